Context: an optimization exercise on an open-source flow, tuned for small area, a short achievable clock period and few clock cycles per item. The choices shown serve that exercise and are no tape-out recipe. RTL that was checked went through simulation tests only; none was proved equivalent to the original. Runs are listed by start time; runs that overlapped did not see each other's results, and the first one shown may already differ from the original design. Some runs may be left out. An edit can pass the tests and still lose a function that they never use. For runs 1 to 11, 16, 18, 25, 28 and 29, only the layout was checked, not whether the RTL still works. Power and IR drop assume default switching activity.

==> design/flow/design.v <==
`timescale 1ns / 1ps
module multiplier
(
    input CLK,
    input [31:0] A,
    input [31:0] B,
    output reg [63:0] P
);
reg [31:0] a_r;
reg [31:0] b_r;
reg [63:0] p1, p2, p3, p4;
always @(posedge CLK) begin
    a_r <= A;
    b_r <= B;
    p1 <= a_r * b_r;
    p2 <= p1;
    p3 <= p2;
    p4 <= p3;
    P <= p4;
end
endmodule
`timescale 1ns / 1ps
module matrix_multiplier_v2
# (
    ADDR_WIDTH = 17,
    DATA_WIDTH = 32
)
(
    input clk,
    input rst,
    input start,
    input [DATA_WIDTH - 1 : 0] x_data,
    input [DATA_WIDTH - 1 : 0] y_data,
    input [ADDR_WIDTH - 1 : 0] x_rows,
    input [ADDR_WIDTH - 1 : 0] y_cols,
    input [ADDR_WIDTH - 1 : 0] x_cols_y_rows,
    output reg [ADDR_WIDTH - 1 : 0] x_addr,
    output reg [ADDR_WIDTH - 1 : 0] y_addr,
    output reg [ADDR_WIDTH - 1 : 0] z_addr,
    output reg [DATA_WIDTH - 1 : 0] z_data,
    output reg z_wen,
    output reg busy
);
reg [DATA_WIDTH - 1 : 0] multi_iter;
reg [DATA_WIDTH - 1 : 0] x_row;
reg [DATA_WIDTH - 1 : 0] y_col;
reg [DATA_WIDTH - 1 : 0] x_col_y_row;
reg [1:0] x_addr_cnt_en;
reg x_addr_cnt_rst;
reg [1:0] y_addr_cnt_en;
reg y_addr_cnt_rst;
reg z_addr_cnt_en;
reg z_addr_cnt_rst;
reg z_sum_reg_en;
reg z_sum_reg_rst;
reg multi_iter_en;
reg multi_iter_rst;
reg x_row_en;
reg x_row_rst;
reg y_col_en;
reg y_col_rst;
reg x_col_y_row_en;
reg x_col_y_row_rst;
wire [63:0] x_mul_y;
reg [2:0] current_state;
reg [2:0] next_state;
localparam done = 0, x_row_loop = 1, y_col_loop = 2, x_addr_loop = 3, x_col_y_row_loop = 4, y_addr_loop = 5, z_sum_loop = 6, z_sum_store = 7;
always @ (posedge clk) begin
    if (rst)
        current_state <= done;
    else
        current_state <= next_state;
end
always @(
    current_state,
    start,
    z_data,
    multi_iter,
    x_row,
    y_col,
    x_col_y_row,
    x_data,
    x_rows,
    y_cols,
    x_cols_y_rows
     ) begin
    busy = 0;
    z_wen = 0;
    x_addr_cnt_en = 0;
    x_addr_cnt_rst = 0;
    y_addr_cnt_en = 0;
    y_addr_cnt_rst = 0;
    z_addr_cnt_en = 0;
    z_addr_cnt_rst = 0;
    z_sum_reg_en = 0;
    z_sum_reg_rst = 0;
    multi_iter_en = 0;
    multi_iter_rst = 0;
    x_row_en = 0;
    x_row_rst = 0;
    y_col_en = 0;
    y_col_rst = 0;
    x_col_y_row_en = 0;
    x_col_y_row_rst = 0;
    next_state = current_state;
    case (current_state)
        done:
        begin
            if (start) begin
                busy = 1;
                x_addr_cnt_rst = 1;
                y_addr_cnt_rst = 1;
                z_addr_cnt_rst = 1;
                z_sum_reg_rst = 1;
                multi_iter_rst = 1;
                x_row_rst = 1;
                y_col_rst = 1;
                x_col_y_row_rst = 1;
                next_state = x_row_loop;
            end
        end
        x_row_loop:
        begin
            busy = 1;
            if (x_row == x_rows) begin
                next_state = done;
            end
            else begin
                y_col_rst = 1;
                next_state = y_col_loop;
            end
        end
        y_col_loop:
        begin
            busy = 1;
            if (y_col == y_cols) begin
                x_row_en = 1;
                next_state = x_row_loop;
            end
            else begin
                z_sum_reg_rst = 1;
                x_addr_cnt_rst = 1;
                multi_iter_rst = 1;
                x_col_y_row_rst = 1;
                next_state = x_addr_loop;
            end
        end
        x_addr_loop:
        begin
            busy = 1;
            if (multi_iter == x_row) begin
                next_state = x_col_y_row_loop; 
            end
            else begin
                x_addr_cnt_en = 2'b01;
                multi_iter_en = 1;
            end
        end
        x_col_y_row_loop:
        begin
            busy = 1;
            if (x_col_y_row == x_cols_y_rows) begin
                z_wen = 1;
                z_addr_cnt_en = 1;
                y_col_en = 1;
                next_state = y_col_loop;
            end
            else begin
                y_addr_cnt_rst = 1;
                multi_iter_rst = 1;
                next_state = y_addr_loop;
            end
        end
        y_addr_loop:
        begin
            busy = 1;
            if (multi_iter == x_col_y_row) begin
                multi_iter_en = 1;
                y_addr_cnt_en = 2'b10;
            end
            else if(multi_iter == x_col_y_row + 1) begin
                multi_iter_rst = 1;
                next_state = z_sum_loop;
            end
            else begin
                multi_iter_en = 1;
                y_addr_cnt_en = 2'b01;
            end
        end
        z_sum_loop:
        begin
            busy = 1;
            multi_iter_en = 1;
            if (multi_iter == 6)
                next_state = z_sum_store;
        end
        z_sum_store:
        begin
            busy = 1;
            z_sum_reg_en = 1;
            x_addr_cnt_en = 2'b10;
            x_col_y_row_en = 1;
            next_state = x_col_y_row_loop;
        end
        default:
        begin
            busy = 0;
            z_wen = 0;
            x_addr_cnt_en = 0;
            x_addr_cnt_rst = 0;
            y_addr_cnt_en = 0;
            y_addr_cnt_rst = 0;
            z_addr_cnt_en = 0;
            z_addr_cnt_rst = 0;
            z_sum_reg_en = 0;
            z_sum_reg_rst = 0;
            multi_iter_en = 0;
            multi_iter_rst = 0;
            x_row_en = 0;
            x_row_rst = 0;
            y_col_en = 0;
            y_col_rst = 0;
            x_col_y_row_en = 0;
            x_col_y_row_rst = 0;
        end
    endcase
end
always @(posedge clk) begin
    if (x_addr_cnt_rst)
        x_addr <= 0;
    else if(x_addr_cnt_en == 2'b01) 
        x_addr <= x_addr + x_cols_y_rows;
    else if (x_addr_cnt_en == 2'b10)
        x_addr <= x_addr + 1;
end
always @(posedge clk) begin
    if (y_addr_cnt_rst)
        y_addr <= 0;
    else if(y_addr_cnt_en == 2'b01)
        y_addr <= y_addr + y_cols;
    else if(y_addr_cnt_en == 2'b10) 
        y_addr <= y_addr + y_col;
end
always @(posedge clk) begin
    if (z_addr_cnt_rst)
        z_addr <= 0;
    else if(z_addr_cnt_en) 
        z_addr <= z_addr + 1;
end
always @(posedge clk) begin
    if (multi_iter_rst)
        multi_iter <= 0;
    else if(multi_iter_en) 
        multi_iter <= multi_iter + 1;
end
always @(posedge clk) begin
    if (x_row_rst)
        x_row <= 0;
    else if(x_row_en) 
        x_row <= x_row + 1;
end
always @(posedge clk) begin
    if (y_col_rst)
        y_col <= 0;
    else if(y_col_en) 
        y_col <= y_col + 1;
end
always @(posedge clk) begin
    if (x_col_y_row_rst)
        x_col_y_row <= 0;
    else if(x_col_y_row_en) 
        x_col_y_row <= x_col_y_row + 1;
end
always @(posedge clk) begin
    if (z_sum_reg_rst)
        z_data <= 0;
    else if(z_sum_reg_en) 
        z_data <= x_mul_y[31:0] + z_data;
end
multiplier multiplier
(
    .CLK(clk),
    .A(x_data),
    .B(y_data),
    .P(x_mul_y)
);
endmodule
==> design/flow/run.sh <==
#!/bin/bash
# synth_recipe.tcl (not shown) runs the flow's synth.tcl, then flattens the netlist and writes it again
# the make line also repeats each setting of config.mk as NAME=value (left out here)
make -C /OpenROAD-flow-scripts/flow DESIGN_CONFIG=/design/flow/config.mk WORK_HOME=/design/flow/orfs CLKGATE_MAP_FILE= SYNTH_SCRIPT=/design/flow/synth_recipe.tcl finish
==> design/flow/config.mk <==
export PLATFORM = sky130hd
export DESIGN_NAME = matrix_multiplier_v2
export DESIGN_NICKNAME = matrix_multiplier_v2
export VERILOG_FILES = /design/flow/design.v
export SDC_FILE = /design/flow/constraint.sdc
export NUM_CORES = 4
export LEC_CHECK = 0
export CAP_MARGIN = 20
export CORE_MARGIN = 2
export CORE_UTILIZATION = 40
export SLEW_MARGIN = 20
==> design/flow/constraint.sdc <==
create_clock -name core_clock -period 8.5 [get_ports {clk}]
set_input_delay 1.7000 -clock core_clock [delete_from_list [all_inputs] [get_ports {clk}]]
set_output_delay 1.7000 -clock core_clock [all_outputs]
set_load 0.01 [all_outputs]
==> results.tsv, run 1 <==
stage	metric	value	unit
sta	Tcrit/Tclk final	0.899	
critical_path	FF-to-FF setup slack	0.85	ns
global_route	GRT met3 Usage	0.0272	
global_route	initial antenna violation count	5	
clock_tree	Clock Latency Late Sink	0.62	ns
sta	setup ws final	0.854	ns
route	initial detailed-routing violation count	1566	
cells_and_area	final core occ	0.459	
route	drt wl/cell	17.5	um
clock_tree	CTS tree	built	
route	Antenna Nets Post-Route	0	
place	Post-DP HPWL	69.7	mm
sta	Worst-Margin Slew	1.01	ns
route	DR vias	25200	
synth	main combinational cell family by area after synthesis	adder cells	
cells_and_area	Synth-to-Final Area Change	13.4	%
sta	final-report hold violation count	0	
synth	cell area after synthesis	0.0346	mm2
cells_and_area	commonest non-fill, non-tap cell in the layout	inv_1	
clock_tree	CTS root buf	clkbuf_16	
place	placer congestion estimate	0.892	
synth	#FFs+latches synth	438	
clock_tree	CTS Hold Bufs	0	
cells_and_area	fill cell count	8212	
global_route	vias in the first global route	25300	
flow_run	max cap viols	0	
global_route	first-pass GRT wire length	142	mm
worst_hold_path	hold endpoint	multiplier.p3[30]	
sta	skew final	0.0380	ns
floorplanning	Die W	298	um
synth	synthesized-area fraction occupied by adder cells	0.308	
sta	RSZ-0062 raised after global routing	false	
floorplanning	core area	0.0855	mm2
place	Place WS	0.805	ns
critical_path	Crit Path Class	flop to flop	
clock_tree	clock tree buffer depth	3	
global_route	GRT Overall Usage	0.201	
worst_hold_path	Worst Hold Class	flop to flop	
synth	ys async rst share	0	
worst_hold_path	Hold Path Stages	0	
clock_tree	CTS buffer count	49	
clock_tree	deepest level of the CTS H-tree	2	
clock_tree	clock-pin slew on the worst setup and hold paths	0.06	ns
sta	TNS Setup	0	ns
floorplanning	initial cell density of the core	0.405	
cells_and_area	most frequent cells in the layout	inv_1 (449), dfxtp_1 (438), fa_1 (412)	
clock_tree	post-CTS sizing	0	
critical_path	worst reg2reg path depth	24	
sta	fin. max-slew vios	0	
route	TritonRoute pass-1 iters	5	
sta	Peak Freq	131	MHz
synth	Post-synth EDFFs	0	
synth	main flop type after synthesis	dfxtp_1	
global_route	largest net degree at the start of global routing	80	
sta	Tmin final	7.65	ns
clock_tree	# clock sinks	438	
synth	Cells after Synth	3789	
cells_and_area	share of layout cells above drive strength 1	0.0436	
worst_hold_path	Worst Min Path Start	multiplier.p2[30]	
synth	post-synthesis simple-gate area fraction	0.188	
critical_path	crit path capture type	flop	
floorplanning	die area	0.0890	mm2
route	drt total wl	88.8	mm
synth	post-synthesis compound-gate area fraction	0.0676	
critical_path	WP data arrival	8.10	ns
synth	yosys warns	2	
cells_and_area	final net count	4602	
sta	Worst slew margin	0.324	
place	port bufs	202	
run_status	outcome	complete, no violations	
critical_path	reg2reg start	multiplier.a_r[6]	
critical_path	crit-path max FO	26	
floorplanning	Placement Rows	107	
synth	XOR/XNOR share of the synthesized area	0.0978	
global_route	Remaining Overflow, GRT	0	
route	residual DRC count	0	
synth	mux contribution to synthesized area	0.0125	
sta	Finish-stage setup viols	0	
global_route	M1 GR Usage	0.284	
floorplanning	Die Y	298	um
critical_path	worst path required time	8.96	ns
critical_path	R2R Path End	multiplier.p1[31]	
synth	library cells used by synthesis	83	
route	via/cell ratio	4.98	
floorplanning	IO Pins	203	
clock_tree	Post-CTS Repair Setup Buffers	0	
global_route	M2 GR Usage	0.319	
synth	sequential cell area fraction in the yosys report	0.253	
synth	syn avg cell area	9.14	um2
critical_path	Startpoint Class	flop	
global_route	grt peak-use layer	met2	
[stage by stage]
step	hold WS, ns	cells	area, um2
final	0.291	5066	39300
after CTS	0.291	5064	39300
after global routing	0.305	5065	39300
after global placement	0.310	4972	37600
after detailed placement	0.312	4972	37600
after floorplan	0.310	3789	34600
[Yosys cell counts (13+ instances only)]
master | count | area, um2
mux2i_1 | 24 | 240
nand2b_1 | 15 | 93.8
nor3_1 | 48 | 240
nor2_1 | 258 | 968
a2111oi_0 | 18 | 158
nand3_1 | 70 | 350
and3_1 | 35 | 219
a21o_1 | 29 | 218
nand4_1 | 57 | 357
o21a_1 | 13 | 97.6
buf_2 | 15 | 75.1
and4_1 | 14 | 123
mux2_2 | 17 | 191
o21ai_0 | 57 | 285
fa_1 | 412 | 8250
nor2b_1 | 13 | 81.3
xnor2_1 | 260 | 2280
xor2_1 | 125 | 1090
nor4_1 | 33 | 206
ha_1 | 193 | 2410
o22ai_1 | 13 | 81.3
a31oi_1 | 15 | 93.8
inv_1 | 449 | 1690
a211oi_1 | 34 | 255
and2_1 | 305 | 1910
nand2_1 | 402 | 1510
or3_1 | 24 | 150
clkbuf_1 | 168 | 631
dfxtp_1 | 438 | 8770
a21oi_1 | 109 | 546
[state kept, by name (all words and copies together), names as in the netlist, 17 cells and up]
name and count:
y_addr 17, z_addr 17, multi_iter 32, x_addr 17, multiplier.p2 32, multiplier.p1 32, y_col 32, multiplier.b_r 32
multiplier.P 32, multiplier.p4 32, z_data 32, x_row 32, multiplier.p3 32, multiplier.a_r 32, x_col_y_row 32
[critical path, stage by stage (launching register included)]
cell and delay, ns:
dfxtp_1 0.98, and2_1 0.27, fa_1 0.45, fa_1 0.51, inv_1 0.05, fa_1 0.46
fa_1 0.49, inv_1 0.04, ha_1 0.26, ha_1 0.30, fa_1 0.48, inv_1 0.05
fa_1 0.47, inv_1 0.04, ha_1 0.22, or3_1 0.38, nor4_1 0.15, a21boi_0 0.32
nor4_1 0.13, o2111ai_1 0.25, a21oi_1 0.11, o31ai_1 0.46, nand2_1 0.18, a311oi_1 0.33
xnor2_1 0.09
[metal layers]
layer	vias up	part of all wire	routed length [um]
li1	12200	-	-
met1	12300	0.47	41700
met2	634	0.45	39900
met3	118	0.053	4710
met4	0	0.028	2510
met5	-	0	0
[cell type report]
| class | instances | area, um2 | area share |
|---|---|---|---|
| flip-flops and latches | 438 | 8770 | 0.223 |
| inverters | 450 | 1690 | 0.0430 |
| well taps | 1144 | 1430 | 0.0364 |
| diodes | 2 | 5.00 | 0.000127 |
| clock inverters | 23 | 332 | 0.00844 |
| multi-input cells | 2700 | 23400 | 0.595 |
| clock buffers | 69 | 1370 | 0.0349 |
| repair buffers | 240 | 2310 | 0.0587 |
[worst max path at each step]
stage	start	end	slack [ns]	cells past startpoint
floorplan	multiplier.a_r[13]	multiplier.p1[30]	1.77	23
global placement	multiplier.a_r[6]	multiplier.p1[31]	0.92	24
detailed placement	multiplier.a_r[6]	multiplier.p1[31]	0.81	24
CTS	multiplier.a_r[6]	multiplier.p1[31]	0.78	24
global route	multiplier.a_r[6]	multiplier.p1[31]	0.41	24
finish	multiplier.a_r[6]	multiplier.p1[31]	0.85	24
[logic make-up (layout without fill, tap and decap cells)]
group	after synthesis	after routing
fa+ha+maj	606	606
xor+xnor	386	386
mux	41	41
simple gates	1312	1312
flops	438	438
compound gates	355	355
other cells	0	2
buf+inv	651	782
Power of run 1 is not shown: the default activity estimate is doubtful for this run.
==> run 2: changes to the inputs <==
==> design/flow/design.v (replaced) <==
`timescale 1ns / 1ps
module mul_pp_tree
(
    input  [31:0] A,
    input  [31:0] B,
    output [121:0] MID
);
wire pp0_0 = A[0] & B[0];
wire pp0_1 = A[1] & B[0];
wire pp0_2 = A[2] & B[0];
wire pp0_3 = A[3] & B[0];
wire pp0_4 = A[4] & B[0];
wire pp0_5 = A[5] & B[0];
wire pp0_6 = A[6] & B[0];
wire pp0_7 = A[7] & B[0];
wire pp0_8 = A[8] & B[0];
wire pp0_9 = A[9] & B[0];
wire pp0_10 = A[10] & B[0];
wire pp0_11 = A[11] & B[0];
wire pp0_12 = A[12] & B[0];
wire pp0_13 = A[13] & B[0];
wire pp0_14 = A[14] & B[0];
wire pp0_15 = A[15] & B[0];
wire pp0_16 = A[16] & B[0];
wire pp0_17 = A[17] & B[0];
wire pp0_18 = A[18] & B[0];
wire pp0_19 = A[19] & B[0];
wire pp0_20 = A[20] & B[0];
wire pp0_21 = A[21] & B[0];
wire pp0_22 = A[22] & B[0];
wire pp0_23 = A[23] & B[0];
wire pp0_24 = A[24] & B[0];
wire pp0_25 = A[25] & B[0];
wire pp0_26 = A[26] & B[0];
wire pp0_27 = A[27] & B[0];
wire pp0_28 = A[28] & B[0];
wire pp0_29 = A[29] & B[0];
wire pp0_30 = A[30] & B[0];
wire pp0_31 = A[31] & B[0];
wire pp1_0 = A[0] & B[1];
wire pp1_1 = A[1] & B[1];
wire pp1_2 = A[2] & B[1];
wire pp1_3 = A[3] & B[1];
wire pp1_4 = A[4] & B[1];
wire pp1_5 = A[5] & B[1];
wire pp1_6 = A[6] & B[1];
wire pp1_7 = A[7] & B[1];
wire pp1_8 = A[8] & B[1];
wire pp1_9 = A[9] & B[1];
wire pp1_10 = A[10] & B[1];
wire pp1_11 = A[11] & B[1];
wire pp1_12 = A[12] & B[1];
wire pp1_13 = A[13] & B[1];
wire pp1_14 = A[14] & B[1];
wire pp1_15 = A[15] & B[1];
wire pp1_16 = A[16] & B[1];
wire pp1_17 = A[17] & B[1];
wire pp1_18 = A[18] & B[1];
wire pp1_19 = A[19] & B[1];
wire pp1_20 = A[20] & B[1];
wire pp1_21 = A[21] & B[1];
wire pp1_22 = A[22] & B[1];
wire pp1_23 = A[23] & B[1];
wire pp1_24 = A[24] & B[1];
wire pp1_25 = A[25] & B[1];
wire pp1_26 = A[26] & B[1];
wire pp1_27 = A[27] & B[1];
wire pp1_28 = A[28] & B[1];
wire pp1_29 = A[29] & B[1];
wire pp1_30 = A[30] & B[1];
wire pp2_0 = A[0] & B[2];
wire pp2_1 = A[1] & B[2];
wire pp2_2 = A[2] & B[2];
wire pp2_3 = A[3] & B[2];
wire pp2_4 = A[4] & B[2];
wire pp2_5 = A[5] & B[2];
wire pp2_6 = A[6] & B[2];
wire pp2_7 = A[7] & B[2];
wire pp2_8 = A[8] & B[2];
wire pp2_9 = A[9] & B[2];
wire pp2_10 = A[10] & B[2];
wire pp2_11 = A[11] & B[2];
wire pp2_12 = A[12] & B[2];
wire pp2_13 = A[13] & B[2];
wire pp2_14 = A[14] & B[2];
wire pp2_15 = A[15] & B[2];
wire pp2_16 = A[16] & B[2];
wire pp2_17 = A[17] & B[2];
wire pp2_18 = A[18] & B[2];
wire pp2_19 = A[19] & B[2];
wire pp2_20 = A[20] & B[2];
wire pp2_21 = A[21] & B[2];
wire pp2_22 = A[22] & B[2];
wire pp2_23 = A[23] & B[2];
wire pp2_24 = A[24] & B[2];
wire pp2_25 = A[25] & B[2];
wire pp2_26 = A[26] & B[2];
wire pp2_27 = A[27] & B[2];
wire pp2_28 = A[28] & B[2];
wire pp2_29 = A[29] & B[2];
wire pp3_0 = A[0] & B[3];
wire pp3_1 = A[1] & B[3];
wire pp3_2 = A[2] & B[3];
wire pp3_3 = A[3] & B[3];
wire pp3_4 = A[4] & B[3];
wire pp3_5 = A[5] & B[3];
wire pp3_6 = A[6] & B[3];
wire pp3_7 = A[7] & B[3];
wire pp3_8 = A[8] & B[3];
wire pp3_9 = A[9] & B[3];
wire pp3_10 = A[10] & B[3];
wire pp3_11 = A[11] & B[3];
wire pp3_12 = A[12] & B[3];
wire pp3_13 = A[13] & B[3];
wire pp3_14 = A[14] & B[3];
wire pp3_15 = A[15] & B[3];
wire pp3_16 = A[16] & B[3];
wire pp3_17 = A[17] & B[3];
wire pp3_18 = A[18] & B[3];
wire pp3_19 = A[19] & B[3];
wire pp3_20 = A[20] & B[3];
wire pp3_21 = A[21] & B[3];
wire pp3_22 = A[22] & B[3];
wire pp3_23 = A[23] & B[3];
wire pp3_24 = A[24] & B[3];
wire pp3_25 = A[25] & B[3];
wire pp3_26 = A[26] & B[3];
wire pp3_27 = A[27] & B[3];
wire pp3_28 = A[28] & B[3];
wire pp4_0 = A[0] & B[4];
wire pp4_1 = A[1] & B[4];
wire pp4_2 = A[2] & B[4];
wire pp4_3 = A[3] & B[4];
wire pp4_4 = A[4] & B[4];
wire pp4_5 = A[5] & B[4];
wire pp4_6 = A[6] & B[4];
wire pp4_7 = A[7] & B[4];
wire pp4_8 = A[8] & B[4];
wire pp4_9 = A[9] & B[4];
wire pp4_10 = A[10] & B[4];
wire pp4_11 = A[11] & B[4];
wire pp4_12 = A[12] & B[4];
wire pp4_13 = A[13] & B[4];
wire pp4_14 = A[14] & B[4];
wire pp4_15 = A[15] & B[4];
wire pp4_16 = A[16] & B[4];
wire pp4_17 = A[17] & B[4];
wire pp4_18 = A[18] & B[4];
wire pp4_19 = A[19] & B[4];
wire pp4_20 = A[20] & B[4];
wire pp4_21 = A[21] & B[4];
wire pp4_22 = A[22] & B[4];
wire pp4_23 = A[23] & B[4];
wire pp4_24 = A[24] & B[4];
wire pp4_25 = A[25] & B[4];
wire pp4_26 = A[26] & B[4];
wire pp4_27 = A[27] & B[4];
wire pp5_0 = A[0] & B[5];
wire pp5_1 = A[1] & B[5];
wire pp5_2 = A[2] & B[5];
wire pp5_3 = A[3] & B[5];
wire pp5_4 = A[4] & B[5];
wire pp5_5 = A[5] & B[5];
wire pp5_6 = A[6] & B[5];
wire pp5_7 = A[7] & B[5];
wire pp5_8 = A[8] & B[5];
wire pp5_9 = A[9] & B[5];
wire pp5_10 = A[10] & B[5];
wire pp5_11 = A[11] & B[5];
wire pp5_12 = A[12] & B[5];
wire pp5_13 = A[13] & B[5];
wire pp5_14 = A[14] & B[5];
wire pp5_15 = A[15] & B[5];
wire pp5_16 = A[16] & B[5];
wire pp5_17 = A[17] & B[5];
wire pp5_18 = A[18] & B[5];
wire pp5_19 = A[19] & B[5];
wire pp5_20 = A[20] & B[5];
wire pp5_21 = A[21] & B[5];
wire pp5_22 = A[22] & B[5];
wire pp5_23 = A[23] & B[5];
wire pp5_24 = A[24] & B[5];
wire pp5_25 = A[25] & B[5];
wire pp5_26 = A[26] & B[5];
wire pp6_0 = A[0] & B[6];
wire pp6_1 = A[1] & B[6];
wire pp6_2 = A[2] & B[6];
wire pp6_3 = A[3] & B[6];
wire pp6_4 = A[4] & B[6];
wire pp6_5 = A[5] & B[6];
wire pp6_6 = A[6] & B[6];
wire pp6_7 = A[7] & B[6];
wire pp6_8 = A[8] & B[6];
wire pp6_9 = A[9] & B[6];
wire pp6_10 = A[10] & B[6];
wire pp6_11 = A[11] & B[6];
wire pp6_12 = A[12] & B[6];
wire pp6_13 = A[13] & B[6];
wire pp6_14 = A[14] & B[6];
wire pp6_15 = A[15] & B[6];
wire pp6_16 = A[16] & B[6];
wire pp6_17 = A[17] & B[6];
wire pp6_18 = A[18] & B[6];
wire pp6_19 = A[19] & B[6];
wire pp6_20 = A[20] & B[6];
wire pp6_21 = A[21] & B[6];
wire pp6_22 = A[22] & B[6];
wire pp6_23 = A[23] & B[6];
wire pp6_24 = A[24] & B[6];
wire pp6_25 = A[25] & B[6];
wire pp7_0 = A[0] & B[7];
wire pp7_1 = A[1] & B[7];
wire pp7_2 = A[2] & B[7];
wire pp7_3 = A[3] & B[7];
wire pp7_4 = A[4] & B[7];
wire pp7_5 = A[5] & B[7];
wire pp7_6 = A[6] & B[7];
wire pp7_7 = A[7] & B[7];
wire pp7_8 = A[8] & B[7];
wire pp7_9 = A[9] & B[7];
wire pp7_10 = A[10] & B[7];
wire pp7_11 = A[11] & B[7];
wire pp7_12 = A[12] & B[7];
wire pp7_13 = A[13] & B[7];
wire pp7_14 = A[14] & B[7];
wire pp7_15 = A[15] & B[7];
wire pp7_16 = A[16] & B[7];
wire pp7_17 = A[17] & B[7];
wire pp7_18 = A[18] & B[7];
wire pp7_19 = A[19] & B[7];
wire pp7_20 = A[20] & B[7];
wire pp7_21 = A[21] & B[7];
wire pp7_22 = A[22] & B[7];
wire pp7_23 = A[23] & B[7];
wire pp7_24 = A[24] & B[7];
wire pp8_0 = A[0] & B[8];
wire pp8_1 = A[1] & B[8];
wire pp8_2 = A[2] & B[8];
wire pp8_3 = A[3] & B[8];
wire pp8_4 = A[4] & B[8];
wire pp8_5 = A[5] & B[8];
wire pp8_6 = A[6] & B[8];
wire pp8_7 = A[7] & B[8];
wire pp8_8 = A[8] & B[8];
wire pp8_9 = A[9] & B[8];
wire pp8_10 = A[10] & B[8];
wire pp8_11 = A[11] & B[8];
wire pp8_12 = A[12] & B[8];
wire pp8_13 = A[13] & B[8];
wire pp8_14 = A[14] & B[8];
wire pp8_15 = A[15] & B[8];
wire pp8_16 = A[16] & B[8];
wire pp8_17 = A[17] & B[8];
wire pp8_18 = A[18] & B[8];
wire pp8_19 = A[19] & B[8];
wire pp8_20 = A[20] & B[8];
wire pp8_21 = A[21] & B[8];
wire pp8_22 = A[22] & B[8];
wire pp8_23 = A[23] & B[8];
wire pp9_0 = A[0] & B[9];
wire pp9_1 = A[1] & B[9];
wire pp9_2 = A[2] & B[9];
wire pp9_3 = A[3] & B[9];
wire pp9_4 = A[4] & B[9];
wire pp9_5 = A[5] & B[9];
wire pp9_6 = A[6] & B[9];
wire pp9_7 = A[7] & B[9];
wire pp9_8 = A[8] & B[9];
wire pp9_9 = A[9] & B[9];
wire pp9_10 = A[10] & B[9];
wire pp9_11 = A[11] & B[9];
wire pp9_12 = A[12] & B[9];
wire pp9_13 = A[13] & B[9];
wire pp9_14 = A[14] & B[9];
wire pp9_15 = A[15] & B[9];
wire pp9_16 = A[16] & B[9];
wire pp9_17 = A[17] & B[9];
wire pp9_18 = A[18] & B[9];
wire pp9_19 = A[19] & B[9];
wire pp9_20 = A[20] & B[9];
wire pp9_21 = A[21] & B[9];
wire pp9_22 = A[22] & B[9];
wire pp10_0 = A[0] & B[10];
wire pp10_1 = A[1] & B[10];
wire pp10_2 = A[2] & B[10];
wire pp10_3 = A[3] & B[10];
wire pp10_4 = A[4] & B[10];
wire pp10_5 = A[5] & B[10];
wire pp10_6 = A[6] & B[10];
wire pp10_7 = A[7] & B[10];
wire pp10_8 = A[8] & B[10];
wire pp10_9 = A[9] & B[10];
wire pp10_10 = A[10] & B[10];
wire pp10_11 = A[11] & B[10];
wire pp10_12 = A[12] & B[10];
wire pp10_13 = A[13] & B[10];
wire pp10_14 = A[14] & B[10];
wire pp10_15 = A[15] & B[10];
wire pp10_16 = A[16] & B[10];
wire pp10_17 = A[17] & B[10];
wire pp10_18 = A[18] & B[10];
wire pp10_19 = A[19] & B[10];
wire pp10_20 = A[20] & B[10];
wire pp10_21 = A[21] & B[10];
wire pp11_0 = A[0] & B[11];
wire pp11_1 = A[1] & B[11];
wire pp11_2 = A[2] & B[11];
wire pp11_3 = A[3] & B[11];
wire pp11_4 = A[4] & B[11];
wire pp11_5 = A[5] & B[11];
wire pp11_6 = A[6] & B[11];
wire pp11_7 = A[7] & B[11];
wire pp11_8 = A[8] & B[11];
wire pp11_9 = A[9] & B[11];
wire pp11_10 = A[10] & B[11];
wire pp11_11 = A[11] & B[11];
wire pp11_12 = A[12] & B[11];
wire pp11_13 = A[13] & B[11];
wire pp11_14 = A[14] & B[11];
wire pp11_15 = A[15] & B[11];
wire pp11_16 = A[16] & B[11];
wire pp11_17 = A[17] & B[11];
wire pp11_18 = A[18] & B[11];
wire pp11_19 = A[19] & B[11];
wire pp11_20 = A[20] & B[11];
wire pp12_0 = A[0] & B[12];
wire pp12_1 = A[1] & B[12];
wire pp12_2 = A[2] & B[12];
wire pp12_3 = A[3] & B[12];
wire pp12_4 = A[4] & B[12];
wire pp12_5 = A[5] & B[12];
wire pp12_6 = A[6] & B[12];
wire pp12_7 = A[7] & B[12];
wire pp12_8 = A[8] & B[12];
wire pp12_9 = A[9] & B[12];
wire pp12_10 = A[10] & B[12];
wire pp12_11 = A[11] & B[12];
wire pp12_12 = A[12] & B[12];
wire pp12_13 = A[13] & B[12];
wire pp12_14 = A[14] & B[12];
wire pp12_15 = A[15] & B[12];
wire pp12_16 = A[16] & B[12];
wire pp12_17 = A[17] & B[12];
wire pp12_18 = A[18] & B[12];
wire pp12_19 = A[19] & B[12];
wire pp13_0 = A[0] & B[13];
wire pp13_1 = A[1] & B[13];
wire pp13_2 = A[2] & B[13];
wire pp13_3 = A[3] & B[13];
wire pp13_4 = A[4] & B[13];
wire pp13_5 = A[5] & B[13];
wire pp13_6 = A[6] & B[13];
wire pp13_7 = A[7] & B[13];
wire pp13_8 = A[8] & B[13];
wire pp13_9 = A[9] & B[13];
wire pp13_10 = A[10] & B[13];
wire pp13_11 = A[11] & B[13];
wire pp13_12 = A[12] & B[13];
wire pp13_13 = A[13] & B[13];
wire pp13_14 = A[14] & B[13];
wire pp13_15 = A[15] & B[13];
wire pp13_16 = A[16] & B[13];
wire pp13_17 = A[17] & B[13];
wire pp13_18 = A[18] & B[13];
wire pp14_0 = A[0] & B[14];
wire pp14_1 = A[1] & B[14];
wire pp14_2 = A[2] & B[14];
wire pp14_3 = A[3] & B[14];
wire pp14_4 = A[4] & B[14];
wire pp14_5 = A[5] & B[14];
wire pp14_6 = A[6] & B[14];
wire pp14_7 = A[7] & B[14];
wire pp14_8 = A[8] & B[14];
wire pp14_9 = A[9] & B[14];
wire pp14_10 = A[10] & B[14];
wire pp14_11 = A[11] & B[14];
wire pp14_12 = A[12] & B[14];
wire pp14_13 = A[13] & B[14];
wire pp14_14 = A[14] & B[14];
wire pp14_15 = A[15] & B[14];
wire pp14_16 = A[16] & B[14];
wire pp14_17 = A[17] & B[14];
wire pp15_0 = A[0] & B[15];
wire pp15_1 = A[1] & B[15];
wire pp15_2 = A[2] & B[15];
wire pp15_3 = A[3] & B[15];
wire pp15_4 = A[4] & B[15];
wire pp15_5 = A[5] & B[15];
wire pp15_6 = A[6] & B[15];
wire pp15_7 = A[7] & B[15];
wire pp15_8 = A[8] & B[15];
wire pp15_9 = A[9] & B[15];
wire pp15_10 = A[10] & B[15];
wire pp15_11 = A[11] & B[15];
wire pp15_12 = A[12] & B[15];
wire pp15_13 = A[13] & B[15];
wire pp15_14 = A[14] & B[15];
wire pp15_15 = A[15] & B[15];
wire pp15_16 = A[16] & B[15];
wire pp16_0 = A[0] & B[16];
wire pp16_1 = A[1] & B[16];
wire pp16_2 = A[2] & B[16];
wire pp16_3 = A[3] & B[16];
wire pp16_4 = A[4] & B[16];
wire pp16_5 = A[5] & B[16];
wire pp16_6 = A[6] & B[16];
wire pp16_7 = A[7] & B[16];
wire pp16_8 = A[8] & B[16];
wire pp16_9 = A[9] & B[16];
wire pp16_10 = A[10] & B[16];
wire pp16_11 = A[11] & B[16];
wire pp16_12 = A[12] & B[16];
wire pp16_13 = A[13] & B[16];
wire pp16_14 = A[14] & B[16];
wire pp16_15 = A[15] & B[16];
wire pp17_0 = A[0] & B[17];
wire pp17_1 = A[1] & B[17];
wire pp17_2 = A[2] & B[17];
wire pp17_3 = A[3] & B[17];
wire pp17_4 = A[4] & B[17];
wire pp17_5 = A[5] & B[17];
wire pp17_6 = A[6] & B[17];
wire pp17_7 = A[7] & B[17];
wire pp17_8 = A[8] & B[17];
wire pp17_9 = A[9] & B[17];
wire pp17_10 = A[10] & B[17];
wire pp17_11 = A[11] & B[17];
wire pp17_12 = A[12] & B[17];
wire pp17_13 = A[13] & B[17];
wire pp17_14 = A[14] & B[17];
wire pp18_0 = A[0] & B[18];
wire pp18_1 = A[1] & B[18];
wire pp18_2 = A[2] & B[18];
wire pp18_3 = A[3] & B[18];
wire pp18_4 = A[4] & B[18];
wire pp18_5 = A[5] & B[18];
wire pp18_6 = A[6] & B[18];
wire pp18_7 = A[7] & B[18];
wire pp18_8 = A[8] & B[18];
wire pp18_9 = A[9] & B[18];
wire pp18_10 = A[10] & B[18];
wire pp18_11 = A[11] & B[18];
wire pp18_12 = A[12] & B[18];
wire pp18_13 = A[13] & B[18];
wire pp19_0 = A[0] & B[19];
wire pp19_1 = A[1] & B[19];
wire pp19_2 = A[2] & B[19];
wire pp19_3 = A[3] & B[19];
wire pp19_4 = A[4] & B[19];
wire pp19_5 = A[5] & B[19];
wire pp19_6 = A[6] & B[19];
wire pp19_7 = A[7] & B[19];
wire pp19_8 = A[8] & B[19];
wire pp19_9 = A[9] & B[19];
wire pp19_10 = A[10] & B[19];
wire pp19_11 = A[11] & B[19];
wire pp19_12 = A[12] & B[19];
wire pp20_0 = A[0] & B[20];
wire pp20_1 = A[1] & B[20];
wire pp20_2 = A[2] & B[20];
wire pp20_3 = A[3] & B[20];
wire pp20_4 = A[4] & B[20];
wire pp20_5 = A[5] & B[20];
wire pp20_6 = A[6] & B[20];
wire pp20_7 = A[7] & B[20];
wire pp20_8 = A[8] & B[20];
wire pp20_9 = A[9] & B[20];
wire pp20_10 = A[10] & B[20];
wire pp20_11 = A[11] & B[20];
wire pp21_0 = A[0] & B[21];
wire pp21_1 = A[1] & B[21];
wire pp21_2 = A[2] & B[21];
wire pp21_3 = A[3] & B[21];
wire pp21_4 = A[4] & B[21];
wire pp21_5 = A[5] & B[21];
wire pp21_6 = A[6] & B[21];
wire pp21_7 = A[7] & B[21];
wire pp21_8 = A[8] & B[21];
wire pp21_9 = A[9] & B[21];
wire pp21_10 = A[10] & B[21];
wire pp22_0 = A[0] & B[22];
wire pp22_1 = A[1] & B[22];
wire pp22_2 = A[2] & B[22];
wire pp22_3 = A[3] & B[22];
wire pp22_4 = A[4] & B[22];
wire pp22_5 = A[5] & B[22];
wire pp22_6 = A[6] & B[22];
wire pp22_7 = A[7] & B[22];
wire pp22_8 = A[8] & B[22];
wire pp22_9 = A[9] & B[22];
wire pp23_0 = A[0] & B[23];
wire pp23_1 = A[1] & B[23];
wire pp23_2 = A[2] & B[23];
wire pp23_3 = A[3] & B[23];
wire pp23_4 = A[4] & B[23];
wire pp23_5 = A[5] & B[23];
wire pp23_6 = A[6] & B[23];
wire pp23_7 = A[7] & B[23];
wire pp23_8 = A[8] & B[23];
wire pp24_0 = A[0] & B[24];
wire pp24_1 = A[1] & B[24];
wire pp24_2 = A[2] & B[24];
wire pp24_3 = A[3] & B[24];
wire pp24_4 = A[4] & B[24];
wire pp24_5 = A[5] & B[24];
wire pp24_6 = A[6] & B[24];
wire pp24_7 = A[7] & B[24];
wire pp25_0 = A[0] & B[25];
wire pp25_1 = A[1] & B[25];
wire pp25_2 = A[2] & B[25];
wire pp25_3 = A[3] & B[25];
wire pp25_4 = A[4] & B[25];
wire pp25_5 = A[5] & B[25];
wire pp25_6 = A[6] & B[25];
wire pp26_0 = A[0] & B[26];
wire pp26_1 = A[1] & B[26];
wire pp26_2 = A[2] & B[26];
wire pp26_3 = A[3] & B[26];
wire pp26_4 = A[4] & B[26];
wire pp26_5 = A[5] & B[26];
wire pp27_0 = A[0] & B[27];
wire pp27_1 = A[1] & B[27];
wire pp27_2 = A[2] & B[27];
wire pp27_3 = A[3] & B[27];
wire pp27_4 = A[4] & B[27];
wire pp28_0 = A[0] & B[28];
wire pp28_1 = A[1] & B[28];
wire pp28_2 = A[2] & B[28];
wire pp28_3 = A[3] & B[28];
wire pp29_0 = A[0] & B[29];
wire pp29_1 = A[1] & B[29];
wire pp29_2 = A[2] & B[29];
wire pp30_0 = A[0] & B[30];
wire pp30_1 = A[1] & B[30];
wire pp31_0 = A[0] & B[31];
wire m1, m2;
csa_ha u_m1 (.a(pp0_28), .b(pp1_27), .s(m1), .co(m2));
wire m3, m4;
csa_fa u_m3 (.a(pp0_29), .b(pp1_28), .c(pp2_27), .s(m3), .co(m4));
wire m5, m6;
csa_ha u_m5 (.a(pp3_26), .b(pp4_25), .s(m5), .co(m6));
wire m7, m8;
csa_fa u_m7 (.a(pp0_30), .b(pp1_29), .c(pp2_28), .s(m7), .co(m8));
wire m9, m10;
csa_fa u_m9 (.a(pp3_27), .b(pp4_26), .c(pp5_25), .s(m9), .co(m10));
wire m11, m12;
csa_ha u_m11 (.a(pp6_24), .b(pp7_23), .s(m11), .co(m12));
wire m13 = pp0_31 ^ pp1_30 ^ pp2_29;
wire m14 = pp3_28 ^ pp4_27 ^ pp5_26;
wire m15 = pp6_25 ^ pp7_24 ^ pp8_23;
wire m16 = pp9_22 ^ pp10_21;
wire m17, m18;
csa_ha u_m17 (.a(pp0_19), .b(pp1_18), .s(m17), .co(m18));
wire m19, m20;
csa_fa u_m19 (.a(pp0_20), .b(pp1_19), .c(pp2_18), .s(m19), .co(m20));
wire m21, m22;
csa_ha u_m21 (.a(pp3_17), .b(pp4_16), .s(m21), .co(m22));
wire m23, m24;
csa_fa u_m23 (.a(pp0_21), .b(pp1_20), .c(pp2_19), .s(m23), .co(m24));
wire m25, m26;
csa_fa u_m25 (.a(pp3_18), .b(pp4_17), .c(pp5_16), .s(m25), .co(m26));
wire m27, m28;
csa_ha u_m27 (.a(pp6_15), .b(pp7_14), .s(m27), .co(m28));
wire m29, m30;
csa_fa u_m29 (.a(pp0_22), .b(pp1_21), .c(pp2_20), .s(m29), .co(m30));
wire m31, m32;
csa_fa u_m31 (.a(pp3_19), .b(pp4_18), .c(pp5_17), .s(m31), .co(m32));
wire m33, m34;
csa_fa u_m33 (.a(pp6_16), .b(pp7_15), .c(pp8_14), .s(m33), .co(m34));
wire m35, m36;
csa_ha u_m35 (.a(pp9_13), .b(pp10_12), .s(m35), .co(m36));
wire m37, m38;
csa_fa u_m37 (.a(pp0_23), .b(pp1_22), .c(pp2_21), .s(m37), .co(m38));
wire m39, m40;
csa_fa u_m39 (.a(pp3_20), .b(pp4_19), .c(pp5_18), .s(m39), .co(m40));
wire m41, m42;
csa_fa u_m41 (.a(pp6_17), .b(pp7_16), .c(pp8_15), .s(m41), .co(m42));
wire m43, m44;
csa_fa u_m43 (.a(pp9_14), .b(pp10_13), .c(pp11_12), .s(m43), .co(m44));
wire m45, m46;
csa_ha u_m45 (.a(pp12_11), .b(pp13_10), .s(m45), .co(m46));
wire m47, m48;
csa_fa u_m47 (.a(pp0_24), .b(pp1_23), .c(pp2_22), .s(m47), .co(m48));
wire m49, m50;
csa_fa u_m49 (.a(pp3_21), .b(pp4_20), .c(pp5_19), .s(m49), .co(m50));
wire m51, m52;
csa_fa u_m51 (.a(pp6_18), .b(pp7_17), .c(pp8_16), .s(m51), .co(m52));
wire m53, m54;
csa_fa u_m53 (.a(pp9_15), .b(pp10_14), .c(pp11_13), .s(m53), .co(m54));
wire m55, m56;
csa_fa u_m55 (.a(pp12_12), .b(pp13_11), .c(pp14_10), .s(m55), .co(m56));
wire m57, m58;
csa_ha u_m57 (.a(pp15_9), .b(pp16_8), .s(m57), .co(m58));
wire m59, m60;
csa_fa u_m59 (.a(pp0_25), .b(pp1_24), .c(pp2_23), .s(m59), .co(m60));
wire m61, m62;
csa_fa u_m61 (.a(pp3_22), .b(pp4_21), .c(pp5_20), .s(m61), .co(m62));
wire m63, m64;
csa_fa u_m63 (.a(pp6_19), .b(pp7_18), .c(pp8_17), .s(m63), .co(m64));
wire m65, m66;
csa_fa u_m65 (.a(pp9_16), .b(pp10_15), .c(pp11_14), .s(m65), .co(m66));
wire m67, m68;
csa_fa u_m67 (.a(pp12_13), .b(pp13_12), .c(pp14_11), .s(m67), .co(m68));
wire m69, m70;
csa_fa u_m69 (.a(pp15_10), .b(pp16_9), .c(pp17_8), .s(m69), .co(m70));
wire m71, m72;
csa_ha u_m71 (.a(pp18_7), .b(pp19_6), .s(m71), .co(m72));
wire m73, m74;
csa_fa u_m73 (.a(pp0_26), .b(pp1_25), .c(pp2_24), .s(m73), .co(m74));
wire m75, m76;
csa_fa u_m75 (.a(pp3_23), .b(pp4_22), .c(pp5_21), .s(m75), .co(m76));
wire m77, m78;
csa_fa u_m77 (.a(pp6_20), .b(pp7_19), .c(pp8_18), .s(m77), .co(m78));
wire m79, m80;
csa_fa u_m79 (.a(pp9_17), .b(pp10_16), .c(pp11_15), .s(m79), .co(m80));
wire m81, m82;
csa_fa u_m81 (.a(pp12_14), .b(pp13_13), .c(pp14_12), .s(m81), .co(m82));
wire m83, m84;
csa_fa u_m83 (.a(pp15_11), .b(pp16_10), .c(pp17_9), .s(m83), .co(m84));
wire m85, m86;
csa_fa u_m85 (.a(pp18_8), .b(pp19_7), .c(pp20_6), .s(m85), .co(m86));
wire m87, m88;
csa_ha u_m87 (.a(pp21_5), .b(pp22_4), .s(m87), .co(m88));
wire m89, m90;
csa_fa u_m89 (.a(pp0_27), .b(pp1_26), .c(pp2_25), .s(m89), .co(m90));
wire m91, m92;
csa_fa u_m91 (.a(pp3_24), .b(pp4_23), .c(pp5_22), .s(m91), .co(m92));
wire m93, m94;
csa_fa u_m93 (.a(pp6_21), .b(pp7_20), .c(pp8_19), .s(m93), .co(m94));
wire m95, m96;
csa_fa u_m95 (.a(pp9_18), .b(pp10_17), .c(pp11_16), .s(m95), .co(m96));
wire m97, m98;
csa_fa u_m97 (.a(pp12_15), .b(pp13_14), .c(pp14_13), .s(m97), .co(m98));
wire m99, m100;
csa_fa u_m99 (.a(pp15_12), .b(pp16_11), .c(pp17_10), .s(m99), .co(m100));
wire m101, m102;
csa_fa u_m101 (.a(pp18_9), .b(pp19_8), .c(pp20_7), .s(m101), .co(m102));
wire m103, m104;
csa_fa u_m103 (.a(pp21_6), .b(pp22_5), .c(pp23_4), .s(m103), .co(m104));
wire m105, m106;
csa_ha u_m105 (.a(pp24_3), .b(pp25_2), .s(m105), .co(m106));
wire m107, m108;
csa_fa u_m107 (.a(pp2_26), .b(pp3_25), .c(pp4_24), .s(m107), .co(m108));
wire m109, m110;
csa_fa u_m109 (.a(pp5_23), .b(pp6_22), .c(pp7_21), .s(m109), .co(m110));
wire m111, m112;
csa_fa u_m111 (.a(pp8_20), .b(pp9_19), .c(pp10_18), .s(m111), .co(m112));
wire m113, m114;
csa_fa u_m113 (.a(pp11_17), .b(pp12_16), .c(pp13_15), .s(m113), .co(m114));
wire m115, m116;
csa_fa u_m115 (.a(pp14_14), .b(pp15_13), .c(pp16_12), .s(m115), .co(m116));
wire m117, m118;
csa_fa u_m117 (.a(pp17_11), .b(pp18_10), .c(pp19_9), .s(m117), .co(m118));
wire m119, m120;
csa_fa u_m119 (.a(pp20_8), .b(pp21_7), .c(pp22_6), .s(m119), .co(m120));
wire m121, m122;
csa_fa u_m121 (.a(pp23_5), .b(pp24_4), .c(pp25_3), .s(m121), .co(m122));
wire m123, m124;
csa_fa u_m123 (.a(pp26_2), .b(pp27_1), .c(pp28_0), .s(m123), .co(m124));
wire m125, m126;
csa_fa u_m125 (.a(pp5_24), .b(pp6_23), .c(pp7_22), .s(m125), .co(m126));
wire m127, m128;
csa_fa u_m127 (.a(pp8_21), .b(pp9_20), .c(pp10_19), .s(m127), .co(m128));
wire m129, m130;
csa_fa u_m129 (.a(pp11_18), .b(pp12_17), .c(pp13_16), .s(m129), .co(m130));
wire m131, m132;
csa_fa u_m131 (.a(pp14_15), .b(pp15_14), .c(pp16_13), .s(m131), .co(m132));
wire m133, m134;
csa_fa u_m133 (.a(pp17_12), .b(pp18_11), .c(pp19_10), .s(m133), .co(m134));
wire m135, m136;
csa_fa u_m135 (.a(pp20_9), .b(pp21_8), .c(pp22_7), .s(m135), .co(m136));
wire m137, m138;
csa_fa u_m137 (.a(pp23_6), .b(pp24_5), .c(pp25_4), .s(m137), .co(m138));
wire m139, m140;
csa_fa u_m139 (.a(pp26_3), .b(pp27_2), .c(pp28_1), .s(m139), .co(m140));
wire m141, m142;
csa_fa u_m141 (.a(pp29_0), .b(m3), .c(m5), .s(m141), .co(m142));
wire m143, m144;
csa_fa u_m143 (.a(pp8_22), .b(pp9_21), .c(pp10_20), .s(m143), .co(m144));
wire m145, m146;
csa_fa u_m145 (.a(pp11_19), .b(pp12_18), .c(pp13_17), .s(m145), .co(m146));
wire m147, m148;
csa_fa u_m147 (.a(pp14_16), .b(pp15_15), .c(pp16_14), .s(m147), .co(m148));
wire m149, m150;
csa_fa u_m149 (.a(pp17_13), .b(pp18_12), .c(pp19_11), .s(m149), .co(m150));
wire m151, m152;
csa_fa u_m151 (.a(pp20_10), .b(pp21_9), .c(pp22_8), .s(m151), .co(m152));
wire m153, m154;
csa_fa u_m153 (.a(pp23_7), .b(pp24_6), .c(pp25_5), .s(m153), .co(m154));
wire m155, m156;
csa_fa u_m155 (.a(pp26_4), .b(pp27_3), .c(pp28_2), .s(m155), .co(m156));
wire m157, m158;
csa_fa u_m157 (.a(pp29_1), .b(pp30_0), .c(m7), .s(m157), .co(m158));
wire m159, m160;
csa_fa u_m159 (.a(m9), .b(m11), .c(m4), .s(m159), .co(m160));
wire m161 = pp11_20 ^ pp12_19 ^ pp13_18;
wire m162 = pp14_17 ^ pp15_16 ^ pp16_15;
wire m163 = pp17_14 ^ pp18_13 ^ pp19_12;
wire m164 = pp20_11 ^ pp21_10 ^ pp22_9;
wire m165 = pp23_8 ^ pp24_7 ^ pp25_6;
wire m166 = pp26_5 ^ pp27_4 ^ pp28_3;
wire m167 = pp29_2 ^ pp30_1 ^ pp31_0;
wire m168 = m13 ^ m14 ^ m15;
wire m169 = m16 ^ m8 ^ m10;
wire m170, m171;
csa_ha u_m170 (.a(pp0_13), .b(pp1_12), .s(m170), .co(m171));
wire m172, m173;
csa_fa u_m172 (.a(pp0_14), .b(pp1_13), .c(pp2_12), .s(m172), .co(m173));
wire m174, m175;
csa_ha u_m174 (.a(pp3_11), .b(pp4_10), .s(m174), .co(m175));
wire m176, m177;
csa_fa u_m176 (.a(pp0_15), .b(pp1_14), .c(pp2_13), .s(m176), .co(m177));
wire m178, m179;
csa_fa u_m178 (.a(pp3_12), .b(pp4_11), .c(pp5_10), .s(m178), .co(m179));
wire m180, m181;
csa_ha u_m180 (.a(pp6_9), .b(pp7_8), .s(m180), .co(m181));
wire m182, m183;
csa_fa u_m182 (.a(pp0_16), .b(pp1_15), .c(pp2_14), .s(m182), .co(m183));
wire m184, m185;
csa_fa u_m184 (.a(pp3_13), .b(pp4_12), .c(pp5_11), .s(m184), .co(m185));
wire m186, m187;
csa_fa u_m186 (.a(pp6_10), .b(pp7_9), .c(pp8_8), .s(m186), .co(m187));
wire m188, m189;
csa_ha u_m188 (.a(pp9_7), .b(pp10_6), .s(m188), .co(m189));
wire m190, m191;
csa_fa u_m190 (.a(pp0_17), .b(pp1_16), .c(pp2_15), .s(m190), .co(m191));
wire m192, m193;
csa_fa u_m192 (.a(pp3_14), .b(pp4_13), .c(pp5_12), .s(m192), .co(m193));
wire m194, m195;
csa_fa u_m194 (.a(pp6_11), .b(pp7_10), .c(pp8_9), .s(m194), .co(m195));
wire m196, m197;
csa_fa u_m196 (.a(pp9_8), .b(pp10_7), .c(pp11_6), .s(m196), .co(m197));
wire m198, m199;
csa_ha u_m198 (.a(pp12_5), .b(pp13_4), .s(m198), .co(m199));
wire m200, m201;
csa_fa u_m200 (.a(pp0_18), .b(pp1_17), .c(pp2_16), .s(m200), .co(m201));
wire m202, m203;
csa_fa u_m202 (.a(pp3_15), .b(pp4_14), .c(pp5_13), .s(m202), .co(m203));
wire m204, m205;
csa_fa u_m204 (.a(pp6_12), .b(pp7_11), .c(pp8_10), .s(m204), .co(m205));
wire m206, m207;
csa_fa u_m206 (.a(pp9_9), .b(pp10_8), .c(pp11_7), .s(m206), .co(m207));
wire m208, m209;
csa_fa u_m208 (.a(pp12_6), .b(pp13_5), .c(pp14_4), .s(m208), .co(m209));
wire m210, m211;
csa_ha u_m210 (.a(pp15_3), .b(pp16_2), .s(m210), .co(m211));
wire m212, m213;
csa_fa u_m212 (.a(pp2_17), .b(pp3_16), .c(pp4_15), .s(m212), .co(m213));
wire m214, m215;
csa_fa u_m214 (.a(pp5_14), .b(pp6_13), .c(pp7_12), .s(m214), .co(m215));
wire m216, m217;
csa_fa u_m216 (.a(pp8_11), .b(pp9_10), .c(pp10_9), .s(m216), .co(m217));
wire m218, m219;
csa_fa u_m218 (.a(pp11_8), .b(pp12_7), .c(pp13_6), .s(m218), .co(m219));
wire m220, m221;
csa_fa u_m220 (.a(pp14_5), .b(pp15_4), .c(pp16_3), .s(m220), .co(m221));
wire m222, m223;
csa_fa u_m222 (.a(pp17_2), .b(pp18_1), .c(pp19_0), .s(m222), .co(m223));
wire m224, m225;
csa_fa u_m224 (.a(pp5_15), .b(pp6_14), .c(pp7_13), .s(m224), .co(m225));
wire m226, m227;
csa_fa u_m226 (.a(pp8_12), .b(pp9_11), .c(pp10_10), .s(m226), .co(m227));
wire m228, m229;
csa_fa u_m228 (.a(pp11_9), .b(pp12_8), .c(pp13_7), .s(m228), .co(m229));
wire m230, m231;
csa_fa u_m230 (.a(pp14_6), .b(pp15_5), .c(pp16_4), .s(m230), .co(m231));
wire m232, m233;
csa_fa u_m232 (.a(pp17_3), .b(pp18_2), .c(pp19_1), .s(m232), .co(m233));
wire m234, m235;
csa_fa u_m234 (.a(pp20_0), .b(m19), .c(m21), .s(m234), .co(m235));
wire m236, m237;
csa_fa u_m236 (.a(pp8_13), .b(pp9_12), .c(pp10_11), .s(m236), .co(m237));
wire m238, m239;
csa_fa u_m238 (.a(pp11_10), .b(pp12_9), .c(pp13_8), .s(m238), .co(m239));
wire m240, m241;
csa_fa u_m240 (.a(pp14_7), .b(pp15_6), .c(pp16_5), .s(m240), .co(m241));
wire m242, m243;
csa_fa u_m242 (.a(pp17_4), .b(pp18_3), .c(pp19_2), .s(m242), .co(m243));
wire m244, m245;
csa_fa u_m244 (.a(pp20_1), .b(pp21_0), .c(m23), .s(m244), .co(m245));
wire m246, m247;
csa_fa u_m246 (.a(m25), .b(m27), .c(m20), .s(m246), .co(m247));
wire m248, m249;
csa_fa u_m248 (.a(pp11_11), .b(pp12_10), .c(pp13_9), .s(m248), .co(m249));
wire m250, m251;
csa_fa u_m250 (.a(pp14_8), .b(pp15_7), .c(pp16_6), .s(m250), .co(m251));
wire m252, m253;
csa_fa u_m252 (.a(pp17_5), .b(pp18_4), .c(pp19_3), .s(m252), .co(m253));
wire m254, m255;
csa_fa u_m254 (.a(pp20_2), .b(pp21_1), .c(pp22_0), .s(m254), .co(m255));
wire m256, m257;
csa_fa u_m256 (.a(m29), .b(m31), .c(m33), .s(m256), .co(m257));
wire m258, m259;
csa_fa u_m258 (.a(m35), .b(m24), .c(m26), .s(m258), .co(m259));
wire m260, m261;
csa_fa u_m260 (.a(pp14_9), .b(pp15_8), .c(pp16_7), .s(m260), .co(m261));
wire m262, m263;
csa_fa u_m262 (.a(pp17_6), .b(pp18_5), .c(pp19_4), .s(m262), .co(m263));
wire m264, m265;
csa_fa u_m264 (.a(pp20_3), .b(pp21_2), .c(pp22_1), .s(m264), .co(m265));
wire m266, m267;
csa_fa u_m266 (.a(pp23_0), .b(m37), .c(m39), .s(m266), .co(m267));
wire m268, m269;
csa_fa u_m268 (.a(m41), .b(m43), .c(m45), .s(m268), .co(m269));
wire m270, m271;
csa_fa u_m270 (.a(m30), .b(m32), .c(m34), .s(m270), .co(m271));
wire m272, m273;
csa_fa u_m272 (.a(pp17_7), .b(pp18_6), .c(pp19_5), .s(m272), .co(m273));
wire m274, m275;
csa_fa u_m274 (.a(pp20_4), .b(pp21_3), .c(pp22_2), .s(m274), .co(m275));
wire m276, m277;
csa_fa u_m276 (.a(pp23_1), .b(pp24_0), .c(m47), .s(m276), .co(m277));
wire m278, m279;
csa_fa u_m278 (.a(m49), .b(m51), .c(m53), .s(m278), .co(m279));
wire m280, m281;
csa_fa u_m280 (.a(m55), .b(m57), .c(m38), .s(m280), .co(m281));
wire m282, m283;
csa_fa u_m282 (.a(m40), .b(m42), .c(m44), .s(m282), .co(m283));
wire m284, m285;
csa_fa u_m284 (.a(pp20_5), .b(pp21_4), .c(pp22_3), .s(m284), .co(m285));
wire m286, m287;
csa_fa u_m286 (.a(pp23_2), .b(pp24_1), .c(pp25_0), .s(m286), .co(m287));
wire m288, m289;
csa_fa u_m288 (.a(m59), .b(m61), .c(m63), .s(m288), .co(m289));
wire m290, m291;
csa_fa u_m290 (.a(m65), .b(m67), .c(m69), .s(m290), .co(m291));
wire m292, m293;
csa_fa u_m292 (.a(m71), .b(m48), .c(m50), .s(m292), .co(m293));
wire m294, m295;
csa_fa u_m294 (.a(m52), .b(m54), .c(m56), .s(m294), .co(m295));
wire m296, m297;
csa_fa u_m296 (.a(pp23_3), .b(pp24_2), .c(pp25_1), .s(m296), .co(m297));
wire m298, m299;
csa_fa u_m298 (.a(pp26_0), .b(m73), .c(m75), .s(m298), .co(m299));
wire m300, m301;
csa_fa u_m300 (.a(m77), .b(m79), .c(m81), .s(m300), .co(m301));
wire m302, m303;
csa_fa u_m302 (.a(m83), .b(m85), .c(m87), .s(m302), .co(m303));
wire m304, m305;
csa_fa u_m304 (.a(m60), .b(m62), .c(m64), .s(m304), .co(m305));
wire m306, m307;
csa_fa u_m306 (.a(m66), .b(m68), .c(m70), .s(m306), .co(m307));
wire m308, m309;
csa_fa u_m308 (.a(pp26_1), .b(pp27_0), .c(m89), .s(m308), .co(m309));
wire m310, m311;
csa_fa u_m310 (.a(m91), .b(m93), .c(m95), .s(m310), .co(m311));
wire m312, m313;
csa_fa u_m312 (.a(m97), .b(m99), .c(m101), .s(m312), .co(m313));
wire m314, m315;
csa_fa u_m314 (.a(m103), .b(m105), .c(m74), .s(m314), .co(m315));
wire m316, m317;
csa_fa u_m316 (.a(m76), .b(m78), .c(m80), .s(m316), .co(m317));
wire m318, m319;
csa_fa u_m318 (.a(m82), .b(m84), .c(m86), .s(m318), .co(m319));
wire m320, m321;
csa_fa u_m320 (.a(m1), .b(m107), .c(m109), .s(m320), .co(m321));
wire m322, m323;
csa_fa u_m322 (.a(m111), .b(m113), .c(m115), .s(m322), .co(m323));
wire m324, m325;
csa_fa u_m324 (.a(m117), .b(m119), .c(m121), .s(m324), .co(m325));
wire m326, m327;
csa_fa u_m326 (.a(m123), .b(m90), .c(m92), .s(m326), .co(m327));
wire m328, m329;
csa_fa u_m328 (.a(m94), .b(m96), .c(m98), .s(m328), .co(m329));
wire m330, m331;
csa_fa u_m330 (.a(m100), .b(m102), .c(m104), .s(m330), .co(m331));
wire m332, m333;
csa_fa u_m332 (.a(m2), .b(m125), .c(m127), .s(m332), .co(m333));
wire m334, m335;
csa_fa u_m334 (.a(m129), .b(m131), .c(m133), .s(m334), .co(m335));
wire m336, m337;
csa_fa u_m336 (.a(m135), .b(m137), .c(m139), .s(m336), .co(m337));
wire m338, m339;
csa_fa u_m338 (.a(m141), .b(m108), .c(m110), .s(m338), .co(m339));
wire m340, m341;
csa_fa u_m340 (.a(m112), .b(m114), .c(m116), .s(m340), .co(m341));
wire m342, m343;
csa_fa u_m342 (.a(m118), .b(m120), .c(m122), .s(m342), .co(m343));
wire m344, m345;
csa_fa u_m344 (.a(m6), .b(m143), .c(m145), .s(m344), .co(m345));
wire m346, m347;
csa_fa u_m346 (.a(m147), .b(m149), .c(m151), .s(m346), .co(m347));
wire m348, m349;
csa_fa u_m348 (.a(m153), .b(m155), .c(m157), .s(m348), .co(m349));
wire m350, m351;
csa_fa u_m350 (.a(m159), .b(m126), .c(m128), .s(m350), .co(m351));
wire m352, m353;
csa_fa u_m352 (.a(m130), .b(m132), .c(m134), .s(m352), .co(m353));
wire m354, m355;
csa_fa u_m354 (.a(m136), .b(m138), .c(m140), .s(m354), .co(m355));
wire m356 = m12 ^ m161 ^ m162;
wire m357 = m163 ^ m164 ^ m165;
wire m358 = m166 ^ m167 ^ m168;
wire m359 = m169 ^ m144 ^ m146;
wire m360 = m148 ^ m150 ^ m152;
wire m361 = m154 ^ m156 ^ m158;
wire m362, m363;
csa_ha u_m362 (.a(pp0_9), .b(pp1_8), .s(m362), .co(m363));
wire m364, m365;
csa_fa u_m364 (.a(pp0_10), .b(pp1_9), .c(pp2_8), .s(m364), .co(m365));
wire m366, m367;
csa_ha u_m366 (.a(pp3_7), .b(pp4_6), .s(m366), .co(m367));
wire m368, m369;
csa_fa u_m368 (.a(pp0_11), .b(pp1_10), .c(pp2_9), .s(m368), .co(m369));
wire m370, m371;
csa_fa u_m370 (.a(pp3_8), .b(pp4_7), .c(pp5_6), .s(m370), .co(m371));
wire m372, m373;
csa_ha u_m372 (.a(pp6_5), .b(pp7_4), .s(m372), .co(m373));
wire m374, m375;
csa_fa u_m374 (.a(pp0_12), .b(pp1_11), .c(pp2_10), .s(m374), .co(m375));
wire m376, m377;
csa_fa u_m376 (.a(pp3_9), .b(pp4_8), .c(pp5_7), .s(m376), .co(m377));
wire m378, m379;
csa_fa u_m378 (.a(pp6_6), .b(pp7_5), .c(pp8_4), .s(m378), .co(m379));
wire m380, m381;
csa_ha u_m380 (.a(pp9_3), .b(pp10_2), .s(m380), .co(m381));
wire m382, m383;
csa_fa u_m382 (.a(pp2_11), .b(pp3_10), .c(pp4_9), .s(m382), .co(m383));
wire m384, m385;
csa_fa u_m384 (.a(pp5_8), .b(pp6_7), .c(pp7_6), .s(m384), .co(m385));
wire m386, m387;
csa_fa u_m386 (.a(pp8_5), .b(pp9_4), .c(pp10_3), .s(m386), .co(m387));
wire m388, m389;
csa_fa u_m388 (.a(pp11_2), .b(pp12_1), .c(pp13_0), .s(m388), .co(m389));
wire m390, m391;
csa_fa u_m390 (.a(pp5_9), .b(pp6_8), .c(pp7_7), .s(m390), .co(m391));
wire m392, m393;
csa_fa u_m392 (.a(pp8_6), .b(pp9_5), .c(pp10_4), .s(m392), .co(m393));
wire m394, m395;
csa_fa u_m394 (.a(pp11_3), .b(pp12_2), .c(pp13_1), .s(m394), .co(m395));
wire m396, m397;
csa_fa u_m396 (.a(pp14_0), .b(m172), .c(m174), .s(m396), .co(m397));
wire m398, m399;
csa_fa u_m398 (.a(pp8_7), .b(pp9_6), .c(pp10_5), .s(m398), .co(m399));
wire m400, m401;
csa_fa u_m400 (.a(pp11_4), .b(pp12_3), .c(pp13_2), .s(m400), .co(m401));
wire m402, m403;
csa_fa u_m402 (.a(pp14_1), .b(pp15_0), .c(m176), .s(m402), .co(m403));
wire m404, m405;
csa_fa u_m404 (.a(m178), .b(m180), .c(m173), .s(m404), .co(m405));
wire m406, m407;
csa_fa u_m406 (.a(pp11_5), .b(pp12_4), .c(pp13_3), .s(m406), .co(m407));
wire m408, m409;
csa_fa u_m408 (.a(pp14_2), .b(pp15_1), .c(pp16_0), .s(m408), .co(m409));
wire m410, m411;
csa_fa u_m410 (.a(m182), .b(m184), .c(m186), .s(m410), .co(m411));
wire m412, m413;
csa_fa u_m412 (.a(m188), .b(m177), .c(m179), .s(m412), .co(m413));
wire m414, m415;
csa_fa u_m414 (.a(pp14_3), .b(pp15_2), .c(pp16_1), .s(m414), .co(m415));
wire m416, m417;
csa_fa u_m416 (.a(pp17_0), .b(m190), .c(m192), .s(m416), .co(m417));
wire m418, m419;
csa_fa u_m418 (.a(m194), .b(m196), .c(m198), .s(m418), .co(m419));
wire m420, m421;
csa_fa u_m420 (.a(m183), .b(m185), .c(m187), .s(m420), .co(m421));
wire m422, m423;
csa_fa u_m422 (.a(pp17_1), .b(pp18_0), .c(m200), .s(m422), .co(m423));
wire m424, m425;
csa_fa u_m424 (.a(m202), .b(m204), .c(m206), .s(m424), .co(m425));
wire m426, m427;
csa_fa u_m426 (.a(m208), .b(m210), .c(m191), .s(m426), .co(m427));
wire m428, m429;
csa_fa u_m428 (.a(m193), .b(m195), .c(m197), .s(m428), .co(m429));
wire m430, m431;
csa_fa u_m430 (.a(m17), .b(m212), .c(m214), .s(m430), .co(m431));
wire m432, m433;
csa_fa u_m432 (.a(m216), .b(m218), .c(m220), .s(m432), .co(m433));
wire m434, m435;
csa_fa u_m434 (.a(m222), .b(m201), .c(m203), .s(m434), .co(m435));
wire m436, m437;
csa_fa u_m436 (.a(m205), .b(m207), .c(m209), .s(m436), .co(m437));
wire m438, m439;
csa_fa u_m438 (.a(m18), .b(m224), .c(m226), .s(m438), .co(m439));
wire m440, m441;
csa_fa u_m440 (.a(m228), .b(m230), .c(m232), .s(m440), .co(m441));
wire m442, m443;
csa_fa u_m442 (.a(m234), .b(m213), .c(m215), .s(m442), .co(m443));
wire m444, m445;
csa_fa u_m444 (.a(m217), .b(m219), .c(m221), .s(m444), .co(m445));
wire m446, m447;
csa_fa u_m446 (.a(m22), .b(m236), .c(m238), .s(m446), .co(m447));
wire m448, m449;
csa_fa u_m448 (.a(m240), .b(m242), .c(m244), .s(m448), .co(m449));
wire m450, m451;
csa_fa u_m450 (.a(m246), .b(m225), .c(m227), .s(m450), .co(m451));
wire m452, m453;
csa_fa u_m452 (.a(m229), .b(m231), .c(m233), .s(m452), .co(m453));
wire m454, m455;
csa_fa u_m454 (.a(m28), .b(m248), .c(m250), .s(m454), .co(m455));
wire m456, m457;
csa_fa u_m456 (.a(m252), .b(m254), .c(m256), .s(m456), .co(m457));
wire m458, m459;
csa_fa u_m458 (.a(m258), .b(m237), .c(m239), .s(m458), .co(m459));
wire m460, m461;
csa_fa u_m460 (.a(m241), .b(m243), .c(m245), .s(m460), .co(m461));
wire m462, m463;
csa_fa u_m462 (.a(m36), .b(m260), .c(m262), .s(m462), .co(m463));
wire m464, m465;
csa_fa u_m464 (.a(m264), .b(m266), .c(m268), .s(m464), .co(m465));
wire m466, m467;
csa_fa u_m466 (.a(m270), .b(m249), .c(m251), .s(m466), .co(m467));
wire m468, m469;
csa_fa u_m468 (.a(m253), .b(m255), .c(m257), .s(m468), .co(m469));
wire m470, m471;
csa_fa u_m470 (.a(m46), .b(m272), .c(m274), .s(m470), .co(m471));
wire m472, m473;
csa_fa u_m472 (.a(m276), .b(m278), .c(m280), .s(m472), .co(m473));
wire m474, m475;
csa_fa u_m474 (.a(m282), .b(m261), .c(m263), .s(m474), .co(m475));
wire m476, m477;
csa_fa u_m476 (.a(m265), .b(m267), .c(m269), .s(m476), .co(m477));
wire m478, m479;
csa_fa u_m478 (.a(m58), .b(m284), .c(m286), .s(m478), .co(m479));
wire m480, m481;
csa_fa u_m480 (.a(m288), .b(m290), .c(m292), .s(m480), .co(m481));
wire m482, m483;
csa_fa u_m482 (.a(m294), .b(m273), .c(m275), .s(m482), .co(m483));
wire m484, m485;
csa_fa u_m484 (.a(m277), .b(m279), .c(m281), .s(m484), .co(m485));
wire m486, m487;
csa_fa u_m486 (.a(m72), .b(m296), .c(m298), .s(m486), .co(m487));
wire m488, m489;
csa_fa u_m488 (.a(m300), .b(m302), .c(m304), .s(m488), .co(m489));
wire m490, m491;
csa_fa u_m490 (.a(m306), .b(m285), .c(m287), .s(m490), .co(m491));
wire m492, m493;
csa_fa u_m492 (.a(m289), .b(m291), .c(m293), .s(m492), .co(m493));
wire m494, m495;
csa_fa u_m494 (.a(m88), .b(m308), .c(m310), .s(m494), .co(m495));
wire m496, m497;
csa_fa u_m496 (.a(m312), .b(m314), .c(m316), .s(m496), .co(m497));
wire m498, m499;
csa_fa u_m498 (.a(m318), .b(m297), .c(m299), .s(m498), .co(m499));
wire m500, m501;
csa_fa u_m500 (.a(m301), .b(m303), .c(m305), .s(m500), .co(m501));
wire m502, m503;
csa_fa u_m502 (.a(m106), .b(m320), .c(m322), .s(m502), .co(m503));
wire m504, m505;
csa_fa u_m504 (.a(m324), .b(m326), .c(m328), .s(m504), .co(m505));
wire m506, m507;
csa_fa u_m506 (.a(m330), .b(m309), .c(m311), .s(m506), .co(m507));
wire m508, m509;
csa_fa u_m508 (.a(m313), .b(m315), .c(m317), .s(m508), .co(m509));
wire m510, m511;
csa_fa u_m510 (.a(m124), .b(m332), .c(m334), .s(m510), .co(m511));
wire m512, m513;
csa_fa u_m512 (.a(m336), .b(m338), .c(m340), .s(m512), .co(m513));
wire m514, m515;
csa_fa u_m514 (.a(m342), .b(m321), .c(m323), .s(m514), .co(m515));
wire m516, m517;
csa_fa u_m516 (.a(m325), .b(m327), .c(m329), .s(m516), .co(m517));
wire m518, m519;
csa_fa u_m518 (.a(m142), .b(m344), .c(m346), .s(m518), .co(m519));
wire m520, m521;
csa_fa u_m520 (.a(m348), .b(m350), .c(m352), .s(m520), .co(m521));
wire m522, m523;
csa_fa u_m522 (.a(m354), .b(m333), .c(m335), .s(m522), .co(m523));
wire m524, m525;
csa_fa u_m524 (.a(m337), .b(m339), .c(m341), .s(m524), .co(m525));
wire m526 = m160 ^ m356 ^ m357;
wire m527 = m358 ^ m359 ^ m360;
wire m528 = m361 ^ m345 ^ m347;
wire m529 = m349 ^ m351 ^ m353;
wire m530, m531;
csa_ha u_m530 (.a(pp0_6), .b(pp1_5), .s(m530), .co(m531));
wire m532, m533;
csa_fa u_m532 (.a(pp0_7), .b(pp1_6), .c(pp2_5), .s(m532), .co(m533));
wire m534, m535;
csa_ha u_m534 (.a(pp3_4), .b(pp4_3), .s(m534), .co(m535));
wire m536, m537;
csa_fa u_m536 (.a(pp0_8), .b(pp1_7), .c(pp2_6), .s(m536), .co(m537));
wire m538, m539;
csa_fa u_m538 (.a(pp3_5), .b(pp4_4), .c(pp5_3), .s(m538), .co(m539));
wire m540, m541;
csa_ha u_m540 (.a(pp6_2), .b(pp7_1), .s(m540), .co(m541));
wire m542, m543;
csa_fa u_m542 (.a(pp2_7), .b(pp3_6), .c(pp4_5), .s(m542), .co(m543));
wire m544, m545;
csa_fa u_m544 (.a(pp5_4), .b(pp6_3), .c(pp7_2), .s(m544), .co(m545));
wire m546, m547;
csa_fa u_m546 (.a(pp8_1), .b(pp9_0), .c(m362), .s(m546), .co(m547));
wire m548, m549;
csa_fa u_m548 (.a(pp5_5), .b(pp6_4), .c(pp7_3), .s(m548), .co(m549));
wire m550, m551;
csa_fa u_m550 (.a(pp8_2), .b(pp9_1), .c(pp10_0), .s(m550), .co(m551));
wire m552, m553;
csa_fa u_m552 (.a(m364), .b(m366), .c(m363), .s(m552), .co(m553));
wire m554, m555;
csa_fa u_m554 (.a(pp8_3), .b(pp9_2), .c(pp10_1), .s(m554), .co(m555));
wire m556, m557;
csa_fa u_m556 (.a(pp11_0), .b(m368), .c(m370), .s(m556), .co(m557));
wire m558, m559;
csa_fa u_m558 (.a(m372), .b(m365), .c(m367), .s(m558), .co(m559));
wire m560, m561;
csa_fa u_m560 (.a(pp11_1), .b(pp12_0), .c(m374), .s(m560), .co(m561));
wire m562, m563;
csa_fa u_m562 (.a(m376), .b(m378), .c(m380), .s(m562), .co(m563));
wire m564, m565;
csa_fa u_m564 (.a(m369), .b(m371), .c(m373), .s(m564), .co(m565));
wire m566, m567;
csa_fa u_m566 (.a(m170), .b(m382), .c(m384), .s(m566), .co(m567));
wire m568, m569;
csa_fa u_m568 (.a(m386), .b(m388), .c(m375), .s(m568), .co(m569));
wire m570, m571;
csa_fa u_m570 (.a(m377), .b(m379), .c(m381), .s(m570), .co(m571));
wire m572, m573;
csa_fa u_m572 (.a(m171), .b(m390), .c(m392), .s(m572), .co(m573));
wire m574, m575;
csa_fa u_m574 (.a(m394), .b(m396), .c(m383), .s(m574), .co(m575));
wire m576, m577;
csa_fa u_m576 (.a(m385), .b(m387), .c(m389), .s(m576), .co(m577));
wire m578, m579;
csa_fa u_m578 (.a(m175), .b(m398), .c(m400), .s(m578), .co(m579));
wire m580, m581;
csa_fa u_m580 (.a(m402), .b(m404), .c(m391), .s(m580), .co(m581));
wire m582, m583;
csa_fa u_m582 (.a(m393), .b(m395), .c(m397), .s(m582), .co(m583));
wire m584, m585;
csa_fa u_m584 (.a(m181), .b(m406), .c(m408), .s(m584), .co(m585));
wire m586, m587;
csa_fa u_m586 (.a(m410), .b(m412), .c(m399), .s(m586), .co(m587));
wire m588, m589;
csa_fa u_m588 (.a(m401), .b(m403), .c(m405), .s(m588), .co(m589));
wire m590, m591;
csa_fa u_m590 (.a(m189), .b(m414), .c(m416), .s(m590), .co(m591));
wire m592, m593;
csa_fa u_m592 (.a(m418), .b(m420), .c(m407), .s(m592), .co(m593));
wire m594, m595;
csa_fa u_m594 (.a(m409), .b(m411), .c(m413), .s(m594), .co(m595));
wire m596, m597;
csa_fa u_m596 (.a(m199), .b(m422), .c(m424), .s(m596), .co(m597));
wire m598, m599;
csa_fa u_m598 (.a(m426), .b(m428), .c(m415), .s(m598), .co(m599));
wire m600, m601;
csa_fa u_m600 (.a(m417), .b(m419), .c(m421), .s(m600), .co(m601));
wire m602, m603;
csa_fa u_m602 (.a(m211), .b(m430), .c(m432), .s(m602), .co(m603));
wire m604, m605;
csa_fa u_m604 (.a(m434), .b(m436), .c(m423), .s(m604), .co(m605));
wire m606, m607;
csa_fa u_m606 (.a(m425), .b(m427), .c(m429), .s(m606), .co(m607));
wire m608, m609;
csa_fa u_m608 (.a(m223), .b(m438), .c(m440), .s(m608), .co(m609));
wire m610, m611;
csa_fa u_m610 (.a(m442), .b(m444), .c(m431), .s(m610), .co(m611));
wire m612, m613;
csa_fa u_m612 (.a(m433), .b(m435), .c(m437), .s(m612), .co(m613));
wire m614, m615;
csa_fa u_m614 (.a(m235), .b(m446), .c(m448), .s(m614), .co(m615));
wire m616, m617;
csa_fa u_m616 (.a(m450), .b(m452), .c(m439), .s(m616), .co(m617));
wire m618, m619;
csa_fa u_m618 (.a(m441), .b(m443), .c(m445), .s(m618), .co(m619));
wire m620, m621;
csa_fa u_m620 (.a(m247), .b(m454), .c(m456), .s(m620), .co(m621));
wire m622, m623;
csa_fa u_m622 (.a(m458), .b(m460), .c(m447), .s(m622), .co(m623));
wire m624, m625;
csa_fa u_m624 (.a(m449), .b(m451), .c(m453), .s(m624), .co(m625));
wire m626, m627;
csa_fa u_m626 (.a(m259), .b(m462), .c(m464), .s(m626), .co(m627));
wire m628, m629;
csa_fa u_m628 (.a(m466), .b(m468), .c(m455), .s(m628), .co(m629));
wire m630, m631;
csa_fa u_m630 (.a(m457), .b(m459), .c(m461), .s(m630), .co(m631));
wire m632, m633;
csa_fa u_m632 (.a(m271), .b(m470), .c(m472), .s(m632), .co(m633));
wire m634, m635;
csa_fa u_m634 (.a(m474), .b(m476), .c(m463), .s(m634), .co(m635));
wire m636, m637;
csa_fa u_m636 (.a(m465), .b(m467), .c(m469), .s(m636), .co(m637));
wire m638, m639;
csa_fa u_m638 (.a(m283), .b(m478), .c(m480), .s(m638), .co(m639));
wire m640, m641;
csa_fa u_m640 (.a(m482), .b(m484), .c(m471), .s(m640), .co(m641));
wire m642, m643;
csa_fa u_m642 (.a(m473), .b(m475), .c(m477), .s(m642), .co(m643));
wire m644, m645;
csa_fa u_m644 (.a(m295), .b(m486), .c(m488), .s(m644), .co(m645));
wire m646, m647;
csa_fa u_m646 (.a(m490), .b(m492), .c(m479), .s(m646), .co(m647));
wire m648, m649;
csa_fa u_m648 (.a(m481), .b(m483), .c(m485), .s(m648), .co(m649));
wire m650, m651;
csa_fa u_m650 (.a(m307), .b(m494), .c(m496), .s(m650), .co(m651));
wire m652, m653;
csa_fa u_m652 (.a(m498), .b(m500), .c(m487), .s(m652), .co(m653));
wire m654, m655;
csa_fa u_m654 (.a(m489), .b(m491), .c(m493), .s(m654), .co(m655));
wire m656, m657;
csa_fa u_m656 (.a(m319), .b(m502), .c(m504), .s(m656), .co(m657));
wire m658, m659;
csa_fa u_m658 (.a(m506), .b(m508), .c(m495), .s(m658), .co(m659));
wire m660, m661;
csa_fa u_m660 (.a(m497), .b(m499), .c(m501), .s(m660), .co(m661));
wire m662, m663;
csa_fa u_m662 (.a(m331), .b(m510), .c(m512), .s(m662), .co(m663));
wire m664, m665;
csa_fa u_m664 (.a(m514), .b(m516), .c(m503), .s(m664), .co(m665));
wire m666, m667;
csa_fa u_m666 (.a(m505), .b(m507), .c(m509), .s(m666), .co(m667));
wire m668, m669;
csa_fa u_m668 (.a(m343), .b(m518), .c(m520), .s(m668), .co(m669));
wire m670, m671;
csa_fa u_m670 (.a(m522), .b(m524), .c(m511), .s(m670), .co(m671));
wire m672, m673;
csa_fa u_m672 (.a(m513), .b(m515), .c(m517), .s(m672), .co(m673));
wire m674 = m355 ^ m526 ^ m527;
wire m675 = m528 ^ m529 ^ m519;
wire m676 = m521 ^ m523 ^ m525;
wire m677, m678;
csa_ha u_m677 (.a(pp0_4), .b(pp1_3), .s(m677), .co(m678));
wire m679, m680;
csa_fa u_m679 (.a(pp0_5), .b(pp1_4), .c(pp2_3), .s(m679), .co(m680));
wire m681, m682;
csa_ha u_m681 (.a(pp3_2), .b(pp4_1), .s(m681), .co(m682));
wire m683, m684;
csa_fa u_m683 (.a(pp2_4), .b(pp3_3), .c(pp4_2), .s(m683), .co(m684));
wire m685, m686;
csa_fa u_m685 (.a(pp5_1), .b(pp6_0), .c(m530), .s(m685), .co(m686));
wire m687, m688;
csa_fa u_m687 (.a(pp5_2), .b(pp6_1), .c(pp7_0), .s(m687), .co(m688));
wire m689, m690;
csa_fa u_m689 (.a(m532), .b(m534), .c(m531), .s(m689), .co(m690));
wire m691, m692;
csa_fa u_m691 (.a(pp8_0), .b(m536), .c(m538), .s(m691), .co(m692));
wire m693, m694;
csa_fa u_m693 (.a(m540), .b(m533), .c(m535), .s(m693), .co(m694));
wire m695, m696;
csa_fa u_m695 (.a(m542), .b(m544), .c(m546), .s(m695), .co(m696));
wire m697, m698;
csa_fa u_m697 (.a(m537), .b(m539), .c(m541), .s(m697), .co(m698));
wire m699, m700;
csa_fa u_m699 (.a(m548), .b(m550), .c(m552), .s(m699), .co(m700));
wire m701, m702;
csa_fa u_m701 (.a(m543), .b(m545), .c(m547), .s(m701), .co(m702));
wire m703, m704;
csa_fa u_m703 (.a(m554), .b(m556), .c(m558), .s(m703), .co(m704));
wire m705, m706;
csa_fa u_m705 (.a(m549), .b(m551), .c(m553), .s(m705), .co(m706));
wire m707, m708;
csa_fa u_m707 (.a(m560), .b(m562), .c(m564), .s(m707), .co(m708));
wire m709, m710;
csa_fa u_m709 (.a(m555), .b(m557), .c(m559), .s(m709), .co(m710));
wire m711, m712;
csa_fa u_m711 (.a(m566), .b(m568), .c(m570), .s(m711), .co(m712));
wire m713, m714;
csa_fa u_m713 (.a(m561), .b(m563), .c(m565), .s(m713), .co(m714));
wire m715, m716;
csa_fa u_m715 (.a(m572), .b(m574), .c(m576), .s(m715), .co(m716));
wire m717, m718;
csa_fa u_m717 (.a(m567), .b(m569), .c(m571), .s(m717), .co(m718));
wire m719, m720;
csa_fa u_m719 (.a(m578), .b(m580), .c(m582), .s(m719), .co(m720));
wire m721, m722;
csa_fa u_m721 (.a(m573), .b(m575), .c(m577), .s(m721), .co(m722));
wire m723, m724;
csa_fa u_m723 (.a(m584), .b(m586), .c(m588), .s(m723), .co(m724));
wire m725, m726;
csa_fa u_m725 (.a(m579), .b(m581), .c(m583), .s(m725), .co(m726));
wire m727, m728;
csa_fa u_m727 (.a(m590), .b(m592), .c(m594), .s(m727), .co(m728));
wire m729, m730;
csa_fa u_m729 (.a(m585), .b(m587), .c(m589), .s(m729), .co(m730));
wire m731, m732;
csa_fa u_m731 (.a(m596), .b(m598), .c(m600), .s(m731), .co(m732));
wire m733, m734;
csa_fa u_m733 (.a(m591), .b(m593), .c(m595), .s(m733), .co(m734));
wire m735, m736;
csa_fa u_m735 (.a(m602), .b(m604), .c(m606), .s(m735), .co(m736));
wire m737, m738;
csa_fa u_m737 (.a(m597), .b(m599), .c(m601), .s(m737), .co(m738));
wire m739, m740;
csa_fa u_m739 (.a(m608), .b(m610), .c(m612), .s(m739), .co(m740));
wire m741, m742;
csa_fa u_m741 (.a(m603), .b(m605), .c(m607), .s(m741), .co(m742));
wire m743, m744;
csa_fa u_m743 (.a(m614), .b(m616), .c(m618), .s(m743), .co(m744));
wire m745, m746;
csa_fa u_m745 (.a(m609), .b(m611), .c(m613), .s(m745), .co(m746));
wire m747, m748;
csa_fa u_m747 (.a(m620), .b(m622), .c(m624), .s(m747), .co(m748));
wire m749, m750;
csa_fa u_m749 (.a(m615), .b(m617), .c(m619), .s(m749), .co(m750));
wire m751, m752;
csa_fa u_m751 (.a(m626), .b(m628), .c(m630), .s(m751), .co(m752));
wire m753, m754;
csa_fa u_m753 (.a(m621), .b(m623), .c(m625), .s(m753), .co(m754));
wire m755, m756;
csa_fa u_m755 (.a(m632), .b(m634), .c(m636), .s(m755), .co(m756));
wire m757, m758;
csa_fa u_m757 (.a(m627), .b(m629), .c(m631), .s(m757), .co(m758));
wire m759, m760;
csa_fa u_m759 (.a(m638), .b(m640), .c(m642), .s(m759), .co(m760));
wire m761, m762;
csa_fa u_m761 (.a(m633), .b(m635), .c(m637), .s(m761), .co(m762));
wire m763, m764;
csa_fa u_m763 (.a(m644), .b(m646), .c(m648), .s(m763), .co(m764));
wire m765, m766;
csa_fa u_m765 (.a(m639), .b(m641), .c(m643), .s(m765), .co(m766));
wire m767, m768;
csa_fa u_m767 (.a(m650), .b(m652), .c(m654), .s(m767), .co(m768));
wire m769, m770;
csa_fa u_m769 (.a(m645), .b(m647), .c(m649), .s(m769), .co(m770));
wire m771, m772;
csa_fa u_m771 (.a(m656), .b(m658), .c(m660), .s(m771), .co(m772));
wire m773, m774;
csa_fa u_m773 (.a(m651), .b(m653), .c(m655), .s(m773), .co(m774));
wire m775, m776;
csa_fa u_m775 (.a(m662), .b(m664), .c(m666), .s(m775), .co(m776));
wire m777, m778;
csa_fa u_m777 (.a(m657), .b(m659), .c(m661), .s(m777), .co(m778));
wire m779, m780;
csa_fa u_m779 (.a(m668), .b(m670), .c(m672), .s(m779), .co(m780));
wire m781, m782;
csa_fa u_m781 (.a(m663), .b(m665), .c(m667), .s(m781), .co(m782));
wire m783 = m674 ^ m675 ^ m676;
wire m784 = m669 ^ m671 ^ m673;
assign MID = {m782, m780, m784, m783, m778, m776, m781, m779, m774, m772, m777, m775, m770, m768, m773, m771, m766, m764, m769, m767, m762, m760, m765, m763, m758, m756, m761, m759, m754, m752, m757, m755, m750, m748, m753, m751, m746, m744, m749, m747, m742, m740, m745, m743, m738, m736, m741, m739, m734, m732, m737, m735, m730, m728, m733, m731, m726, m724, m729, m727, m722, m720, m725, m723, m718, m716, m721, m719, m714, m712, m717, m715, m710, m708, m713, m711, m706, m704, m709, m707, m702, m700, m705, m703, m698, m696, m701, m699, m694, m692, m697, m695, m690, m688, m693, m691, m686, m684, m689, m687, m682, m680, m685, m683, m678, m681, m679, pp5_0, m677, pp4_0, pp3_1, pp2_2, pp3_0, pp2_1, pp1_2, pp0_3, pp2_0, pp1_1, pp0_2, pp1_0, pp0_1, pp0_0};
endmodule
module mac_tree
(
    input  [121:0] MID,
    input  [31:0] ACC,
    output [31:0] SUM
);
wire k1, k2;
csa_ha u_k1 (.a(MID[6]), .b(MID[7]), .s(k1), .co(k2));
wire k3, k4;
csa_fa u_k3 (.a(MID[10]), .b(MID[11]), .c(MID[12]), .s(k3), .co(k4));
wire k5, k6;
csa_fa u_k5 (.a(MID[14]), .b(MID[15]), .c(MID[16]), .s(k5), .co(k6));
wire k7, k8;
csa_fa u_k7 (.a(MID[18]), .b(MID[19]), .c(MID[20]), .s(k7), .co(k8));
wire k9, k10;
csa_fa u_k9 (.a(MID[22]), .b(MID[23]), .c(MID[24]), .s(k9), .co(k10));
wire k11, k12;
csa_fa u_k11 (.a(MID[26]), .b(MID[27]), .c(MID[28]), .s(k11), .co(k12));
wire k13, k14;
csa_fa u_k13 (.a(MID[30]), .b(MID[31]), .c(MID[32]), .s(k13), .co(k14));
wire k15, k16;
csa_fa u_k15 (.a(MID[34]), .b(MID[35]), .c(MID[36]), .s(k15), .co(k16));
wire k17, k18;
csa_fa u_k17 (.a(MID[38]), .b(MID[39]), .c(MID[40]), .s(k17), .co(k18));
wire k19, k20;
csa_fa u_k19 (.a(MID[42]), .b(MID[43]), .c(MID[44]), .s(k19), .co(k20));
wire k21, k22;
csa_fa u_k21 (.a(MID[46]), .b(MID[47]), .c(MID[48]), .s(k21), .co(k22));
wire k23, k24;
csa_fa u_k23 (.a(MID[50]), .b(MID[51]), .c(MID[52]), .s(k23), .co(k24));
wire k25, k26;
csa_fa u_k25 (.a(MID[54]), .b(MID[55]), .c(MID[56]), .s(k25), .co(k26));
wire k27, k28;
csa_fa u_k27 (.a(MID[58]), .b(MID[59]), .c(MID[60]), .s(k27), .co(k28));
wire k29, k30;
csa_fa u_k29 (.a(MID[62]), .b(MID[63]), .c(MID[64]), .s(k29), .co(k30));
wire k31, k32;
csa_fa u_k31 (.a(MID[66]), .b(MID[67]), .c(MID[68]), .s(k31), .co(k32));
wire k33, k34;
csa_fa u_k33 (.a(MID[70]), .b(MID[71]), .c(MID[72]), .s(k33), .co(k34));
wire k35, k36;
csa_fa u_k35 (.a(MID[74]), .b(MID[75]), .c(MID[76]), .s(k35), .co(k36));
wire k37, k38;
csa_fa u_k37 (.a(MID[78]), .b(MID[79]), .c(MID[80]), .s(k37), .co(k38));
wire k39, k40;
csa_fa u_k39 (.a(MID[82]), .b(MID[83]), .c(MID[84]), .s(k39), .co(k40));
wire k41, k42;
csa_fa u_k41 (.a(MID[86]), .b(MID[87]), .c(MID[88]), .s(k41), .co(k42));
wire k43, k44;
csa_fa u_k43 (.a(MID[90]), .b(MID[91]), .c(MID[92]), .s(k43), .co(k44));
wire k45, k46;
csa_fa u_k45 (.a(MID[94]), .b(MID[95]), .c(MID[96]), .s(k45), .co(k46));
wire k47, k48;
csa_fa u_k47 (.a(MID[98]), .b(MID[99]), .c(MID[100]), .s(k47), .co(k48));
wire k49, k50;
csa_fa u_k49 (.a(MID[102]), .b(MID[103]), .c(MID[104]), .s(k49), .co(k50));
wire k51, k52;
csa_fa u_k51 (.a(MID[106]), .b(MID[107]), .c(MID[108]), .s(k51), .co(k52));
wire k53, k54;
csa_fa u_k53 (.a(MID[110]), .b(MID[111]), .c(MID[112]), .s(k53), .co(k54));
wire k55, k56;
csa_fa u_k55 (.a(MID[114]), .b(MID[115]), .c(MID[116]), .s(k55), .co(k56));
wire k57 = MID[118] ^ MID[119] ^ MID[120];
wire k58, k59;
csa_ha u_k58 (.a(MID[3]), .b(MID[4]), .s(k58), .co(k59));
wire k60, k61;
csa_fa u_k60 (.a(MID[8]), .b(MID[9]), .c(ACC[3]), .s(k60), .co(k61));
wire k62, k63;
csa_fa u_k62 (.a(MID[13]), .b(ACC[4]), .c(k3), .s(k62), .co(k63));
wire k64, k65;
csa_fa u_k64 (.a(MID[17]), .b(ACC[5]), .c(k5), .s(k64), .co(k65));
wire k66, k67;
csa_fa u_k66 (.a(MID[21]), .b(ACC[6]), .c(k7), .s(k66), .co(k67));
wire k68, k69;
csa_fa u_k68 (.a(MID[25]), .b(ACC[7]), .c(k9), .s(k68), .co(k69));
wire k70, k71;
csa_fa u_k70 (.a(MID[29]), .b(ACC[8]), .c(k11), .s(k70), .co(k71));
wire k72, k73;
csa_fa u_k72 (.a(MID[33]), .b(ACC[9]), .c(k13), .s(k72), .co(k73));
wire k74, k75;
csa_fa u_k74 (.a(MID[37]), .b(ACC[10]), .c(k15), .s(k74), .co(k75));
wire k76, k77;
csa_fa u_k76 (.a(MID[41]), .b(ACC[11]), .c(k17), .s(k76), .co(k77));
wire k78, k79;
csa_fa u_k78 (.a(MID[45]), .b(ACC[12]), .c(k19), .s(k78), .co(k79));
wire k80, k81;
csa_fa u_k80 (.a(MID[49]), .b(ACC[13]), .c(k21), .s(k80), .co(k81));
wire k82, k83;
csa_fa u_k82 (.a(MID[53]), .b(ACC[14]), .c(k23), .s(k82), .co(k83));
wire k84, k85;
csa_fa u_k84 (.a(MID[57]), .b(ACC[15]), .c(k25), .s(k84), .co(k85));
wire k86, k87;
csa_fa u_k86 (.a(MID[61]), .b(ACC[16]), .c(k27), .s(k86), .co(k87));
wire k88, k89;
csa_fa u_k88 (.a(MID[65]), .b(ACC[17]), .c(k29), .s(k88), .co(k89));
wire k90, k91;
csa_fa u_k90 (.a(MID[69]), .b(ACC[18]), .c(k31), .s(k90), .co(k91));
wire k92, k93;
csa_fa u_k92 (.a(MID[73]), .b(ACC[19]), .c(k33), .s(k92), .co(k93));
wire k94, k95;
csa_fa u_k94 (.a(MID[77]), .b(ACC[20]), .c(k35), .s(k94), .co(k95));
wire k96, k97;
csa_fa u_k96 (.a(MID[81]), .b(ACC[21]), .c(k37), .s(k96), .co(k97));
wire k98, k99;
csa_fa u_k98 (.a(MID[85]), .b(ACC[22]), .c(k39), .s(k98), .co(k99));
wire k100, k101;
csa_fa u_k100 (.a(MID[89]), .b(ACC[23]), .c(k41), .s(k100), .co(k101));
wire k102, k103;
csa_fa u_k102 (.a(MID[93]), .b(ACC[24]), .c(k43), .s(k102), .co(k103));
wire k104, k105;
csa_fa u_k104 (.a(MID[97]), .b(ACC[25]), .c(k45), .s(k104), .co(k105));
wire k106, k107;
csa_fa u_k106 (.a(MID[101]), .b(ACC[26]), .c(k47), .s(k106), .co(k107));
wire k108, k109;
csa_fa u_k108 (.a(MID[105]), .b(ACC[27]), .c(k49), .s(k108), .co(k109));
wire k110, k111;
csa_fa u_k110 (.a(MID[109]), .b(ACC[28]), .c(k51), .s(k110), .co(k111));
wire k112, k113;
csa_fa u_k112 (.a(MID[113]), .b(ACC[29]), .c(k53), .s(k112), .co(k113));
wire k114, k115;
csa_fa u_k114 (.a(MID[117]), .b(ACC[30]), .c(k55), .s(k114), .co(k115));
wire k116 = MID[121] ^ ACC[31] ^ k57;
wire k117, k118;
csa_ha u_k117 (.a(MID[1]), .b(MID[2]), .s(k117), .co(k118));
wire k119, k120;
csa_fa u_k119 (.a(MID[5]), .b(ACC[2]), .c(k58), .s(k119), .co(k120));
wire k121, k122;
csa_fa u_k121 (.a(k1), .b(k60), .c(k59), .s(k121), .co(k122));
wire k123, k124;
csa_fa u_k123 (.a(k2), .b(k62), .c(k61), .s(k123), .co(k124));
wire k125, k126;
csa_fa u_k125 (.a(k4), .b(k64), .c(k63), .s(k125), .co(k126));
wire k127, k128;
csa_fa u_k127 (.a(k6), .b(k66), .c(k65), .s(k127), .co(k128));
wire k129, k130;
csa_fa u_k129 (.a(k8), .b(k68), .c(k67), .s(k129), .co(k130));
wire k131, k132;
csa_fa u_k131 (.a(k10), .b(k70), .c(k69), .s(k131), .co(k132));
wire k133, k134;
csa_fa u_k133 (.a(k12), .b(k72), .c(k71), .s(k133), .co(k134));
wire k135, k136;
csa_fa u_k135 (.a(k14), .b(k74), .c(k73), .s(k135), .co(k136));
wire k137, k138;
csa_fa u_k137 (.a(k16), .b(k76), .c(k75), .s(k137), .co(k138));
wire k139, k140;
csa_fa u_k139 (.a(k18), .b(k78), .c(k77), .s(k139), .co(k140));
wire k141, k142;
csa_fa u_k141 (.a(k20), .b(k80), .c(k79), .s(k141), .co(k142));
wire k143, k144;
csa_fa u_k143 (.a(k22), .b(k82), .c(k81), .s(k143), .co(k144));
wire k145, k146;
csa_fa u_k145 (.a(k24), .b(k84), .c(k83), .s(k145), .co(k146));
wire k147, k148;
csa_fa u_k147 (.a(k26), .b(k86), .c(k85), .s(k147), .co(k148));
wire k149, k150;
csa_fa u_k149 (.a(k28), .b(k88), .c(k87), .s(k149), .co(k150));
wire k151, k152;
csa_fa u_k151 (.a(k30), .b(k90), .c(k89), .s(k151), .co(k152));
wire k153, k154;
csa_fa u_k153 (.a(k32), .b(k92), .c(k91), .s(k153), .co(k154));
wire k155, k156;
csa_fa u_k155 (.a(k34), .b(k94), .c(k93), .s(k155), .co(k156));
wire k157, k158;
csa_fa u_k157 (.a(k36), .b(k96), .c(k95), .s(k157), .co(k158));
wire k159, k160;
csa_fa u_k159 (.a(k38), .b(k98), .c(k97), .s(k159), .co(k160));
wire k161, k162;
csa_fa u_k161 (.a(k40), .b(k100), .c(k99), .s(k161), .co(k162));
wire k163, k164;
csa_fa u_k163 (.a(k42), .b(k102), .c(k101), .s(k163), .co(k164));
wire k165, k166;
csa_fa u_k165 (.a(k44), .b(k104), .c(k103), .s(k165), .co(k166));
wire k167, k168;
csa_fa u_k167 (.a(k46), .b(k106), .c(k105), .s(k167), .co(k168));
wire k169, k170;
csa_fa u_k169 (.a(k48), .b(k108), .c(k107), .s(k169), .co(k170));
wire k171, k172;
csa_fa u_k171 (.a(k50), .b(k110), .c(k109), .s(k171), .co(k172));
wire k173, k174;
csa_fa u_k173 (.a(k52), .b(k112), .c(k111), .s(k173), .co(k174));
wire k175, k176;
csa_fa u_k175 (.a(k54), .b(k114), .c(k113), .s(k175), .co(k176));
wire k177 = k56 ^ k116 ^ k115;
wire [31:0] ra = {k177, k175, k173, k171, k169, k167, k165, k163, k161, k159, k157, k155, k153, k151, k149, k147, k145, k143, k141, k139, k137, k135, k133, k131, k129, k127, k125, k123, k121, k119, ACC[1], MID[0]};
wire [31:0] rb = {k176, k174, k172, k170, k168, k166, k164, k162, k160, k158, k156, k154, k152, k150, k148, k146, k144, k142, k140, k138, k136, k134, k132, k130, k128, k126, k124, k122, k120, k118, k117, ACC[0]};
assign SUM = ra + rb;
endmodule
module csa_fa (input a, input b, input c, output s, output co);
assign s = a ^ b ^ c;
assign co = (a & b) | (a & c) | (b & c);
endmodule
module csa_ha (input a, input b, output s, output co);
assign s = a ^ b;
assign co = a & b;
endmodule
`timescale 1ns / 1ps
module matrix_multiplier_v2
# (
    parameter ADDR_WIDTH = 17,
    parameter DATA_WIDTH = 32
)
(
    input clk,
    input rst,
    input start,
    input [DATA_WIDTH - 1 : 0] x_data,
    input [DATA_WIDTH - 1 : 0] y_data,
    input [ADDR_WIDTH - 1 : 0] x_rows,
    input [ADDR_WIDTH - 1 : 0] y_cols,
    input [ADDR_WIDTH - 1 : 0] x_cols_y_rows,
    output reg [ADDR_WIDTH - 1 : 0] x_addr,
    output reg [ADDR_WIDTH - 1 : 0] y_addr,
    output reg [ADDR_WIDTH - 1 : 0] z_addr,
    output reg [DATA_WIDTH - 1 : 0] z_data,
    output reg z_wen,
    output reg busy
);
localparam AW = ADDR_WIDTH;
localparam DW = DATA_WIDTH;
reg          act;        
reg          kz;         
reg          fst;        
reg [AW-1:0] kcnt;       
reg [AW-1:0] kload;      
reg [AW-1:0] cm1;        
reg [AW-1:0] rcnt;       
reg [AW-1:0] col;        
reg [AW-1:0] rowbase;    
wire last_k = (kcnt == 0);
wire last_c = (col == cm1);
wire last_r = (rcnt == 0);
always @(posedge clk) begin
    if (rst) begin
        act <= 1'b0;
    end else if (start && !act) begin
        act     <= (x_rows != 0) && (y_cols != 0);
        kz      <= (x_cols_y_rows == 0);
        kload   <= (x_cols_y_rows == 0) ? {AW{1'b0}} : x_cols_y_rows - 1'b1;
        kcnt    <= (x_cols_y_rows == 0) ? {AW{1'b0}} : x_cols_y_rows - 1'b1;
        cm1     <= y_cols - 1'b1;
        rcnt    <= x_rows - 1'b1;
        col     <= {AW{1'b0}};
        rowbase <= {AW{1'b0}};
        x_addr  <= {AW{1'b0}};
        y_addr  <= {AW{1'b0}};
        fst     <= 1'b1;
    end else if (act) begin
        fst <= last_k;
        if (!last_k) begin
            kcnt   <= kcnt - 1'b1;
            x_addr <= x_addr + 1'b1;
            y_addr <= y_addr + y_cols;
        end else begin
            kcnt <= kload;
            if (!last_c) begin
                col    <= col + 1'b1;
                y_addr <= col + 1'b1;
                x_addr <= rowbase;
            end else begin
                col     <= {AW{1'b0}};
                y_addr  <= {AW{1'b0}};
                rowbase <= rowbase + x_cols_y_rows;
                x_addr  <= rowbase + x_cols_y_rows;
                rcnt    <= rcnt - 1'b1;
                if (last_r)
                    act <= 1'b0;
            end
        end
    end
end
reg v1, f1, l1;
reg v2, f2, l2;
reg [DW-1:0] a_r, b_r;
reg v3, f3, l3;
localparam MW = 122;
reg [MW-1:0] mid_r;
wire [MW-1:0] mid;
wire [DW-1:0] sum;
mul_pp_tree mul_pp_tree
(
    .A(a_r),
    .B(b_r),
    .MID(mid)
);
mac_tree mac_tree
(
    .MID(mid_r),
    .ACC(f3 ? {DW{1'b0}} : z_data),
    .SUM(sum)
);
always @(posedge clk) begin
    if (rst) begin
        v1 <= 1'b0; v2 <= 1'b0; v3 <= 1'b0;
        z_wen <= 1'b0;
        busy  <= 1'b0;
    end else begin
        v1 <= act;
        v2 <= v1;
        v3 <= v2;
        z_wen <= v3 & l3;
        busy  <= (start & (x_rows != 0) & (y_cols != 0)) | act | v1 | v2 | v3;
    end
end
always @(posedge clk) begin
    f1 <= fst;    l1 <= last_k;
    f2 <= f1;     l2 <= l1;
    f3 <= f2;     l3 <= l2;
    a_r <= kz ? {DW{1'b0}} : x_data;
    b_r <= y_data;
    mid_r <= mid;
    z_data <= sum;
end
always @(posedge clk) begin
    if (start && !busy)
        z_addr <= {AW{1'b0}};
    else if (z_wen)
        z_addr <= z_addr + 1'b1;
end
endmodule
--- a/design/flow/config.mk
+++ b/design/flow/config.mk
@@ -9,3 +9,5 @@
 export CORE_MARGIN = 2
 export CORE_UTILIZATION = 40
 export SLEW_MARGIN = 20
+export SYNTH_HIERARCHICAL = 1
+export SYNTH_MINIMUM_KEEP_SIZE = 0
==> results.tsv, run 2 <==
stage	metric	value	unit	change
synth	area leader, netlist	fa_1		
critical_path	worst reg2reg path depth	11		-54%
clock_tree	CTS buffer count	47		-4.1%
critical_path	CP max stage cell	a2111oi_0		
route	initial detailed-routing violation count	1467		-6.3%
floorplanning	Die W	281	um	-5.7%
power	PwrDens	346	mW/mm2	
synth	sequential cell area fraction in the yosys report	0.296		+0.0425
synth	yosys warns	7		+5
route	Antenna Nets Post-Route	0		unchanged
clock_tree	clock tree buffer depth	3		unchanged
sta	Worst slew margin	0.248		-0.0766
worst_hold_path	Worst Hold Class	flop to flop		
run_status	outcome	complete, no violations		
clock_tree	Clock Latency Late Sink	0.62	ns	about the same
global_route	largest net degree at the start of global routing	91		+14%
clock_tree	# clock sinks	385		-12%
floorplanning	Placement Rows	101		-5.6%
synth	main flop type after synthesis	dfxtp_1		
critical_path	Crit Path Class	input pin to flop		
place	Post-DP HPWL	63.9	mm	-8.4%
global_route	GRT Overall Usage	0.230		+0.0296
sta	skew final	0.0361	ns	-0.00197 ns
route	drt total wl	89.7	mm	+1.0%
sta	hold slack	0.323	ns	+0.0318 ns
cells_and_area	final net count	3530		-23%
sta	Tcrit/Tclk final	0.533		-0.367
floorplanning	initial cell density of the core	0.404		-0.000826
route	DR vias	21200		-16%
synth	Commonest cells post-synth	and2_1 (499), fa_1 (438), dfxtp_1 (247)		
clock_tree	CTS tree	built		
global_route	initial antenna violation count	14		+9
synth	ys async rst share	0		unchanged
floorplanning	Die Y	281	um	-5.7%
route	drt wl/cell	22.8	um	+30%
cells_and_area	Largest register FFs	122		
place	port bufs	202		unchanged
clock_tree	deepest level of the CTS H-tree	2		unchanged
place	placer congestion estimate	0.901		+1.1%
floorplanning	IO Pins	203		unchanged
flow_run	max cap viols	0		unchanged
cells_and_area	Final Cell Area	0.0345	mm2	-12%
sta	Worst-Margin Slew	1.13	ns	+0.115 ns
route	residual DRC count	0		unchanged
route	via/cell ratio	5.38		+7.9%
synth	Post-synth EDFFs	138		+138
sta	Peak Freq	221	MHz	+69%
sta	Finish-stage setup viols	0		unchanged
clock_tree	Post-CTS Repair Setup Buffers	0		unchanged
sta	RSZ-0062 raised after global routing	false		
synth	most frequent cell after synthesis	and2_1		
place	Placed Area	0.0330	mm2	-12%
clock_tree	clock-pin slew on the worst setup and hold paths	0.06	ns	about the same
cells_and_area	Biggest register	mid_r		
cells_and_area	Synth-to-Final Area Change	12.4	%	
floorplanning	die area	0.0791	mm2	-11%
critical_path	critical path's largest stage delay	0.89	ns	-0.09 ns
global_route	Remaining Overflow, GRT	0		unchanged
sta	final-report hold violation count	0		unchanged
cells_and_area	share of layout cells above drive strength 1	0.0475		+0.00387
route	TritonRoute pass-1 iters	5		unchanged
critical_path	worst path required time	8.84	ns	-0.12 ns
sta	TNS Setup	0	ns	unchanged
worst_hold_path	Hold Path Stages	0		unchanged
place	placed insts	3851		-23%
critical_path	Startpoint Class	input pin		
critical_path	WP data arrival	4.87	ns	-3.23 ns
sta	fin. max-slew vios	0		unchanged
synth	Cells after Synth	2828		-25%
clock_tree	CTS root buf	clkbuf_16		
power	Leak	14.1	nW	
sta	Tmin final	4.53	ns	-3.12 ns
synth	library cells used by synthesis	74		-11%
global_route	vias in the first global route	22800		-9.8%
power	Max IR drop VDD	0.000262	V	
cells_and_area	Non-Filler Instances	3938		-22%
cells_and_area	most frequent cells in the layout	and2_1 (499), fa_1 (438), dfxtp_1 (247)		
floorplanning	core area	0.0761	mm2	-11%
synth	cell area after synthesis	0.0307	mm2	-11%
critical_path	Most common cell on crit path	a21o_1		
synth	post-synth top area share	0.285		+0.0321
synth	syn avg cell area	10.9	um2	+19%
critical_path	critical-path cell list	clkdlybuf4s50_1, ha_1, fa_1, a21o_1, a21o_1, a2111oi_0, o31ai_1, a31oi_1, xnor2_1, a21oi_1, nor2_1		
critical_path	crit-path max FO	4		-85%
critical_path	crit path capture type	flop		
clock_tree	post-CTS sizing	0		unchanged
synth	#FFs+latches synth	385		-12%
synth	top cells by area, synth	fa_1 (29%), dfxtp_1 (16%), edfxtp_1 (13%), and2_1 (10%), ha_1 (4.2%)		
global_route	first-pass GRT wire length	137	mm	-3.1%
clock_tree	CTS Hold Bufs	0		unchanged
cells_and_area	commonest non-fill, non-tap cell in the layout	and2_1		
run 2: cell count changes after synthesis, moves of 42 or more:
cell	before	now
and2_1	305	499
buf_4	9	122
clkbuf_1	168	108
dfxtp_1	438	247
edfxtp_1	0	138
ha_1	193	103
inv_1	449	27
nand2_1	402	133
nand4_1	57	15
nor2_1	258	180
nor2b_1	13	75
xnor2_1	260	129
run 2: kinds of logic (layout without fill, tap and decap cells):
kind of cell / after synthesis / count (layout) / synth area share
compound gates: 298 / 298 / 0.0613
xor+xnor: 228 / 228 / 0.0656
fa+ha+maj: 541 / 541 / 0.327
buf+inv: 275 / 353 / 0.0489
flops: 385 / 385 / 0.296
mux: 25 / 25 / 0.00814
other cells: 0 / 2 / 0
simple gates: 1076 / 1076 / 0.193
run 2: cell type report:
| type | instances | area (um2) |
|---|---|---|
| repair buffers | 241 | 2330 |
| clock buffers | 65 | 1350 |
| diodes | 2 | 5.00 |
| well taps | 1030 | 1290 |
| clock inverters | 19 | 206 |
| inverters | 28 | 105 |
| flip-flops and latches | 385 | 9090 |
| fillers | 7124 | 41500 |
| multi-input cells | 2168 | 20200 |
run 2: worst max-delay path, delay by kind of cell:
family,cells,cell delay [ns]
xor gates and xnor gates,1,0.09
adders and majority gates,2,0.66
and+or+nand+nor,1,0.05
buffers and inverters,1,0.47
AOI/OAI and AO/OA,6,1.90
run 2: per-layer routing:
metal,vias up,part of all wire,global-route usage
met1,10800,0.43,0.310
met5,-,0.0019,0
li1,9289,-,-
met3,205,0.086,0.0564
met4,26,0.028,0.0666
met2,890,0.46,0.369
run 2: worst paths after layout:
kind	to	from	slack [ns]
setup reg to reg	z_data[29]	f3	4.12
hold reg to reg	f2	f1	0.32
hold / removal	f2	f1	0.32
setup / recovery	y_addr[14]	y_cols[0]	3.97
run 2: Yosys stat by module, one instance, submodules excluded:
module,area (um2),copies in the design,flip-flops and latches,cells inside
csa_fa,20.0,435,0,1
csa_ha,12.5,30,0,1
mac_tree,1820,1,0,261
matrix_multiplier_v2,14900,1,385,1320
mul_pp_tree,4930,1,0,782
run 2: metrics by stage:
step            util  total power (W)  setup slack, ns
2_1_floorplan      -          0.00826             3.94
3_3_place_gp   0.433          0.00969             3.43
3_5_place_dp   0.433          0.00987             3.38
4_1_cts        0.454           0.0120             4.06
5_1_grt        0.454           0.0129             3.80
6_report       0.454           0.0120             3.97
run 2: report_power, final:
part | total [W] | switching (W) | internal (W)
clock network | 0.00203 | 0.000851 | 0.00117
registers | 0.00257 | 0.000222 | 0.00235
logic | 0.00736 | 0.00430 | 0.00306
total | 0.0120 | 0.00537 | 0.00659
--- run 3: outline of the changes from run 2 ---
design/flow/design.v: 1640 -> 1632 lines; modules unchanged: 1
  mul_pp_tree: edited, 1320 -> 1320 lines, not shown
  mac_tree: edited, 187 -> 187 lines, not shown
  removed: csa_fa, csa_ha
--- a/design/flow/config.mk
+++ b/design/flow/config.mk
@@ -9,5 +9,3 @@
 export CORE_MARGIN = 2
 export CORE_UTILIZATION = 40
 export SLEW_MARGIN = 20
-export SYNTH_HIERARCHICAL = 1
-export SYNTH_MINIMUM_KEEP_SIZE = 0
==> results.tsv, run 3 <==
stage	metric	value	unit	change
floorplanning	core area	0.0771	mm2	+1.3%
floorplanning	Die Y	283	um	+0.48%
sta	hold slack	0.326	ns	+0.00269 ns
synth	ys async rst share	0		unchanged
place	Place WS	2.97	ns	-0.407 ns
clock_tree	CTS root buf	clkbuf_16		
critical_path	CP Capture Point	rcnt[13]		
critical_path	start point of the critical path	kcnt[8]		
power	PwrDens	317	mW/mm2	-8.4%
synth	Cells after Synth	3156		+12%
power	Power Total	0.0114	W	-4.8%
sta	skew final	0.0291	ns	-0.00699 ns
cells_and_area	Synth-to-Final Area Change	15.7	%	
global_route	GRT Overall Usage	0.214		-0.0163
sta	Worst slew margin	0.273		+0.0249
route	Antenna Nets Post-Route	0		unchanged
global_route	largest net degree at the start of global routing	73		-20%
synth	library cells used by synthesis	60		-19%
sta	final-report hold violation count	0		unchanged
flow_run	max cap viols	0		unchanged
synth	cell area after synthesis	0.0310	mm2	+0.98%
floorplanning	IO Pins	203		unchanged
critical_path	crit path capture type	flop		
global_route	Remaining Overflow, GRT	0		unchanged
critical_path	Startpoint Class	flop		
place	Post-DP HPWL	59.9	mm	-6.1%
critical_path	critical path's largest stage delay	0.84	ns	-0.05 ns
synth	syn avg cell area	9.84	um2	-9.5%
critical_path	FF-to-FF setup slack	3.60	ns	-0.52 ns
route	DR vias	21600		+2.0%
critical_path	worst path required time	8.72	ns	-0.12 ns
synth	main flop type after synthesis	dfxtp_1		
critical_path	Levels on crit path	8		-3
cells_and_area	most frequent cells in the layout	inv_1 (550), fa_1 (438), and2_1 (394)		
global_route	first-pass GRT wire length	129	mm	-5.9%
run_status	outcome	complete, no violations		
sta	Tcrit/Tclk final	0.576		+0.0435
place	port bufs	202		unchanged
worst_hold_path	Worst Hold Class	flop to flop		
cells_and_area	share of layout cells above drive strength 1	0.0412		-0.00632
critical_path	critical-path cell list	or4_4, or4_4, or4_1, nor2_1, nor2_1, nor3_2, buf_4, and2_1		
sta	Peak Freq	204	MHz	-7.6%
synth	yosys warns	1		-6
place	placer congestion estimate	0.862		-4.3%
floorplanning	Die W	283	um	+0.48%
critical_path	crit-path max FO	35		+31
clock_tree	CTS Hold Bufs	0		unchanged
global_route	vias in the first global route	22500		-1.5%
power	Max IR drop VDD	0.000519	V	+98%
global_route	GRT met3 Usage	0.0386		-0.0179
critical_path	worst reg2reg path depth	8		-3
clock_tree	deepest level of the CTS H-tree	2		unchanged
synth	post-synth top area share	0.282		-0.00276
floorplanning	die area	0.0799	mm2	+0.97%
global_route	M2 GR Usage	0.354		-0.0142
cells_and_area	Biggest register	mid_r		
synth	#FFs+latches synth	385		unchanged
synth	top cells by area, synth	fa_1 (28%), dfxtp_1 (16%), edfxtp_1 (13%), and2_1 (7.9%), inv_1 (6.7%)		
clock_tree	CTS buffer count	47		unchanged
sta	setup ws final	3.60	ns	-0.370 ns
cells_and_area	Final Cell Area	0.0359	mm2	+3.9%
floorplanning	initial cell density of the core	0.403		-0.00139
synth	most frequent cell after synthesis	inv_1		
route	initial detailed-routing violation count	1496		+2.0%
cells_and_area	commonest non-fill, non-tap cell in the layout	inv_1		
route	residual DRC count	0		unchanged
clock_tree	clock tree buffer depth	3		unchanged
cells_and_area	Largest register FFs	122		unchanged
place	Placed Area	0.0342	mm2	+3.6%
clock_tree	clock-pin slew on the worst setup and hold paths	0.06	ns	about the same
critical_path	CP bufs+invs	1		unchanged
route	drt total wl	83.5	mm	-6.9%
synth	Commonest cells post-synth	inv_1 (550), fa_1 (438), and2_1 (394)		
sta	Worst-Margin Slew	1.09	ns	-0.0398 ns
synth	area leader, netlist	fa_1		
sta	RSZ-0062 raised after global routing	false		
synth	sequential cell area fraction in the yosys report	0.293		-0.00286
clock_tree	post-CTS sizing	0		unchanged
route	TritonRoute pass-1 iters	5		unchanged
route	drt wl/cell	19.0	um	-16%
route	via/cell ratio	4.92		-8.5%
sta	Finish-stage setup viols	0		unchanged
cells_and_area	final net count	3970		+12%
synth	Post-synth EDFFs	138		unchanged
sta	fin. max-slew vios	0		unchanged
power	Leak	15.6	nW	+11%
clock_tree	Clock Latency Late Sink	0.61	ns	about the same
clock_tree	# clock sinks	385		unchanged
critical_path	Crit Path Class	flop to flop		
critical_path	CP max stage cell	nor2_1		
sta	Tmin final	4.90	ns	+0.370 ns
critical_path	Worst path top cell family by delay	simple AND/OR/NAND/NOR gates		
critical_path	R2R Path End	rcnt[13]		
global_route	initial antenna violation count	6		-8
clock_tree	Post-CTS Repair Setup Buffers	0		unchanged
floorplanning	Placement Rows	102		+0.99%
global_route	M1 GR Usage	0.288		-0.0223
clock_tree	CTS tree	built		
critical_path	reg2reg start	kcnt[8]		
sta	TNS Setup	0	ns	unchanged
critical_path	WP data arrival	5.12	ns	+0.25 ns
cells_and_area	n_diodes	0		-2
global_route	grt peak-use layer	met2		
-- run 3: cell count changes in the layout (fill, tap and decap cells not counted), moves of 6 or more --
cell,before,now
a21o_1,30,22
a21oi_1,104,66
and2_1,499,394
inv_1,27,550
mux2i_1,25,32
nand2_1,133,223
nand2b_1,5,23
nor2_1,177,169
nor3_1,43,51
o211ai_1,13,5
o21bai_1,10,4
xnor2_1,129,146
xor2_1,97,87
-- run 3: area by class of cell --
cell class                 count  area, um2
fill                        7395      41200
inverter                     551       2070
multi-input combinational   2093      19400
timing repair buffer         236       2300
clock buffer                  68       1440
tap                         1040       1300
clock inverter                19        283
sequential                   385       9090
-- run 3: logic make-up after synthesis --
family          after synthesis  share of synthesized area
simple gates               1054                      0.179
buf+inv                     678                     0.0826
fa+ha+maj                   538                      0.323
flops                       385                      0.293
compound gates              236                     0.0472
xor+xnor                    233                     0.0657
mux                          32                     0.0103
-- run 3: power by group --
part	total [W]	internal (W)	switching, W
Clock	0.00217	0.00131	0.000860
Combinational	0.00666	0.00286	0.00380
Sequential	0.00255	0.00235	0.000202
Total	0.0114	0.00652	0.00486
-- run 3: layer usage --
layer / vias up / part of all wire
met1: 10800 / 0.44
met3: 149 / 0.066
met2: 671 / 0.47
met4: 10 / 0.028
li1: 10000 / -
met5: - / 0.00078
-- run 3: metrics by stage --
stage | util | cells
2_1_floorplan | - | 3156
3_3_place_gp | 0.443 | 4304
3_5_place_dp | 0.443 | 4304
4_1_cts | 0.465 | 4391
5_1_grt | 0.466 | 4392
6_report | 0.466 | 4392
-- run 3: how the worst min path moves through the flow --
stage / startpoint / to / slack, ns / depth (start not counted)
after floorplan: f1 / f2 / 0.31 / 0
after global placement: l1 / l2 / 0.31 / 0
after detailed placement: l2 / l3 / 0.31 / 0
after CTS: l2 / l3 / 0.33 / 0
after global routing: l2 / l3 / 0.33 / 0
final: l2 / l3 / 0.33 / 0
## Run 4: large edit since run 3, in outline
design/flow/design.v: 1632 -> 1642 lines; modules unchanged: 0
  mul_pp_tree: edited, 1320 -> 1320 lines, not shown
  mac_tree: edited, 187 -> 187 lines, not shown
  csa_fa: new, 4 lines
  csa_ha: new, 4 lines
  matrix_multiplier_v2: edited, 123 -> 125 lines, not shown
==> module csa_fa as of run 4 <==
module csa_fa (input a, input b, input c, output s, output co);
assign s = a ^ b ^ c;
assign co = (a & b) | (a & c) | (b & c);
endmodule
==> module csa_ha as of run 4 <==
module csa_ha (input a, input b, output s, output co);
assign s = a ^ b;
assign co = a & b;
endmodule
--- a/design/flow/config.mk
+++ b/design/flow/config.mk
@@ -8,4 +8,7 @@
 export CAP_MARGIN = 20
 export CORE_MARGIN = 2
 export CORE_UTILIZATION = 40
+export SETUP_SLACK_MARGIN = 5
 export SLEW_MARGIN = 20
+export SYNTH_HIERARCHICAL = 1
+export SYNTH_MINIMUM_KEEP_SIZE = 0
==> results.tsv, run 4 <==
stage	metric	value	unit	change
critical_path	crit-path max FO	4		-89%
synth	sequential cell area fraction in the yosys report	0.246		-0.0464
critical_path	CP max stage cell	fa_2		
critical_path	critical-path cell list	buf_12, and2_4, fa_2, fa_1, fa_2, fa_1, fa_2, fa_2		
synth	Commonest cells post-synth	and2_1 (504), fa_1 (437), dfxtp_1 (350)		
floorplanning	die area	0.0736	mm2	-7.9%
global_route	initial antenna violation count	4		-2
synth	area leader, netlist	fa_1		
sta	Peak Freq	266	MHz	+30%
synth	ys async rst share	0		unchanged
clock_tree	CTS buffer count	42		-11%
synth	#FFs+latches synth	351		-8.8%
critical_path	crit path capture type	flop		
power	Clk pwr share	0.192		about the same
cells_and_area	multi-input logic area	0.0209	mm2	+7.7%
cells_and_area	commonest non-fill, non-tap cell in the layout	and2_1		
place	placer congestion estimate	0.896		+3.9%
critical_path	FF-to-FF setup slack	4.74	ns	+1.14 ns
worst_hold_path	hold endpoint	l2		
route	TritonRoute pass-1 iters	5		unchanged
power	Switching Share	0.416		-0.0107
critical_path	WP data arrival	4.23	ns	-0.89 ns
floorplanning	Die W	271	um	-4.0%
critical_path	Crit Path Class	flop to flop		
critical_path	reg2reg start	b_r[0]		
critical_path	Most common cell on crit path	fa_2		
synth	Post-synth EDFFs	1		-99%
worst_hold_path	Hold Path Stages	0		unchanged
synth	main flop type after synthesis	dfxtp_1		
sta	final-report hold violation count	0		unchanged
clock_tree	# clock sinks	351		-8.8%
global_route	GRT Overall Usage	0.234		+0.0199
cells_and_area	fill cell count	6403		-13%
cells_and_area	Synth-to-Final Area Change	19.0	%	
route	drt wl/cell	22.8	um	+20%
critical_path	CP bufs+invs	1		unchanged
sta	Worst-Margin Slew	0.996	ns	-0.0908 ns
global_route	first-pass GRT wire length	132	mm	+2.4%
cells_and_area	Biggest register	mid_r		
sta	fin. max-slew vios	0		unchanged
critical_path	Startpoint Class	flop		
power	combinational cell fraction of total power	0.587		+0.002
cells_and_area	final core occ	0.483		+0.0170
power	Max IR drop VDD	0.000260	V	-50%
power	register share of total power	0.221		-0.003
cells_and_area	share of layout cells above drive strength 1	0.151		+0.110
power	Net Sw Power	0.00411	W	-15%
clock_tree	CTS root buf	clkbuf_16		
synth	top cells by area, synth	fa_1 (31%), dfxtp_1 (25%), and2_1 (11%), xnor2_1 (4.1%), ha_1 (3.6%)		
power	Leak	14.2	nW	-9.3%
synth	Cells after Synth	2715		-14%
global_route	largest net degree at the start of global routing	86		+18%
sta	skew final	0.0281	ns	-0.00102 ns
global_route	vias in the first global route	22200		-1.3%
cells_and_area	most frequent cells in the layout	and2_1 (492), fa_1 (414), dfxtp_1 (309)		
floorplanning	initial cell density of the core	0.406		+0.00309
clock_tree	CTS tree	built		
worst_hold_path	Worst Min Path Start	l1		
floorplanning	core area	0.0704	mm2	-8.7%
floorplanning	Die Y	271	um	-4.0%
cells_and_area	final net count	3441		-13%
worst_hold_path	Worst Hold Class	flop to flop		
route	initial detailed-routing violation count	1454		-2.8%
sta	Finish-stage setup viols	0		unchanged
place	Post-DP HPWL	59.7	mm	-0.45%
synth	yosys warns	7		+6
flow_run	max cap viols	0		unchanged
critical_path	critical path's largest stage delay	0.56	ns	-0.28 ns
synth	library cells used by synthesis	90		+50%
synth	most frequent cell after synthesis	and2_1		
sta	TNS Setup	0	ns	unchanged
route	drt total wl	86.1	mm	+3.1%
clock_tree	deepest level of the CTS H-tree	2		unchanged
sta	Tmin final	3.76	ns	-1.14 ns
power	Internal Dissipation	0.00577	W	-12%
critical_path	Worst path top cell family by delay	adder cells		
floorplanning	Placement Rows	97		-4.9%
clock_tree	clock-pin slew on the worst setup and hold paths	0.06	ns	about the same
critical_path	R2R Path End	mid_r[110]		
power	PwrDens	291	mW/mm2	-8.3%
route	Antenna Nets Post-Route	0		unchanged
sta	Worst slew margin	0.336		+0.0632
synth	post-synth top area share	0.306		+0.0238
synth	cell area after synthesis	0.0286	mm2	-8.0%
sta	RSZ-0062 raised after global routing	true		
route	DR vias	20400		-5.4%
floorplanning	IO Pins	203		unchanged
sta	hold slack	0.324	ns	-0.00109 ns
cells_and_area	FF/Latch Area	0.00713	mm2	-22%
clock_tree	clock tree buffer depth	3		unchanged
critical_path	worst path required time	8.96	ns	+0.24 ns
route	via/cell ratio	5.41		+9.9%
sta	Tcrit/Tclk final	0.442		-0.134
clock_tree	Clock Latency Late Sink	0.59	ns	-0.02 ns
global_route	Remaining Overflow, GRT	0		unchanged
route	residual DRC count	0		unchanged
synth	syn avg cell area	10.5	um2	+7.0%
cells_and_area	Largest register FFs	122		unchanged
run_status	outcome	complete, no violations		
place	port bufs	202		unchanged
critical_path	worst reg2reg path depth	8		unchanged
==> run 4: cell types whose count changed after synthesis, sizes merged, moves of 91 or more <==
cell,delta
inv,-528
edfxtp,-137
nand2,-91
and2,+110
buf,+139
dfxtp,+103
==> run 4: metal layers <==
layer / track usage / wire length, um
met1: 0.311 / 37100
met2: 0.381 / 40100
met3: 0.0411 / 5570
met4: 0.0896 / 3270
met5: 0 / 11
==> run 4: Yosys stat by module (local to each module, per instance) <==
module                cell area [um2]  cells inside
mac_tree                         1820           261
matrix_multiplier_v2            12700          1207
csa_fa                           20.0             1
csa_ha                           12.5             1
mul_pp_tree                      4930           782
==> run 4: cell families (layout without fill, tap and decap cells) <==
group	count (synthesis)	in the layout	synth area share
compound gates	253	254	0.0631
xor+xnor	216	216	0.0679
fa+ha+maj	520	520	0.343
buf+inv	289	406	0.0559
flops	351	351	0.246
mux	34	34	0.0131
other cells	0	5	0
simple gates	1052	1053	0.211
==> run 4: worst max-delay path by stage <==
| stage | from | endpoint | cells past startpoint |
|---|---|---|---|
| finish | b_r[0] | mid_r[110] | 8 |
| global placement | y_cols[4] | rowbase[16] | 9 |
| CTS | b_r[0] | mid_r[110] | 8 |
| floorplan | y_cols[5] | row[0] | 6 |
| detailed placement | y_cols[4] | rowbase[16] | 9 |
| global route | mid_r[14] | z_data[28] | 11 |
==> run 4: worst register-to-register path: stages (launching register included) <==
cell and delay, ns:
dfxtp_4 0.35, buf_12 0.14, and2_4 0.16, fa_2 0.52, fa_1 0.45, fa_2 0.56
fa_1 0.45, fa_2 0.56, fa_2 0.43
==> run 4: cell type report <==
| class | instances | area share |
|---|---|---|
| inverter | 25 | 0.00283 |
| clock buffer | 58 | 0.0348 |
| sequential | 351 | 0.210 |
| timing repair buffer | 306 | 0.0943 |
| antenna | 5 | 0.000368 |
| clock inverter | 17 | 0.00780 |
| tap | 940 | 0.0346 |
| multi-input combinational | 2077 | 0.616 |
==> run 4: power groups by stage <==
stage / Clock, W / Sequential [W] / Combinational [W]
3_3_place_gp: 0 / 0.00222 / 0.00483
4_1_cts: 0.00194 / 0.00219 / 0.00554
5_1_grt: 0.00201 / 0.00222 / 0.00635
3_5_place_dp: 0 / 0.00223 / 0.00494
6_report: 0.00190 / 0.00219 / 0.00580
2_1_floorplan: 0 / 0.00219 / 0.00395
==> run 4: repair_timing <==
| action | CTS | global route |
|---|---|---|
| buffers inserted | 60 | 6 |
| resized for setup | 207 | 114 |
| hold buffers | 0 | 0 |
| endpoints found under the setup margin | 165 | 112 |
| cloned | 8 | 0 |
| pin swaps | 101 | 70 |
==> run 4: through the flow <==
step	power, W	cells	cell area (um2)	setup slack, ns
after floorplan	0.00613	2715	28900	4.66
after global placement	0.00705	3625	30800	3.38
after detailed placement	0.00717	3625	30800	3.32
after CTS	0.00967	3768	33600	4.72
after global routing	0.0106	3775	34000	4.70
final	0.00988	3779	34000	4.74
## Run 5: large edit since run 4, in outline
design/flow/design.v: 1642 -> 1634 lines; modules unchanged: 1
  mul_pp_tree: edited, 1320 -> 1320 lines, not shown
  mac_tree: edited, 187 -> 187 lines, not shown
  removed: csa_fa, csa_ha
--- a/design/flow/config.mk
+++ b/design/flow/config.mk
@@ -10,5 +10,3 @@
 export CORE_UTILIZATION = 40
 export SETUP_SLACK_MARGIN = 5
 export SLEW_MARGIN = 20
-export SYNTH_HIERARCHICAL = 1
-export SYNTH_MINIMUM_KEEP_SIZE = 0
==> results.tsv, run 5 <==
stage	metric	value	unit	change
cells_and_area	most frequent cells in the layout	inv_1 (505), fa_1 (393), and2_1 (382)		
synth	#FFs+latches synth	351		unchanged
cells_and_area	FF/Latch Area	0.00711	mm2	-0.28%
cells_and_area	commonest non-fill, non-tap cell in the layout	inv_1		
cells_and_area	Biggest register	mid_r		
synth	Cells after Synth	3019		+11%
sta	Worst-Margin Slew	0.906	ns	-0.0902 ns
sta	Finish-stage setup viols	0		unchanged
critical_path	Levels on crit path	16		+8
flow_run	max cap viols	0		unchanged
floorplanning	initial cell density of the core	0.402		-0.00342
power	PwrDens	290	mW/mm2	-0.16%
floorplanning	Die Y	271	um	about the same
synth	synthesized-area fraction occupied by adder cells	0.342		-0.000614
clock_tree	CTS root buf	clkbuf_16		
power	Clk pwr share	0.197		+0.005
route	via/cell ratio	4.92		-9.0%
critical_path	CP bufs+invs	4		+3
synth	library cells used by synthesis	70		-22%
critical_path	R2R Path End	z_data[18]		
place	Place WS	3.96	ns	+0.643 ns
sta	Tmin final	3.95	ns	+0.191 ns
place	Post-DP HPWL	56.0	mm	-6.1%
clock_tree	Clock Latency Late Sink	0.58	ns	about the same
floorplanning	Die W	271	um	about the same
global_route	Remaining Overflow, GRT	0		unchanged
synth	mux contribution to synthesized area	0.0139		+0.000895
power	register share of total power	0.213		-0.008
sta	TNS Setup	0	ns	unchanged
power	Max IR drop VDD	0.000286	V	+9.8%
critical_path	critical-path cell list	inv_2, fa_1, inv_1, fa_1, inv_1, fa_1, inv_2, ha_4, a21o_1, a211o_4, o32ai_4, nor2_4, a31o_4, a31o_4, a21oi_4, xnor2_1		
cells_and_area	share of layout cells above drive strength 1	0.130		-0.0211
clock_tree	CTS tree	built		
synth	sequential cell area fraction in the yosys report	0.246		-0.000442
run_status	outcome	complete, no violations		
floorplanning	IO Pins	203		unchanged
critical_path	reg2reg start	mid_r[38]		
clock_tree	clock tree buffer depth	3		unchanged
critical_path	FF-to-FF setup slack	4.55	ns	-0.19 ns
synth	Commonest cells post-synth	inv_1 (549), fa_1 (437), and2_1 (395)		
global_route	initial antenna violation count	14		+10
sta	final-report hold violation count	0		unchanged
route	drt wl/cell	19.3	um	-15%
clock_tree	CTS buffer count	43		+2.4%
clock_tree	# clock sinks	351		unchanged
global_route	largest net degree at the start of global routing	83		-3.5%
critical_path	WP data arrival	4.46	ns	+0.23 ns
route	drt total wl	81.4	mm	-5.4%
power	Net Sw Power	0.00419	W	+1.8%
floorplanning	core area	0.0711	mm2	+1.0%
synth	area leader, netlist	fa_1		
critical_path	Crit Path Class	flop to flop		
critical_path	worst reg2reg path depth	16		+8
cells_and_area	fill cell count	6634		+3.6%
synth	main flop type after synthesis	dfxtp_1		
critical_path	critical path's largest stage delay	0.53	ns	-0.03 ns
sta	Worst slew margin	0.396		+0.0602
synth	main combinational cell family by area after synthesis	adder cells		
synth	most frequent cell after synthesis	inv_1		
critical_path	start point of the critical path	mid_r[38]		
sta	RSZ-0062 raised after global routing	true		
worst_hold_path	Worst Hold Class	flop to flop		
synth	top cells by area, synth	fa_1 (31%), dfxtp_1 (24%), and2_1 (8.6%), inv_1 (7.2%), xnor2_1 (4.2%)		
synth	post-synthesis simple-gate area fraction	0.191		-0.0199
cells_and_area	Synth-to-Final Area Change	22.1	%	
sta	fin. max-slew vios	0		unchanged
cells_and_area	multi-input logic area	0.0199	mm2	-5.0%
place	placer congestion estimate	0.838		-6.5%
cells_and_area	final net count	3877		+13%
synth	post-synthesis compound-gate area fraction	0.0481		-0.0150
power	Leak	15.4	nW	+8.6%
synth	cell area after synthesis	0.0286	mm2	+0.18%
sta	Peak Freq	253	MHz	-4.8%
route	TritonRoute pass-1 iters	5		unchanged
global_route	first-pass GRT wire length	127	mm	-3.9%
route	residual DRC count	0		unchanged
route	DR vias	20800		+1.7%
critical_path	CP Capture Point	z_data[18]		
clock_tree	CTS Hold Bufs	0		unchanged
place	port bufs	202		unchanged
power	combinational cell fraction of total power	0.591		+0.004
critical_path	CP max stage cell	fa_1		
sta	hold slack	0.325	ns	+0.0000280 ns
synth	syn avg cell area	9.48	um2	-9.9%
cells_and_area	Largest register FFs	122		unchanged
floorplanning	die area	0.0737	mm2	+0.18%
synth	post-synth top area share	0.306		-0.000549
route	Antenna Nets Post-Route	0		unchanged
critical_path	crit-path max FO	3		-1
critical_path	Worst path top cell family by delay	adder cells		
sta	setup ws final	4.55	ns	-0.191 ns
power	Switching Share	0.413		-0.00324
clock_tree	clock-pin slew on the worst setup and hold paths	0.06	ns	about the same
global_route	vias in the first global route	22100		-0.55%
synth	XOR/XNOR share of the synthesized area	0.0684		+0.000490
critical_path	Most common cell on crit path	fa_1		
critical_path	crit path capture type	flop		
global_route	GRT Overall Usage	0.224		-0.0100
synth	Post-synth EDFFs	1		unchanged
synth	ys async rst share	0		unchanged
route	initial detailed-routing violation count	946		-35%
power	Internal Dissipation	0.00595	W	+3.2%
synth	yosys warns	1		-6
sta	skew final	0.0219	ns	-0.00618 ns
clock_tree	deepest level of the CTS H-tree	2		unchanged
sta	Tcrit/Tclk final	0.465		+0.0225
floorplanning	Placement Rows	98		+1.0%
critical_path	worst path required time	9.01	ns	+0.05 ns
critical_path	Startpoint Class	flop		
==> run 5: changes by cell type after synthesis, sizes merged, moves of 19 or more <==
cell,delta
mux2i,+21
and2,-109
nand2,+98
xor2,-19
a211oi,-29
inv,+526
o21ai,+20
nor2b,-22
buf,-132
==> run 5: metrics by stage <==
stage / util / std cells / instance area (um2) / total power (W)
CTS: 0.483 / 4205 / 34400 / 0.00970
global placement: 0.446 / 4080 / 31700 / 0.00713
global route: 0.491 / 4221 / 34900 / 0.0110
floorplan: - / 3019 / 28800 / 0.00580
detailed placement: 0.446 / 4080 / 31700 / 0.00719
finish: 0.491 / 4224 / 34900 / 0.0101
==> run 5: worst reg2reg max path: stages (launching register included) <==
cell     delay [ns]
dfxtp_2        0.32
inv_2          0.04
fa_1           0.53
inv_1          0.05
fa_1           0.47
inv_1          0.05
fa_1           0.49
inv_2          0.05
ha_4           0.21
a21o_1         0.18
a211o_4        0.30
o32ai_4        0.37
nor2_4         0.12
a31o_4         0.26
a31o_4         0.23
a21oi_4        0.12
xnor2_1        0.12
==> run 5: worst min-delay path by stage <==
stage / start / to / slack [ns] / depth (start not counted)
after floorplan: fst / f1 / 0.31 / 0
after global placement: f1 / f2 / 0.31 / 0
after CTS: f1 / f2 / 0.33 / 0
final: f1 / f2 / 0.32 / 0
after detailed placement: fst / f1 / 0.31 / 0
after global routing: l2 / l3 / 0.33 / 0
==> run 5: final cells by class <==
| class | instances | share of cell area |
|---|---|---|
| inverters | 552 | 0.0595 |
| clock inverters | 14 | 0.00734 |
| multi-input cells | 1991 | 0.569 |
| clock buffers | 63 | 0.0367 |
| diodes | 3 | 0.000215 |
| well taps | 950 | 0.0340 |
| flip-flops and latches | 351 | 0.203 |
| repair buffers | 300 | 0.0898 |
==> run 5: cells by family after synthesis <==
family | Yosys count
muxes | 39
buffers and inverters | 678
xor gates and xnor gates | 206
adders and majority gates | 520
AOI/OAI and AO/OA | 213
and+or+nand+nor | 1012
DFF | 351
==> run 5: timing repair <==
item                       4_1_cts  5_1_grt
setup buffers                   44       14
cloned                           4        2
gates resized for setup        197      124
pin swaps                      106       96
setup endpoints to repair      127      129
==> run 5: power by group through the flow <==
stage	Sequential (W)	Combinational (W)	Clock, W
after global routing	0.00219	0.00669	0.00211
final	0.00216	0.00599	0.00199
after detailed placement	0.00220	0.00499	0
after CTS	0.00216	0.00548	0.00205
after global placement	0.00220	0.00493	0
after floorplan	0.00215	0.00365	0
==> run 5: per-layer routing <==
layer	global-route usage	share of wire	vias up
li1	-	-	9608
met1	0.286	0.42	10400
met2	0.387	0.49	614
met3	0.0414	0.063	150
met4	0.0642	0.029	20
met5	0	0.0015	-
## Run 6: large edit since run 5, in outline
design/flow/design.v: 1634 -> 967 lines; modules unchanged: 0
  mul_pp_tree: edited, 1320 -> 633 lines, not shown
  mac_tree: edited, 187 -> 187 lines, not shown
  csa_fa: new, 4 lines
  csa_ha: new, 4 lines
  matrix_multiplier_v2: edited, 125 -> 137 lines, not shown
==> module csa_fa as of run 6 <==
module csa_fa (input a, input b, input c, output s, output co);
assign s = a ^ b ^ c;
assign co = (a & b) | (a & c) | (b & c);
endmodule
==> module csa_ha as of run 6 <==
module csa_ha (input a, input b, output s, output co);
assign s = a ^ b;
assign co = a & b;
endmodule
--- a/design/flow/config.mk
+++ b/design/flow/config.mk
@@ -10,3 +10,5 @@
 export CORE_UTILIZATION = 40
 export SETUP_SLACK_MARGIN = 5
 export SLEW_MARGIN = 20
+export SYNTH_HIERARCHICAL = 1
+export SYNTH_MINIMUM_KEEP_SIZE = 0
==> results.tsv, run 6 <==
stage	metric	value	unit	change
sta	Tcrit/Tclk final	0.474		+0.00893
critical_path	worst path required time	8.91	ns	-0.10 ns
route	drt total wl	76.5	mm	-6.1%
floorplanning	die area	0.0666	mm2	-9.6%
cells_and_area	FF/Latch Area	0.00734	mm2	+3.3%
critical_path	worst reg2reg path depth	11		-5
clock_tree	Clock Latency Late Sink	0.59	ns	about the same
critical_path	crit path capture type	flop		
cells_and_area	top flop regs	mid_r: 119 flops, a_r: 32 flops, z_data: 32 flops		
route	residual DRC count	0		unchanged
critical_path	reg2reg start	mid_r[27]		
synth	yosys warns	7		+6
route	via/cell ratio	5.58		+13%
floorplanning	Die Y	258	um	-4.9%
cells_and_area	final net count	3082		-21%
synth	post-synth top area share	0.281		-0.0243
critical_path	Startpoint Class	input pin		
floorplanning	core area	0.0641	mm2	-9.8%
sta	Worst-Margin Slew	1.09	ns	+0.187 ns
worst_hold_path	hold endpoint	f1		
synth	top cells by area, synth	dfxtp_1 (28%), fa_1 (18%), xnor2_1 (13%), a22oi_1 (7.3%), ha_1 (4.8%)		
clock_tree	clock-pin slew on the worst setup and hold paths	0.06	ns	about the same
synth	post-synthesis compound-gate area fraction	0.145		+0.0971
cells_and_area	Final Cell Area	0.0311	mm2	-11%
synth	library cells used by synthesis	89		+27%
synth	most frequent cell after synthesis	xnor2_1		
sta	fin. max-slew vios	0		unchanged
cells_and_area	multi-input logic area	0.0178	mm2	-11%
synth	Cells after Synth	2589		-14%
worst_hold_path	Worst Min Path Start	fst		
worst_hold_path	Hold Path Stages	0		unchanged
global_route	largest net degree at the start of global routing	76		-8.4%
synth	cell area after synthesis	0.0258	mm2	-9.8%
critical_path	crit-path max FO	5		+2
place	Placed Area	0.0276	mm2	-13%
global_route	vias in the first global route	20400		-7.6%
synth	Commonest cells post-synth	xnor2_1 (388), dfxtp_1 (363), a22oi_1 (250)		
route	drt wl/cell	21.7	um	+12%
cells_and_area	Biggest register	mid_r		
sta	RSZ-0062 raised after global routing	true		
floorplanning	IO Pins	203		unchanged
sta	Worst slew margin	0.270		-0.125
critical_path	FF-to-FF setup slack	4.78	ns	+0.23 ns
route	initial detailed-routing violation count	1716		+81%
clock_tree	# clock sinks	364		+3.7%
sta	skew final	0.0315	ns	+0.00959 ns
synth	mux contribution to synthesized area	0.00320		-0.0107
floorplanning	initial cell density of the core	0.403		+0.000414
synth	sequential cell area fraction in the yosys report	0.283		+0.0367
cells_and_area	commonest non-fill, non-tap cell in the layout	xnor2_1		
synth	#FFs+latches synth	364		+3.7%
clock_tree	deepest level of the CTS H-tree	2		unchanged
run_status	outcome	complete, no violations		
synth	synthesized-area fraction occupied by adder cells	0.224		-0.118
cells_and_area	Synth-to-Final Area Change	20.6	%	
synth	post-synthesis simple-gate area fraction	0.115		-0.0759
synth	main combinational cell family by area after synthesis	adder cells		
synth	ys async rst share	0		unchanged
synth	main flop type after synthesis	dfxtp_1		
place	Post-DP HPWL	52.4	mm	-6.4%
cells_and_area	fill cell count	5744		-13%
critical_path	R2R Path End	z_data[30]		
clock_tree	CTS Hold Bufs	0		unchanged
clock_tree	CTS tree	built		
sta	Tmin final	4.03	ns	+0.0759 ns
global_route	Remaining Overflow, GRT	0		unchanged
floorplanning	Placement Rows	93		-5.1%
cells_and_area	share of layout cells above drive strength 1	0.152		+0.0213
sta	final-report hold violation count	0		unchanged
place	placer congestion estimate	0.878		+4.8%
worst_hold_path	Worst Hold Class	flop to flop		
sta	Finish-stage setup viols	0		unchanged
place	port bufs	202		unchanged
route	TritonRoute pass-1 iters	6		+1
clock_tree	clock tree buffer depth	3		unchanged
clock_tree	CTS root buf	clkbuf_16		
flow_run	max cap viols	0		unchanged
global_route	initial antenna violation count	17		+3
sta	TNS Setup	0	ns	unchanged
global_route	GRT Overall Usage	0.225		+0.00116
route	DR vias	19700		-5.2%
synth	Post-synth EDFFs	1		unchanged
critical_path	Crit Path Class	input pin to flop		
sta	Peak Freq	248	MHz	-1.9%
cells_and_area	most frequent cells in the layout	xnor2_1 (385), dfxtp_1 (335), a22oi_1 (250)		
clock_tree	CTS buffer count	44		+2.3%
floorplanning	Die W	258	um	-4.9%
synth	XOR/XNOR share of the synthesized area	0.160		+0.0914
sta	hold slack	0.323	ns	-0.00155 ns
cells_and_area	Largest register FFs	119		-2.5%
synth	area leader, netlist	dfxtp_1		
global_route	first-pass GRT wire length	118	mm	-7.4%
synth	syn avg cell area	9.98	um2	+5.2%
route	Antenna Nets Post-Route	0		unchanged
critical_path	WP data arrival	4.44	ns	-0.02 ns
run 6: changes by cell type after synthesis, moves of 30 or more:
| cell | change |
|---|---|
| buf_1 | +34 |
| and2_1 | -385 |
| fa_1 | -210 |
| inv_1 | -526 |
| buf_2 | +30 |
| xnor2_1 | +251 |
| buf_4 | +121 |
| a22oi_1 | +244 |
| nor2_1 | +41 |
| nand2_1 | -124 |
run 6: per-layer routing:
layer	GRT usage	vias up	part of all wire
met3	0.0539	216	0.081
met4	0.0902	22	0.040
met2	0.375	832	0.48
met5	0	-	0.0019
li1	-	8939	-
met1	0.280	9694	0.40
run 6: what timing repair did:
action                     4_1_cts  5_1_grt
setup endpoints to repair      109      106
setup buffers                   37       16
resized for setup              224      107
pin swaps                       86       70
cloned                          10        5
run 6: how the worst max path moves through the flow:
| stage | start | endpoint | slack, ns | depth (start not counted) |
|---|---|---|---|---|
| global route | y_cols[10] | row[11] | 4.42 | 10 |
| global placement | y_cols[10] | row[14] | 3.35 | 10 |
| detailed placement | y_cols[10] | row[14] | 3.31 | 10 |
| floorplan | y_cols[10] | row[11] | 4.22 | 10 |
| finish | y_cols[10] | row[14] | 4.47 | 11 |
| CTS | y_cols[10] | row[7] | 4.54 | 11 |
run 6: logic make-up (layout without fill, tap and decap cells):
logic type / Yosys count / in the layout
adders and majority gates: 326 / 326
DFF: 364 / 364
buffers and inverters: 335 / 416
AOI/OAI and AO/OA: 513 / 514
muxes: 8 / 8
and+or+nand+nor: 580 / 581
xor gates and xnor gates: 463 / 463
other: 0 / 6
run 6: through the flow:
| stage | utilization | cells | setup slack (ns) |
|---|---|---|---|
| after floorplan | - | 2589 | 4.22 |
| after global placement | 0.430 | 3379 | 3.35 |
| after detailed placement | 0.430 | 3379 | 3.31 |
| after CTS | 0.476 | 3506 | 4.54 |
| after global routing | 0.486 | 3531 | 4.42 |
| final | 0.486 | 3533 | 4.47 |
run 6: final cells by class:
cell class                      count  share of cell area
Clock buffer                       52              0.0390
Clock inverter                     28              0.0144
Tap cell                          855              0.0344
Inverter                           25             0.00309
Antenna cell                        6            0.000482
Sequential cell                   364               0.236
Multi-Input combinational cell   1892               0.571
Timing Repair Buffer              311               0.102
run 6: worst max-delay path, stage by stage:
cell	delay [ns]
buf_8	0.11
xnor2_4	0.12
a311oi_2	0.28
a21oi_1	0.12
or4_1	0.51
a211o_1	0.31
or4_4	0.53
buf_12	0.17
bufbuf_16	0.27
o31ai_4	0.24
a21oi_2	0.08
run 6: per-module statistics from Yosys, one instance, submodules excluded:
module | cells | times used | cell area [um2]
mul_pp_tree | 819 | 1 | 6110
matrix_multiplier_v2 | 1240 | 1 | 12800
mac_tree | 274 | 1 | 2010
csa_fa | 1 | 225 | 20.0
csa_ha | 1 | 31 | 12.5
Power of run 6 is not shown: the default activity estimate is doubtful for this run.
==> run 7: changes to the inputs <==
--- a/design/flow/design.v
+++ b/design/flow/design.v
@@ -5,7 +5,7 @@
     input  [15:0] ONE,
     input  [15:0] TWO,
     input  [15:0] NEG,
-    output [118:0] MID
+    output [91:0] MID
 );
 wire pp0_0 = (ONE[0] & A[0]) ^ NEG[0];
 wire pp0_1 = ((ONE[0] & A[1]) | (TWO[0] & A[0])) ^ NEG[0];
@@ -630,193 +630,193 @@
 csa_fa u_m348 (.a(m240), .b(m242), .c(m244), .s(m348), .co(m349));
 wire m350 = m251 ^ m252 ^ m253;
 wire m351 = m246 ^ m248 ^ m250;
-assign MID = {m349, m347, m351, m350, m345, m343, m348, m346, m341, m339, m344, m342, m337, m335, m340, m338, m333, m331, m336, m334, m329, m327, m332, m330, m325, m323, m328, m326, m321, m319, m324, m322, m317, m315, m320, m318, m313, m311, m316, m314, m309, m307, m312, m310, m305, m303, m308, m306, m301, m299, m304, m302, m297, m295, m300, m298, m293, m291, m296, m294, m289, m287, m292, m290, m285, m283, m288, m286, m281, m279, m284, m282, m277, m275, m280, m278, m273, m271, m276, m274, m269, m267, m272, m270, m265, m263, m268, m266, m261, m259, m264, m262, m257, m260, m258, NEG[4], m255, m256, pp3_1, pp2_3, m254, NEG[3], pp3_0, pp2_2, pp2_1, pp1_3, pp0_5, NEG[2], pp2_0, pp1_2, pp0_4, pp1_1, pp0_3, NEG[1], pp1_0, pp0_2, pp0_1, NEG[0], pp0_0};
+wire m352, m353;
+csa_ha u_m352 (.a(pp0_4), .b(pp1_2), .s(m352), .co(m353));
+wire m354, m355;
+csa_ha u_m354 (.a(pp0_5), .b(pp1_3), .s(m354), .co(m355));
+wire m356, m357;
+csa_fa u_m356 (.a(pp2_2), .b(pp3_0), .c(NEG[3]), .s(m356), .co(m357));
+wire m358, m359;
+csa_fa u_m358 (.a(pp2_3), .b(pp3_1), .c(m256), .s(m358), .co(m359));
+wire m360, m361;
+csa_fa u_m360 (.a(NEG[4]), .b(m258), .c(m260), .s(m360), .co(m361));
+wire m362, m363;
+csa_fa u_m362 (.a(m262), .b(m264), .c(m259), .s(m362), .co(m363));
+wire m364, m365;
+csa_fa u_m364 (.a(m266), .b(m268), .c(m263), .s(m364), .co(m365));
+wire m366, m367;
+csa_fa u_m366 (.a(m270), .b(m272), .c(m267), .s(m366), .co(m367));
+wire m368, m369;
+csa_fa u_m368 (.a(m274), .b(m276), .c(m271), .s(m368), .co(m369));
+wire m370, m371;
+csa_fa u_m370 (.a(m278), .b(m280), .c(m275), .s(m370), .co(m371));
+wire m372, m373;
+csa_fa u_m372 (.a(m282), .b(m284), .c(m279), .s(m372), .co(m373));
+wire m374, m375;
+csa_fa u_m374 (.a(m286), .b(m288), .c(m283), .s(m374), .co(m375));
+wire m376, m377;
+csa_fa u_m376 (.a(m290), .b(m292), .c(m287), .s(m376), .co(m377));
+wire m378, m379;
+csa_fa u_m378 (.a(m294), .b(m296), .c(m291), .s(m378), .co(m379));
+wire m380, m381;
+csa_fa u_m380 (.a(m298), .b(m300), .c(m295), .s(m380), .co(m381));
+wire m382, m383;
+csa_fa u_m382 (.a(m302), .b(m304), .c(m299), .s(m382), .co(m383));
+wire m384, m385;
+csa_fa u_m384 (.a(m306), .b(m308), .c(m303), .s(m384), .co(m385));
+wire m386, m387;
+csa_fa u_m386 (.a(m310), .b(m312), .c(m307), .s(m386), .co(m387));
+wire m388, m389;
+csa_fa u_m388 (.a(m314), .b(m316), .c(m311), .s(m388), .co(m389));
+wire m390, m391;
+csa_fa u_m390 (.a(m318), .b(m320), .c(m315), .s(m390), .co(m391));
+wire m392, m393;
+csa_fa u_m392 (.a(m322), .b(m324), .c(m319), .s(m392), .co(m393));
+wire m394, m395;
+csa_fa u_m394 (.a(m326), .b(m328), .c(m323), .s(m394), .co(m395));
+wire m396, m397;
+csa_fa u_m396 (.a(m330), .b(m332), .c(m327), .s(m396), .co(m397));
+wire m398, m399;
+csa_fa u_m398 (.a(m334), .b(m336), .c(m331), .s(m398), .co(m399));
+wire m400, m401;
+csa_fa u_m400 (.a(m338), .b(m340), .c(m335), .s(m400), .co(m401));
+wire m402, m403;
+csa_fa u_m402 (.a(m342), .b(m344), .c(m339), .s(m402), .co(m403));
+wire m404, m405;
+csa_fa u_m404 (.a(m346), .b(m348), .c(m343), .s(m404), .co(m405));
+wire m406 = m350 ^ m351 ^ m347;
+assign MID = {m405, m406, m349, m403, m404, m345, m401, m402, m341, m399, m400, m337, m397, m398, m333, m395, m396, m329, m393, m394, m325, m391, m392, m321, m389, m390, m317, m387, m388, m313, m385, m386, m309, m383, m384, m305, m381, m382, m301, m379, m380, m297, m377, m378, m293, m375, m376, m289, m373, m374, m285, m371, m372, m281, m369, m370, m277, m367, m368, m273, m365, m366, m269, m363, m364, m265, m361, m362, m261, m359, m360, m257, m357, m358, m255, m355, m356, m254, m353, m354, pp2_1, m352, NEG[2], pp2_0, pp1_1, pp0_3, NEG[1], pp1_0, pp0_2, pp0_1, NEG[0], pp0_0};
 endmodule
 module mac_tree
 (
-    input  [118:0] MID,
+    input  [91:0] MID,
     input  [31:0] ACC,
     output [31:0] SUM
 );
 wire k1, k2;
-csa_ha u_k1 (.a(MID[8]), .b(MID[9]), .s(k1), .co(k2));
+csa_ha u_k1 (.a(MID[3]), .b(MID[4]), .s(k1), .co(k2));
 wire k3, k4;
-csa_ha u_k3 (.a(MID[12]), .b(MID[13]), .s(k3), .co(k4));
+csa_ha u_k3 (.a(MID[6]), .b(MID[7]), .s(k3), .co(k4));
 wire k5, k6;
-csa_fa u_k5 (.a(MID[15]), .b(MID[16]), .c(MID[17]), .s(k5), .co(k6));
+csa_fa u_k5 (.a(MID[8]), .b(MID[9]), .c(MID[10]), .s(k5), .co(k6));
 wire k7, k8;
-csa_fa u_k7 (.a(MID[19]), .b(MID[20]), .c(MID[21]), .s(k7), .co(k8));
+csa_fa u_k7 (.a(MID[11]), .b(MID[12]), .c(MID[13]), .s(k7), .co(k8));
 wire k9, k10;
-csa_fa u_k9 (.a(MID[23]), .b(MID[24]), .c(MID[25]), .s(k9), .co(k10));
+csa_fa u_k9 (.a(MID[14]), .b(MID[15]), .c(MID[16]), .s(k9), .co(k10));
 wire k11, k12;
-csa_fa u_k11 (.a(MID[27]), .b(MID[28]), .c(MID[29]), .s(k11), .co(k12));
+csa_fa u_k11 (.a(MID[17]), .b(MID[18]), .c(MID[19]), .s(k11), .co(k12));
 wire k13, k14;
-csa_fa u_k13 (.a(MID[31]), .b(MID[32]), .c(MID[33]), .s(k13), .co(k14));
+csa_fa u_k13 (.a(MID[20]), .b(MID[21]), .c(MID[22]), .s(k13), .co(k14));
 wire k15, k16;
-csa_fa u_k15 (.a(MID[35]), .b(MID[36]), .c(MID[37]), .s(k15), .co(k16));
+csa_fa u_k15 (.a(MID[23]), .b(MID[24]), .c(MID[25]), .s(k15), .co(k16));
 wire k17, k18;
-csa_fa u_k17 (.a(MID[39]), .b(MID[40]), .c(MID[41]), .s(k17), .co(k18));
+csa_fa u_k17 (.a(MID[26]), .b(MID[27]), .c(MID[28]), .s(k17), .co(k18));
 wire k19, k20;
-csa_fa u_k19 (.a(MID[43]), .b(MID[44]), .c(MID[45]), .s(k19), .co(k20));
+csa_fa u_k19 (.a(MID[29]), .b(MID[30]), .c(MID[31]), .s(k19), .co(k20));
 wire k21, k22;
-csa_fa u_k21 (.a(MID[47]), .b(MID[48]), .c(MID[49]), .s(k21), .co(k22));
+csa_fa u_k21 (.a(MID[32]), .b(MID[33]), .c(MID[34]), .s(k21), .co(k22));
 wire k23, k24;
-csa_fa u_k23 (.a(MID[51]), .b(MID[52]), .c(MID[53]), .s(k23), .co(k24));
+csa_fa u_k23 (.a(MID[35]), .b(MID[36]), .c(MID[37]), .s(k23), .co(k24));
 wire k25, k26;
-csa_fa u_k25 (.a(MID[55]), .b(MID[56]), .c(MID[57]), .s(k25), .co(k26));
+csa_fa u_k25 (.a(MID[38]), .b(MID[39]), .c(MID[40]), .s(k25), .co(k26));
 wire k27, k28;
-csa_fa u_k27 (.a(MID[59]), .b(MID[60]), .c(MID[61]), .s(k27), .co(k28));
+csa_fa u_k27 (.a(MID[41]), .b(MID[42]), .c(MID[43]), .s(k27), .co(k28));
 wire k29, k30;
-csa_fa u_k29 (.a(MID[63]), .b(MID[64]), .c(MID[65]), .s(k29), .co(k30));
+csa_fa u_k29 (.a(MID[44]), .b(MID[45]), .c(MID[46]), .s(k29), .co(k30));
 wire k31, k32;
-csa_fa u_k31 (.a(MID[67]), .b(MID[68]), .c(MID[69]), .s(k31), .co(k32));
+csa_fa u_k31 (.a(MID[47]), .b(MID[48]), .c(MID[49]), .s(k31), .co(k32));
 wire k33, k34;
-csa_fa u_k33 (.a(MID[71]), .b(MID[72]), .c(MID[73]), .s(k33), .co(k34));
+csa_fa u_k33 (.a(MID[50]), .b(MID[51]), .c(MID[52]), .s(k33), .co(k34));
 wire k35, k36;
-csa_fa u_k35 (.a(MID[75]), .b(MID[76]), .c(MID[77]), .s(k35), .co(k36));
+csa_fa u_k35 (.a(MID[53]), .b(MID[54]), .c(MID[55]), .s(k35), .co(k36));
 wire k37, k38;
-csa_fa u_k37 (.a(MID[79]), .b(MID[80]), .c(MID[81]), .s(k37), .co(k38));
+csa_fa u_k37 (.a(MID[56]), .b(MID[57]), .c(MID[58]), .s(k37), .co(k38));
 wire k39, k40;
-csa_fa u_k39 (.a(MID[83]), .b(MID[84]), .c(MID[85]), .s(k39), .co(k40));
+csa_fa u_k39 (.a(MID[59]), .b(MID[60]), .c(MID[61]), .s(k39), .co(k40));
 wire k41, k42;
-csa_fa u_k41 (.a(MID[87]), .b(MID[88]), .c(MID[89]), .s(k41), .co(k42));
+csa_fa u_k41 (.a(MID[62]), .b(MID[63]), .c(MID[64]), .s(k41), .co(k42));
 wire k43, k44;
-csa_fa u_k43 (.a(MID[91]), .b(MID[92]), .c(MID[93]), .s(k43), .co(k44));
+csa_fa u_k43 (.a(MID[65]), .b(MID[66]), .c(MID[67]), .s(k43), .co(k44));
 wire k45, k46;
-csa_fa u_k45 (.a(MID[95]), .b(MID[96]), .c(MID[97]), .s(k45), .co(k46));
+csa_fa u_k45 (.a(MID[68]), .b(MID[69]), .c(MID[70]), .s(k45), .co(k46));
 wire k47, k48;
-csa_fa u_k47 (.a(MID[99]), .b(MID[100]), .c(MID[101]), .s(k47), .co(k48));
+csa_fa u_k47 (.a(MID[71]), .b(MID[72]), .c(MID[73]), .s(k47), .co(k48));
 wire k49, k50;
-csa_fa u_k49 (.a(MID[103]), .b(MID[104]), .c(MID[105]), .s(k49), .co(k50));
+csa_fa u_k49 (.a(MID[74]), .b(MID[75]), .c(MID[76]), .s(k49), .co(k50));
 wire k51, k52;
-csa_fa u_k51 (.a(MID[107]), .b(MID[108]), .c(MID[109]), .s(k51), .co(k52));
+csa_fa u_k51 (.a(MID[77]), .b(MID[78]), .c(MID[79]), .s(k51), .co(k52));
 wire k53, k54;
-csa_fa u_k53 (.a(MID[111]), .b(MID[112]), .c(MID[113]), .s(k53), .co(k54));
-wire k55 = MID[115] ^ MID[116] ^ MID[117];
-wire k56, k57;
-csa_ha u_k56 (.a(MID[3]), .b(MID[4]), .s(k56), .co(k57));
-wire k58, k59;
-csa_ha u_k58 (.a(MID[6]), .b(MID[7]), .s(k58), .co(k59));
+csa_fa u_k53 (.a(MID[80]), .b(MID[81]), .c(MID[82]), .s(k53), .co(k54));
+wire k55, k56;
+csa_fa u_k55 (.a(MID[83]), .b(MID[84]), .c(MID[85]), .s(k55), .co(k56));
+wire k57, k58;
+csa_fa u_k57 (.a(MID[86]), .b(MID[87]), .c(MID[88]), .s(k57), .co(k58));
+wire k59 = MID[89] ^ MID[90] ^ MID[91];
 wire k60, k61;
-csa_fa u_k60 (.a(MID[10]), .b(MID[11]), .c(ACC[4]), .s(k60), .co(k61));
+csa_ha u_k60 (.a(MID[0]), .b(MID[1]), .s(k60), .co(k61));
 wire k62, k63;
-csa_fa u_k62 (.a(MID[14]), .b(ACC[5]), .c(k3), .s(k62), .co(k63));
+csa_ha u_k62 (.a(MID[2]), .b(ACC[1]), .s(k62), .co(k63));
 wire k64, k65;
-csa_fa u_k64 (.a(MID[18]), .b(ACC[6]), .c(k5), .s(k64), .co(k65));
+csa_fa u_k64 (.a(MID[5]), .b(ACC[2]), .c(k1), .s(k64), .co(k65));
 wire k66, k67;
-csa_fa u_k66 (.a(MID[22]), .b(ACC[7]), .c(k7), .s(k66), .co(k67));
+csa_fa u_k66 (.a(ACC[3]), .b(k3), .c(k2), .s(k66), .co(k67));
 wire k68, k69;
-csa_fa u_k68 (.a(MID[26]), .b(ACC[8]), .c(k9), .s(k68), .co(k69));
+csa_fa u_k68 (.a(ACC[4]), .b(k5), .c(k4), .s(k68), .co(k69));
 wire k70, k71;
-csa_fa u_k70 (.a(MID[30]), .b(ACC[9]), .c(k11), .s(k70), .co(k71));
+csa_fa u_k70 (.a(ACC[5]), .b(k7), .c(k6), .s(k70), .co(k71));
 wire k72, k73;
-csa_fa u_k72 (.a(MID[34]), .b(ACC[10]), .c(k13), .s(k72), .co(k73));
+csa_fa u_k72 (.a(ACC[6]), .b(k9), .c(k8), .s(k72), .co(k73));
 wire k74, k75;
-csa_fa u_k74 (.a(MID[38]), .b(ACC[11]), .c(k15), .s(k74), .co(k75));
+csa_fa u_k74 (.a(ACC[7]), .b(k11), .c(k10), .s(k74), .co(k75));
 wire k76, k77;
-csa_fa u_k76 (.a(MID[42]), .b(ACC[12]), .c(k17), .s(k76), .co(k77));
+csa_fa u_k76 (.a(ACC[8]), .b(k13), .c(k12), .s(k76), .co(k77));
 wire k78, k79;
-csa_fa u_k78 (.a(MID[46]), .b(ACC[13]), .c(k19), .s(k78), .co(k79));
+csa_fa u_k78 (.a(ACC[9]), .b(k15), .c(k14), .s(k78), .co(k79));
 wire k80, k81;
-csa_fa u_k80 (.a(MID[50]), .b(ACC[14]), .c(k21), .s(k80), .co(k81));
+csa_fa u_k80 (.a(ACC[10]), .b(k17), .c(k16), .s(k80), .co(k81));
 wire k82, k83;
-csa_fa u_k82 (.a(MID[54]), .b(ACC[15]), .c(k23), .s(k82), .co(k83));
+csa_fa u_k82 (.a(ACC[11]), .b(k19), .c(k18), .s(k82), .co(k83));
 wire k84, k85;
-csa_fa u_k84 (.a(MID[58]), .b(ACC[16]), .c(k25), .s(k84), .co(k85));
+csa_fa u_k84 (.a(ACC[12]), .b(k21), .c(k20), .s(k84), .co(k85));
 wire k86, k87;
-csa_fa u_k86 (.a(MID[62]), .b(ACC[17]), .c(k27), .s(k86), .co(k87));
+csa_fa u_k86 (.a(ACC[13]), .b(k23), .c(k22), .s(k86), .co(k87));
 wire k88, k89;
-csa_fa u_k88 (.a(MID[66]), .b(ACC[18]), .c(k29), .s(k88), .co(k89));
+csa_fa u_k88 (.a(ACC[14]), .b(k25), .c(k24), .s(k88), .co(k89));
 wire k90, k91;
-csa_fa u_k90 (.a(MID[70]), .b(ACC[19]), .c(k31), .s(k90), .co(k91));
+csa_fa u_k90 (.a(ACC[15]), .b(k27), .c(k26), .s(k90), .co(k91));
 wire k92, k93;
-csa_fa u_k92 (.a(MID[74]), .b(ACC[20]), .c(k33), .s(k92), .co(k93));
+csa_fa u_k92 (.a(ACC[16]), .b(k29), .c(k28), .s(k92), .co(k93));
 wire k94, k95;
-csa_fa u_k94 (.a(MID[78]), .b(ACC[21]), .c(k35), .s(k94), .co(k95));
+csa_fa u_k94 (.a(ACC[17]), .b(k31), .c(k30), .s(k94), .co(k95));
 wire k96, k97;
-csa_fa u_k96 (.a(MID[82]), .b(ACC[22]), .c(k37), .s(k96), .co(k97));
+csa_fa u_k96 (.a(ACC[18]), .b(k33), .c(k32), .s(k96), .co(k97));
 wire k98, k99;
-csa_fa u_k98 (.a(MID[86]), .b(ACC[23]), .c(k39), .s(k98), .co(k99));
+csa_fa u_k98 (.a(ACC[19]), .b(k35), .c(k34), .s(k98), .co(k99));
 wire k100, k101;
-csa_fa u_k100 (.a(MID[90]), .b(ACC[24]), .c(k41), .s(k100), .co(k101));
+csa_fa u_k100 (.a(ACC[20]), .b(k37), .c(k36), .s(k100), .co(k101));
 wire k102, k103;
-csa_fa u_k102 (.a(MID[94]), .b(ACC[25]), .c(k43), .s(k102), .co(k103));
+csa_fa u_k102 (.a(ACC[21]), .b(k39), .c(k38), .s(k102), .co(k103));
 wire k104, k105;
-csa_fa u_k104 (.a(MID[98]), .b(ACC[26]), .c(k45), .s(k104), .co(k105));
+csa_fa u_k104 (.a(ACC[22]), .b(k41), .c(k40), .s(k104), .co(k105));
 wire k106, k107;
-csa_fa u_k106 (.a(MID[102]), .b(ACC[27]), .c(k47), .s(k106), .co(k107));
+csa_fa u_k106 (.a(ACC[23]), .b(k43), .c(k42), .s(k106), .co(k107));
 wire k108, k109;
-csa_fa u_k108 (.a(MID[106]), .b(ACC[28]), .c(k49), .s(k108), .co(k109));
+csa_fa u_k108 (.a(ACC[24]), .b(k45), .c(k44), .s(k108), .co(k109));
 wire k110, k111;
-csa_fa u_k110 (.a(MID[110]), .b(ACC[29]), .c(k51), .s(k110), .co(k111));
+csa_fa u_k110 (.a(ACC[25]), .b(k47), .c(k46), .s(k110), .co(k111));
 wire k112, k113;
-csa_fa u_k112 (.a(MID[114]), .b(ACC[30]), .c(k53), .s(k112), .co(k113));
-wire k114 = MID[118] ^ ACC[31] ^ k55;
-wire k115, k116;
-csa_ha u_k115 (.a(MID[0]), .b(MID[1]), .s(k115), .co(k116));
-wire k117, k118;
-csa_ha u_k117 (.a(MID[2]), .b(ACC[1]), .s(k117), .co(k118));
-wire k119, k120;
-csa_fa u_k119 (.a(MID[5]), .b(ACC[2]), .c(k56), .s(k119), .co(k120));
-wire k121, k122;
-csa_fa u_k121 (.a(ACC[3]), .b(k58), .c(k57), .s(k121), .co(k122));
-wire k123, k124;
-csa_fa u_k123 (.a(k1), .b(k60), .c(k59), .s(k123), .co(k124));
-wire k125, k126;
-csa_fa u_k125 (.a(k2), .b(k62), .c(k61), .s(k125), .co(k126));
-wire k127, k128;
-csa_fa u_k127 (.a(k4), .b(k64), .c(k63), .s(k127), .co(k128));
-wire k129, k130;
-csa_fa u_k129 (.a(k6), .b(k66), .c(k65), .s(k129), .co(k130));
-wire k131, k132;
-csa_fa u_k131 (.a(k8), .b(k68), .c(k67), .s(k131), .co(k132));
-wire k133, k134;
-csa_fa u_k133 (.a(k10), .b(k70), .c(k69), .s(k133), .co(k134));
-wire k135, k136;
-csa_fa u_k135 (.a(k12), .b(k72), .c(k71), .s(k135), .co(k136));
-wire k137, k138;
-csa_fa u_k137 (.a(k14), .b(k74), .c(k73), .s(k137), .co(k138));
-wire k139, k140;
-csa_fa u_k139 (.a(k16), .b(k76), .c(k75), .s(k139), .co(k140));
-wire k141, k142;
-csa_fa u_k141 (.a(k18), .b(k78), .c(k77), .s(k141), .co(k142));
-wire k143, k144;
-csa_fa u_k143 (.a(k20), .b(k80), .c(k79), .s(k143), .co(k144));
-wire k145, k146;
-csa_fa u_k145 (.a(k22), .b(k82), .c(k81), .s(k145), .co(k146));
-wire k147, k148;
-csa_fa u_k147 (.a(k24), .b(k84), .c(k83), .s(k147), .co(k148));
-wire k149, k150;
-csa_fa u_k149 (.a(k26), .b(k86), .c(k85), .s(k149), .co(k150));
-wire k151, k152;
-csa_fa u_k151 (.a(k28), .b(k88), .c(k87), .s(k151), .co(k152));
-wire k153, k154;
-csa_fa u_k153 (.a(k30), .b(k90), .c(k89), .s(k153), .co(k154));
-wire k155, k156;
-csa_fa u_k155 (.a(k32), .b(k92), .c(k91), .s(k155), .co(k156));
-wire k157, k158;
-csa_fa u_k157 (.a(k34), .b(k94), .c(k93), .s(k157), .co(k158));
-wire k159, k160;
-csa_fa u_k159 (.a(k36), .b(k96), .c(k95), .s(k159), .co(k160));
-wire k161, k162;
-csa_fa u_k161 (.a(k38), .b(k98), .c(k97), .s(k161), .co(k162));
-wire k163, k164;
-csa_fa u_k163 (.a(k40), .b(k100), .c(k99), .s(k163), .co(k164));
-wire k165, k166;
-csa_fa u_k165 (.a(k42), .b(k102), .c(k101), .s(k165), .co(k166));
-wire k167, k168;
-csa_fa u_k167 (.a(k44), .b(k104), .c(k103), .s(k167), .co(k168));
-wire k169, k170;
-csa_fa u_k169 (.a(k46), .b(k106), .c(k105), .s(k169), .co(k170));
-wire k171, k172;
-csa_fa u_k171 (.a(k48), .b(k108), .c(k107), .s(k171), .co(k172));
-wire k173, k174;
-csa_fa u_k173 (.a(k50), .b(k110), .c(k109), .s(k173), .co(k174));
-wire k175, k176;
-csa_fa u_k175 (.a(k52), .b(k112), .c(k111), .s(k175), .co(k176));
-wire k177 = k54 ^ k114 ^ k113;
-wire [31:0] ra = {k177, k175, k173, k171, k169, k167, k165, k163, k161, k159, k157, k155, k153, k151, k149, k147, k145, k143, k141, k139, k137, k135, k133, k131, k129, k127, k125, k123, k121, k119, k117, ACC[0]};
-wire [31:0] rb = {k176, k174, k172, k170, k168, k166, k164, k162, k160, k158, k156, k154, k152, k150, k148, k146, k144, k142, k140, k138, k136, k134, k132, k130, k128, k126, k124, k122, k120, k118, k116, k115};
+csa_fa u_k112 (.a(ACC[26]), .b(k49), .c(k48), .s(k112), .co(k113));
+wire k114, k115;
+csa_fa u_k114 (.a(ACC[27]), .b(k51), .c(k50), .s(k114), .co(k115));
+wire k116, k117;
+csa_fa u_k116 (.a(ACC[28]), .b(k53), .c(k52), .s(k116), .co(k117));
+wire k118, k119;
+csa_fa u_k118 (.a(ACC[29]), .b(k55), .c(k54), .s(k118), .co(k119));
+wire k120, k121;
+csa_fa u_k120 (.a(ACC[30]), .b(k57), .c(k56), .s(k120), .co(k121));
+wire k122 = ACC[31] ^ k59 ^ k58;
+wire [31:0] ra = {k122, k120, k118, k116, k114, k112, k110, k108, k106, k104, k102, k100, k98, k96, k94, k92, k90, k88, k86, k84, k82, k80, k78, k76, k74, k72, k70, k68, k66, k64, k62, ACC[0]};
+wire [31:0] rb = {k121, k119, k117, k115, k113, k111, k109, k107, k105, k103, k101, k99, k97, k95, k93, k91, k89, k87, k85, k83, k81, k79, k77, k75, k73, k71, k69, k67, k65, k63, k61, k60};
 assign SUM = ra + rb;
 endmodule
 module csa_fa (input a, input b, input c, output s, output co);
@@ -851,7 +851,7 @@
 );
 localparam AW = ADDR_WIDTH;
 localparam DW = DATA_WIDTH;
-localparam MW = 119;
+localparam MW = 92;
 localparam ND = 16;
 reg          act;        
 reg          kz;         
==> results.tsv, run 7 <==
stage	metric	value	unit	change
route	via/cell ratio	5.70		+2.1%
synth	Commonest cells post-synth	xnor2_1 (392), dfxtp_1 (336), a22oi_1 (257)		
cells_and_area	commonest non-fill, non-tap cell in the layout	xnor2_1		
critical_path	crit-path max FO	5		unchanged
clock_tree	CTS tree	built		
sta	Finish-stage setup viols	0		unchanged
synth	main flop type after synthesis	dfxtp_1		
power	PwrDens	351	mW/mm2	
synth	Cells after Synth	2572		-0.66%
synth	library cells used by synthesis	83		-6.7%
flow_run	max cap viols	0		unchanged
floorplanning	die area	0.0659	mm2	-1.1%
cells_and_area	final core occ	0.492		+0.00610
cells_and_area	share of layout cells above drive strength 1	0.155		+0.00308
floorplanning	Placement Rows	92		-1.1%
place	port bufs	202		unchanged
global_route	first-pass GRT wire length	124	mm	+5.0%
global_route	GRT Overall Usage	0.239		+0.0139
clock_tree	clock tree buffer depth	3		unchanged
route	drt wl/cell	22.7	um	+4.9%
cells_and_area	top flop regs	mid_r: 92 flops, a_r: 32 flops, z_data: 32 flops		
worst_hold_path	Worst Min Path Start	f2		
place	Post-DP HPWL	54.7	mm	+4.3%
route	residual DRC count	0		unchanged
sta	skew final	0.0348	ns	+0.00335 ns
global_route	vias in the first global route	21000		+3.0%
critical_path	reg2reg start	two_r[3]		
global_route	largest net degree at the start of global routing	71		-6.6%
cells_and_area	fill cell count	5736		-0.14%
synth	area leader, netlist	dfxtp_1		
sta	fin. max-slew vios	0		unchanged
cells_and_area	final net count	3088		+0.19%
clock_tree	CTS root buf	clkbuf_16		
route	TritonRoute pass-1 iters	7		+1
cells_and_area	Synth-to-Final Area Change	21.5	%	
floorplanning	IO Pins	203		unchanged
clock_tree	# clock sinks	337		-7.4%
worst_hold_path	Hold Path Stages	0		unchanged
run_status	outcome	complete, no violations		
clock_tree	Clock Latency Late Sink	0.59	ns	about the same
place	placer congestion estimate	0.898		+2.2%
power	Power Total	0.0109	W	
floorplanning	Die Y	257	um	-0.56%
critical_path	Startpoint Class	flop		
synth	syn avg cell area	9.93	um2	-0.49%
sta	Tmin final	3.74	ns	-0.285 ns
clock_tree	deepest level of the CTS H-tree	2		unchanged
critical_path	worst reg2reg path depth	12		+1
synth	yosys warns	7		unchanged
sta	Worst-Margin Slew	1.06	ns	-0.0282 ns
global_route	Remaining Overflow, GRT	0		unchanged
critical_path	Crit Path Class	flop to flop		
sta	TNS Setup	0	ns	unchanged
cells_and_area	Non-Filler Instances	3526		-0.20%
cells_and_area	most frequent cells in the layout	xnor2_1 (380), dfxtp_1 (293), a22oi_1 (233)		
route	initial detailed-routing violation count	1742		+1.5%
sta	Worst slew margin	0.284		+0.0133
clock_tree	clock-pin slew on the worst setup and hold paths	0.07	ns	about the same
power	Max IR drop VDD	0.000269	V	
worst_hold_path	Worst Hold Class	flop to flop		
power	Leak	11.3	nW	
floorplanning	core area	0.0631	mm2	-1.6%
floorplanning	Die W	257	um	-0.56%
floorplanning	initial cell density of the core	0.405		+0.00193
sta	Peak Freq	267	MHz	+7.6%
synth	top cells by area, synth	dfxtp_1 (26%), fa_1 (18%), xnor2_1 (13%), a22oi_1 (7.6%), ha_1 (4.9%)		
synth	cell area after synthesis	0.0255	mm2	-1.1%
synth	ys async rst share	0		unchanged
cells_and_area	Biggest register	mid_r		
synth	#FFs+latches synth	337		-7.4%
critical_path	worst path required time	8.97	ns	+0.06 ns
route	DR vias	20100		+1.9%
cells_and_area	Largest register FFs	92		-23%
route	Antenna Nets Post-Route	0		unchanged
synth	sequential cell area fraction in the yosys report	0.265		-0.0179
synth	most frequent cell after synthesis	xnor2_1		
clock_tree	CTS buffer count	41		-6.8%
sta	Tcrit/Tclk final	0.440		-0.0336
critical_path	WP data arrival	4.21	ns	-0.23 ns
sta	RSZ-0062 raised after global routing	true		
synth	Post-synth EDFFs	1		unchanged
synth	post-synth top area share	0.263		-0.0179
critical_path	crit path capture type	flop		
place	placed insts	3365		-0.41%
critical_path	start point of the critical path	two_r[3]		
global_route	initial antenna violation count	12		-5
sta	final-report hold violation count	0		unchanged
route	drt total wl	80.1	mm	+4.7%
==> run 7: cell count changes in the layout (fill, tap and decap cells not counted), sizes merged, moves of 12 or more <==
cell    before  now
a21o        31   13
bufbuf       2   14
dfxtp      363  336
mux2i        6   20
nand2      107  125
nand3       34   49
nor2       159  113
nor4        25   38
o41ai        0   12
==> run 7: layer usage <==
metal  wire (um)  global-route usage  vias up
met2       36700               0.385      896
met4        2720              0.0921       18
met3        6340              0.0527      195
met1       34300               0.313     9937
li1            -                   -     9036
met5         105                   0        -
==> run 7: layout make-up <==
type	instances	area (um2)	share of cell area
Clock buffer	48	1100	0.0356
Inverter	32	120	0.00387
Antenna cell	3	7.51	0.000242
Sequential cell	337	6890	0.222
Timing Repair Buffer	324	3610	0.117
Tap cell	846	1060	0.0341
Multi-Input combinational cell	1908	17900	0.578
Clock inverter	28	288	0.00928
==> run 7: worst paths after layout <==
| check | endpoint | slack [ns] |
|---|---|---|
| setup reg to reg | mid_r[90] | 4.76 |
| hold / removal | f3 | 0.34 |
| setup / recovery | mid_r[90] | 4.76 |
| hold reg to reg | f3 | 0.34 |
==> run 7: cells by family (layout without fill, tap and decap cells) <==
| logic type | count (synthesis) | count (layout) | share of synthesized area |
|---|---|---|---|
| buffers and inverters | 329 | 432 | 0.0673 |
| AOI/OAI and AO/OA | 509 | 509 | 0.145 |
| xor gates and xnor gates | 474 | 474 | 0.166 |
| muxes | 30 | 30 | 0.0123 |
| other | 0 | 3 | 0 |
| adders and majority gates | 326 | 326 | 0.227 |
| and+or+nand+nor | 567 | 569 | 0.118 |
| DFF | 337 | 337 | 0.265 |
==> run 7: worst max-delay path: stages (launching register included) <==
cell	delay (ns)
dfxtp_4	0.35
buf_12	0.13
a22oi_2	0.20
xnor2_2	0.10
fa_1	0.61
fa_1	0.46
fa_1	0.46
fa_2	0.37
xor2_2	0.16
xnor2_1	0.19
xnor2_1	0.14
xnor3_2	0.27
xnor3_1	0.18
==> run 7: modules after synthesis, one instance, submodules excluded <==
module,area [um2],times used,flip-flops and latches
csa_fa,20.0,225,0
csa_ha,12.5,31,0
mac_tree,1830,1,0
matrix_multiplier_v2,12900,1,337
mul_pp_tree,5860,1,0
==> run 7: per-stage QoR <==
| step | hold slack [ns] | setup slack (ns) | cell area [um2] |
|---|---|---|---|
| global route | 0.340 | 4.64 | 31000 |
| finish | 0.335 | 4.76 | 31000 |
| detailed placement | 0.312 | 3.51 | 27700 |
| global placement | 0.311 | 3.59 | 27700 |
| CTS | 0.322 | 4.77 | 30400 |
| floorplan | 0.310 | 4.80 | 26000 |
==> run 7: where the power goes <==
part / total, W / switching, W / internal (W)
Clock: 0.00180 / 0.000764 / 0.00104
Combinational: 0.00684 / 0.00371 / 0.00312
Sequential: 0.00225 / 0.000226 / 0.00202
==> run 7: what timing repair did <==
item	4_1_cts	5_1_grt
hold buffers	0	0
gates cloned	17	0
setup endpoints to repair	125	103
resized for setup	182	93
buffers inserted	30	35
pin swaps	57	63
==> run 8: changes to the inputs <==
--- a/design/flow/design.v
+++ b/design/flow/design.v
@@ -5,7 +5,7 @@
     input  [15:0] ONE,
     input  [15:0] TWO,
     input  [15:0] NEG,
-    output [91:0] MID
+    output [118:0] MID
 );
 wire pp0_0 = (ONE[0] & A[0]) ^ NEG[0];
 wire pp0_1 = ((ONE[0] & A[1]) | (TWO[0] & A[0])) ^ NEG[0];
@@ -630,68 +630,15 @@
 csa_fa u_m348 (.a(m240), .b(m242), .c(m244), .s(m348), .co(m349));
 wire m350 = m251 ^ m252 ^ m253;
 wire m351 = m246 ^ m248 ^ m250;
-wire m352, m353;
-csa_ha u_m352 (.a(pp0_4), .b(pp1_2), .s(m352), .co(m353));
-wire m354, m355;
-csa_ha u_m354 (.a(pp0_5), .b(pp1_3), .s(m354), .co(m355));
-wire m356, m357;
-csa_fa u_m356 (.a(pp2_2), .b(pp3_0), .c(NEG[3]), .s(m356), .co(m357));
-wire m358, m359;
-csa_fa u_m358 (.a(pp2_3), .b(pp3_1), .c(m256), .s(m358), .co(m359));
-wire m360, m361;
-csa_fa u_m360 (.a(NEG[4]), .b(m258), .c(m260), .s(m360), .co(m361));
-wire m362, m363;
-csa_fa u_m362 (.a(m262), .b(m264), .c(m259), .s(m362), .co(m363));
-wire m364, m365;
-csa_fa u_m364 (.a(m266), .b(m268), .c(m263), .s(m364), .co(m365));
-wire m366, m367;
-csa_fa u_m366 (.a(m270), .b(m272), .c(m267), .s(m366), .co(m367));
-wire m368, m369;
-csa_fa u_m368 (.a(m274), .b(m276), .c(m271), .s(m368), .co(m369));
-wire m370, m371;
-csa_fa u_m370 (.a(m278), .b(m280), .c(m275), .s(m370), .co(m371));
-wire m372, m373;
-csa_fa u_m372 (.a(m282), .b(m284), .c(m279), .s(m372), .co(m373));
-wire m374, m375;
-csa_fa u_m374 (.a(m286), .b(m288), .c(m283), .s(m374), .co(m375));
-wire m376, m377;
-csa_fa u_m376 (.a(m290), .b(m292), .c(m287), .s(m376), .co(m377));
-wire m378, m379;
-csa_fa u_m378 (.a(m294), .b(m296), .c(m291), .s(m378), .co(m379));
-wire m380, m381;
-csa_fa u_m380 (.a(m298), .b(m300), .c(m295), .s(m380), .co(m381));
-wire m382, m383;
-csa_fa u_m382 (.a(m302), .b(m304), .c(m299), .s(m382), .co(m383));
-wire m384, m385;
-csa_fa u_m384 (.a(m306), .b(m308), .c(m303), .s(m384), .co(m385));
-wire m386, m387;
-csa_fa u_m386 (.a(m310), .b(m312), .c(m307), .s(m386), .co(m387));
-wire m388, m389;
-csa_fa u_m388 (.a(m314), .b(m316), .c(m311), .s(m388), .co(m389));
-wire m390, m391;
-csa_fa u_m390 (.a(m318), .b(m320), .c(m315), .s(m390), .co(m391));
-wire m392, m393;
-csa_fa u_m392 (.a(m322), .b(m324), .c(m319), .s(m392), .co(m393));
-wire m394, m395;
-csa_fa u_m394 (.a(m326), .b(m328), .c(m323), .s(m394), .co(m395));
-wire m396, m397;
-csa_fa u_m396 (.a(m330), .b(m332), .c(m327), .s(m396), .co(m397));
-wire m398, m399;
-csa_fa u_m398 (.a(m334), .b(m336), .c(m331), .s(m398), .co(m399));
-wire m400, m401;
-csa_fa u_m400 (.a(m338), .b(m340), .c(m335), .s(m400), .co(m401));
-wire m402, m403;
-csa_fa u_m402 (.a(m342), .b(m344), .c(m339), .s(m402), .co(m403));
-wire m404, m405;
-csa_fa u_m404 (.a(m346), .b(m348), .c(m343), .s(m404), .co(m405));
-wire m406 = m350 ^ m351 ^ m347;
-assign MID = {m405, m406, m349, m403, m404, m345, m401, m402, m341, m399, m400, m337, m397, m398, m333, m395, m396, m329, m393, m394, m325, m391, m392, m321, m389, m390, m317, m387, m388, m313, m385, m386, m309, m383, m384, m305, m381, m382, m301, m379, m380, m297, m377, m378, m293, m375, m376, m289, m373, m374, m285, m371, m372, m281, m369, m370, m277, m367, m368, m273, m365, m366, m269, m363, m364, m265, m361, m362, m261, m359, m360, m257, m357, m358, m255, m355, m356, m254, m353, m354, pp2_1, m352, NEG[2], pp2_0, pp1_1, pp0_3, NEG[1], pp1_0, pp0_2, pp0_1, NEG[0], pp0_0};
+assign MID = {m349, m347, m351, m350, m345, m343, m348, m346, m341, m339, m344, m342, m337, m335, m340, m338, m333, m331, m336, m334, m329, m327, m332, m330, m325, m323, m328, m326, m321, m319, m324, m322, m317, m315, m320, m318, m313, m311, m316, m314, m309, m307, m312, m310, m305, m303, m308, m306, m301, m299, m304, m302, m297, m295, m300, m298, m293, m291, m296, m294, m289, m287, m292, m290, m285, m283, m288, m286, m281, m279, m284, m282, m277, m275, m280, m278, m273, m271, m276, m274, m269, m267, m272, m270, m265, m263, m268, m266, m261, m259, m264, m262, m257, m260, m258, NEG[4], m255, m256, pp3_1, pp2_3, m254, NEG[3], pp3_0, pp2_2, pp2_1, pp1_3, pp0_5, NEG[2], pp2_0, pp1_2, pp0_4, pp1_1, pp0_3, NEG[1], pp1_0, pp0_2, pp0_1, NEG[0], pp0_0};
 endmodule
 module mac_tree
 (
-    input  [91:0] MID,
+    input  [118:0] MID,
     input  [31:0] ACC,
-    output [31:0] SUM
+    input  [31:0] ACC2,
+    output [31:0] S,
+    output [31:0] C
 );
 wire k1, k2;
 csa_ha u_k1 (.a(MID[3]), .b(MID[4]), .s(k1), .co(k2));
@@ -700,124 +647,243 @@
 wire k5, k6;
 csa_fa u_k5 (.a(MID[8]), .b(MID[9]), .c(MID[10]), .s(k5), .co(k6));
 wire k7, k8;
-csa_fa u_k7 (.a(MID[11]), .b(MID[12]), .c(MID[13]), .s(k7), .co(k8));
+csa_ha u_k7 (.a(MID[11]), .b(ACC[4]), .s(k7), .co(k8));
 wire k9, k10;
-csa_fa u_k9 (.a(MID[14]), .b(MID[15]), .c(MID[16]), .s(k9), .co(k10));
+csa_fa u_k9 (.a(MID[12]), .b(MID[13]), .c(MID[14]), .s(k9), .co(k10));
 wire k11, k12;
-csa_fa u_k11 (.a(MID[17]), .b(MID[18]), .c(MID[19]), .s(k11), .co(k12));
+csa_ha u_k11 (.a(ACC[5]), .b(ACC2[5]), .s(k11), .co(k12));
 wire k13, k14;
-csa_fa u_k13 (.a(MID[20]), .b(MID[21]), .c(MID[22]), .s(k13), .co(k14));
+csa_fa u_k13 (.a(MID[15]), .b(MID[16]), .c(MID[17]), .s(k13), .co(k14));
 wire k15, k16;
-csa_fa u_k15 (.a(MID[23]), .b(MID[24]), .c(MID[25]), .s(k15), .co(k16));
+csa_fa u_k15 (.a(MID[18]), .b(ACC[6]), .c(ACC2[6]), .s(k15), .co(k16));
 wire k17, k18;
-csa_fa u_k17 (.a(MID[26]), .b(MID[27]), .c(MID[28]), .s(k17), .co(k18));
+csa_fa u_k17 (.a(MID[19]), .b(MID[20]), .c(MID[21]), .s(k17), .co(k18));
 wire k19, k20;
-csa_fa u_k19 (.a(MID[29]), .b(MID[30]), .c(MID[31]), .s(k19), .co(k20));
+csa_fa u_k19 (.a(MID[22]), .b(ACC[7]), .c(ACC2[7]), .s(k19), .co(k20));
 wire k21, k22;
-csa_fa u_k21 (.a(MID[32]), .b(MID[33]), .c(MID[34]), .s(k21), .co(k22));
+csa_fa u_k21 (.a(MID[23]), .b(MID[24]), .c(MID[25]), .s(k21), .co(k22));
 wire k23, k24;
-csa_fa u_k23 (.a(MID[35]), .b(MID[36]), .c(MID[37]), .s(k23), .co(k24));
+csa_fa u_k23 (.a(MID[26]), .b(ACC[8]), .c(ACC2[8]), .s(k23), .co(k24));
 wire k25, k26;
-csa_fa u_k25 (.a(MID[38]), .b(MID[39]), .c(MID[40]), .s(k25), .co(k26));
+csa_fa u_k25 (.a(MID[27]), .b(MID[28]), .c(MID[29]), .s(k25), .co(k26));
 wire k27, k28;
-csa_fa u_k27 (.a(MID[41]), .b(MID[42]), .c(MID[43]), .s(k27), .co(k28));
+csa_fa u_k27 (.a(MID[30]), .b(ACC[9]), .c(ACC2[9]), .s(k27), .co(k28));
 wire k29, k30;
-csa_fa u_k29 (.a(MID[44]), .b(MID[45]), .c(MID[46]), .s(k29), .co(k30));
+csa_fa u_k29 (.a(MID[31]), .b(MID[32]), .c(MID[33]), .s(k29), .co(k30));
 wire k31, k32;
-csa_fa u_k31 (.a(MID[47]), .b(MID[48]), .c(MID[49]), .s(k31), .co(k32));
+csa_fa u_k31 (.a(MID[34]), .b(ACC[10]), .c(ACC2[10]), .s(k31), .co(k32));
 wire k33, k34;
-csa_fa u_k33 (.a(MID[50]), .b(MID[51]), .c(MID[52]), .s(k33), .co(k34));
+csa_fa u_k33 (.a(MID[35]), .b(MID[36]), .c(MID[37]), .s(k33), .co(k34));
 wire k35, k36;
-csa_fa u_k35 (.a(MID[53]), .b(MID[54]), .c(MID[55]), .s(k35), .co(k36));
+csa_fa u_k35 (.a(MID[38]), .b(ACC[11]), .c(ACC2[11]), .s(k35), .co(k36));
 wire k37, k38;
-csa_fa u_k37 (.a(MID[56]), .b(MID[57]), .c(MID[58]), .s(k37), .co(k38));
+csa_fa u_k37 (.a(MID[39]), .b(MID[40]), .c(MID[41]), .s(k37), .co(k38));
 wire k39, k40;
-csa_fa u_k39 (.a(MID[59]), .b(MID[60]), .c(MID[61]), .s(k39), .co(k40));
+csa_fa u_k39 (.a(MID[42]), .b(ACC[12]), .c(ACC2[12]), .s(k39), .co(k40));
 wire k41, k42;
-csa_fa u_k41 (.a(MID[62]), .b(MID[63]), .c(MID[64]), .s(k41), .co(k42));
+csa_fa u_k41 (.a(MID[43]), .b(MID[44]), .c(MID[45]), .s(k41), .co(k42));
 wire k43, k44;
-csa_fa u_k43 (.a(MID[65]), .b(MID[66]), .c(MID[67]), .s(k43), .co(k44));
+csa_fa u_k43 (.a(MID[46]), .b(ACC[13]), .c(ACC2[13]), .s(k43), .co(k44));
 wire k45, k46;
-csa_fa u_k45 (.a(MID[68]), .b(MID[69]), .c(MID[70]), .s(k45), .co(k46));
+csa_fa u_k45 (.a(MID[47]), .b(MID[48]), .c(MID[49]), .s(k45), .co(k46));
 wire k47, k48;
-csa_fa u_k47 (.a(MID[71]), .b(MID[72]), .c(MID[73]), .s(k47), .co(k48));
+csa_fa u_k47 (.a(MID[50]), .b(ACC[14]), .c(ACC2[14]), .s(k47), .co(k48));
 wire k49, k50;
-csa_fa u_k49 (.a(MID[74]), .b(MID[75]), .c(MID[76]), .s(k49), .co(k50));
+csa_fa u_k49 (.a(MID[51]), .b(MID[52]), .c(MID[53]), .s(k49), .co(k50));
 wire k51, k52;
-csa_fa u_k51 (.a(MID[77]), .b(MID[78]), .c(MID[79]), .s(k51), .co(k52));
+csa_fa u_k51 (.a(MID[54]), .b(ACC[15]), .c(ACC2[15]), .s(k51), .co(k52));
 wire k53, k54;
-csa_fa u_k53 (.a(MID[80]), .b(MID[81]), .c(MID[82]), .s(k53), .co(k54));
+csa_fa u_k53 (.a(MID[55]), .b(MID[56]), .c(MID[57]), .s(k53), .co(k54));
 wire k55, k56;
-csa_fa u_k55 (.a(MID[83]), .b(MID[84]), .c(MID[85]), .s(k55), .co(k56));
+csa_fa u_k55 (.a(MID[58]), .b(ACC[16]), .c(ACC2[16]), .s(k55), .co(k56));
 wire k57, k58;
-csa_fa u_k57 (.a(MID[86]), .b(MID[87]), .c(MID[88]), .s(k57), .co(k58));
-wire k59 = MID[89] ^ MID[90] ^ MID[91];
-wire k60, k61;
-csa_ha u_k60 (.a(MID[0]), .b(MID[1]), .s(k60), .co(k61));
-wire k62, k63;
-csa_ha u_k62 (.a(MID[2]), .b(ACC[1]), .s(k62), .co(k63));
-wire k64, k65;
-csa_fa u_k64 (.a(MID[5]), .b(ACC[2]), .c(k1), .s(k64), .co(k65));
-wire k66, k67;
-csa_fa u_k66 (.a(ACC[3]), .b(k3), .c(k2), .s(k66), .co(k67));
-wire k68, k69;
-csa_fa u_k68 (.a(ACC[4]), .b(k5), .c(k4), .s(k68), .co(k69));
-wire k70, k71;
-csa_fa u_k70 (.a(ACC[5]), .b(k7), .c(k6), .s(k70), .co(k71));
-wire k72, k73;
-csa_fa u_k72 (.a(ACC[6]), .b(k9), .c(k8), .s(k72), .co(k73));
-wire k74, k75;
-csa_fa u_k74 (.a(ACC[7]), .b(k11), .c(k10), .s(k74), .co(k75));
-wire k76, k77;
-csa_fa u_k76 (.a(ACC[8]), .b(k13), .c(k12), .s(k76), .co(k77));
-wire k78, k79;
-csa_fa u_k78 (.a(ACC[9]), .b(k15), .c(k14), .s(k78), .co(k79));
-wire k80, k81;
-csa_fa u_k80 (.a(ACC[10]), .b(k17), .c(k16), .s(k80), .co(k81));
-wire k82, k83;
-csa_fa u_k82 (.a(ACC[11]), .b(k19), .c(k18), .s(k82), .co(k83));
-wire k84, k85;
-csa_fa u_k84 (.a(ACC[12]), .b(k21), .c(k20), .s(k84), .co(k85));
-wire k86, k87;
-csa_fa u_k86 (.a(ACC[13]), .b(k23), .c(k22), .s(k86), .co(k87));
-wire k88, k89;
-csa_fa u_k88 (.a(ACC[14]), .b(k25), .c(k24), .s(k88), .co(k89));
-wire k90, k91;
-csa_fa u_k90 (.a(ACC[15]), .b(k27), .c(k26), .s(k90), .co(k91));
-wire k92, k93;
-csa_fa u_k92 (.a(ACC[16]), .b(k29), .c(k28), .s(k92), .co(k93));
-wire k94, k95;
-csa_fa u_k94 (.a(ACC[17]), .b(k31), .c(k30), .s(k94), .co(k95));
-wire k96, k97;
-csa_fa u_k96 (.a(ACC[18]), .b(k33), .c(k32), .s(k96), .co(k97));
-wire k98, k99;
-csa_fa u_k98 (.a(ACC[19]), .b(k35), .c(k34), .s(k98), .co(k99));
-wire k100, k101;
-csa_fa u_k100 (.a(ACC[20]), .b(k37), .c(k36), .s(k100), .co(k101));
-wire k102, k103;
-csa_fa u_k102 (.a(ACC[21]), .b(k39), .c(k38), .s(k102), .co(k103));
-wire k104, k105;
-csa_fa u_k104 (.a(ACC[22]), .b(k41), .c(k40), .s(k104), .co(k105));
-wire k106, k107;
-csa_fa u_k106 (.a(ACC[23]), .b(k43), .c(k42), .s(k106), .co(k107));
-wire k108, k109;
-csa_fa u_k108 (.a(ACC[24]), .b(k45), .c(k44), .s(k108), .co(k109));
-wire k110, k111;
-csa_fa u_k110 (.a(ACC[25]), .b(k47), .c(k46), .s(k110), .co(k111));
-wire k112, k113;
-csa_fa u_k112 (.a(ACC[26]), .b(k49), .c(k48), .s(k112), .co(k113));
-wire k114, k115;
-csa_fa u_k114 (.a(ACC[27]), .b(k51), .c(k50), .s(k114), .co(k115));
-wire k116, k117;
-csa_fa u_k116 (.a(ACC[28]), .b(k53), .c(k52), .s(k116), .co(k117));
-wire k118, k119;
-csa_fa u_k118 (.a(ACC[29]), .b(k55), .c(k54), .s(k118), .co(k119));
-wire k120, k121;
-csa_fa u_k120 (.a(ACC[30]), .b(k57), .c(k56), .s(k120), .co(k121));
-wire k122 = ACC[31] ^ k59 ^ k58;
-wire [31:0] ra = {k122, k120, k118, k116, k114, k112, k110, k108, k106, k104, k102, k100, k98, k96, k94, k92, k90, k88, k86, k84, k82, k80, k78, k76, k74, k72, k70, k68, k66, k64, k62, ACC[0]};
-wire [31:0] rb = {k121, k119, k117, k115, k113, k111, k109, k107, k105, k103, k101, k99, k97, k95, k93, k91, k89, k87, k85, k83, k81, k79, k77, k75, k73, k71, k69, k67, k65, k63, k61, k60};
-assign SUM = ra + rb;
+csa_fa u_k57 (.a(MID[59]), .b(MID[60]), .c(MID[61]), .s(k57), .co(k58));
+wire k59, k60;
+csa_fa u_k59 (.a(MID[62]), .b(ACC[17]), .c(ACC2[17]), .s(k59), .co(k60));
+wire k61, k62;
+csa_fa u_k61 (.a(MID[63]), .b(MID[64]), .c(MID[65]), .s(k61), .co(k62));
+wire k63, k64;
+csa_fa u_k63 (.a(MID[66]), .b(ACC[18]), .c(ACC2[18]), .s(k63), .co(k64));
+wire k65, k66;
+csa_fa u_k65 (.a(MID[67]), .b(MID[68]), .c(MID[69]), .s(k65), .co(k66));
+wire k67, k68;
+csa_fa u_k67 (.a(MID[70]), .b(ACC[19]), .c(ACC2[19]), .s(k67), .co(k68));
+wire k69, k70;
+csa_fa u_k69 (.a(MID[71]), .b(MID[72]), .c(MID[73]), .s(k69), .co(k70));
+wire k71, k72;
+csa_fa u_k71 (.a(MID[74]), .b(ACC[20]), .c(ACC2[20]), .s(k71), .co(k72));
+wire k73, k74;
+csa_fa u_k73 (.a(MID[75]), .b(MID[76]), .c(MID[77]), .s(k73), .co(k74));
+wire k75, k76;
+csa_fa u_k75 (.a(MID[78]), .b(ACC[21]), .c(ACC2[21]), .s(k75), .co(k76));
+wire k77, k78;
+csa_fa u_k77 (.a(MID[79]), .b(MID[80]), .c(MID[81]), .s(k77), .co(k78));
+wire k79, k80;
+csa_fa u_k79 (.a(MID[82]), .b(ACC[22]), .c(ACC2[22]), .s(k79), .co(k80));
+wire k81, k82;
+csa_fa u_k81 (.a(MID[83]), .b(MID[84]), .c(MID[85]), .s(k81), .co(k82));
+wire k83, k84;
+csa_fa u_k83 (.a(MID[86]), .b(ACC[23]), .c(ACC2[23]), .s(k83), .co(k84));
+wire k85, k86;
+csa_fa u_k85 (.a(MID[87]), .b(MID[88]), .c(MID[89]), .s(k85), .co(k86));
+wire k87, k88;
+csa_fa u_k87 (.a(MID[90]), .b(ACC[24]), .c(ACC2[24]), .s(k87), .co(k88));
+wire k89, k90;
+csa_fa u_k89 (.a(MID[91]), .b(MID[92]), .c(MID[93]), .s(k89), .co(k90));
+wire k91, k92;
+csa_fa u_k91 (.a(MID[94]), .b(ACC[25]), .c(ACC2[25]), .s(k91), .co(k92));
+wire k93, k94;
+csa_fa u_k93 (.a(MID[95]), .b(MID[96]), .c(MID[97]), .s(k93), .co(k94));
+wire k95, k96;
+csa_fa u_k95 (.a(MID[98]), .b(ACC[26]), .c(ACC2[26]), .s(k95), .co(k96));
+wire k97, k98;
+csa_fa u_k97 (.a(MID[99]), .b(MID[100]), .c(MID[101]), .s(k97), .co(k98));
+wire k99, k100;
+csa_fa u_k99 (.a(MID[102]), .b(ACC[27]), .c(ACC2[27]), .s(k99), .co(k100));
+wire k101, k102;
+csa_fa u_k101 (.a(MID[103]), .b(MID[104]), .c(MID[105]), .s(k101), .co(k102));
+wire k103, k104;
+csa_fa u_k103 (.a(MID[106]), .b(ACC[28]), .c(ACC2[28]), .s(k103), .co(k104));
+wire k105, k106;
+csa_fa u_k105 (.a(MID[107]), .b(MID[108]), .c(MID[109]), .s(k105), .co(k106));
+wire k107, k108;
+csa_fa u_k107 (.a(MID[110]), .b(ACC[29]), .c(ACC2[29]), .s(k107), .co(k108));
+wire k109, k110;
+csa_fa u_k109 (.a(MID[111]), .b(MID[112]), .c(MID[113]), .s(k109), .co(k110));
+wire k111, k112;
+csa_fa u_k111 (.a(MID[114]), .b(ACC[30]), .c(ACC2[30]), .s(k111), .co(k112));
+wire k113 = MID[115] ^ MID[116] ^ MID[117];
+wire k114 = MID[118] ^ ACC[31] ^ ACC2[31];
+wire k115, k116;
+csa_ha u_k115 (.a(MID[0]), .b(MID[1]), .s(k115), .co(k116));
+wire k117, k118;
+csa_ha u_k117 (.a(MID[2]), .b(ACC[1]), .s(k117), .co(k118));
+wire k119, k120;
+csa_fa u_k119 (.a(MID[5]), .b(ACC[2]), .c(ACC2[2]), .s(k119), .co(k120));
+wire k121, k122;
+csa_fa u_k121 (.a(ACC[3]), .b(ACC2[3]), .c(k3), .s(k121), .co(k122));
+wire k123, k124;
+csa_fa u_k123 (.a(ACC2[4]), .b(k5), .c(k7), .s(k123), .co(k124));
+wire k125, k126;
+csa_fa u_k125 (.a(k9), .b(k11), .c(k6), .s(k125), .co(k126));
+wire k127, k128;
+csa_fa u_k127 (.a(k13), .b(k15), .c(k10), .s(k127), .co(k128));
+wire k129, k130;
+csa_fa u_k129 (.a(k17), .b(k19), .c(k14), .s(k129), .co(k130));
+wire k131, k132;
+csa_fa u_k131 (.a(k21), .b(k23), .c(k18), .s(k131), .co(k132));
+wire k133, k134;
+csa_fa u_k133 (.a(k25), .b(k27), .c(k22), .s(k133), .co(k134));
+wire k135, k136;
+csa_fa u_k135 (.a(k29), .b(k31), .c(k26), .s(k135), .co(k136));
+wire k137, k138;
+csa_fa u_k137 (.a(k33), .b(k35), .c(k30), .s(k137), .co(k138));
+wire k139, k140;
+csa_fa u_k139 (.a(k37), .b(k39), .c(k34), .s(k139), .co(k140));
+wire k141, k142;
+csa_fa u_k141 (.a(k41), .b(k43), .c(k38), .s(k141), .co(k142));
+wire k143, k144;
+csa_fa u_k143 (.a(k45), .b(k47), .c(k42), .s(k143), .co(k144));
+wire k145, k146;
+csa_fa u_k145 (.a(k49), .b(k51), .c(k46), .s(k145), .co(k146));
+wire k147, k148;
+csa_fa u_k147 (.a(k53), .b(k55), .c(k50), .s(k147), .co(k148));
+wire k149, k150;
+csa_fa u_k149 (.a(k57), .b(k59), .c(k54), .s(k149), .co(k150));
+wire k151, k152;
+csa_fa u_k151 (.a(k61), .b(k63), .c(k58), .s(k151), .co(k152));
+wire k153, k154;
+csa_fa u_k153 (.a(k65), .b(k67), .c(k62), .s(k153), .co(k154));
+wire k155, k156;
+csa_fa u_k155 (.a(k69), .b(k71), .c(k66), .s(k155), .co(k156));
+wire k157, k158;
+csa_fa u_k157 (.a(k73), .b(k75), .c(k70), .s(k157), .co(k158));
+wire k159, k160;
+csa_fa u_k159 (.a(k77), .b(k79), .c(k74), .s(k159), .co(k160));
+wire k161, k162;
+csa_fa u_k161 (.a(k81), .b(k83), .c(k78), .s(k161), .co(k162));
+wire k163, k164;
+csa_fa u_k163 (.a(k85), .b(k87), .c(k82), .s(k163), .co(k164));
+wire k165, k166;
+csa_fa u_k165 (.a(k89), .b(k91), .c(k86), .s(k165), .co(k166));
+wire k167, k168;
+csa_fa u_k167 (.a(k93), .b(k95), .c(k90), .s(k167), .co(k168));
+wire k169, k170;
+csa_fa u_k169 (.a(k97), .b(k99), .c(k94), .s(k169), .co(k170));
+wire k171, k172;
+csa_fa u_k171 (.a(k101), .b(k103), .c(k98), .s(k171), .co(k172));
+wire k173, k174;
+csa_fa u_k173 (.a(k105), .b(k107), .c(k102), .s(k173), .co(k174));
+wire k175, k176;
+csa_fa u_k175 (.a(k109), .b(k111), .c(k106), .s(k175), .co(k176));
+wire k177 = k113 ^ k114 ^ k110;
+wire k178, k179;
+csa_ha u_k178 (.a(ACC[0]), .b(ACC2[0]), .s(k178), .co(k179));
+wire k180, k181;
+csa_fa u_k180 (.a(ACC2[1]), .b(k117), .c(k116), .s(k180), .co(k181));
+wire k182, k183;
+csa_fa u_k182 (.a(k1), .b(k119), .c(k118), .s(k182), .co(k183));
+wire k184, k185;
+csa_fa u_k184 (.a(k2), .b(k121), .c(k120), .s(k184), .co(k185));
+wire k186, k187;
+csa_fa u_k186 (.a(k4), .b(k123), .c(k122), .s(k186), .co(k187));
+wire k188, k189;
+csa_fa u_k188 (.a(k8), .b(k125), .c(k124), .s(k188), .co(k189));
+wire k190, k191;
+csa_fa u_k190 (.a(k12), .b(k127), .c(k126), .s(k190), .co(k191));
+wire k192, k193;
+csa_fa u_k192 (.a(k16), .b(k129), .c(k128), .s(k192), .co(k193));
+wire k194, k195;
+csa_fa u_k194 (.a(k20), .b(k131), .c(k130), .s(k194), .co(k195));
+wire k196, k197;
+csa_fa u_k196 (.a(k24), .b(k133), .c(k132), .s(k196), .co(k197));
+wire k198, k199;
+csa_fa u_k198 (.a(k28), .b(k135), .c(k134), .s(k198), .co(k199));
+wire k200, k201;
+csa_fa u_k200 (.a(k32), .b(k137), .c(k136), .s(k200), .co(k201));
+wire k202, k203;
+csa_fa u_k202 (.a(k36), .b(k139), .c(k138), .s(k202), .co(k203));
+wire k204, k205;
+csa_fa u_k204 (.a(k40), .b(k141), .c(k140), .s(k204), .co(k205));
+wire k206, k207;
+csa_fa u_k206 (.a(k44), .b(k143), .c(k142), .s(k206), .co(k207));
+wire k208, k209;
+csa_fa u_k208 (.a(k48), .b(k145), .c(k144), .s(k208), .co(k209));
+wire k210, k211;
+csa_fa u_k210 (.a(k52), .b(k147), .c(k146), .s(k210), .co(k211));
+wire k212, k213;
+csa_fa u_k212 (.a(k56), .b(k149), .c(k148), .s(k212), .co(k213));
+wire k214, k215;
+csa_fa u_k214 (.a(k60), .b(k151), .c(k150), .s(k214), .co(k215));
+wire k216, k217;
+csa_fa u_k216 (.a(k64), .b(k153), .c(k152), .s(k216), .co(k217));
+wire k218, k219;
+csa_fa u_k218 (.a(k68), .b(k155), .c(k154), .s(k218), .co(k219));
+wire k220, k221;
+csa_fa u_k220 (.a(k72), .b(k157), .c(k156), .s(k220), .co(k221));
+wire k222, k223;
+csa_fa u_k222 (.a(k76), .b(k159), .c(k158), .s(k222), .co(k223));
+wire k224, k225;
+csa_fa u_k224 (.a(k80), .b(k161), .c(k160), .s(k224), .co(k225));
+wire k226, k227;
+csa_fa u_k226 (.a(k84), .b(k163), .c(k162), .s(k226), .co(k227));
+wire k228, k229;
+csa_fa u_k228 (.a(k88), .b(k165), .c(k164), .s(k228), .co(k229));
+wire k230, k231;
+csa_fa u_k230 (.a(k92), .b(k167), .c(k166), .s(k230), .co(k231));
+wire k232, k233;
+csa_fa u_k232 (.a(k96), .b(k169), .c(k168), .s(k232), .co(k233));
+wire k234, k235;
+csa_fa u_k234 (.a(k100), .b(k171), .c(k170), .s(k234), .co(k235));
+wire k236, k237;
+csa_fa u_k236 (.a(k104), .b(k173), .c(k172), .s(k236), .co(k237));
+wire k238, k239;
+csa_fa u_k238 (.a(k108), .b(k175), .c(k174), .s(k238), .co(k239));
+wire k240 = k112 ^ k177 ^ k176;
+wire [31:0] ra = {k240, k238, k236, k234, k232, k230, k228, k226, k224, k222, k220, k218, k216, k214, k212, k210, k208, k206, k204, k202, k200, k198, k196, k194, k192, k190, k188, k186, k184, k182, k180, k115};
+wire [31:0] rb = {k239, k237, k235, k233, k231, k229, k227, k225, k223, k221, k219, k217, k215, k213, k211, k209, k207, k205, k203, k201, k199, k197, k195, k193, k191, k189, k187, k185, k183, k181, k179, k178};
+assign S = ra;
+assign C = rb;
 endmodule
 module csa_fa (input a, input b, input c, output s, output co);
 assign s = a ^ b ^ c;
@@ -851,69 +917,83 @@
 );
 localparam AW = ADDR_WIDTH;
 localparam DW = DATA_WIDTH;
-localparam MW = 92;
+localparam MW = 119;
 localparam ND = 16;
 reg          act;        
 reg          kz;         
+reg          k1, c1;     
 reg          fst;        
+reg          lk, lc, lr; 
 reg [AW-1:0] kcnt;       
+reg [AW-1:0] ccnt;       
+reg [AW-1:0] rcnt;       
 reg [AW-1:0] col;        
-reg [AW-1:0] row;        
 reg [AW-1:0] rowbase;    
 wire [AW-1:0] col_inc = col + 1'b1;
-wire [AW-1:0] row_inc = row + 1'b1;
 wire [AW-1:0] x_inc   = x_addr + 1'b1;
-wire last_k = kz | (kcnt == 1);
-wire last_c = (col_inc == y_cols);
-wire last_r = (row_inc == x_rows);
 always @(posedge clk) begin
     if (rst)
         act <= 1'b0;
     else if (start)
         act <= (x_rows != 0) && (y_cols != 0);
-    else if (last_k && last_c && last_r)
+    else if (lk && lc && lr)
         act <= 1'b0;
 end
 always @(posedge clk) begin
     if (start) begin
         kz      <= (x_cols_y_rows == 0);
+        k1      <= (x_cols_y_rows == 1);
+        c1      <= (y_cols == 1);
+        lk      <= (x_cols_y_rows == 0) || (x_cols_y_rows == 1);
+        lc      <= (y_cols == 1);
+        lr      <= (x_rows == 1);
         kcnt    <= x_cols_y_rows;
+        ccnt    <= y_cols;
+        rcnt    <= x_rows;
         col     <= {AW{1'b0}};
-        row     <= {AW{1'b0}};
         rowbase <= {AW{1'b0}};
         x_addr  <= {AW{1'b0}};
         y_addr  <= {AW{1'b0}};
         fst     <= 1'b1;
     end else begin
-        fst <= last_k;
-        if (!last_k) begin
+        fst <= lk;
+        if (!lk) begin
             kcnt   <= kcnt - 1'b1;
+            lk     <= (kcnt == 2);
             x_addr <= x_inc;
             y_addr <= y_addr + y_cols;
         end else begin
             kcnt <= x_cols_y_rows;
-            if (!last_c) begin
+            lk   <= kz | k1;
+            if (!lc) begin
+                ccnt   <= ccnt - 1'b1;
+                lc     <= (ccnt == 2);
                 col    <= col_inc;
                 y_addr <= col_inc;
                 x_addr <= rowbase;
             end else begin
+                ccnt    <= y_cols;
+                lc      <= c1;
                 col     <= {AW{1'b0}};
                 y_addr  <= {AW{1'b0}};
-                row     <= row_inc;
+                rcnt    <= rcnt - 1'b1;
+                lr      <= (rcnt == 2);
                 rowbase <= x_inc;
                 x_addr  <= x_inc;
             end
         end
     end
 end
-reg v1, f1, l1;
-reg v2, f2, l2;
+reg v1, f1, l1;                      
+reg v2, f2, l2;                      
 reg [DW-1:0] a_r;
 reg [ND-1:0] one_r, two_r, neg_r;    
-reg v3, f3, l3;
+reg v3, f3, l3;                      
 reg [MW-1:0] mid_r;
+reg v4, l4;                          
+reg [DW-1:0] acc_s, acc_c;
 wire [MW-1:0] mid;
-wire [DW-1:0] sum;
+wire [DW-1:0] nxt_s, nxt_c;
 mul_pp_tree mul_pp_tree
 (
     .A(a_r),
@@ -925,20 +1005,23 @@
 mac_tree mac_tree
 (
     .MID(mid_r),
-    .ACC(f3 ? {DW{1'b0}} : z_data),
-    .SUM(sum)
+    .ACC(f3 ? {DW{1'b0}} : acc_s),
+    .ACC2(f3 ? {DW{1'b0}} : acc_c),
+    .S(nxt_s),
+    .C(nxt_c)
 );
 always @(posedge clk) begin
     if (rst) begin
-        v1 <= 1'b0; v2 <= 1'b0; v3 <= 1'b0;
+        v1 <= 1'b0; v2 <= 1'b0; v3 <= 1'b0; v4 <= 1'b0;
         z_wen <= 1'b0;
         busy  <= 1'b0;
     end else begin
         v1 <= act;
         v2 <= v1;
         v3 <= v2;
-        z_wen <= v3 & l3;
-        busy  <= (start & (x_rows != 0) & (y_cols != 0)) | act | v1 | v2 | v3;
+        v4 <= v3;
+        z_wen <= v4 & l4;
+        busy  <= (start & (x_rows != 0) & (y_cols != 0)) | act | v1 | v2 | v3 | v4;
     end
 end
 wire [DW:0] yb = {y_data, 1'b0};
@@ -951,12 +1034,15 @@
     end
 end
 always @(posedge clk) begin
-    f1 <= fst;    l1 <= last_k;
+    f1 <= fst;    l1 <= lk;
     f2 <= f1;     l2 <= l1;
     f3 <= f2;     l3 <= l2;
+    l4 <= l3;
     a_r <= kz ? {DW{1'b0}} : x_data;
     mid_r <= mid;
-    z_data <= sum;
+    acc_s <= nxt_s;
+    acc_c <= nxt_c;
+    z_data <= acc_s + acc_c;
 end
 always @(posedge clk) begin
     if (start)
==> results.tsv, run 8 <==
stage	metric	value	unit	change
power	Power Total	0.0104	W	-4.1%
route	initial detailed-routing violation count	1445		-17%
synth	Post-synth EDFFs	39		+38
synth	syn avg cell area	10.4	um2	+5.1%
place	placer congestion estimate	0.901		+0.32%
global_route	largest net degree at the start of global routing	67		-5.6%
cells_and_area	share of layout cells above drive strength 1	0.0619		-0.0927
critical_path	WP data arrival	1.74	ns	-2.47 ns
clock_tree	deepest level of the CTS H-tree	2		unchanged
cells_and_area	Synth-to-Final Area Change	10.9	%	
critical_path	reg2reg start	two_r[0]		
synth	cell area after synthesis	0.0285	mm2	+12%
critical_path	crit-path max FO	7		+2
cells_and_area	Largest register FFs	119		+29%
power	register share of total power	0.307		+0.101
power	combinational cell fraction of total power	0.479		-0.149
global_route	Remaining Overflow, GRT	0		unchanged
critical_path	Crit Path Class	flop to output pin		
cells_and_area	FF/Latch Area	0.00946	mm2	+37%
cells_and_area	fill cell count	6556		+14%
route	via/cell ratio	5.38		-5.6%
route	TritonRoute pass-1 iters	6		-1
route	drt total wl	73.5	mm	-8.2%
floorplanning	Die Y	271	um	+5.6%
sta	setup ws final	5.06	ns	+0.301 ns
worst_hold_path	Worst Min Path Start	fst		
sta	Worst slew margin	0.356		+0.0727
power	PwrDens	330	mW/mm2	-6.0%
floorplanning	IO Pins	203		unchanged
critical_path	CP bufs+invs	1		unchanged
cells_and_area	final net count	3135		+1.5%
place	Place WS	4.16	ns	+0.648 ns
route	drt wl/cell	20.2	um	-11%
clock_tree	clock-pin slew on the worst setup and hold paths	0.06	ns	about the same
clock_tree	# clock sinks	452		+34%
clock_tree	Clock Latency Late Sink	0.62	ns	+0.03 ns
critical_path	crit path capture type	output pin		
clock_tree	clock tree buffer depth	3		unchanged
global_route	initial antenna violation count	8		-4
global_route	GRT Overall Usage	0.199		-0.0398
synth	library cells used by synthesis	71		-14%
place	Post-DP HPWL	53.4	mm	-2.3%
synth	top cells by area, synth	dfxtp_1 (29%), fa_1 (18%), xnor2_1 (11%), a22oi_1 (6.6%), buf_4 (4.9%)		
synth	most frequent cell after synthesis	dfxtp_1		
cells_and_area	most frequent cells in the layout	dfxtp_1 (399), xnor2_1 (369), fa_1 (256)		
critical_path	Worst path top cell family by delay	buffers and inverters		
cells_and_area	final core occ	0.450		-0.0420
clock_tree	CTS tree	built		
synth	area leader, netlist	dfxtp_1		
synth	ys async rst share	0		unchanged
power	Max IR drop VDD	0.000153	V	-43%
power	Internal Dissipation	0.00652	W	+5.5%
route	Antenna Nets Post-Route	0		unchanged
route	residual DRC count	0		unchanged
route	DR vias	19600		-2.6%
sta	Peak Freq	291	MHz	+8.8%
floorplanning	die area	0.0735	mm2	+12%
sta	fin. max-slew vios	0		unchanged
power	Net Sw Power	0.00392	W	-17%
sta	skew final	0.0358	ns	+0.00101 ns
critical_path	worst path required time	6.80	ns	-2.17 ns
place	port bufs	202		unchanged
synth	main flop type after synthesis	dfxtp_1		
cells_and_area	multi-input logic area	0.0169	mm2	-5.9%
critical_path	CP max stage cell	clkdlybuf4s50_1		
power	Switching Share	0.375		-0.0568
floorplanning	Die W	271	um	+5.6%
sta	Worst-Margin Slew	0.964	ns	-0.101 ns
clock_tree	CTS root buf	clkbuf_16		
global_route	first-pass GRT wire length	116	mm	-6.2%
sta	Tcrit/Tclk final	0.405		-0.0354
sta	TNS Setup	0	ns	unchanged
global_route	vias in the first global route	20400		-2.9%
floorplanning	Placement Rows	97		+5.4%
worst_hold_path	Worst Hold Class	flop to flop		
critical_path	critical path's largest stage delay	0.63	ns	+0.02 ns
floorplanning	initial cell density of the core	0.405		+0.000671
flow_run	max cap viols	0		unchanged
run_status	outcome	complete, no violations		
synth	yosys warns	7		unchanged
synth	Cells after Synth	2736		+6.4%
sta	Finish-stage setup viols	0		unchanged
critical_path	critical-path cell list	clkdlybuf4s50_1		
cells_and_area	commonest non-fill, non-tap cell in the layout	dfxtp_1		
power	Leak	11.7	nW	+3.2%
synth	#FFs+latches synth	452		+34%
sta	Tmin final	3.44	ns	-0.301 ns
floorplanning	core area	0.0704	mm2	+12%
sta	RSZ-0062 raised after global routing	true		
synth	sequential cell area fraction in the yosys report	0.331		+0.0661
sta	final-report hold violation count	0		unchanged
critical_path	Startpoint Class	flop		
cells_and_area	Biggest register	mid_r		
critical_path	start point of the critical path	x_addr[0]		
synth	post-synth top area share	0.290		+0.0263
power	Clk pwr share	0.214		+0.048
clock_tree	CTS buffer count	50		+22%
synth	Commonest cells post-synth	dfxtp_1 (413), xnor2_1 (369), fa_1 (257)		
==> run 8: cell count changes after synthesis, moves of 14 or more <==
cell      before  now
nand3_1       48   31
mux2i_1       20    6
xnor2_1      392  369
nor2b_1       96  121
a21oi_1       57   42
edfxtp_1       1   39
nor2_1       112  127
o21ai_0       49   91
dfxtp_1      336  413
fa_1         227  257
nand2_1      124  140
buf_4        107  187
==> run 8: final timing paths <==
check / cells after the start / slack, ns / endpoint
max: 1 / 5.06 / x_addr[0]
max reg2reg: 7 / 5.15 / mid_r[107]
min reg2reg: 0 / 0.33 / f1
min: 0 / 0.33 / f1
==> run 8: layout make-up <==
cell class                      instances  share of cell area
Sequential cell                       452               0.299
Multi-Input combinational cell       1886               0.533
Clock buffer                           71              0.0455
Timing Repair Buffer                  244              0.0736
Antenna cell                            3            0.000237
Clock inverter                         21             0.00901
Inverter                               23             0.00281
Tap cell                              940              0.0371
==> run 8: timing repair <==
| action | 4_1_cts | 5_1_grt |
|---|---|---|
| pin swaps | 3 | 2 |
| endpoints found under the hold margin | 0 | 0 |
| buffers inserted | 1 | 1 |
| endpoints found under the setup margin | 10 | 16 |
| hold buffers | 0 | 0 |
| resized for setup | 2 | 17 |
==> run 8: stage by stage <==
step	std cells	area (um2)	hold slack, ns
floorplan	2736	28500	0.310
global placement	3543	29900	0.311
detailed placement	3543	29900	0.314
CTS	3636	31600	0.327
global route	3640	31700	0.336
finish	3640	31700	0.326
==> run 8: logic make-up (layout without fill, tap and decap cells) <==
| group | count (synthesis) | count (layout) | synth area share |
|---|---|---|---|
| XOR/XNOR | 442 | 442 | 0.138 |
| buffers and inverters | 398 | 359 | 0.0791 |
| multiplexers | 6 | 6 | 0.00210 |
| other | 0 | 3 | 0 |
| adder cells (fa/ha/maj) | 360 | 360 | 0.225 |
| flip-flops | 452 | 452 | 0.331 |
| AO/OA/AOI/OAI | 534 | 534 | 0.130 |
| AND/OR/NAND/NOR | 544 | 544 | 0.0944 |
==> run 8: power by group through the flow <==
stage,clock [W],sequential (W),combinational (W)
global placement,0,0.00324,0.00492
floorplan,0,0.00315,0.00541
detailed placement,0,0.00324,0.00508
global route,0.00239,0.00327,0.00575
CTS,0.00230,0.00321,0.00510
finish,0.00224,0.00320,0.00500
==> run 8: metal layers <==
| layer | global-route usage | routed length, um | part of all wire | vias up |
|---|---|---|---|---|
| li1 | - | - | - | 9018 |
| met1 | 0.264 | 31700 | 0.43 | 9624 |
| met2 | 0.324 | 34200 | 0.47 | 757 |
| met3 | 0.0432 | 5430 | 0.074 | 159 |
| met4 | 0.0652 | 2110 | 0.029 | 10 |
| met5 | 0 | 66 | 0.00090 | - |
==> run 8: modules after synthesis (local to each module, per instance) <==
module | cells | flip-flops and latches | area, um2 | copies in the design
csa_ha | 1 | 0 | 12.5 | 32
csa_fa | 1 | 0 | 20.0 | 255
matrix_multiplier_v2 | 1559 | 452 | 16400 | 1
mac_tree | 71 | 0 | 563 | 1
mul_pp_tree | 819 | 0 | 6110 | 1
==> run 9: changes to the inputs <==
==> design/flow/flow/run.sh (new file) <==
#!/bin/bash
# The standard layout, with the ports buffered by a plain buffer
# instead of the delay cell buffer_ports picks by default.
set -euo pipefail
bash standard.sh "BUFFER_PORTS_ARGS=-buffer_cell sky130_fd_sc_hd__buf_2" finish > standard.log 2>&1
==> design/flow/standard.sh (new file) <==
#!/bin/bash
# synth_recipe.tcl (not shown) runs the flow's synth.tcl, then flattens the netlist and writes it again
# the make line also repeats each setting of config.mk as NAME=value (left out here)
make -C /OpenROAD-flow-scripts/flow DESIGN_CONFIG=/design/flow/config.mk WORK_HOME=/design/flow/orfs CLKGATE_MAP_FILE= SYNTH_SCRIPT=/design/flow/synth_recipe.tcl "${@:-finish}"
removed: design/flow/run.sh
==> results.tsv, run 9 <==
stage	metric	value	unit	change
synth	main flop type after synthesis	dfxtp_1		
clock_tree	CTS buffer count	49		-2.0%
critical_path	Startpoint Class	flop		
place	placed insts	3538		-0.14%
cells_and_area	share of layout cells above drive strength 1	0.135		+0.0727
power	PwrDens	336	mW/mm2	+1.9%
route	residual DRC count	0		unchanged
synth	syn avg cell area	10.4	um2	unchanged
power	Power Total	0.0103	W	-1.5%
critical_path	R2R Path End	mid_r[111]		
place	Place WS	4.08	ns	-0.0756 ns
sta	setup ws final	5.06	ns	-0.000890 ns
critical_path	CP bufs+invs	0		-1
floorplanning	initial cell density of the core	0.405		unchanged
clock_tree	Clock Latency Late Sink	0.62	ns	about the same
global_route	GRT Overall Usage	0.197		-0.00193
floorplanning	Placement Rows	97		unchanged
critical_path	WP data arrival	3.92	ns	+2.18 ns
synth	Commonest cells post-synth	dfxtp_1 (413), xnor2_1 (369), fa_1 (257)		
critical_path	Most common cell on crit path	fa_1		
sta	Tmin final	3.44	ns	+0.000890 ns
run_status	outcome	complete, no violations		
sta	Worst slew margin	0.280		-0.0765
critical_path	CP max stage cell	dfxtp_1		
critical_path	Worst path top cell family by delay	adder cells		
sta	skew final	0.0286	ns	-0.00727 ns
cells_and_area	Biggest register	mid_r		
sta	hold slack	0.326	ns	+0.0000370 ns
synth	Cells after Synth	2736		unchanged
clock_tree	CTS tree	built		
critical_path	start point of the critical path	two_r[8]		
cells_and_area	Largest register FFs	119		unchanged
sta	Finish-stage setup viols	0		unchanged
synth	cell area after synthesis	0.0285	mm2	unchanged
floorplanning	IO Pins	203		unchanged
global_route	first-pass GRT wire length	115	mm	-0.95%
place	port bufs	202		unchanged
critical_path	FF-to-FF setup slack	5.06	ns	-0.09 ns
floorplanning	Die W	271	um	unchanged
floorplanning	die area	0.0735	mm2	unchanged
clock_tree	deepest level of the CTS H-tree	2		unchanged
route	initial detailed-routing violation count	1391		-3.7%
sta	Tcrit/Tclk final	0.405		about the same
sta	Peak Freq	291	MHz	about the same
synth	most frequent cell after synthesis	dfxtp_1		
floorplanning	core area	0.0704	mm2	unchanged
synth	yosys warns	7		unchanged
synth	Post-synth EDFFs	39		unchanged
sta	final-report hold violation count	0		unchanged
cells_and_area	final net count	3127		-0.26%
critical_path	reg2reg start	two_r[8]		
cells_and_area	Synth-to-Final Area Change	7.27	%	
critical_path	crit path capture type	flop		
clock_tree	clock-pin slew on the worst setup and hold paths	0.06	ns	about the same
route	TritonRoute pass-1 iters	6		unchanged
synth	post-synth top area share	0.290		unchanged
cells_and_area	fill cell count	6744		+2.9%
critical_path	crit-path max FO	15		+8
place	Post-DP HPWL	52.5	mm	-1.8%
critical_path	worst path required time	8.98	ns	+2.18 ns
synth	top cells by area, synth	dfxtp_1 (29%), fa_1 (18%), xnor2_1 (11%), a22oi_1 (6.6%), buf_4 (4.9%)		
global_route	initial antenna violation count	6		-2
cells_and_area	Non-Filler Instances	3635		-0.14%
synth	ys async rst share	0		unchanged
critical_path	worst reg2reg path depth	6		-1
synth	area leader, netlist	dfxtp_1		
route	via/cell ratio	5.34		-0.69%
sta	fin. max-slew vios	0		unchanged
sta	TNS Setup	0	ns	unchanged
sta	RSZ-0062 raised after global routing	false		
global_route	Remaining Overflow, GRT	0		unchanged
synth	sequential cell area fraction in the yosys report	0.331		unchanged
flow_run	max cap viols	0		unchanged
synth	#FFs+latches synth	452		unchanged
power	Max IR drop VDD	0.000165	V	+7.7%
power	Leak	11.8	nW	+0.59%
global_route	vias in the first global route	20300		-0.37%
route	drt total wl	72.6	mm	-1.2%
route	DR vias	19400		-0.83%
synth	library cells used by synthesis	71		unchanged
critical_path	Crit Path Class	flop to flop		
route	drt wl/cell	20.0	um	-1.1%
clock_tree	clock tree buffer depth	3		unchanged
clock_tree	Post-CTS Repair Setup Buffers	0		-1
global_route	largest net degree at the start of global routing	99		+48%
critical_path	critical-path cell list	a22oi_1, xnor2_1, fa_1, fa_1, fa_1, fa_1		
place	placer congestion estimate	0.896		-0.57%
floorplanning	Die Y	271	um	unchanged
clock_tree	CTS root buf	clkbuf_16		
sta	Worst-Margin Slew	1.08	ns	+0.115 ns
cells_and_area	most frequent cells in the layout	dfxtp_1 (396), xnor2_1 (369), fa_1 (257)		
critical_path	critical path's largest stage delay	0.90	ns	+0.27 ns
clock_tree	# clock sinks	452		unchanged
cells_and_area	commonest non-fill, non-tap cell in the layout	dfxtp_1		
critical_path	CP Capture Point	mid_r[111]		
route	Antenna Nets Post-Route	0		unchanged
worst_hold_path	Worst Hold Class	flop to flop		
critical_path	Levels on crit path	6		+5
[run 9: cell counts after synthesis]
Identical to the previous run, type by type.
[run 9: Yosys stat by module, one instance, submodules excluded]
module                flip-flops and latches  times used
csa_fa                                     0         255
csa_ha                                     0          32
mac_tree                                   0           1
matrix_multiplier_v2                     452           1
mul_pp_tree                                0           1
[run 9: layer usage]
metal | GRT usage | up-vias | wire (um)
li1 | - | 8993 | -
met2 | 0.326 | 698 | 34200
met5 | 0 | - | 8
met4 | 0.0661 | 2 | 1990
met3 | 0.0358 | 141 | 4770
met1 | 0.260 | 9572 | 31700
[run 9: area by class of cell]
cell class                 count  area, um2  area share
antenna                        6       15.0    0.000490
clock buffer                  66       1390      0.0455
clock inverter                25        353      0.0115
inverter                      23       88.8     0.00290
multi-input combinational   1886      16800       0.550
sequential                   452       9460       0.309
tap                          940       1180      0.0384
timing repair buffer         237       1280      0.0417
[run 9: repair_timing]
| item | CTS | global route |
|---|---|---|
| gates resized for setup | 3 | 12 |
| setup endpoints to repair | 39 | 7 |
| hold buffers | 0 | 0 |
[run 9: through the flow]
step / util / instance area (um2)
final: 0.435 / 30600
after global routing: 0.435 / 30600
after CTS: 0.434 / 30600
after detailed placement: 0.410 / 28800
after global placement: 0.410 / 28800
after floorplan: - / 28500
[run 9: worst min-delay path by stage]
| stage | slack (ns) | startpoint | cells past startpoint | end |
|---|---|---|---|---|
| after CTS | 0.33 | f1 | 0 | f2 |
| after global routing | 0.34 | f1 | 0 | f2 |
| after global placement | 0.31 | l1 | 0 | l2 |
| after floorplan | 0.31 | fst | 0 | f1 |
| final | 0.33 | f1 | 0 | f2 |
| after detailed placement | 0.31 | f2 | 0 | f3 |
[run 9: cell families (layout without fill, tap and decap cells)]
kind of cell | Yosys count | count (layout) | share of synthesized area
other | 0 | 6 | 0
buffers and inverters | 398 | 351 | 0.0791
and+or+nand+nor | 544 | 544 | 0.0944
AOI/OAI and AO/OA | 534 | 534 | 0.130
adders and majority gates | 360 | 360 | 0.225
muxes | 6 | 6 | 0.00210
DFF | 452 | 452 | 0.331
xor gates and xnor gates | 442 | 442 | 0.138
[run 9: report_power, final]
group,total [W],switching [W],internal [W]
Sequential,0.00321,0.000385,0.00282
Clock,0.00227,0.000941,0.00132
Combinational,0.00482,0.00258,0.00224
Total,0.0103,0.00391,0.00638
==> run 10: changes to the inputs <==
==> design/flow/flow/run.sh (replaced) <==
#!/bin/bash
# The standard layout, with the ports buffered by a plain buffer
# instead of the delay cell buffer_ports picks by default.
set -euo pipefail
bash standard.sh "BUFFER_PORTS_ARGS=-buffer_cell sky130_fd_sc_hd__buf_2" SETUP_SLACK_MARGIN=5.5 finish > standard.log 2>&1
==> results.tsv, run 10 <==
stage	metric	value	unit	change
critical_path	Crit Path Class	flop to flop		
floorplanning	die area	0.0735	mm2	unchanged
cells_and_area	final net count	3164		+1.2%
flow_run	max cap viols	0		unchanged
power	Leak	12.3	nW	+4.5%
floorplanning	IO Pins	203		unchanged
worst_hold_path	Worst Hold Class	flop to flop		
worst_hold_path	Worst Min Path Start	f2		
synth	Commonest cells post-synth	dfxtp_1 (413), xnor2_1 (369), fa_1 (257)		
synth	post-synth top area share	0.290		unchanged
critical_path	crit-path max FO	25		+10
route	drt wl/cell	20.9	um	+4.5%
critical_path	WP data arrival	3.55	ns	-0.37 ns
place	placer congestion estimate	0.916		+2.3%
clock_tree	CTS Hold Bufs	0		unchanged
cells_and_area	most frequent cells in the layout	dfxtp_1 (361), xnor2_1 (357), fa_1 (246)		
route	residual DRC count	0		unchanged
critical_path	start point of the critical path	neg_r[4]		
synth	top cells by area, synth	dfxtp_1 (29%), fa_1 (18%), xnor2_1 (11%), a22oi_1 (6.6%), buf_4 (4.9%)		
cells_and_area	fill cell count	6603		-2.1%
synth	post-synthesis compound-gate area fraction	0.130		unchanged
synth	post-synthesis simple-gate area fraction	0.0944		unchanged
synth	sequential cell area fraction in the yosys report	0.331		unchanged
synth	ys async rst share	0		unchanged
cells_and_area	final core occ	0.453		+0.0185
synth	yosys warns	7		unchanged
clock_tree	clock tree buffer depth	3		unchanged
sta	Peak Freq	326	MHz	+12%
synth	synthesized-area fraction occupied by adder cells	0.225		unchanged
critical_path	critical-path cell list	clkbuf_8, xnor2_2, fa_1, fa_2, fa_2, fa_1		
global_route	M1 GR Usage	0.258		-0.00245
route	via/cell ratio	5.42		+1.5%
clock_tree	CTS tree	built		
sta	Finish-stage setup viols	0		unchanged
clock_tree	CTS buffer count	53		+8.2%
route	drt total wl	76.8	mm	+5.8%
cells_and_area	share of layout cells above drive strength 1	0.183		+0.0487
place	Placed Area	0.0289	mm2	+0.35%
place	Place WS	4.13	ns	+0.0457 ns
sta	setup ws final	5.44	ns	+0.377 ns
synth	library cells used by synthesis	71		unchanged
critical_path	CP bufs+invs	1		+1
global_route	grt peak-use layer	met2		
synth	syn avg cell area	10.4	um2	unchanged
global_route	GRT met3 Usage	0.0518		+0.0161
global_route	vias in the first global route	20800		+2.5%
floorplanning	initial cell density of the core	0.405		unchanged
synth	XOR/XNOR share of the synthesized area	0.138		unchanged
synth	Cells after Synth	2736		unchanged
sta	Worst slew margin	0.456		+0.176
synth	most frequent cell after synthesis	dfxtp_1		
floorplanning	Die W	271	um	unchanged
synth	#FFs+latches synth	452		unchanged
place	Post-DP HPWL	54.2	mm	+3.3%
clock_tree	deepest level of the CTS H-tree	2		unchanged
cells_and_area	Final Cell Area	0.0319	mm2	+4.3%
critical_path	FF-to-FF setup slack	5.44	ns	+0.38 ns
sta	Worst-Margin Slew	0.815	ns	-0.263 ns
cells_and_area	commonest non-fill, non-tap cell in the layout	dfxtp_1		
route	DR vias	19900		+2.7%
power	PwrDens	331	mW/mm2	-1.5%
global_route	first-pass GRT wire length	120	mm	+4.0%
global_route	largest net degree at the start of global routing	99		unchanged
global_route	M2 GR Usage	0.345		+0.0189
critical_path	critical path's largest stage delay	0.61	ns	-0.29 ns
route	initial detailed-routing violation count	1662		+19%
sta	Tmin final	3.06	ns	-0.377 ns
clock_tree	# clock sinks	452		unchanged
place	port bufs	202		unchanged
run_status	outcome	complete, no violations		
floorplanning	core area	0.0704	mm2	unchanged
route	Antenna Nets Post-Route	0		unchanged
critical_path	Startpoint Class	flop		
cells_and_area	Biggest register	mid_r		
synth	Post-synth EDFFs	39		unchanged
sta	TNS Setup	0	ns	unchanged
sta	skew final	0.0406	ns	+0.0120 ns
critical_path	reg2reg start	neg_r[4]		
sta	fin. max-slew vios	0		unchanged
critical_path	Worst path top cell family by delay	adder cells		
sta	Tcrit/Tclk final	0.361		-0.0444
critical_path	crit path capture type	flop		
synth	area leader, netlist	dfxtp_1		
clock_tree	Clock Latency Late Sink	0.64	ns	+0.02 ns
cells_and_area	Synth-to-Final Area Change	11.8	%	
cells_and_area	multi-input logic area	0.0172	mm2	+2.2%
global_route	GRT Overall Usage	0.207		+0.00979
cells_and_area	Largest register FFs	119		unchanged
synth	cell area after synthesis	0.0285	mm2	unchanged
route	TritonRoute pass-1 iters	7		+1
floorplanning	Placement Rows	97		unchanged
synth	main combinational cell family by area after synthesis	adder cells		
synth	main flop type after synthesis	dfxtp_1		
critical_path	CP max stage cell	fa_1		
cells_and_area	FF/Latch Area	0.00958	mm2	+1.3%
sta	RSZ-0062 raised after global routing	true		
synth	mux contribution to synthesized area	0.00210		unchanged
global_route	initial antenna violation count	29		+23
floorplanning	Die Y	271	um	unchanged
clock_tree	CTS root buf	clkbuf_16		
critical_path	worst path required time	8.99	ns	about the same
global_route	Remaining Overflow, GRT	0		unchanged
sta	final-report hold violation count	0		unchanged
clock_tree	clock-pin slew on the worst setup and hold paths	0.06	ns	about the same
power	Max IR drop VDD	0.000199	V	+21%
run 10: cells by family after synthesis:
| group | count (synthesis) |
|---|---|
| flops | 452 |
| buf+inv | 398 |
| simple gates | 544 |
| compound gates | 534 |
| xor+xnor | 442 |
| fa+ha+maj | 360 |
| mux | 6 |
run 10: power breakdown:
group          total [W]  internal (W)  switching [W]
clock            0.00235       0.00141       0.000949
sequential       0.00321       0.00282       0.000393
combinational    0.00500       0.00236        0.00264
run 10: repair_timing:
action,4_1_cts,5_1_grt
cloned,8,1
setup endpoints to repair,111,33
gates resized for setup,130,64
pin swaps,39,59
setup buffers,12,11
run 10: final timing paths:
check,to,cells after the start
setup / recovery,mid_r[107],6
hold / removal,f3,0
setup reg to reg,mid_r[107],6
hold reg to reg,f3,0
run 10: area by class of cell:
type,instances,area share
multi-input combinational,1886,0.540
sequential,452,0.300
timing repair buffer,270,0.0617
clock buffer,76,0.0487
tap,940,0.0368
clock inverter,21,0.00909
inverter,23,0.00278
antenna,11,0.000862
run 10: through the flow:
stage / hold slack (ns) / total power, W / cells
global placement: 0.311 / 0.00801 / 3539
floorplan: 0.310 / 0.00858 / 2736
detailed placement: 0.312 / 0.00819 / 3539
global route: 0.337 / 0.0115 / 3673
finish: 0.323 / 0.0106 / 3679
CTS: 0.326 / 0.0107 / 3656
run 10: layer usage:
layer / vias up / share of wire
met2: 846 / 0.47
met1: 9737 / 0.40
li1: 9086 / -
met4: 34 / 0.038
met5: - / 0.0030
met3: 224 / 0.084
run 10: per-module statistics from Yosys (local to each module, per instance):
module                cell area [um2]  copies in the design  cells
matrix_multiplier_v2            16400                     1   1559
mul_pp_tree                      6110                     1    819
mac_tree                          563                     1     71
csa_fa                           20.0                   255      1
csa_ha                           12.5                    32      1
==> run 11: changes to the inputs <==
==> design/flow/flow/run.sh (replaced) <==
#!/bin/bash
# The standard layout, with the ports buffered by a plain buffer
# instead of the delay cell buffer_ports picks by default.
set -euo pipefail
bash standard.sh "BUFFER_PORTS_ARGS=-buffer_cell sky130_fd_sc_hd__buf_2" SETUP_SLACK_MARGIN=5.8 finish > standard.log 2>&1
==> results.tsv, run 11 <==
stage	metric	value	unit	change
run_status	outcome	complete, no violations		
synth	#FFs+latches synth	452		unchanged
global_route	largest net degree at the start of global routing	57		-42%
critical_path	Startpoint Class	flop		
floorplanning	Die Y	271	um	unchanged
route	TritonRoute pass-1 iters	5		-2
sta	Peak Freq	335	MHz	+2.7%
cells_and_area	most frequent cells in the layout	xnor2_1 (354), dfxtp_1 (295), fa_1 (224)		
critical_path	Crit Path Class	flop to flop		
synth	cell area after synthesis	0.0285	mm2	unchanged
synth	Cells after Synth	2736		unchanged
place	placer congestion estimate	0.894		-2.5%
synth	ys async rst share	0		unchanged
route	via/cell ratio	5.39		-0.57%
cells_and_area	Synth-to-Final Area Change	17.6	%	
power	Max IR drop VDD	0.000186	V	-6.3%
sta	skew final	0.0450	ns	+0.00437 ns
clock_tree	Clock Latency Late Sink	0.63	ns	about the same
cells_and_area	Largest register FFs	119		unchanged
synth	sequential cell area fraction in the yosys report	0.331		unchanged
synth	Post-synth EDFFs	39		unchanged
floorplanning	Die W	271	um	unchanged
critical_path	worst path required time	8.97	ns	-0.02 ns
clock_tree	CTS tree	built		
sta	setup ws final	5.52	ns	+0.0797 ns
clock_tree	deepest level of the CTS H-tree	2		unchanged
critical_path	WP data arrival	3.46	ns	-0.09 ns
synth	most frequent cell after synthesis	dfxtp_1		
route	initial detailed-routing violation count	1693		+1.9%
floorplanning	die area	0.0735	mm2	unchanged
floorplanning	initial cell density of the core	0.405		unchanged
route	drt total wl	78.3	mm	+2.0%
sta	Tmin final	2.98	ns	-0.0797 ns
floorplanning	IO Pins	203		unchanged
sta	Worst slew margin	0.565		+0.109
synth	main flop type after synthesis	dfxtp_1		
synth	syn avg cell area	10.4	um2	unchanged
route	residual DRC count	0		unchanged
clock_tree	clock tree buffer depth	3		unchanged
floorplanning	Placement Rows	97		unchanged
worst_hold_path	Worst Hold Class	flop to flop		
clock_tree	# clock sinks	452		unchanged
flow_run	max cap viols	0		unchanged
cells_and_area	Biggest register	mid_r		
sta	RSZ-0062 raised after global routing	true		
floorplanning	core area	0.0704	mm2	unchanged
sta	fin. max-slew vios	0		unchanged
critical_path	crit path capture type	flop		
global_route	vias in the first global route	21200		+2.0%
sta	final-report hold violation count	0		unchanged
clock_tree	CTS root buf	clkbuf_16		
route	Antenna Nets Post-Route	0		unchanged
cells_and_area	commonest non-fill, non-tap cell in the layout	xnor2_1		
synth	Commonest cells post-synth	dfxtp_1 (413), xnor2_1 (369), fa_1 (257)		
sta	Finish-stage setup viols	0		unchanged
cells_and_area	share of layout cells above drive strength 1	0.255		+0.0720
synth	library cells used by synthesis	71		unchanged
power	PwrDens	321	mW/mm2	-3.1%
sta	TNS Setup	0	ns	unchanged
critical_path	crit-path max FO	4		-84%
global_route	initial antenna violation count	26		-10%
cells_and_area	final net count	3242		+2.5%
global_route	Remaining Overflow, GRT	0		unchanged
route	DR vias	20300		+1.7%
place	Post-DP HPWL	53.9	mm	-0.51%
place	port bufs	202		unchanged
place	Place WS	4.44	ns	+0.310 ns
global_route	GRT Overall Usage	0.212		+0.00457
global_route	first-pass GRT wire length	122	mm	+2.2%
route	drt wl/cell	20.8	um	-0.32%
clock_tree	CTS buffer count	52		-1.9%
sta	Worst-Margin Slew	0.647	ns	-0.169 ns
clock_tree	clock-pin slew on the worst setup and hold paths	0.06	ns	about the same
sta	Tcrit/Tclk final	0.351		-0.00938
synth	area leader, netlist	dfxtp_1		
synth	top cells by area, synth	dfxtp_1 (29%), fa_1 (18%), xnor2_1 (11%), a22oi_1 (6.6%), buf_4 (4.9%)		
synth	post-synth top area share	0.290		unchanged
power	Leak	12.8	nW	+4.6%
synth	yosys warns	7		unchanged
==> run 11: cell counts after synthesis <==
Identical to the previous run, type by type.
==> run 11: layer usage <==
| layer | up-vias | part of all wire | global-route usage |
|---|---|---|---|
| met5 | - | 0.0016 | 0 |
| met2 | 819 | 0.46 | 0.340 |
| met4 | 18 | 0.055 | 0.113 |
| met1 | 9939 | 0.41 | 0.269 |
| met3 | 245 | 0.073 | 0.0427 |
| li1 | 9245 | - | - |
==> run 11: what timing repair did <==
action                                  CTS  global route
endpoints found under the setup margin  274           174
gates resized for setup                 303           119
gates cloned                             10             0
pin swaps                                45            69
buffers inserted                         75            29
hold endpoints to repair                  0             0
hold buffers                              0             0
==> run 11: final timing paths <==
kind / depth (start not counted) / from / endpoint / slack, ns
setup / recovery: 8 / two_r[1] / mid_r[103] / 5.52
hold reg to reg: 0 / f2 / f3 / 0.31
hold / removal: 0 / f2 / f3 / 0.31
setup reg to reg: 8 / two_r[1] / mid_r[103] / 5.52
==> run 11: area by class of cell <==
| cell class | count | area [um2] |
|---|---|---|
| antenna | 18 | 45.0 |
| clock buffer | 73 | 1470 |
| clock inverter | 22 | 214 |
| fill | 6414 | 36800 |
| inverter | 23 | 87.6 |
| multi-input combinational | 1886 | 17700 |
| sequential | 452 | 9730 |
| tap | 940 | 1180 |
| timing repair buffer | 349 | 3150 |
==> run 11: critical path, cell delays in order, from the launching register on <==
cell	delay, ns
dfxtp_4	0.35
buf_12	0.13
buf_12	0.13
a22oi_2	0.13
xnor2_1	0.15
fa_1	0.45
fa_1	0.50
fa_2	0.57
fa_2	0.42
==> run 11: Yosys stat by module (local to each module, per instance) <==
module | times used | cells inside | flip-flops and latches
csa_fa | 255 | 1 | 0
csa_ha | 32 | 1 | 0
mac_tree | 1 | 71 | 0
matrix_multiplier_v2 | 1 | 1559 | 452
mul_pp_tree | 1 | 819 | 0
==> run 11: report_power, final <==
| part | internal, W | switching [W] |
|---|---|---|
| logic | 0.00260 | 0.00274 |
| clock network | 0.00125 | 0.000946 |
| registers | 0.00284 | 0.000399 |
==> run 11: logic make-up (layout without fill, tap and decap cells) <==
logic type / after synthesis / count (layout) / share of synthesized area
buf+inv: 398 / 467 / 0.0791
flops: 452 / 452 / 0.331
fa+ha+maj: 360 / 360 / 0.225
compound gates: 534 / 534 / 0.130
simple gates: 544 / 544 / 0.0944
other cells: 0 / 18 / 0
xor+xnor: 442 / 442 / 0.138
mux: 6 / 6 / 0.00210
==> run 11: through the flow <==
step | util | cells | cell area (um2) | hold WS (ns) | power [W]
finish | 0.477 | 3763 | 33600 | 0.307 | 0.0108
global route | 0.477 | 3759 | 33600 | 0.310 | 0.0118
CTS | 0.466 | 3716 | 32800 | 0.298 | 0.0107
detailed placement | 0.414 | 3536 | 29100 | 0.314 | 0.00818
global placement | 0.414 | 3536 | 29100 | 0.315 | 0.00806
floorplan | - | 2736 | 29100 | 0.310 | 0.00864
--- run 12: outline of the changes from run 11 ---
design/flow/design.v: 1053 -> 1053 lines; modules unchanged: 2
  mul_pp_tree: edited, 633 -> 535 lines, not shown
  mac_tree: edited, 253 -> 351 lines, not shown
  matrix_multiplier_v2: edited, 157 -> 157 lines
==> module matrix_multiplier_v2, changes in run 12 <==
@@ -21,7 +21,7 @@
 );
 localparam AW = ADDR_WIDTH;
 localparam DW = DATA_WIDTH;
-localparam MW = 119;
+localparam MW = 167;
 localparam ND = 16;
 reg          act;        
 reg          kz;         
==> design/flow/flow/run.sh (replaced) <==
#!/bin/bash
# The standard layout, with the ports buffered by a plain buffer
# instead of the delay cell buffer_ports picks by default.
set -euo pipefail
bash standard.sh "BUFFER_PORTS_ARGS=-buffer_cell sky130_fd_sc_hd__buf_2" SETUP_SLACK_MARGIN=5.5 finish > standard.log 2>&1
==> results.tsv, run 12 <==
stage	metric	value	unit	change
clock_tree	deepest level of the CTS H-tree	2		unchanged
floorplanning	initial cell density of the core	0.402		-0.00319
route	residual DRC count	0		unchanged
cells_and_area	share of layout cells above drive strength 1	0.143		-0.112
cells_and_area	final core occ	0.432		-0.0451
global_route	M1 GR Usage	0.263		-0.00552
route	via/cell ratio	5.40		+0.22%
power	Switching Share	0.377		-0.00225
global_route	first-pass GRT wire length	120	mm	-1.7%
critical_path	WP data arrival	3.50	ns	+0.04 ns
synth	main flop type after synthesis	dfxtp_1		
cells_and_area	Synth-to-Final Area Change	7.37	%	
sta	Finish-stage setup viols	0		unchanged
place	placer congestion estimate	0.872		-2.4%
power	combinational cell fraction of total power	0.481		-0.015
route	drt wl/cell	20.7	um	-0.66%
power	Max IR drop VDD	0.000210	V	+13%
critical_path	Startpoint Class	input pin		
cells_and_area	Biggest register	mid_r		
floorplanning	Die Y	277	um	+2.1%
synth	post-synth top area share	0.310		+0.0200
power	Clk pwr share	0.218		+0.014
global_route	vias in the first global route	21000		-1.1%
floorplanning	Die W	277	um	+2.1%
power	register share of total power	0.301		about the same
route	drt total wl	76.8	mm	-1.9%
power	Net Sw Power	0.00443	W	+8.5%
cells_and_area	final net count	3174		-2.1%
cells_and_area	multi-input logic area	0.0169	mm2	-4.3%
critical_path	CP Capture Point	y_addr[16]		
floorplanning	Placement Rows	100		+3.1%
critical_path	FF-to-FF setup slack	5.53	ns	about the same
sta	Worst-Margin Slew	1.09	ns	+0.440 ns
critical_path	Crit Path Class	input pin to flop		
synth	Commonest cells post-synth	dfxtp_1 (461), xnor2_1 (367), fa_1 (257)		
place	port bufs	202		unchanged
global_route	Remaining Overflow, GRT	0		unchanged
clock_tree	# clock sinks	500		+11%
flow_run	max cap viols	0		unchanged
synth	most frequent cell after synthesis	dfxtp_1		
floorplanning	IO Pins	203		unchanged
critical_path	worst path required time	8.98	ns	about the same
synth	yosys warns	7		unchanged
power	Leak	12.4	nW	-3.4%
synth	library cells used by synthesis	65		-8.5%
cells_and_area	FF/Latch Area	0.0104	mm2	+7.2%
critical_path	start point of the critical path	y_cols[0]		
clock_tree	Clock Latency Late Sink	0.62	ns	about the same
run_status	outcome	complete, no violations		
sta	TNS Setup	0	ns	unchanged
global_route	GRT Overall Usage	0.197		-0.0142
global_route	largest net degree at the start of global routing	99		+74%
synth	ys async rst share	0		unchanged
critical_path	crit-path max FO	4		unchanged
synth	top cells by area, synth	dfxtp_1 (31%), fa_1 (17%), xnor2_1 (11%), a22oi_1 (6.5%), buf_4 (5.9%)		
place	Post-DP HPWL	54.4	mm	+1.0%
cells_and_area	most frequent cells in the layout	dfxtp_1 (436), xnor2_1 (367), fa_1 (256), a22oi_1 (256), buf_2 (201)		
worst_hold_path	Worst Hold Class	flop to flop		
route	DR vias	20100		-1.1%
global_route	grt peak-use layer	met2		
route	TritonRoute pass-1 iters	6		+1
synth	#FFs+latches synth	500		+11%
critical_path	worst reg2reg path depth	7		-1
synth	Post-synth EDFFs	39		unchanged
sta	final-report hold violation count	0		unchanged
sta	RSZ-0062 raised after global routing	true		
power	Internal Dissipation	0.00732	W	+9.5%
cells_and_area	fill cell count	7035		+9.7%
critical_path	reg2reg start	two_r[7]		
clock_tree	CTS root buf	clkbuf_16		
floorplanning	core area	0.0741	mm2	+5.2%
sta	skew final	0.0218	ns	-0.0232 ns
synth	cell area after synthesis	0.0298	mm2	+4.4%
sta	Worst slew margin	0.275		-0.290
sta	Tcrit/Tclk final	0.355		+0.00333
sta	Peak Freq	332	MHz	-0.94%
global_route	M2 GR Usage	0.326		-0.0134
sta	fin. max-slew vios	0		unchanged
power	PwrDens	368	mW/mm2	+15%
floorplanning	die area	0.0767	mm2	+4.3%
cells_and_area	Largest register FFs	167		+40%
cells_and_area	commonest non-fill, non-tap cell in the layout	dfxtp_1		
route	Antenna Nets Post-Route	0		unchanged
clock_tree	clock tree buffer depth	3		unchanged
critical_path	crit path capture type	flop		
critical_path	R2R Path End	mid_r[162]		
clock_tree	CTS buffer count	53		+1.9%
synth	syn avg cell area	10.6	um2	+1.3%
clock_tree	clock-pin slew on the worst setup and hold paths	0.06	ns	about the same
global_route	GRT met3 Usage	0.0291		-0.0136
sta	Tmin final	3.01	ns	+0.0283 ns
clock_tree	CTS tree	built		
synth	sequential cell area fraction in the yosys report	0.349		+0.0183
global_route	initial antenna violation count	7		-73%
synth	Cells after Synth	2821		+3.1%
route	initial detailed-routing violation count	1717		+1.4%
synth	area leader, netlist	dfxtp_1		
-- run 12: final cells by class --
type	instances	share of cell area
inverter	25	0.00309
multi-input combinational	1877	0.530
sequential	500	0.326
timing repair buffer	239	0.0411
tap	969	0.0379
clock inverter	27	0.0135
clock buffer	72	0.0481
antenna	6	0.000469
-- run 12: through the flow --
| stage | setup slack (ns) | power [W] | hold WS (ns) | instance area [um2] | std cells |
|---|---|---|---|---|---|
| floorplan | 5.16 | 0.00979 | 0.310 | 29900 | 2821 |
| global route | 5.38 | 0.0128 | 0.326 | 32000 | 3715 |
| CTS | 5.51 | 0.0119 | 0.324 | 31900 | 3707 |
| finish | 5.49 | 0.0118 | 0.323 | 32000 | 3715 |
| detailed placement | 4.35 | 0.00930 | 0.316 | 29900 | 3608 |
| global placement | 4.47 | 0.00909 | 0.311 | 29900 | 3608 |
-- run 12: Yosys stat by module, one instance, submodules excluded --
module	cells inside	flip-flops and latches
csa_ha	1	0
matrix_multiplier_v2	1600	500
mul_pp_tree	861	0
csa_fa	1	0
mac_tree	73	0
-- run 12: what timing repair did --
action,CTS,global route
endpoints found under the setup margin,69,23
setup buffers,0,2
resized for setup,13,23
pin swaps,1,7
hold buffers,0,0
-- run 12: logic make-up after synthesis --
kind of cell,count (synthesis),synth area share
AOI/OAI and AO/OA,537,0.124
and+or+nand+nor,536,0.0892
DFF,500,0.349
buffers and inverters,444,0.0872
xor gates and xnor gates,438,0.132
adders and majority gates,360,0.216
muxes,6,0.00202
-- run 12: worst min path at each step --
stage / start / to / slack, ns / cells past startpoint
after detailed placement: l1 / l2 / 0.32 / 0
after global routing: l2 / l3 / 0.33 / 0
after global placement: l1 / l2 / 0.31 / 0
final: l2 / l3 / 0.32 / 0
after floorplan: fst / f1 / 0.31 / 0
after CTS: fst / f1 / 0.32 / 0
-- run 12: power by group through the flow --
stage	combinational [W]	clock [W]	sequential, W
global placement	0.00552	0	0.00357
detailed placement	0.00572	0	0.00358
finish	0.00566	0.00257	0.00354
global route	0.00649	0.00270	0.00360
floorplan	0.00632	0	0.00347
CTS	0.00576	0.00262	0.00354
-- run 12: metal layers --
| layer | vias to the layer above | part of all wire |
|---|---|---|
| met5 | - | 0.00016 |
| met4 | 2 | 0.034 |
| met3 | 164 | 0.064 |
| met2 | 785 | 0.47 |
| met1 | 9978 | 0.43 |
| li1 | 9122 | - |
-- run 12: critical path, cell delays in order --
cell	delay [ns]
buf_8	0.10
ha_4	0.16
fa_2	0.41
a211oi_4	0.27
o21a_1	0.21
nor3_2	0.07
o21ai_2	0.20
a31oi_2	0.12
xnor2_1	0.15
o22ai_1	0.09
Testbench counts for the RTL of run 12, summed over its fixed seeds: cycles 9,759, items 95.
==> run 13: changes to the inputs <==
==> design/flow/flow/run.sh (replaced) <==
#!/bin/bash
# The standard layout, with the ports buffered by a plain buffer
# instead of the delay cell buffer_ports picks by default.
set -euo pipefail
bash standard.sh "BUFFER_PORTS_ARGS=-buffer_cell sky130_fd_sc_hd__buf_2" SETUP_SLACK_MARGIN=5.8 finish > standard.log 2>&1
--- a/design/flow/config.mk
+++ b/design/flow/config.mk
@@ -7,8 +7,9 @@
 export LEC_CHECK = 0
 export CAP_MARGIN = 20
 export CORE_MARGIN = 2
-export CORE_UTILIZATION = 40
-export SETUP_SLACK_MARGIN = 5
+export CORE_UTILIZATION = 60
+export CTS_CLUSTER_DIAMETER = 100
+export CTS_CLUSTER_SIZE = 20
 export SLEW_MARGIN = 20
 export SYNTH_HIERARCHICAL = 1
 export SYNTH_MINIMUM_KEEP_SIZE = 0
==> results.tsv, run 13 <==
stage	metric	value	unit	change
synth	Cells after Synth	2821		unchanged
critical_path	Crit Path Class	input pin to flop		
clock_tree	deepest level of the CTS H-tree	1		-1
power	Leak	12.5	nW	+0.62%
sta	RSZ-0062 raised after global routing	true		
power	Max IR drop VDD	0.000216	V	+2.7%
floorplanning	Die W	227	um	-18%
floorplanning	Placement Rows	81		-19%
cells_and_area	most frequent cells in the layout	xnor2_1 (365), dfxtp_1 (357), a22oi_1 (256)		
synth	Commonest cells post-synth	dfxtp_1 (461), xnor2_1 (367), fa_1 (257)		
clock_tree	CTS tree	built		
synth	sequential cell area fraction in the yosys report	0.349		unchanged
critical_path	worst path required time	8.97	ns	about the same
global_route	vias in the first global route	20500		-2.6%
route	via/cell ratio	5.90		+9.4%
sta	Worst-Margin Slew	0.856	ns	-0.231 ns
clock_tree	clock-pin slew on the worst setup and hold paths	0.08	ns	+0.02 ns
cells_and_area	final net count	3227		+1.7%
synth	post-synth top area share	0.310		unchanged
critical_path	R2R Path End	mid_r[156]		
route	drt wl/cell	21.8	um	+5.2%
route	DR vias	20200		+0.78%
synth	main flop type after synthesis	dfxtp_1		
flow_run	max cap viols	0		unchanged
global_route	largest net degree at the start of global routing	99		unchanged
route	residual DRC count	0		unchanged
place	port bufs	202		unchanged
critical_path	reg2reg start	two_r[10]		
cells_and_area	commonest non-fill, non-tap cell in the layout	xnor2_1		
sta	Finish-stage setup viols	0		unchanged
clock_tree	CTS root buf	clkbuf_16		
global_route	first-pass GRT wire length	117	mm	-2.7%
route	drt total wl	74.5	mm	-3.1%
sta	final-report hold violation count	0		unchanged
critical_path	FF-to-FF setup slack	5.84	ns	+0.31 ns
worst_hold_path	hold endpoint	f3		
worst_hold_path	Hold Path Stages	0		unchanged
critical_path	crit-path max FO	3		-1
cells_and_area	Synth-to-Final Area Change	7.66	%	
critical_path	Startpoint Class	input pin		
worst_hold_path	Worst Hold Class	flop to flop		
sta	Tmin final	2.97	ns	-0.0441 ns
synth	yosys warns	7		unchanged
synth	area leader, netlist	dfxtp_1		
clock_tree	CTS buffer count	30		-43%
global_route	GRT Overall Usage	0.294		+0.0963
cells_and_area	Biggest register	mid_r		
sta	skew final	0.0181	ns	-0.00362 ns
critical_path	crit path capture type	flop		
sta	Tcrit/Tclk final	0.349		-0.00519
run_status	outcome	complete, no violations		
critical_path	CP max stage cell	fa_2		
floorplanning	initial cell density of the core	0.609		+0.206
synth	syn avg cell area	10.6	um2	unchanged
critical_path	worst reg2reg path depth	5		-2
synth	Post-synth EDFFs	39		unchanged
place	Post-DP HPWL	52.0	mm	-4.4%
global_route	Remaining Overflow, GRT	0		unchanged
sta	fin. max-slew vios	0		unchanged
global_route	initial antenna violation count	4		-3
route	TritonRoute pass-1 iters	6		unchanged
route	initial detailed-routing violation count	1749		+1.9%
synth	#FFs+latches synth	500		unchanged
floorplanning	Die Y	227	um	-18%
floorplanning	IO Pins	203		unchanged
synth	most frequent cell after synthesis	dfxtp_1		
synth	top cells by area, synth	dfxtp_1 (31%), fa_1 (17%), xnor2_1 (11%), a22oi_1 (6.5%), buf_4 (5.9%)		
critical_path	WP data arrival	3.44	ns	-0.06 ns
clock_tree	Clock Latency Late Sink	0.61	ns	about the same
power	PwrDens	338	mW/mm2	-7.9%
synth	library cells used by synthesis	65		unchanged
cells_and_area	final core occ	0.655		+0.223
sta	Peak Freq	337	MHz	+1.5%
clock_tree	clock tree buffer depth	3		unchanged
synth	cell area after synthesis	0.0298	mm2	unchanged
critical_path	critical path's largest stage delay	0.41	ns	about the same
cells_and_area	Largest register FFs	167		unchanged
sta	Worst slew margin	0.429		+0.155
place	placer congestion estimate	0.920		+5.5%
critical_path	critical-path cell list	buf_8, ha_4, fa_2, a211oi_4, o21a_2, nor3_4, o21ai_2, a21oi_1, xnor2_1, o22ai_1		
route	Antenna Nets Post-Route	0		unchanged
synth	ys async rst share	0		unchanged
floorplanning	die area	0.0515	mm2	-33%
floorplanning	core area	0.0490	mm2	-34%
worst_hold_path	Worst Min Path Start	f2		
sta	TNS Setup	0	ns	unchanged
cells_and_area	share of layout cells above drive strength 1	0.186		+0.0426
clock_tree	CTS Hold Bufs	0		unchanged
cells_and_area	fill cell count	3825		-46%
clock_tree	# clock sinks	500		unchanged
==> run 13: cell counts after synthesis <==
No cell type changed its count.
==> run 13: critical path: cells and delay by family <==
kind	cells	cell delay (ns)
AO/OA/AOI/OAI	5	0.85
AND/OR/NAND/NOR	1	0.06
adder cells (fa/ha/maj)	2	0.56
buffers and inverters	1	0.10
XOR/XNOR	1	0.16
==> run 13: worst max-delay path by stage <==
stage	startpoint	endpoint	slack, ns	cells past startpoint
5_1_grt	y_cols[7]	y_addr[16]	5.45	9
3_3_place_gp	start	col[12]	4.46	6
2_1_floorplan	y_cols[0]	y_addr[16]	5.16	9
3_5_place_dp	start	col[12]	4.37	6
6_report	y_cols[0]	y_addr[14]	5.53	10
4_1_cts	y_cols[9]	y_addr[16]	5.54	9
==> run 13: cell type report <==
type                            count  area [um2]  share of cell area
Antenna cell                        2        5.00            0.000156
Clock inverter                      4        75.1             0.00234
Multi-Input combinational cell   1877       17100               0.533
Tap cell                          664         831              0.0259
Inverter                           25         106             0.00332
Sequential cell                   500       10600               0.331
Timing Repair Buffer              315        2530              0.0788
Clock buffer                       36         795              0.0248
==> run 13: per-stage QoR <==
step | instance area [um2] | hold WS (ns) | setup WS [ns] | cells | power, W
floorplan | 29900 | 0.310 | 5.16 | 2821 | 0.00979
global placement | 29500 | 0.312 | 4.46 | 3299 | 0.00896
detailed placement | 29500 | 0.312 | 4.37 | 3299 | 0.00917
CTS | 31500 | 0.335 | 5.54 | 3389 | 0.0108
global route | 32100 | 0.340 | 5.45 | 3423 | 0.0119
finish | 32100 | 0.332 | 5.53 | 3423 | 0.0109
==> run 13: what timing repair did <==
action	4_1_cts	5_1_grt
endpoints found under the setup margin	231	116
gates resized for setup	229	83
buffers inserted	50	31
pin swaps	24	19
==> run 13: kinds of logic (layout without fill, tap and decap cells) <==
group,count (synthesis),count (layout),synth area share
adders and majority gates,360,360,0.216
AOI/OAI and AO/OA,537,537,0.124
DFF,500,500,0.349
and+or+nand+nor,536,536,0.0892
other,0,2,0
buffers and inverters,444,380,0.0872
xor gates and xnor gates,438,438,0.132
muxes,6,6,0.00202
==> run 13: per-module statistics from Yosys (local to each module, per instance) <==
module,cells,cell area (um2)
mac_tree,73,601
csa_fa,1,20.0
mul_pp_tree,861,6380
csa_ha,1,12.5
matrix_multiplier_v2,1600,17300
==> run 13: report_power, final <==
part           internal, W  switching [W]  total (W)
sequential         0.00313       0.000421    0.00355
clock             0.000696       0.000810    0.00151
combinational      0.00281        0.00299    0.00580
==> run 13: metal layers <==
layer | wire length [um] | up-vias | track usage
met5 | 7 | - | 0
met4 | 2470 | 2 | 0.0917
met3 | 5690 | 151 | 0.0575
met2 | 33700 | 825 | 0.464
met1 | 32600 | 10000 | 0.408
li1 | - | 9195 | -
==> run 14: changes to the inputs <==
==> design/flow/flow/run.sh (replaced) <==
#!/bin/bash
# The standard layout, with the ports buffered by a plain buffer
# instead of the delay cell buffer_ports picks by default.
set -euo pipefail
bash standard.sh "BUFFER_PORTS_ARGS=-buffer_cell sky130_fd_sc_hd__buf_2" SETUP_SLACK_MARGIN=5.5 finish > standard.log 2>&1
==> results.tsv, run 14 <==
stage	metric	value	unit	change
place	Place WS	4.54	ns	+0.166 ns
worst_hold_path	Worst Hold Class	flop to flop		
cells_and_area	Biggest register	mid_r		
sta	setup ws final	5.51	ns	-0.0190 ns
critical_path	Worst path top cell family by delay	compound AO/OA/AOI/OAI gates		
clock_tree	clock-pin slew on the worst setup and hold paths	0.09	ns	about the same
synth	Cells after Synth	2821		unchanged
clock_tree	clock tree buffer depth	3		unchanged
critical_path	CP bufs+invs	1		unchanged
worst_hold_path	Hold Path Stages	0		unchanged
sta	RSZ-0062 raised after global routing	true		
cells_and_area	Largest register FFs	167		unchanged
synth	most frequent cell after synthesis	dfxtp_1		
power	Leak	11.9	nW	-4.9%
power	PwrDens	348	mW/mm2	+2.9%
critical_path	CP max stage cell	fa_2		
cells_and_area	Synth-to-Final Area Change	2.41	%	
synth	Post-synth EDFFs	39		unchanged
cells_and_area	commonest non-fill, non-tap cell in the layout	dfxtp_1		
global_route	M2 GR Usage	0.447		-0.0166
sta	Tmin final	2.99	ns	+0.0190 ns
synth	top cells by area, synth	dfxtp_1 (31%), fa_1 (17%), xnor2_1 (11%), a22oi_1 (6.5%), buf_4 (5.9%)		
sta	fin. max-slew vios	0		unchanged
route	DR vias	19600		-3.2%
floorplanning	initial cell density of the core	0.609		unchanged
critical_path	critical-path cell list	buf_8, ha_4, fa_2, a211oi_4, o21a_2, nor3_4, o21ai_4, a31oi_1, xnor2_1, o22ai_1		
power	Net Sw Power	0.00416	W	-1.5%
route	residual DRC count	0		unchanged
power	Clk pwr share	0.141		+0.002
clock_tree	Clock Latency Late Sink	0.61	ns	about the same
sta	Worst slew margin	0.269		-0.160
critical_path	WP data arrival	3.44	ns	about the same
worst_hold_path	Worst Min Path Start	fst		
power	Power Total	0.0106	W	-2.1%
sta	final-report hold violation count	0		unchanged
power	register share of total power	0.334		+0.007
floorplanning	core area	0.0490	mm2	unchanged
global_route	vias in the first global route	19900		-2.6%
global_route	Remaining Overflow, GRT	0		unchanged
floorplanning	IO Pins	203		unchanged
global_route	M1 GR Usage	0.403		-0.00501
global_route	initial antenna violation count	4		unchanged
sta	Finish-stage setup viols	0		unchanged
global_route	GRT Overall Usage	0.286		-0.00738
critical_path	FF-to-FF setup slack	5.57	ns	-0.27 ns
sta	TNS Setup	0	ns	unchanged
synth	area leader, netlist	dfxtp_1		
sta	Worst-Margin Slew	1.09	ns	+0.239 ns
floorplanning	Die W	227	um	unchanged
power	Switching Share	0.391		+0.00248
floorplanning	die area	0.0515	mm2	unchanged
critical_path	worst reg2reg path depth	10		+5
worst_hold_path	hold endpoint	f1		
route	TritonRoute pass-1 iters	6		unchanged
route	drt wl/cell	21.6	um	-0.48%
critical_path	Startpoint Class	input pin		
critical_path	crit path capture type	flop		
synth	Commonest cells post-synth	dfxtp_1 (461), xnor2_1 (367), fa_1 (257)		
synth	post-synth top area share	0.310		unchanged
critical_path	reg2reg start	acc_s[0]		
place	port bufs	202		unchanged
route	drt total wl	72.5	mm	-2.7%
critical_path	critical path's largest stage delay	0.36	ns	-0.05 ns
cells_and_area	fill cell count	4056		+6.0%
cells_and_area	share of layout cells above drive strength 1	0.127		-0.0590
global_route	GRT met3 Usage	0.0535		-0.00402
clock_tree	# clock sinks	500		unchanged
synth	main flop type after synthesis	dfxtp_1		
power	Max IR drop VDD	0.000246	V	+14%
floorplanning	Placement Rows	81		unchanged
place	Post-DP HPWL	51.9	mm	-0.19%
power	combinational cell fraction of total power	0.525		-0.009
route	via/cell ratio	5.84		-1.0%
global_route	largest net degree at the start of global routing	99		unchanged
synth	#FFs+latches synth	500		unchanged
clock_tree	CTS buffer count	30		unchanged
place	placer congestion estimate	0.900		-2.2%
sta	Tcrit/Tclk final	0.352		+0.00223
route	Antenna Nets Post-Route	0		unchanged
synth	ys async rst share	0		unchanged
cells_and_area	most frequent cells in the layout	dfxtp_1 (432), xnor2_1 (367), fa_1 (256), a22oi_1 (256), buf_2 (201)		
run_status	outcome	complete, no violations		
critical_path	R2R Path End	z_data[24]		
synth	cell area after synthesis	0.0298	mm2	unchanged
synth	sequential cell area fraction in the yosys report	0.349		unchanged
critical_path	worst path required time	8.95	ns	-0.02 ns
global_route	grt peak-use layer	met2		
synth	syn avg cell area	10.6	um2	unchanged
global_route	first-pass GRT wire length	113	mm	-3.0%
clock_tree	CTS Hold Bufs	0		unchanged
clock_tree	CTS tree	built		
critical_path	Crit Path Class	input pin to flop		
synth	library cells used by synthesis	65		unchanged
route	initial detailed-routing violation count	1732		-0.97%
floorplanning	Die Y	227	um	unchanged
sta	skew final	0.0219	ns	+0.00373 ns
critical_path	crit-path max FO	4		+1
clock_tree	CTS root buf	clkbuf_16		
clock_tree	deepest level of the CTS H-tree	1		unchanged
power	Internal Dissipation	0.00647	W	-2.5%
flow_run	max cap viols	0		unchanged
synth	yosys warns	7		unchanged
sta	Peak Freq	335	MHz	-0.64%
cells_and_area	final net count	3150		-2.4%
## run 14: final cells by class
| cell class | count | area, um2 | area share |
|---|---|---|---|
| Tap cell | 664 | 831 | 0.0272 |
| Timing Repair Buffer | 238 | 1320 | 0.0432 |
| Clock inverter | 4 | 71.3 | 0.00234 |
| Multi-Input combinational cell | 1877 | 16900 | 0.555 |
| Antenna cell | 1 | 2.50 | 0.0000820 |
| Clock buffer | 39 | 806 | 0.0264 |
| Sequential cell | 500 | 10400 | 0.342 |
| Inverter | 25 | 93.8 | 0.00308 |
## run 14: cell families after synthesis
| kind of cell | synth area share |
|---|---|
| compound gates | 0.124 |
| simple gates | 0.0892 |
| flops | 0.349 |
| buf+inv | 0.0872 |
| xor+xnor | 0.132 |
| fa+ha+maj | 0.216 |
| mux | 0.00202 |
## run 14: metal layers
metal	wire length, um	vias up
met3	5830	141
met5	49	-
met1	32100	9574
met2	32300	814
li1	-	9030
met4	2200	4
## run 14: through the flow
| stage | hold slack (ns) | util | instance area (um2) | cells |
|---|---|---|---|---|
| after CTS | 0.330 | 0.621 | 30400 | 3344 |
| after global placement | 0.312 | 0.602 | 29500 | 3300 |
| after global routing | 0.336 | 0.623 | 30500 | 3348 |
| after floorplan | 0.310 | - | 29900 | 2821 |
| final | 0.329 | 0.623 | 30500 | 3348 |
| after detailed placement | 0.312 | 0.602 | 29500 | 3300 |
## run 14: modules after synthesis, one instance, submodules excluded
module	area, um2	flip-flops and latches	cells inside	times used
mul_pp_tree	6380	0	861	1
csa_ha	12.5	0	1	32
csa_fa	20.0	0	1	255
matrix_multiplier_v2	17300	500	1600	1
mac_tree	601	0	73	1
## run 14: power groups by stage
stage	registers, W	clock network (W)	logic [W]
global route	0.00361	0.00163	0.00641
CTS	0.00354	0.00155	0.00568
detailed placement	0.00359	0	0.00564
finish	0.00355	0.00150	0.00558
global placement	0.00358	0	0.00539
floorplan	0.00347	0	0.00632
## run 14: timing repair
action | CTS | global route
pin swaps | 7 | 12
gates cloned | 0 | 0
endpoints found under the setup margin | 52 | 14
setup buffers | 1 | 3
gates resized for setup | 24 | 22
## run 14: how the worst max path moves through the flow
stage,startpoint,end,slack [ns],cells past startpoint
after floorplan,y_cols[0],y_addr[16],5.16,9
after global placement,start,col[5],4.61,8
after detailed placement,start,col[5],4.54,8
after CTS,y_cols[0],y_addr[16],5.50,10
after global routing,y_cols[9],y_addr[16],5.45,9
final,y_cols[0],y_addr[16],5.51,10
==> run 15: changes to the inputs <==
--- a/design/flow/design.v
+++ b/design/flow/design.v
@@ -925,7 +925,7 @@
 reg          fst;        
 reg          lk, lc, lr; 
 reg [AW-1:0] kcnt;       
-reg [AW-1:0] ccnt;       
+reg [AW-1:0] cm1;        
 reg [AW-1:0] rcnt;       
 reg [AW-1:0] col;        
 reg [AW-1:0] rowbase;    
@@ -948,7 +948,7 @@
         lc      <= (y_cols == 1);
         lr      <= (x_rows == 1);
         kcnt    <= x_cols_y_rows;
-        ccnt    <= y_cols;
+        cm1     <= y_cols - 1'b1;
         rcnt    <= x_rows;
         col     <= {AW{1'b0}};
         rowbase <= {AW{1'b0}};
@@ -961,18 +961,16 @@
             kcnt   <= kcnt - 1'b1;
             lk     <= (kcnt == 2);
             x_addr <= x_inc;
-            y_addr <= y_addr + y_cols;
+            y_addr <= y_addr + cm1 + 1'b1;
         end else begin
             kcnt <= x_cols_y_rows;
             lk   <= kz | k1;
             if (!lc) begin
-                ccnt   <= ccnt - 1'b1;
-                lc     <= (ccnt == 2);
+                lc     <= (col_inc == cm1);
                 col    <= col_inc;
                 y_addr <= col_inc;
                 x_addr <= rowbase;
             end else begin
-                ccnt    <= y_cols;
                 lc      <= c1;
                 col     <= {AW{1'b0}};
                 y_addr  <= {AW{1'b0}};
==> results.tsv, run 15 <==
stage	metric	value	unit	change
cells_and_area	share of layout cells above drive strength 1	0.123		-0.00341
critical_path	critical-path cell list	buf_2		
sta	Worst slew margin	0.272		+0.00298
cells_and_area	Non-Filler Instances	3348		unchanged
flow_run	max cap viols	0		unchanged
floorplanning	Die Y	227	um	-0.13%
sta	Tcrit/Tclk final	0.344		-0.00759
synth	ys async rst share	0		unchanged
global_route	Remaining Overflow, GRT	0		unchanged
synth	main flop type after synthesis	dfxtp_1		
floorplanning	IO Pins	203		unchanged
route	TritonRoute pass-1 iters	7		+1
synth	sequential cell area fraction in the yosys report	0.350		+0.000956
power	Leak	11.8	nW	-0.57%
global_route	initial antenna violation count	25		+21
synth	Commonest cells post-synth	dfxtp_1 (461), xnor2_1 (377), a22oi_1 (257), fa_1 (257), buf_4 (234)		
clock_tree	# clock sinks	500		unchanged
clock_tree	CTS root buf	clkbuf_16		
cells_and_area	Biggest register	mid_r		
cells_and_area	final net count	3140		-0.32%
route	residual DRC count	0		unchanged
sta	RSZ-0062 raised after global routing	true		
sta	Worst-Margin Slew	1.09	ns	-0.00447 ns
worst_hold_path	Worst Hold Class	flop to flop		
sta	fin. max-slew vios	0		unchanged
synth	yosys warns	7		unchanged
critical_path	WP data arrival	1.22	ns	-2.22 ns
clock_tree	CTS buffer count	29		-3.3%
synth	Cells after Synth	2789		-1.1%
global_route	vias in the first global route	20100		+0.75%
synth	most frequent cell after synthesis	dfxtp_1		
floorplanning	Placement Rows	81		unchanged
synth	syn avg cell area	10.7	um2	+0.87%
cells_and_area	Synth-to-Final Area Change	2.39	%	about the same
global_route	first-pass GRT wire length	113	mm	-0.63%
place	port bufs	202		unchanged
synth	library cells used by synthesis	69		+6.2%
floorplanning	die area	0.0513	mm2	-0.27%
sta	TNS Setup	0	ns	unchanged
synth	cell area after synthesis	0.0297	mm2	-0.27%
critical_path	Startpoint Class	flop		
sta	Tmin final	2.92	ns	-0.0645 ns
global_route	GRT Overall Usage	0.286		-0.000525
route	via/cell ratio	5.76		-1.5%
cells_and_area	most frequent cells in the layout	dfxtp_1 (444), xnor2_1 (377), a22oi_1 (257)		
critical_path	CP bufs+invs	1		unchanged
place	placed insts	3289		-0.33%
critical_path	crit path capture type	output pin		
clock_tree	deepest level of the CTS H-tree	1		unchanged
sta	final-report hold violation count	0		unchanged
place	Post-DP HPWL	51.5	mm	-0.92%
power	Max IR drop VDD	0.000225	V	-8.5%
power	PwrDens	342	mW/mm2	-1.7%
route	initial detailed-routing violation count	1526		-12%
floorplanning	Die W	227	um	-0.13%
critical_path	crit-path max FO	6		+2
synth	top cells by area, synth	dfxtp_1 (31%), fa_1 (17%), xnor2_1 (11%), a22oi_1 (6.5%), buf_4 (5.9%)		
synth	Post-synth EDFFs	39		unchanged
sta	Peak Freq	342	MHz	+2.2%
critical_path	worst path required time	6.80	ns	-2.15 ns
sta	skew final	0.0319	ns	+0.0100 ns
critical_path	CP max stage cell	dfxtp_1		
route	drt total wl	71.5	mm	-1.3%
clock_tree	clock tree buffer depth	3		unchanged
synth	area leader, netlist	dfxtp_1		
cells_and_area	commonest non-fill, non-tap cell in the layout	dfxtp_1		
critical_path	Worst path top cell family by delay	flip-flops		
critical_path	critical path's largest stage delay	0.43	ns	+0.07 ns
cells_and_area	Largest register FFs	167		unchanged
clock_tree	CTS Hold Bufs	0		unchanged
sta	Finish-stage setup viols	0		unchanged
route	DR vias	19300		-1.5%
global_route	largest net degree at the start of global routing	94		-5.1%
run_status	outcome	complete, no violations		
floorplanning	core area	0.0490	mm2	unchanged
synth	post-synth top area share	0.311		+0.000848
floorplanning	initial cell density of the core	0.607		-0.00166
clock_tree	Clock Latency Late Sink	0.62	ns	about the same
clock_tree	CTS tree	built		
critical_path	Crit Path Class	flop to output pin		
clock_tree	clock-pin slew on the worst setup and hold paths	0.08	ns	about the same
place	placer congestion estimate	0.875		-2.8%
route	Antenna Nets Post-Route	0		unchanged
synth	#FFs+latches synth	500		unchanged
route	drt wl/cell	21.4	um	-1.3%
==> run 15: changes by cell type in the layout (fill, tap and decap cells not counted), moves of 10 or more <==
cell,delta
nand2_1,-21
buf_4,+17
diode_2,+15
o21ai_0,-14
dfxtp_1,+12
inv_1,+12
xnor2_1,+10
==> run 15: layout make-up <==
class	count	area (um2)
timing repair buffer	250	1380
antenna	16	40.0
tap	664	831
clock buffer	35	748
sequential	500	10400
inverter	37	143
fill	4098	18500
clock inverter	3	66.3
timing repair inverter	1	5.00
multi-input combinational	1842	16800
==> run 15: timing repair <==
item	in CTS	in global routing
setup endpoints to repair	26	10
pin swaps	1	4
setup buffers	2	2
hold endpoints to repair	0	0
cloned	1	0
resized for setup	10	16
==> run 15: power breakdown <==
part / internal, W / total [W] / switching, W
Sequential: 0.00311 / 0.00349 / 0.000382
Clock: 0.000657 / 0.00145 / 0.000791
Combinational: 0.00262 / 0.00547 / 0.00286
==> run 15: worst paths after layout <==
check	from	endpoint	slack (ns)	depth (start not counted)
max	z_addr[5]	z_addr[5]	5.58	1
min	f1	f2	0.33	0
max reg2reg	two_r[8]	mid_r[162]	5.58	7
min reg2reg	f1	f2	0.33	0
==> run 15: through the flow <==
| stage | cell area [um2] | setup WS, ns | hold slack [ns] | total power, W | utilization |
|---|---|---|---|---|---|
| after floorplan | 29700 | 5.56 | 0.310 | 0.00968 | - |
| after global placement | 29400 | 4.78 | 0.311 | 0.00885 | 0.601 |
| after detailed placement | 29400 | 4.80 | 0.312 | 0.00903 | 0.601 |
| after CTS | 30300 | 5.47 | 0.332 | 0.0105 | 0.619 |
| after global routing | 30400 | 5.41 | 0.337 | 0.0115 | 0.621 |
| final | 30400 | 5.58 | 0.332 | 0.0104 | 0.621 |
==> run 15: per-module statistics from Yosys (local to each module, per instance) <==
module                times used  flops+latches  area, um2  cells inside
mac_tree                       1              0        601            73
csa_fa                       255              0       20.0             1
matrix_multiplier_v2           1            500      17200          1568
mul_pp_tree                    1              0       6380           861
csa_ha                        32              0       12.5             1
==> run 15: kinds of logic after synthesis <==
group | after synthesis | share of synthesized area
buf+inv | 447 | 0.0876
flops | 500 | 0.350
simple gates | 525 | 0.0885
compound gates | 495 | 0.117
fa+ha+maj | 361 | 0.217
xor+xnor | 456 | 0.138
mux | 5 | 0.00168
==> run 15: metal layers <==
metal | vias to the layer above | global-route usage | share of wire
li1 | 8971 | - | -
met1 | 9472 | 0.355 | 0.40
met2 | 669 | 0.497 | 0.50
met3 | 143 | 0.0531 | 0.069
met4 | 18 | 0.102 | 0.033
met5 | - | 0 | 0.0018
Testbench counts for the RTL of run 15, summed over its fixed seeds: cycles 9,759, items 95.
==> run 16: changes to the inputs <==
--- a/design/flow/design.v
+++ b/design/flow/design.v
@@ -5,7 +5,7 @@
     input  [15:0] ONE,
     input  [15:0] TWO,
     input  [15:0] NEG,
-    output [166:0] MID
+    output [118:0] MID
 );
 wire pp0_0 = (ONE[0] & A[0]) ^ NEG[0];
 wire pp0_1 = ((ONE[0] & A[1]) | (TWO[0] & A[0])) ^ NEG[0];
@@ -532,356 +532,356 @@
 wire m251 = m32 ^ m133 ^ m134;
 wire m252 = m135 ^ m136 ^ m126;
 wire m253 = m128 ^ m130 ^ m132;
-assign MID = {m250, m248, m246, m253, m252, m251, m244, m242, m240, m249, m247, m245, m238, m236, m234, m243, m241, m239, m232, m230, m228, m237, m235, m233, m226, m224, m222, m231, m229, m227, m220, m218, m216, m225, m223, m221, m214, m212, m210, m219, m217, m215, m208, m206, m204, m213, m211, m209, m202, m200, m198, m207, m205, m203, m196, m194, m192, m201, m199, m197, m190, m188, m186, m195, m193, m191, m184, m182, m180, m189, m187, m185, m178, m176, m174, m183, m181, m179, m172, m170, m168, m177, m175, m173, m166, m164, m162, m171, m169, m167, m160, m158, m156, m165, m163, m161, m154, m152, m150, m159, m157, m155, m148, m146, m153, m151, m149, NEG[7], m144, m142, m147, m145, pp6_1, pp5_3, m140, m143, m141, NEG[6], pp6_0, pp5_2, m138, m139, pp5_1, pp4_3, pp3_5, pp2_7, m137, NEG[5], pp5_0, pp4_2, pp3_4, pp2_6, pp4_1, pp3_3, pp2_5, pp1_7, pp0_9, NEG[4], pp4_0, pp3_2, pp2_4, pp1_6, pp0_8, pp3_1, pp2_3, pp1_5, pp0_7, NEG[3], pp3_0, pp2_2, pp1_4, pp0_6, pp2_1, pp1_3, pp0_5, NEG[2], pp2_0, pp1_2, pp0_4, pp1_1, pp0_3, NEG[1], pp1_0, pp0_2, pp0_1, NEG[0], pp0_0};
+wire m254, m255;
+csa_ha u_m254 (.a(pp0_6), .b(pp1_4), .s(m254), .co(m255));
+wire m256, m257;
+csa_ha u_m256 (.a(pp0_7), .b(pp1_5), .s(m256), .co(m257));
+wire m258, m259;
+csa_fa u_m258 (.a(pp0_8), .b(pp1_6), .c(pp2_4), .s(m258), .co(m259));
+wire m260, m261;
+csa_ha u_m260 (.a(pp3_2), .b(pp4_0), .s(m260), .co(m261));
+wire m262, m263;
+csa_fa u_m262 (.a(pp0_9), .b(pp1_7), .c(pp2_5), .s(m262), .co(m263));
+wire m264, m265;
+csa_ha u_m264 (.a(pp3_3), .b(pp4_1), .s(m264), .co(m265));
+wire m266, m267;
+csa_fa u_m266 (.a(pp2_6), .b(pp3_4), .c(pp4_2), .s(m266), .co(m267));
+wire m268, m269;
+csa_fa u_m268 (.a(pp5_0), .b(NEG[5]), .c(m137), .s(m268), .co(m269));
+wire m270, m271;
+csa_fa u_m270 (.a(pp2_7), .b(pp3_5), .c(pp4_3), .s(m270), .co(m271));
+wire m272, m273;
+csa_fa u_m272 (.a(pp5_1), .b(m139), .c(m138), .s(m272), .co(m273));
+wire m274, m275;
+csa_fa u_m274 (.a(pp5_2), .b(pp6_0), .c(NEG[6]), .s(m274), .co(m275));
+wire m276, m277;
+csa_fa u_m276 (.a(m141), .b(m143), .c(m140), .s(m276), .co(m277));
+wire m278, m279;
+csa_fa u_m278 (.a(pp5_3), .b(pp6_1), .c(m145), .s(m278), .co(m279));
+wire m280, m281;
+csa_fa u_m280 (.a(m147), .b(m142), .c(m144), .s(m280), .co(m281));
+wire m282, m283;
+csa_fa u_m282 (.a(NEG[7]), .b(m149), .c(m151), .s(m282), .co(m283));
+wire m284, m285;
+csa_fa u_m284 (.a(m153), .b(m146), .c(m148), .s(m284), .co(m285));
+wire m286, m287;
+csa_fa u_m286 (.a(m155), .b(m157), .c(m159), .s(m286), .co(m287));
+wire m288, m289;
+csa_fa u_m288 (.a(m150), .b(m152), .c(m154), .s(m288), .co(m289));
+wire m290, m291;
+csa_fa u_m290 (.a(m161), .b(m163), .c(m165), .s(m290), .co(m291));
+wire m292, m293;
+csa_fa u_m292 (.a(m156), .b(m158), .c(m160), .s(m292), .co(m293));
+wire m294, m295;
+csa_fa u_m294 (.a(m167), .b(m169), .c(m171), .s(m294), .co(m295));
+wire m296, m297;
+csa_fa u_m296 (.a(m162), .b(m164), .c(m166), .s(m296), .co(m297));
+wire m298, m299;
+csa_fa u_m298 (.a(m173), .b(m175), .c(m177), .s(m298), .co(m299));
+wire m300, m301;
+csa_fa u_m300 (.a(m168), .b(m170), .c(m172), .s(m300), .co(m301));
+wire m302, m303;
+csa_fa u_m302 (.a(m179), .b(m181), .c(m183), .s(m302), .co(m303));
+wire m304, m305;
+csa_fa u_m304 (.a(m174), .b(m176), .c(m178), .s(m304), .co(m305));
+wire m306, m307;
+csa_fa u_m306 (.a(m185), .b(m187), .c(m189), .s(m306), .co(m307));
+wire m308, m309;
+csa_fa u_m308 (.a(m180), .b(m182), .c(m184), .s(m308), .co(m309));
+wire m310, m311;
+csa_fa u_m310 (.a(m191), .b(m193), .c(m195), .s(m310), .co(m311));
+wire m312, m313;
+csa_fa u_m312 (.a(m186), .b(m188), .c(m190), .s(m312), .co(m313));
+wire m314, m315;
+csa_fa u_m314 (.a(m197), .b(m199), .c(m201), .s(m314), .co(m315));
+wire m316, m317;
+csa_fa u_m316 (.a(m192), .b(m194), .c(m196), .s(m316), .co(m317));
+wire m318, m319;
+csa_fa u_m318 (.a(m203), .b(m205), .c(m207), .s(m318), .co(m319));
+wire m320, m321;
+csa_fa u_m320 (.a(m198), .b(m200), .c(m202), .s(m320), .co(m321));
+wire m322, m323;
+csa_fa u_m322 (.a(m209), .b(m211), .c(m213), .s(m322), .co(m323));
+wire m324, m325;
+csa_fa u_m324 (.a(m204), .b(m206), .c(m208), .s(m324), .co(m325));
+wire m326, m327;
+csa_fa u_m326 (.a(m215), .b(m217), .c(m219), .s(m326), .co(m327));
+wire m328, m329;
+csa_fa u_m328 (.a(m210), .b(m212), .c(m214), .s(m328), .co(m329));
+wire m330, m331;
+csa_fa u_m330 (.a(m221), .b(m223), .c(m225), .s(m330), .co(m331));
+wire m332, m333;
+csa_fa u_m332 (.a(m216), .b(m218), .c(m220), .s(m332), .co(m333));
+wire m334, m335;
+csa_fa u_m334 (.a(m227), .b(m229), .c(m231), .s(m334), .co(m335));
+wire m336, m337;
+csa_fa u_m336 (.a(m222), .b(m224), .c(m226), .s(m336), .co(m337));
+wire m338, m339;
+csa_fa u_m338 (.a(m233), .b(m235), .c(m237), .s(m338), .co(m339));
+wire m340, m341;
+csa_fa u_m340 (.a(m228), .b(m230), .c(m232), .s(m340), .co(m341));
+wire m342, m343;
+csa_fa u_m342 (.a(m239), .b(m241), .c(m243), .s(m342), .co(m343));
+wire m344, m345;
+csa_fa u_m344 (.a(m234), .b(m236), .c(m238), .s(m344), .co(m345));
+wire m346, m347;
+csa_fa u_m346 (.a(m245), .b(m247), .c(m249), .s(m346), .co(m347));
+wire m348, m349;
+csa_fa u_m348 (.a(m240), .b(m242), .c(m244), .s(m348), .co(m349));
+wire m350 = m251 ^ m252 ^ m253;
+wire m351 = m246 ^ m248 ^ m250;
+assign MID = {m349, m347, m351, m350, m345, m343, m348, m346, m341, m339, m344, m342, m337, m335, m340, m338, m333, m331, m336, m334, m329, m327, m332, m330, m325, m323, m328, m326, m321, m319, m324, m322, m317, m315, m320, m318, m313, m311, m316, m314, m309, m307, m312, m310, m305, m303, m308, m306, m301, m299, m304, m302, m297, m295, m300, m298, m293, m291, m296, m294, m289, m287, m292, m290, m285, m283, m288, m286, m281, m279, m284, m282, m277, m275, m280, m278, m273, m271, m276, m274, m269, m267, m272, m270, m265, m263, m268, m266, m261, m259, m264, m262, m257, m260, m258, NEG[4], m255, m256, pp3_1, pp2_3, m254, NEG[3], pp3_0, pp2_2, pp2_1, pp1_3, pp0_5, NEG[2], pp2_0, pp1_2, pp0_4, pp1_1, pp0_3, NEG[1], pp1_0, pp0_2, pp0_1, NEG[0], pp0_0};
 endmodule
 module mac_tree
 (
-    input  [166:0] MID,
+    input  [118:0] MID,
     input  [31:0] ACC,
     input  [31:0] ACC2,
     output [31:0] S,
     output [31:0] C
 );
 wire k1, k2;
-csa_ha u_k1 (.a(MID[15]), .b(MID[16]), .s(k1), .co(k2));
+csa_ha u_k1 (.a(MID[3]), .b(MID[4]), .s(k1), .co(k2));
 wire k3, k4;
-csa_ha u_k3 (.a(MID[20]), .b(MID[21]), .s(k3), .co(k4));
+csa_ha u_k3 (.a(MID[6]), .b(MID[7]), .s(k3), .co(k4));
 wire k5, k6;
-csa_fa u_k5 (.a(MID[24]), .b(MID[25]), .c(MID[26]), .s(k5), .co(k6));
+csa_fa u_k5 (.a(MID[8]), .b(MID[9]), .c(MID[10]), .s(k5), .co(k6));
 wire k7, k8;
-csa_ha u_k7 (.a(MID[27]), .b(MID[28]), .s(k7), .co(k8));
+csa_ha u_k7 (.a(MID[11]), .b(ACC[4]), .s(k7), .co(k8));
 wire k9, k10;
-csa_fa u_k9 (.a(MID[30]), .b(MID[31]), .c(MID[32]), .s(k9), .co(k10));
+csa_fa u_k9 (.a(MID[12]), .b(MID[13]), .c(MID[14]), .s(k9), .co(k10));
 wire k11, k12;
-csa_ha u_k11 (.a(MID[33]), .b(MID[34]), .s(k11), .co(k12));
+csa_ha u_k11 (.a(ACC[5]), .b(ACC2[5]), .s(k11), .co(k12));
 wire k13, k14;
-csa_fa u_k13 (.a(MID[35]), .b(MID[36]), .c(MID[37]), .s(k13), .co(k14));
+csa_fa u_k13 (.a(MID[15]), .b(MID[16]), .c(MID[17]), .s(k13), .co(k14));
 wire k15, k16;
-csa_fa u_k15 (.a(MID[38]), .b(MID[39]), .c(MID[40]), .s(k15), .co(k16));
+csa_fa u_k15 (.a(MID[18]), .b(ACC[6]), .c(ACC2[6]), .s(k15), .co(k16));
 wire k17, k18;
-csa_fa u_k17 (.a(MID[41]), .b(MID[42]), .c(MID[43]), .s(k17), .co(k18));
+csa_fa u_k17 (.a(MID[19]), .b(MID[20]), .c(MID[21]), .s(k17), .co(k18));
 wire k19, k20;
-csa_fa u_k19 (.a(MID[44]), .b(MID[45]), .c(MID[46]), .s(k19), .co(k20));
+csa_fa u_k19 (.a(MID[22]), .b(ACC[7]), .c(ACC2[7]), .s(k19), .co(k20));
 wire k21, k22;
-csa_fa u_k21 (.a(MID[47]), .b(MID[48]), .c(MID[49]), .s(k21), .co(k22));
+csa_fa u_k21 (.a(MID[23]), .b(MID[24]), .c(MID[25]), .s(k21), .co(k22));
 wire k23, k24;
-csa_fa u_k23 (.a(MID[50]), .b(MID[51]), .c(MID[52]), .s(k23), .co(k24));
+csa_fa u_k23 (.a(MID[26]), .b(ACC[8]), .c(ACC2[8]), .s(k23), .co(k24));
 wire k25, k26;
-csa_fa u_k25 (.a(MID[53]), .b(MID[54]), .c(MID[55]), .s(k25), .co(k26));
+csa_fa u_k25 (.a(MID[27]), .b(MID[28]), .c(MID[29]), .s(k25), .co(k26));
 wire k27, k28;
-csa_fa u_k27 (.a(MID[56]), .b(MID[57]), .c(MID[58]), .s(k27), .co(k28));
+csa_fa u_k27 (.a(MID[30]), .b(ACC[9]), .c(ACC2[9]), .s(k27), .co(k28));
 wire k29, k30;
-csa_fa u_k29 (.a(MID[59]), .b(MID[60]), .c(MID[61]), .s(k29), .co(k30));
+csa_fa u_k29 (.a(MID[31]), .b(MID[32]), .c(MID[33]), .s(k29), .co(k30));
 wire k31, k32;
-csa_fa u_k31 (.a(MID[62]), .b(MID[63]), .c(MID[64]), .s(k31), .co(k32));
+csa_fa u_k31 (.a(MID[34]), .b(ACC[10]), .c(ACC2[10]), .s(k31), .co(k32));
 wire k33, k34;
-csa_fa u_k33 (.a(MID[65]), .b(MID[66]), .c(MID[67]), .s(k33), .co(k34));
+csa_fa u_k33 (.a(MID[35]), .b(MID[36]), .c(MID[37]), .s(k33), .co(k34));
 wire k35, k36;
-csa_fa u_k35 (.a(MID[68]), .b(MID[69]), .c(MID[70]), .s(k35), .co(k36));
+csa_fa u_k35 (.a(MID[38]), .b(ACC[11]), .c(ACC2[11]), .s(k35), .co(k36));
 wire k37, k38;
-csa_fa u_k37 (.a(MID[71]), .b(MID[72]), .c(MID[73]), .s(k37), .co(k38));
+csa_fa u_k37 (.a(MID[39]), .b(MID[40]), .c(MID[41]), .s(k37), .co(k38));
 wire k39, k40;
-csa_fa u_k39 (.a(MID[74]), .b(MID[75]), .c(MID[76]), .s(k39), .co(k40));
+csa_fa u_k39 (.a(MID[42]), .b(ACC[12]), .c(ACC2[12]), .s(k39), .co(k40));
 wire k41, k42;
-csa_fa u_k41 (.a(MID[77]), .b(MID[78]), .c(MID[79]), .s(k41), .co(k42));
+csa_fa u_k41 (.a(MID[43]), .b(MID[44]), .c(MID[45]), .s(k41), .co(k42));
 wire k43, k44;
-csa_fa u_k43 (.a(MID[80]), .b(MID[81]), .c(MID[82]), .s(k43), .co(k44));
+csa_fa u_k43 (.a(MID[46]), .b(ACC[13]), .c(ACC2[13]), .s(k43), .co(k44));
 wire k45, k46;
-csa_fa u_k45 (.a(MID[83]), .b(MID[84]), .c(MID[85]), .s(k45), .co(k46));
+csa_fa u_k45 (.a(MID[47]), .b(MID[48]), .c(MID[49]), .s(k45), .co(k46));
 wire k47, k48;
-csa_fa u_k47 (.a(MID[86]), .b(MID[87]), .c(MID[88]), .s(k47), .co(k48));
+csa_fa u_k47 (.a(MID[50]), .b(ACC[14]), .c(ACC2[14]), .s(k47), .co(k48));
 wire k49, k50;
-csa_fa u_k49 (.a(MID[89]), .b(MID[90]), .c(MID[91]), .s(k49), .co(k50));
+csa_fa u_k49 (.a(MID[51]), .b(MID[52]), .c(MID[53]), .s(k49), .co(k50));
 wire k51, k52;
-csa_fa u_k51 (.a(MID[92]), .b(MID[93]), .c(MID[94]), .s(k51), .co(k52));
+csa_fa u_k51 (.a(MID[54]), .b(ACC[15]), .c(ACC2[15]), .s(k51), .co(k52));
 wire k53, k54;
-csa_fa u_k53 (.a(MID[95]), .b(MID[96]), .c(MID[97]), .s(k53), .co(k54));
+csa_fa u_k53 (.a(MID[55]), .b(MID[56]), .c(MID[57]), .s(k53), .co(k54));
 wire k55, k56;
-csa_fa u_k55 (.a(MID[98]), .b(MID[99]), .c(MID[100]), .s(k55), .co(k56));
+csa_fa u_k55 (.a(MID[58]), .b(ACC[16]), .c(ACC2[16]), .s(k55), .co(k56));
 wire k57, k58;
-csa_fa u_k57 (.a(MID[101]), .b(MID[102]), .c(MID[103]), .s(k57), .co(k58));
+csa_fa u_k57 (.a(MID[59]), .b(MID[60]), .c(MID[61]), .s(k57), .co(k58));
 wire k59, k60;
-csa_fa u_k59 (.a(MID[104]), .b(MID[105]), .c(MID[106]), .s(k59), .co(k60));
+csa_fa u_k59 (.a(MID[62]), .b(ACC[17]), .c(ACC2[17]), .s(k59), .co(k60));
 wire k61, k62;
-csa_fa u_k61 (.a(MID[107]), .b(MID[108]), .c(MID[109]), .s(k61), .co(k62));
+csa_fa u_k61 (.a(MID[63]), .b(MID[64]), .c(MID[65]), .s(k61), .co(k62));
 wire k63, k64;
-csa_fa u_k63 (.a(MID[110]), .b(MID[111]), .c(MID[112]), .s(k63), .co(k64));
+csa_fa u_k63 (.a(MID[66]), .b(ACC[18]), .c(ACC2[18]), .s(k63), .co(k64));
 wire k65, k66;
-csa_fa u_k65 (.a(MID[113]), .b(MID[114]), .c(MID[115]), .s(k65), .co(k66));
+csa_fa u_k65 (.a(MID[67]), .b(MID[68]), .c(MID[69]), .s(k65), .co(k66));
 wire k67, k68;
-csa_fa u_k67 (.a(MID[116]), .b(MID[117]), .c(MID[118]), .s(k67), .co(k68));
+csa_fa u_k67 (.a(MID[70]), .b(ACC[19]), .c(ACC2[19]), .s(k67), .co(k68));
 wire k69, k70;
-csa_fa u_k69 (.a(MID[119]), .b(MID[120]), .c(MID[121]), .s(k69), .co(k70));
+csa_fa u_k69 (.a(MID[71]), .b(MID[72]), .c(MID[73]), .s(k69), .co(k70));
 wire k71, k72;
-csa_fa u_k71 (.a(MID[122]), .b(MID[123]), .c(MID[124]), .s(k71), .co(k72));
+csa_fa u_k71 (.a(MID[74]), .b(ACC[20]), .c(ACC2[20]), .s(k71), .co(k72));
 wire k73, k74;
-csa_fa u_k73 (.a(MID[125]), .b(MID[126]), .c(MID[127]), .s(k73), .co(k74));
+csa_fa u_k73 (.a(MID[75]), .b(MID[76]), .c(MID[77]), .s(k73), .co(k74));
 wire k75, k76;
-csa_fa u_k75 (.a(MID[128]), .b(MID[129]), .c(MID[130]), .s(k75), .co(k76));
+csa_fa u_k75 (.a(MID[78]), .b(ACC[21]), .c(ACC2[21]), .s(k75), .co(k76));
 wire k77, k78;
-csa_fa u_k77 (.a(MID[131]), .b(MID[132]), .c(MID[133]), .s(k77), .co(k78));
+csa_fa u_k77 (.a(MID[79]), .b(MID[80]), .c(MID[81]), .s(k77), .co(k78));
 wire k79, k80;
-csa_fa u_k79 (.a(MID[134]), .b(MID[135]), .c(MID[136]), .s(k79), .co(k80));
+csa_fa u_k79 (.a(MID[82]), .b(ACC[22]), .c(ACC2[22]), .s(k79), .co(k80));
 wire k81, k82;
-csa_fa u_k81 (.a(MID[137]), .b(MID[138]), .c(MID[139]), .s(k81), .co(k82));
+csa_fa u_k81 (.a(MID[83]), .b(MID[84]), .c(MID[85]), .s(k81), .co(k82));
 wire k83, k84;
-csa_fa u_k83 (.a(MID[140]), .b(MID[141]), .c(MID[142]), .s(k83), .co(k84));
+csa_fa u_k83 (.a(MID[86]), .b(ACC[23]), .c(ACC2[23]), .s(k83), .co(k84));
 wire k85, k86;
-csa_fa u_k85 (.a(MID[143]), .b(MID[144]), .c(MID[145]), .s(k85), .co(k86));
+csa_fa u_k85 (.a(MID[87]), .b(MID[88]), .c(MID[89]), .s(k85), .co(k86));
 wire k87, k88;
-csa_fa u_k87 (.a(MID[146]), .b(MID[147]), .c(MID[148]), .s(k87), .co(k88));
+csa_fa u_k87 (.a(MID[90]), .b(ACC[24]), .c(ACC2[24]), .s(k87), .co(k88));
 wire k89, k90;
-csa_fa u_k89 (.a(MID[149]), .b(MID[150]), .c(MID[151]), .s(k89), .co(k90));
+csa_fa u_k89 (.a(MID[91]), .b(MID[92]), .c(MID[93]), .s(k89), .co(k90));
 wire k91, k92;
-csa_fa u_k91 (.a(MID[152]), .b(MID[153]), .c(MID[154]), .s(k91), .co(k92));
+csa_fa u_k91 (.a(MID[94]), .b(ACC[25]), .c(ACC2[25]), .s(k91), .co(k92));
 wire k93, k94;
-csa_fa u_k93 (.a(MID[155]), .b(MID[156]), .c(MID[157]), .s(k93), .co(k94));
+csa_fa u_k93 (.a(MID[95]), .b(MID[96]), .c(MID[97]), .s(k93), .co(k94));
 wire k95, k96;
-csa_fa u_k95 (.a(MID[158]), .b(MID[159]), .c(MID[160]), .s(k95), .co(k96));
-wire k97 = MID[161] ^ MID[162] ^ MID[163];
-wire k98 = MID[164] ^ MID[165] ^ MID[166];
+csa_fa u_k95 (.a(MID[98]), .b(ACC[26]), .c(ACC2[26]), .s(k95), .co(k96));
+wire k97, k98;
+csa_fa u_k97 (.a(MID[99]), .b(MID[100]), .c(MID[101]), .s(k97), .co(k98));
 wire k99, k100;
-csa_ha u_k99 (.a(MID[3]), .b(MID[4]), .s(k99), .co(k100));
+csa_fa u_k99 (.a(MID[102]), .b(ACC[27]), .c(ACC2[27]), .s(k99), .co(k100));
 wire k101, k102;
-csa_ha u_k101 (.a(MID[6]), .b(MID[7]), .s(k101), .co(k102));
+csa_fa u_k101 (.a(MID[103]), .b(MID[104]), .c(MID[105]), .s(k101), .co(k102));
 wire k103, k104;
-csa_fa u_k103 (.a(MID[8]), .b(MID[9]), .c(MID[10]), .s(k103), .co(k104));
+csa_fa u_k103 (.a(MID[106]), .b(ACC[28]), .c(ACC2[28]), .s(k103), .co(k104));
 wire k105, k106;
-csa_ha u_k105 (.a(MID[11]), .b(ACC[4]), .s(k105), .co(k106));
+csa_fa u_k105 (.a(MID[107]), .b(MID[108]), .c(MID[109]), .s(k105), .co(k106));
 wire k107, k108;
-csa_fa u_k107 (.a(MID[12]), .b(MID[13]), .c(MID[14]), .s(k107), .co(k108));
+csa_fa u_k107 (.a(MID[110]), .b(ACC[29]), .c(ACC2[29]), .s(k107), .co(k108));
 wire k109, k110;
-csa_ha u_k109 (.a(ACC[5]), .b(ACC2[5]), .s(k109), .co(k110));
+csa_fa u_k109 (.a(MID[111]), .b(MID[112]), .c(MID[113]), .s(k109), .co(k110));
 wire k111, k112;
-csa_fa u_k111 (.a(MID[17]), .b(MID[18]), .c(MID[19]), .s(k111), .co(k112));
-wire k113, k114;
-csa_fa u_k113 (.a(ACC[6]), .b(ACC2[6]), .c(k1), .s(k113), .co(k114));
+csa_fa u_k111 (.a(MID[114]), .b(ACC[30]), .c(ACC2[30]), .s(k111), .co(k112));
+wire k113 = MID[115] ^ MID[116] ^ MID[117];
+wire k114 = MID[118] ^ ACC[31] ^ ACC2[31];
 wire k115, k116;
-csa_fa u_k115 (.a(MID[22]), .b(MID[23]), .c(ACC[7]), .s(k115), .co(k116));
+csa_ha u_k115 (.a(MID[0]), .b(MID[1]), .s(k115), .co(k116));
 wire k117, k118;
-csa_fa u_k117 (.a(ACC2[7]), .b(k3), .c(k2), .s(k117), .co(k118));
+csa_ha u_k117 (.a(MID[2]), .b(ACC[1]), .s(k117), .co(k118));
 wire k119, k120;
-csa_fa u_k119 (.a(MID[29]), .b(ACC[8]), .c(ACC2[8]), .s(k119), .co(k120));
+csa_fa u_k119 (.a(MID[5]), .b(ACC[2]), .c(ACC2[2]), .s(k119), .co(k120));
 wire k121, k122;
-csa_fa u_k121 (.a(k5), .b(k7), .c(k4), .s(k121), .co(k122));
+csa_fa u_k121 (.a(ACC[3]), .b(ACC2[3]), .c(k3), .s(k121), .co(k122));
 wire k123, k124;
-csa_fa u_k123 (.a(ACC[9]), .b(ACC2[9]), .c(k9), .s(k123), .co(k124));
+csa_fa u_k123 (.a(ACC2[4]), .b(k5), .c(k7), .s(k123), .co(k124));
 wire k125, k126;
-csa_fa u_k125 (.a(k11), .b(k6), .c(k8), .s(k125), .co(k126));
+csa_fa u_k125 (.a(k9), .b(k11), .c(k6), .s(k125), .co(k126));
 wire k127, k128;
-csa_fa u_k127 (.a(ACC[10]), .b(ACC2[10]), .c(k13), .s(k127), .co(k128));
+csa_fa u_k127 (.a(k13), .b(k15), .c(k10), .s(k127), .co(k128));
 wire k129, k130;
-csa_fa u_k129 (.a(k15), .b(k10), .c(k12), .s(k129), .co(k130));
+csa_fa u_k129 (.a(k17), .b(k19), .c(k14), .s(k129), .co(k130));
 wire k131, k132;
-csa_fa u_k131 (.a(ACC[11]), .b(ACC2[11]), .c(k17), .s(k131), .co(k132));
+csa_fa u_k131 (.a(k21), .b(k23), .c(k18), .s(k131), .co(k132));
 wire k133, k134;
-csa_fa u_k133 (.a(k19), .b(k14), .c(k16), .s(k133), .co(k134));
+csa_fa u_k133 (.a(k25), .b(k27), .c(k22), .s(k133), .co(k134));
 wire k135, k136;
-csa_fa u_k135 (.a(ACC[12]), .b(ACC2[12]), .c(k21), .s(k135), .co(k136));
+csa_fa u_k135 (.a(k29), .b(k31), .c(k26), .s(k135), .co(k136));
 wire k137, k138;
-csa_fa u_k137 (.a(k23), .b(k18), .c(k20), .s(k137), .co(k138));
+csa_fa u_k137 (.a(k33), .b(k35), .c(k30), .s(k137), .co(k138));
 wire k139, k140;
-csa_fa u_k139 (.a(ACC[13]), .b(ACC2[13]), .c(k25), .s(k139), .co(k140));
+csa_fa u_k139 (.a(k37), .b(k39), .c(k34), .s(k139), .co(k140));
 wire k141, k142;
-csa_fa u_k141 (.a(k27), .b(k22), .c(k24), .s(k141), .co(k142));
+csa_fa u_k141 (.a(k41), .b(k43), .c(k38), .s(k141), .co(k142));
 wire k143, k144;
-csa_fa u_k143 (.a(ACC[14]), .b(ACC2[14]), .c(k29), .s(k143), .co(k144));
+csa_fa u_k143 (.a(k45), .b(k47), .c(k42), .s(k143), .co(k144));
 wire k145, k146;
-csa_fa u_k145 (.a(k31), .b(k26), .c(k28), .s(k145), .co(k146));
+csa_fa u_k145 (.a(k49), .b(k51), .c(k46), .s(k145), .co(k146));
 wire k147, k148;
-csa_fa u_k147 (.a(ACC[15]), .b(ACC2[15]), .c(k33), .s(k147), .co(k148));
+csa_fa u_k147 (.a(k53), .b(k55), .c(k50), .s(k147), .co(k148));
 wire k149, k150;
-csa_fa u_k149 (.a(k35), .b(k30), .c(k32), .s(k149), .co(k150));
+csa_fa u_k149 (.a(k57), .b(k59), .c(k54), .s(k149), .co(k150));
 wire k151, k152;
-csa_fa u_k151 (.a(ACC[16]), .b(ACC2[16]), .c(k37), .s(k151), .co(k152));
+csa_fa u_k151 (.a(k61), .b(k63), .c(k58), .s(k151), .co(k152));
 wire k153, k154;
-csa_fa u_k153 (.a(k39), .b(k34), .c(k36), .s(k153), .co(k154));
+csa_fa u_k153 (.a(k65), .b(k67), .c(k62), .s(k153), .co(k154));
 wire k155, k156;
-csa_fa u_k155 (.a(ACC[17]), .b(ACC2[17]), .c(k41), .s(k155), .co(k156));
+csa_fa u_k155 (.a(k69), .b(k71), .c(k66), .s(k155), .co(k156));
 wire k157, k158;
-csa_fa u_k157 (.a(k43), .b(k38), .c(k40), .s(k157), .co(k158));
+csa_fa u_k157 (.a(k73), .b(k75), .c(k70), .s(k157), .co(k158));
 wire k159, k160;
-csa_fa u_k159 (.a(ACC[18]), .b(ACC2[18]), .c(k45), .s(k159), .co(k160));
+csa_fa u_k159 (.a(k77), .b(k79), .c(k74), .s(k159), .co(k160));
 wire k161, k162;
-csa_fa u_k161 (.a(k47), .b(k42), .c(k44), .s(k161), .co(k162));
+csa_fa u_k161 (.a(k81), .b(k83), .c(k78), .s(k161), .co(k162));
 wire k163, k164;
-csa_fa u_k163 (.a(ACC[19]), .b(ACC2[19]), .c(k49), .s(k163), .co(k164));
+csa_fa u_k163 (.a(k85), .b(k87), .c(k82), .s(k163), .co(k164));
 wire k165, k166;
-csa_fa u_k165 (.a(k51), .b(k46), .c(k48), .s(k165), .co(k166));
+csa_fa u_k165 (.a(k89), .b(k91), .c(k86), .s(k165), .co(k166));
 wire k167, k168;
-csa_fa u_k167 (.a(ACC[20]), .b(ACC2[20]), .c(k53), .s(k167), .co(k168));
+csa_fa u_k167 (.a(k93), .b(k95), .c(k90), .s(k167), .co(k168));
 wire k169, k170;
-csa_fa u_k169 (.a(k55), .b(k50), .c(k52), .s(k169), .co(k170));
+csa_fa u_k169 (.a(k97), .b(k99), .c(k94), .s(k169), .co(k170));
 wire k171, k172;
-csa_fa u_k171 (.a(ACC[21]), .b(ACC2[21]), .c(k57), .s(k171), .co(k172));
+csa_fa u_k171 (.a(k101), .b(k103), .c(k98), .s(k171), .co(k172));
 wire k173, k174;
-csa_fa u_k173 (.a(k59), .b(k54), .c(k56), .s(k173), .co(k174));
+csa_fa u_k173 (.a(k105), .b(k107), .c(k102), .s(k173), .co(k174));
 wire k175, k176;
-csa_fa u_k175 (.a(ACC[22]), .b(ACC2[22]), .c(k61), .s(k175), .co(k176));
-wire k177, k178;
-csa_fa u_k177 (.a(k63), .b(k58), .c(k60), .s(k177), .co(k178));
-wire k179, k180;
-csa_fa u_k179 (.a(ACC[23]), .b(ACC2[23]), .c(k65), .s(k179), .co(k180));
-wire k181, k182;
-csa_fa u_k181 (.a(k67), .b(k62), .c(k64), .s(k181), .co(k182));
-wire k183, k184;
-csa_fa u_k183 (.a(ACC[24]), .b(ACC2[24]), .c(k69), .s(k183), .co(k184));
-wire k185, k186;
-csa_fa u_k185 (.a(k71), .b(k66), .c(k68), .s(k185), .co(k186));
-wire k187, k188;
-csa_fa u_k187 (.a(ACC[25]), .b(ACC2[25]), .c(k73), .s(k187), .co(k188));
-wire k189, k190;
-csa_fa u_k189 (.a(k75), .b(k70), .c(k72), .s(k189), .co(k190));
-wire k191, k192;
-csa_fa u_k191 (.a(ACC[26]), .b(ACC2[26]), .c(k77), .s(k191), .co(k192));
-wire k193, k194;
-csa_fa u_k193 (.a(k79), .b(k74), .c(k76), .s(k193), .co(k194));
-wire k195, k196;
-csa_fa u_k195 (.a(ACC[27]), .b(ACC2[27]), .c(k81), .s(k195), .co(k196));
-wire k197, k198;
-csa_fa u_k197 (.a(k83), .b(k78), .c(k80), .s(k197), .co(k198));
-wire k199, k200;
-csa_fa u_k199 (.a(ACC[28]), .b(ACC2[28]), .c(k85), .s(k199), .co(k200));
-wire k201, k202;
-csa_fa u_k201 (.a(k87), .b(k82), .c(k84), .s(k201), .co(k202));
-wire k203, k204;
-csa_fa u_k203 (.a(ACC[29]), .b(ACC2[29]), .c(k89), .s(k203), .co(k204));
-wire k205, k206;
-csa_fa u_k205 (.a(k91), .b(k86), .c(k88), .s(k205), .co(k206));
-wire k207, k208;
-csa_fa u_k207 (.a(ACC[30]), .b(ACC2[30]), .c(k93), .s(k207), .co(k208));
-wire k209, k210;
-csa_fa u_k209 (.a(k95), .b(k90), .c(k92), .s(k209), .co(k210));
-wire k211 = ACC[31] ^ ACC2[31] ^ k97;
-wire k212 = k98 ^ k94 ^ k96;
-wire k213, k214;
-csa_ha u_k213 (.a(MID[0]), .b(MID[1]), .s(k213), .co(k214));
-wire k215, k216;
-csa_ha u_k215 (.a(MID[2]), .b(ACC[1]), .s(k215), .co(k216));
-wire k217, k218;
-csa_fa u_k217 (.a(MID[5]), .b(ACC[2]), .c(ACC2[2]), .s(k217), .co(k218));
-wire k219, k220;
-csa_fa u_k219 (.a(ACC[3]), .b(ACC2[3]), .c(k101), .s(k219), .co(k220));
-wire k221, k222;
-csa_fa u_k221 (.a(ACC2[4]), .b(k103), .c(k105), .s(k221), .co(k222));
-wire k223, k224;
-csa_fa u_k223 (.a(k107), .b(k109), .c(k104), .s(k223), .co(k224));
-wire k225, k226;
-csa_fa u_k225 (.a(k111), .b(k113), .c(k108), .s(k225), .co(k226));
-wire k227, k228;
-csa_fa u_k227 (.a(k115), .b(k117), .c(k112), .s(k227), .co(k228));
-wire k229, k230;
-csa_fa u_k229 (.a(k119), .b(k121), .c(k116), .s(k229), .co(k230));
-wire k231, k232;
-csa_fa u_k231 (.a(k123), .b(k125), .c(k120), .s(k231), .co(k232));
-wire k233, k234;
-csa_fa u_k233 (.a(k127), .b(k129), .c(k124), .s(k233), .co(k234));
-wire k235, k236;
-csa_fa u_k235 (.a(k131), .b(k133), .c(k128), .s(k235), .co(k236));
-wire k237, k238;
-csa_fa u_k237 (.a(k135), .b(k137), .c(k132), .s(k237), .co(k238));
-wire k239, k240;
-csa_fa u_k239 (.a(k139), .b(k141), .c(k136), .s(k239), .co(k240));
-wire k241, k242;
-csa_fa u_k241 (.a(k143), .b(k145), .c(k140), .s(k241), .co(k242));
-wire k243, k244;
-csa_fa u_k243 (.a(k147), .b(k149), .c(k144), .s(k243), .co(k244));
-wire k245, k246;
-csa_fa u_k245 (.a(k151), .b(k153), .c(k148), .s(k245), .co(k246));
-wire k247, k248;
-csa_fa u_k247 (.a(k155), .b(k157), .c(k152), .s(k247), .co(k248));
-wire k249, k250;
-csa_fa u_k249 (.a(k159), .b(k161), .c(k156), .s(k249), .co(k250));
-wire k251, k252;
-csa_fa u_k251 (.a(k163), .b(k165), .c(k160), .s(k251), .co(k252));
-wire k253, k254;
-csa_fa u_k253 (.a(k167), .b(k169), .c(k164), .s(k253), .co(k254));
-wire k255, k256;
-csa_fa u_k255 (.a(k171), .b(k173), .c(k168), .s(k255), .co(k256));
-wire k257, k258;
-csa_fa u_k257 (.a(k175), .b(k177), .c(k172), .s(k257), .co(k258));
-wire k259, k260;
-csa_fa u_k259 (.a(k179), .b(k181), .c(k176), .s(k259), .co(k260));
-wire k261, k262;
-csa_fa u_k261 (.a(k183), .b(k185), .c(k180), .s(k261), .co(k262));
-wire k263, k264;
-csa_fa u_k263 (.a(k187), .b(k189), .c(k184), .s(k263), .co(k264));
-wire k265, k266;
-csa_fa u_k265 (.a(k191), .b(k193), .c(k188), .s(k265), .co(k266));
-wire k267, k268;
-csa_fa u_k267 (.a(k195), .b(k197), .c(k192), .s(k267), .co(k268));
-wire k269, k270;
-csa_fa u_k269 (.a(k199), .b(k201), .c(k196), .s(k269), .co(k270));
-wire k271, k272;
-csa_fa u_k271 (.a(k203), .b(k205), .c(k200), .s(k271), .co(k272));
-wire k273, k274;
-csa_fa u_k273 (.a(k207), .b(k209), .c(k204), .s(k273), .co(k274));
-wire k275 = k211 ^ k212 ^ k208;
-wire k276, k277;
-csa_ha u_k276 (.a(ACC[0]), .b(ACC2[0]), .s(k276), .co(k277));
-wire k278, k279;
-csa_fa u_k278 (.a(ACC2[1]), .b(k215), .c(k214), .s(k278), .co(k279));
-wire k280, k281;
-csa_fa u_k280 (.a(k99), .b(k217), .c(k216), .s(k280), .co(k281));
-wire k282, k283;
-csa_fa u_k282 (.a(k100), .b(k219), .c(k218), .s(k282), .co(k283));
-wire k284, k285;
-csa_fa u_k284 (.a(k102), .b(k221), .c(k220), .s(k284), .co(k285));
-wire k286, k287;
-csa_fa u_k286 (.a(k106), .b(k223), .c(k222), .s(k286), .co(k287));
-wire k288, k289;
-csa_fa u_k288 (.a(k110), .b(k225), .c(k224), .s(k288), .co(k289));
-wire k290, k291;
-csa_fa u_k290 (.a(k114), .b(k227), .c(k226), .s(k290), .co(k291));
-wire k292, k293;
-csa_fa u_k292 (.a(k118), .b(k229), .c(k228), .s(k292), .co(k293));
-wire k294, k295;
-csa_fa u_k294 (.a(k122), .b(k231), .c(k230), .s(k294), .co(k295));
-wire k296, k297;
-csa_fa u_k296 (.a(k126), .b(k233), .c(k232), .s(k296), .co(k297));
-wire k298, k299;
-csa_fa u_k298 (.a(k130), .b(k235), .c(k234), .s(k298), .co(k299));
-wire k300, k301;
-csa_fa u_k300 (.a(k134), .b(k237), .c(k236), .s(k300), .co(k301));
-wire k302, k303;
-csa_fa u_k302 (.a(k138), .b(k239), .c(k238), .s(k302), .co(k303));
-wire k304, k305;
-csa_fa u_k304 (.a(k142), .b(k241), .c(k240), .s(k304), .co(k305));
-wire k306, k307;
-csa_fa u_k306 (.a(k146), .b(k243), .c(k242), .s(k306), .co(k307));
-wire k308, k309;
-csa_fa u_k308 (.a(k150), .b(k245), .c(k244), .s(k308), .co(k309));
-wire k310, k311;
-csa_fa u_k310 (.a(k154), .b(k247), .c(k246), .s(k310), .co(k311));
-wire k312, k313;
-csa_fa u_k312 (.a(k158), .b(k249), .c(k248), .s(k312), .co(k313));
-wire k314, k315;
-csa_fa u_k314 (.a(k162), .b(k251), .c(k250), .s(k314), .co(k315));
-wire k316, k317;
-csa_fa u_k316 (.a(k166), .b(k253), .c(k252), .s(k316), .co(k317));
-wire k318, k319;
-csa_fa u_k318 (.a(k170), .b(k255), .c(k254), .s(k318), .co(k319));
-wire k320, k321;
-csa_fa u_k320 (.a(k174), .b(k257), .c(k256), .s(k320), .co(k321));
-wire k322, k323;
-csa_fa u_k322 (.a(k178), .b(k259), .c(k258), .s(k322), .co(k323));
-wire k324, k325;
-csa_fa u_k324 (.a(k182), .b(k261), .c(k260), .s(k324), .co(k325));
-wire k326, k327;
-csa_fa u_k326 (.a(k186), .b(k263), .c(k262), .s(k326), .co(k327));
-wire k328, k329;
-csa_fa u_k328 (.a(k190), .b(k265), .c(k264), .s(k328), .co(k329));
-wire k330, k331;
-csa_fa u_k330 (.a(k194), .b(k267), .c(k266), .s(k330), .co(k331));
-wire k332, k333;
-csa_fa u_k332 (.a(k198), .b(k269), .c(k268), .s(k332), .co(k333));
-wire k334, k335;
-csa_fa u_k334 (.a(k202), .b(k271), .c(k270), .s(k334), .co(k335));
-wire k336, k337;
-csa_fa u_k336 (.a(k206), .b(k273), .c(k272), .s(k336), .co(k337));
-wire k338 = k210 ^ k275 ^ k274;
-wire [31:0] ra = {k338, k336, k334, k332, k330, k328, k326, k324, k322, k320, k318, k316, k314, k312, k310, k308, k306, k304, k302, k300, k298, k296, k294, k292, k290, k288, k286, k284, k282, k280, k278, k213};
-wire [31:0] rb = {k337, k335, k333, k331, k329, k327, k325, k323, k321, k319, k317, k315, k313, k311, k309, k307, k305, k303, k301, k299, k297, k295, k293, k291, k289, k287, k285, k283, k281, k279, k277, k276};
+csa_fa u_k175 (.a(k109), .b(k111), .c(k106), .s(k175), .co(k176));
+wire k177 = k113 ^ k114 ^ k110;
+wire k178, k179;
+csa_ha u_k178 (.a(ACC[0]), .b(ACC2[0]), .s(k178), .co(k179));
+wire k180, k181;
+csa_fa u_k180 (.a(ACC2[1]), .b(k117), .c(k116), .s(k180), .co(k181));
+wire k182, k183;
+csa_fa u_k182 (.a(k1), .b(k119), .c(k118), .s(k182), .co(k183));
+wire k184, k185;
+csa_fa u_k184 (.a(k2), .b(k121), .c(k120), .s(k184), .co(k185));
+wire k186, k187;
+csa_fa u_k186 (.a(k4), .b(k123), .c(k122), .s(k186), .co(k187));
+wire k188, k189;
+csa_fa u_k188 (.a(k8), .b(k125), .c(k124), .s(k188), .co(k189));
+wire k190, k191;
+csa_fa u_k190 (.a(k12), .b(k127), .c(k126), .s(k190), .co(k191));
+wire k192, k193;
+csa_fa u_k192 (.a(k16), .b(k129), .c(k128), .s(k192), .co(k193));
+wire k194, k195;
+csa_fa u_k194 (.a(k20), .b(k131), .c(k130), .s(k194), .co(k195));
+wire k196, k197;
+csa_fa u_k196 (.a(k24), .b(k133), .c(k132), .s(k196), .co(k197));
+wire k198, k199;
+csa_fa u_k198 (.a(k28), .b(k135), .c(k134), .s(k198), .co(k199));
+wire k200, k201;
+csa_fa u_k200 (.a(k32), .b(k137), .c(k136), .s(k200), .co(k201));
+wire k202, k203;
+csa_fa u_k202 (.a(k36), .b(k139), .c(k138), .s(k202), .co(k203));
+wire k204, k205;
+csa_fa u_k204 (.a(k40), .b(k141), .c(k140), .s(k204), .co(k205));
+wire k206, k207;
+csa_fa u_k206 (.a(k44), .b(k143), .c(k142), .s(k206), .co(k207));
+wire k208, k209;
+csa_fa u_k208 (.a(k48), .b(k145), .c(k144), .s(k208), .co(k209));
+wire k210, k211;
+csa_fa u_k210 (.a(k52), .b(k147), .c(k146), .s(k210), .co(k211));
+wire k212, k213;
+csa_fa u_k212 (.a(k56), .b(k149), .c(k148), .s(k212), .co(k213));
+wire k214, k215;
+csa_fa u_k214 (.a(k60), .b(k151), .c(k150), .s(k214), .co(k215));
+wire k216, k217;
+csa_fa u_k216 (.a(k64), .b(k153), .c(k152), .s(k216), .co(k217));
+wire k218, k219;
+csa_fa u_k218 (.a(k68), .b(k155), .c(k154), .s(k218), .co(k219));
+wire k220, k221;
+csa_fa u_k220 (.a(k72), .b(k157), .c(k156), .s(k220), .co(k221));
+wire k222, k223;
+csa_fa u_k222 (.a(k76), .b(k159), .c(k158), .s(k222), .co(k223));
+wire k224, k225;
+csa_fa u_k224 (.a(k80), .b(k161), .c(k160), .s(k224), .co(k225));
+wire k226, k227;
+csa_fa u_k226 (.a(k84), .b(k163), .c(k162), .s(k226), .co(k227));
+wire k228, k229;
+csa_fa u_k228 (.a(k88), .b(k165), .c(k164), .s(k228), .co(k229));
+wire k230, k231;
+csa_fa u_k230 (.a(k92), .b(k167), .c(k166), .s(k230), .co(k231));
+wire k232, k233;
+csa_fa u_k232 (.a(k96), .b(k169), .c(k168), .s(k232), .co(k233));
+wire k234, k235;
+csa_fa u_k234 (.a(k100), .b(k171), .c(k170), .s(k234), .co(k235));
+wire k236, k237;
+csa_fa u_k236 (.a(k104), .b(k173), .c(k172), .s(k236), .co(k237));
+wire k238, k239;
+csa_fa u_k238 (.a(k108), .b(k175), .c(k174), .s(k238), .co(k239));
+wire k240 = k112 ^ k177 ^ k176;
+wire [31:0] ra = {k240, k238, k236, k234, k232, k230, k228, k226, k224, k222, k220, k218, k216, k214, k212, k210, k208, k206, k204, k202, k200, k198, k196, k194, k192, k190, k188, k186, k184, k182, k180, k115};
+wire [31:0] rb = {k239, k237, k235, k233, k231, k229, k227, k225, k223, k221, k219, k217, k215, k213, k211, k209, k207, k205, k203, k201, k199, k197, k195, k193, k191, k189, k187, k185, k183, k181, k179, k178};
 assign S = ra;
 assign C = rb;
 endmodule
@@ -917,7 +917,7 @@
 );
 localparam AW = ADDR_WIDTH;
 localparam DW = DATA_WIDTH;
-localparam MW = 167;
+localparam MW = 119;
 localparam ND = 16;
 reg          act;        
 reg          kz;         
==> results.tsv, run 16 <==
stage	metric	value	unit	change
synth	top cells by area, synth	dfxtp_1 (29%), fa_1 (18%), xnor2_1 (12%), a22oi_1 (6.6%), buf_4 (4.9%)		
floorplanning	Die Y	221	um	-2.2%
sta	Tcrit/Tclk final	0.352		+0.00841
global_route	grt peak-use layer	met2		
worst_hold_path	hold endpoint	l2		
flow_run	max cap viols	0		unchanged
critical_path	worst path required time	8.96	ns	+2.16 ns
clock_tree	# clock sinks	452		-9.6%
global_route	GRT met3 Usage	0.0509		-0.00227
global_route	initial antenna violation count	21		-16%
route	initial detailed-routing violation count	1336		-12%
synth	post-synth top area share	0.291		-0.0192
sta	Tmin final	3.00	ns	+0.0715 ns
clock_tree	Clock Latency Late Sink	0.61	ns	about the same
cells_and_area	fill cell count	3725		-9.1%
critical_path	critical-path cell list	buf_12, a22oi_2, xnor2_2, fa_1, fa_1, fa_1, fa_1		
clock_tree	CTS root buf	clkbuf_16		
sta	Worst slew margin	0.442		+0.169
global_route	GRT Overall Usage	0.279		-0.00634
floorplanning	die area	0.0490	mm2	-4.4%
synth	cell area after synthesis	0.0284	mm2	-4.5%
worst_hold_path	Hold Path Stages	0		unchanged
synth	main flop type after synthesis	dfxtp_1		
clock_tree	CTS Hold Bufs	0		unchanged
route	drt total wl	70.1	mm	-2.1%
cells_and_area	most frequent cells in the layout	dfxtp_1 (371), xnor2_1 (369), fa_1 (255)		
place	placed insts	3183		-3.2%
critical_path	Startpoint Class	flop		
route	residual DRC count	0		unchanged
sta	fin. max-slew vios	0		unchanged
synth	Commonest cells post-synth	dfxtp_1 (413), xnor2_1 (380), fa_1 (257)		
cells_and_area	Synth-to-Final Area Change	7.31	%	
sta	Worst-Margin Slew	0.836	ns	-0.254 ns
cells_and_area	FF/Latch Area	0.00955	mm2	-8.3%
place	Post-DP HPWL	48.3	mm	-6.2%
clock_tree	clock tree buffer depth	3		unchanged
power	Max IR drop VDD	0.000171	V	-24%
critical_path	WP data arrival	3.46	ns	+2.24 ns
synth	Post-synth EDFFs	39		unchanged
critical_path	worst reg2reg path depth	7		unchanged
cells_and_area	share of layout cells above drive strength 1	0.166		+0.0426
place	placer congestion estimate	0.881		+0.64%
global_route	vias in the first global route	19600		-2.5%
floorplanning	initial cell density of the core	0.608		+0.00123
synth	Cells after Synth	2691		-3.5%
cells_and_area	Non-Filler Instances	3267		-2.4%
global_route	M2 GR Usage	0.472		-0.0250
power	PwrDens	305	mW/mm2	-11%
synth	area leader, netlist	dfxtp_1		
power	Leak	11.9	nW	+0.44%
critical_path	crit path capture type	flop		
synth	sequential cell area fraction in the yosys report	0.333		-0.0174
synth	most frequent cell after synthesis	dfxtp_1		
worst_hold_path	Worst Min Path Start	l1		
critical_path	Most common cell on crit path	fa_1		
critical_path	R2R Path End	mid_r[103]		
place	Place WS	4.44	ns	-0.354 ns
synth	library cells used by synthesis	68		-1.4%
floorplanning	Placement Rows	79		-2.5%
critical_path	critical path's largest stage delay	0.58	ns	+0.15 ns
cells_and_area	Biggest register	mid_r		
sta	Finish-stage setup viols	0		unchanged
route	Antenna Nets Post-Route	0		unchanged
route	via/cell ratio	5.91		+2.7%
cells_and_area	Largest register FFs	119		-29%
cells_and_area	multi-input logic area	0.0171	mm2	+1.7%
global_route	Remaining Overflow, GRT	0		unchanged
route	DR vias	19300		+0.20%
route	drt wl/cell	21.4	um	+0.36%
cells_and_area	commonest non-fill, non-tap cell in the layout	dfxtp_1		
sta	final-report hold violation count	0		unchanged
sta	RSZ-0062 raised after global routing	true		
synth	yosys warns	7		unchanged
critical_path	CP max stage cell	fa_1		
floorplanning	IO Pins	203		unchanged
critical_path	crit-path max FO	12		+6
clock_tree	CTS tree	built		
sta	Peak Freq	334	MHz	-2.4%
clock_tree	deepest level of the CTS H-tree	1		unchanged
sta	TNS Setup	0	ns	unchanged
synth	syn avg cell area	10.5	um2	-1.0%
run_status	outcome	complete, no violations		
floorplanning	core area	0.0467	mm2	-4.7%
critical_path	FF-to-FF setup slack	5.50	ns	-0.07 ns
synth	ys async rst share	0		unchanged
clock_tree	clock-pin slew on the worst setup and hold paths	0.08	ns	about the same
cells_and_area	final net count	3124		-0.51%
global_route	largest net degree at the start of global routing	103		+9.6%
sta	setup ws final	5.50	ns	-0.0715 ns
floorplanning	Die W	221	um	-2.2%
global_route	M1 GR Usage	0.367		+0.0114
global_route	first-pass GRT wire length	108	mm	-3.7%
synth	#FFs+latches synth	452		-9.6%
critical_path	reg2reg start	two_r[4]		
place	port bufs	202		unchanged
critical_path	Crit Path Class	flop to flop		
clock_tree	CTS buffer count	26		-10%
worst_hold_path	Worst Hold Class	flop to flop		
sta	skew final	0.0337	ns	+0.00181 ns
route	TritonRoute pass-1 iters	17		+10
-- run 16: changes by cell type in the layout (fill, tap and decap cells not counted), moves of 6 or more --
cell,delta
a22oi_1,-28
bufbuf_16,+8
buf_12,+17
xnor2_2,+12
ha_1,-7
o211ai_1,+6
diode_2,-8
dfxtp_1,-73
nor2_1,-15
dfxtp_4,+25
a22oi_2,+27
xnor2_1,-8
o31ai_1,+6
-- run 16: modules after synthesis, one instance, submodules excluded --
module,flip-flops and latches,cells
csa_fa,0,1
matrix_multiplier_v2,452,1514
csa_ha,0,1
mac_tree,0,71
mul_pp_tree,0,819
-- run 16: cell families after synthesis --
| group | Yosys count | share of synthesized area |
|---|---|---|
| DFF | 452 | 0.333 |
| buffers and inverters | 396 | 0.0795 |
| AOI/OAI and AO/OA | 507 | 0.126 |
| xor gates and xnor gates | 454 | 0.142 |
| and+or+nand+nor | 517 | 0.0913 |
| muxes | 4 | 0.00141 |
| adders and majority gates | 361 | 0.227 |
-- run 16: final cells by class --
class	count	share of cell area
clock inverters	2	0.00127
repair buffers	290	0.0723
flip-flops and latches	452	0.314
inverters	32	0.00394
multi-input cells	1843	0.561
diodes	8	0.000657
clock buffers	33	0.0222
well taps	607	0.0249
-- run 16: worst max path at each step --
| stage | startpoint | endpoint | slack, ns | cells after the start |
|---|---|---|---|---|
| 2_1_floorplan | one_r[6] | mid_r[111] | 5.43 | 8 |
| 3_3_place_gp | start | y_addr[11] | 4.47 | 9 |
| 3_5_place_dp | start | y_addr[11] | 4.44 | 9 |
| 4_1_cts | one_r[7] | mid_r[111] | 5.45 | 7 |
| 5_1_grt | cm1[0] | y_addr[16] | 5.43 | 12 |
| 6_report | two_r[4] | mid_r[103] | 5.50 | 7 |
-- run 16: repair_timing --
action | CTS | global route
pin swaps | 27 | 55
cloned | 8 | 3
endpoints found under the setup margin | 79 | 23
gates resized for setup | 109 | 80
buffers inserted | 4 | 26
-- run 16: per-stage QoR --
stage	hold WS (ns)	utilization	instance area [um2]	power, W
2_1_floorplan	0.310	-	28500	0.00840
3_3_place_gp	0.311	0.609	28400	0.00776
3_5_place_dp	0.314	0.609	28400	0.00791
4_1_cts	0.335	0.639	29800	0.00933
5_1_grt	0.339	0.652	30400	0.0102
6_report	0.332	0.653	30400	0.00930
-- run 16: where the power goes --
group	internal [W]	total, W	switching [W]
combinational	0.00235	0.00486	0.00251
clock	0.000564	0.00127	0.000709
sequential	0.00282	0.00316	0.000349
total	0.00573	0.00930	0.00357
-- run 16: layer usage --
metal	part of all wire	vias up
met2	0.49	666
met3	0.068	148
li1	-	8883
met4	0.031	26
met1	0.41	9588
met5	0.0025	-
-- run 16: critical path: cells and delay by family (launching register included) --
kind | cells | cell delay [ns]
compound gates | 1 | 0.18
xor+xnor | 1 | 0.15
flops | 1 | 0.37
fa+ha+maj | 4 | 1.99
buf+inv | 1 | 0.16
==> run 17: changes to the inputs <==
==> design/flow/design.v: back to that of run 15 <==
==> design/flow/flow/run.sh (replaced) <==
#!/bin/bash
# The standard layout, with the ports buffered by a plain buffer
# instead of the delay cell buffer_ports picks by default.
set -euo pipefail
bash standard.sh "BUFFER_PORTS_ARGS=-buffer_cell sky130_fd_sc_hd__buf_1" SETUP_SLACK_MARGIN=5.5 finish > standard.log 2>&1
==> results.tsv, run 17 <==
stage	metric	value	unit	change
run_status	outcome	complete, no violations		
floorplanning	IO Pins	203		unchanged
place	Post-DP HPWL	51.7	mm	+7.0%
route	drt wl/cell	21.6	um	+0.60%
synth	syn avg cell area	10.7	um2	+1.0%
global_route	vias in the first global route	20400		+3.9%
route	drt total wl	72.2	mm	+3.1%
critical_path	crit path capture type	flop		
power	Max IR drop VDD	0.000194	V	+13%
synth	synthesized-area fraction occupied by adder cells	0.217		-0.0102
critical_path	WP data arrival	3.47	ns	about the same
sta	Peak Freq	335	MHz	+0.38%
synth	main flop type after synthesis	dfxtp_1		
sta	TNS Setup	0	ns	unchanged
cells_and_area	final core occ	0.616		-0.0363
clock_tree	CTS root buf	clkbuf_16		
clock_tree	deepest level of the CTS H-tree	1		unchanged
critical_path	FF-to-FF setup slack	5.52	ns	about the same
cells_and_area	Biggest register	mid_r		
synth	post-synthesis simple-gate area fraction	0.0885		-0.00280
route	Max Used Layer	met5		
power	Clk pwr share	0.139		+0.002
worst_hold_path	Hold Path Stages	0		unchanged
floorplanning	Die Y	227	um	+2.3%
place	placed insts	3288		+3.3%
synth	top cells by area, synth	dfxtp_1 (31%), fa_1 (17%), xnor2_1 (11%), a22oi_1 (6.5%), buf_4 (5.9%)		
synth	XOR/XNOR share of the synthesized area	0.138		-0.00447
clock_tree	CTS tree	built		
cells_and_area	Largest register FFs	167		+40%
synth	Commonest cells post-synth	dfxtp_1 (461), xnor2_1 (377), a22oi_1 (257), fa_1 (257), buf_4 (234)		
global_route	largest net degree at the start of global routing	100		-2.9%
synth	main combinational cell family by area after synthesis	adder cells		
sta	fin. max-slew vios	0		unchanged
clock_tree	clock-pin slew on the worst setup and hold paths	0.08	ns	about the same
synth	cell area after synthesis	0.0297	mm2	+4.7%
clock_tree	Clock Latency Late Sink	0.61	ns	about the same
global_route	initial antenna violation count	26		+24%
cells_and_area	most frequent cells in the layout	dfxtp_1 (445), xnor2_1 (377), a22oi_1 (257), fa_1 (257), buf_1 (201)		
critical_path	Startpoint Class	flop		
synth	Post-synth EDFFs	39		unchanged
sta	Worst-Margin Slew	1.00	ns	+0.165 ns
floorplanning	core area	0.0490	mm2	+4.9%
place	placer congestion estimate	0.853		-3.2%
synth	post-synth top area share	0.311		+0.0192
synth	sequential cell area fraction in the yosys report	0.350		+0.0174
power	Switching Share	0.389		+0.00556
place	port bufs	202		unchanged
worst_hold_path	Worst Min Path Start	f2		
critical_path	reg2reg start	acc_s[0]		
global_route	Remaining Overflow, GRT	0		unchanged
route	TritonRoute pass-1 iters	7		-10
synth	yosys warns	7		unchanged
sta	Finish-stage setup viols	0		unchanged
floorplanning	initial cell density of the core	0.607		-0.00123
clock_tree	# clock sinks	500		+11%
cells_and_area	fill cell count	4116		+10%
sta	Worst slew margin	0.332		-0.110
critical_path	crit-path max FO	4		-8
power	Power Total	0.0104	W	+12%
flow_run	max cap viols	0		unchanged
critical_path	worst reg2reg path depth	10		+3
sta	Tcrit/Tclk final	0.351		-0.00134
power	Leak	11.2	nW	-5.7%
floorplanning	Placement Rows	81		+2.5%
synth	post-synthesis compound-gate area fraction	0.117		-0.00834
worst_hold_path	Worst Hold Class	flop to flop		
power	Net Sw Power	0.00406	W	+14%
floorplanning	Die W	227	um	+2.3%
route	wl on met1	29.2	mm	+1.0%
route	met3 wire len	4.76	mm	+0.19%
clock_tree	clock tree buffer depth	3		unchanged
cells_and_area	Non-Filler Instances	3348		+2.5%
power	register share of total power	0.335		-0.005
cells_and_area	commonest non-fill, non-tap cell in the layout	dfxtp_1		
cells_and_area	Synth-to-Final Area Change	1.55	%	
sta	RSZ-0062 raised after global routing	true		
route	initial detailed-routing violation count	1469		+10%
route	residual DRC count	0		unchanged
global_route	GRT Overall Usage	0.288		+0.00849
critical_path	Crit Path Class	flop to flop		
power	PwrDens	346	mW/mm2	+13%
route	Antenna Nets Post-Route	0		unchanged
clock_tree	CTS buffer count	29		+12%
floorplanning	die area	0.0513	mm2	+4.6%
route	routed wl met2	35.6	mm	+4.5%
sta	skew final	0.0221	ns	-0.0116 ns
synth	area leader, netlist	dfxtp_1		
power	combinational cell fraction of total power	0.525		+0.002
critical_path	worst path required time	8.99	ns	+0.03 ns
cells_and_area	final net count	3138		+0.45%
global_route	first-pass GRT wire length	114	mm	+4.7%
synth	Cells after Synth	2789		+3.6%
route	DR vias	19400		+0.48%
route	via/cell ratio	5.80		-2.0%
synth	#FFs+latches synth	500		+11%
power	Internal Dissipation	0.00637	W	+11%
cells_and_area	FF/Latch Area	0.0104	mm2	+9.1%
cells_and_area	share of layout cells above drive strength 1	0.0480		-0.118
synth	ys async rst share	0		unchanged
cells_and_area	multi-input logic area	0.0168	mm2	-1.7%
synth	library cells used by synthesis	69		+1.5%
synth	mux contribution to synthesized area	0.00168		+0.000273
clock_tree	CTS Hold Bufs	0		unchanged
critical_path	start point of the critical path	acc_s[0]		
synth	most frequent cell after synthesis	dfxtp_1		
sta	Tmin final	2.98	ns	-0.0114 ns
sta	final-report hold violation count	0		unchanged
run 17: cell type report:
type | instances | area share
Multi-Input combinational cell | 1842 | 0.557
Sequential cell | 500 | 0.345
Timing Repair Buffer | 248 | 0.0368
Tap cell | 664 | 0.0275
Clock buffer | 35 | 0.0255
Inverter | 37 | 0.00473
Clock inverter | 3 | 0.00182
Antenna cell | 18 | 0.00149
Timing Repair inverter | 1 | 0.000166
run 17: path summary, 6_finish.rpt:
check	to
worst max-delay path	z_data[28]
worst min-delay path	f3
worst max register to register	z_data[28]
worst min register to register	f3
run 17: what timing repair did:
item,4_1_cts,5_1_grt
buffers inserted,2,1
pin swaps,1,1
gates resized for setup,12,13
cloned,1,0
hold endpoints to repair,0,0
setup endpoints to repair,25,11
run 17: kinds of logic (layout without fill, tap and decap cells):
group | count (synthesis) | after routing
adder cells (fa/ha/maj) | 361 | 361
other | 0 | 18
multiplexers | 5 | 5
buffers and inverters | 447 | 324
flip-flops | 500 | 500
AND/OR/NAND/NOR | 525 | 525
XOR/XNOR | 456 | 456
AO/OA/AOI/OAI | 495 | 495
run 17: critical path, cell delays in order (launching register included):
cell and delay (ns):
dfxtp_1 0.32, ha_1 0.24, fa_1 0.42, a21o_1 0.23, a221oi_2 0.29, nand3_1 0.14
a31o_4 0.31, o2111ai_4 0.22, a31oi_2 0.14, o2111a_1 0.25, a311o_1 0.30
run 17: power groups by stage:
stage	Sequential (W)	Combinational, W	Clock [W]
floorplan	0.00347	0.00621	0
global placement	0.00354	0.00528	0
detailed placement	0.00355	0.00549	0
CTS	0.00350	0.00554	0.00149
global route	0.00357	0.00632	0.00158
finish	0.00350	0.00548	0.00145
run 17: metrics by stage:
stage / worst slack, ns / instance area, um2 / hold slack, ns
finish: 5.52 / 30200 / 0.332
CTS: 5.51 / 30100 / 0.330
global route: 5.39 / 30100 / 0.347
detailed placement: 4.78 / 29200 / 0.312
floorplan: 5.56 / 29700 / 0.310
global placement: 4.82 / 29200 / 0.310
run 17: per-module statistics from Yosys, one instance, submodules excluded:
module / cells inside / copies in the design / flip-flops and latches
matrix_multiplier_v2: 1568 / 1 / 500
mul_pp_tree: 861 / 1 / 0
mac_tree: 73 / 1 / 0
csa_fa: 1 / 255 / 0
csa_ha: 1 / 32 / 0
run 17: metal layers:
metal | vias to the layer above | GRT usage
met2 | 650 | 0.496
met1 | 9619 | 0.359
li1 | 8955 | -
met3 | 163 | 0.0575
met4 | 16 | 0.105
met5 | - | 0
Testbench counts for the RTL of run 17, summed over its fixed seeds: cycles 9,759, items 95.
==> run 18: changes to the inputs <==
--- a/design/flow/design.v
+++ b/design/flow/design.v
@@ -985,7 +985,8 @@
 reg v1, f1, l1;                      
 reg v2, f2, l2;                      
 reg [DW-1:0] a_r;
-reg [ND-1:0] one_r, two_r, neg_r;    
+reg [DW-1:0] b_r;
+reg [ND-1:0] one_d, two_d, neg_d;    
 reg v3, f3, l3;                      
 reg [MW-1:0] mid_r;
 reg v4, l4;                          
@@ -995,9 +996,9 @@
 mul_pp_tree mul_pp_tree
 (
     .A(a_r),
-    .ONE(one_r),
-    .TWO(two_r),
-    .NEG(neg_r),
+    .ONE(one_d),
+    .TWO(two_d),
+    .NEG(neg_d),
     .MID(mid)
 );
 mac_tree mac_tree
@@ -1022,13 +1023,13 @@
         busy  <= (start & (x_rows != 0) & (y_cols != 0)) | act | v1 | v2 | v3 | v4;
     end
 end
-wire [DW:0] yb = {y_data, 1'b0};
+wire [DW:0] yb = {b_r, 1'b0};
 integer i;
-always @(posedge clk) begin
+always @* begin
     for (i = 0; i < ND; i = i + 1) begin
-        one_r[i] <= yb[2*i+1] ^ yb[2*i];
-        two_r[i] <= (yb[2*i+2] ^ yb[2*i+1]) & ~(yb[2*i+1] ^ yb[2*i]);
-        neg_r[i] <= yb[2*i+2] & ~(yb[2*i+1] & yb[2*i]);
+        one_d[i] = yb[2*i+1] ^ yb[2*i];
+        two_d[i] = (yb[2*i+2] ^ yb[2*i+1]) & ~(yb[2*i+1] ^ yb[2*i]);
+        neg_d[i] = yb[2*i+2] & ~(yb[2*i+1] & yb[2*i]);
     end
 end
 always @(posedge clk) begin
@@ -1037,6 +1038,7 @@
     f3 <= f2;     l3 <= l2;
     l4 <= l3;
     a_r <= kz ? {DW{1'b0}} : x_data;
+    b_r <= y_data;
     mid_r <= mid;
     acc_s <= nxt_s;
     acc_c <= nxt_c;
==> results.tsv, run 18 <==
stage	metric	value	unit	change
run_status	outcome	complete, no violations		
synth	Post-synth EDFFs	39		unchanged
route	DR vias	19900		+2.5%
clock_tree	clock-pin slew on the worst setup and hold paths	0.09	ns	about the same
floorplanning	core area	0.0487	mm2	-0.41%
clock_tree	CTS buffer count	28		-3.4%
cells_and_area	most frequent cells in the layout	dfxtp_1 (420), xnor2_1 (369), fa_1 (257)		
clock_tree	Clock Latency Late Sink	0.62	ns	about the same
worst_hold_path	Worst Hold Class	flop to flop		
sta	TNS Setup	0	ns	unchanged
route	via/cell ratio	5.84		+0.72%
power	Max IR drop VDD	0.000180	V	-7.4%
place	port bufs	202		unchanged
power	Power Total	0.0104	W	about the same
synth	most frequent cell after synthesis	dfxtp_1		
sta	Tcrit/Tclk final	0.351		about the same
cells_and_area	share of layout cells above drive strength 1	0.0861		+0.0381
critical_path	Startpoint Class	flop		
sta	final-report hold violation count	0		unchanged
cells_and_area	commonest non-fill, non-tap cell in the layout	dfxtp_1		
clock_tree	CTS Hold Bufs	0		unchanged
synth	sequential cell area fraction in the yosys report	0.341		-0.00899
global_route	vias in the first global route	20500		+0.55%
route	Antenna Nets Post-Route	0		unchanged
place	placer congestion estimate	0.899		+5.5%
place	Post-DP HPWL	52.4	mm	+1.4%
synth	yosys warns	7		unchanged
floorplanning	IO Pins	203		unchanged
critical_path	crit path capture type	flop		
cells_and_area	Largest register FFs	167		unchanged
critical_path	Crit Path Class	flop to flop		
route	drt total wl	75.1	mm	+3.9%
sta	Finish-stage setup viols	0		unchanged
synth	post-synth top area share	0.301		-0.00919
synth	mux contribution to synthesized area	0.00135		-0.000330
sta	hold slack	0.324	ns	-0.00768 ns
synth	main combinational cell family by area after synthesis	adder cells		
clock_tree	clock tree buffer depth	3		unchanged
synth	library cells used by synthesis	66		-4.3%
synth	post-synthesis simple-gate area fraction	0.0957		+0.00716
floorplanning	Placement Rows	81		unchanged
sta	skew final	0.0363	ns	+0.0142 ns
synth	synthesized-area fraction occupied by adder cells	0.218		+0.00115
synth	XOR/XNOR share of the synthesized area	0.136		-0.00164
flow_run	max cap viols	0		unchanged
power	Leak	11.5	nW	+3.0%
clock_tree	deepest level of the CTS H-tree	1		unchanged
floorplanning	Die W	226	um	-0.26%
critical_path	worst path required time	8.97	ns	-0.02 ns
clock_tree	# clock sinks	484		-3.2%
sta	Worst-Margin Slew	0.972	ns	-0.0292 ns
route	residual DRC count	0		unchanged
critical_path	crit-path max FO	5		+1
synth	syn avg cell area	10.5	um2	-1.7%
place	placed insts	3320		+0.97%
cells_and_area	final net count	3213		+2.4%
synth	top cells by area, synth	dfxtp_1 (30%), fa_1 (17%), xnor2_1 (11%), a22oi_1 (6.5%), buf_4 (5.9%)		
clock_tree	CTS tree	built		
synth	area leader, netlist	dfxtp_1		
sta	Peak Freq	335	MHz	about the same
floorplanning	initial cell density of the core	0.606		-0.000685
sta	fin. max-slew vios	0		unchanged
synth	ys async rst share	0		unchanged
global_route	largest net degree at the start of global routing	65		-35%
route	TritonRoute pass-1 iters	6		-1
synth	cell area after synthesis	0.0296	mm2	-0.53%
synth	#FFs+latches synth	484		-3.2%
global_route	Remaining Overflow, GRT	0		unchanged
sta	Worst slew margin	0.351		+0.0195
synth	main flop type after synthesis	dfxtp_1		
cells_and_area	Biggest register	mid_r		
cells_and_area	Non-Filler Instances	3407		+1.8%
global_route	initial antenna violation count	4		-85%
synth	Commonest cells post-synth	dfxtp_1 (445), xnor2_1 (372), a22oi_1 (257), fa_1 (257), buf_4 (234)		
global_route	first-pass GRT wire length	117	mm	+3.1%
synth	post-synthesis compound-gate area fraction	0.120		+0.00261
cells_and_area	Synth-to-Final Area Change	4.97	%	
sta	Tmin final	2.98	ns	-0.00252 ns
floorplanning	die area	0.0510	mm2	-0.52%
global_route	GRT Overall Usage	0.300		+0.0120
route	drt wl/cell	22.0	um	+2.1%
floorplanning	Die Y	226	um	-0.26%
clock_tree	CTS root buf	clkbuf_16		
sta	RSZ-0062 raised after global routing	true		
power	PwrDens	336	mW/mm2	-2.8%
route	initial detailed-routing violation count	1646		+12%
critical_path	WP data arrival	3.45	ns	-0.02 ns
synth	Cells after Synth	2821		+1.1%
## run 18: worst max-delay path, cell delays in order (launching register included)
cell and delay, ns:
dfxtp_4 0.37, ha_4 0.27, buf_12 0.13, nor2_4 0.11
buf_12 0.14, a22oi_2 0.08, xnor2_1 0.18, fa_1 0.62
fa_1 0.47, fa_1 0.49
## run 18: area by class of cell
type,instances,area (um2)
fillers,4021,17700
multi-input cells,1894,17300
flip-flops and latches,484,10100
repair buffers,297,1840
well taps,664,831
clock buffers,34,744
inverters,29,114
clock inverters,3,33.8
diodes,2,5.00
## run 18: worst paths after layout
kind              startpoint          to  slack, ns  cells after the start
setup / recovery      b_r[5]  mid_r[150]       5.52                      9
setup reg to reg      b_r[5]  mid_r[150]       5.52                      9
hold / removal            f1          f2       0.32                      0
hold reg to reg           f1          f2       0.32                      0
## run 18: power by group
part | switching, W | internal, W
clock | 0.000779 | 0.000620
combinational | 0.00296 | 0.00266
sequential | 0.000385 | 0.00303
## run 18: layer usage
layer | up-vias | wire, um | part of all wire | track usage
met4 | 2 | 3170 | 0.042 | 0.127
met2 | 753 | 34900 | 0.47 | 0.481
met5 | - | 15 | 0.00020 | 0
met3 | 150 | 5410 | 0.072 | 0.0557
met1 | 9816 | 31500 | 0.42 | 0.400
li1 | 9166 | - | - | -
## run 18: logic make-up after synthesis
kind of cell             count (synthesis)
AND/OR/NAND/NOR                        563
AO/OA/AOI/OAI                          518
flip-flops                             484
XOR/XNOR                               448
buffers and inverters                  443
adder cells (fa/ha/maj)                361
multiplexers                             4
## run 18: modules after synthesis, one instance, submodules excluded
module                times used  cells inside
matrix_multiplier_v2           1          1600
mul_pp_tree                    1           861
mac_tree                       1            73
csa_fa                       255             1
csa_ha                        32             1
## run 18: repair_timing
action,in CTS,in global routing
setup buffers,30,11
resized for setup,95,54
pin swaps,34,36
cloned,7,0
endpoints found under the setup margin,77,32
## run 18: metrics by stage
stage | setup slack (ns) | utilization | instance area [um2]
after floorplan | 5.44 | - | 29600
after global placement | 4.62 | 0.597 | 29100
after detailed placement | 4.62 | 0.597 | 29100
after CTS | 5.41 | 0.631 | 30800
after global routing | 5.47 | 0.636 | 31000
final | 5.52 | 0.636 | 31000
==> run 19: changes to the inputs <==
--- a/design/flow/design.v
+++ b/design/flow/design.v
@@ -985,8 +985,7 @@
 reg v1, f1, l1;                      
 reg v2, f2, l2;                      
 reg [DW-1:0] a_r;
-reg [DW-1:0] b_r;
-reg [ND-1:0] one_d, two_d, neg_d;    
+reg [ND-1:0] one_r, two_r, neg_r;    
 reg v3, f3, l3;                      
 reg [MW-1:0] mid_r;
 reg v4, l4;                          
@@ -996,9 +995,9 @@
 mul_pp_tree mul_pp_tree
 (
     .A(a_r),
-    .ONE(one_d),
-    .TWO(two_d),
-    .NEG(neg_d),
+    .ONE(one_r),
+    .TWO(two_r),
+    .NEG(neg_r),
     .MID(mid)
 );
 mac_tree mac_tree
@@ -1023,13 +1022,13 @@
         busy  <= (start & (x_rows != 0) & (y_cols != 0)) | act | v1 | v2 | v3 | v4;
     end
 end
-wire [DW:0] yb = {b_r, 1'b0};
+wire [DW:0] yb = {y_data, 1'b0};
 integer i;
-always @* begin
+always @(posedge clk) begin
     for (i = 0; i < ND; i = i + 1) begin
-        one_d[i] = yb[2*i+1] ^ yb[2*i];
-        two_d[i] = (yb[2*i+2] ^ yb[2*i+1]) & ~(yb[2*i+1] ^ yb[2*i]);
-        neg_d[i] = yb[2*i+2] & ~(yb[2*i+1] & yb[2*i]);
+        one_r[i] <= yb[2*i+1] ^ yb[2*i];
+        two_r[i] <= (yb[2*i+2] ^ yb[2*i+1]) & ~(yb[2*i+1] ^ yb[2*i]);
+        neg_r[i] <= yb[2*i+2] & ~(yb[2*i+1] & yb[2*i]);
     end
 end
 always @(posedge clk) begin
@@ -1038,7 +1037,6 @@
     f3 <= f2;     l3 <= l2;
     l4 <= l3;
     a_r <= kz ? {DW{1'b0}} : x_data;
-    b_r <= y_data;
     mid_r <= mid;
     acc_s <= nxt_s;
     acc_c <= nxt_c;
==> design/flow/flow/run.sh (replaced) <==
#!/bin/bash
# The standard layout, with the ports buffered by a plain buffer
# instead of the delay cell buffer_ports picks by default.
set -euo pipefail
bash standard.sh "BUFFER_PORTS_ARGS=-buffer_cell sky130_fd_sc_hd__buf_1" SETUP_SLACK_MARGIN=5.3 finish > standard.log 2>&1
==> results.tsv, run 19 <==
stage	metric	value	unit	change
floorplanning	Placement Rows	81		unchanged
sta	Peak Freq	328	MHz	-2.3%
clock_tree	CTS Hold Bufs	0		unchanged
clock_tree	# clock sinks	500		+3.3%
critical_path	crit path capture type	flop		
synth	post-synth top area share	0.311		+0.00919
power	Leak	11.2	nW	-3.0%
synth	yosys warns	7		unchanged
critical_path	Worst path top cell family by delay	compound AO/OA/AOI/OAI gates		
synth	ys async rst share	0		unchanged
place	port bufs	202		unchanged
synth	cell area after synthesis	0.0297	mm2	+0.53%
power	PwrDens	346	mW/mm2	+3.0%
global_route	largest net degree at the start of global routing	92		+42%
route	initial detailed-routing violation count	1376		-16%
sta	Tmin final	3.05	ns	+0.0692 ns
synth	Commonest cells post-synth	dfxtp_1 (461), xnor2_1 (377), a22oi_1 (257), fa_1 (257), buf_4 (234)		
flow_run	max cap viols	0		unchanged
critical_path	Startpoint Class	flop		
route	via/cell ratio	5.80		-0.60%
cells_and_area	multi-input logic area	0.0167	mm2	-3.6%
clock_tree	clock tree buffer depth	3		unchanged
route	residual DRC count	0		unchanged
route	drt total wl	71.1	mm	-5.2%
cells_and_area	final net count	3136		-2.4%
floorplanning	die area	0.0513	mm2	+0.52%
sta	Worst-Margin Slew	1.03	ns	+0.0539 ns
critical_path	WP data arrival	3.54	ns	+0.09 ns
floorplanning	Die Y	227	um	+0.26%
route	TritonRoute pass-1 iters	5		-1
sta	fin. max-slew vios	0		unchanged
floorplanning	Die W	227	um	+0.26%
synth	area leader, netlist	dfxtp_1		
global_route	Remaining Overflow, GRT	0		unchanged
floorplanning	core area	0.0490	mm2	+0.42%
route	Antenna Nets Post-Route	0		unchanged
clock_tree	clock-pin slew on the worst setup and hold paths	0.08	ns	about the same
synth	#FFs+latches synth	500		+3.3%
synth	syn avg cell area	10.7	um2	+1.7%
sta	skew final	0.0279	ns	-0.00840 ns
clock_tree	CTS root buf	clkbuf_16		
worst_hold_path	Worst Hold Class	flop to flop		
sta	Finish-stage setup viols	0		unchanged
clock_tree	CTS tree	built		
critical_path	critical-path cell list	ha_1, fa_1, a21o_1, a221oi_2, nand3_1, a31o_4, o2111ai_2, a31oi_1, o2111a_1, a311o_1		
cells_and_area	share of layout cells above drive strength 1	0.0398		-0.0463
sta	Tcrit/Tclk final	0.359		+0.00814
cells_and_area	FF/Latch Area	0.0104	mm2	+2.8%
floorplanning	IO Pins	203		unchanged
critical_path	CP max stage cell	fa_1		
global_route	initial antenna violation count	16		+12
cells_and_area	most frequent cells in the layout	dfxtp_1 (454), xnor2_1 (377), a22oi_1 (257), fa_1 (257), buf_1 (201)		
clock_tree	CTS buffer count	29		+3.6%
synth	most frequent cell after synthesis	dfxtp_1		
synth	sequential cell area fraction in the yosys report	0.350		+0.00899
global_route	first-pass GRT wire length	111	mm	-4.9%
route	drt wl/cell	21.3	um	-3.2%
cells_and_area	Synth-to-Final Area Change	1.12	%	
global_route	vias in the first global route	19800		-3.2%
synth	top cells by area, synth	dfxtp_1 (31%), fa_1 (17%), xnor2_1 (11%), a22oi_1 (6.5%), buf_4 (5.9%)		
critical_path	worst path required time	8.99	ns	+0.02 ns
place	placer congestion estimate	0.871		-3.2%
cells_and_area	commonest non-fill, non-tap cell in the layout	dfxtp_1		
place	Post-DP HPWL	50.8	mm	-3.1%
synth	Post-synth EDFFs	39		unchanged
power	Max IR drop VDD	0.000217	V	+21%
cells_and_area	Largest register FFs	167		unchanged
sta	Worst slew margin	0.315		-0.0360
global_route	GRT Overall Usage	0.282		-0.0181
synth	main flop type after synthesis	dfxtp_1		
synth	Cells after Synth	2789		-1.1%
cells_and_area	fill cell count	4215		+4.8%
run_status	outcome	complete, no violations		
clock_tree	Clock Latency Late Sink	0.62	ns	about the same
critical_path	CP bufs+invs	0		-2
critical_path	Crit Path Class	flop to flop		
critical_path	crit-path max FO	4		-1
sta	RSZ-0062 raised after global routing	false		
sta	final-report hold violation count	0		unchanged
sta	hold slack	0.331	ns	+0.00612 ns
synth	library cells used by synthesis	69		+4.5%
cells_and_area	Biggest register	mid_r		
critical_path	critical path's largest stage delay	0.42	ns	-0.20 ns
sta	TNS Setup	0	ns	unchanged
route	DR vias	19400		-2.6%
clock_tree	deepest level of the CTS H-tree	1		unchanged
floorplanning	initial cell density of the core	0.607		+0.000685
==> run 19: changes by cell type after synthesis, moves of 8 or more <==
cell	change
nor2_1	+15
nand2_1	-31
nand2b_1	-8
o21ai_0	-26
dfxtp_1	+16
inv_1	+9
a211oi_1	+11
==> run 19: path summary, 6_finish.rpt <==
path / start / endpoint / slack (ns) / depth (start not counted)
setup / recovery: acc_s[0] / z_data[28] / 5.45 / 10
hold / removal: f2 / f3 / 0.33 / 0
setup reg to reg: acc_s[0] / z_data[28] / 5.45 / 10
hold reg to reg: f2 / f3 / 0.33 / 0
==> run 19: metrics by stage <==
stage                     instance area [um2]  setup WS [ns]  std cells  total power (W)  utilization
after floorplan                         29700           5.37       2789          0.00968            -
after global placement                  29200           5.04       3289          0.00883        0.596
after detailed placement                29200           4.97       3289          0.00905        0.596
after CTS                               30000           5.42       3328           0.0106        0.613
after global routing                    30000           5.31       3333           0.0114        0.614
final                                   30000           5.45       3337           0.0104        0.614
==> run 19: layer usage <==
layer / part of all wire / track usage / vias to the layer above
li1: - / - / 8934
met1: 0.41 / 0.358 / 9548
met2: 0.48 / 0.476 / 717
met3: 0.074 / 0.0577 / 147
met4: 0.033 / 0.105 / 16
met5: 0.0016 / 0 / -
==> run 19: power breakdown <==
group	leakage [nW]	switching, W	internal (W)	total [W]
Sequential	4.23	0.000369	0.00311	0.00348
Clock	0.409	0.000789	0.000670	0.00146
Combinational	6.54	0.00288	0.00258	0.00546
Total	11.2	0.00404	0.00636	0.0104
==> run 19: kinds of logic (layout without fill, tap and decap cells) <==
group / count (synthesis) / in the layout / share of synthesized area
flip-flops: 500 / 500 / 0.350
AO/OA/AOI/OAI: 495 / 495 / 0.117
buffers and inverters: 447 / 323 / 0.0876
AND/OR/NAND/NOR: 525 / 525 / 0.0885
XOR/XNOR: 456 / 456 / 0.138
adder cells (fa/ha/maj): 361 / 361 / 0.217
other: 0 / 8 / 0
multiplexers: 5 / 5 / 0.00168
==> run 19: worst reg2reg max path: stages, from the launching register on <==
cell       delay (ns)
dfxtp_1          0.32
ha_1             0.24
fa_1             0.42
a21o_1           0.24
a221oi_2         0.30
nand3_1          0.15
a31o_4           0.30
o2111ai_2        0.23
a31oi_1          0.17
o2111a_1         0.25
a311o_1          0.31
==> run 19: per-module statistics from Yosys, one instance, submodules excluded <==
| module | area [um2] | flops+latches | cells |
|---|---|---|---|
| csa_fa | 20.0 | 0 | 1 |
| csa_ha | 12.5 | 0 | 1 |
| mac_tree | 601 | 0 | 73 |
| matrix_multiplier_v2 | 17200 | 500 | 1568 |
| mul_pp_tree | 6380 | 0 | 861 |
==> run 19: area by class of cell <==
type | count | share of cell area
well taps | 664 | 0.0277
clock buffers | 34 | 0.0248
inverters | 37 | 0.00462
flip-flops and latches | 500 | 0.346
clock inverters | 5 | 0.00283
multi-input cells | 1842 | 0.556
diodes | 8 | 0.000666
repair buffers | 247 | 0.0366
==> run 19: what timing repair did <==
item                                    in CTS  in global routing
gates resized for setup                      0                  3
setup buffers                                0                  1
endpoints found under the setup margin       0                  3
Testbench counts for the RTL of run 19, summed over its fixed seeds: cycles 9,759, items 95.
==> run 20: changes to the inputs <==
==> design/flow/flow/run.sh (replaced) <==
#!/bin/bash
# The standard layout, with the ports buffered by a plain buffer
# instead of the delay cell buffer_ports picks by default.
set -euo pipefail
bash standard.sh "BUFFER_PORTS_ARGS=-buffer_cell sky130_fd_sc_hd__buf_1" SETUP_SLACK_MARGIN=5.5 finish > standard.log 2>&1
--- a/design/flow/config.mk
+++ b/design/flow/config.mk
@@ -7,7 +7,7 @@
 export LEC_CHECK = 0
 export CAP_MARGIN = 20
 export CORE_MARGIN = 2
-export CORE_UTILIZATION = 60
+export CORE_UTILIZATION = 75
 export CTS_CLUSTER_DIAMETER = 100
 export CTS_CLUSTER_SIZE = 20
 export SLEW_MARGIN = 20
==> results.tsv, run 20 <==
stage	metric	value	unit	change
floorplanning	Die Y	203	um	-10%
sta	Peak Freq	340	MHz	+3.6%
route	via/cell ratio	6.22		+7.1%
sta	Worst slew margin	0.296		-0.0193
cells_and_area	share of layout cells above drive strength 1	0.0445		+0.00477
sta	TNS Setup	0	ns	unchanged
worst_hold_path	Worst Hold Class	flop to flop		
critical_path	crit path capture type	output pin		
critical_path	Worst path top cell family by delay	flip-flops		
critical_path	critical-path cell list	buf_1		
synth	top cells by area, synth	dfxtp_1 (31%), fa_1 (17%), xnor2_1 (11%), a22oi_1 (6.5%), buf_4 (5.9%)		
sta	setup ws final	5.56	ns	+0.106 ns
sta	final-report hold violation count	0		unchanged
critical_path	reg2reg start	acc_s[0]		
route	Antenna Nets Post-Route	0		unchanged
critical_path	critical path's largest stage delay	0.41	ns	about the same
synth	Cells after Synth	2789		unchanged
clock_tree	CTS Hold Bufs	0		unchanged
cells_and_area	most frequent cells in the layout	dfxtp_1 (435), xnor2_1 (377), a22oi_1 (257)		
global_route	vias in the first global route	20200		+1.7%
clock_tree	# clock sinks	500		unchanged
floorplanning	Placement Rows	72		-11%
place	Placed Area	0.0289	mm2	-0.96%
sta	Worst-Margin Slew	1.06	ns	+0.0289 ns
critical_path	WP data arrival	1.24	ns	-2.30 ns
floorplanning	IO Pins	203		unchanged
sta	fin. max-slew vios	0		unchanged
route	initial detailed-routing violation count	2069		+50%
route	residual DRC count	0		unchanged
cells_and_area	final net count	3124		-0.38%
cells_and_area	Final Cell Area	0.0298	mm2	-0.85%
power	Max IR drop VDD	0.000274	V	+26%
global_route	initial antenna violation count	0		-16
cells_and_area	Synth-to-Final Area Change	0.261	%	
sta	Finish-stage setup viols	0		unchanged
synth	syn avg cell area	10.7	um2	unchanged
synth	Commonest cells post-synth	dfxtp_1 (461), xnor2_1 (377), a22oi_1 (257), fa_1 (257), buf_4 (234)		
global_route	Remaining Overflow, GRT	0		unchanged
power	PwrDens	348	mW/mm2	+0.48%
route	DR vias	19700		+1.7%
floorplanning	initial cell density of the core	0.763		+0.156
cells_and_area	Biggest register	mid_r		
critical_path	Startpoint Class	flop		
clock_tree	CTS tree	built		
critical_path	CP max stage cell	dfxtp_1		
floorplanning	Die W	203	um	-10%
synth	cell area after synthesis	0.0297	mm2	unchanged
critical_path	worst path required time	6.80	ns	-2.19 ns
synth	yosys warns	7		unchanged
sta	Tmin final	2.94	ns	-0.106 ns
sta	skew final	0.0499	ns	+0.0220 ns
synth	post-synth top area share	0.311		unchanged
synth	area leader, netlist	dfxtp_1		
power	Power Total	0.0104	W	-0.37%
place	Post-DP HPWL	48.8	mm	-3.8%
place	port bufs	202		unchanged
clock_tree	Clock Latency Late Sink	0.61	ns	about the same
critical_path	CP bufs+invs	1		+1
cells_and_area	Largest register FFs	167		unchanged
clock_tree	CTS root buf	clkbuf_16		
cells_and_area	final core occ	0.765		+0.152
synth	main flop type after synthesis	dfxtp_1		
synth	#FFs+latches synth	500		unchanged
sta	Tcrit/Tclk final	0.346		-0.0124
critical_path	crit-path max FO	5		+1
worst_hold_path	Worst Min Path Start	l3		
clock_tree	deepest level of the CTS H-tree	1		unchanged
critical_path	Crit Path Class	flop to output pin		
critical_path	start point of the critical path	x_addr[2]		
synth	ys async rst share	0		unchanged
synth	sequential cell area fraction in the yosys report	0.350		unchanged
route	TritonRoute pass-1 iters	10		+5
synth	library cells used by synthesis	69		unchanged
global_route	first-pass GRT wire length	108	mm	-3.0%
route	drt total wl	67.8	mm	-4.7%
floorplanning	core area	0.0389	mm2	-20%
clock_tree	clock tree buffer depth	3		unchanged
global_route	largest net degree at the start of global routing	93		+1.1%
power	Leak	11.1	nW	-0.75%
cells_and_area	n_diodes	0		-8
place	Place WS	4.79	ns	-0.178 ns
run_status	outcome	complete, no violations		
route	drt wl/cell	21.4	um	+0.38%
place	placer congestion estimate	0.990		+14%
synth	most frequent cell after synthesis	dfxtp_1		
cells_and_area	commonest non-fill, non-tap cell in the layout	dfxtp_1		
global_route	GRT Overall Usage	0.333		+0.0511
floorplanning	die area	0.0412	mm2	-20%
flow_run	max cap viols	0		unchanged
clock_tree	clock-pin slew on the worst setup and hold paths	0.08	ns	about the same
synth	Post-synth EDFFs	39		unchanged
clock_tree	CTS buffer count	28		-3.4%
sta	RSZ-0062 raised after global routing	false		
## run 20: worst paths after layout
| check | end | slack, ns | depth (start not counted) |
|---|---|---|---|
| worst max-delay path | x_addr[2] | 5.56 | 1 |
| worst min-delay path | l4 | 0.30 | 0 |
| worst max register to register | z_data[28] | 5.60 | 10 |
| worst min register to register | l4 | 0.30 | 0 |
## run 20: where the power goes
part           leakage (nW)  switching [W]  internal, W  total [W]
sequential             4.24       0.000444      0.00311    0.00356
clock                 0.358       0.000759     0.000596    0.00136
combinational          6.50        0.00285      0.00259    0.00545
total                  11.1        0.00406      0.00630     0.0104
## run 20: layout make-up
cell class,instances,area [um2]
fill,2664,9130
multi-input combinational,1842,16800
inverter,37,139
clock inverter,1,16.3
timing repair buffer,236,1040
sequential,500,10400
clock buffer,33,719
tap,518,648
## run 20: metal layers
layer  global-route usage  vias up  routed length [um]
li1                     -     8906                   -
met1                0.473     9623               28800
met2                0.525      986               30900
met3               0.0552      172                5790
met4                0.109        0                2310
met5                    0        -                   0
## run 20: cell families (layout without fill, tap and decap cells)
family / count (synthesis) / in the layout / synth area share
simple gates: 525 / 525 / 0.0885
compound gates: 495 / 495 / 0.117
xor+xnor: 456 / 456 / 0.138
mux: 5 / 5 / 0.00168
fa+ha+maj: 361 / 361 / 0.217
buf+inv: 447 / 307 / 0.0876
flops: 500 / 500 / 0.350
## run 20: per-module statistics from Yosys, one instance, submodules excluded
module / cell area, um2 / flip-flops and latches / times used / cells
mac_tree: 601 / 0 / 1 / 73
matrix_multiplier_v2: 17200 / 500 / 1 / 1568
csa_fa: 20.0 / 0 / 255 / 1
csa_ha: 12.5 / 0 / 32 / 1
mul_pp_tree: 6380 / 0 / 1 / 861
## run 20: what timing repair did
action / CTS / global route
gates resized for setup: 11 / 30
buffers inserted: 1 / 2
pin swaps: 1 / 4
endpoints found under the setup margin: 35 / 26
## run 20: per-stage QoR
step / std cells / hold WS (ns)
global route: 3167 / 0.304
finish: 3167 / 0.305
detailed placement: 3129 / 0.315
CTS: 3164 / 0.301
global placement: 3129 / 0.312
floorplan: 2789 / 0.310
==> run 21: changes to the inputs <==
==> design/flow/flow/run.sh (replaced) <==
#!/bin/bash
# The standard layout, with the ports buffered by a plain buffer
# instead of the delay cell buffer_ports picks by default.
set -euo pipefail
bash standard.sh "BUFFER_PORTS_ARGS=-buffer_cell sky130_fd_sc_hd__buf_1" SETUP_SLACK_MARGIN=5.75 finish > standard.log 2>&1
--- a/design/flow/config.mk
+++ b/design/flow/config.mk
@@ -7,7 +7,7 @@
 export LEC_CHECK = 0
 export CAP_MARGIN = 20
 export CORE_MARGIN = 2
-export CORE_UTILIZATION = 75
+export CORE_UTILIZATION = 60
 export CTS_CLUSTER_DIAMETER = 100
 export CTS_CLUSTER_SIZE = 20
 export SLEW_MARGIN = 20
==> results.tsv, run 21 <==
stage	metric	value	unit	change
sta	Worst-Margin Slew	0.944	ns	-0.111 ns
cells_and_area	final net count	3192		+2.2%
critical_path	worst reg2reg path depth	10		unchanged
synth	top cells by area, synth	dfxtp_1 (31%), fa_1 (17%), xnor2_1 (11%), a22oi_1 (6.5%), buf_4 (5.9%)		
power	Switching Share	0.390		-0.00151
floorplanning	Die W	227	um	+12%
floorplanning	initial cell density of the core	0.607		-0.156
power	register share of total power	0.329		-0.014
power	Max IR drop VDD	0.000198	V	-28%
route	DR vias	19800		+0.65%
floorplanning	Placement Rows	81		+13%
critical_path	FF-to-FF setup slack	5.73	ns	+0.13 ns
critical_path	WP data arrival	1.10	ns	-0.14 ns
critical_path	CP Capture Point	z_addr[11]		
sta	Finish-stage setup viols	0		unchanged
sta	fin. max-slew vios	0		unchanged
sta	final-report hold violation count	0		unchanged
sta	Tmin final	2.80	ns	-0.149 ns
critical_path	crit path capture type	output pin		
power	Net Sw Power	0.00417	W	+2.9%
synth	library cells used by synthesis	69		unchanged
power	PwrDens	340	mW/mm2	-2.4%
synth	Post-synth EDFFs	39		unchanged
synth	sequential cell area fraction in the yosys report	0.350		unchanged
power	Clk pwr share	0.132		about the same
clock_tree	Clock Latency Late Sink	0.62	ns	about the same
cells_and_area	fill cell count	3995		+50%
place	port bufs	202		unchanged
place	Placed Area	0.0292	mm2	+1.2%
cells_and_area	Largest register FFs	167		unchanged
synth	Cells after Synth	2789		unchanged
clock_tree	CTS tree	built		
global_route	largest net degree at the start of global routing	98		+5.4%
critical_path	worst path required time	6.80	ns	about the same
synth	syn avg cell area	10.7	um2	unchanged
synth	main flop type after synthesis	dfxtp_1		
sta	TNS Setup	0	ns	unchanged
critical_path	CP max stage cell	dfxtp_4		
cells_and_area	Non-Filler Instances	3387		+6.9%
cells_and_area	Synth-to-Final Area Change	6.05	%	
floorplanning	IO Pins	203		unchanged
synth	#FFs+latches synth	500		unchanged
route	residual DRC count	0		unchanged
critical_path	Levels on crit path	1		unchanged
critical_path	crit-path max FO	4		-1
floorplanning	die area	0.0513	mm2	+24%
sta	Tcrit/Tclk final	0.329		-0.0175
floorplanning	Die Y	227	um	+12%
critical_path	Startpoint Class	flop		
clock_tree	deepest level of the CTS H-tree	1		unchanged
route	drt total wl	74.9	mm	+10%
flow_run	max cap viols	0		unchanged
sta	RSZ-0062 raised after global routing	true		
critical_path	start point of the critical path	z_addr[11]		
route	TritonRoute pass-1 iters	7		-3
synth	most frequent cell after synthesis	dfxtp_1		
cells_and_area	Final Cell Area	0.0315	mm2	+5.8%
cells_and_area	Biggest register	mid_r		
place	placer congestion estimate	0.861		-13%
clock_tree	CTS root buf	clkbuf_16		
floorplanning	core area	0.0490	mm2	+26%
clock_tree	clock tree buffer depth	3		unchanged
synth	Commonest cells post-synth	dfxtp_1 (461), xnor2_1 (377), a22oi_1 (257), fa_1 (257), buf_4 (234)		
power	Leak	12.0	nW	+7.7%
critical_path	Worst path top cell family by delay	flip-flops		
global_route	GRT Overall Usage	0.295		-0.0380
critical_path	critical path's largest stage delay	0.37	ns	-0.04 ns
clock_tree	CTS buffer count	29		+3.6%
synth	area leader, netlist	dfxtp_1		
synth	yosys warns	7		unchanged
worst_hold_path	Worst Hold Class	flop to flop		
cells_and_area	most frequent cells in the layout	xnor2_1 (377), dfxtp_1 (369), a22oi_1 (256)		
place	Post-DP HPWL	50.9	mm	+4.2%
cells_and_area	share of layout cells above drive strength 1	0.137		+0.0925
sta	Worst slew margin	0.370		+0.0744
global_route	initial antenna violation count	5		+5
route	initial detailed-routing violation count	1449		-30%
clock_tree	clock-pin slew on the worst setup and hold paths	0.08	ns	about the same
synth	cell area after synthesis	0.0297	mm2	unchanged
critical_path	CP bufs+invs	1		unchanged
clock_tree	# clock sinks	500		unchanged
place	placed insts	3289		+5.1%
sta	skew final	0.0241	ns	-0.0258 ns
global_route	first-pass GRT wire length	116	mm	+7.1%
cells_and_area	commonest non-fill, non-tap cell in the layout	xnor2_1		
sta	Peak Freq	358	MHz	+5.3%
route	via/cell ratio	5.85		-5.9%
critical_path	Crit Path Class	flop to output pin		
critical_path	critical-path cell list	buf_6		
route	drt wl/cell	22.1	um	+3.3%
synth	post-synth top area share	0.311		unchanged
power	Internal Dissipation	0.00652	W	+3.5%
synth	ys async rst share	0		unchanged
route	Antenna Nets Post-Route	0		unchanged
cells_and_area	final core occ	0.644		-0.122
critical_path	reg2reg start	acc_s[0]		
run_status	outcome	complete, no violations		
global_route	vias in the first global route	20400		+1.2%
global_route	Remaining Overflow, GRT	0		unchanged
power	combinational cell fraction of total power	0.539		+0.013
critical_path	R2R Path End	z_data[28]		
[run 21: modules after synthesis (local to each module, per instance)]
module	flip-flops and latches	times used	area, um2	cells
csa_fa	0	255	20.0	1
mac_tree	0	1	601	73
mul_pp_tree	0	1	6380	861
matrix_multiplier_v2	500	1	17200	1568
csa_ha	0	32	12.5	1
[run 21: final cells by class]
cell class / instances / area [um2] / area share
multi-input cells: 1843 / 17000 / 0.540
inverters: 37 / 141 / 0.00449
diodes: 2 / 5.00 / 0.000159
clock buffers: 35 / 748 / 0.0237
repair buffers: 302 / 2180 / 0.0691
flip-flops and latches: 500 / 10500 / 0.335
clock inverters: 4 / 36.3 / 0.00115
well taps: 664 / 831 / 0.0264
[run 21: layer usage]
metal / GRT usage / vias up / routed length (um)
met5: 0 / - / 44
met4: 0.125 / 6 / 3310
met3: 0.0513 / 197 / 5180
met2: 0.487 / 799 / 35800
met1: 0.384 / 9770 / 30500
li1: - / 9043 / -
[run 21: kinds of logic after synthesis]
logic type / count (synthesis) / share of synthesized area
XOR/XNOR: 456 / 0.138
AO/OA/AOI/OAI: 495 / 0.117
AND/OR/NAND/NOR: 525 / 0.0885
buffers and inverters: 447 / 0.0876
flip-flops: 500 / 0.350
multiplexers: 5 / 0.00168
adder cells (fa/ha/maj): 361 / 0.217
[run 21: stage by stage]
stage                     total power (W)  hold slack, ns  setup WS (ns)
after floorplan                   0.00968           0.310           5.66
after global placement            0.00884           0.315           4.63
after detailed placement          0.00906           0.312           4.63
after CTS                          0.0107           0.332           5.63
after global routing               0.0117           0.339           5.65
final                              0.0107           0.329           5.70
[run 21: worst min-delay path by stage]
stage	from	to	slack (ns)	cells after the start
2_1_floorplan	fst	f1	0.31	0
3_3_place_gp	l1	l2	0.32	0
3_5_place_dp	l2	l3	0.31	0
4_1_cts	f2	f3	0.33	0
5_1_grt	l2	l3	0.34	0
6_report	f2	f3	0.33	0
[run 21: repair_timing]
item	CTS	global route
pin swaps	14	11
resized for setup	259	81
gates cloned	1	1
setup buffers	42	13
hold buffers	0	0
endpoints found under the setup margin	132	130
[run 21: power by group through the flow]
stage | logic (W) | clock network [W] | registers [W]
after floorplan | 0.00621 | 0 | 0.00347
after global placement | 0.00532 | 0 | 0.00353
after CTS | 0.00574 | 0.00146 | 0.00350
after detailed placement | 0.00552 | 0 | 0.00354
final | 0.00577 | 0.00141 | 0.00352
after global routing | 0.00660 | 0.00154 | 0.00358
==> run 22: changes to the inputs <==
==> design/flow/flow/run.sh (replaced) <==
#!/bin/bash
# The standard layout, with the ports buffered by a plain buffer
# instead of the delay cell buffer_ports picks by default.
set -euo pipefail
bash standard.sh "BUFFER_PORTS_ARGS=-buffer_cell sky130_fd_sc_hd__buf_1" SETUP_SLACK_MARGIN=5.65 finish > standard.log 2>&1
--- a/design/flow/config.mk
+++ b/design/flow/config.mk
@@ -7,7 +7,7 @@
 export LEC_CHECK = 0
 export CAP_MARGIN = 20
 export CORE_MARGIN = 2
-export CORE_UTILIZATION = 60
+export CORE_UTILIZATION = 75
 export CTS_CLUSTER_DIAMETER = 100
 export CTS_CLUSTER_SIZE = 20
 export SLEW_MARGIN = 20
==> results.tsv, run 22 <==
stage	metric	value	unit	change
run_status	outcome	complete, no violations		
route	drt total wl	69.7	mm	-6.9%
synth	top cells by area, synth	dfxtp_1 (31%), fa_1 (17%), xnor2_1 (11%), a22oi_1 (6.5%), buf_4 (5.9%)		
cells_and_area	Synth-to-Final Area Change	1.87	%	
sta	TNS Setup	0	ns	unchanged
critical_path	worst reg2reg path depth	9		-1
critical_path	FF-to-FF setup slack	5.66	ns	-0.07 ns
clock_tree	Clock Latency Late Sink	0.61	ns	about the same
sta	skew final	0.0330	ns	+0.00890 ns
place	port bufs	202		unchanged
floorplanning	Placement Rows	72		-11%
global_route	largest net degree at the start of global routing	96		-2.0%
clock_tree	CTS tree	built		
cells_and_area	n_diodes	0		-2
critical_path	reg2reg start	acc_s[16]		
clock_tree	CTS buffer count	28		-3.4%
place	Post-DP HPWL	48.8	mm	-4.1%
cells_and_area	Largest register FFs	167		unchanged
clock_tree	deepest level of the CTS H-tree	1		unchanged
clock_tree	CTS root buf	clkbuf_16		
synth	main flop type after synthesis	dfxtp_1		
critical_path	R2R Path End	z_data[31]		
critical_path	critical path's largest stage delay	0.41	ns	+0.04 ns
critical_path	crit path capture type	flop		
sta	Worst-Margin Slew	0.925	ns	-0.0187 ns
route	Antenna Nets Post-Route	0		unchanged
critical_path	critical-path cell list	ha_1, and2_1, a221o_1, a221oi_4, o22ai_1, o21a_1, a22o_1, mux2i_1, a211oi_2		
clock_tree	CTS Hold Bufs	0		unchanged
critical_path	crit-path max FO	4		unchanged
cells_and_area	Final Cell Area	0.0303	mm2	-3.9%
synth	yosys warns	7		unchanged
critical_path	CP max stage cell	a221o_1		
worst_hold_path	Worst Hold Class	flop to flop		
global_route	initial antenna violation count	0		-5
route	via/cell ratio	6.28		+7.3%
synth	most frequent cell after synthesis	dfxtp_1		
worst_hold_path	Hold Path Stages	0		unchanged
sta	Tcrit/Tclk final	0.334		+0.00481
global_route	GRT Overall Usage	0.343		+0.0475
synth	Cells after Synth	2789		unchanged
synth	Post-synth EDFFs	39		unchanged
route	TritonRoute pass-1 iters	9		+2
clock_tree	# clock sinks	500		unchanged
critical_path	WP data arrival	3.34	ns	+2.24 ns
place	placer congestion estimate	0.922		+7.1%
sta	fin. max-slew vios	0		unchanged
global_route	first-pass GRT wire length	111	mm	-4.0%
worst_hold_path	Worst Min Path Start	l3		
sta	Peak Freq	353	MHz	-1.4%
place	Placed Area	0.0289	mm2	-1.1%
synth	sequential cell area fraction in the yosys report	0.350		unchanged
cells_and_area	final net count	3144		-1.5%
cells_and_area	share of layout cells above drive strength 1	0.0910		-0.0461
synth	ys async rst share	0		unchanged
sta	Finish-stage setup viols	0		unchanged
floorplanning	IO Pins	203		unchanged
worst_hold_path	hold endpoint	l4		
cells_and_area	Biggest register	mid_r		
sta	Tmin final	2.84	ns	+0.0409 ns
cells_and_area	commonest non-fill, non-tap cell in the layout	dfxtp_1		
critical_path	worst path required time	9.00	ns	+2.20 ns
flow_run	max cap viols	0		unchanged
floorplanning	initial cell density of the core	0.763		+0.156
route	initial detailed-routing violation count	1919		+32%
power	PwrDens	349	mW/mm2	+2.7%
clock_tree	clock-pin slew on the worst setup and hold paths	0.09	ns	about the same
critical_path	Crit Path Class	flop to flop		
synth	syn avg cell area	10.7	um2	unchanged
floorplanning	core area	0.0389	mm2	-20%
route	drt wl/cell	21.9	um	-1.0%
synth	cell area after synthesis	0.0297	mm2	unchanged
synth	post-synth top area share	0.311		unchanged
sta	final-report hold violation count	0		unchanged
route	residual DRC count	0		unchanged
critical_path	Worst path top cell family by delay	compound AO/OA/AOI/OAI gates		
critical_path	CP bufs+invs	0		-1
sta	Worst slew margin	0.383		+0.0125
synth	Commonest cells post-synth	dfxtp_1 (461), xnor2_1 (377), a22oi_1 (257), fa_1 (257), buf_4 (234)		
clock_tree	clock tree buffer depth	3		unchanged
floorplanning	Die Y	203	um	-10%
floorplanning	Die W	203	um	-10%
synth	library cells used by synthesis	69		unchanged
global_route	Remaining Overflow, GRT	0		unchanged
synth	#FFs+latches synth	500		unchanged
cells_and_area	most frequent cells in the layout	dfxtp_1 (392), xnor2_1 (376), a22oi_1 (257)		
route	DR vias	20000		+0.97%
global_route	vias in the first global route	20600		+0.70%
critical_path	Startpoint Class	flop		
sta	RSZ-0062 raised after global routing	true		
floorplanning	die area	0.0412	mm2	-20%
synth	area leader, netlist	dfxtp_1		
power	Max IR drop VDD	0.000206	V	+4.2%
power	Leak	11.5	nW	-4.1%
==> run 22: cell types whose count changed in the layout (fill, tap and decap cells not counted), sizes merged <==
cell	change
diode	-2
clkbuf	+12
nor2	-1
clkinvlp	-1
inv	-2
buf	-59
==> run 22: routing by layer <==
layer | up-vias | share of wire | track usage | wire length, um
li1 | 8945 | - | - | -
met3 | 174 | 0.098 | 0.0722 | 6840
met2 | 1121 | 0.45 | 0.536 | 31400
met5 | - | 0 | 0 | 0
met1 | 9767 | 0.42 | 0.479 | 29000
met4 | 0 | 0.036 | 0.115 | 2510
==> run 22: worst max-delay path by stage <==
stage / start / end / slack, ns / cells past startpoint
4_1_cts: acc_s[0] / z_data[28] / 5.65 / 10
2_1_floorplan: y_cols[3] / cm1[12] / 5.60 / 7
5_1_grt: start / lc / 5.49 / 7
6_report: acc_s[16] / z_data[31] / 5.66 / 9
3_3_place_gp: start / y_addr[11] / 4.57 / 6
3_5_place_dp: start / y_addr[11] / 4.49 / 6
==> run 22: worst reg2reg max path: stages (launching register included) <==
cell and delay, ns:
dfxtp_1 0.32, ha_1 0.34, and2_1 0.21, a221o_1 0.41, a221oi_4 0.39, o22ai_1 0.14
o21a_1 0.23, a22o_1 0.30, mux2i_1 0.17, a211oi_2 0.23
==> run 22: repair_timing <==
action | in CTS | in global routing
gates resized for setup | 112 | 66
pin swaps | 4 | 13
setup endpoints to repair | 110 | 54
endpoints found under the hold margin | 0 | 0
setup buffers | 7 | 14
==> run 22: cells by family after synthesis <==
kind of cell / share of synthesized area
and+or+nand+nor: 0.0885
AOI/OAI and AO/OA: 0.117
buffers and inverters: 0.0876
muxes: 0.00168
DFF: 0.350
xor gates and xnor gates: 0.138
adders and majority gates: 0.217
==> run 22: stage by stage <==
stage / utilization / setup WS [ns] / instances / hold WS [ns] / power, W
3_3_place_gp: 0.743 / 4.57 / 3131 / 0.310 / 0.00867
2_1_floorplan: - / 5.60 / 2789 / 0.310 / 0.00968
4_1_cts: 0.769 / 5.65 / 3173 / 0.313 / 0.0105
3_5_place_dp: 0.743 / 4.49 / 3131 / 0.313 / 0.00900
5_1_grt: 0.778 / 5.49 / 3188 / 0.331 / 0.0115
6_report: 0.778 / 5.66 / 3188 / 0.319 / 0.0106
==> run 22: area by class of cell <==
class	instances	area [um2]
Tap cell	518	648
Inverter	37	139
Sequential cell	500	10500
Timing Repair Buffer	256	1290
Multi-Input combinational cell	1842	16900
Clock buffer	34	723
Fill cell	2581	8650
Clock inverter	1	16.3
==> run 22: per-module statistics from Yosys, one instance, submodules excluded <==
module                copies in the design  flip-flops and latches  cell area [um2]  cells inside
mul_pp_tree                              1                       0             6380           861
mac_tree                                 1                       0              601            73
csa_ha                                  32                       0             12.5             1
csa_fa                                 255                       0             20.0             1
matrix_multiplier_v2                     1                     500            17200          1568
==> run 22: where the power goes <==
part / switching [W] / internal (W)
clock: 0.000763 / 0.000598
sequential: 0.000441 / 0.00311
combinational: 0.00297 / 0.00267
total: 0.00418 / 0.00638
==> run 23: changes to the inputs <==
==> design/flow/flow/run.sh (replaced) <==
#!/bin/bash
# The standard layout, with the ports buffered by a plain buffer
# instead of the delay cell buffer_ports picks by default.
set -euo pipefail
bash standard.sh "BUFFER_PORTS_ARGS=-buffer_cell sky130_fd_sc_hd__buf_1" SETUP_SLACK_MARGIN=5.6 finish > standard.log 2>&1
--- a/design/flow/config.mk
+++ b/design/flow/config.mk
@@ -7,7 +7,7 @@
 export LEC_CHECK = 0
 export CAP_MARGIN = 20
 export CORE_MARGIN = 2
-export CORE_UTILIZATION = 75
+export CORE_UTILIZATION = 60
 export CTS_CLUSTER_DIAMETER = 100
 export CTS_CLUSTER_SIZE = 20
 export SLEW_MARGIN = 20
==> results.tsv, run 23 <==
stage	metric	value	unit	change
run_status	outcome	complete, no violations		
cells_and_area	Non-Filler Instances	3343		+4.9%
synth	cell area after synthesis	0.0297	mm2	unchanged
place	placed insts	3289		+5.0%
route	residual DRC count	0		unchanged
cells_and_area	multi-input logic area	0.0169	mm2	-0.35%
sta	Tcrit/Tclk final	0.336		+0.00255
sta	Peak Freq	350	MHz	-0.76%
clock_tree	CTS Hold Bufs	0		unchanged
sta	RSZ-0062 raised after global routing	true		
synth	library cells used by synthesis	69		unchanged
floorplanning	IO Pins	203		unchanged
synth	yosys warns	7		unchanged
critical_path	worst path required time	6.80	ns	-2.20 ns
place	Post-DP HPWL	51.5	mm	+5.6%
flow_run	max cap viols	0		unchanged
sta	fin. max-slew vios	0		unchanged
critical_path	start point of the critical path	z_addr[9]		
sta	hold slack	0.329	ns	+0.00967 ns
critical_path	WP data arrival	1.16	ns	-2.18 ns
cells_and_area	final core occ	0.622		-0.155
route	drt wl/cell	22.0	um	+0.58%
synth	ys async rst share	0		unchanged
critical_path	Crit Path Class	flop to output pin		
floorplanning	initial cell density of the core	0.607		-0.156
cells_and_area	final net count	3146		+0.064%
critical_path	critical-path cell list	buf_1		
clock_tree	clock tree buffer depth	3		unchanged
cells_and_area	FF/Latch Area	0.0105	mm2	-0.54%
floorplanning	Die Y	227	um	+12%
cells_and_area	fill cell count	4131		+60%
floorplanning	Die W	227	um	+12%
cells_and_area	Biggest register	mid_r		
route	TritonRoute pass-1 iters	7		-2
critical_path	R2R Path End	z_data[28]		
power	Leak	11.4	nW	-0.93%
cells_and_area	commonest non-fill, non-tap cell in the layout	dfxtp_1		
cells_and_area	Largest register FFs	167		unchanged
critical_path	critical path's largest stage delay	0.39	ns	-0.02 ns
sta	Worst slew margin	0.407		+0.0246
synth	area leader, netlist	dfxtp_1		
critical_path	worst reg2reg path depth	10		+1
synth	top cells by area, synth	dfxtp_1 (31%), fa_1 (17%), xnor2_1 (11%), a22oi_1 (6.5%), buf_4 (5.9%)		
synth	post-synth top area share	0.311		unchanged
synth	main flop type after synthesis	dfxtp_1		
critical_path	CP bufs+invs	1		+1
global_route	M1 GR Usage	0.364		-0.115
clock_tree	clock-pin slew on the worst setup and hold paths	0.08	ns	about the same
sta	skew final	0.0180	ns	-0.0149 ns
power	PwrDens	342	mW/mm2	-1.8%
critical_path	crit path capture type	output pin		
critical_path	Levels on crit path	1		-8
global_route	Remaining Overflow, GRT	0		unchanged
synth	#FFs+latches synth	500		unchanged
global_route	vias in the first global route	20300		-1.2%
critical_path	CP max stage cell	dfxtp_2		
sta	TNS Setup	0	ns	unchanged
sta	Worst-Margin Slew	0.888	ns	-0.0368 ns
cells_and_area	Synth-to-Final Area Change	2.56	%	
synth	Cells after Synth	2789		unchanged
global_route	largest net degree at the start of global routing	103		+7.3%
sta	Tmin final	2.86	ns	+0.0217 ns
route	initial detailed-routing violation count	1443		-25%
critical_path	reg2reg start	acc_s[0]		
power	Max IR drop VDD	0.000199	V	-3.4%
clock_tree	CTS buffer count	29		+3.6%
critical_path	Startpoint Class	flop		
synth	sequential cell area fraction in the yosys report	0.350		unchanged
floorplanning	die area	0.0513	mm2	+24%
route	via/cell ratio	5.82		-7.3%
critical_path	crit-path max FO	6		+2
sta	final-report hold violation count	0		unchanged
cells_and_area	share of layout cells above drive strength 1	0.0729		-0.0181
synth	Post-synth EDFFs	39		unchanged
global_route	M2 GR Usage	0.500		-0.0363
clock_tree	CTS tree	built		
floorplanning	Placement Rows	81		+13%
power	Power Total	0.0104	W	-1.1%
clock_tree	# clock sinks	500		unchanged
global_route	first-pass GRT wire length	115	mm	+3.2%
place	placer congestion estimate	0.877		-4.9%
synth	Commonest cells post-synth	dfxtp_1 (461), xnor2_1 (377), a22oi_1 (257), fa_1 (257), buf_4 (234)		
worst_hold_path	Worst Hold Class	flop to flop		
clock_tree	Clock Latency Late Sink	0.60	ns	about the same
cells_and_area	most frequent cells in the layout	dfxtp_1 (409), xnor2_1 (377), a22oi_1 (257)		
clock_tree	deepest level of the CTS H-tree	1		unchanged
critical_path	FF-to-FF setup slack	5.65	ns	about the same
synth	most frequent cell after synthesis	dfxtp_1		
route	DR vias	19500		-2.8%
route	drt total wl	73.5	mm	+5.5%
critical_path	CP Capture Point	z_addr[9]		
global_route	GRT Overall Usage	0.291		-0.0514
global_route	GRT met3 Usage	0.0544		-0.0178
global_route	initial antenna violation count	12		+12
global_route	grt peak-use layer	met2		
synth	syn avg cell area	10.7	um2	unchanged
clock_tree	CTS root buf	clkbuf_16		
place	port bufs	202		unchanged
route	Antenna Nets Post-Route	0		unchanged
sta	Finish-stage setup viols	0		unchanged
critical_path	Worst path top cell family by delay	flip-flops		
floorplanning	core area	0.0490	mm2	+26%
## run 23: cell counts after synthesis
Identical to the previous run, type by type.
## run 23: logic make-up (layout without fill, tap and decap cells)
logic type / count (synthesis) / in the layout / synth area share
fa+ha+maj: 361 / 361 / 0.217
simple gates: 525 / 525 / 0.0885
xor+xnor: 456 / 456 / 0.138
flops: 500 / 500 / 0.350
buf+inv: 447 / 332 / 0.0876
compound gates: 495 / 495 / 0.117
mux: 5 / 5 / 0.00168
other cells: 0 / 5 / 0
## run 23: cell type report
type | count | area share
Clock buffer | 35 | 0.0256
Tap cell | 664 | 0.0273
Timing Repair Buffer | 257 | 0.0441
Multi-Input combinational cell | 1842 | 0.553
Inverter | 37 | 0.00468
Sequential cell | 500 | 0.344
Antenna cell | 5 | 0.000411
Clock inverter | 3 | 0.000862
## run 23: Yosys stat by module (local to each module, per instance)
module / cells inside / copies in the design / area [um2]
csa_fa: 1 / 255 / 20.0
mac_tree: 73 / 1 / 601
csa_ha: 1 / 32 / 12.5
mul_pp_tree: 861 / 1 / 6380
matrix_multiplier_v2: 1568 / 1 / 17200
## run 23: routing by layer
layer,share of wire,up-vias
li1,-,8959
met1,0.41,9656
met2,0.49,648
met3,0.061,179
met4,0.041,14
met5,0.0011,-
## run 23: power by group
part / internal [W] / switching, W / total [W]
clock: 0.000647 / 0.000783 / 0.00143
sequential: 0.00311 / 0.000390 / 0.00350
combinational: 0.00262 / 0.00289 / 0.00550
total: 0.00638 / 0.00406 / 0.0104
## run 23: per-stage QoR
step	setup slack (ns)	instance area, um2
finish	5.64	30500
floorplan	5.57	29700
detailed placement	4.43	29200
CTS	5.55	30100
global placement	4.53	29200
global route	5.53	30500
## run 23: worst min path at each step
stage / startpoint / slack (ns) / depth (start not counted) / end
finish: f2 / 0.33 / 0 / f3
global route: f2 / 0.33 / 0 / f3
CTS: f2 / 0.33 / 0 / f3
detailed placement: f2 / 0.31 / 0 / f3
global placement: l1 / 0.31 / 0 / l2
floorplan: fst / 0.31 / 0 / f1
## run 23: timing repair
item / 4_1_cts / 5_1_grt
pin swaps: 2 / 14
setup endpoints to repair: 83 / 37
gates cloned: 0 / 1
buffers inserted: 2 / 8
gates resized for setup: 52 / 73
hold endpoints to repair: 0 / 0
==> run 24: changes to the inputs <==
==> design/flow/flow/run.sh (replaced) <==
#!/bin/bash
# The standard layout, with the ports buffered by a plain buffer
# instead of the delay cell buffer_ports picks by default.
set -euo pipefail
bash standard.sh "BUFFER_PORTS_ARGS=-buffer_cell sky130_fd_sc_hd__buf_1" SETUP_SLACK_MARGIN=5.65 finish > standard.log 2>&1
--- a/design/flow/config.mk
+++ b/design/flow/config.mk
@@ -5,9 +5,10 @@
 export SDC_FILE = /design/flow/constraint.sdc
 export NUM_CORES = 4
 export LEC_CHECK = 0
+export ABC_AREA = 1
 export CAP_MARGIN = 20
 export CORE_MARGIN = 2
-export CORE_UTILIZATION = 60
+export CORE_UTILIZATION = 75
 export CTS_CLUSTER_DIAMETER = 100
 export CTS_CLUSTER_SIZE = 20
 export SLEW_MARGIN = 20
==> results.tsv, run 24 <==
stage	metric	value	unit	change
worst_hold_path	Worst Hold Class	flop to flop		
critical_path	CP Capture Point	mid_r[156]		
route	Antenna Nets Post-Route	0		unchanged
synth	sequential cell area fraction in the yosys report	0.337		-0.0125
clock_tree	Clock Latency Late Sink	0.61	ns	about the same
synth	top cells by area, synth	dfxtp_1 (30%), fa_1 (17%), xor2_1 (8.7%), buf_4 (5.9%), o22ai_1 (5.5%)		
global_route	Remaining Overflow, GRT	0		unchanged
critical_path	Crit Path Class	flop to flop		
power	Net Sw Power	0.00453	W	+12%
sta	Finish-stage setup viols	0		unchanged
power	Max IR drop VDD	0.000327	V	+64%
cells_and_area	Non-Filler Instances	3886		+16%
place	placer congestion estimate	0.981		+12%
power	register share of total power	0.330		-0.006
critical_path	worst path required time	8.98	ns	+2.18 ns
synth	library cells used by synthesis	54		-22%
clock_tree	CTS buffer count	28		-3.4%
clock_tree	CTS tree	built		
floorplanning	core area	0.0407	mm2	-17%
flow_run	max cap viols	0		unchanged
sta	final-report hold violation count	0		unchanged
cells_and_area	fill cell count	2808		-32%
cells_and_area	final net count	3821		+21%
power	Switching Share	0.424		+0.0353
global_route	initial antenna violation count	5		-7
critical_path	crit-path max FO	8		+2
place	Post-DP HPWL	56.4	mm	+9.5%
clock_tree	# clock sinks	500		unchanged
synth	syn avg cell area	9.02	um2	-15%
route	DR vias	23400		+20%
synth	area leader, netlist	dfxtp_1		
global_route	largest net degree at the start of global routing	65		-37%
route	drt wl/cell	20.1	um	-8.7%
power	Clk pwr share	0.129		-0.008
cells_and_area	most frequent cells in the layout	nand2_1 (418), dfxtp_1 (406), inv_1 (359)		
power	Internal Dissipation	0.00615	W	-3.6%
global_route	GRT Overall Usage	0.369		+0.0779
run_status	outcome	complete, no violations		
global_route	vias in the first global route	23400		+15%
critical_path	crit path capture type	flop		
synth	Post-synth EDFFs	39		unchanged
sta	TNS Setup	0	ns	unchanged
floorplanning	IO Pins	203		unchanged
clock_tree	CTS root buf	clkbuf_16		
clock_tree	deepest level of the CTS H-tree	1		unchanged
critical_path	WP data arrival	3.39	ns	+2.23 ns
sta	Tcrit/Tclk final	0.343		+0.00632
cells_and_area	commonest non-fill, non-tap cell in the layout	nand2_1		
route	TritonRoute pass-1 iters	7		unchanged
sta	fin. max-slew vios	0		unchanged
sta	Worst slew margin	0.292		-0.115
power	PwrDens	339	mW/mm2	-1.0%
critical_path	R2R Path End	mid_r[156]		
sta	Worst-Margin Slew	1.06	ns	+0.172 ns
place	port bufs	202		unchanged
sta	Tmin final	2.91	ns	+0.0537 ns
critical_path	worst reg2reg path depth	6		-4
sta	setup ws final	5.59	ns	-0.0537 ns
clock_tree	CTS Hold Bufs	0		unchanged
cells_and_area	Synth-to-Final Area Change	2.20	%	
route	via/cell ratio	6.02		+3.5%
cells_and_area	Biggest register	mid_r		
critical_path	reg2reg start	one_r[8]		
sta	Peak Freq	343	MHz	-1.8%
power	Leak	14.1	nW	+24%
critical_path	start point of the critical path	one_r[8]		
global_route	first-pass GRT wire length	123	mm	+7.2%
cells_and_area	Largest register FFs	167		unchanged
power	combinational cell fraction of total power	0.541		+0.014
clock_tree	clock tree buffer depth	3		unchanged
route	drt total wl	78.0	mm	+6.1%
synth	main flop type after synthesis	dfxtp_1		
route	initial detailed-routing violation count	2551		+77%
sta	skew final	0.0253	ns	+0.00733 ns
synth	most frequent cell after synthesis	dfxtp_1		
clock_tree	clock-pin slew on the worst setup and hold paths	0.09	ns	about the same
sta	RSZ-0062 raised after global routing	true		
critical_path	Startpoint Class	flop		
floorplanning	initial cell density of the core	0.756		+0.149
place	Place WS	4.70	ns	+0.273 ns
synth	Cells after Synth	3416		+22%
floorplanning	Placement Rows	74		-8.6%
place	placed insts	3802		+16%
synth	#FFs+latches synth	500		unchanged
floorplanning	die area	0.0427	mm2	-17%
route	residual DRC count	0		unchanged
synth	ys async rst share	0		unchanged
floorplanning	Die Y	207	um	-8.8%
floorplanning	Die W	207	um	-8.8%
synth	post-synth top area share	0.299		-0.0111
synth	yosys warns	7		unchanged
critical_path	FF-to-FF setup slack	5.59	ns	-0.06 ns
synth	Commonest cells post-synth	dfxtp_1 (461), nand2_1 (420), inv_1 (377)		
cells_and_area	share of layout cells above drive strength 1	0.0905		+0.0176
synth	cell area after synthesis	0.0308	mm2	+3.7%
-- run 24: per-module statistics from Yosys (local to each module, per instance) --
module	area, um2	flops+latches	cells
mac_tree	728	0	116
csa_ha	12.5	0	1
csa_fa	20.0	0	1
mul_pp_tree	6550	0	1020
matrix_multiplier_v2	18000	500	1993
-- run 24: what timing repair did --
action                                 CTS  global route
setup buffers                           12            18
endpoints found under the hold margin    0             0
pin swaps                                0             4
gates cloned                             7             4
setup endpoints to repair              130           118
resized for setup                      106            66
-- run 24: worst min path at each step --
stage               startpoint  endpoint  slack [ns]  cells after the start
finish                      f2        f3        0.33                      0
CTS                        fst        f1        0.33                      0
global placement            f2        f3        0.31                      0
floorplan                  fst        f1        0.31                      0
global route                f2        f3        0.33                      0
detailed placement         fst        f1        0.31                      0
-- run 24: logic make-up (layout without fill, tap and decap cells) --
group / Yosys count / after routing / share of synthesized area
AOI/OAI and AO/OA: 501 / 501 / 0.0962
other: 0 / 6 / 0
buffers and inverters: 770 / 702 / 0.125
xor gates and xnor gates: 362 / 362 / 0.103
DFF: 500 / 500 / 0.337
muxes: 1 / 1 / 0.000325
and+or+nand+nor: 921 / 921 / 0.129
adders and majority gates: 361 / 361 / 0.209
-- run 24: cell type report --
| cell class | count | area [um2] | share of cell area |
|---|---|---|---|
| flip-flops and latches | 500 | 10500 | 0.334 |
| inverters | 405 | 1650 | 0.0523 |
| clock buffers | 35 | 727 | 0.0231 |
| repair inverters | 11 | 55.1 | 0.00175 |
| diodes | 6 | 15.0 | 0.000477 |
| multi-input cells | 2146 | 16600 | 0.528 |
| repair buffers | 250 | 1230 | 0.0390 |
| clock inverters | 1 | 16.3 | 0.000516 |
| well taps | 532 | 666 | 0.0211 |
-- run 24: power groups by stage --
| stage | logic [W] | registers [W] | clock network (W) |
|---|---|---|---|
| after global routing | 0.00662 | 0.00358 | 0.00147 |
| after detailed placement | 0.00569 | 0.00355 | 0 |
| after floorplan | 0.00618 | 0.00348 | 0 |
| final | 0.00578 | 0.00352 | 0.00138 |
| after CTS | 0.00576 | 0.00351 | 0.00139 |
| after global placement | 0.00520 | 0.00352 | 0 |
-- run 24: metal layers --
metal | track usage | vias to the layer above | part of all wire
met3 | 0.0816 | 362 | 0.11
li1 | - | 10600 | -
met1 | 0.483 | 11000 | 0.39
met4 | 0.183 | 0 | 0.054
met2 | 0.583 | 1423 | 0.45
met5 | 0 | - | 0
-- run 24: critical path, stage by stage, from the launching register on --
cell	delay, ns
dfxtp_1	0.53
clkinvlp_4	0.34
o22ai_1	0.21
xor2_1	0.22
fa_1	0.46
fa_2	0.62
fa_1	0.40
-- run 24: through the flow --
stage / cell area (um2) / power, W / utilization / hold WS (ns)
floorplan: 30900 / 0.00966 / - / 0.310
global route: 31500 / 0.0117 / 0.773 / 0.334
CTS: 31200 / 0.0107 / 0.765 / 0.331
detailed placement: 30100 / 0.00923 / 0.739 / 0.312
global placement: 30100 / 0.00872 / 0.739 / 0.311
finish: 31500 / 0.0107 / 0.773 / 0.327
==> run 25: too many edits to list; what changed since run 24 <==
design/flow/design.v: 1051 -> 815 lines; modules unchanged: 2
  mul_pp_tree: edited, 535 -> 392 lines, not shown
  mac_tree: edited, 351 -> 247 lines, not shown
  matrix_multiplier_v2: edited, 155 -> 166 lines, not shown
--- a/design/flow/config.mk
+++ b/design/flow/config.mk
@@ -5,7 +5,6 @@
 export SDC_FILE = /design/flow/constraint.sdc
 export NUM_CORES = 4
 export LEC_CHECK = 0
-export ABC_AREA = 1
 export CAP_MARGIN = 20
 export CORE_MARGIN = 2
 export CORE_UTILIZATION = 75
==> results.tsv, run 25 <==
stage	metric	value	unit	change
critical_path	Startpoint Class	input pin		
run_status	outcome	complete, no violations		
cells_and_area	commonest non-fill, non-tap cell in the layout	dfxtp_1		
place	port bufs	202		unchanged
floorplanning	die area	0.0422	mm2	-1.3%
route	TritonRoute pass-1 iters	10		+3
clock_tree	CTS root buf	clkbuf_16		
sta	final-report hold violation count	0		unchanged
power	Max IR drop VDD	0.000192	V	-41%
floorplanning	Die W	205	um	-0.67%
cells_and_area	most frequent cells in the layout	dfxtp_1 (372), xnor2_1 (288), nor2_1 (197)		
place	placer congestion estimate	0.973		-0.88%
sta	TNS Setup	0	ns	unchanged
route	DR vias	24300		+3.8%
clock_tree	deepest level of the CTS H-tree	1		unchanged
critical_path	Crit Path Class	input pin to flop		
sta	Peak Freq	276	MHz	-20%
synth	cell area after synthesis	0.0304	mm2	-1.4%
global_route	GRT Overall Usage	0.390		+0.0207
critical_path	worst path required time	9.03	ns	+0.05 ns
global_route	vias in the first global route	23900		+2.0%
sta	Worst slew margin	0.190		-0.103
sta	Worst-Margin Slew	1.21	ns	+0.154 ns
route	routed wl met2	40.1	mm	+14%
sta	setup ws final	4.88	ns	-0.711 ns
place	Post-DP HPWL	55.7	mm	-1.3%
cells_and_area	final net count	3460		-9.4%
floorplanning	initial cell density of the core	0.763		+0.00681
route	Antenna Nets Post-Route	0		unchanged
worst_hold_path	Worst Hold Class	flop to flop		
cells_and_area	share of layout cells above drive strength 1	0.137		+0.0465
place	Place WS	4.15	ns	-0.550 ns
global_route	largest net degree at the start of global routing	65		unchanged
sta	skew final	0.0193	ns	-0.00606 ns
global_route	initial antenna violation count	5		unchanged
synth	Cells after Synth	3100		-9.3%
global_route	first-pass GRT wire length	129	mm	+5.1%
clock_tree	CTS buffer count	28		unchanged
clock_tree	Clock Latency Late Sink	0.60	ns	about the same
floorplanning	IO Pins	203		unchanged
clock_tree	clock tree buffer depth	3		unchanged
power	Power Total	0.00974	W	-8.8%
route	drt total wl	83.6	mm	+7.2%
cells_and_area	Biggest register	mid_r		
critical_path	crit path capture type	flop		
sta	RSZ-0062 raised after global routing	true		
floorplanning	Die Y	205	um	-0.67%
clock_tree	CTS tree	built		
route	drt wl/cell	23.6	um	+17%
sta	Tcrit/Tclk final	0.426		+0.0837
synth	yosys warns	7		unchanged
clock_tree	# clock sinks	482		-3.6%
sta	Finish-stage setup viols	0		unchanged
power	Leak	12.5	nW	-11%
sta	fin. max-slew vios	0		unchanged
critical_path	crit-path max FO	4		-4
critical_path	WP data arrival	4.15	ns	+0.76 ns
synth	syn avg cell area	9.80	um2	+8.7%
route	Max Used Layer	met5		
sta	Tmin final	3.62	ns	+0.711 ns
route	met3 wire len	8.00	mm	-3.8%
cells_and_area	Largest register FFs	113		-32%
clock_tree	clock-pin slew on the worst setup and hold paths	0.09	ns	about the same
cells_and_area	Synth-to-Final Area Change	6.90	%	
cells_and_area	fill cell count	2281		-19%
floorplanning	core area	0.0398	mm2	-2.2%
global_route	Remaining Overflow, GRT	0		unchanged
route	via/cell ratio	6.85		+14%
flow_run	max cap viols	0		unchanged
clock_tree	CTS Hold Bufs	0		unchanged
route	residual DRC count	0		unchanged
floorplanning	Placement Rows	73		-1.4%
route	initial detailed-routing violation count	3292		+29%
route	wl on met1	29.5	mm	-2.8%
power	PwrDens	300	mW/mm2	-12%
## run 25: final timing paths
path / from / to / slack, ns / cells past startpoint
worst max register to register: kz / a3_r[29] / 5.21 / 11
worst min-delay path: f2 / f3 / 0.33 / 0
worst max-delay path: x_data[1] / a3_r[24] / 4.88 / 16
worst min register to register: f2 / f3 / 0.33 / 0
## run 25: worst max-delay path, stage by stage
cell and delay (ns):
buf_6 0.10, nor2b_4 0.14, buf_6 0.13, buf_6 0.10
buf_6 0.11, ha_4 0.21, a21oi_4 0.17, a22oi_2 0.10
a21oi_2 0.24, o31ai_4 0.11, a21o_4 0.22, a31o_4 0.24
buf_6 0.11, buf_6 0.12, and2b_1 0.22, xnor2_1 0.13
## run 25: final cells by class
cell class,count,area [um2],share of cell area
Sequential cell,482,10200,0.313
Multi-Input combinational cell,2135,18800,0.579
Antenna cell,2,5.00,0.000154
Tap cell,525,657,0.0202
Clock buffer,34,744,0.0229
Timing Repair Buffer,285,1730,0.0533
Clock inverter,1,20.0,0.000616
Inverter,85,319,0.00982
## run 25: report_power, final
group | total, W | internal (W) | switching (W)
Sequential | 0.00339 | 0.00294 | 0.000450
Combinational | 0.00496 | 0.00223 | 0.00274
Clock | 0.00138 | 0.000618 | 0.000765
## run 25: what timing repair did
item                                    CTS  global route
pin swaps                                44            66
gates cloned                              2             3
resized for setup                       167           126
buffers inserted                         23            24
endpoints found under the setup margin  173           111
## run 25: per-stage QoR
stage	instances	utilization	hold WS (ns)	instance area [um2]
3_3_place_gp	3460	0.764	0.309	30400
3_5_place_dp	3460	0.764	0.314	30400
6_report	3549	0.816	0.332	32500
2_1_floorplan	3102	-	0.310	31000
4_1_cts	3520	0.800	0.332	31900
5_1_grt	3547	0.816	0.333	32500
## run 25: metal layers
| metal | up-vias | GRT usage |
|---|---|---|
| met4 | 6 | 0.223 |
| met3 | 497 | 0.0904 |
| met1 | 11600 | 0.455 |
| met2 | 1549 | 0.660 |
| met5 | - | 0 |
| li1 | 10700 | - |
==> run 26: changes to the inputs <==
==> design/flow/design.v: back to that of run 15 <==
--- a/design/flow/config.mk
+++ b/design/flow/config.mk
@@ -5,6 +5,7 @@
 export SDC_FILE = /design/flow/constraint.sdc
 export NUM_CORES = 4
 export LEC_CHECK = 0
+export ABC_CLOCK_PERIOD_IN_PS = 2800
 export CAP_MARGIN = 20
 export CORE_MARGIN = 2
 export CORE_UTILIZATION = 75
==> results.tsv, run 26 <==
stage	metric	value	unit	change
run_status	outcome	complete, no violations		
floorplanning	initial cell density of the core	0.763		about the same
power	PwrDens	349	mW/mm2	+16%
sta	Tmin final	2.84	ns	-0.787 ns
synth	area leader, netlist	dfxtp_1		
synth	Post-synth EDFFs	39		
route	DR vias	20000		-18%
cells_and_area	commonest non-fill, non-tap cell in the layout	dfxtp_1		
route	Antenna Nets Post-Route	0		unchanged
place	placer congestion estimate	0.922		-5.2%
critical_path	crit path capture type	flop		
clock_tree	CTS root buf	clkbuf_16		
clock_tree	CTS buffer count	28		unchanged
cells_and_area	share of layout cells above drive strength 1	0.0910		-0.0460
synth	syn avg cell area	10.7	um2	+8.7%
place	Post-DP HPWL	48.8	mm	-12%
clock_tree	deepest level of the CTS H-tree	1		unchanged
floorplanning	Placement Rows	72		-1.4%
synth	ys async rst share	0		
synth	top cells by area, synth	dfxtp_1 (31%), fa_1 (17%), xnor2_1 (11%), a22oi_1 (6.5%), buf_4 (5.9%)		
synth	sequential cell area fraction in the yosys report	0.350		
flow_run	max cap viols	0		unchanged
synth	#FFs+latches synth	500		
cells_and_area	Final Cell Area	0.0303	mm2	-6.9%
floorplanning	Die W	203	um	-1.1%
floorplanning	Die Y	203	um	-1.1%
clock_tree	CTS tree	built		
synth	most frequent cell after synthesis	dfxtp_1		
critical_path	worst path required time	9.00	ns	-0.03 ns
global_route	GRT Overall Usage	0.343		-0.0472
synth	library cells used by synthesis	69		
critical_path	WP data arrival	3.34	ns	-0.81 ns
cells_and_area	Biggest register	mid_r		
route	residual DRC count	0		unchanged
global_route	first-pass GRT wire length	111	mm	-14%
synth	Cells after Synth	2789		-10%
global_route	largest net degree at the start of global routing	96		+48%
sta	Finish-stage setup viols	0		unchanged
sta	RSZ-0062 raised after global routing	true		
critical_path	crit-path max FO	4		unchanged
power	Leak	11.5	nW	-8.1%
sta	Worst-Margin Slew	0.925	ns	-0.289 ns
sta	skew final	0.0330	ns	+0.0137 ns
sta	TNS Setup	0	ns	unchanged
route	initial detailed-routing violation count	1919		-42%
cells_and_area	final core occ	0.778		-0.0382
cells_and_area	final net count	3144		-9.1%
global_route	initial antenna violation count	0		-5
sta	final-report hold violation count	0		unchanged
floorplanning	IO Pins	203		unchanged
cells_and_area	fill cell count	2581		+13%
power	Max IR drop VDD	0.000206	V	+7.5%
clock_tree	clock tree buffer depth	3		unchanged
route	TritonRoute pass-1 iters	9		-1
sta	fin. max-slew vios	0		unchanged
critical_path	Crit Path Class	flop to flop		
cells_and_area	Largest register FFs	167		+48%
synth	Commonest cells post-synth	dfxtp_1 (461), xnor2_1 (377), a22oi_1 (257), fa_1 (257), buf_4 (234)		
route	drt wl/cell	21.9	um	-7.1%
sta	Tcrit/Tclk final	0.334		-0.0925
place	Placed Area	0.0289	mm2	-4.9%
critical_path	Startpoint Class	flop		
clock_tree	Clock Latency Late Sink	0.61	ns	about the same
cells_and_area	multi-input logic area	0.0169	mm2	-10%
synth	post-synth top area share	0.311		
cells_and_area	Synth-to-Final Area Change	1.87	%	
floorplanning	core area	0.0389	mm2	-2.3%
route	drt total wl	69.7	mm	-17%
sta	Worst slew margin	0.383		+0.193
synth	cell area after synthesis	0.0297	mm2	-2.2%
global_route	Remaining Overflow, GRT	0		unchanged
route	via/cell ratio	6.28		-8.4%
synth	yosys warns	7		unchanged
place	port bufs	202		unchanged
cells_and_area	n_diodes	0		-2
worst_hold_path	Worst Hold Class	flop to flop		
clock_tree	clock-pin slew on the worst setup and hold paths	0.09	ns	about the same
clock_tree	# clock sinks	500		+3.7%
global_route	vias in the first global route	20600		-14%
floorplanning	die area	0.0412	mm2	-2.2%
sta	Peak Freq	353	MHz	+28%
cells_and_area	FF/Latch Area	0.0105	mm2	+3.4%
cells_and_area	most frequent cells in the layout	dfxtp_1 (392), xnor2_1 (376), a22oi_1 (257)		
synth	main flop type after synthesis	dfxtp_1		
run 26: cells by family (layout without fill, tap and decap cells):
logic type | count (synthesis) | in the layout | synth area share
fa+ha+maj | 361 | 361 | 0.217
buf+inv | 447 | 328 | 0.0876
flops | 500 | 500 | 0.350
simple gates | 525 | 525 | 0.0885
compound gates | 495 | 495 | 0.117
mux | 5 | 5 | 0.00168
xor+xnor | 456 | 456 | 0.138
run 26: metrics by stage:
step	total power (W)	cells	hold slack, ns	worst slack, ns
floorplan	0.00968	2789	0.310	5.60
global placement	0.00867	3131	0.310	4.57
detailed placement	0.00900	3131	0.313	4.49
CTS	0.0105	3173	0.313	5.65
global route	0.0115	3188	0.331	5.49
finish	0.0106	3188	0.319	5.66
run 26: area by class of cell:
cell class	count	area share
multi-input cells	1842	0.559
flip-flops and latches	500	0.348
repair buffers	256	0.0426
clock buffers	34	0.0239
well taps	518	0.0214
inverters	37	0.00459
clock inverters	1	0.000537
run 26: path summary, 6_finish.rpt:
kind | start | depth (start not counted) | slack, ns | end
max | acc_s[16] | 9 | 5.66 | z_data[31]
min | l3 | 0 | 0.32 | l4
max reg2reg | acc_s[16] | 9 | 5.66 | z_data[31]
min reg2reg | l3 | 0 | 0.32 | l4
run 26: per-module statistics from Yosys, one instance, submodules excluded:
module,area (um2),copies in the design,cells,flip-flops and latches
csa_ha,12.5,32,1,0
mul_pp_tree,6380,1,861,0
csa_fa,20.0,255,1,0
matrix_multiplier_v2,17200,1,1568,500
mac_tree,601,1,73,0
run 26: report_power, final:
part	internal (W)	total, W	switching (W)	leakage, nW
combinational	0.00267	0.00564	0.00297	6.85
sequential	0.00311	0.00355	0.000441	4.26
clock	0.000598	0.00136	0.000763	0.359
total	0.00638	0.0106	0.00418	11.5
run 26: routing by layer:
metal / wire (um) / up-vias / part of all wire / global-route usage
met5: 0 / - / 0 / 0
met4: 2510 / 0 / 0.036 / 0.115
li1: - / 8945 / - / -
met3: 6840 / 174 / 0.098 / 0.0722
met1: 29000 / 9767 / 0.42 / 0.479
met2: 31400 / 1121 / 0.45 / 0.536
run 26: worst max-delay path: stages, from the launching register on:
cell      delay (ns)
dfxtp_1         0.32
ha_1            0.34
and2_1          0.21
a221o_1         0.41
a221oi_4        0.39
o22ai_1         0.14
o21a_1          0.23
a22o_1          0.30
mux2i_1         0.16
a211oi_2        0.23
run 26: repair_timing:
item	in CTS	in global routing
setup endpoints to repair	110	54
buffers inserted	7	14
pin swaps	4	13
hold endpoints to repair	0	0
gates resized for setup	112	66
hold buffers	0	0
Testbench counts for the RTL of run 26, summed over its fixed seeds: cycles 9,759, items 95.
==> run 27: changes to the inputs <==
--- a/design/flow/config.mk
+++ b/design/flow/config.mk
@@ -5,10 +5,9 @@
 export SDC_FILE = /design/flow/constraint.sdc
 export NUM_CORES = 4
 export LEC_CHECK = 0
-export ABC_CLOCK_PERIOD_IN_PS = 2800
 export CAP_MARGIN = 20
 export CORE_MARGIN = 2
-export CORE_UTILIZATION = 75
+export CORE_UTILIZATION = 85
 export CTS_CLUSTER_DIAMETER = 100
 export CTS_CLUSTER_SIZE = 20
 export SLEW_MARGIN = 20
==> results.tsv, run 27 <==
stage	metric	value	unit	change
route	TritonRoute pass-1 iters	12		+3
power	PwrDens	367	mW/mm2	+5.3%
floorplanning	IO Pins	203		unchanged
synth	main combinational cell family by area after synthesis	adder cells		
critical_path	Crit Path Class	flop to flop		
sta	Tcrit/Tclk final	0.348		+0.0140
critical_path	crit-path max FO	14		+10
critical_path	CP bufs+invs	0		unchanged
cells_and_area	most frequent cells in the layout	dfxtp_1 (397), xnor2_1 (377), a22oi_1 (257)		
route	drt total wl	79.7	mm	+14%
clock_tree	CTS tree	built		
clock_tree	deepest level of the CTS H-tree	1		unchanged
synth	yosys warns	7		unchanged
clock_tree	CTS root buf	clkbuf_16		
cells_and_area	final core occ	0.877		+0.0991
power	Max IR drop VDD	0.000376	V	+83%
sta	Worst-Margin Slew	1.13	ns	+0.204 ns
floorplanning	Die Y	191	um	-5.9%
critical_path	FF-to-FF setup slack	5.54	ns	-0.12 ns
global_route	vias in the first global route	22100		+7.3%
synth	library cells used by synthesis	69		unchanged
clock_tree	Clock Latency Late Sink	0.61	ns	about the same
global_route	largest net degree at the start of global routing	118		+23%
route	residual DRC count	0		unchanged
critical_path	CP max stage cell	dfxtp_1		
synth	sequential cell area fraction in the yosys report	0.350		unchanged
route	via/cell ratio	6.84		+9.1%
critical_path	Worst path top cell family by delay	adder cells		
route	DR vias	21300		+6.7%
synth	most frequent cell after synthesis	dfxtp_1		
synth	Cells after Synth	2789		unchanged
synth	post-synthesis compound-gate area fraction	0.117		unchanged
place	Post-DP HPWL	51.3	mm	+5.1%
synth	syn avg cell area	10.7	um2	unchanged
synth	XOR/XNOR share of the synthesized area	0.138		unchanged
clock_tree	# clock sinks	500		unchanged
worst_hold_path	Worst Hold Class	flop to flop		
sta	Tmin final	2.96	ns	+0.119 ns
critical_path	Startpoint Class	flop		
cells_and_area	share of layout cells above drive strength 1	0.0872		-0.00386
global_route	initial antenna violation count	1		+1
route	Antenna Nets Post-Route	0		unchanged
critical_path	worst path required time	8.97	ns	-0.03 ns
synth	top cells by area, synth	dfxtp_1 (31%), fa_1 (17%), xnor2_1 (11%), a22oi_1 (6.5%), buf_4 (5.9%)		
critical_path	Most common cell on crit path	fa_1		
critical_path	critical-path cell list	a22oi_1, xnor2_1, ha_1, fa_1, fa_1		
cells_and_area	Largest register FFs	167		unchanged
critical_path	crit path capture type	flop		
sta	Worst slew margin	0.246		-0.136
clock_tree	clock tree buffer depth	3		unchanged
route	initial detailed-routing violation count	2779		+45%
global_route	Remaining Overflow, GRT	0		unchanged
floorplanning	Placement Rows	68		-5.6%
sta	fin. max-slew vios	0		unchanged
sta	final-report hold violation count	0		unchanged
synth	ys async rst share	0		unchanged
sta	Peak Freq	338	MHz	-4.0%
floorplanning	initial cell density of the core	0.862		+0.0988
sta	skew final	0.0317	ns	-0.00124 ns
cells_and_area	Synth-to-Final Area Change	1.68	%	
floorplanning	die area	0.0365	mm2	-12%
flow_run	max cap viols	0		unchanged
floorplanning	Die W	191	um	-5.9%
sta	TNS Setup	0	ns	unchanged
global_route	first-pass GRT wire length	119	mm	+7.4%
power	Leak	11.4	nW	-0.58%
synth	#FFs+latches synth	500		unchanged
sta	RSZ-0062 raised after global routing	true		
cells_and_area	Biggest register	mid_r		
route	drt wl/cell	25.6	um	+17%
clock_tree	clock-pin slew on the worst setup and hold paths	0.08	ns	about the same
synth	area leader, netlist	dfxtp_1		
synth	post-synthesis simple-gate area fraction	0.0885		unchanged
cells_and_area	final net count	3136		-0.25%
synth	Post-synth EDFFs	39		unchanged
synth	mux contribution to synthesized area	0.00168		unchanged
sta	Finish-stage setup viols	0		unchanged
run_status	outcome	complete, no violations		
synth	synthesized-area fraction occupied by adder cells	0.217		unchanged
synth	cell area after synthesis	0.0297	mm2	unchanged
critical_path	critical path's largest stage delay	0.91	ns	+0.50 ns
synth	post-synth top area share	0.311		unchanged
place	port bufs	202		unchanged
critical_path	WP data arrival	3.43	ns	+0.09 ns
cells_and_area	commonest non-fill, non-tap cell in the layout	dfxtp_1		
floorplanning	core area	0.0345	mm2	-11%
place	placer congestion estimate	0.958		+3.9%
global_route	GRT Overall Usage	0.429		+0.0866
synth	Commonest cells post-synth	dfxtp_1 (461), xnor2_1 (377), a22oi_1 (257), fa_1 (257), buf_4 (234)		
synth	main flop type after synthesis	dfxtp_1		
clock_tree	CTS buffer count	28		unchanged
## run 27: cell counts after synthesis
Identical to the previous run, type by type.
## run 27: cells by family (layout without fill, tap and decap cells)
| family | after synthesis | in the layout |
|---|---|---|
| compound gates | 495 | 495 |
| xor+xnor | 456 | 456 |
| fa+ha+maj | 361 | 361 |
| buf+inv | 447 | 320 |
| flops | 500 | 500 |
| mux | 5 | 5 |
| other cells | 0 | 1 |
| simple gates | 525 | 525 |
## run 27: metal layers
metal	share of wire	global-route usage
met5	0	0.00549
met4	0.064	0.250
met3	0.12	0.110
met2	0.46	0.680
met1	0.35	0.536
## run 27: repair_timing
action / 4_1_cts / 5_1_grt
gates cloned: 0 / 2
setup buffers: 4 / 9
resized for setup: 86 / 103
endpoints found under the setup margin: 162 / 71
pin swaps: 10 / 14
hold buffers: 0 / 0
hold endpoints to repair: 0 / 0
## run 27: per-stage QoR
stage	instances	worst slack, ns	power, W	hold WS [ns]	cell area (um2)
2_1_floorplan	2789	5.60	0.00968	0.310	29700
3_3_place_gp	3067	4.57	0.00856	0.311	28800
3_5_place_dp	3067	4.44	0.00915	0.314	28800
4_1_cts	3106	5.62	0.0107	0.332	29800
5_1_grt	3118	5.51	0.0118	0.344	30200
6_report	3118	5.54	0.0111	0.333	30200
## run 27: layout make-up
class	count	area [um2]
Inverter	37	139
Multi-Input combinational cell	1842	16900
Timing Repair Buffer	248	1290
Sequential cell	500	10500
Clock buffer	34	723
Clock inverter	1	16.3
Fill cell	1627	4250
Antenna cell	1	2.50
Tap cell	455	569
## run 27: power breakdown
| group | internal (W) | total (W) | switching (W) |
|---|---|---|---|
| combinational | 0.00277 | 0.00613 | 0.00335 |
| clock | 0.000598 | 0.00137 | 0.000768 |
| sequential | 0.00311 | 0.00360 | 0.000488 |
| total | 0.00649 | 0.0111 | 0.00461 |
## run 27: final timing paths
kind                 start    endpoint  cells past startpoint
hold reg to reg        fst          f1                      0
setup / recovery  one_r[9]  mid_r[156]                      5
setup reg to reg  one_r[9]  mid_r[156]                      5
hold / removal         fst          f1                      0
## run 27: Yosys stat by module, one instance, submodules excluded
| module | area [um2] | times used |
|---|---|---|
| mul_pp_tree | 6380 | 1 |
| csa_ha | 12.5 | 32 |
| csa_fa | 20.0 | 255 |
| matrix_multiplier_v2 | 17200 | 1 |
| mac_tree | 601 | 1 |
## run 27: worst register-to-register path, cell delays in order (launching register included)
cell	delay [ns]
dfxtp_1	0.91
a22oi_1	0.25
xnor2_1	0.22
ha_1	0.39
fa_1	0.64
fa_1	0.44
==> run 28: changes to the inputs <==
--- a/design/flow/design.v
+++ b/design/flow/design.v
@@ -922,7 +922,6 @@
 reg          act;        
 reg          kz;         
 reg          k1, c1;     
-reg          fst;        
 reg          lk, lc, lr; 
 reg [AW-1:0] kcnt;       
 reg [AW-1:0] cm1;        
@@ -954,9 +953,7 @@
         rowbase <= {AW{1'b0}};
         x_addr  <= {AW{1'b0}};
         y_addr  <= {AW{1'b0}};
-        fst     <= 1'b1;
     end else begin
-        fst <= lk;
         if (!lk) begin
             kcnt   <= kcnt - 1'b1;
             lk     <= (kcnt == 2);
@@ -982,14 +979,15 @@
         end
     end
 end
-reg v1, f1, l1;                      
-reg v2, f2, l2;                      
+reg v1, l1;                          
+reg v2, l2;                          
 reg [DW-1:0] a_r;
 reg [ND-1:0] one_r, two_r, neg_r;    
-reg v3, f3, l3;                      
+reg v3, l3;                          
 reg [MW-1:0] mid_r;
 reg v4, l4;                          
 reg [DW-1:0] acc_s, acc_c;
+wire f3 = l4 | ~v4;
 wire [MW-1:0] mid;
 wire [DW-1:0] nxt_s, nxt_c;
 mul_pp_tree mul_pp_tree
@@ -1032,9 +1030,9 @@
     end
 end
 always @(posedge clk) begin
-    f1 <= fst;    l1 <= lk;
-    f2 <= f1;     l2 <= l1;
-    f3 <= f2;     l3 <= l2;
+    l1 <= lk;
+    l2 <= l1;
+    l3 <= l2;
     l4 <= l3;
     a_r <= kz ? {DW{1'b0}} : x_data;
     mid_r <= mid;
--- a/design/flow/config.mk
+++ b/design/flow/config.mk
@@ -7,7 +7,7 @@
 export LEC_CHECK = 0
 export CAP_MARGIN = 20
 export CORE_MARGIN = 2
-export CORE_UTILIZATION = 85
+export CORE_UTILIZATION = 75
 export CTS_CLUSTER_DIAMETER = 100
 export CTS_CLUSTER_SIZE = 20
 export SLEW_MARGIN = 20
==> results.tsv, run 28 <==
stage	metric	value	unit	change
critical_path	Crit Path Class	input pin to flop		
synth	Cells after Synth	2805		+0.57%
clock_tree	Clock Latency Late Sink	0.62	ns	about the same
critical_path	WP data arrival	3.53	ns	+0.10 ns
sta	hold slack	0.331	ns	-0.00151 ns
route	initial detailed-routing violation count	2221		-20%
place	placed insts	3149		+2.7%
critical_path	CP max stage cell	or4_4		
route	residual DRC count	0		unchanged
sta	skew final	0.0412	ns	+0.00948 ns
critical_path	crit path capture type	flop		
cells_and_area	most frequent cells in the layout	dfxtp_1 (388), xnor2_1 (373), a22oi_1 (257), fa_1 (257), buf_1 (151)		
clock_tree	deepest level of the CTS H-tree	1		unchanged
critical_path	CP bufs+invs	1		+1
sta	final-report hold violation count	0		unchanged
cells_and_area	final net count	3152		+0.51%
synth	Post-synth EDFFs	39		unchanged
synth	yosys warns	7		unchanged
synth	ys async rst share	0		unchanged
sta	TNS Setup	0	ns	unchanged
power	Power Total	0.00945	W	-15%
critical_path	worst path required time	8.97	ns	about the same
critical_path	Startpoint Class	input pin		
sta	Tcrit/Tclk final	0.359		+0.0113
sta	Tmin final	3.05	ns	+0.0964 ns
route	TritonRoute pass-1 iters	8		-4
power	Clk pwr share	0.144		+0.021
global_route	GRT Overall Usage	0.342		-0.0873
place	placer congestion estimate	0.942		-1.7%
synth	library cells used by synthesis	75		+8.7%
cells_and_area	commonest non-fill, non-tap cell in the layout	dfxtp_1		
floorplanning	Die W	203	um	+6.3%
synth	Commonest cells post-synth	dfxtp_1 (457), xnor2_1 (374), a22oi_1 (257), fa_1 (257), buf_4 (234)		
floorplanning	initial cell density of the core	0.763		-0.0988
power	combinational cell fraction of total power	0.488		-0.064
critical_path	crit-path max FO	2		-12
global_route	largest net degree at the start of global routing	81		-31%
floorplanning	core area	0.0389	mm2	+13%
place	Post-DP HPWL	49.7	mm	-3.1%
floorplanning	Placement Rows	72		+5.9%
power	PwrDens	313	mW/mm2	-15%
power	Net Sw Power	0.00365	W	-21%
synth	main flop type after synthesis	dfxtp_1		
synth	area leader, netlist	dfxtp_1		
sta	setup ws final	5.45	ns	-0.0964 ns
cells_and_area	fill cell count	2578		+58%
cells_and_area	Non-Filler Instances	3197		+2.5%
power	Internal Dissipation	0.00580	W	-11%
route	drt total wl	70.2	mm	-12%
sta	Peak Freq	328	MHz	-3.2%
clock_tree	CTS buffer count	28		unchanged
synth	sequential cell area fraction in the yosys report	0.347		-0.00271
flow_run	max cap viols	0		unchanged
route	drt wl/cell	22.0	um	-14%
floorplanning	die area	0.0412	mm2	+13%
synth	post-synth top area share	0.308		-0.00271
clock_tree	CTS Hold Bufs	0		unchanged
power	register share of total power	0.368		+0.043
global_route	vias in the first global route	20400		-7.6%
clock_tree	CTS root buf	clkbuf_16		
cells_and_area	Largest register FFs	167		unchanged
power	Leak	11.6	nW	+1.4%
place	Place WS	4.57	ns	+0.135 ns
global_route	Remaining Overflow, GRT	0		unchanged
cells_and_area	share of layout cells above drive strength 1	0.0885		+0.00131
route	via/cell ratio	6.30		-8.0%
critical_path	critical path's largest stage delay	0.53	ns	-0.38 ns
critical_path	Worst path top cell family by delay	simple AND/OR/NAND/NOR gates		
synth	top cells by area, synth	dfxtp_1 (31%), fa_1 (17%), xnor2_1 (11%), a22oi_1 (6.5%), buf_4 (5.9%)		
cells_and_area	n_diodes	0		-1
synth	cell area after synthesis	0.0297	mm2	about the same
synth	#FFs+latches synth	496		-0.80%
synth	syn avg cell area	10.6	um2	-0.57%
clock_tree	clock-pin slew on the worst setup and hold paths	0.09	ns	about the same
route	Antenna Nets Post-Route	0		unchanged
critical_path	critical-path cell list	buf_6, or4_4, or3_4, nor3_4, nand3b_1, o221ai_2, a31oi_1		
global_route	first-pass GRT wire length	111	mm	-7.3%
cells_and_area	multi-input logic area	0.0170	mm2	+0.28%
cells_and_area	Synth-to-Final Area Change	1.59	%	about the same
sta	RSZ-0062 raised after global routing	true		
floorplanning	Die Y	203	um	+6.3%
clock_tree	clock tree buffer depth	3		unchanged
worst_hold_path	Worst Hold Class	flop to flop		
synth	most frequent cell after synthesis	dfxtp_1		
power	Switching Share	0.386		-0.0295
power	Max IR drop VDD	0.000242	V	-36%
global_route	initial antenna violation count	0		-1
floorplanning	IO Pins	203		unchanged
cells_and_area	FF/Latch Area	0.0104	mm2	-0.87%
clock_tree	# clock sinks	496		-0.80%
run_status	outcome	complete, no violations		
sta	Worst-Margin Slew	0.926	ns	-0.203 ns
place	port bufs	202		unchanged
clock_tree	CTS tree	built		
cells_and_area	Biggest register	mid_r		
sta	Worst slew margin	0.382		+0.136
route	DR vias	20100		-5.7%
sta	fin. max-slew vios	0		unchanged
sta	Finish-stage setup viols	0		unchanged
[run 28: power by group through the flow]
stage,combinational [W],clock [W],sequential [W]
2_1_floorplan,0.00507,0,0.00337
3_3_place_gp,0.00423,0,0.00348
3_5_place_dp,0.00455,0,0.00351
4_1_cts,0.00460,0.00137,0.00347
5_1_grt,0.00522,0.00146,0.00353
6_report,0.00461,0.00136,0.00348
[run 28: routing by layer]
| layer | global-route usage | share of wire | up-vias |
|---|---|---|---|
| li1 | - | - | 8996 |
| met2 | 0.529 | 0.45 | 1154 |
| met5 | 0 | 0 | - |
| met3 | 0.0650 | 0.10 | 176 |
| met4 | 0.104 | 0.030 | 0 |
| met1 | 0.492 | 0.42 | 9803 |
[run 28: repair_timing]
action                                 CTS  global route
setup endpoints to repair              130            96
buffers inserted                         3             7
cloned                                   0             1
gates resized for setup                 86            88
pin swaps                                1             3
endpoints found under the hold margin    0             0
[run 28: through the flow]
step	area [um2]	util
floorplan	29800	-
global placement	29000	0.744
detailed placement	29000	0.744
CTS	29900	0.768
global route	30200	0.776
finish	30200	0.776
[run 28: final timing paths]
kind,startpoint,end,slack (ns),cells after the start
max,y_cols[11],busy,5.45,7
min,l3,l4,0.33,0
max reg2reg,a_r[8],mid_r[162],5.71,8
min reg2reg,l3,l4,0.33,0
[run 28: layout make-up]
class / count / share of cell area
Multi-Input combinational cell: 1874 / 0.563
Sequential cell: 496 / 0.346
Timing Repair Buffer: 246 / 0.0419
Clock buffer: 34 / 0.0240
Tap cell: 518 / 0.0215
Inverter: 27 / 0.00336
Clock inverter: 2 / 0.000705
[run 28: logic make-up (layout without fill, tap and decap cells)]
group	count (synthesis)	in the layout	synth area share
compound gates	522	522	0.121
buf+inv	435	309	0.0862
fa+ha+maj	361	361	0.217
mux	5	5	0.00168
flops	496	496	0.347
xor+xnor	451	451	0.136
simple gates	535	535	0.0902
[run 28: Yosys stat by module (local to each module, per instance)]
module                copies in the design  cells inside
matrix_multiplier_v2                     1          1584
csa_fa                                 255             1
csa_ha                                  32             1
mul_pp_tree                              1           861
mac_tree                                 1            73
==> run 29: changes to the inputs <==
==> design/flow/design.v: back to that of run 16 <==
==> results.tsv, run 29 <==
stage	metric	value	unit	change
sta	Worst-Margin Slew	0.708	ns	-0.218 ns
global_route	vias in the first global route	20600		+1.1%
clock_tree	# clock sinks	452		-8.9%
route	via/cell ratio	6.42		+1.9%
cells_and_area	multi-input logic area	0.0174	mm2	+2.3%
cells_and_area	Largest register FFs	119		-29%
synth	#FFs+latches synth	452		-8.9%
power	Net Sw Power	0.00389	W	+6.6%
critical_path	WP data arrival	3.55	ns	+0.02 ns
clock_tree	clock tree buffer depth	3		unchanged
sta	RSZ-0062 raised after global routing	true		
cells_and_area	commonest non-fill, non-tap cell in the layout	xnor2_1		
power	register share of total power	0.326		-0.042
flow_run	max cap viols	0		unchanged
worst_hold_path	Worst Min Path Start	f2		
critical_path	crit-path max FO	9		+7
sta	fin. max-slew vios	0		unchanged
clock_tree	deepest level of the CTS H-tree	1		unchanged
clock_tree	CTS tree	built		
sta	Worst slew margin	0.526		+0.145
place	placer congestion estimate	0.931		-1.1%
cells_and_area	Biggest register	mid_r		
power	Switching Share	0.396		+0.0104
floorplanning	Die Y	199	um	-2.2%
synth	yosys warns	7		unchanged
sta	Tmin final	3.07	ns	+0.0133 ns
floorplanning	die area	0.0394	mm2	-4.4%
floorplanning	Die W	199	um	-2.2%
synth	top cells by area, synth	dfxtp_1 (29%), fa_1 (18%), xnor2_1 (12%), a22oi_1 (6.6%), buf_4 (4.9%)		
clock_tree	Clock Latency Late Sink	0.61	ns	about the same
global_route	initial antenna violation count	17		+17
critical_path	critical path's largest stage delay	0.59	ns	+0.06 ns
route	TritonRoute pass-1 iters	9		+1
sta	TNS Setup	0	ns	unchanged
power	Max IR drop VDD	0.000182	V	-25%
power	PwrDens	317	mW/mm2	+1.3%
floorplanning	core area	0.0375	mm2	-3.7%
cells_and_area	share of layout cells above drive strength 1	0.163		+0.0747
route	initial detailed-routing violation count	2387		+7.5%
place	Post-DP HPWL	47.6	mm	-4.3%
critical_path	Crit Path Class	flop to flop		
critical_path	CP max stage cell	fa_1		
route	Antenna Nets Post-Route	0		unchanged
sta	setup ws final	5.43	ns	-0.0133 ns
route	DR vias	20600		+2.1%
sta	Finish-stage setup viols	0		unchanged
place	Placed Area	0.0281	mm2	-3.1%
synth	main flop type after synthesis	dfxtp_1		
power	combinational cell fraction of total power	0.538		+0.050
sta	Peak Freq	326	MHz	-0.43%
critical_path	worst path required time	8.98	ns	about the same
floorplanning	initial cell density of the core	0.757		-0.00658
critical_path	critical-path cell list	buf_12, a22oi_2, xnor2_1, fa_1, fa_2, fa_1, fa_2		
synth	area leader, netlist	dfxtp_1		
cells_and_area	fill cell count	2131		-17%
synth	sequential cell area fraction in the yosys report	0.333		-0.0147
place	Place WS	4.79	ns	+0.216 ns
synth	Post-synth EDFFs	39		unchanged
clock_tree	CTS Hold Bufs	0		unchanged
place	port bufs	202		unchanged
cells_and_area	Synth-to-Final Area Change	8.96	%	
critical_path	Startpoint Class	flop		
route	drt wl/cell	24.0	um	+9.1%
sta	skew final	0.0173	ns	-0.0239 ns
route	residual DRC count	0		unchanged
route	drt total wl	76.7	mm	+9.3%
synth	syn avg cell area	10.5	um2	-0.46%
worst_hold_path	Worst Hold Class	flop to flop		
synth	Cells after Synth	2691		-4.1%
global_route	Remaining Overflow, GRT	0		unchanged
cells_and_area	Final Cell Area	0.0309	mm2	+2.4%
cells_and_area	FF/Latch Area	0.00969	mm2	-7.2%
critical_path	reg2reg start	one_r[0]		
global_route	first-pass GRT wire length	112	mm	+1.1%
cells_and_area	final net count	3155		+0.095%
global_route	largest net degree at the start of global routing	104		+28%
critical_path	start point of the critical path	one_r[0]		
global_route	GRT Overall Usage	0.372		+0.0299
synth	ys async rst share	0		unchanged
power	Internal Dissipation	0.00592	W	+2.0%
clock_tree	CTS buffer count	26		-7.1%
floorplanning	IO Pins	203		unchanged
clock_tree	CTS root buf	clkbuf_16		
run_status	outcome	complete, no violations		
power	Clk pwr share	0.136		-0.008
power	Leak	11.7	nW	+1.3%
sta	final-report hold violation count	0		unchanged
floorplanning	Placement Rows	71		-1.4%
clock_tree	clock-pin slew on the worst setup and hold paths	0.08	ns	about the same
cells_and_area	most frequent cells in the layout	xnor2_1 (361), dfxtp_1 (312), fa_1 (240)		
synth	most frequent cell after synthesis	dfxtp_1		
sta	Tcrit/Tclk final	0.361		+0.00156
critical_path	crit path capture type	flop		
synth	Commonest cells post-synth	dfxtp_1 (413), xnor2_1 (380), fa_1 (257)		
synth	post-synth top area share	0.291		-0.0165
synth	cell area after synthesis	0.0284	mm2	-4.5%
synth	library cells used by synthesis	68		-9.3%
run 29: cell types whose count changed after synthesis, sizes merged, moves of 12 or more:
cell / delta
dfxtp: -44
and2: -60
buf: -23
a211oi: +12
o21ai: -23
nor2b: +63
clkbuf: -22
nand2: -31
run 29: logic make-up (layout without fill, tap and decap cells):
group | after synthesis | after routing | synth area share
other | 0 | 8 | 0
AOI/OAI and AO/OA | 507 | 507 | 0.126
DFF | 452 | 452 | 0.333
xor gates and xnor gates | 454 | 454 | 0.142
adders and majority gates | 361 | 361 | 0.227
and+or+nand+nor | 517 | 517 | 0.0913
buffers and inverters | 396 | 389 | 0.0795
muxes | 4 | 4 | 0.00141
run 29: timing repair:
action | in CTS | in global routing
resized for setup | 209 | 131
endpoints found under the setup margin | 168 | 103
hold endpoints to repair | 0 | 0
pin swaps | 46 | 52
setup buffers | 26 | 46
cloned | 7 | 6
run 29: cell type report:
type                       instances  share of cell area
multi-input combinational       1843               0.562
sequential                       452               0.313
timing repair buffer             321              0.0744
clock buffer                      34              0.0227
tap                              511              0.0207
inverter                          32             0.00433
clock inverter                     2             0.00194
antenna                            8            0.000648
run 29: power by group through the flow:
stage,combinational [W],sequential [W],clock (W)
after floorplan,0.00526,0.00316,0
after global placement,0.00432,0.00320,0
after detailed placement,0.00461,0.00323,0
after CTS,0.00499,0.00321,0.00134
after global routing,0.00583,0.00326,0.00142
final,0.00528,0.00320,0.00133
run 29: Yosys stat by module (local to each module, per instance):
module	flops+latches	area (um2)
mul_pp_tree	0	6110
csa_ha	0	12.5
mac_tree	0	563
csa_fa	0	20.0
matrix_multiplier_v2	452	16200
run 29: worst paths after layout:
path,cells after the start,slack [ns],to
max,7,5.43,mid_r[111]
min,0,0.33,f3
min reg2reg,0,0.33,f3
max reg2reg,7,5.43,mid_r[111]
run 29: stage by stage:
step / instances / total power, W / hold WS (ns) / utilization
after floorplan: 2691 / 0.00841 / 0.310 / -
after global placement: 3073 / 0.00752 / 0.311 / 0.749
after detailed placement: 3073 / 0.00783 / 0.312 / 0.749
after CTS: 3142 / 0.00953 / 0.328 / 0.799
after global routing: 3198 / 0.0105 / 0.337 / 0.824
final: 3203 / 0.00981 / 0.328 / 0.825
run 29: critical path: cells and delay by family (launching register included):
| family | cells | cell delay [ns] |
|---|---|---|
| compound gates | 1 | 0.19 |
| xor+xnor | 1 | 0.15 |
| fa+ha+maj | 4 | 2.08 |
| buf+inv | 1 | 0.15 |
| flops | 1 | 0.37 |
run 29: metal layers:
layer,vias up,share of wire,global-route usage
li1,8948,-,-
met1,9942,0.36,0.451
met2,1276,0.47,0.623
met3,371,0.11,0.0843
met4,18,0.067,0.194
met5,-,0.0013,0
==> run 30: changes to the inputs <==
==> design/flow/design.v: back to that of run 15 <==
--- a/design/flow/config.mk
+++ b/design/flow/config.mk
@@ -9,7 +9,7 @@
 export CORE_MARGIN = 2
 export CORE_UTILIZATION = 75
 export CTS_CLUSTER_DIAMETER = 100
-export CTS_CLUSTER_SIZE = 20
+export CTS_CLUSTER_SIZE = 28
 export SLEW_MARGIN = 20
 export SYNTH_HIERARCHICAL = 1
 export SYNTH_MINIMUM_KEEP_SIZE = 0
==> results.tsv, run 30 <==
stage	metric	value	unit	change
route	drt total wl	69.6	mm	-9.3%
cells_and_area	final net count	3129		-0.82%
critical_path	worst path required time	8.96	ns	-0.02 ns
critical_path	crit-path max FO	9		unchanged
synth	#FFs+latches synth	500		+11%
worst_hold_path	hold endpoint	f3		
critical_path	FF-to-FF setup slack	5.66	ns	+0.23 ns
synth	most frequent cell after synthesis	dfxtp_1		
synth	library cells used by synthesis	69		+1.5%
floorplanning	initial cell density of the core	0.763		+0.00655
clock_tree	clock tree buffer depth	3		unchanged
synth	post-synth top area share	0.311		+0.0192
synth	Cells after Synth	2789		+3.6%
cells_and_area	Largest register FFs	167		+40%
route	drt wl/cell	21.9	um	-8.4%
critical_path	WP data arrival	3.30	ns	-0.25 ns
critical_path	CP max stage cell	dfxtp_1		
cells_and_area	fill cell count	2610		+22%
cells_and_area	Biggest register	mid_r		
clock_tree	CTS tree	built		
global_route	GRT Overall Usage	0.342		-0.0301
place	port bufs	202		unchanged
cells_and_area	final core occ	0.774		-0.0508
global_route	Remaining Overflow, GRT	0		unchanged
critical_path	reg2reg start	two_r[11]		
sta	RSZ-0062 raised after global routing	true		
power	Max IR drop VDD	0.000280	V	+54%
critical_path	crit path capture type	flop		
route	TritonRoute pass-1 iters	6		-3
critical_path	critical path's largest stage delay	0.67	ns	+0.08 ns
route	via/cell ratio	6.25		-2.5%
floorplanning	Placement Rows	72		+1.4%
critical_path	critical-path cell list	a22oi_1, xnor2_1, fa_1, xnor2_1, xnor2_2, xnor3_1, xnor3_1		
synth	top cells by area, synth	dfxtp_1 (31%), fa_1 (17%), xnor2_1 (11%), a22oi_1 (6.5%), buf_4 (5.9%)		
clock_tree	clock-pin slew on the worst setup and hold paths	0.11	ns	+0.03 ns
run_status	outcome	complete, no violations		
synth	main flop type after synthesis	dfxtp_1		
critical_path	worst reg2reg path depth	7		unchanged
floorplanning	Die W	203	um	+2.3%
route	residual DRC count	0		unchanged
clock_tree	CTS root buf	clkbuf_16		
sta	fin. max-slew vios	0		unchanged
floorplanning	core area	0.0389	mm2	+3.8%
global_route	initial antenna violation count	0		-17
synth	Commonest cells post-synth	dfxtp_1 (461), xnor2_1 (377), a22oi_1 (257), fa_1 (257), buf_4 (234)		
worst_hold_path	Hold Path Stages	0		unchanged
clock_tree	CTS Hold Bufs	0		unchanged
flow_run	max cap viols	0		unchanged
clock_tree	deepest level of the CTS H-tree	1		unchanged
route	DR vias	19900		-3.4%
cells_and_area	n_diodes	0		-8
global_route	largest net degree at the start of global routing	96		-7.7%
sta	TNS Setup	0	ns	unchanged
sta	Peak Freq	353	MHz	+8.1%
cells_and_area	commonest non-fill, non-tap cell in the layout	dfxtp_1		
global_route	vias in the first global route	20400		-1.1%
sta	Worst-Margin Slew	1.13	ns	+0.419 ns
critical_path	R2R Path End	mid_r[162]		
power	PwrDens	347	mW/mm2	+9.2%
cells_and_area	Synth-to-Final Area Change	1.37	%	
worst_hold_path	Worst Min Path Start	f2		
clock_tree	CTS buffer count	22		-15%
floorplanning	die area	0.0412	mm2	+4.6%
synth	sequential cell area fraction in the yosys report	0.350		+0.0174
sta	skew final	0.0240	ns	+0.00674 ns
sta	Finish-stage setup viols	0		unchanged
clock_tree	# clock sinks	500		+11%
floorplanning	Die Y	203	um	+2.3%
synth	cell area after synthesis	0.0297	mm2	+4.7%
sta	Tmin final	2.84	ns	-0.230 ns
synth	Post-synth EDFFs	39		unchanged
global_route	first-pass GRT wire length	111	mm	-1.0%
clock_tree	Clock Latency Late Sink	0.57	ns	-0.04 ns
floorplanning	IO Pins	203		unchanged
critical_path	Startpoint Class	flop		
power	Leak	11.3	nW	-3.7%
synth	area leader, netlist	dfxtp_1		
route	Antenna Nets Post-Route	0		unchanged
sta	Worst slew margin	0.248		-0.278
place	Post-DP HPWL	48.8	mm	+2.6%
place	placer congestion estimate	0.922		-1.0%
critical_path	Crit Path Class	flop to flop		
synth	syn avg cell area	10.7	um2	+1.0%
route	initial detailed-routing violation count	2134		-11%
cells_and_area	most frequent cells in the layout	dfxtp_1 (394), xnor2_1 (376), a22oi_1 (257)		
synth	yosys warns	7		unchanged
sta	final-report hold violation count	0		unchanged
worst_hold_path	Worst Hold Class	flop to flop		
synth	ys async rst share	0		unchanged
cells_and_area	share of layout cells above drive strength 1	0.0791		-0.0841
sta	Tcrit/Tclk final	0.334		-0.0270
## run 30: cell count changes in the layout (fill, tap and decap cells not counted), moves of 19 or more
cell	delta
a22oi_1	+38
xnor2_2	-19
a22oi_2	-37
dfxtp_1	+82
buf_1	+25
buf_12	-19
dfxtp_4	-36
buf_4	-43
## run 30: per-layer routing
metal	wire, um	up-vias	track usage
met1	29400	9733	0.480
met4	2230	0	0.0965
met5	0	-	0
li1	-	8902	-
met3	6330	157	0.0684
met2	31600	1058	0.543
## run 30: report_power, final
part	switching, W	total [W]	internal, W
clock	0.000744	0.00125	0.000505
sequential	0.000445	0.00356	0.00311
combinational	0.00295	0.00563	0.00268
## run 30: worst max path at each step
stage,to,slack (ns),from
detailed placement,y_addr[11],4.49,start
finish,mid_r[162],5.66,two_r[11]
global route,z_data[28],5.54,acc_c[0]
global placement,y_addr[11],4.57,start
CTS,z_data[28],5.65,acc_s[0]
floorplan,cm1[12],5.60,y_cols[3]
## run 30: layout make-up
| type | count | area (um2) | area share |
|---|---|---|---|
| Sequential cell | 500 | 10500 | 0.349 |
| Clock inverter | 3 | 43.8 | 0.00145 |
| Timing Repair Buffer | 247 | 1210 | 0.0403 |
| Multi-Input combinational cell | 1842 | 17000 | 0.563 |
| Clock buffer | 27 | 591 | 0.0196 |
| Inverter | 37 | 139 | 0.00461 |
| Tap cell | 518 | 648 | 0.0215 |
## run 30: worst max-delay path: cells and delay by family, from the launching register on
| kind | cells | cell delay, ns |
|---|---|---|
| xor gates and xnor gates | 5 | 1.45 |
| adders and majority gates | 1 | 0.45 |
| DFF | 1 | 0.67 |
| AOI/OAI and AO/OA | 1 | 0.16 |
## run 30: repair_timing
item | in CTS | in global routing
cloned | 0 | 1
setup buffers | 5 | 6
resized for setup | 80 | 75
pin swaps | 6 | 18
endpoints found under the setup margin | 102 | 49
## run 30: per-module statistics from Yosys, one instance, submodules excluded
module | cell area (um2) | flops+latches | cells inside
matrix_multiplier_v2 | 17200 | 500 | 1568
mul_pp_tree | 6380 | 0 | 861
mac_tree | 601 | 0 | 73
csa_fa | 20.0 | 0 | 1
csa_ha | 12.5 | 0 | 1
## run 30: cell families after synthesis
| logic type | after synthesis | synth area share |
|---|---|---|
| buffers and inverters | 447 | 0.0876 |
| AND/OR/NAND/NOR | 525 | 0.0885 |
| adder cells (fa/ha/maj) | 361 | 0.217 |
| XOR/XNOR | 456 | 0.138 |
| multiplexers | 5 | 0.00168 |
| AO/OA/AOI/OAI | 495 | 0.117 |
| flip-flops | 500 | 0.350 |
## run 30: through the flow
| step | power, W | setup WS, ns | cell area (um2) | cells | hold slack (ns) |
|---|---|---|---|---|---|
| 2_1_floorplan | 0.00968 | 5.60 | 29700 | 2789 | 0.310 |
| 3_3_place_gp | 0.00867 | 4.57 | 28900 | 3131 | 0.310 |
| 3_5_place_dp | 0.00900 | 4.49 | 28900 | 3131 | 0.313 |
| 4_1_cts | 0.0104 | 5.65 | 29800 | 3166 | 0.332 |
| 5_1_grt | 0.0114 | 5.54 | 30100 | 3174 | 0.337 |
| 6_report | 0.0104 | 5.66 | 30100 | 3174 | 0.331 |
Testbench counts for the RTL of run 30, summed over its fixed seeds: cycles 9,759, items 95.
==> run 31: changes to the inputs <==
==> design/flow/flow/run.sh (replaced) <==
#!/bin/bash
# The standard layout, with the ports buffered by a plain buffer
# instead of the delay cell buffer_ports picks by default.
set -euo pipefail
bash standard.sh "BUFFER_PORTS_ARGS=-buffer_cell sky130_fd_sc_hd__buf_1" SETUP_SLACK_MARGIN=5.75 finish > standard.log 2>&1
==> results.tsv, run 31 <==
stage	metric	value	unit	change
power	Clk pwr share	0.113		-0.007
synth	main flop type after synthesis	dfxtp_1		
cells_and_area	Synth-to-Final Area Change	4.85	%	
sta	RSZ-0062 raised after global routing	true		
route	residual DRC count	0		unchanged
synth	library cells used by synthesis	69		unchanged
worst_hold_path	Hold Path Stages	0		unchanged
sta	Worst-Margin Slew	0.938	ns	-0.189 ns
cells_and_area	Largest register FFs	167		unchanged
cells_and_area	share of layout cells above drive strength 1	0.139		+0.0601
power	Power Total	0.0105	W	+0.74%
sta	Worst slew margin	0.374		+0.126
power	combinational cell fraction of total power	0.547		+0.008
route	Antenna Nets Post-Route	0		unchanged
synth	area leader, netlist	dfxtp_1		
global_route	vias in the first global route	20900		+2.6%
synth	most frequent cell after synthesis	dfxtp_1		
clock_tree	Clock Latency Late Sink	0.56	ns	about the same
route	routed wl met2	33.3	mm	+5.4%
critical_path	Startpoint Class	flop		
place	placed insts	3130		-0.032%
route	via/cell ratio	6.38		+2.0%
cells_and_area	Biggest register	mid_r		
worst_hold_path	Worst Hold Class	flop to flop		
cells_and_area	Non-Filler Instances	3227		+1.7%
route	wl on met1	29.8	mm	+1.2%
floorplanning	die area	0.0412	mm2	unchanged
synth	syn avg cell area	10.7	um2	unchanged
critical_path	worst reg2reg path depth	10		+3
cells_and_area	most frequent cells in the layout	xnor2_1 (376), dfxtp_1 (355), a22oi_1 (257)		
critical_path	worst path required time	8.96	ns	about the same
global_route	first-pass GRT wire length	113	mm	+1.7%
sta	fin. max-slew vios	0		unchanged
global_route	GRT Overall Usage	0.348		+0.00627
synth	cell area after synthesis	0.0297	mm2	unchanged
cells_and_area	n_diodes	0		unchanged
clock_tree	clock tree buffer depth	3		unchanged
sta	final-report hold violation count	0		unchanged
sta	Finish-stage setup viols	0		unchanged
clock_tree	clock-pin slew on the worst setup and hold paths	0.11	ns	about the same
power	Max IR drop VDD	0.000250	V	-11%
floorplanning	initial cell density of the core	0.763		unchanged
clock_tree	CTS buffer count	21		-4.5%
critical_path	crit-path max FO	4		-5
route	drt wl/cell	22.7	um	+3.4%
synth	post-synth top area share	0.311		unchanged
floorplanning	Die W	203	um	unchanged
place	Post-DP HPWL	48.5	mm	-0.64%
power	Switching Share	0.392		-0.00448
synth	#FFs+latches synth	500		unchanged
clock_tree	deepest level of the CTS H-tree	1		unchanged
place	port bufs	202		unchanged
sta	Tmin final	2.80	ns	-0.0345 ns
critical_path	critical-path cell list	ha_4, fa_2, a21o_1, a221oi_2, nand3_1, a31o_4, o2111ai_4, a31oi_4, o2111a_1, a311o_1		
floorplanning	IO Pins	203		unchanged
sta	Peak Freq	357	MHz	+1.2%
sta	skew final	0.0180	ns	-0.00603 ns
flow_run	max cap viols	0		unchanged
critical_path	crit path capture type	flop		
sta	Tcrit/Tclk final	0.330		-0.00406
synth	Post-synth EDFFs	39		unchanged
synth	Commonest cells post-synth	dfxtp_1 (461), xnor2_1 (377), a22oi_1 (257), fa_1 (257), buf_4 (234)		
sta	TNS Setup	0	ns	unchanged
synth	yosys warns	7		unchanged
synth	ys async rst share	0		unchanged
route	initial detailed-routing violation count	2125		-0.42%
power	register share of total power	0.340		about the same
global_route	Remaining Overflow, GRT	0		unchanged
critical_path	Crit Path Class	flop to flop		
power	Internal Dissipation	0.00639	W	+1.5%
place	placer congestion estimate	0.961		+4.2%
critical_path	CP max stage cell	dfxtp_2		
cells_and_area	final net count	3183		+1.7%
route	met3 wire len	7.15	mm	+13%
floorplanning	core area	0.0389	mm2	unchanged
route	TritonRoute pass-1 iters	10		+4
power	PwrDens	338	mW/mm2	-2.6%
floorplanning	Placement Rows	72		unchanged
run_status	outcome	complete, no violations		
critical_path	WP data arrival	3.26	ns	-0.04 ns
clock_tree	CTS root buf	clkbuf_16		
clock_tree	# clock sinks	500		unchanged
route	Max Used Layer	met4		
clock_tree	CTS Hold Bufs	0		unchanged
global_route	initial antenna violation count	0		unchanged
cells_and_area	commonest non-fill, non-tap cell in the layout	xnor2_1		
synth	sequential cell area fraction in the yosys report	0.350		unchanged
power	Leak	11.9	nW	+5.2%
synth	top cells by area, synth	dfxtp_1 (31%), fa_1 (17%), xnor2_1 (11%), a22oi_1 (6.5%), buf_4 (5.9%)		
floorplanning	Die Y	203	um	unchanged
route	drt total wl	73.1	mm	+5.1%
power	Net Sw Power	0.00413	W	-0.40%
global_route	largest net degree at the start of global routing	65		-32%
synth	Cells after Synth	2789		unchanged
clock_tree	CTS tree	built		
critical_path	critical path's largest stage delay	0.35	ns	-0.32 ns
route	DR vias	20600		+3.7%
## run 31: cell counts after synthesis
No cell type changed its count.
## run 31: Yosys stat by module (local to each module, per instance)
module | area (um2) | copies in the design
csa_ha | 12.5 | 32
csa_fa | 20.0 | 255
mul_pp_tree | 6380 | 1
mac_tree | 601 | 1
matrix_multiplier_v2 | 17200 | 1
## run 31: kinds of logic after synthesis
logic type / Yosys count / synth area share
and+or+nand+nor: 525 / 0.0885
AOI/OAI and AO/OA: 495 / 0.117
muxes: 5 / 0.00168
adders and majority gates: 361 / 0.217
buffers and inverters: 447 / 0.0876
xor gates and xnor gates: 456 / 0.138
DFF: 500 / 0.350
## run 31: power groups by stage
stage | combinational, W | sequential [W] | clock [W]
after floorplan | 0.00621 | 0.00347 | 0
after global placement | 0.00510 | 0.00357 | 0
after detailed placement | 0.00541 | 0.00359 | 0
after CTS | 0.00560 | 0.00355 | 0.00121
after global routing | 0.00651 | 0.00363 | 0.00129
final | 0.00575 | 0.00358 | 0.00119
## run 31: path summary, 6_finish.rpt
kind / slack, ns / end / start
setup / recovery: 5.70 / z_data[28] / acc_s[0]
hold / removal: 0.33 / f2 / f1
setup reg to reg: 5.70 / z_data[28] / acc_s[0]
hold reg to reg: 0.33 / f2 / f1
## run 31: stage by stage
step | hold WS, ns | worst slack [ns] | cell area [um2] | utilization
2_1_floorplan | 0.310 | 5.66 | 29800 | -
3_3_place_gp | 0.312 | 4.54 | 29000 | 0.744
3_5_place_dp | 0.313 | 4.44 | 29000 | 0.744
4_1_cts | 0.336 | 5.71 | 30500 | 0.784
5_1_grt | 0.342 | 5.63 | 31200 | 0.800
6_report | 0.332 | 5.70 | 31200 | 0.800
## run 31: routing by layer
| layer | track usage | up-vias |
|---|---|---|
| li1 | - | 9022 |
| met1 | 0.485 | 10100 |
| met2 | 0.552 | 1266 |
| met3 | 0.0634 | 233 |
| met4 | 0.119 | 0 |
| met5 | 0 | - |
## run 31: cell type report
class	count	area, um2
Clock inverter	1	8.76
Inverter	37	141
Clock buffer	27	568
Fill cell	2379	7770
Sequential cell	500	10600
Multi-Input combinational cell	1843	17000
Timing Repair Buffer	301	2170
Tap cell	518	648
## run 31: timing repair
action / in CTS / in global routing
setup endpoints to repair: 194 / 93
setup buffers: 43 / 22
resized for setup: 240 / 115
gates cloned: 2 / 1
pin swaps: 17 / 26
## run 31: critical path: cells and delay by family (launching register included)
family | cells | cell delay [ns]
flops | 1 | 0.35
compound gates | 7 | 1.68
simple gates | 1 | 0.16
fa+ha+maj | 2 | 0.49
==> run 32: changes to the inputs <==
==> design/flow/flow/run.sh (replaced) <==
#!/bin/bash
# The standard layout, with the ports buffered by a plain buffer
# instead of the delay cell buffer_ports picks by default.
set -euo pipefail
bash standard.sh "BUFFER_PORTS_ARGS=-buffer_cell sky130_fd_sc_hd__buf_1" SETUP_SLACK_MARGIN=5.65 finish > standard.log 2>&1
--- a/design/flow/config.mk
+++ b/design/flow/config.mk
@@ -10,6 +10,7 @@
 export CORE_UTILIZATION = 75
 export CTS_CLUSTER_DIAMETER = 100
 export CTS_CLUSTER_SIZE = 28
+export GPL_TIMING_DRIVEN = 0
 export SLEW_MARGIN = 20
 export SYNTH_HIERARCHICAL = 1
 export SYNTH_MINIMUM_KEEP_SIZE = 0
==> results.tsv, run 32 <==
stage	metric	value	unit	change
floorplanning	Die Y	203	um	unchanged
floorplanning	IO Pins	203		unchanged
cells_and_area	share of layout cells above drive strength 1	0.169		+0.0303
synth	cell area after synthesis	0.0297	mm2	unchanged
cells_and_area	commonest non-fill, non-tap cell in the layout	dfxtp_1		
synth	area leader, netlist	dfxtp_1		
sta	skew final	0.0169	ns	-0.00113 ns
clock_tree	CTS tree	built		
critical_path	Crit Path Class	flop to flop		
cells_and_area	final net count	3502		+10%
sta	setup ws final	5.54	ns	-0.162 ns
clock_tree	CTS buffer count	21		unchanged
global_route	Remaining Overflow, GRT	0		unchanged
place	placer congestion estimate	1.02		+6.5%
global_route	initial antenna violation count	1		+1
sta	RSZ-0062 raised after global routing	true		
cells_and_area	Synth-to-Final Area Change	9.31	%	
route	drt total wl	85.5	mm	+17%
synth	Post-synth EDFFs	39		unchanged
power	PwrDens	410	mW/mm2	+22%
sta	TNS Setup	0	ns	unchanged
route	via/cell ratio	6.35		-0.50%
critical_path	WP data arrival	3.47	ns	+0.21 ns
synth	Commonest cells post-synth	dfxtp_1 (461), xnor2_1 (377), a22oi_1 (257), fa_1 (257), buf_4 (234)		
global_route	first-pass GRT wire length	129	mm	+15%
floorplanning	core area	0.0389	mm2	unchanged
place	placed insts	3509		+12%
route	Antenna Nets Post-Route	0		unchanged
critical_path	worst path required time	9.01	ns	+0.05 ns
global_route	M2 GR Usage	0.649		+0.0963
cells_and_area	fill cell count	2148		-9.7%
synth	most frequent cell after synthesis	dfxtp_1		
route	TritonRoute pass-1 iters	8		-2
global_route	GRT met3 Usage	0.0931		+0.0297
global_route	M1 GR Usage	0.547		+0.0618
critical_path	crit-path max FO	5		+1
global_route	grt peak-use layer	met2		
clock_tree	clock tree buffer depth	3		unchanged
place	Place WS	4.09	ns	-0.347 ns
place	Post-DP HPWL	63.3	mm	+30%
sta	Finish-stage setup viols	0		unchanged
global_route	vias in the first global route	23000		+10%
synth	sequential cell area fraction in the yosys report	0.350		unchanged
synth	yosys warns	7		unchanged
clock_tree	CTS root buf	clkbuf_16		
sta	final-report hold violation count	0		unchanged
synth	Cells after Synth	2789		unchanged
sta	Worst slew margin	0.475		+0.101
synth	syn avg cell area	10.7	um2	unchanged
critical_path	crit path capture type	flop		
global_route	largest net degree at the start of global routing	30		-54%
floorplanning	die area	0.0412	mm2	unchanged
sta	Worst-Margin Slew	0.788	ns	-0.150 ns
synth	main flop type after synthesis	dfxtp_1		
clock_tree	deepest level of the CTS H-tree	1		unchanged
route	initial detailed-routing violation count	2903		+37%
route	DR vias	22500		+9.4%
floorplanning	Placement Rows	72		unchanged
cells_and_area	Non-Filler Instances	3547		+9.9%
synth	library cells used by synthesis	69		unchanged
global_route	GRT Overall Usage	0.410		+0.0617
power	Max IR drop VDD	0.000289	V	+16%
run_status	outcome	complete, no violations		
place	port bufs	202		unchanged
cells_and_area	Biggest register	mid_r		
sta	fin. max-slew vios	0		unchanged
synth	#FFs+latches synth	500		unchanged
cells_and_area	Largest register FFs	167		unchanged
synth	post-synth top area share	0.311		unchanged
synth	top cells by area, synth	dfxtp_1 (31%), fa_1 (17%), xnor2_1 (11%), a22oi_1 (6.5%), buf_4 (5.9%)		
clock_tree	clock-pin slew on the worst setup and hold paths	0.11	ns	about the same
power	Leak	12.8	nW	+7.9%
clock_tree	Clock Latency Late Sink	0.58	ns	+0.02 ns
critical_path	Startpoint Class	flop		
flow_run	max cap viols	0		unchanged
worst_hold_path	Worst Hold Class	flop to flop		
synth	ys async rst share	0		unchanged
clock_tree	# clock sinks	500		unchanged
sta	Peak Freq	337	MHz	-5.5%
route	residual DRC count	0		unchanged
sta	Tmin final	2.96	ns	+0.162 ns
cells_and_area	most frequent cells in the layout	dfxtp_1 (415), xnor2_1 (374), a22oi_1 (254)		
floorplanning	initial cell density of the core	0.763		unchanged
route	drt wl/cell	24.1	um	+6.3%
sta	Tcrit/Tclk final	0.349		+0.0190
floorplanning	Die W	203	um	unchanged
[run 32: cell counts after synthesis]
No cell type changed its count.
[run 32: routing by layer]
metal	vias to the layer above	part of all wire
li1	9666	-
met1	10900	0.38
met2	1589	0.45
met3	355	0.11
met4	0	0.054
met5	-	0
[run 32: worst paths after layout]
| kind | from | endpoint | slack [ns] | cells after the start |
|---|---|---|---|---|
| max | acc_c[4] | z_data[29] | 5.54 | 10 |
| max reg2reg | acc_c[4] | z_data[29] | 5.54 | 10 |
| min | l3 | l4 | 0.33 | 0 |
| min reg2reg | l3 | l4 | 0.33 | 0 |
[run 32: timing repair]
item | CTS | global route
setup buffers | 5 | 4
setup endpoints to repair | 310 | 135
pin swaps | 12 | 16
hold buffers | 0 | 0
gates resized for setup | 185 | 136
[run 32: layout make-up]
type / count / area [um2] / area share
repair buffers: 211 / 872 / 0.0269
plain buffers: 410 / 2770 / 0.0854
diodes: 2 / 5.00 / 0.000154
clock buffers: 26 / 566 / 0.0174
flip-flops and latches: 500 / 10500 / 0.323
multi-input cells: 1842 / 17000 / 0.523
well taps: 518 / 648 / 0.0200
inverters: 37 / 139 / 0.00428
clock inverters: 1 / 8.76 / 0.000270
[run 32: modules after synthesis, one instance, submodules excluded]
module                area (um2)  cells inside
matrix_multiplier_v2       17200          1568
mul_pp_tree                 6380           861
csa_ha                      12.5             1
mac_tree                     601            73
csa_fa                      20.0             1
[run 32: critical path, cell delays in order (launching register included)]
cell	delay (ns)
dfxtp_1	0.34
ha_1	0.42
nand2_1	0.14
o311ai_2	0.50
a221oi_4	0.13
buf_12	0.17
o221ai_1	0.26
nand2_1	0.14
or3_1	0.43
o211ai_1	0.17
xor2_1	0.18
[run 32: where the power goes]
part           internal [W]  switching (W)
sequential          0.00312       0.000369
combinational       0.00466        0.00397
clock              0.000476       0.000727
total               0.00826        0.00507
[run 32: cell families (layout without fill, tap and decap cells)]
| kind of cell | count (synthesis) | count (layout) | synth area share |
|---|---|---|---|
| AOI/OAI and AO/OA | 495 | 495 | 0.117 |
| xor gates and xnor gates | 456 | 456 | 0.138 |
| adders and majority gates | 361 | 361 | 0.217 |
| buffers and inverters | 447 | 685 | 0.0876 |
| DFF | 500 | 500 | 0.350 |
| muxes | 5 | 5 | 0.00168 |
| other | 0 | 2 | 0 |
| and+or+nand+nor | 525 | 525 | 0.0885 |
[run 32: metrics by stage]
stage	cell area, um2	hold WS (ns)	util	power [W]
global placement	31100	0.310	0.800	0.0109
CTS	32200	0.331	0.827	0.0131
finish	32500	0.326	0.834	0.0133
floorplan	29700	0.310	-	0.00968
detailed placement	31100	0.316	0.800	0.0117
global route	32500	0.344	0.834	0.0141
==> run 33: changes to the inputs <==
==> design/flow/flow/run.sh (replaced) <==
#!/bin/bash
# The standard layout, with the ports buffered by a plain buffer
# instead of the delay cell buffer_ports picks by default.
set -euo pipefail
bash standard.sh "BUFFER_PORTS_ARGS=-buffer_cell sky130_fd_sc_hd__buf_1" SETUP_SLACK_MARGIN=5.6 finish > standard.log 2>&1
--- a/design/flow/config.mk
+++ b/design/flow/config.mk
@@ -10,7 +10,6 @@
 export CORE_UTILIZATION = 75
 export CTS_CLUSTER_DIAMETER = 100
 export CTS_CLUSTER_SIZE = 28
-export GPL_TIMING_DRIVEN = 0
 export SLEW_MARGIN = 20
 export SYNTH_HIERARCHICAL = 1
 export SYNTH_MINIMUM_KEEP_SIZE = 0
==> results.tsv, run 33 <==
stage	metric	value	unit	change
synth	yosys warns	7		unchanged
critical_path	reg2reg start	acc_s[1]		
cells_and_area	final net count	3121		-11%
floorplanning	Die Y	203	um	unchanged
global_route	vias in the first global route	20300		-12%
global_route	first-pass GRT wire length	109	mm	-16%
synth	most frequent cell after synthesis	dfxtp_1		
power	Power Total	0.0103	W	-23%
route	drt wl/cell	21.8	um	-9.5%
synth	main flop type after synthesis	dfxtp_1		
synth	syn avg cell area	10.7	um2	unchanged
route	initial detailed-routing violation count	1970		-32%
power	combinational cell fraction of total power	0.534		-0.114
route	DR vias	19800		-12%
place	Placed Area	0.0289	mm2	-7.2%
global_route	Remaining Overflow, GRT	0		unchanged
critical_path	Worst path top cell family by delay	flip-flops		
clock_tree	deepest level of the CTS H-tree	1		unchanged
place	port bufs	202		unchanged
clock_tree	Clock Latency Late Sink	0.58	ns	about the same
critical_path	Startpoint Class	flop		
synth	post-synthesis simple-gate area fraction	0.0885		unchanged
critical_path	critical path's largest stage delay	0.43	ns	-0.07 ns
floorplanning	Die W	203	um	unchanged
sta	RSZ-0062 raised after global routing	true		
synth	#FFs+latches synth	500		unchanged
route	residual DRC count	0		unchanged
cells_and_area	Final Cell Area	0.0298	mm2	-8.1%
synth	main combinational cell family by area after synthesis	adder cells		
floorplanning	IO Pins	203		unchanged
cells_and_area	share of layout cells above drive strength 1	0.0551		-0.114
power	Net Sw Power	0.00409	W	-19%
sta	Tcrit/Tclk final	0.337		-0.0114
synth	sequential cell area fraction in the yosys report	0.350		unchanged
clock_tree	CTS root buf	clkbuf_16		
sta	final-report hold violation count	0		unchanged
critical_path	worst path required time	6.80	ns	-2.21 ns
power	Max IR drop VDD	0.000223	V	-23%
clock_tree	CTS tree	built		
cells_and_area	Largest register FFs	167		unchanged
clock_tree	# clock sinks	500		unchanged
sta	Worst slew margin	0.288		-0.187
sta	Finish-stage setup viols	0		unchanged
power	PwrDens	346	mW/mm2	-16%
critical_path	Crit Path Class	flop to output pin		
sta	TNS Setup	0	ns	unchanged
critical_path	crit path capture type	output pin		
route	via/cell ratio	6.25		-1.6%
synth	area leader, netlist	dfxtp_1		
critical_path	R2R Path End	z_data[31]		
synth	Post-synth EDFFs	39		unchanged
cells_and_area	Synth-to-Final Area Change	0.417	%	
run_status	outcome	complete, no violations		
synth	ys async rst share	0		unchanged
synth	Cells after Synth	2789		unchanged
sta	skew final	0.0237	ns	+0.00676 ns
synth	Commonest cells post-synth	dfxtp_1 (461), xnor2_1 (377), a22oi_1 (257), fa_1 (257), buf_4 (234)		
cells_and_area	commonest non-fill, non-tap cell in the layout	dfxtp_1		
global_route	initial antenna violation count	0		-1
power	Clk pwr share	0.121		+0.031
sta	fin. max-slew vios	0		unchanged
flow_run	max cap viols	0		unchanged
critical_path	critical-path cell list	buf_1		
cells_and_area	most frequent cells in the layout	dfxtp_1 (417), xnor2_1 (377), a22oi_1 (257)		
synth	top cells by area, synth	dfxtp_1 (31%), fa_1 (17%), xnor2_1 (11%), a22oi_1 (6.5%), buf_4 (5.9%)		
clock_tree	clock tree buffer depth	3		unchanged
power	register share of total power	0.345		+0.083
critical_path	FF-to-FF setup slack	5.64	ns	+0.10 ns
floorplanning	initial cell density of the core	0.763		unchanged
critical_path	CP bufs+invs	1		unchanged
route	Antenna Nets Post-Route	0		unchanged
clock_tree	CTS buffer count	22		+4.8%
critical_path	crit-path max FO	7		+2
worst_hold_path	Worst Min Path Start	f2		
global_route	largest net degree at the start of global routing	96		+220%
synth	post-synthesis compound-gate area fraction	0.117		unchanged
sta	Tmin final	2.87	ns	-0.0969 ns
synth	synthesized-area fraction occupied by adder cells	0.217		unchanged
critical_path	CP max stage cell	dfxtp_2		
cells_and_area	n_diodes	0		-2
worst_hold_path	Worst Hold Class	flop to flop		
synth	cell area after synthesis	0.0297	mm2	unchanged
floorplanning	Placement Rows	72		unchanged
power	Leak	11.1	nW	-13%
critical_path	worst reg2reg path depth	9		-1
synth	library cells used by synthesis	69		unchanged
power	Internal Dissipation	0.00623	W	-25%
power	Switching Share	0.396		+0.0160
global_route	GRT Overall Usage	0.337		-0.0724
synth	mux contribution to synthesized area	0.00168		unchanged
place	placer congestion estimate	0.954		-6.8%
sta	Peak Freq	349	MHz	+3.4%
cells_and_area	Biggest register	mid_r		
floorplanning	die area	0.0412	mm2	unchanged
route	drt total wl	69.1	mm	-19%
worst_hold_path	hold endpoint	f3		
sta	Worst-Margin Slew	1.07	ns	+0.278 ns
critical_path	WP data arrival	1.17	ns	-2.30 ns
route	TritonRoute pass-1 iters	7		-1
synth	post-synth top area share	0.311		unchanged
floorplanning	core area	0.0389	mm2	unchanged
clock_tree	clock-pin slew on the worst setup and hold paths	0.10	ns	about the same
synth	XOR/XNOR share of the synthesized area	0.138		unchanged
worst_hold_path	Hold Path Stages	0		unchanged
place	Post-DP HPWL	48.5	mm	-23%
sta	hold slack	0.329	ns	+0.00298 ns
[run 33: cell counts after synthesis]
Identical to the previous run, type by type.
[run 33: worst max path at each step]
stage                     startpoint    endpoint  cells after the start
after floorplan            y_cols[3]     cm1[12]                      7
after global placement         start  y_addr[11]                      6
after detailed placement       start  y_addr[11]                      6
after CTS                  z_addr[5]   z_addr[5]                      1
after global routing        acc_s[0]  z_data[28]                     10
final                          z_wen       z_wen                      1
[run 33: Yosys stat by module, one instance, submodules excluded]
module / times used / flops+latches / area [um2] / cells
csa_ha: 32 / 0 / 12.5 / 1
mac_tree: 1 / 0 / 601 / 73
csa_fa: 255 / 0 / 20.0 / 1
matrix_multiplier_v2: 1 / 500 / 17200 / 1568
mul_pp_tree: 1 / 0 / 6380 / 861
[run 33: cells by family after synthesis]
group,Yosys count
adders and majority gates,361
and+or+nand+nor,525
AOI/OAI and AO/OA,495
DFF,500
buffers and inverters,447
muxes,5
xor gates and xnor gates,456
[run 33: layout make-up]
type	count	area, um2
tap	518	648
inverter	37	139
multi-input combinational	1842	16800
fill	2657	9080
sequential	500	10500
clock inverter	3	38.8
clock buffer	27	591
timing repair buffer	239	1120
[run 33: power groups by stage]
| stage | Combinational (W) | Sequential (W) | Clock, W |
|---|---|---|---|
| global route | 0.00633 | 0.00361 | 0.00135 |
| CTS | 0.00550 | 0.00355 | 0.00127 |
| detailed placement | 0.00540 | 0.00360 | 0 |
| global placement | 0.00509 | 0.00357 | 0 |
| floorplan | 0.00621 | 0.00347 | 0 |
| finish | 0.00551 | 0.00355 | 0.00125 |
[run 33: repair_timing]
action                     4_1_cts  5_1_grt
setup buffers                    1        2
setup endpoints to repair      105       51
gates cloned                     0        2
resized for setup               38       42
hold buffers                     0        0
pin swaps                        3        2
[run 33: layer usage]
layer	routed length, um	up-vias	track usage
met5	0	-	0
met4	2170	0	0.110
met3	6460	169	0.0671
met2	31700	1007	0.540
met1	28800	9695	0.465
li1	-	8901	-
[run 33: worst reg2reg max path: cells and delay by family, from the launching register on]
kind | cells | cell delay [ns]
fa+ha+maj | 1 | 0.32
mux | 1 | 0.16
compound gates | 7 | 1.94
flops | 1 | 0.36
[run 33: per-stage QoR]
stage / setup WS, ns / cells / utilization
finish: 5.63 / 3166 / 0.767
detailed placement: 4.48 / 3130 / 0.743
global route: 5.50 / 3166 / 0.767
CTS: 5.61 / 3161 / 0.762
global placement: 4.55 / 3130 / 0.743
floorplan: 5.57 / 2789 / -
==> run 34: changes to the inputs <==
==> design/flow/flow/run.sh (replaced) <==
#!/bin/bash
# The standard layout, with the ports buffered by a plain buffer
# instead of the delay cell buffer_ports picks by default.
set -euo pipefail
bash standard.sh "BUFFER_PORTS_ARGS=-buffer_cell sky130_fd_sc_hd__buf_1" SETUP_SLACK_MARGIN=5.7 finish > standard.log 2>&1
==> results.tsv, run 34 <==
stage	metric	value	unit	change
run_status	outcome	complete, no violations		
sta	RSZ-0062 raised after global routing	true		
global_route	initial antenna violation count	1		+1
floorplanning	initial cell density of the core	0.763		unchanged
route	Antenna Nets Post-Route	0		unchanged
worst_hold_path	Worst Min Path Start	f1		
global_route	largest net degree at the start of global routing	53		-45%
sta	fin. max-slew vios	0		unchanged
clock_tree	deepest level of the CTS H-tree	1		unchanged
cells_and_area	FF/Latch Area	0.0106	mm2	+0.96%
floorplanning	Placement Rows	72		unchanged
route	drt total wl	69.7	mm	+0.94%
critical_path	WP data arrival	3.26	ns	+2.09 ns
sta	skew final	0.0202	ns	-0.00342 ns
floorplanning	Die W	203	um	unchanged
floorplanning	core area	0.0389	mm2	unchanged
sta	Tcrit/Tclk final	0.327		-0.00971
critical_path	Most common cell on crit path	o21ai_0		
clock_tree	Clock Latency Late Sink	0.58	ns	about the same
critical_path	start point of the critical path	acc_s[16]		
sta	Tmin final	2.78	ns	-0.0825 ns
floorplanning	die area	0.0412	mm2	unchanged
synth	main combinational cell family by area after synthesis	adder cells		
critical_path	crit-path max FO	4		-3
synth	mux contribution to synthesized area	0.00168		unchanged
synth	sequential cell area fraction in the yosys report	0.350		unchanged
clock_tree	CTS root buf	clkbuf_16		
power	Leak	11.7	nW	+5.0%
synth	#FFs+latches synth	500		unchanged
critical_path	critical-path cell list	ha_1, and2_1, a221o_1, nor2_1, o21ai_0, o2111ai_4, a31oi_4, buf_4, o21ai_0, a311o_1		
clock_tree	CTS buffer count	21		-4.5%
global_route	GRT Overall Usage	0.342		+0.00502
place	port bufs	202		unchanged
synth	area leader, netlist	dfxtp_1		
sta	Peak Freq	359	MHz	+3.0%
sta	final-report hold violation count	0		unchanged
place	Post-DP HPWL	48.6	mm	about the same
critical_path	R2R Path End	z_data[28]		
cells_and_area	Biggest register	mid_r		
flow_run	max cap viols	0		unchanged
clock_tree	clock tree buffer depth	3		unchanged
clock_tree	CTS tree	built		
synth	syn avg cell area	10.7	um2	unchanged
synth	Commonest cells post-synth	dfxtp_1 (461), xnor2_1 (377), a22oi_1 (257), fa_1 (257), buf_4 (234)		
critical_path	Crit Path Class	flop to flop		
synth	synthesized-area fraction occupied by adder cells	0.217		unchanged
power	Max IR drop VDD	0.000254	V	+14%
worst_hold_path	Hold Path Stages	0		unchanged
cells_and_area	share of layout cells above drive strength 1	0.115		+0.0601
synth	post-synth top area share	0.311		unchanged
sta	Worst-Margin Slew	0.979	ns	-0.0871 ns
critical_path	FF-to-FF setup slack	5.72	ns	+0.08 ns
cells_and_area	most frequent cells in the layout	dfxtp_1 (377), xnor2_1 (375), a22oi_1 (257)		
synth	Cells after Synth	2789		unchanged
route	TritonRoute pass-1 iters	10		+3
power	Power Total	0.0103	W	about the same
synth	XOR/XNOR share of the synthesized area	0.138		unchanged
route	residual DRC count	0		unchanged
synth	cell area after synthesis	0.0297	mm2	unchanged
cells_and_area	Largest register FFs	167		unchanged
worst_hold_path	Worst Hold Class	flop to flop		
synth	top cells by area, synth	dfxtp_1 (31%), fa_1 (17%), xnor2_1 (11%), a22oi_1 (6.5%), buf_4 (5.9%)		
critical_path	crit path capture type	flop		
sta	Worst slew margin	0.346		+0.0582
cells_and_area	Final Cell Area	0.0306	mm2	+2.4%
synth	post-synthesis simple-gate area fraction	0.0885		unchanged
synth	Post-synth EDFFs	39		unchanged
worst_hold_path	hold endpoint	f2		
critical_path	worst reg2reg path depth	10		+1
cells_and_area	fill cell count	2447		-7.9%
synth	yosys warns	7		unchanged
sta	Finish-stage setup viols	0		unchanged
clock_tree	# clock sinks	500		unchanged
route	initial detailed-routing violation count	2048		+4.0%
cells_and_area	n_diodes	0		unchanged
sta	TNS Setup	0	ns	unchanged
sta	hold slack	0.332	ns	+0.00292 ns
synth	most frequent cell after synthesis	dfxtp_1		
critical_path	reg2reg start	acc_s[16]		
critical_path	Startpoint Class	flop		
critical_path	CP max stage cell	o21ai_0		
place	placer congestion estimate	0.942		-1.2%
cells_and_area	multi-input logic area	0.0170	mm2	+0.83%
global_route	Remaining Overflow, GRT	0		unchanged
synth	main flop type after synthesis	dfxtp_1		
global_route	first-pass GRT wire length	111	mm	+1.3%
critical_path	critical path's largest stage delay	0.47	ns	+0.04 ns
critical_path	worst path required time	8.98	ns	+2.18 ns
cells_and_area	Synth-to-Final Area Change	2.85	%	
synth	post-synthesis compound-gate area fraction	0.117		unchanged
floorplanning	Die Y	203	um	unchanged
cells_and_area	final net count	3166		+1.4%
route	DR vias	20100		+1.6%
power	PwrDens	337	mW/mm2	-2.4%
global_route	vias in the first global route	20500		+1.1%
place	Placed Area	0.0290	mm2	+0.19%
synth	ys async rst share	0		unchanged
synth	library cells used by synthesis	69		unchanged
floorplanning	IO Pins	203		unchanged
clock_tree	clock-pin slew on the worst setup and hold paths	0.12	ns	+0.02 ns
cells_and_area	commonest non-fill, non-tap cell in the layout	dfxtp_1		
route	drt wl/cell	21.7	um	-0.41%
route	via/cell ratio	6.26		+0.22%
run 34: cell counts after synthesis:
Identical to the previous run, type by type.
run 34: final cells by class:
class | count | area share
clock buffers | 26 | 0.0185
clock inverters | 1 | 0.000287
inverters | 37 | 0.00454
multi-input cells | 1843 | 0.555
flip-flops and latches | 500 | 0.346
well taps | 518 | 0.0212
repair buffers | 284 | 0.0544
run 34: critical path, delay by kind of cell (launching register included):
family                     cells  cell delay (ns)
DFF                            1             0.33
and+or+nand+nor                2             0.27
buffers and inverters          1             0.15
AOI/OAI and AO/OA              6             1.60
adders and majority gates      1             0.34
run 34: worst max-delay path by stage:
stage	cells after the start	to
2_1_floorplan	7	cm1[12]
3_3_place_gp	8	lk
3_5_place_dp	8	lk
4_1_cts	10	z_data[28]
5_1_grt	8	lc
6_report	10	z_data[28]
run 34: per-layer routing:
metal,global-route usage,wire length [um],up-vias,share of wire
li1,-,-,8980,-
met5,0,18,-,0.00026
met3,0.0695,6780,217,0.097
met2,0.540,31500,1088,0.45
met1,0.479,28800,9798,0.41
met4,0.109,2620,2,0.038
run 34: kinds of logic (layout without fill, tap and decap cells):
logic type	Yosys count	in the layout
AND/OR/NAND/NOR	525	526
flip-flops	500	500
AO/OA/AOI/OAI	495	495
XOR/XNOR	456	456
buffers and inverters	447	348
adder cells (fa/ha/maj)	361	361
multiplexers	5	5
run 34: timing repair:
item | CTS | global route
buffers inserted | 24 | 22
pin swaps | 14 | 18
hold buffers | 0 | 0
gates resized for setup | 149 | 97
endpoints found under the setup margin | 184 | 84
gates cloned | 3 | 0
run 34: metrics by stage:
stage	setup slack, ns	instances	utilization
after global placement	4.39	3132	0.744
after floorplan	5.65	2789	-
after global routing	5.61	3209	0.785
after CTS	5.68	3186	0.774
final	5.72	3209	0.785
after detailed placement	4.31	3132	0.744
run 34: modules after synthesis (local to each module, per instance):
module / cells / cell area, um2 / flip-flops and latches / copies in the design
mul_pp_tree: 861 / 6380 / 0 / 1
mac_tree: 73 / 601 / 0 / 1
csa_ha: 1 / 12.5 / 0 / 32
csa_fa: 1 / 20.0 / 0 / 255
matrix_multiplier_v2: 1568 / 17200 / 500 / 1
run 34: report_power, final:
part	switching (W)	total [W]	internal (W)
clock	0.000724	0.00120	0.000476
combinational	0.00289	0.00555	0.00265
sequential	0.000441	0.00356	0.00312

## separate check: timing with driven ports
The results above use ideal ports. As a check the final layouts listed here were re-extracted and re-timed, cells and wires unchanged. Step 1 sets driving cells, clkbuf_16 on the clock port and buf_2 on the other inputs (assumed; they add their load-dependent delay and slew). Step 2 times the ports against the registers' clock, not the clock port: input delays grow and output delays shrink by t, the midpoint of the rising clock arrivals with the driver on. Slacks: ideal ports / drivers / drivers and shift; pairs: ideal ports / drivers.
run	shift t [ns]	setup WS [ns]	slew at the worst register clock pin (ns)	cell pins on the clock port's net
run 1	0.663	0.854 / 0.854 / 0.854	0.07 / 0.07	1
run 2	0.673	3.974 / 4.018 / 3.345	0.07 / 0.07	1
run 3	0.665	3.604 / 3.604 / 3.027	0.06 / 0.06	1
run 4	0.643	4.739 / 4.739 / 4.397	0.06 / 0.06	1
run 5	0.632	4.548 / 4.548 / 4.418	0.07 / 0.07	1
run 6	0.635	4.472 / 4.492 / 3.857	0.06 / 0.06	1
run 7	0.631	4.758 / 4.758 / 4.480	0.07 / 0.07	1
run 8	0.669	5.059 / 4.996 / 4.433	0.07 / 0.07	1
run 9	0.670	5.058 / 5.058 / 4.631	0.07 / 0.07	1
run 10	0.678	5.435 / 5.435 / 4.801	0.06 / 0.06	1
run 11	0.671	5.515 / 5.515 / 4.948	0.07 / 0.07	1
run 12	0.674	5.487 / 5.489 / 4.815	0.07 / 0.07	1
run 13	0.664	5.531 / 5.552 / 4.888	0.09 / 0.09	1
run 14	0.660	5.512 / 5.509 / 4.872	0.09 / 0.09	1
run 15	0.670	5.576 / 5.512 / 5.025	0.09 / 0.09	1
run 16	0.655	5.505 / 5.490 / 5.029	0.10 / 0.10	1
run 17	0.663	5.516 / 5.494 / 4.996	0.09 / 0.09	1
run 18	0.662	5.519 / 5.486 / 5.082	0.10 / 0.10	1
run 19	0.671	5.450 / 5.428 / 4.939	0.09 / 0.09	1
run 20	0.644	5.555 / 5.500 / 5.042	0.10 / 0.10	1
run 21	0.665	5.704 / 5.641 / 5.223	0.09 / 0.09	1
run 22	0.651	5.663 / 5.615 / 5.075	0.10 / 0.10	1
run 23	0.648	5.642 / 5.580 / 5.048	0.09 / 0.09	1
run 24	0.656	5.588 / 5.588 / 5.153	0.10 / 0.10	1
run 25	0.655	4.877 / 4.904 / 4.249	0.09 / 0.09	1
run 26	0.651	5.663 / 5.615 / 5.075	0.10 / 0.10	1
run 27	0.661	5.544 / 5.544 / 5.095	0.09 / 0.09	1
run 28	0.659	5.448 / 5.472 / 4.813	0.10 / 0.10	1
run 29	0.666	5.434 / 5.434 / 5.107	0.09 / 0.09	1
run 30	0.617	5.664 / 5.632 / 5.152	0.12 / 0.12	1
run 31	0.613	5.699 / 5.677 / 5.219	0.11 / 0.11	1
run 32	0.628	5.537 / 5.537 / 5.109	0.12 / 0.12	1
run 33	0.623	5.634 / 5.576 / 5.239	0.11 / 0.11	1
run 34	0.624	5.716 / 5.671 / 5.226	0.12 / 0.12	1
After both steps every run listed still meets setup and hold. For run 12, which loses most, drivers alone change the setup slack by +0.002 ns; drivers and shift together by -0.672 ns.
